Background: an optimization exercise with open tools, aiming at small area, a short achievable clock period and few clock cycles per item. Do not read the settings as production practice.
The RTL was checked by simulation tests, not by an equivalence proof against the original design.
Order is by start time. A run may have started before the one above it ended, and the first run may already hold edits.
The series may have gaps, and a smaller design here may also do less where the tests do not look.

==> design.v <==
module aes_8_bit (rst, clk, key_in, d_in, d_out, d_vld);
    input rst, clk;
    input [7:0] key_in;
    input [7:0] d_in;
    output [7:0] d_out;
    output reg d_vld;
    wire [3:0] round_cnt_w;
    reg input_sel, sbox_sel, last_out_sel, bit_out_sel;
    reg [7:0] rcon_en;
    reg [3:0] cnt;
    reg [7:0] round_cnt;
    reg [2:0] state;
    wire [7:0] rk_delayed_out, rk_last_out;
    reg [1:0] c3;
    wire pld;
    reg [7:0] mc_en_reg;
    reg pld_reg;
    wire [7:0] mc_en;
    reg [7:0] d_out;
    wire [7:0] d_out_w;
    always @ (posedge clk)
    begin
        d_out <= d_out_w;
    end
    assign pld = pld_reg;
    assign mc_en = mc_en_reg;
    assign round_cnt_w = round_cnt[7:4];
    key_expansion key (key_in, rk_delayed_out, round_cnt_w, rk_last_out, clk, input_sel, sbox_sel, last_out_sel, bit_out_sel, rcon_en);
    aes_data_path data_path (d_in, d_out_w, pld, c3, clk, mc_en, rk_delayed_out, rk_last_out);
    parameter load = 3'h0;  
    parameter b1st = 3'h1;  
    parameter b2nd = 3'h2;  
    parameter b3rd = 3'h3;  
    parameter norm = 3'h4;  
    parameter shif = 3'h5;  
    always @ (posedge clk)
    begin
        if (rst == 1'b1)
        begin
            state <= load;
            cnt <= 4'h0;
        end
        else
        begin
            case (state)
                load: 
                begin
                    cnt <= cnt + 4'h1;
                    if (cnt == 4'hf)
                    begin
                        state <= b1st;
                        cnt <= 4'h0;
                    end
                end
                b1st:
                begin
                    state <= b2nd;
                    cnt <= 4'h0;
                end
                b2nd:
                begin
                    cnt <= cnt + 4'h1;
                    if (cnt == 4'h1)
                    begin
                        state <= b3rd;
                        cnt <= 4'h0;
                    end
                end
                b3rd:
                begin
                    state <= norm;
                    cnt <= 4'h0;
                end
                norm: 
                begin
                    cnt <= cnt + 4'h1;
                    if(cnt == 4'h7)
                    begin
                        state <= shif;
                        cnt <= 4'h0;
                    end
                end
                shif:
                begin
                    cnt <= cnt + 4'h1;
                    if(cnt == 4'h3)
                    begin
                        state <= b1st;
                        cnt <= 4'h0;
                    end
                end
            endcase
        end
    end
    always @ (*)
    begin
        case(state)
            load: 
            begin
                input_sel <= 1'b0;
                sbox_sel <= 1'b1;
                last_out_sel <= 1'b0;
                bit_out_sel <= 1'b0;
                rcon_en <= 8'h00;
            end
            b1st:
            begin
                input_sel <= 1'b1;
                sbox_sel <= 1'b1;
                last_out_sel <= 1'b0;
                bit_out_sel <= 1'b1;
                rcon_en <= 8'hFF;
            end
            b2nd:
            begin
                input_sel <= 1'b1;
                sbox_sel <= 1'b1;
                last_out_sel <= 1'b0;
                bit_out_sel <= 1'b1;
                rcon_en <= 8'h00;
            end
            b3rd:
            begin
                input_sel <= 1'b1;
                sbox_sel <= 1'b0;
                last_out_sel <= 1'b0;
                bit_out_sel <= 1'b1;
                rcon_en <= 8'h00;
            end
            norm:
            begin
                input_sel <= 1'b1;
                sbox_sel <= 1'b0;
                last_out_sel <= 1'b1;
                bit_out_sel <= 1'b1;
                rcon_en <= 8'h00;
            end
            shif:
            begin
                input_sel <= 1'b1;
                sbox_sel <= 1'b0;
                last_out_sel <= 1'b1;
                bit_out_sel <= 1'b0;
                rcon_en <= 8'h00;
            end
            default: 
            begin
                input_sel <= 1'b0;
                sbox_sel <= 1'b1;
                last_out_sel <= 1'b0;
                bit_out_sel <= 1'b0;
                rcon_en <= 8'h00;
            end
        endcase
    end
    always @ (posedge clk)
    begin
        if (rst == 1'b1 || cnt == 4'hf || round_cnt_w == 4'ha)
        begin
            round_cnt <= 6'h00;
        end
        else
        begin
            round_cnt <= round_cnt + 6'h01;
        end
    end
    always @ (posedge clk)
    begin
        if (state == load) 
        begin
            c3 <= 2'h3;
        end
        else
        begin
            case (round_cnt[3:0])
                4'h0: c3 <= 2'h2;
                4'h1: c3 <= 2'h1;
                4'h2: c3 <= 2'h0;
                4'h3: c3 <= 2'h3;
                4'h4: c3 <= 2'h2;
                4'h5: c3 <= 2'h1;
                4'h6: c3 <= 2'h1;
                4'h7: c3 <= 2'h3;
                4'h8: c3 <= 2'h2;
                4'h9: c3 <= 2'h3;
                4'hA: c3 <= 2'h2;
                4'hB: c3 <= 2'h3;
                4'hC: c3 <= 2'h3;
                4'hD: c3 <= 2'h3;
                4'hE: c3 <= 2'h3;
                4'hF: c3 <= 2'h3;
            endcase
        end
    end
    always @ (posedge clk)
    begin
        if (round_cnt[1:0] == 2'b11)
        begin
            mc_en_reg <= 8'h00;
        end
        else
        begin
            mc_en_reg <= 8'hFF;
        end
    end
    always @ (posedge clk)
    begin
        if (state == load)
        begin
            pld_reg <= 1'b0;
        end
        else
        begin
            if (round_cnt[1:0] == 2'b11)
            begin
                pld_reg <= 1'b1;
            end
            else
            begin
                pld_reg <= 1'b0;
            end
        end
    end
    always @(posedge clk)
    begin
        if (rst == 1'b1)
        begin
            d_vld <= 1'b0;
        end
        else
        begin
            if (round_cnt == 8'h90)
            begin
                d_vld <= 1'b1;
            end
        end
    end
endmodule
module aes_data_path(d_in, d_out, pld, c3, clk, mc_en, rk_delayed_out, rk_last_out);
    input [7:0] d_in;
    output [7:0] d_out;
    input pld;
    input [1:0] c3;
    input clk;
    input [7:0] mc_en;
    input [7:0] rk_delayed_out, rk_last_out;
    wire [7:0] sr_in, sr_out, s_out, mc_out0, mc_out1, mc_out2, mc_out3, sbox_o;
    wire [31:0] pdin;
    assign pdin = {mc_out0, mc_out1, mc_out2, mc_out3};
    assign sr_in = rk_delayed_out ^ s_out;
    assign d_out = sbox_o ^ rk_last_out;
    byte_permutation SR (sr_in, sr_out, c3, clk);
    ps_conv PS (d_in, s_out, pdin, pld, clk);
    mixcolumn_8 MC (sbox_o, mc_en, mc_out0, mc_out1, mc_out2, mc_out3, clk);
    bSbox SB (sr_out, sbox_o);
endmodule
module byte_permutation (din, dout, c3, clk);
    input [7:0] din;
    output [7:0] dout;
    input [1:0] c3;
    input clk;
    wire c0, c1, c2;
    wire [7:0] mux0_o, mux1_o, mux2_o;
    reg [7:0] reg12, reg11, reg10, reg9, reg8, reg7, reg6, reg5, reg4, reg3, reg2, reg1;
    assign c0 = ~ (c3[1] | c3[0]);
    assign c1 = ~ (c3[1] | (~ c3[0])); 
    assign c2 = ~ ((~ c3[1]) | c3[0]);
    mux2_1 mux0 (reg1, din, mux0_o, c0);
    mux2_1 mux1 (reg1, reg9, mux1_o, c1);
    mux2_1 mux2 (reg1, reg5, mux2_o, c2);
    mux4_1 mux3 (din, reg9, reg5, reg1, dout, c3);
    always @ (posedge clk)
    begin
        reg12 <= mux0_o;
        reg11 <= reg12;
        reg10 <= reg11;
        reg9  <= reg10;
        reg8  <= mux1_o;
        reg7  <= reg8;
        reg6  <= reg7;
        reg5  <= reg6;
        reg4  <= mux2_o;
        reg3  <= reg4;
        reg2  <= reg3;
        reg1  <= reg2;
    end
endmodule
module key_expansion(key_in, rk_delayed_out, round_cnt, rk_last_out, clk, input_sel, sbox_sel, last_out_sel, bit_out_sel, rcon_en);
    input [7:0] key_in;
    output [7:0] rk_delayed_out;
    output [7:0] rk_last_out;
    input [3:0] round_cnt;
    input clk;
    input input_sel, sbox_sel, last_out_sel, bit_out_sel; 
    input [7:0] rcon_en;
    reg [7:0] r15, r14, r13, r12, r11, r10, r9, r8, r7, r6, r5, r4, r3, r2, r1, r0, r_redun;
    wire [7:0] rcon_sbox_o, sbox_o, rcon_o, sbox_in, mux_in_o, mux_bit_o, rcon_num;
    function [7:0] rcon;
      input [3:0] x;
        casex (x)
          4'b0000: rcon = 8'h01;
          4'b0001: rcon = 8'h02;
          4'b0010: rcon = 8'h04;
          4'b0011: rcon = 8'h08;
          4'b0100: rcon = 8'h10;
          4'b0101: rcon = 8'h20;
          4'b0110: rcon = 8'h40;
          4'b0111: rcon = 8'h80;
          4'b1000: rcon = 8'h1b;
          4'b1001: rcon = 8'h36;
          default: rcon = 8'h01;
        endcase
    endfunction
    assign rcon_num = rcon(round_cnt);
    assign rcon_sbox_o = sbox_o ^ rcon_o;
    assign rcon_o = rcon_en & rcon_num;
    assign rk_delayed_out = r12;
    mux2_1 mux_in (rk_last_out, key_in, mux_in_o, input_sel);
    mux2_1 mux_sbox (r13, r_redun, sbox_in, sbox_sel); 
    mux2_1 mux_bit ((r4 ^ rk_last_out), r4, mux_bit_o, bit_out_sel); 
    mux2_1 mux_last_out (r0, ( r0 ^ rcon_sbox_o),  rk_last_out, last_out_sel);
    bSbox sbox (sbox_in, sbox_o);
    always @ (posedge clk)
    begin
        r15 <= mux_in_o;
        r14 <= r15;
        r13 <= r14;
        r12 <= r13;
        r11 <= r12;
        r10 <= r11;
        r9 <= r10;
        r8 <= r9;
        r7 <= r8;
        r6 <= r7;
        r5 <= r6;
        r4 <= r5;
        r3 <= mux_bit_o;
        r2 <= r3;
        r1 <= r2;
        r0 <= r1;
    end
    always @ (posedge clk)
    begin
        if (rcon_en == 8'hff)
        begin
            r_redun <= r12;
        end
    end 
endmodule
module mixcolumn_8 (din, en, dout0, dout1, dout2, dout3, clk);
    input [7:0] din;
    input [7:0] en;
    output [7:0] dout0, dout1, dout2, dout3;
    input clk;
    reg [7:0] reg0, reg1, reg2, reg3;
    wire [7:0] din02, din03;
    assign din02 = {din[6:4], din[3] ^ din[7], din[2] ^ din[7] , din[1], din[0] ^ din[7], din[7]};
    assign din03 = {din[7] ^ din[6], din[6] ^ din[5], din[5] ^ din[4], din[4] ^ din[3] ^ din[7], din[3] ^ din[2] ^ din[7] , din[2] ^ din[1], din[1] ^ din[0] ^ din[7], din[0] ^ din[7]};
    always @ (posedge clk)
    begin
        reg0 <= din ^ (reg1 & en);
        reg1 <= din ^ (reg2 & en);
        reg2 <= din03 ^ (reg3 & en);
        reg3 <= din02 ^ (reg0 & en);
    end
    assign dout0 = reg0;
    assign dout1 = reg1;
    assign dout2 = reg2;
    assign dout3 = reg3;
endmodule
module mux2_1(In1, In2, Out, sel);
    input [7:0] In1, In2;
    output [7:0] Out;
    input sel;
    assign Out = sel ? In1 : In2;
endmodule
module mux4_1(In1, In2, In3, In4, Out, sel);
    input [7:0] In1, In2, In3, In4;
    output [7:0] Out;
    input [1:0] sel;
    reg [7:0] Out_reg;
    assign Out = Out_reg;
    always@(*)
    begin
        case(sel)
            2'b00: Out_reg = In1;
            2'b01: Out_reg = In2;
            2'b10: Out_reg = In3;
            default: Out_reg = In4;
        endcase
    end
endmodule
module ps_conv(din, dout, pdin, pld, clk);
    input [7:0] din;
    output [7:0] dout; 
    input [31:0] pdin;  
    input pld;  
    input clk;
    reg [7:0] reg3, reg2, reg1, reg0;
    wire [7:0] mux1_o, mux2_o, mux3_o;
    mux2_1 mux0 (pdin[31:24], reg0, dout, pld);
    mux2_1 mux1 (pdin[23:16], reg1, mux1_o, pld);
    mux2_1 mux2 (pdin[15: 8], reg2, mux2_o, pld);
    mux2_1 mux3 (pdin[ 7: 0], reg3, mux3_o, pld);
    always @ (posedge clk)
    begin
        reg3 <= din;
        reg2 <= mux3_o;
        reg1 <= mux2_o;
        reg0 <= mux1_o;
    end
endmodule
module GF_SQ_2 ( A, Q );
    input [1:0] A;
    output [1:0] Q;
    assign Q = { A[0], A[1] };
endmodule
module GF_MULS_2 ( A, ab, B, cd, Y );
    input [1:0] A;
    input ab;
    input [1:0] B;
    input cd;
    output [1:0] Y;
    wire abcd, p, q;
    assign abcd = ~(ab & cd);  
    assign p = (~(A[1] & B[1])) ^ abcd;
    assign q = (~(A[0] & B[0])) ^ abcd;
    assign Y = { p, q };
endmodule
module GF_MULS_SCL_2 ( A, ab, B, cd, Y );
    input [1:0] A;
    input ab;
    input [1:0] B;
    input cd;
    output [1:0] Y;
    wire t, p, q;
    assign t = ~(A[0] & B[0]);  
    assign p = (~(ab & cd)) ^ t;
    assign q = (~(A[1] & B[1])) ^ t;
    assign Y = { p, q };
endmodule
module GF_INV_4 ( X, Y );
input [3:0] X;
output [3:0] Y;
    wire [1:0] a, b, c, d, p, q;
    wire sa, sb, sd;  
    assign a = X[3:2];
    assign b = X[1:0];
    assign sa = a[1] ^ a[0];
    assign sb = b[1] ^ b[0];
    assign c = {  
    ~(a[1] | b[1]) ^ (~(sa & sb)) ,
    ~(sa | sb) ^ (~(a[0] & b[0])) };
    GF_SQ_2 dinv( c, d);
    assign sd = d[1] ^ d[0];
    GF_MULS_2 pmul(d, sd, b, sb, p);
    GF_MULS_2 qmul(d, sd, a, sa, q);
    assign Y = { p, q };
endmodule
module GF_MULS_4 ( A, a1, Al, Ah, aa, B, b1, Bl, Bh, bb, Q );
    input [3:0] A;
    input [1:0] a1;
    input Al;
    input Ah;
    input aa;
    input [3:0] B;
    input [1:0] b1;
    input Bl;
    input Bh;
    input bb;
    output [3:0] Q;
    wire [1:0] ph, pl, p;
    GF_MULS_2 himul(A[3:2], Ah, B[3:2], Bh, ph);
    GF_MULS_2 lomul(A[1:0], Al, B[1:0], Bl, pl);
    GF_MULS_SCL_2 summul( a1, aa, b1, bb, p);
    assign Q = { (ph ^ p), (pl ^ p) };
endmodule
module GF_INV_8 ( X, Y );
    input [7:0] X;
    output [7:0] Y;
    wire [3:0] a, b, c, d, p, q;
    wire [1:0] sa, sb, sd;  
    wire al, ah, aa, bl, bh, bb, dl, dh, dd;  
    wire c1, c2, c3;  
    assign a = X[7:4];
    assign b = X[3:0];
    assign sa = a[3:2] ^ a[1:0];
    assign sb = b[3:2] ^ b[1:0];
    assign al = a[1] ^ a[0];
    assign ah = a[3] ^ a[2];
    assign aa = sa[1] ^ sa[0];
    assign bl = b[1] ^ b[0];
    assign bh = b[3] ^ b[2];
    assign bb = sb[1] ^ sb[0];
    assign c1 = ~(ah & bh);
    assign c2 = ~(sa[0] & sb[0]);
    assign c3 = ~(aa & bb);
    assign c = { 
    (~(sa[0] | sb[0]) ^ (~(a[3] & b[3]))) ^ c1 ^ c3 ,
    (~(sa[1] | sb[1]) ^ (~(a[2] & b[2]))) ^ c1 ^ c2 ,
    (~(al | bl) ^ (~(a[1] & b[1]))) ^ c2 ^ c3 ,
    (~(a[0] | b[0]) ^ (~(al & bl))) ^ (~(sa[1] & sb[1])) ^ c2 };
    GF_INV_4 dinv( c, d);
    assign sd = d[3:2] ^ d[1:0];
    assign dl = d[1] ^ d[0];
    assign dh = d[3] ^ d[2];
    assign dd = sd[1] ^ sd[0];
    GF_MULS_4 pmul(d, sd, dl, dh, dd, b, sb, bl, bh, bb, p);
    GF_MULS_4 qmul(d, sd, dl, dh, dd, a, sa, al, ah, aa, q);
    assign Y = { p, q };
endmodule
module bSbox ( A, Q );
    input [7:0] A;
    output [7:0] Q;
    wire [7:0] B, C;
    wire R1, R2, R3, R4, R5, R6, R7, R8, R9;
    wire T1, T2, T3, T4, T5, T6, T7, T8, T9;
    assign R1 = A[7] ^ A[5] ;
    assign R2 = A[7] ^ A[4] ;
    assign R3 = A[6] ^ A[0] ;
    assign R4 = A[5] ^ R3 ;
    assign R5 = A[4] ^ R4 ;
    assign R6 = A[3] ^ A[0] ;
    assign R7 = A[2] ^ R1 ;
    assign R8 = A[1] ^ R3 ;
    assign R9 = A[3] ^ R8 ;
    assign B[7] = R7 ^ R8 ;
    assign B[6] = R5 ;
    assign B[5] = A[1] ^ R4 ;
    assign B[4] = R1 ^ R3 ;
    assign B[3] = A[1] ^ R2 ^ R6 ;
    assign B[2] = A[0] ;
    assign B[1] = R4 ;
    assign B[0] = A[2] ^ R9 ;
    GF_INV_8 inv( B, C );
    assign T1 = C[7] ^ C[3] ;
    assign T2 = C[6] ^ C[4] ;
    assign T3 = C[6] ^ C[0] ;
    assign T4 = C[5] ^ C[3] ;
    assign T5 = C[5] ^ T1 ;
    assign T6 = C[5] ^ C[1] ;
    assign T7 = C[4] ^ T6 ;
    assign T8 = C[2] ^ T4 ;
    assign T9 = C[1] ^ T2 ;
    assign Q[7] = T4 ;
    assign Q[6] = ~T1 ;
    assign Q[5] = ~T3 ;
    assign Q[4] = T5 ;
    assign Q[3] = T2 ^ T5 ;
    assign Q[2] = T3 ^ T8 ;
    assign Q[1] = ~T7 ;
    assign Q[0] = ~T9 ;
endmodule
==> run.sh <==
#!/bin/bash
# synth_recipe.tcl (not shown) runs the flow's synth.tcl, then flattens the netlist and writes it again
# the make line also repeats each setting of config.mk as NAME=value (left out here)
make -C /OpenROAD-flow-scripts/flow DESIGN_CONFIG=/design/flow/config.mk WORK_HOME=/design/flow/orfs CLKGATE_MAP_FILE= SYNTH_SCRIPT=/design/flow/synth_recipe.tcl finish
==> config.mk <==
export PLATFORM = sky130hd
export DESIGN_NAME = aes_8_bit
export DESIGN_NICKNAME = aes_8_bit
export VERILOG_FILES = /design/flow/design.v
export SDC_FILE = /design/flow/constraint.sdc
export NUM_CORES = 4
export LEC_CHECK = 0
export CAP_MARGIN = 20
export CORE_MARGIN = 2
export CORE_UTILIZATION = 40
export SLEW_MARGIN = 20
==> constraint.sdc <==
create_clock -name core_clock -period 7.0 [get_ports {clk}]
set_input_delay 1.4000 -clock core_clock [delete_from_list [all_inputs] [get_ports {clk}]]
set_output_delay 1.4000 -clock core_clock [all_outputs]
set_load 0.01 [all_outputs]
==> results of run 1 <==
[repair_timing]
action,4_1_cts,5_1_grt
resized for setup,0,6
endpoints found under the hold margin,0,0
endpoints found under the setup margin,0,19
setup buffers,0,1
[path summary, 6_finish.rpt]
kind                                          end  slack, ns                  start
worst max-delay path             d_out[2]$_DFF_P_       0.54  state[2]$_SDFFE_PP0P_
worst min-delay path            key.r9[2]$_DFF_P_       0.31     key.r10[2]$_DFF_P_
worst max register to register   d_out[2]$_DFF_P_       0.54  state[2]$_SDFFE_PP0P_
worst min register to register  key.r9[2]$_DFF_P_       0.31     key.r10[2]$_DFF_P_
[per-layer routing]
metal / up-vias / track usage / wire length, µm
met5: - / 0 / 0
li1: 4453 / - / -
met4: 0 / 0.0665 / 992
met3: 54 / 0.0258 / 1090
met1: 4273 / 0.220 / 13400
met2: 176 / 0.291 / 13700
[area by class of cell]
type	count	share of cell area
Clock buffer	47	0.0663
Clock inverter	13	0.0115
Inverter	13	0.00317
Multi-Input combinational cell	842	0.407
Sequential cell	332	0.437
Tap cell	442	0.0359
Timing Repair Buffer	72	0.0394
[cells in the mapped netlist (all sizes together), types with 4 or more instances]
| library cell | n |
|---|---|
| a221oi | 9 |
| nor3 | 20 |
| a22oi | 8 |
| nand3 | 34 |
| a2111oi | 5 |
| xnor2 | 117 |
| xnor3 | 14 |
| a21boi | 8 |
| o32ai | 7 |
| mux2 | 46 |
| clkbuf | 33 |
| dfxtp | 324 |
| a21o | 4 |
| nor3b | 7 |
| o221ai | 4 |
| nor4 | 4 |
| a31oi | 15 |
| o22ai | 8 |
| a211oi | 8 |
| o21ai | 44 |
| and2 | 14 |
| buf | 18 |
| and3 | 16 |
| nand2b | 6 |
| nor2 | 88 |
| a211o | 5 |
| nand2 | 112 |
| a221o | 4 |
| o211ai | 13 |
| edfxtp | 8 |
| ha | 6 |
| or2 | 6 |
| inv | 13 |
| a2111o | 4 |
| mux2i | 30 |
| o21a | 6 |
| a21oi | 55 |
| nand4 | 9 |
| or3 | 7 |
| xor2 | 56 |
[metrics by stage]
step | utilization | hold slack, ns | instance area (µm²)
2_1_floorplan | - | 0.310 | 13200
3_3_place_gp | 0.435 | 0.310 | 14100
3_5_place_dp | 0.435 | 0.312 | 14100
4_1_cts | 0.472 | 0.303 | 15300
5_1_grt | 0.473 | 0.324 | 15400
6_report | 0.473 | 0.306 | 15400
[worst register-to-register path, stage by stage, from the launching register on]
cell	delay, ns
dfxtp_1	0.54
nand2_1	0.20
a21boi_0	0.40
a21oi_2	0.14
xnor2_4	0.38
xnor2_1	0.24
inv_1	0.14
ha_1	0.32
xnor2_1	0.27
xnor3_1	0.33
or3_1	0.33
nand3_1	0.18
xnor2_1	0.14
buf_4	0.25
nor4_1	0.08
or2_1	0.30
a2111oi_0	0.43
buf_4	0.20
xnor2_1	0.12
xnor3_1	0.29
xor3_1	0.40
or3_1	0.33
and2_1	0.20
xnor2_1	0.13
[cell usage in the layout (no fill, tap or decap), drive strengths merged, types with 9 or more instances in the layout]
master | synthesis | layout
a21oi | 55 | 55
xor2 | 56 | 56
and3 | 16 | 16
xnor2 | 117 | 117
mux2 | 46 | 46
xnor3 | 14 | 14
nor3 | 20 | 20
nand3 | 34 | 34
buf | 18 | 46
clkbuf | 33 | 47
and2 | 14 | 14
mux2i | 30 | 30
o21ai | 44 | 44
o211ai | 13 | 13
nand2 | 112 | 112
clkdlybuf4s50 | 0 | 26
nor2 | 88 | 88
dfxtp | 324 | 324
nand4 | 9 | 9
inv | 13 | 16
a221oi | 9 | 9
a31oi | 15 | 15
[cells by family after synthesis]
| group | count (synthesis) |
|---|---|
| simple gates | 335 |
| flops | 332 |
| compound gates | 236 |
| xor+xnor | 189 |
| mux | 76 |
| buf+inv | 64 |
| fa+ha+maj | 6 |
==> run notes, run 1 <==
- Chip width: 186 µm
- Num rows: 66
- Worst setup SP type: register
- Pin count of the biggest net entering global routing: 33
- Worst Max-Slew Pin Slew: 0.879 ns
- Outcome: timing/DRC/antenna clean
- Most area-consuming cells after synthesis: dfxtp_1, xnor2_1, mux2_2, nand2_1, xor2_1
- Synth Area in Compound Gates: 0.129
- Most frequent cell on the critical path: xnor2_1
- Root Buffer: clkbuf_16
- CTS tree: built
- Synthesized area: 13200 µm²
- Buf/Inv on CP: 3
- Crit path max-delay family: XOR/XNOR gates
- Main synth FF type: dfxtp_1
- Multiplexer share of the synthesized area: 0.0622
- Setup Viol. Count Final: 0
- Fraction of layout cells with a size suffix above 1: 0.149
- Multi-input logic area: 6250 µm²
- Max stage delay cell, worst path: dfxtp_1
- Wirelength per Cell: 16.6 µm
- Critical path's largest stage delay: 0.54 ns
- First-pass DRT Iterations: 8
- Final Max Tran Viols: 0
- Post-synthesis simple-gate area fraction: 0.118
- Total clock sinks: 332
- Final Skew: 0.0216 ns
- Seq cells post-synth: 332
- # placed instances: 1700
- Fin crit share: 0.923
- Yosys cell types: 88
- Post-synthesis instance total: 1238
- Hold Buf Count CTS: 0
- Final Worst Setup Slack: 0.538 ns
- Largest family of logic cells by synthesized area: XOR/XNOR gates
- DRC viols: 0
- Insertion delay to the later sink of the worst-skew pair: 0.52 ns
- Minimum clock period: 6.46 ns
- EDFF count, synth: 8
- Mapped Nets: 1262
- Die area: 34500 µm²
- XOR/XNOR share of the synthesized area: 0.156
- Die Y: 186 µm
- Layout Cells excl Fill: 1761
- Cells on worst reg2reg path: 23
- Register area: 6730 µm²
- Yosys warns: 6
- MaxCap Viol Count: 0
- Data arrival, critical path: 6.86 ns
- Sequential cell area fraction in the yosys report: 0.509
- Critical path depth: 23
- Async SR Flop Fraction: 0
- Slew headroom: 0.411
- H-tree levels: 2
- Gr usage total: 0.172
- Vias post-DR: 8956
- GRT overflow: 0
- Crit Path Max Fanout: 19
- Vias in the first global route: 8660
- Area grow syn2layout: 16.4%
- Worst hold path type: register to register
- Final ANT Viol Nets: 0
- DR vias/cell: 5.09
- Detailed placer's ending HPWL: 21.3 mm
- Routability cong.: 0.901
- Max Root-Sink Buffers: 3
- Final hold vios: 0
- Endpoint class of the critical path: register
- Core area: 32500 µm²
- Worst Hold Path Cells: 0
- Dpl ws: 0.400 ns
- Critical Path RT: 7.40 ns
- Final Net Count: 1319
- TritonCTS buffer count: 34
- I/O pin count: 27
- Post-Synthesis Mean Instance Area: 10.7 µm²
- Fmax: 155 MHz
- Initial antenna violation count: 0
- Synth Area in Adders: 0.00568
- Worst path cell trace: nand2_1, a21boi_0, a21oi_2, xnor2_4, xnor2_1, inv_1, ha_1, xnor2_1, xnor3_1, or3_1, nand3_1, xnor2_1, buf_4, nor4_1, or2_1, a2111oi_0, buf_4, xnor2_1, xnor3_1, xor3_1, or3_1, and2_1, xnor2_1
- Port buffer count: 26
- Total Wirelength: 29.2 mm
- Sum Neg Setup Slack: 0 ns
- Starting Density: 0.406
- Fill cells: 3075
- Ant diodes: 0
- Worst Path Class, Setup: register to register
- Synth area leader: dfxtp_1
- CTS clk-pin slew, worst paths: 0.06 ns
- 1st-iter DRT viols: 537
- Share of the synthesized area in the top cell type: 0.491
- First-pass GRT wire length: 46.5 mm
Testbench counts, summed over its fixed seeds: cycles 90,624, blocks 512.
Power of run 1 is left out: the tool's default activity adds up to more than one toggle a clock period on the data nets, which glitch-free logic cannot reach.
==> run 2: changes to the inputs <==
==> design.v (replaced) <==
module aes_8_bit (rst, clk, key_in, d_in, d_out, d_vld);
    input rst, clk;
    input [7:0] key_in;
    input [7:0] d_in;
    output reg [7:0] d_out;
    output reg d_vld;
    reg [6:0] cnt;
    always @(posedge clk) begin
        if (rst) cnt <= 7'd0;
        else if (cnt != 7'd127) cnt <= cnt + 7'd1;
    end
    localparam CW = 27;
    localparam [CW-1:0] CW0 = 27'b100000000000000000000000000;
    wire [CW-1:0] nx;
    assign nx[0] = (cnt == 7'd76) | (cnt == 7'd78) | (cnt == 7'd80) | (cnt == 7'd82) | (cnt == 7'd84) | (cnt == 7'd86) | (cnt == 7'd88) | (cnt == 7'd90);
    assign nx[1] = (cnt == 7'd77) | (cnt == 7'd78) | (cnt == 7'd81) | (cnt == 7'd82) | (cnt == 7'd85) | (cnt == 7'd86) | (cnt == 7'd89) | (cnt == 7'd90);
    assign nx[2] = (cnt == 7'd75) | (cnt == 7'd76) | (cnt == 7'd77) | (cnt == 7'd78) | (cnt == 7'd79) | (cnt == 7'd80) | (cnt == 7'd81) | (cnt == 7'd82) | (cnt == 7'd83) | (cnt == 7'd84) | (cnt == 7'd85) | (cnt == 7'd86) | (cnt == 7'd87) | (cnt == 7'd88) | (cnt == 7'd89) | (cnt == 7'd90);
    assign nx[3] = (cnt == 7'd1) | (cnt == 7'd5) | (cnt == 7'd9) | (cnt == 7'd13) | (cnt == 7'd25) | (cnt == 7'd26) | (cnt == 7'd27) | (cnt == 7'd28) | (cnt == 7'd31) | (cnt == 7'd32) | (cnt == 7'd33) | (cnt == 7'd34) | (cnt == 7'd37) | (cnt == 7'd38) | (cnt == 7'd39) | (cnt == 7'd40) | (cnt == 7'd43) | (cnt == 7'd44) | (cnt == 7'd45) | (cnt == 7'd46) | (cnt == 7'd49) | (cnt == 7'd50) | (cnt == 7'd51) | (cnt == 7'd52) | (cnt == 7'd55) | (cnt == 7'd56) | (cnt == 7'd57) | (cnt == 7'd58) | (cnt == 7'd61) | (cnt == 7'd62) | (cnt == 7'd63) | (cnt == 7'd64) | (cnt == 7'd67) | (cnt == 7'd68) | (cnt == 7'd69) | (cnt == 7'd70) | (cnt == 7'd73) | (cnt == 7'd74) | (cnt == 7'd75) | (cnt == 7'd76);
    assign nx[4] = (cnt == 7'd2) | (cnt == 7'd6) | (cnt == 7'd10) | (cnt == 7'd14) | (cnt == 7'd25) | (cnt == 7'd26) | (cnt == 7'd27) | (cnt == 7'd28) | (cnt == 7'd31) | (cnt == 7'd32) | (cnt == 7'd33) | (cnt == 7'd34) | (cnt == 7'd37) | (cnt == 7'd38) | (cnt == 7'd39) | (cnt == 7'd40) | (cnt == 7'd43) | (cnt == 7'd44) | (cnt == 7'd45) | (cnt == 7'd46) | (cnt == 7'd49) | (cnt == 7'd50) | (cnt == 7'd51) | (cnt == 7'd52) | (cnt == 7'd55) | (cnt == 7'd56) | (cnt == 7'd57) | (cnt == 7'd58) | (cnt == 7'd61) | (cnt == 7'd62) | (cnt == 7'd63) | (cnt == 7'd64) | (cnt == 7'd67) | (cnt == 7'd68) | (cnt == 7'd69) | (cnt == 7'd70) | (cnt == 7'd73) | (cnt == 7'd74) | (cnt == 7'd75) | (cnt == 7'd76);
    assign nx[5] = (cnt == 7'd3) | (cnt == 7'd7) | (cnt == 7'd11) | (cnt == 7'd15) | (cnt == 7'd25) | (cnt == 7'd26) | (cnt == 7'd27) | (cnt == 7'd28) | (cnt == 7'd31) | (cnt == 7'd32) | (cnt == 7'd33) | (cnt == 7'd34) | (cnt == 7'd37) | (cnt == 7'd38) | (cnt == 7'd39) | (cnt == 7'd40) | (cnt == 7'd43) | (cnt == 7'd44) | (cnt == 7'd45) | (cnt == 7'd46) | (cnt == 7'd49) | (cnt == 7'd50) | (cnt == 7'd51) | (cnt == 7'd52) | (cnt == 7'd55) | (cnt == 7'd56) | (cnt == 7'd57) | (cnt == 7'd58) | (cnt == 7'd61) | (cnt == 7'd62) | (cnt == 7'd63) | (cnt == 7'd64) | (cnt == 7'd67) | (cnt == 7'd68) | (cnt == 7'd69) | (cnt == 7'd70) | (cnt == 7'd73) | (cnt == 7'd74) | (cnt == 7'd75) | (cnt == 7'd76);
    assign nx[6] = (cnt == 7'd4) | (cnt == 7'd8) | (cnt == 7'd12) | (cnt == 7'd16) | (cnt == 7'd25) | (cnt == 7'd26) | (cnt == 7'd27) | (cnt == 7'd28) | (cnt == 7'd31) | (cnt == 7'd32) | (cnt == 7'd33) | (cnt == 7'd34) | (cnt == 7'd37) | (cnt == 7'd38) | (cnt == 7'd39) | (cnt == 7'd40) | (cnt == 7'd43) | (cnt == 7'd44) | (cnt == 7'd45) | (cnt == 7'd46) | (cnt == 7'd49) | (cnt == 7'd50) | (cnt == 7'd51) | (cnt == 7'd52) | (cnt == 7'd55) | (cnt == 7'd56) | (cnt == 7'd57) | (cnt == 7'd58) | (cnt == 7'd61) | (cnt == 7'd62) | (cnt == 7'd63) | (cnt == 7'd64) | (cnt == 7'd67) | (cnt == 7'd68) | (cnt == 7'd69) | (cnt == 7'd70) | (cnt == 7'd73) | (cnt == 7'd74) | (cnt == 7'd75) | (cnt == 7'd76);
    assign nx[7] = (cnt == 7'd1) | (cnt == 7'd2) | (cnt == 7'd3) | (cnt == 7'd4) | (cnt == 7'd25) | (cnt == 7'd31) | (cnt == 7'd37) | (cnt == 7'd43) | (cnt == 7'd49) | (cnt == 7'd55) | (cnt == 7'd61) | (cnt == 7'd67) | (cnt == 7'd73);
    assign nx[8] = (cnt == 7'd5) | (cnt == 7'd6) | (cnt == 7'd7) | (cnt == 7'd8) | (cnt == 7'd26) | (cnt == 7'd32) | (cnt == 7'd38) | (cnt == 7'd44) | (cnt == 7'd50) | (cnt == 7'd56) | (cnt == 7'd62) | (cnt == 7'd68) | (cnt == 7'd74);
    assign nx[9] = (cnt == 7'd9) | (cnt == 7'd10) | (cnt == 7'd11) | (cnt == 7'd12) | (cnt == 7'd27) | (cnt == 7'd33) | (cnt == 7'd39) | (cnt == 7'd45) | (cnt == 7'd51) | (cnt == 7'd57) | (cnt == 7'd63) | (cnt == 7'd69) | (cnt == 7'd75);
    assign nx[10] = (cnt == 7'd13) | (cnt == 7'd14) | (cnt == 7'd15) | (cnt == 7'd16) | (cnt == 7'd28) | (cnt == 7'd34) | (cnt == 7'd40) | (cnt == 7'd46) | (cnt == 7'd52) | (cnt == 7'd58) | (cnt == 7'd64) | (cnt == 7'd70) | (cnt == 7'd76);
    assign nx[11] = (cnt == 7'd17) | (cnt == 7'd18) | (cnt == 7'd19) | (cnt == 7'd20) | (cnt == 7'd65);
    assign nx[12] = (cnt == 7'd23) | (cnt == 7'd65) | (cnt == 7'd71);
    assign nx[13] = (cnt == 7'd29) | (cnt == 7'd71);
    assign nx[14] = (cnt == 7'd35) | (cnt == 7'd65);
    assign nx[15] = (cnt == 7'd41) | (cnt == 7'd65) | (cnt == 7'd71);
    assign nx[16] = (cnt == 7'd47) | (cnt == 7'd71);
    assign nx[17] = (cnt == 7'd53);
    assign nx[18] = (cnt == 7'd59);
    assign nx[19] = (cnt == 7'd78) | (cnt == 7'd82) | (cnt == 7'd86) | (cnt == 7'd90);
    assign nx[20] = (cnt == 7'd17) | (cnt == 7'd23) | (cnt == 7'd29) | (cnt == 7'd35) | (cnt == 7'd41) | (cnt == 7'd47) | (cnt == 7'd53) | (cnt == 7'd59) | (cnt == 7'd65) | (cnt == 7'd71);
    assign nx[21] = (cnt == 7'd17) | (cnt == 7'd18) | (cnt == 7'd19) | (cnt == 7'd20) | (cnt == 7'd23) | (cnt == 7'd24) | (cnt == 7'd25) | (cnt == 7'd26) | (cnt == 7'd29) | (cnt == 7'd30) | (cnt == 7'd31) | (cnt == 7'd32) | (cnt == 7'd35) | (cnt == 7'd36) | (cnt == 7'd37) | (cnt == 7'd38) | (cnt == 7'd41) | (cnt == 7'd42) | (cnt == 7'd43) | (cnt == 7'd44) | (cnt == 7'd47) | (cnt == 7'd48) | (cnt == 7'd49) | (cnt == 7'd50) | (cnt == 7'd53) | (cnt == 7'd54) | (cnt == 7'd55) | (cnt == 7'd56) | (cnt == 7'd59) | (cnt == 7'd60) | (cnt == 7'd61) | (cnt == 7'd62) | (cnt == 7'd65) | (cnt == 7'd66) | (cnt == 7'd67) | (cnt == 7'd68) | (cnt == 7'd71) | (cnt == 7'd72) | (cnt == 7'd73) | (cnt == 7'd74);
    assign nx[22] = (cnt == 7'd24) | (cnt == 7'd26) | (cnt == 7'd30) | (cnt == 7'd32) | (cnt == 7'd36) | (cnt == 7'd38) | (cnt == 7'd42) | (cnt == 7'd44) | (cnt == 7'd48) | (cnt == 7'd50) | (cnt == 7'd54) | (cnt == 7'd56) | (cnt == 7'd60) | (cnt == 7'd62) | (cnt == 7'd66) | (cnt == 7'd68) | (cnt == 7'd72) | (cnt == 7'd74) | (cnt == 7'd79) | (cnt == 7'd80) | (cnt == 7'd81) | (cnt == 7'd82) | (cnt == 7'd87) | (cnt == 7'd88) | (cnt == 7'd89) | (cnt == 7'd90);
    assign nx[23] = (cnt == 7'd25) | (cnt == 7'd26) | (cnt == 7'd31) | (cnt == 7'd32) | (cnt == 7'd37) | (cnt == 7'd38) | (cnt == 7'd43) | (cnt == 7'd44) | (cnt == 7'd49) | (cnt == 7'd50) | (cnt == 7'd55) | (cnt == 7'd56) | (cnt == 7'd61) | (cnt == 7'd62) | (cnt == 7'd67) | (cnt == 7'd68) | (cnt == 7'd73) | (cnt == 7'd74) | (cnt == 7'd83) | (cnt == 7'd84) | (cnt == 7'd85) | (cnt == 7'd86) | (cnt == 7'd87) | (cnt == 7'd88) | (cnt == 7'd89) | (cnt == 7'd90);
    assign nx[24] = (cnt == 7'd23) | (cnt == 7'd24) | (cnt == 7'd25) | (cnt == 7'd26) | (cnt == 7'd29) | (cnt == 7'd30) | (cnt == 7'd31) | (cnt == 7'd32) | (cnt == 7'd35) | (cnt == 7'd36) | (cnt == 7'd37) | (cnt == 7'd38) | (cnt == 7'd41) | (cnt == 7'd42) | (cnt == 7'd43) | (cnt == 7'd44) | (cnt == 7'd47) | (cnt == 7'd48) | (cnt == 7'd49) | (cnt == 7'd50) | (cnt == 7'd53) | (cnt == 7'd54) | (cnt == 7'd55) | (cnt == 7'd56) | (cnt == 7'd59) | (cnt == 7'd60) | (cnt == 7'd61) | (cnt == 7'd62) | (cnt == 7'd65) | (cnt == 7'd66) | (cnt == 7'd67) | (cnt == 7'd68) | (cnt == 7'd71) | (cnt == 7'd72) | (cnt == 7'd73) | (cnt == 7'd74);
    assign nx[25] = (cnt == 7'd15) | (cnt == 7'd21) | (cnt == 7'd27) | (cnt == 7'd33) | (cnt == 7'd39) | (cnt == 7'd45) | (cnt == 7'd51) | (cnt == 7'd57) | (cnt == 7'd63) | (cnt == 7'd69);
    assign nx[26] = (cnt == 7'd0) | (cnt == 7'd1) | (cnt == 7'd2) | (cnt == 7'd3) | (cnt == 7'd4) | (cnt == 7'd5) | (cnt == 7'd6) | (cnt == 7'd7) | (cnt == 7'd8) | (cnt == 7'd9) | (cnt == 7'd10) | (cnt == 7'd11) | (cnt == 7'd12) | (cnt == 7'd13) | (cnt == 7'd14);
    reg [CW-1:0] cw;
    always @(posedge clk) cw <= rst ? CW0 : nx;
    wire       ld      = cw[26];
    wire       p1_key  = cw[25];
    wire       p1_dat  = cw[24];
    wire [1:0] gc      = cw[23:22];
    wire       k_step  = cw[21];
    wire       k_step0 = cw[20];
    wire       k_rot   = cw[19];
    wire [7:0] rcv     = cw[18:11];
    wire [3:0] s_col   = cw[10:7];
    wire [3:0] s_row   = cw[6:3];
    wire       outp    = cw[2];
    wire [1:0] orow    = cw[1:0];
    reg [7:0] S [0:3][0:3];    
    reg [31:0] K0, K1, K2, K3;  
    reg [31:0] P1;
    reg [47:0] P2;
    function [7:0] xt;
        input [7:0] b;
        xt = {b[6:0], 1'b0} ^ (b[7] ? 8'h1b : 8'h00);
    endfunction
    wire [7:0] g0 = S[0][gc];
    reg [7:0] spare;
    always @(posedge clk) spare <= S[1][0];
    wire [1:0] gc1 = gc + 2'd1;
    wire [7:0] g1 = (gc1 == 2'd0) ? spare : S[1][gc1];
    wire [1:0] gc2 = gc + 2'd2;
    wire [1:0] gc3 = gc + 2'd3;
    wire [7:0] g2 = S[2][gc2];
    wire [7:0] g3 = S[3][gc3];
    wire [7:0] mt = g0 ^ g1 ^ g2 ^ g3;
    wire [7:0] m0 = g0 ^ mt ^ xt(g0 ^ g1);
    wire [7:0] m1 = g1 ^ mt ^ xt(g1 ^ g2);
    wire [7:0] m2 = g2 ^ mt ^ xt(g2 ^ g3);
    wire [7:0] m3 = g3 ^ mt ^ xt(g3 ^ g0);
    wire [31:0] xr = {m0, m1, m2, m3} ^ K0;      
    wire [31:0] xo = {g0, g1, g2, g3} ^ K0;      
    wire [7:0] x0in = d_in ^ key_in;
    always @(posedge clk) begin
        if (p1_dat) P1 <= xr;
        else if (p1_key) P1 <= {K3[23:16], K3[15:8], K3[7:0], K3[31:24]};
        else P1 <= {4{x0in}};
    end
    wire [47:0] mid;
    wire [31:0] sb;
    genvar l;
    generate
        for (l = 0; l < 4; l = l + 1) begin : lane
            sbox_s1 u1 (P1[31-8*l -: 8], mid[47-12*l -: 12]);
            sbox_s2 u2 (P2[47-12*l -: 12], sb[31-8*l -: 8]);
        end
    endgenerate
    always @(posedge clk) P2 <= mid;
    integer i, j;
    always @(posedge clk) begin
        for (i = 0; i < 4; i = i + 1)
            for (j = 0; j < 4; j = j + 1)
                if (s_row[i] & s_col[j]) S[i][j] <= sb[31-8*i -: 8];
    end
    wire [31:0] knew = K0 ^ (k_step0 ? (sb ^ {rcv, 24'h0}) : (k_rot ? 32'h0 : K3));
    always @(posedge clk) begin
        if (ld) begin
            case (cnt[1:0])
                2'd0: begin
                    if (cnt[3:2] != 2'd0) begin
                        K0 <= K1; K1 <= K2; K2 <= K3;
                    end
                    K3[31:24] <= key_in;
                end
                2'd1: K3[23:16] <= key_in;
                2'd2: K3[15:8] <= key_in;
                2'd3: K3[7:0] <= key_in;
            endcase
        end else if (k_step | k_rot) begin
            K0 <= K1; K1 <= K2; K2 <= K3; K3 <= knew;
        end
    end
    always @(posedge clk) begin
        d_out <= xo[31 - 8*orow -: 8];
        if (rst) d_vld <= 1'b0;
        else if (outp) d_vld <= 1'b1;
    end
endmodule
module GF_SQ_2 ( A, Q );
    input [1:0] A;
    output [1:0] Q;
    assign Q = { A[0], A[1] };
endmodule
module GF_MULS_2 ( A, ab, B, cd, Y );
    input [1:0] A;
    input ab;
    input [1:0] B;
    input cd;
    output [1:0] Y;
    wire abcd, p, q;
    assign abcd = ~(ab & cd);  
    assign p = (~(A[1] & B[1])) ^ abcd;
    assign q = (~(A[0] & B[0])) ^ abcd;
    assign Y = { p, q };
endmodule
module GF_MULS_SCL_2 ( A, ab, B, cd, Y );
    input [1:0] A;
    input ab;
    input [1:0] B;
    input cd;
    output [1:0] Y;
    wire t, p, q;
    assign t = ~(A[0] & B[0]);  
    assign p = (~(ab & cd)) ^ t;
    assign q = (~(A[1] & B[1])) ^ t;
    assign Y = { p, q };
endmodule
module GF_INV_4 ( X, Y );
input [3:0] X;
output [3:0] Y;
    wire [1:0] a, b, c, d, p, q;
    wire sa, sb, sd;  
    assign a = X[3:2];
    assign b = X[1:0];
    assign sa = a[1] ^ a[0];
    assign sb = b[1] ^ b[0];
    assign c = {  
    ~(a[1] | b[1]) ^ (~(sa & sb)) ,
    ~(sa | sb) ^ (~(a[0] & b[0])) };
    GF_SQ_2 dinv( c, d);
    assign sd = d[1] ^ d[0];
    GF_MULS_2 pmul(d, sd, b, sb, p);
    GF_MULS_2 qmul(d, sd, a, sa, q);
    assign Y = { p, q };
endmodule
module GF_MULS_4 ( A, a1, Al, Ah, aa, B, b1, Bl, Bh, bb, Q );
    input [3:0] A;
    input [1:0] a1;
    input Al;
    input Ah;
    input aa;
    input [3:0] B;
    input [1:0] b1;
    input Bl;
    input Bh;
    input bb;
    output [3:0] Q;
    wire [1:0] ph, pl, p;
    GF_MULS_2 himul(A[3:2], Ah, B[3:2], Bh, ph);
    GF_MULS_2 lomul(A[1:0], Al, B[1:0], Bl, pl);
    GF_MULS_SCL_2 summul( a1, aa, b1, bb, p);
    assign Q = { (ph ^ p), (pl ^ p) };
endmodule
module GF_INV_8 ( X, Y );
    input [7:0] X;
    output [7:0] Y;
    wire [3:0] a, b, c, d, p, q;
    wire [1:0] sa, sb, sd;  
    wire al, ah, aa, bl, bh, bb, dl, dh, dd;  
    wire c1, c2, c3;  
    assign a = X[7:4];
    assign b = X[3:0];
    assign sa = a[3:2] ^ a[1:0];
    assign sb = b[3:2] ^ b[1:0];
    assign al = a[1] ^ a[0];
    assign ah = a[3] ^ a[2];
    assign aa = sa[1] ^ sa[0];
    assign bl = b[1] ^ b[0];
    assign bh = b[3] ^ b[2];
    assign bb = sb[1] ^ sb[0];
    assign c1 = ~(ah & bh);
    assign c2 = ~(sa[0] & sb[0]);
    assign c3 = ~(aa & bb);
    assign c = { 
    (~(sa[0] | sb[0]) ^ (~(a[3] & b[3]))) ^ c1 ^ c3 ,
    (~(sa[1] | sb[1]) ^ (~(a[2] & b[2]))) ^ c1 ^ c2 ,
    (~(al | bl) ^ (~(a[1] & b[1]))) ^ c2 ^ c3 ,
    (~(a[0] | b[0]) ^ (~(al & bl))) ^ (~(sa[1] & sb[1])) ^ c2 };
    GF_INV_4 dinv( c, d);
    assign sd = d[3:2] ^ d[1:0];
    assign dl = d[1] ^ d[0];
    assign dh = d[3] ^ d[2];
    assign dd = sd[1] ^ sd[0];
    GF_MULS_4 pmul(d, sd, dl, dh, dd, b, sb, bl, bh, bb, p);
    GF_MULS_4 qmul(d, sd, dl, dh, dd, a, sa, al, ah, aa, q);
    assign Y = { p, q };
endmodule
module bSbox ( A, Q );
    input [7:0] A;
    output [7:0] Q;
    wire [7:0] B, C;
    wire R1, R2, R3, R4, R5, R6, R7, R8, R9;
    wire T1, T2, T3, T4, T5, T6, T7, T8, T9;
    assign R1 = A[7] ^ A[5] ;
    assign R2 = A[7] ^ A[4] ;
    assign R3 = A[6] ^ A[0] ;
    assign R4 = A[5] ^ R3 ;
    assign R5 = A[4] ^ R4 ;
    assign R6 = A[3] ^ A[0] ;
    assign R7 = A[2] ^ R1 ;
    assign R8 = A[1] ^ R3 ;
    assign R9 = A[3] ^ R8 ;
    assign B[7] = R7 ^ R8 ;
    assign B[6] = R5 ;
    assign B[5] = A[1] ^ R4 ;
    assign B[4] = R1 ^ R3 ;
    assign B[3] = A[1] ^ R2 ^ R6 ;
    assign B[2] = A[0] ;
    assign B[1] = R4 ;
    assign B[0] = A[2] ^ R9 ;
    GF_INV_8 inv( B, C );
    assign T1 = C[7] ^ C[3] ;
    assign T2 = C[6] ^ C[4] ;
    assign T3 = C[6] ^ C[0] ;
    assign T4 = C[5] ^ C[3] ;
    assign T5 = C[5] ^ T1 ;
    assign T6 = C[5] ^ C[1] ;
    assign T7 = C[4] ^ T6 ;
    assign T8 = C[2] ^ T4 ;
    assign T9 = C[1] ^ T2 ;
    assign Q[7] = T4 ;
    assign Q[6] = ~T1 ;
    assign Q[5] = ~T3 ;
    assign Q[4] = T5 ;
    assign Q[3] = T2 ^ T5 ;
    assign Q[2] = T3 ^ T8 ;
    assign Q[1] = ~T7 ;
    assign Q[0] = ~T9 ;
endmodule
module sbox_s1 ( A, M );
    input [7:0] A;
    output [11:0] M;  
    wire [7:0] B;
    wire R1, R2, R3, R4, R5, R6, R7, R8, R9;
    wire [3:0] a, b, c, d;
    wire [1:0] sa, sb;
    wire al, ah, aa, bl, bh, bb, c1, c2, c3;
    assign R1 = A[7] ^ A[5] ;
    assign R2 = A[7] ^ A[4] ;
    assign R3 = A[6] ^ A[0] ;
    assign R4 = A[5] ^ R3 ;
    assign R5 = A[4] ^ R4 ;
    assign R6 = A[3] ^ A[0] ;
    assign R7 = A[2] ^ R1 ;
    assign R8 = A[1] ^ R3 ;
    assign R9 = A[3] ^ R8 ;
    assign B[7] = R7 ^ R8 ;
    assign B[6] = R5 ;
    assign B[5] = A[1] ^ R4 ;
    assign B[4] = R1 ^ R3 ;
    assign B[3] = A[1] ^ R2 ^ R6 ;
    assign B[2] = A[0] ;
    assign B[1] = R4 ;
    assign B[0] = A[2] ^ R9 ;
    assign a = B[7:4];
    assign b = B[3:0];
    assign sa = a[3:2] ^ a[1:0];
    assign sb = b[3:2] ^ b[1:0];
    assign al = a[1] ^ a[0];
    assign ah = a[3] ^ a[2];
    assign aa = sa[1] ^ sa[0];
    assign bl = b[1] ^ b[0];
    assign bh = b[3] ^ b[2];
    assign bb = sb[1] ^ sb[0];
    assign c1 = ~(ah & bh);
    assign c2 = ~(sa[0] & sb[0]);
    assign c3 = ~(aa & bb);
    assign c = {
    (~(sa[0] | sb[0]) ^ (~(a[3] & b[3]))) ^ c1 ^ c3 ,
    (~(sa[1] | sb[1]) ^ (~(a[2] & b[2]))) ^ c1 ^ c2 ,
    (~(al | bl) ^ (~(a[1] & b[1]))) ^ c2 ^ c3 ,
    (~(a[0] | b[0]) ^ (~(al & bl))) ^ (~(sa[1] & sb[1])) ^ c2 };
    GF_INV_4 dinv( c, d);
    assign M = {d, a, b};
endmodule
module sbox_s2 ( M, Q );
    input [11:0] M;
    output [7:0] Q;
    wire [3:0] a, b, d, p, q;
    wire [1:0] sa, sb, sd;
    wire al, ah, aa, bl, bh, bb, dl, dh, dd;
    wire [7:0] C;
    wire T1, T2, T3, T4, T5, T6, T7, T8, T9;
    assign d = M[11:8];
    assign a = M[7:4];
    assign b = M[3:0];
    assign sa = a[3:2] ^ a[1:0];
    assign sb = b[3:2] ^ b[1:0];
    assign al = a[1] ^ a[0];
    assign ah = a[3] ^ a[2];
    assign aa = sa[1] ^ sa[0];
    assign bl = b[1] ^ b[0];
    assign bh = b[3] ^ b[2];
    assign bb = sb[1] ^ sb[0];
    assign sd = d[3:2] ^ d[1:0];
    assign dl = d[1] ^ d[0];
    assign dh = d[3] ^ d[2];
    assign dd = sd[1] ^ sd[0];
    GF_MULS_4 pmul(d, sd, dl, dh, dd, b, sb, bl, bh, bb, p);
    GF_MULS_4 qmul(d, sd, dl, dh, dd, a, sa, al, ah, aa, q);
    assign C = { p, q };
    assign T1 = C[7] ^ C[3] ;
    assign T2 = C[6] ^ C[4] ;
    assign T3 = C[6] ^ C[0] ;
    assign T4 = C[5] ^ C[3] ;
    assign T5 = C[5] ^ T1 ;
    assign T6 = C[5] ^ C[1] ;
    assign T7 = C[4] ^ T6 ;
    assign T8 = C[2] ^ T4 ;
    assign T9 = C[1] ^ T2 ;
    assign Q[7] = T4 ;
    assign Q[6] = ~T1 ;
    assign Q[5] = ~T3 ;
    assign Q[4] = T5 ;
    assign Q[3] = T2 ^ T5 ;
    assign Q[2] = T3 ^ T8 ;
    assign Q[1] = ~T7 ;
    assign Q[0] = ~T9 ;
endmodule
--- a/config.mk
+++ b/config.mk
@@ -10,2 +10,3 @@
 export CORE_UTILIZATION = 40
+export SETUP_SLACK_MARGIN = 4.0
 export SLEW_MARGIN = 20
==> run notes, run 2 <==
- Outcome: timing/DRC/antenna clean
- I/O pin count: 27
- Commonest non-fill, non-tap cell in the layout: edfxtp_1
- Worst Path Class, Setup: register to register
- End of the worst register-to-register path: d_out[3]$_DFF_P_
- Post-synthesis instance total: 2006
- Mapped Nets: 2040
- Critical Path RT: 7.45 ns
- CTS clk-pin slew, worst paths: 0.06 ns
- Multiplexer share of the synthesized area: 0.0319
- Fill cells: 4882
- Hold Buf Count CTS: 0
- Final ANT Viol Nets: 0
- Cells on worst reg2reg path: 5
- Worst Max-Slew Pin Slew: 0.967 ns
- MaxCap Viol Count: 0
- Reg2Reg Setup Slack: 4.01 ns
- Endpoint class of the critical path: register
- Top Usage Layer GRT: met2
- Grt met2 use: 0.337
- Die Y: 237 µm
- Yosys warns: 2
- Main synth FF type: edfxtp_1
- Met1 usage: 0.288
- Commonest non-fill, non-tap cells in the layout: edfxtp_1, xnor2_1, nand2_1, a21oi_1, xor2_1
- Num rows: 85
- Most area-consuming cells after synthesis: edfxtp_1, dfxtp_1, xnor2_1, xor2_1, a21oi_1
- Worst r2r src: cw[0]$_SDFF_PP0_
- Synthesized area: 21700 µm²
- Final Skew: 0.0310 ns
- TritonCTS buffer count: 44
- Crit Path Max Fanout: 11
- Fin crit share: 0.427
- Fraction of layout cells with a size suffix above 1: 0.183
- Data arrival, critical path: 3.44 ns
- Critical path's largest stage delay: 0.73 ns
- Initial antenna violation count: 2
- Core area: 53800 µm²
- H-tree levels: 2
- Largest Register: S
- First-pass GRT wire length: 90.5 mm
- DR vias/cell: 5.54
- Largest family of logic cells by synthesized area: XOR/XNOR gates
- Count leader, synth: xnor2_1
- Top Registers: S (128), P2 (48)
- End point of the critical path: d_out[3]$_DFF_P_
- Insertion delay to the later sink of the worst-skew pair: 0.60 ns
- Detailed placer's ending HPWL: 41.6 mm
- Post-synthesis simple-gate area fraction: 0.0967
- Sequential cell area fraction in the yosys report: 0.474
- CTS tree: built
- Setup Viol. Count Final: 0
- Final hold vios: 0
- Top post-synthesis cells by count: xnor2_1, edfxtp_1, xor2_1
- Async SR Flop Fraction: 0
- Gr usage total: 0.210
- Critical path startpoint: cw[0]$_SDFF_PP0_
- Crit path max-delay family: flip-flops
- 1st-iter DRT viols: 1438
- Worst path cell trace: inv_1, ha_1, nor2_2, a32oi_1, o22ai_1
- Starting Density: 0.404
- Worst hold path type: register to register
- GRT overflow: 0
- Final Max Tran Viols: 0
- Wirelength per Cell: 21.6 µm
- Routability cong.: 0.932
- Synth Area in Adders: 0.0101
- Total clock sinks: 387
- Synth area leader: edfxtp_1
- Max reg flops: 128
- Minimum clock period: 2.99 ns
- Vias post-DR: 15300
- Max Root-Sink Buffers: 3
- Worst setup SP type: register
- Synth Area in Compound Gates: 0.139
- Seq cells post-synth: 387
- Total Wirelength: 59.6 mm
- Critical path depth: 5
- Vias in the first global route: 14800
- Share of the synthesized area in the top cell type: 0.354
- Sum Neg Setup Slack: 0 ns
- Port buffer count: 26
- First-pass DRT Iterations: 5
- Chip width: 237 µm
- Pin count of the biggest net entering global routing: 65
- Global-route track usage on met3: 0.0405
- Post-Synthesis Mean Instance Area: 10.8 µm²
- Slew headroom: 0.356
- XOR/XNOR share of the synthesized area: 0.215
- DRC viols: 0
- Fmax: 334 MHz
- Buf/Inv on CP: 1
- Area grow syn2layout: 17.5%
- RSZ-0062 raised after global routing: true
- Final Net Count: 2059
- Yosys cell types: 87
- Root Buffer: clkbuf_16
- EDFF count, synth: 256
- Die area: 56200 µm²
- Max stage delay cell, worst path: dfxtp_1
run 2: cell types whose count changed after synthesis, sizes merged, moves of 18 or more:
| cell | change |
|---|---|
| inv | +45 |
| a22oi | +67 |
| o21ai | +59 |
| dfxtp | -193 |
| mux2 | -19 |
| a21oi | +79 |
| nand2b | +57 |
| nor2b | +18 |
| xor2 | +89 |
| clkbuf | +43 |
| buf | +20 |
| edfxtp | +248 |
| xnor2 | +200 |
run 2: area by class of cell:
type / instances / area, µm² / area share
Antenna cell: 1 / 2.50 / 0.0000979
Clock buffer: 56 / 1210 / 0.0474
Clock inverter: 26 / 282 / 0.0110
Timing Repair Buffer: 87 / 747 / 0.0292
Inverter: 60 / 241 / 0.00945
Multi-Input combinational cell: 1445 / 11800 / 0.462
Tap cell: 696 / 871 / 0.0341
Sequential cell: 387 / 10400 / 0.407
run 2: cells by family after synthesis:
kind of cell	Yosys count
AOI/OAI and AO/OA	458
and+or+nand+nor	425
DFF	387
adders and majority gates	18
xor gates and xnor gates	478
muxes	66
buffers and inverters	174
run 2: how the worst min path moves through the flow:
stage                                 start          endpoint  slack, ns  cells past startpoint
final                     S[4][7]$_DFFE_PP_  spare[7]$_DFF_P_       0.32                      0
after global routing      S[4][7]$_DFFE_PP_  spare[7]$_DFF_P_       0.33                      0
after CTS                 S[4][7]$_DFFE_PP_  spare[7]$_DFF_P_       0.32                      0
after detailed placement  S[4][5]$_DFFE_PP_  spare[5]$_DFF_P_       0.33                      0
after global placement    S[4][5]$_DFFE_PP_  spare[5]$_DFF_P_       0.32                      0
after floorplan           S[4][0]$_DFFE_PP_  spare[0]$_DFF_P_       0.32                      0
run 2: through the flow:
stage               std cells  area (µm²)  setup WS [ns]   util  hold slack, ns
finish                   2758       25600           4.01  0.475           0.322
global route             2757       25600           3.84  0.475           0.328
CTS                      2731       24700           3.98  0.460           0.319
detailed placement       2628       22600           3.21  0.419           0.328
global placement         2628       22600           3.30  0.419           0.324
floorplan                2006       21800           4.00      -           0.323
run 2: what timing repair did:
item / CTS / global route
setup endpoints to repair: 90 / 74
gates resized for setup: 97 / 118
pin swaps: 19 / 26
gates cloned: 0 / 0
buffers inserted: 21 / 26
run 2: per-layer routing:
layer,share of wire,vias to the layer above
met1,0.44,7464
met4,0.034,0
met3,0.071,99
met5,0,-
li1,-,7174
met2,0.46,530
Testbench counts for the RTL of run 2, summed over its fixed seeds: cycles 47,616, blocks 512.
Power of run 2 is not shown: the default activity estimate is doubtful for this run.
==> run 3: changes to the inputs <==
--- a/config.mk
+++ b/config.mk
@@ -7,2 +7,3 @@
 export LEC_CHECK = 0
+export ABC_CLOCK_PERIOD_IN_PS = 2500
 export CAP_MARGIN = 20
@@ -10,3 +11,3 @@
 export CORE_UTILIZATION = 40
-export SETUP_SLACK_MARGIN = 4.0
+export SETUP_SLACK_MARGIN = 4.5
 export SLEW_MARGIN = 20
==> run notes, run 3 <==
- Outcome: timing/DRC/antenna clean
- Async SR Flop Fraction: 0
- Worst Path Class, Setup: register to register
- Worst setup SP type: register
- Fin crit share: 0.398
- Insertion delay to the later sink of the worst-skew pair: 0.60 ns
- Cells on worst reg2reg path: 10
- First-pass DRT Iterations: 8
- Max Root-Sink Buffers: 3
- Root Buffer: clkbuf_16
- Commonest non-fill, non-tap cell in the layout: edfxtp_1
- Smallest hold slack: 0.332 ns
- Endpoint class of the critical path: register
- DR vias/cell: 5.53
- Die area: 56200 µm²
- First-pass GRT wire length: 95.3 mm
- Routability cong.: 0.906
- Wirelength per Cell: 22.1 µm
- Sequential cell area fraction in the yosys report: 0.474
- Top Registers: S (128), P2 (48)
- CTS tree: built
- Vias post-DR: 16500
- Pin count of the biggest net entering global routing: 80
- I/O pin count: 27
- Largest Register: S
- Hold Buf Count CTS: 0
- Num rows: 85
- Fmax: 359 MHz
- Final Worst Setup Slack: 4.21 ns
- GRT overflow: 0
- Most area-consuming cells after synthesis: edfxtp_1, dfxtp_1, xnor2_1, xor2_1, a21oi_1
- Top post-synthesis cells by count: xnor2_1, edfxtp_1, xor2_1
- Slew headroom: 0.367
- Final Max Tran Viols: 0
- Minimum clock period: 2.79 ns
- CTS clk-pin slew, worst paths: 0.06 ns
- H-tree levels: 2
- Main synth FF type: edfxtp_1
- Initial antenna violation count: 1
- RSZ-0062 raised after global routing: true
- Die Y: 237 µm
- TritonCTS buffer count: 43
- Core area: 53800 µm²
- MaxCap Viol Count: 0
- Vias in the first global route: 15600
- Worst hold path type: register to register
- Starting Density: 0.404
- Synth area leader: edfxtp_1
- Fraction of layout cells with a size suffix above 1: 0.382
- Detailed placer's ending HPWL: 42.6 mm
- Final ANT Viol Nets: 0
- Share of the synthesized area in the top cell type: 0.354
- Final Net Count: 2280
- Max reg flops: 128
- Final hold vios: 0
- Chip width: 237 µm
- Crit Path Max Fanout: 8
- Post-synthesis instance total: 2006
- Post-Synthesis Mean Instance Area: 10.8 µm²
- Total clock sinks: 387
- Count leader, synth: xnor2_1
- Yosys cell types: 87
- EDFF count, synth: 256
- Yosys warns: 2
- Worst Hold Path Cells: 0
- Mapped Nets: 2040
- 1st-iter DRT viols: 1439
- Critical Path RT: 7.43 ns
- Gr usage total: 0.222
- Total Wirelength: 65.7 mm
- Area grow syn2layout: 37.6%
- Setup Viol. Count Final: 0
- Dpl ws: 3.26 ns
- DRC viols: 0
- Synthesized area: 21700 µm²
- Worst Max-Slew Pin Slew: 0.949 ns
- Fin util: 0.556
- Data arrival, critical path: 3.22 ns
- Final Skew: 0.0345 ns
- Seq cells post-synth: 387
- Sum Neg Setup Slack: 0 ns
- Port buffer count: 26
- Commonest non-fill, non-tap cells in the layout: edfxtp_1, buf_4, xnor2_1
==> run 3: cell count changes in the layout (fill, tap and decap cells not counted), moves of 26 or more <==
cell / change
xnor2_2: +57
buf_4: +142
xnor2_1: -92
buf_6: +62
xnor2_4: +35
dfxtp_4: +26
dfxtp_1: -37
xor2_1: -26
==> run 3: layout make-up <==
cell class,instances,area (µm²)
multi-input cells,1445,14000
clock buffers,57,1170
repair buffers,309,2880
fillers,4396,23900
diodes,1,2.50
inverters,60,253
clock inverters,22,205
well taps,696,871
flip-flops and latches,387,10500
==> run 3: cell families after synthesis <==
| group | after synthesis | synth area share |
|---|---|---|
| multiplexers | 66 | 0.0319 |
| flip-flops | 387 | 0.474 |
| AND/OR/NAND/NOR | 425 | 0.0967 |
| adder cells (fa/ha/maj) | 18 | 0.0101 |
| AO/OA/AOI/OAI | 458 | 0.139 |
| XOR/XNOR | 478 | 0.215 |
| buffers and inverters | 174 | 0.0331 |
==> run 3: worst paths after layout <==
kind	slack [ns]	from	endpoint
max	4.21	cw[22]$_SDFF_PP0_	P1[21]$_DFF_P_
max reg2reg	4.21	cw[22]$_SDFF_PP0_	P1[21]$_DFF_P_
min reg2reg	0.33	S[4][5]$_DFFE_PP_	spare[5]$_DFF_P_
min	0.33	S[4][5]$_DFFE_PP_	spare[5]$_DFF_P_
==> run 3: timing repair <==
action / in CTS / in global routing
buffers inserted: 160 / 109
resized for setup: 407 / 253
cloned: 0 / 0
setup endpoints to repair: 267 / 108
pin swaps: 144 / 185
==> run 3: metal layers <==
| layer | routed length [µm] | global-route usage | up-vias |
|---|---|---|---|
| met4 | 1670 | 0.0541 | 0 |
| met3 | 4420 | 0.0262 | 91 |
| met2 | 31600 | 0.368 | 562 |
| met5 | 0 | 0 | - |
| met1 | 28000 | 0.310 | 8209 |
| li1 | - | - | 7594 |
==> run 3: through the flow <==
step                      area, µm²  instances
after floorplan               22400       2006
after global placement        23000       2628
after detailed placement      23000       2628
after CTS                     27600       2867
after global routing          29900       2976
final                         29900       2977
==> run 3: worst max-delay path, cell delays in order, from the launching register on <==
cell	delay (ns)
dfxtp_4	0.38
inv_4	0.05
ha_4	0.17
buf_12	0.13
or4_4	0.65
buf_12	0.20
a31oi_4	0.32
xor2_4	0.29
xnor2_2	0.17
xnor2_1	0.16
a21oi_1	0.11
Power of run 3 is not shown: default switching activity piles up to over one toggle a cycle in this logic, so the estimate is an artifact.
==> run 4: changes to the inputs <==
==> design.v (replaced) <==
module aes_8_bit (rst, clk, key_in, d_in, d_out, d_vld);
    input rst, clk;
    input [7:0] key_in;
    input [7:0] d_in;
    output reg [7:0] d_out;
    output reg d_vld;
    reg [6:0] cnt;
    always @(posedge clk) begin
        if (rst) cnt <= 7'd0;
        else if (cnt != 7'd127) cnt <= cnt + 7'd1;
    end
    localparam CW = 43;
    localparam [CW-1:0] CW0 = 43'b1001000010000100001000000000000000000000001;
    wire [CW-1:0] nx;
    assign nx[0] = (cnt == 7'd0) | (cnt == 7'd1) | (cnt == 7'd2) | (cnt == 7'd3) | (cnt == 7'd4) | (cnt == 7'd5) | (cnt == 7'd6) | (cnt == 7'd7) | (cnt == 7'd8) | (cnt == 7'd9) | (cnt == 7'd10) | (cnt == 7'd11) | (cnt == 7'd12) | (cnt == 7'd13) | (cnt == 7'd14) | (cnt == 7'd15) | (cnt == 7'd16) | (cnt == 7'd17) | (cnt == 7'd18) | (cnt == 7'd19) | (cnt == 7'd20) | (cnt == 7'd21) | (cnt == 7'd22) | (cnt == 7'd23) | (cnt == 7'd24) | (cnt == 7'd25) | (cnt == 7'd26) | (cnt == 7'd27) | (cnt == 7'd28) | (cnt == 7'd29) | (cnt == 7'd30) | (cnt == 7'd31) | (cnt == 7'd32) | (cnt == 7'd33) | (cnt == 7'd34) | (cnt == 7'd35) | (cnt == 7'd36) | (cnt == 7'd37) | (cnt == 7'd38) | (cnt == 7'd39) | (cnt == 7'd40) | (cnt == 7'd41) | (cnt == 7'd42) | (cnt == 7'd43) | (cnt == 7'd44) | (cnt == 7'd45) | (cnt == 7'd46) | (cnt == 7'd47) | (cnt == 7'd48) | (cnt == 7'd49) | (cnt == 7'd50) | (cnt == 7'd51) | (cnt == 7'd52) | (cnt == 7'd53) | (cnt == 7'd54) | (cnt == 7'd55) | (cnt == 7'd56) | (cnt == 7'd57) | (cnt == 7'd58) | (cnt == 7'd59) | (cnt == 7'd60) | (cnt == 7'd61) | (cnt == 7'd62) | (cnt == 7'd63) | (cnt == 7'd64) | (cnt == 7'd65) | (cnt == 7'd66) | (cnt == 7'd67) | (cnt == 7'd68) | (cnt == 7'd69) | (cnt == 7'd70) | (cnt == 7'd71) | (cnt == 7'd72) | (cnt == 7'd73) | (cnt == 7'd74) | (cnt == 7'd75) | (cnt == 7'd79) | (cnt == 7'd83) | (cnt == 7'd87) | (cnt == 7'd91) | (cnt == 7'd92) | (cnt == 7'd93) | (cnt == 7'd94) | (cnt == 7'd95) | (cnt == 7'd96) | (cnt == 7'd97) | (cnt == 7'd98) | (cnt == 7'd99) | (cnt == 7'd100) | (cnt == 7'd101) | (cnt == 7'd102) | (cnt == 7'd103) | (cnt == 7'd104) | (cnt == 7'd105) | (cnt == 7'd106) | (cnt == 7'd107) | (cnt == 7'd108) | (cnt == 7'd109) | (cnt == 7'd110) | (cnt == 7'd111) | (cnt == 7'd112) | (cnt == 7'd113) | (cnt == 7'd114) | (cnt == 7'd115) | (cnt == 7'd116) | (cnt == 7'd117) | (cnt == 7'd118) | (cnt == 7'd119) | (cnt == 7'd120) | (cnt == 7'd121) | (cnt == 7'd122) | (cnt == 7'd123) | (cnt == 7'd124) | (cnt == 7'd125) | (cnt == 7'd126) | (cnt == 7'd127);
    assign nx[1] = (cnt == 7'd76) | (cnt == 7'd80) | (cnt == 7'd84) | (cnt == 7'd88);
    assign nx[2] = (cnt == 7'd77) | (cnt == 7'd81) | (cnt == 7'd85) | (cnt == 7'd89);
    assign nx[3] = (cnt == 7'd78) | (cnt == 7'd82) | (cnt == 7'd86) | (cnt == 7'd90);
    assign nx[4] = (cnt == 7'd75) | (cnt == 7'd76) | (cnt == 7'd77) | (cnt == 7'd78) | (cnt == 7'd79) | (cnt == 7'd80) | (cnt == 7'd81) | (cnt == 7'd82) | (cnt == 7'd83) | (cnt == 7'd84) | (cnt == 7'd85) | (cnt == 7'd86) | (cnt == 7'd87) | (cnt == 7'd88) | (cnt == 7'd89) | (cnt == 7'd90);
    assign nx[5] = (cnt == 7'd1) | (cnt == 7'd5) | (cnt == 7'd9) | (cnt == 7'd13) | (cnt == 7'd25) | (cnt == 7'd26) | (cnt == 7'd27) | (cnt == 7'd28) | (cnt == 7'd31) | (cnt == 7'd32) | (cnt == 7'd33) | (cnt == 7'd34) | (cnt == 7'd37) | (cnt == 7'd38) | (cnt == 7'd39) | (cnt == 7'd40) | (cnt == 7'd43) | (cnt == 7'd44) | (cnt == 7'd45) | (cnt == 7'd46) | (cnt == 7'd49) | (cnt == 7'd50) | (cnt == 7'd51) | (cnt == 7'd52) | (cnt == 7'd55) | (cnt == 7'd56) | (cnt == 7'd57) | (cnt == 7'd58) | (cnt == 7'd61) | (cnt == 7'd62) | (cnt == 7'd63) | (cnt == 7'd64) | (cnt == 7'd67) | (cnt == 7'd68) | (cnt == 7'd69) | (cnt == 7'd70) | (cnt == 7'd73) | (cnt == 7'd74) | (cnt == 7'd75) | (cnt == 7'd76);
    assign nx[6] = (cnt == 7'd2) | (cnt == 7'd6) | (cnt == 7'd10) | (cnt == 7'd14) | (cnt == 7'd25) | (cnt == 7'd26) | (cnt == 7'd27) | (cnt == 7'd28) | (cnt == 7'd31) | (cnt == 7'd32) | (cnt == 7'd33) | (cnt == 7'd34) | (cnt == 7'd37) | (cnt == 7'd38) | (cnt == 7'd39) | (cnt == 7'd40) | (cnt == 7'd43) | (cnt == 7'd44) | (cnt == 7'd45) | (cnt == 7'd46) | (cnt == 7'd49) | (cnt == 7'd50) | (cnt == 7'd51) | (cnt == 7'd52) | (cnt == 7'd55) | (cnt == 7'd56) | (cnt == 7'd57) | (cnt == 7'd58) | (cnt == 7'd61) | (cnt == 7'd62) | (cnt == 7'd63) | (cnt == 7'd64) | (cnt == 7'd67) | (cnt == 7'd68) | (cnt == 7'd69) | (cnt == 7'd70) | (cnt == 7'd73) | (cnt == 7'd74) | (cnt == 7'd75) | (cnt == 7'd76);
    assign nx[7] = (cnt == 7'd3) | (cnt == 7'd7) | (cnt == 7'd11) | (cnt == 7'd15) | (cnt == 7'd25) | (cnt == 7'd26) | (cnt == 7'd27) | (cnt == 7'd28) | (cnt == 7'd31) | (cnt == 7'd32) | (cnt == 7'd33) | (cnt == 7'd34) | (cnt == 7'd37) | (cnt == 7'd38) | (cnt == 7'd39) | (cnt == 7'd40) | (cnt == 7'd43) | (cnt == 7'd44) | (cnt == 7'd45) | (cnt == 7'd46) | (cnt == 7'd49) | (cnt == 7'd50) | (cnt == 7'd51) | (cnt == 7'd52) | (cnt == 7'd55) | (cnt == 7'd56) | (cnt == 7'd57) | (cnt == 7'd58) | (cnt == 7'd61) | (cnt == 7'd62) | (cnt == 7'd63) | (cnt == 7'd64) | (cnt == 7'd67) | (cnt == 7'd68) | (cnt == 7'd69) | (cnt == 7'd70) | (cnt == 7'd73) | (cnt == 7'd74) | (cnt == 7'd75) | (cnt == 7'd76);
    assign nx[8] = (cnt == 7'd4) | (cnt == 7'd8) | (cnt == 7'd12) | (cnt == 7'd16) | (cnt == 7'd25) | (cnt == 7'd26) | (cnt == 7'd27) | (cnt == 7'd28) | (cnt == 7'd31) | (cnt == 7'd32) | (cnt == 7'd33) | (cnt == 7'd34) | (cnt == 7'd37) | (cnt == 7'd38) | (cnt == 7'd39) | (cnt == 7'd40) | (cnt == 7'd43) | (cnt == 7'd44) | (cnt == 7'd45) | (cnt == 7'd46) | (cnt == 7'd49) | (cnt == 7'd50) | (cnt == 7'd51) | (cnt == 7'd52) | (cnt == 7'd55) | (cnt == 7'd56) | (cnt == 7'd57) | (cnt == 7'd58) | (cnt == 7'd61) | (cnt == 7'd62) | (cnt == 7'd63) | (cnt == 7'd64) | (cnt == 7'd67) | (cnt == 7'd68) | (cnt == 7'd69) | (cnt == 7'd70) | (cnt == 7'd73) | (cnt == 7'd74) | (cnt == 7'd75) | (cnt == 7'd76);
    assign nx[9] = (cnt == 7'd1) | (cnt == 7'd2) | (cnt == 7'd3) | (cnt == 7'd4) | (cnt == 7'd25) | (cnt == 7'd31) | (cnt == 7'd37) | (cnt == 7'd43) | (cnt == 7'd49) | (cnt == 7'd55) | (cnt == 7'd61) | (cnt == 7'd67) | (cnt == 7'd73);
    assign nx[10] = (cnt == 7'd5) | (cnt == 7'd6) | (cnt == 7'd7) | (cnt == 7'd8) | (cnt == 7'd26) | (cnt == 7'd32) | (cnt == 7'd38) | (cnt == 7'd44) | (cnt == 7'd50) | (cnt == 7'd56) | (cnt == 7'd62) | (cnt == 7'd68) | (cnt == 7'd74);
    assign nx[11] = (cnt == 7'd9) | (cnt == 7'd10) | (cnt == 7'd11) | (cnt == 7'd12) | (cnt == 7'd27) | (cnt == 7'd33) | (cnt == 7'd39) | (cnt == 7'd45) | (cnt == 7'd51) | (cnt == 7'd57) | (cnt == 7'd63) | (cnt == 7'd69) | (cnt == 7'd75);
    assign nx[12] = (cnt == 7'd13) | (cnt == 7'd14) | (cnt == 7'd15) | (cnt == 7'd16) | (cnt == 7'd28) | (cnt == 7'd34) | (cnt == 7'd40) | (cnt == 7'd46) | (cnt == 7'd52) | (cnt == 7'd58) | (cnt == 7'd64) | (cnt == 7'd70) | (cnt == 7'd76);
    assign nx[13] = (cnt == 7'd17) | (cnt == 7'd18) | (cnt == 7'd19) | (cnt == 7'd20) | (cnt == 7'd65);
    assign nx[14] = (cnt == 7'd23) | (cnt == 7'd65) | (cnt == 7'd71);
    assign nx[15] = (cnt == 7'd29) | (cnt == 7'd71);
    assign nx[16] = (cnt == 7'd35) | (cnt == 7'd65);
    assign nx[17] = (cnt == 7'd41) | (cnt == 7'd65) | (cnt == 7'd71);
    assign nx[18] = (cnt == 7'd47) | (cnt == 7'd71);
    assign nx[19] = (cnt == 7'd53);
    assign nx[20] = (cnt == 7'd59);
    assign nx[21] = (cnt == 7'd78) | (cnt == 7'd82) | (cnt == 7'd86) | (cnt == 7'd90);
    assign nx[22] = (cnt == 7'd17) | (cnt == 7'd23) | (cnt == 7'd29) | (cnt == 7'd35) | (cnt == 7'd41) | (cnt == 7'd47) | (cnt == 7'd53) | (cnt == 7'd59) | (cnt == 7'd65) | (cnt == 7'd71);
    assign nx[23] = (cnt == 7'd17) | (cnt == 7'd18) | (cnt == 7'd19) | (cnt == 7'd20) | (cnt == 7'd23) | (cnt == 7'd24) | (cnt == 7'd25) | (cnt == 7'd26) | (cnt == 7'd29) | (cnt == 7'd30) | (cnt == 7'd31) | (cnt == 7'd32) | (cnt == 7'd35) | (cnt == 7'd36) | (cnt == 7'd37) | (cnt == 7'd38) | (cnt == 7'd41) | (cnt == 7'd42) | (cnt == 7'd43) | (cnt == 7'd44) | (cnt == 7'd47) | (cnt == 7'd48) | (cnt == 7'd49) | (cnt == 7'd50) | (cnt == 7'd53) | (cnt == 7'd54) | (cnt == 7'd55) | (cnt == 7'd56) | (cnt == 7'd59) | (cnt == 7'd60) | (cnt == 7'd61) | (cnt == 7'd62) | (cnt == 7'd65) | (cnt == 7'd66) | (cnt == 7'd67) | (cnt == 7'd68) | (cnt == 7'd71) | (cnt == 7'd72) | (cnt == 7'd73) | (cnt == 7'd74);
    assign nx[24] = (cnt == 7'd0) | (cnt == 7'd1) | (cnt == 7'd2) | (cnt == 7'd3) | (cnt == 7'd4) | (cnt == 7'd5) | (cnt == 7'd6) | (cnt == 7'd7) | (cnt == 7'd8) | (cnt == 7'd9) | (cnt == 7'd10) | (cnt == 7'd11) | (cnt == 7'd12) | (cnt == 7'd13) | (cnt == 7'd14) | (cnt == 7'd15) | (cnt == 7'd16) | (cnt == 7'd17) | (cnt == 7'd18) | (cnt == 7'd19) | (cnt == 7'd20) | (cnt == 7'd21) | (cnt == 7'd22) | (cnt == 7'd23) | (cnt == 7'd27) | (cnt == 7'd28) | (cnt == 7'd29) | (cnt == 7'd33) | (cnt == 7'd34) | (cnt == 7'd35) | (cnt == 7'd39) | (cnt == 7'd40) | (cnt == 7'd41) | (cnt == 7'd45) | (cnt == 7'd46) | (cnt == 7'd47) | (cnt == 7'd51) | (cnt == 7'd52) | (cnt == 7'd53) | (cnt == 7'd57) | (cnt == 7'd58) | (cnt == 7'd59) | (cnt == 7'd63) | (cnt == 7'd64) | (cnt == 7'd65) | (cnt == 7'd69) | (cnt == 7'd70) | (cnt == 7'd71) | (cnt == 7'd75) | (cnt == 7'd76) | (cnt == 7'd77) | (cnt == 7'd78) | (cnt == 7'd91) | (cnt == 7'd92) | (cnt == 7'd93) | (cnt == 7'd94) | (cnt == 7'd95) | (cnt == 7'd96) | (cnt == 7'd97) | (cnt == 7'd98) | (cnt == 7'd99) | (cnt == 7'd100) | (cnt == 7'd101) | (cnt == 7'd102) | (cnt == 7'd103) | (cnt == 7'd104) | (cnt == 7'd105) | (cnt == 7'd106) | (cnt == 7'd107) | (cnt == 7'd108) | (cnt == 7'd109) | (cnt == 7'd110) | (cnt == 7'd111) | (cnt == 7'd112) | (cnt == 7'd113) | (cnt == 7'd114) | (cnt == 7'd115) | (cnt == 7'd116) | (cnt == 7'd117) | (cnt == 7'd118) | (cnt == 7'd119) | (cnt == 7'd120) | (cnt == 7'd121) | (cnt == 7'd122) | (cnt == 7'd123) | (cnt == 7'd124) | (cnt == 7'd125) | (cnt == 7'd126) | (cnt == 7'd127);
    assign nx[25] = (cnt == 7'd24) | (cnt == 7'd30) | (cnt == 7'd36) | (cnt == 7'd42) | (cnt == 7'd48) | (cnt == 7'd54) | (cnt == 7'd60) | (cnt == 7'd66) | (cnt == 7'd72) | (cnt == 7'd79) | (cnt == 7'd80) | (cnt == 7'd81) | (cnt == 7'd82);
    assign nx[26] = (cnt == 7'd25) | (cnt == 7'd31) | (cnt == 7'd37) | (cnt == 7'd43) | (cnt == 7'd49) | (cnt == 7'd55) | (cnt == 7'd61) | (cnt == 7'd67) | (cnt == 7'd73) | (cnt == 7'd83) | (cnt == 7'd84) | (cnt == 7'd85) | (cnt == 7'd86);
    assign nx[27] = (cnt == 7'd26) | (cnt == 7'd32) | (cnt == 7'd38) | (cnt == 7'd44) | (cnt == 7'd50) | (cnt == 7'd56) | (cnt == 7'd62) | (cnt == 7'd68) | (cnt == 7'd74) | (cnt == 7'd87) | (cnt == 7'd88) | (cnt == 7'd89) | (cnt == 7'd90);
    assign nx[28] = (cnt == 7'd26) | (cnt == 7'd32) | (cnt == 7'd38) | (cnt == 7'd44) | (cnt == 7'd50) | (cnt == 7'd56) | (cnt == 7'd62) | (cnt == 7'd68) | (cnt == 7'd74) | (cnt == 7'd87) | (cnt == 7'd88) | (cnt == 7'd89) | (cnt == 7'd90);
    assign nx[29] = (cnt == 7'd0) | (cnt == 7'd1) | (cnt == 7'd2) | (cnt == 7'd3) | (cnt == 7'd4) | (cnt == 7'd5) | (cnt == 7'd6) | (cnt == 7'd7) | (cnt == 7'd8) | (cnt == 7'd9) | (cnt == 7'd10) | (cnt == 7'd11) | (cnt == 7'd12) | (cnt == 7'd13) | (cnt == 7'd14) | (cnt == 7'd15) | (cnt == 7'd16) | (cnt == 7'd17) | (cnt == 7'd18) | (cnt == 7'd19) | (cnt == 7'd20) | (cnt == 7'd21) | (cnt == 7'd22) | (cnt == 7'd23) | (cnt == 7'd27) | (cnt == 7'd28) | (cnt == 7'd29) | (cnt == 7'd33) | (cnt == 7'd34) | (cnt == 7'd35) | (cnt == 7'd39) | (cnt == 7'd40) | (cnt == 7'd41) | (cnt == 7'd45) | (cnt == 7'd46) | (cnt == 7'd47) | (cnt == 7'd51) | (cnt == 7'd52) | (cnt == 7'd53) | (cnt == 7'd57) | (cnt == 7'd58) | (cnt == 7'd59) | (cnt == 7'd63) | (cnt == 7'd64) | (cnt == 7'd65) | (cnt == 7'd69) | (cnt == 7'd70) | (cnt == 7'd71) | (cnt == 7'd75) | (cnt == 7'd76) | (cnt == 7'd77) | (cnt == 7'd78) | (cnt == 7'd91) | (cnt == 7'd92) | (cnt == 7'd93) | (cnt == 7'd94) | (cnt == 7'd95) | (cnt == 7'd96) | (cnt == 7'd97) | (cnt == 7'd98) | (cnt == 7'd99) | (cnt == 7'd100) | (cnt == 7'd101) | (cnt == 7'd102) | (cnt == 7'd103) | (cnt == 7'd104) | (cnt == 7'd105) | (cnt == 7'd106) | (cnt == 7'd107) | (cnt == 7'd108) | (cnt == 7'd109) | (cnt == 7'd110) | (cnt == 7'd111) | (cnt == 7'd112) | (cnt == 7'd113) | (cnt == 7'd114) | (cnt == 7'd115) | (cnt == 7'd116) | (cnt == 7'd117) | (cnt == 7'd118) | (cnt == 7'd119) | (cnt == 7'd120) | (cnt == 7'd121) | (cnt == 7'd122) | (cnt == 7'd123) | (cnt == 7'd124) | (cnt == 7'd125) | (cnt == 7'd126) | (cnt == 7'd127);
    assign nx[30] = (cnt == 7'd24) | (cnt == 7'd30) | (cnt == 7'd36) | (cnt == 7'd42) | (cnt == 7'd48) | (cnt == 7'd54) | (cnt == 7'd60) | (cnt == 7'd66) | (cnt == 7'd72) | (cnt == 7'd79) | (cnt == 7'd80) | (cnt == 7'd81) | (cnt == 7'd82);
    assign nx[31] = (cnt == 7'd25) | (cnt == 7'd31) | (cnt == 7'd37) | (cnt == 7'd43) | (cnt == 7'd49) | (cnt == 7'd55) | (cnt == 7'd61) | (cnt == 7'd67) | (cnt == 7'd73) | (cnt == 7'd83) | (cnt == 7'd84) | (cnt == 7'd85) | (cnt == 7'd86);
    assign nx[32] = (cnt == 7'd25) | (cnt == 7'd31) | (cnt == 7'd37) | (cnt == 7'd43) | (cnt == 7'd49) | (cnt == 7'd55) | (cnt == 7'd61) | (cnt == 7'd67) | (cnt == 7'd73) | (cnt == 7'd83) | (cnt == 7'd84) | (cnt == 7'd85) | (cnt == 7'd86);
    assign nx[33] = (cnt == 7'd26) | (cnt == 7'd32) | (cnt == 7'd38) | (cnt == 7'd44) | (cnt == 7'd50) | (cnt == 7'd56) | (cnt == 7'd62) | (cnt == 7'd68) | (cnt == 7'd74) | (cnt == 7'd87) | (cnt == 7'd88) | (cnt == 7'd89) | (cnt == 7'd90);
    assign nx[34] = (cnt == 7'd0) | (cnt == 7'd1) | (cnt == 7'd2) | (cnt == 7'd3) | (cnt == 7'd4) | (cnt == 7'd5) | (cnt == 7'd6) | (cnt == 7'd7) | (cnt == 7'd8) | (cnt == 7'd9) | (cnt == 7'd10) | (cnt == 7'd11) | (cnt == 7'd12) | (cnt == 7'd13) | (cnt == 7'd14) | (cnt == 7'd15) | (cnt == 7'd16) | (cnt == 7'd17) | (cnt == 7'd18) | (cnt == 7'd19) | (cnt == 7'd20) | (cnt == 7'd21) | (cnt == 7'd22) | (cnt == 7'd23) | (cnt == 7'd27) | (cnt == 7'd28) | (cnt == 7'd29) | (cnt == 7'd33) | (cnt == 7'd34) | (cnt == 7'd35) | (cnt == 7'd39) | (cnt == 7'd40) | (cnt == 7'd41) | (cnt == 7'd45) | (cnt == 7'd46) | (cnt == 7'd47) | (cnt == 7'd51) | (cnt == 7'd52) | (cnt == 7'd53) | (cnt == 7'd57) | (cnt == 7'd58) | (cnt == 7'd59) | (cnt == 7'd63) | (cnt == 7'd64) | (cnt == 7'd65) | (cnt == 7'd69) | (cnt == 7'd70) | (cnt == 7'd71) | (cnt == 7'd75) | (cnt == 7'd76) | (cnt == 7'd77) | (cnt == 7'd78) | (cnt == 7'd91) | (cnt == 7'd92) | (cnt == 7'd93) | (cnt == 7'd94) | (cnt == 7'd95) | (cnt == 7'd96) | (cnt == 7'd97) | (cnt == 7'd98) | (cnt == 7'd99) | (cnt == 7'd100) | (cnt == 7'd101) | (cnt == 7'd102) | (cnt == 7'd103) | (cnt == 7'd104) | (cnt == 7'd105) | (cnt == 7'd106) | (cnt == 7'd107) | (cnt == 7'd108) | (cnt == 7'd109) | (cnt == 7'd110) | (cnt == 7'd111) | (cnt == 7'd112) | (cnt == 7'd113) | (cnt == 7'd114) | (cnt == 7'd115) | (cnt == 7'd116) | (cnt == 7'd117) | (cnt == 7'd118) | (cnt == 7'd119) | (cnt == 7'd120) | (cnt == 7'd121) | (cnt == 7'd122) | (cnt == 7'd123) | (cnt == 7'd124) | (cnt == 7'd125) | (cnt == 7'd126) | (cnt == 7'd127);
    assign nx[35] = (cnt == 7'd24) | (cnt == 7'd30) | (cnt == 7'd36) | (cnt == 7'd42) | (cnt == 7'd48) | (cnt == 7'd54) | (cnt == 7'd60) | (cnt == 7'd66) | (cnt == 7'd72) | (cnt == 7'd79) | (cnt == 7'd80) | (cnt == 7'd81) | (cnt == 7'd82);
    assign nx[36] = (cnt == 7'd24) | (cnt == 7'd30) | (cnt == 7'd36) | (cnt == 7'd42) | (cnt == 7'd48) | (cnt == 7'd54) | (cnt == 7'd60) | (cnt == 7'd66) | (cnt == 7'd72) | (cnt == 7'd79) | (cnt == 7'd80) | (cnt == 7'd81) | (cnt == 7'd82);
    assign nx[37] = (cnt == 7'd25) | (cnt == 7'd31) | (cnt == 7'd37) | (cnt == 7'd43) | (cnt == 7'd49) | (cnt == 7'd55) | (cnt == 7'd61) | (cnt == 7'd67) | (cnt == 7'd73) | (cnt == 7'd83) | (cnt == 7'd84) | (cnt == 7'd85) | (cnt == 7'd86);
    assign nx[38] = (cnt == 7'd26) | (cnt == 7'd32) | (cnt == 7'd38) | (cnt == 7'd44) | (cnt == 7'd50) | (cnt == 7'd56) | (cnt == 7'd62) | (cnt == 7'd68) | (cnt == 7'd74) | (cnt == 7'd87) | (cnt == 7'd88) | (cnt == 7'd89) | (cnt == 7'd90);
    assign nx[39] = (cnt == 7'd0) | (cnt == 7'd1) | (cnt == 7'd2) | (cnt == 7'd3) | (cnt == 7'd4) | (cnt == 7'd5) | (cnt == 7'd6) | (cnt == 7'd7) | (cnt == 7'd8) | (cnt == 7'd9) | (cnt == 7'd10) | (cnt == 7'd11) | (cnt == 7'd12) | (cnt == 7'd13) | (cnt == 7'd14) | (cnt == 7'd15) | (cnt == 7'd16) | (cnt == 7'd17) | (cnt == 7'd18) | (cnt == 7'd19) | (cnt == 7'd20) | (cnt == 7'd21) | (cnt == 7'd22) | (cnt == 7'd23) | (cnt == 7'd27) | (cnt == 7'd28) | (cnt == 7'd29) | (cnt == 7'd33) | (cnt == 7'd34) | (cnt == 7'd35) | (cnt == 7'd39) | (cnt == 7'd40) | (cnt == 7'd41) | (cnt == 7'd45) | (cnt == 7'd46) | (cnt == 7'd47) | (cnt == 7'd51) | (cnt == 7'd52) | (cnt == 7'd53) | (cnt == 7'd57) | (cnt == 7'd58) | (cnt == 7'd59) | (cnt == 7'd63) | (cnt == 7'd64) | (cnt == 7'd65) | (cnt == 7'd69) | (cnt == 7'd70) | (cnt == 7'd71) | (cnt == 7'd75) | (cnt == 7'd76) | (cnt == 7'd77) | (cnt == 7'd78) | (cnt == 7'd91) | (cnt == 7'd92) | (cnt == 7'd93) | (cnt == 7'd94) | (cnt == 7'd95) | (cnt == 7'd96) | (cnt == 7'd97) | (cnt == 7'd98) | (cnt == 7'd99) | (cnt == 7'd100) | (cnt == 7'd101) | (cnt == 7'd102) | (cnt == 7'd103) | (cnt == 7'd104) | (cnt == 7'd105) | (cnt == 7'd106) | (cnt == 7'd107) | (cnt == 7'd108) | (cnt == 7'd109) | (cnt == 7'd110) | (cnt == 7'd111) | (cnt == 7'd112) | (cnt == 7'd113) | (cnt == 7'd114) | (cnt == 7'd115) | (cnt == 7'd116) | (cnt == 7'd117) | (cnt == 7'd118) | (cnt == 7'd119) | (cnt == 7'd120) | (cnt == 7'd121) | (cnt == 7'd122) | (cnt == 7'd123) | (cnt == 7'd124) | (cnt == 7'd125) | (cnt == 7'd126) | (cnt == 7'd127);
    assign nx[40] = (cnt == 7'd23) | (cnt == 7'd24) | (cnt == 7'd25) | (cnt == 7'd26) | (cnt == 7'd29) | (cnt == 7'd30) | (cnt == 7'd31) | (cnt == 7'd32) | (cnt == 7'd35) | (cnt == 7'd36) | (cnt == 7'd37) | (cnt == 7'd38) | (cnt == 7'd41) | (cnt == 7'd42) | (cnt == 7'd43) | (cnt == 7'd44) | (cnt == 7'd47) | (cnt == 7'd48) | (cnt == 7'd49) | (cnt == 7'd50) | (cnt == 7'd53) | (cnt == 7'd54) | (cnt == 7'd55) | (cnt == 7'd56) | (cnt == 7'd59) | (cnt == 7'd60) | (cnt == 7'd61) | (cnt == 7'd62) | (cnt == 7'd65) | (cnt == 7'd66) | (cnt == 7'd67) | (cnt == 7'd68) | (cnt == 7'd71) | (cnt == 7'd72) | (cnt == 7'd73) | (cnt == 7'd74);
    assign nx[41] = (cnt == 7'd15) | (cnt == 7'd21) | (cnt == 7'd27) | (cnt == 7'd33) | (cnt == 7'd39) | (cnt == 7'd45) | (cnt == 7'd51) | (cnt == 7'd57) | (cnt == 7'd63) | (cnt == 7'd69);
    assign nx[42] = (cnt == 7'd0) | (cnt == 7'd1) | (cnt == 7'd2) | (cnt == 7'd3) | (cnt == 7'd4) | (cnt == 7'd5) | (cnt == 7'd6) | (cnt == 7'd7) | (cnt == 7'd8) | (cnt == 7'd9) | (cnt == 7'd10) | (cnt == 7'd11) | (cnt == 7'd12) | (cnt == 7'd13) | (cnt == 7'd14);
    reg [CW-1:0] cw;
    always @(posedge clk) cw <= rst ? CW0 : nx;
    wire        ld      = cw[42];
    wire        p1_key  = cw[41];
    wire        p1_dat  = cw[40];
    wire [15:0] gsel    = cw[39:24];    
    wire        k_step  = cw[23];
    wire        k_step0 = cw[22];
    wire        k_rot   = cw[21];
    wire [7:0]  rcv     = cw[20:13];
    wire [3:0]  s_col   = cw[12:9];
    wire [3:0]  s_row   = cw[8:5];
    wire        outp    = cw[4];
    wire [3:0]  orow    = cw[3:0];      
    reg [7:0] S [0:3][0:3];    
    reg [31:0] K0, K1, K2, K3;  
    reg [31:0] P1;
    reg [47:0] P2;
    function [7:0] xt;
        input [7:0] b;
        xt = {b[6:0], 1'b0} ^ (b[7] ? 8'h1b : 8'h00);
    endfunction
    reg [7:0] spare;
    always @(posedge clk) spare <= S[1][0];
    function [7:0] sel4;
        input [3:0] s;
        input [7:0] a0, a1, a2, a3;
        sel4 = ({8{s[0]}} & a0) | ({8{s[1]}} & a1) | ({8{s[2]}} & a2) | ({8{s[3]}} & a3);
    endfunction
    wire [7:0] g0 = sel4(gsel[3:0],   S[0][0], S[0][1], S[0][2], S[0][3]);
    wire [7:0] g1 = sel4(gsel[7:4],   spare,   S[1][1], S[1][2], S[1][3]);
    wire [7:0] g2 = sel4(gsel[11:8],  S[2][0], S[2][1], S[2][2], S[2][3]);
    wire [7:0] g3 = sel4(gsel[15:12], S[3][0], S[3][1], S[3][2], S[3][3]);
    wire [7:0] mt = g0 ^ g1 ^ g2 ^ g3;
    wire [7:0] m0 = g0 ^ mt ^ xt(g0 ^ g1);
    wire [7:0] m1 = g1 ^ mt ^ xt(g1 ^ g2);
    wire [7:0] m2 = g2 ^ mt ^ xt(g2 ^ g3);
    wire [7:0] m3 = g3 ^ mt ^ xt(g3 ^ g0);
    wire [31:0] xr = {m0, m1, m2, m3} ^ K0;      
    wire [31:0] xo = {g0, g1, g2, g3} ^ K0;      
    wire [7:0] x0in = d_in ^ key_in;
    always @(posedge clk) begin
        if (p1_dat) P1 <= xr;
        else if (p1_key) P1 <= {K3[23:16], K3[15:8], K3[7:0], K3[31:24]};
        else P1 <= {4{x0in}};
    end
    wire [47:0] mid;
    wire [31:0] sb;
    genvar l;
    generate
        for (l = 0; l < 4; l = l + 1) begin : lane
            sbox_s1 u1 (P1[31-8*l -: 8], mid[47-12*l -: 12]);
            sbox_s2 u2 (P2[47-12*l -: 12], sb[31-8*l -: 8]);
        end
    endgenerate
    always @(posedge clk) P2 <= mid;
    integer i, j;
    always @(posedge clk) begin
        for (i = 0; i < 4; i = i + 1)
            for (j = 0; j < 4; j = j + 1)
                if (s_row[i] & s_col[j]) S[i][j] <= sb[31-8*i -: 8];
    end
    wire [31:0] knew = K0 ^ (k_step0 ? (sb ^ {rcv, 24'h0}) : (k_rot ? 32'h0 : K3));
    always @(posedge clk) begin
        if (ld) begin
            case (cnt[1:0])
                2'd0: begin
                    if (cnt[3:2] != 2'd0) begin
                        K0 <= K1; K1 <= K2; K2 <= K3;
                    end
                    K3[31:24] <= key_in;
                end
                2'd1: K3[23:16] <= key_in;
                2'd2: K3[15:8] <= key_in;
                2'd3: K3[7:0] <= key_in;
            endcase
        end else if (k_step | k_rot) begin
            K0 <= K1; K1 <= K2; K2 <= K3; K3 <= knew;
        end
    end
    always @(posedge clk) begin
        d_out <= sel4(orow, xo[31:24], xo[23:16], xo[15:8], xo[7:0]);
        if (rst) d_vld <= 1'b0;
        else if (outp) d_vld <= 1'b1;
    end
endmodule
module GF_SQ_2 ( A, Q );
    input [1:0] A;
    output [1:0] Q;
    assign Q = { A[0], A[1] };
endmodule
module GF_MULS_2 ( A, ab, B, cd, Y );
    input [1:0] A;
    input ab;
    input [1:0] B;
    input cd;
    output [1:0] Y;
    wire abcd, p, q;
    assign abcd = ~(ab & cd);  
    assign p = (~(A[1] & B[1])) ^ abcd;
    assign q = (~(A[0] & B[0])) ^ abcd;
    assign Y = { p, q };
endmodule
module GF_MULS_SCL_2 ( A, ab, B, cd, Y );
    input [1:0] A;
    input ab;
    input [1:0] B;
    input cd;
    output [1:0] Y;
    wire t, p, q;
    assign t = ~(A[0] & B[0]);  
    assign p = (~(ab & cd)) ^ t;
    assign q = (~(A[1] & B[1])) ^ t;
    assign Y = { p, q };
endmodule
module GF_INV_4 ( X, Y );
input [3:0] X;
output [3:0] Y;
    wire [1:0] a, b, c, d, p, q;
    wire sa, sb, sd;  
    assign a = X[3:2];
    assign b = X[1:0];
    assign sa = a[1] ^ a[0];
    assign sb = b[1] ^ b[0];
    assign c = {  
    ~(a[1] | b[1]) ^ (~(sa & sb)) ,
    ~(sa | sb) ^ (~(a[0] & b[0])) };
    GF_SQ_2 dinv( c, d);
    assign sd = d[1] ^ d[0];
    GF_MULS_2 pmul(d, sd, b, sb, p);
    GF_MULS_2 qmul(d, sd, a, sa, q);
    assign Y = { p, q };
endmodule
module GF_MULS_4 ( A, a1, Al, Ah, aa, B, b1, Bl, Bh, bb, Q );
    input [3:0] A;
    input [1:0] a1;
    input Al;
    input Ah;
    input aa;
    input [3:0] B;
    input [1:0] b1;
    input Bl;
    input Bh;
    input bb;
    output [3:0] Q;
    wire [1:0] ph, pl, p;
    GF_MULS_2 himul(A[3:2], Ah, B[3:2], Bh, ph);
    GF_MULS_2 lomul(A[1:0], Al, B[1:0], Bl, pl);
    GF_MULS_SCL_2 summul( a1, aa, b1, bb, p);
    assign Q = { (ph ^ p), (pl ^ p) };
endmodule
module GF_INV_8 ( X, Y );
    input [7:0] X;
    output [7:0] Y;
    wire [3:0] a, b, c, d, p, q;
    wire [1:0] sa, sb, sd;  
    wire al, ah, aa, bl, bh, bb, dl, dh, dd;  
    wire c1, c2, c3;  
    assign a = X[7:4];
    assign b = X[3:0];
    assign sa = a[3:2] ^ a[1:0];
    assign sb = b[3:2] ^ b[1:0];
    assign al = a[1] ^ a[0];
    assign ah = a[3] ^ a[2];
    assign aa = sa[1] ^ sa[0];
    assign bl = b[1] ^ b[0];
    assign bh = b[3] ^ b[2];
    assign bb = sb[1] ^ sb[0];
    assign c1 = ~(ah & bh);
    assign c2 = ~(sa[0] & sb[0]);
    assign c3 = ~(aa & bb);
    assign c = { 
    (~(sa[0] | sb[0]) ^ (~(a[3] & b[3]))) ^ c1 ^ c3 ,
    (~(sa[1] | sb[1]) ^ (~(a[2] & b[2]))) ^ c1 ^ c2 ,
    (~(al | bl) ^ (~(a[1] & b[1]))) ^ c2 ^ c3 ,
    (~(a[0] | b[0]) ^ (~(al & bl))) ^ (~(sa[1] & sb[1])) ^ c2 };
    GF_INV_4 dinv( c, d);
    assign sd = d[3:2] ^ d[1:0];
    assign dl = d[1] ^ d[0];
    assign dh = d[3] ^ d[2];
    assign dd = sd[1] ^ sd[0];
    GF_MULS_4 pmul(d, sd, dl, dh, dd, b, sb, bl, bh, bb, p);
    GF_MULS_4 qmul(d, sd, dl, dh, dd, a, sa, al, ah, aa, q);
    assign Y = { p, q };
endmodule
module bSbox ( A, Q );
    input [7:0] A;
    output [7:0] Q;
    wire [7:0] B, C;
    wire R1, R2, R3, R4, R5, R6, R7, R8, R9;
    wire T1, T2, T3, T4, T5, T6, T7, T8, T9;
    assign R1 = A[7] ^ A[5] ;
    assign R2 = A[7] ^ A[4] ;
    assign R3 = A[6] ^ A[0] ;
    assign R4 = A[5] ^ R3 ;
    assign R5 = A[4] ^ R4 ;
    assign R6 = A[3] ^ A[0] ;
    assign R7 = A[2] ^ R1 ;
    assign R8 = A[1] ^ R3 ;
    assign R9 = A[3] ^ R8 ;
    assign B[7] = R7 ^ R8 ;
    assign B[6] = R5 ;
    assign B[5] = A[1] ^ R4 ;
    assign B[4] = R1 ^ R3 ;
    assign B[3] = A[1] ^ R2 ^ R6 ;
    assign B[2] = A[0] ;
    assign B[1] = R4 ;
    assign B[0] = A[2] ^ R9 ;
    GF_INV_8 inv( B, C );
    assign T1 = C[7] ^ C[3] ;
    assign T2 = C[6] ^ C[4] ;
    assign T3 = C[6] ^ C[0] ;
    assign T4 = C[5] ^ C[3] ;
    assign T5 = C[5] ^ T1 ;
    assign T6 = C[5] ^ C[1] ;
    assign T7 = C[4] ^ T6 ;
    assign T8 = C[2] ^ T4 ;
    assign T9 = C[1] ^ T2 ;
    assign Q[7] = T4 ;
    assign Q[6] = ~T1 ;
    assign Q[5] = ~T3 ;
    assign Q[4] = T5 ;
    assign Q[3] = T2 ^ T5 ;
    assign Q[2] = T3 ^ T8 ;
    assign Q[1] = ~T7 ;
    assign Q[0] = ~T9 ;
endmodule
module sbox_s1 ( A, M );
    input [7:0] A;
    output [11:0] M;  
    wire [7:0] B;
    wire R1, R2, R3, R4, R5, R6, R7, R8, R9;
    wire [3:0] a, b, c, d;
    wire [1:0] sa, sb;
    wire al, ah, aa, bl, bh, bb, c1, c2, c3;
    assign R1 = A[7] ^ A[5] ;
    assign R2 = A[7] ^ A[4] ;
    assign R3 = A[6] ^ A[0] ;
    assign R4 = A[5] ^ R3 ;
    assign R5 = A[4] ^ R4 ;
    assign R6 = A[3] ^ A[0] ;
    assign R7 = A[2] ^ R1 ;
    assign R8 = A[1] ^ R3 ;
    assign R9 = A[3] ^ R8 ;
    assign B[7] = R7 ^ R8 ;
    assign B[6] = R5 ;
    assign B[5] = A[1] ^ R4 ;
    assign B[4] = R1 ^ R3 ;
    assign B[3] = A[1] ^ R2 ^ R6 ;
    assign B[2] = A[0] ;
    assign B[1] = R4 ;
    assign B[0] = A[2] ^ R9 ;
    assign a = B[7:4];
    assign b = B[3:0];
    assign sa = a[3:2] ^ a[1:0];
    assign sb = b[3:2] ^ b[1:0];
    assign al = a[1] ^ a[0];
    assign ah = a[3] ^ a[2];
    assign aa = sa[1] ^ sa[0];
    assign bl = b[1] ^ b[0];
    assign bh = b[3] ^ b[2];
    assign bb = sb[1] ^ sb[0];
    assign c1 = ~(ah & bh);
    assign c2 = ~(sa[0] & sb[0]);
    assign c3 = ~(aa & bb);
    assign c = {
    (~(sa[0] | sb[0]) ^ (~(a[3] & b[3]))) ^ c1 ^ c3 ,
    (~(sa[1] | sb[1]) ^ (~(a[2] & b[2]))) ^ c1 ^ c2 ,
    (~(al | bl) ^ (~(a[1] & b[1]))) ^ c2 ^ c3 ,
    (~(a[0] | b[0]) ^ (~(al & bl))) ^ (~(sa[1] & sb[1])) ^ c2 };
    GF_INV_4 dinv( c, d);
    assign M = {d, a, b};
endmodule
module sbox_s2 ( M, Q );
    input [11:0] M;
    output [7:0] Q;
    wire [3:0] a, b, d, p, q;
    wire [1:0] sa, sb, sd;
    wire al, ah, aa, bl, bh, bb, dl, dh, dd;
    wire [7:0] C;
    wire T1, T2, T3, T4, T5, T6, T7, T8, T9;
    assign d = M[11:8];
    assign a = M[7:4];
    assign b = M[3:0];
    assign sa = a[3:2] ^ a[1:0];
    assign sb = b[3:2] ^ b[1:0];
    assign al = a[1] ^ a[0];
    assign ah = a[3] ^ a[2];
    assign aa = sa[1] ^ sa[0];
    assign bl = b[1] ^ b[0];
    assign bh = b[3] ^ b[2];
    assign bb = sb[1] ^ sb[0];
    assign sd = d[3:2] ^ d[1:0];
    assign dl = d[1] ^ d[0];
    assign dh = d[3] ^ d[2];
    assign dd = sd[1] ^ sd[0];
    GF_MULS_4 pmul(d, sd, dl, dh, dd, b, sb, bl, bh, bb, p);
    GF_MULS_4 qmul(d, sd, dl, dh, dd, a, sa, al, ah, aa, q);
    assign C = { p, q };
    assign T1 = C[7] ^ C[3] ;
    assign T2 = C[6] ^ C[4] ;
    assign T3 = C[6] ^ C[0] ;
    assign T4 = C[5] ^ C[3] ;
    assign T5 = C[5] ^ T1 ;
    assign T6 = C[5] ^ C[1] ;
    assign T7 = C[4] ^ T6 ;
    assign T8 = C[2] ^ T4 ;
    assign T9 = C[1] ^ T2 ;
    assign Q[7] = T4 ;
    assign Q[6] = ~T1 ;
    assign Q[5] = ~T3 ;
    assign Q[4] = T5 ;
    assign Q[3] = T2 ^ T5 ;
    assign Q[2] = T3 ^ T8 ;
    assign Q[1] = ~T7 ;
    assign Q[0] = ~T9 ;
endmodule
--- a/config.mk
+++ b/config.mk
@@ -7,3 +7,2 @@
 export LEC_CHECK = 0
-export ABC_CLOCK_PERIOD_IN_PS = 2500
 export CAP_MARGIN = 20
@@ -11,3 +10,3 @@
 export CORE_UTILIZATION = 40
-export SETUP_SLACK_MARGIN = 4.5
+export SETUP_SLACK_MARGIN = 4.0
 export SLEW_MARGIN = 20
==> run notes, run 4 <==
- Outcome: timing/DRC/antenna clean
- Insertion delay to the later sink of the worst-skew pair: 0.57 ns
- Vias post-DR: 14900
- Fraction of layout cells with a size suffix above 1: 0.136
- Top Registers: S (128), P2 (48)
- MaxCap Viol Count: 0
- Endpoint class of the critical path: register
- Worst Max-Slew Pin Slew: 1.04 ns
- Yosys cell types: 76
- Seq cells post-synth: 390
- Sequential cell area fraction in the yosys report: 0.484
- Most area-consuming cells after synthesis: edfxtp_1, dfxtp_1, xnor2_1, xor2_1, a22oi_1
- Worst setup SP type: register
- Root Buffer: clkbuf_16
- Total Wirelength: 56.9 mm
- Final ANT Viol Nets: 0
- Chip width: 235 µm
- Main synth FF type: edfxtp_1
- Cells on worst reg2reg path: 14
- Final hold vios: 0
- Final Max Tran Viols: 0
- Setup Viol. Count Final: 0
- Crit Path Max Fanout: 9
- H-tree levels: 2
- Sum Neg Setup Slack: 0 ns
- Max stage delay cell, worst path: xnor3_1
- First-pass DRT Iterations: 6
- Fin crit share: 0.417
- Max reg flops: 128
- Commonest non-fill, non-tap cells in the layout: edfxtp_1, xnor2_1, xor2_1
- Async SR Flop Fraction: 0
- Synthesized area: 21400 µm²
- Worst Hold Path Cells: 0
- Critical path's largest stage delay: 0.44 ns
- Worst path cell trace: xnor3_1, inv_2, ha_4, xnor2_2, xor2_1, buf_4, mux2i_1, o21ai_0, a21oi_2, xnor2_2, buf_4, nand2_1, o21ai_0, a21oi_1
- Share of the synthesized area in the top cell type: 0.359
- CTS clk-pin slew, worst paths: 0.06 ns
- Ant diodes: 0
- TritonCTS buffer count: 44
- Worst hold path type: register to register
- Total clock sinks: 390
- 1st-iter DRT viols: 1292
- Pin count of the biggest net entering global routing: 65
- DR vias/cell: 5.52
- Die area: 55400 µm²
- Num rows: 84
- I/O pin count: 27
- Wirelength per Cell: 21.0 µm
- Slew headroom: 0.306
- Routability cong.: 0.914
- First-pass GRT wire length: 86.2 mm
- Detailed placer's ending HPWL: 40.1 mm
- Largest Register: S
- # placed instances: 2605
- Final Net Count: 2010
- CTS tree: built
- GRT overflow: 0
- Mapped Nets: 2023
- Die Y: 235 µm
- RSZ-0062 raised after global routing: true
- Data arrival, critical path: 3.37 ns
- Fill cells: 4846
- Post-synthesis instance total: 1997
- Gr usage total: 0.202
- Fmax: 343 MHz
- Count leader, synth: xnor2_1
- Top post-synthesis cells by count: xnor2_1, edfxtp_1, xor2_1
- Critical Path RT: 7.45 ns
- DRC viols: 0
- Minimum clock period: 2.92 ns
- Initial antenna violation count: 4
- Layout Cells excl Fill: 2708
- Post-Synthesis Mean Instance Area: 10.7 µm²
- Hold Buf Count CTS: 0
- Yosys warns: 2
- Synth area leader: edfxtp_1
- Port buffer count: 26
- Area grow syn2layout: 14.2%
- EDFF count, synth: 256
- Max Root-Sink Buffers: 3
- Starting Density: 0.406
- Worst Path Class, Setup: register to register
- Core area: 52800 µm²
- Vias in the first global route: 14400
- Commonest non-fill, non-tap cell in the layout: edfxtp_1
- Final Skew: 0.0227 ns
## run 4: changes by cell type after synthesis, sizes merged, moves of 16 or more
| cell | delta |
|---|---|
| inv | -25 |
| a222oi | -16 |
| xnor2 | -37 |
| xor2 | +43 |
| a22oi | +56 |
| nand2 | +23 |
## run 4: cells by family (layout without fill, tap and decap cells)
| logic type | after synthesis | after routing | share of synthesized area |
|---|---|---|---|
| compound gates | 457 | 457 | 0.137 |
| xor+xnor | 485 | 485 | 0.218 |
| simple gates | 449 | 449 | 0.101 |
| flops | 390 | 390 | 0.484 |
| mux | 52 | 52 | 0.0259 |
| buf+inv | 156 | 179 | 0.0294 |
| fa+ha+maj | 8 | 8 | 0.00467 |
## run 4: per-stage QoR
stage / cell area, µm² / setup WS, ns / hold WS, ns / utilization
2_1_floorplan: 21500 / 3.96 / 0.323 / -
3_3_place_gp: 22200 / 3.68 / 0.324 / 0.421
6_report: 24500 / 4.08 / 0.340 / 0.463
4_1_cts: 23900 / 4.00 / 0.341 / 0.454
3_5_place_dp: 22200 / 3.54 / 0.328 / 0.421
5_1_grt: 24500 / 3.92 / 0.342 / 0.463
## run 4: timing repair
item / CTS / global route
endpoints found under the setup margin: 30 / 50
pin swaps: 7 / 20
setup buffers: 6 / 14
resized for setup: 53 / 73
## run 4: final timing paths
path                                         from               end  slack, ns
worst max-delay path               P1[30]$_DFF_P_    P2[47]$_DFF_P_       4.08
worst min-delay path            S[4][2]$_DFFE_PP_  spare[2]$_DFF_P_       0.34
worst max register to register     P1[30]$_DFF_P_    P2[47]$_DFF_P_       4.08
worst min register to register  S[4][2]$_DFFE_PP_  spare[2]$_DFF_P_       0.34
## run 4: area by class of cell
| class | instances | area [µm²] | share of cell area |
|---|---|---|---|
| clock buffer | 57 | 1180 | 0.0483 |
| clock inverter | 25 | 322 | 0.0131 |
| inverter | 34 | 134 | 0.00547 |
| multi-input combinational | 1451 | 11000 | 0.448 |
| sequential | 390 | 10400 | 0.427 |
| tap | 688 | 861 | 0.0352 |
| timing repair buffer | 63 | 552 | 0.0226 |
## run 4: layer usage
metal / routed length (µm) / up-vias / GRT usage / part of all wire
li1: - / 7064 / - / -
met1: 24500 / 7281 / 0.267 / 0.43
met2: 26700 / 477 / 0.325 / 0.47
met3: 3370 / 117 / 0.0355 / 0.059
met4: 2300 / 4 / 0.0857 / 0.040
met5: 22 / - / 0 / 0.00039
## run 4: worst max-delay path, delay by kind of cell (launching register included)
family / cells / cell delay [ns]
buf+inv: 3 / 0.43
mux: 1 / 0.06
xor+xnor: 4 / 1.14
simple gates: 1 / 0.04
compound gates: 4 / 0.52
flops: 1 / 0.41
fa+ha+maj: 1 / 0.23
Testbench counts for the RTL of run 4, summed over its fixed seeds: cycles 47,616, blocks 512.
Power of run 4 is not shown: the default activity estimate is doubtful for this run.
==> run 5: changes to the inputs <==
--- a/config.mk
+++ b/config.mk
@@ -9,4 +9,4 @@
 export CORE_MARGIN = 2
-export CORE_UTILIZATION = 40
-export SETUP_SLACK_MARGIN = 4.0
+export CORE_UTILIZATION = 55
+export SETUP_SLACK_MARGIN = 4.3
 export SLEW_MARGIN = 20
==> run notes, run 5 <==
- CTS tree: built
- I/O pin count: 27
- Top post-synthesis cells by count: xnor2_1, edfxtp_1, xor2_1
- Insertion delay to the later sink of the worst-skew pair: 0.57 ns
- Area grow syn2layout: 18.9%
- GRT overflow: 0
- Worst setup SP type: register
- Synthesized area: 21400 µm²
- RSZ-0062 raised after global routing: true
- Final ANT Viol Nets: 0
- Crit Path Max Fanout: 7
- Fill cells: 3027
- Minimum clock period: 2.77 ns
- Largest Register: S
- Vias post-DR: 15200
- Critical Path RT: 7.29 ns
- Chip width: 201 µm
- Yosys warns: 2
- Hold Buf Count CTS: 0
- Ant diodes: 0
- Total Wirelength: 58.2 mm
- Worst Path Class, Setup: register to register
- Setup Viol. Count Final: 0
- Met3 WL: 3.80 mm
- Wirelength per Cell: 22.4 µm
- Vias in the first global route: 14700
- Fraction of layout cells with a size suffix above 1: 0.210
- Met2 wire len: 27.1 mm
- Endpoint class of the critical path: register
- Num rows: 72
- Count leader, synth: xnor2_1
- Final Max Tran Viols: 0
- Synth area leader: edfxtp_1
- Post-Synthesis Mean Instance Area: 10.7 µm²
- Most area-consuming cells after synthesis: edfxtp_1, dfxtp_1, xnor2_1, xor2_1, a22oi_1
- MaxCap Viol Count: 0
- Die Y: 201 µm
- Main synth FF type: edfxtp_1
- Pin count of the biggest net entering global routing: 72
- Worst hold path type: register to register
- Max Root-Sink Buffers: 3
- Sequential cell area fraction in the yosys report: 0.484
- First-pass DRT Iterations: 5
- Seq cells post-synth: 390
- Outcome: timing/DRC/antenna clean
- DR vias/cell: 5.88
- EDFF count, synth: 256
- Worst Max-Slew Pin Slew: 0.947 ns
- H-tree levels: 2
- 1st-iter DRT viols: 1509
- Data arrival, critical path: 3.05 ns
- Yosys cell types: 76
- Mapped Nets: 2023
- Detailed placer's ending HPWL: 39.4 mm
- Slew headroom: 0.364
- Fin crit share: 0.395
- Port buffer count: 26
- Starting Density: 0.555
- Async SR Flop Fraction: 0
- DRC viols: 0
- Gr usage total: 0.284
- DR top layer: met4
- Final Skew: 0.0267 ns
- Initial antenna violation count: 1
- Final hold vios: 0
- Root Buffer: clkbuf_16
- First-pass GRT wire length: 87.9 mm
- Top Registers: S (128), P2 (48)
- Met1 wire length: 25.1 mm
- Commonest non-fill, non-tap cells in the layout: edfxtp_1, xnor2_1, xor2_1
- Max reg flops: 128
- Core area: 38600 µm²
- Sum Neg Setup Slack: 0 ns
- Fmax: 361 MHz
- Die area: 40500 µm²
- Routability cong.: 0.922
- Total clock sinks: 390
- TritonCTS buffer count: 43
- Commonest non-fill, non-tap cell in the layout: edfxtp_1
- Final Net Count: 2068
- Post-synthesis instance total: 1997
- Share of the synthesized area in the top cell type: 0.359
- CTS clk-pin slew, worst paths: 0.06 ns
==> run 5: changes by cell type in the layout (fill, tap and decap cells not counted), moves of 15 or more <==
| cell | change |
|---|---|
| xor2_1 | -15 |
| xnor2_1 | -31 |
| dfxtp_4 | +18 |
| buf_4 | +51 |
| xnor2_4 | +17 |
==> run 5: worst max-delay path, cell delays in order (launching register included) <==
cell	delay, ns
dfxtp_4	0.38
xnor2_4	0.24
and4bb_2	0.29
a211oi_4	0.38
xnor2_4	0.20
xnor3_2	0.32
xnor3_2	0.30
a22oi_2	0.16
xor2_1	0.16
o21ai_1	0.07
==> run 5: through the flow <==
stage	hold WS, ns	util	worst slack, ns	instances	area (µm²)
floorplan	0.323	-	3.96	1997	21700
global placement	0.324	0.574	3.71	2437	22100
detailed placement	0.328	0.574	3.70	2437	22100
CTS	0.343	0.632	4.19	2545	24400
global route	0.346	0.660	4.09	2592	25500
finish	0.343	0.660	4.23	2592	25500
==> run 5: routing by layer <==
layer / global-route usage / up-vias
li1: - / 7166
met1: 0.395 / 7444
met2: 0.449 / 523
met3: 0.0405 / 108
met4: 0.118 / 0
met5: 0 / -
==> run 5: worst paths after layout <==
path | start | to | slack, ns | cells after the start
worst min register to register | S[4][4]$_DFFE_PP_ | spare[4]$_DFF_P_ | 0.34 | 0
worst min-delay path | S[4][4]$_DFFE_PP_ | spare[4]$_DFF_P_ | 0.34 | 0
worst max register to register | P2[21]$_DFF_P_ | K3[10]$_DFFE_PP_ | 4.23 | 9
worst max-delay path | P2[21]$_DFF_P_ | K3[10]$_DFFE_PP_ | 4.23 | 9
==> run 5: timing repair <==
action,in CTS,in global routing
hold endpoints to repair,0,0
gates cloned,0,1
pin swaps,38,47
endpoints found under the setup margin,138,131
gates resized for setup,146,132
setup buffers,31,45
==> run 5: layout make-up <==
class                           instances  area [µm²]  area share
Tap cell                              518         648      0.0255
Multi-Input combinational cell       1452       11800       0.464
Inverter                               34         143     0.00560
Clock inverter                         21         174     0.00683
Clock buffer                           56        1190      0.0466
Timing Repair Buffer                  121        1010      0.0396
Sequential cell                       390       10500       0.412
==> run 5: cell families (layout without fill, tap and decap cells) <==
group,after synthesis,after routing,synth area share
compound gates,457,458,0.137
xor+xnor,485,485,0.218
fa+ha+maj,8,8,0.00467
buf+inv,156,232,0.0294
flops,390,390,0.484
mux,52,52,0.0259
simple gates,449,449,0.101
Power of run 5 is not shown: the default activity estimate is doubtful for this run.
==> run 6: changes to the inputs <==
==> design.v (replaced) <==
module aes_8_bit (rst, clk, key_in, d_in, d_out, d_vld);
    input rst, clk;
    input [7:0] key_in;
    input [7:0] d_in;
    output reg [7:0] d_out;
    output reg d_vld;
    reg [6:0] cnt;
    always @(posedge clk) begin
        if (rst) cnt <= 7'd0;
        else if (cnt != 7'd127) cnt <= cnt + 7'd1;
    end
    localparam CW = 32;
    localparam [CW-1:0] CW0 = 32'b10000010000000000000000000000001;
    wire [CW-1:0] nx;
    assign nx[0] = (cnt == 7'd0) | (cnt == 7'd1) | (cnt == 7'd2) | (cnt == 7'd3) | (cnt == 7'd4) | (cnt == 7'd5) | (cnt == 7'd6) | (cnt == 7'd7) | (cnt == 7'd8) | (cnt == 7'd9) | (cnt == 7'd10) | (cnt == 7'd11) | (cnt == 7'd12) | (cnt == 7'd13) | (cnt == 7'd14) | (cnt == 7'd15) | (cnt == 7'd16) | (cnt == 7'd17) | (cnt == 7'd18) | (cnt == 7'd19) | (cnt == 7'd20) | (cnt == 7'd21) | (cnt == 7'd22) | (cnt == 7'd23) | (cnt == 7'd24) | (cnt == 7'd25) | (cnt == 7'd26) | (cnt == 7'd27) | (cnt == 7'd28) | (cnt == 7'd29) | (cnt == 7'd30) | (cnt == 7'd31) | (cnt == 7'd32) | (cnt == 7'd33) | (cnt == 7'd34) | (cnt == 7'd35) | (cnt == 7'd36) | (cnt == 7'd37) | (cnt == 7'd38) | (cnt == 7'd39) | (cnt == 7'd40) | (cnt == 7'd41) | (cnt == 7'd42) | (cnt == 7'd43) | (cnt == 7'd44) | (cnt == 7'd45) | (cnt == 7'd46) | (cnt == 7'd47) | (cnt == 7'd48) | (cnt == 7'd49) | (cnt == 7'd50) | (cnt == 7'd51) | (cnt == 7'd52) | (cnt == 7'd53) | (cnt == 7'd54) | (cnt == 7'd55) | (cnt == 7'd56) | (cnt == 7'd57) | (cnt == 7'd58) | (cnt == 7'd59) | (cnt == 7'd60) | (cnt == 7'd61) | (cnt == 7'd62) | (cnt == 7'd63) | (cnt == 7'd64) | (cnt == 7'd65) | (cnt == 7'd66) | (cnt == 7'd67) | (cnt == 7'd68) | (cnt == 7'd69) | (cnt == 7'd70) | (cnt == 7'd71) | (cnt == 7'd72) | (cnt == 7'd73) | (cnt == 7'd74) | (cnt == 7'd78) | (cnt == 7'd82) | (cnt == 7'd86) | (cnt == 7'd90) | (cnt == 7'd91) | (cnt == 7'd92) | (cnt == 7'd93) | (cnt == 7'd94) | (cnt == 7'd95) | (cnt == 7'd96) | (cnt == 7'd97) | (cnt == 7'd98) | (cnt == 7'd99) | (cnt == 7'd100) | (cnt == 7'd101) | (cnt == 7'd102) | (cnt == 7'd103) | (cnt == 7'd104) | (cnt == 7'd105) | (cnt == 7'd106) | (cnt == 7'd107) | (cnt == 7'd108) | (cnt == 7'd109) | (cnt == 7'd110) | (cnt == 7'd111) | (cnt == 7'd112) | (cnt == 7'd113) | (cnt == 7'd114) | (cnt == 7'd115) | (cnt == 7'd116) | (cnt == 7'd117) | (cnt == 7'd118) | (cnt == 7'd119) | (cnt == 7'd120) | (cnt == 7'd121) | (cnt == 7'd122) | (cnt == 7'd123) | (cnt == 7'd124) | (cnt == 7'd125) | (cnt == 7'd126) | (cnt == 7'd127);
    assign nx[1] = (cnt == 7'd75) | (cnt == 7'd79) | (cnt == 7'd83) | (cnt == 7'd87);
    assign nx[2] = (cnt == 7'd76) | (cnt == 7'd80) | (cnt == 7'd84) | (cnt == 7'd88);
    assign nx[3] = (cnt == 7'd77) | (cnt == 7'd81) | (cnt == 7'd85) | (cnt == 7'd89);
    assign nx[4] = (cnt == 7'd74);
    assign nx[5] = (cnt == 7'd74) | (cnt == 7'd75) | (cnt == 7'd76) | (cnt == 7'd77) | (cnt == 7'd78) | (cnt == 7'd79) | (cnt == 7'd80) | (cnt == 7'd81) | (cnt == 7'd82) | (cnt == 7'd83) | (cnt == 7'd84) | (cnt == 7'd85) | (cnt == 7'd86) | (cnt == 7'd87) | (cnt == 7'd88) | (cnt == 7'd89);
    assign nx[6] = (cnt == 7'd1) | (cnt == 7'd5) | (cnt == 7'd9) | (cnt == 7'd13) | (cnt == 7'd25) | (cnt == 7'd26) | (cnt == 7'd27) | (cnt == 7'd28) | (cnt == 7'd31) | (cnt == 7'd32) | (cnt == 7'd33) | (cnt == 7'd34) | (cnt == 7'd37) | (cnt == 7'd38) | (cnt == 7'd39) | (cnt == 7'd40) | (cnt == 7'd43) | (cnt == 7'd44) | (cnt == 7'd45) | (cnt == 7'd46) | (cnt == 7'd49) | (cnt == 7'd50) | (cnt == 7'd51) | (cnt == 7'd52) | (cnt == 7'd55) | (cnt == 7'd56) | (cnt == 7'd57) | (cnt == 7'd58) | (cnt == 7'd61) | (cnt == 7'd62) | (cnt == 7'd63) | (cnt == 7'd64) | (cnt == 7'd67) | (cnt == 7'd68) | (cnt == 7'd69) | (cnt == 7'd70) | (cnt == 7'd73) | (cnt == 7'd74) | (cnt == 7'd75) | (cnt == 7'd76);
    assign nx[7] = (cnt == 7'd2) | (cnt == 7'd6) | (cnt == 7'd10) | (cnt == 7'd14) | (cnt == 7'd25) | (cnt == 7'd26) | (cnt == 7'd27) | (cnt == 7'd28) | (cnt == 7'd31) | (cnt == 7'd32) | (cnt == 7'd33) | (cnt == 7'd34) | (cnt == 7'd37) | (cnt == 7'd38) | (cnt == 7'd39) | (cnt == 7'd40) | (cnt == 7'd43) | (cnt == 7'd44) | (cnt == 7'd45) | (cnt == 7'd46) | (cnt == 7'd49) | (cnt == 7'd50) | (cnt == 7'd51) | (cnt == 7'd52) | (cnt == 7'd55) | (cnt == 7'd56) | (cnt == 7'd57) | (cnt == 7'd58) | (cnt == 7'd61) | (cnt == 7'd62) | (cnt == 7'd63) | (cnt == 7'd64) | (cnt == 7'd67) | (cnt == 7'd68) | (cnt == 7'd69) | (cnt == 7'd70) | (cnt == 7'd73) | (cnt == 7'd74) | (cnt == 7'd75) | (cnt == 7'd76);
    assign nx[8] = (cnt == 7'd3) | (cnt == 7'd7) | (cnt == 7'd11) | (cnt == 7'd15) | (cnt == 7'd25) | (cnt == 7'd26) | (cnt == 7'd27) | (cnt == 7'd28) | (cnt == 7'd31) | (cnt == 7'd32) | (cnt == 7'd33) | (cnt == 7'd34) | (cnt == 7'd37) | (cnt == 7'd38) | (cnt == 7'd39) | (cnt == 7'd40) | (cnt == 7'd43) | (cnt == 7'd44) | (cnt == 7'd45) | (cnt == 7'd46) | (cnt == 7'd49) | (cnt == 7'd50) | (cnt == 7'd51) | (cnt == 7'd52) | (cnt == 7'd55) | (cnt == 7'd56) | (cnt == 7'd57) | (cnt == 7'd58) | (cnt == 7'd61) | (cnt == 7'd62) | (cnt == 7'd63) | (cnt == 7'd64) | (cnt == 7'd67) | (cnt == 7'd68) | (cnt == 7'd69) | (cnt == 7'd70) | (cnt == 7'd73) | (cnt == 7'd74) | (cnt == 7'd75) | (cnt == 7'd76);
    assign nx[9] = (cnt == 7'd4) | (cnt == 7'd8) | (cnt == 7'd12) | (cnt == 7'd16) | (cnt == 7'd25) | (cnt == 7'd26) | (cnt == 7'd27) | (cnt == 7'd28) | (cnt == 7'd31) | (cnt == 7'd32) | (cnt == 7'd33) | (cnt == 7'd34) | (cnt == 7'd37) | (cnt == 7'd38) | (cnt == 7'd39) | (cnt == 7'd40) | (cnt == 7'd43) | (cnt == 7'd44) | (cnt == 7'd45) | (cnt == 7'd46) | (cnt == 7'd49) | (cnt == 7'd50) | (cnt == 7'd51) | (cnt == 7'd52) | (cnt == 7'd55) | (cnt == 7'd56) | (cnt == 7'd57) | (cnt == 7'd58) | (cnt == 7'd61) | (cnt == 7'd62) | (cnt == 7'd63) | (cnt == 7'd64) | (cnt == 7'd67) | (cnt == 7'd68) | (cnt == 7'd69) | (cnt == 7'd70) | (cnt == 7'd73) | (cnt == 7'd74) | (cnt == 7'd75) | (cnt == 7'd76);
    assign nx[10] = (cnt == 7'd1) | (cnt == 7'd2) | (cnt == 7'd3) | (cnt == 7'd4) | (cnt == 7'd25) | (cnt == 7'd31) | (cnt == 7'd37) | (cnt == 7'd43) | (cnt == 7'd49) | (cnt == 7'd55) | (cnt == 7'd61) | (cnt == 7'd67) | (cnt == 7'd73);
    assign nx[11] = (cnt == 7'd5) | (cnt == 7'd6) | (cnt == 7'd7) | (cnt == 7'd8) | (cnt == 7'd26) | (cnt == 7'd32) | (cnt == 7'd38) | (cnt == 7'd44) | (cnt == 7'd50) | (cnt == 7'd56) | (cnt == 7'd62) | (cnt == 7'd68) | (cnt == 7'd74);
    assign nx[12] = (cnt == 7'd9) | (cnt == 7'd10) | (cnt == 7'd11) | (cnt == 7'd12) | (cnt == 7'd27) | (cnt == 7'd33) | (cnt == 7'd39) | (cnt == 7'd45) | (cnt == 7'd51) | (cnt == 7'd57) | (cnt == 7'd63) | (cnt == 7'd69) | (cnt == 7'd75);
    assign nx[13] = (cnt == 7'd13) | (cnt == 7'd14) | (cnt == 7'd15) | (cnt == 7'd16) | (cnt == 7'd28) | (cnt == 7'd34) | (cnt == 7'd40) | (cnt == 7'd46) | (cnt == 7'd52) | (cnt == 7'd58) | (cnt == 7'd64) | (cnt == 7'd70) | (cnt == 7'd76);
    assign nx[14] = (cnt == 7'd17) | (cnt == 7'd18) | (cnt == 7'd19) | (cnt == 7'd20) | (cnt == 7'd65);
    assign nx[15] = (cnt == 7'd23) | (cnt == 7'd65) | (cnt == 7'd71);
    assign nx[16] = (cnt == 7'd29) | (cnt == 7'd71);
    assign nx[17] = (cnt == 7'd35) | (cnt == 7'd65);
    assign nx[18] = (cnt == 7'd41) | (cnt == 7'd65) | (cnt == 7'd71);
    assign nx[19] = (cnt == 7'd47) | (cnt == 7'd71);
    assign nx[20] = (cnt == 7'd53);
    assign nx[21] = (cnt == 7'd59);
    assign nx[22] = (cnt == 7'd77) | (cnt == 7'd81) | (cnt == 7'd85) | (cnt == 7'd89);
    assign nx[23] = (cnt == 7'd17) | (cnt == 7'd23) | (cnt == 7'd29) | (cnt == 7'd35) | (cnt == 7'd41) | (cnt == 7'd47) | (cnt == 7'd53) | (cnt == 7'd59) | (cnt == 7'd65) | (cnt == 7'd71);
    assign nx[24] = (cnt == 7'd17) | (cnt == 7'd18) | (cnt == 7'd19) | (cnt == 7'd20) | (cnt == 7'd23) | (cnt == 7'd24) | (cnt == 7'd25) | (cnt == 7'd26) | (cnt == 7'd29) | (cnt == 7'd30) | (cnt == 7'd31) | (cnt == 7'd32) | (cnt == 7'd35) | (cnt == 7'd36) | (cnt == 7'd37) | (cnt == 7'd38) | (cnt == 7'd41) | (cnt == 7'd42) | (cnt == 7'd43) | (cnt == 7'd44) | (cnt == 7'd47) | (cnt == 7'd48) | (cnt == 7'd49) | (cnt == 7'd50) | (cnt == 7'd53) | (cnt == 7'd54) | (cnt == 7'd55) | (cnt == 7'd56) | (cnt == 7'd59) | (cnt == 7'd60) | (cnt == 7'd61) | (cnt == 7'd62) | (cnt == 7'd65) | (cnt == 7'd66) | (cnt == 7'd67) | (cnt == 7'd68) | (cnt == 7'd71) | (cnt == 7'd72) | (cnt == 7'd73) | (cnt == 7'd74);
    assign nx[25] = (cnt == 7'd0) | (cnt == 7'd1) | (cnt == 7'd2) | (cnt == 7'd3) | (cnt == 7'd4) | (cnt == 7'd5) | (cnt == 7'd6) | (cnt == 7'd7) | (cnt == 7'd8) | (cnt == 7'd9) | (cnt == 7'd10) | (cnt == 7'd11) | (cnt == 7'd12) | (cnt == 7'd13) | (cnt == 7'd14) | (cnt == 7'd15) | (cnt == 7'd16) | (cnt == 7'd17) | (cnt == 7'd18) | (cnt == 7'd19) | (cnt == 7'd20) | (cnt == 7'd21) | (cnt == 7'd22) | (cnt == 7'd23) | (cnt == 7'd27) | (cnt == 7'd28) | (cnt == 7'd29) | (cnt == 7'd33) | (cnt == 7'd34) | (cnt == 7'd35) | (cnt == 7'd39) | (cnt == 7'd40) | (cnt == 7'd41) | (cnt == 7'd45) | (cnt == 7'd46) | (cnt == 7'd47) | (cnt == 7'd51) | (cnt == 7'd52) | (cnt == 7'd53) | (cnt == 7'd57) | (cnt == 7'd58) | (cnt == 7'd59) | (cnt == 7'd63) | (cnt == 7'd64) | (cnt == 7'd65) | (cnt == 7'd69) | (cnt == 7'd70) | (cnt == 7'd71) | (cnt == 7'd75) | (cnt == 7'd76) | (cnt == 7'd77) | (cnt == 7'd90) | (cnt == 7'd91) | (cnt == 7'd92) | (cnt == 7'd93) | (cnt == 7'd94) | (cnt == 7'd95) | (cnt == 7'd96) | (cnt == 7'd97) | (cnt == 7'd98) | (cnt == 7'd99) | (cnt == 7'd100) | (cnt == 7'd101) | (cnt == 7'd102) | (cnt == 7'd103) | (cnt == 7'd104) | (cnt == 7'd105) | (cnt == 7'd106) | (cnt == 7'd107) | (cnt == 7'd108) | (cnt == 7'd109) | (cnt == 7'd110) | (cnt == 7'd111) | (cnt == 7'd112) | (cnt == 7'd113) | (cnt == 7'd114) | (cnt == 7'd115) | (cnt == 7'd116) | (cnt == 7'd117) | (cnt == 7'd118) | (cnt == 7'd119) | (cnt == 7'd120) | (cnt == 7'd121) | (cnt == 7'd122) | (cnt == 7'd123) | (cnt == 7'd124) | (cnt == 7'd125) | (cnt == 7'd126) | (cnt == 7'd127);
    assign nx[26] = (cnt == 7'd24) | (cnt == 7'd30) | (cnt == 7'd36) | (cnt == 7'd42) | (cnt == 7'd48) | (cnt == 7'd54) | (cnt == 7'd60) | (cnt == 7'd66) | (cnt == 7'd72) | (cnt == 7'd78) | (cnt == 7'd79) | (cnt == 7'd80) | (cnt == 7'd81);
    assign nx[27] = (cnt == 7'd25) | (cnt == 7'd31) | (cnt == 7'd37) | (cnt == 7'd43) | (cnt == 7'd49) | (cnt == 7'd55) | (cnt == 7'd61) | (cnt == 7'd67) | (cnt == 7'd73) | (cnt == 7'd82) | (cnt == 7'd83) | (cnt == 7'd84) | (cnt == 7'd85);
    assign nx[28] = (cnt == 7'd26) | (cnt == 7'd32) | (cnt == 7'd38) | (cnt == 7'd44) | (cnt == 7'd50) | (cnt == 7'd56) | (cnt == 7'd62) | (cnt == 7'd68) | (cnt == 7'd74) | (cnt == 7'd86) | (cnt == 7'd87) | (cnt == 7'd88) | (cnt == 7'd89);
    assign nx[29] = (cnt == 7'd23) | (cnt == 7'd24) | (cnt == 7'd25) | (cnt == 7'd26) | (cnt == 7'd29) | (cnt == 7'd30) | (cnt == 7'd31) | (cnt == 7'd32) | (cnt == 7'd35) | (cnt == 7'd36) | (cnt == 7'd37) | (cnt == 7'd38) | (cnt == 7'd41) | (cnt == 7'd42) | (cnt == 7'd43) | (cnt == 7'd44) | (cnt == 7'd47) | (cnt == 7'd48) | (cnt == 7'd49) | (cnt == 7'd50) | (cnt == 7'd53) | (cnt == 7'd54) | (cnt == 7'd55) | (cnt == 7'd56) | (cnt == 7'd59) | (cnt == 7'd60) | (cnt == 7'd61) | (cnt == 7'd62) | (cnt == 7'd65) | (cnt == 7'd66) | (cnt == 7'd67) | (cnt == 7'd68) | (cnt == 7'd71) | (cnt == 7'd72) | (cnt == 7'd73) | (cnt == 7'd74);
    assign nx[30] = (cnt == 7'd15) | (cnt == 7'd21) | (cnt == 7'd27) | (cnt == 7'd33) | (cnt == 7'd39) | (cnt == 7'd45) | (cnt == 7'd51) | (cnt == 7'd57) | (cnt == 7'd63) | (cnt == 7'd69);
    assign nx[31] = (cnt == 7'd0) | (cnt == 7'd1) | (cnt == 7'd2) | (cnt == 7'd3) | (cnt == 7'd4) | (cnt == 7'd5) | (cnt == 7'd6) | (cnt == 7'd7) | (cnt == 7'd8) | (cnt == 7'd9) | (cnt == 7'd10) | (cnt == 7'd11) | (cnt == 7'd12) | (cnt == 7'd13) | (cnt == 7'd14);
    reg [CW-1:0] cw;
    always @(posedge clk) cw <= rst ? CW0 : nx;
    wire        ld      = cw[31];
    wire        p1_key  = cw[30];
    wire        p1_dat  = cw[29];
    wire [3:0]  gsel    = cw[28:25];    
    wire        k_step  = cw[24];
    wire        k_step0 = cw[23];
    wire        k_rot   = cw[22];
    wire [7:0]  rcv     = cw[21:14];
    wire [3:0]  s_col   = cw[13:10];
    wire [3:0]  s_row   = cw[9:6];
    wire        outp    = cw[5];
    wire        first   = cw[4];        
    wire [3:0]  orow    = cw[3:0];      
    reg [7:0] S [0:3][0:3];    
    reg [31:0] K0, K1, K2, K3;  
    reg [31:0] P1;
    reg [47:0] P2;
    function [7:0] xt;
        input [7:0] b;
        xt = {b[6:0], 1'b0} ^ (b[7] ? 8'h1b : 8'h00);
    endfunction
    reg [7:0] spare;
    always @(posedge clk) spare <= S[1][0];
    function [7:0] sel4;
        input [3:0] s;
        input [7:0] a0, a1, a2, a3;
        sel4 = ({8{s[0]}} & a0) | ({8{s[1]}} & a1) | ({8{s[2]}} & a2) | ({8{s[3]}} & a3);
    endfunction
    wire [7:0] g0 = sel4(gsel,                 S[0][0], S[0][1], S[0][2], S[0][3]);
    wire [7:0] g1 = sel4({gsel[2:0], gsel[3]},   spare,   S[1][1], S[1][2], S[1][3]);
    wire [7:0] g2 = sel4({gsel[1:0], gsel[3:2]}, S[2][0], S[2][1], S[2][2], S[2][3]);
    wire [7:0] g3 = sel4({gsel[0], gsel[3:1]},   S[3][0], S[3][1], S[3][2], S[3][3]);
    wire [7:0] mt = g0 ^ g1 ^ g2 ^ g3;
    wire [7:0] m0 = g0 ^ mt ^ xt(g0 ^ g1);
    wire [7:0] m1 = g1 ^ mt ^ xt(g1 ^ g2);
    wire [7:0] m2 = g2 ^ mt ^ xt(g2 ^ g3);
    wire [7:0] m3 = g3 ^ mt ^ xt(g3 ^ g0);
    wire [31:0] xr = {m0, m1, m2, m3} ^ K0;      
    wire [31:0] xo = {g0, g1, g2, g3} ^ K0;      
    wire [7:0] x0in = d_in ^ key_in;
    always @(posedge clk) begin
        if (p1_dat) P1 <= xr;
        else if (p1_key) P1 <= {K3[23:16], K3[15:8], K3[7:0], K3[31:24]};
        else P1 <= {4{x0in}};
    end
    wire [47:0] mid;
    wire [31:0] sb;
    genvar l;
    generate
        for (l = 0; l < 4; l = l + 1) begin : lane
            sbox_s1 u1 (P1[31-8*l -: 8], mid[47-12*l -: 12]);
            sbox_s2 u2 (P2[47-12*l -: 12], sb[31-8*l -: 8]);
        end
    endgenerate
    always @(posedge clk) P2 <= mid;
    integer i, j;
    always @(posedge clk) begin
        for (i = 0; i < 4; i = i + 1)
            for (j = 0; j < 4; j = j + 1)
                if (s_row[i] & s_col[j]) S[i][j] <= sb[31-8*i -: 8];
    end
    wire [31:0] knew = K0 ^ (k_step0 ? (sb ^ {rcv, 24'h0}) : (k_rot ? 32'h0 : K3));
    always @(posedge clk) begin
        if (ld) begin
            case (cnt[1:0])
                2'd0: begin
                    if (cnt[3:2] != 2'd0) begin
                        K0 <= K1; K1 <= K2; K2 <= K3;
                    end
                    K3[31:24] <= key_in;
                end
                2'd1: K3[23:16] <= key_in;
                2'd2: K3[15:8] <= key_in;
                2'd3: K3[7:0] <= key_in;
            endcase
        end else if (k_step | k_rot) begin
            K0 <= K1; K1 <= K2; K2 <= K3; K3 <= knew;
        end
    end
    always @(posedge clk) begin
        d_out <= first ? (S[0][0] ^ K1[31:24])
                       : sel4(orow, xo[31:24], xo[23:16], xo[15:8], xo[7:0]);
        if (rst) d_vld <= 1'b0;
        else if (outp) d_vld <= 1'b1;
    end
endmodule
module GF_SQ_2 ( A, Q );
    input [1:0] A;
    output [1:0] Q;
    assign Q = { A[0], A[1] };
endmodule
module GF_MULS_2 ( A, ab, B, cd, Y );
    input [1:0] A;
    input ab;
    input [1:0] B;
    input cd;
    output [1:0] Y;
    wire abcd, p, q;
    assign abcd = ~(ab & cd);  
    assign p = (~(A[1] & B[1])) ^ abcd;
    assign q = (~(A[0] & B[0])) ^ abcd;
    assign Y = { p, q };
endmodule
module GF_MULS_SCL_2 ( A, ab, B, cd, Y );
    input [1:0] A;
    input ab;
    input [1:0] B;
    input cd;
    output [1:0] Y;
    wire t, p, q;
    assign t = ~(A[0] & B[0]);  
    assign p = (~(ab & cd)) ^ t;
    assign q = (~(A[1] & B[1])) ^ t;
    assign Y = { p, q };
endmodule
module GF_INV_4 ( X, Y );
input [3:0] X;
output [3:0] Y;
    wire [1:0] a, b, c, d, p, q;
    wire sa, sb, sd;  
    assign a = X[3:2];
    assign b = X[1:0];
    assign sa = a[1] ^ a[0];
    assign sb = b[1] ^ b[0];
    assign c = {  
    ~(a[1] | b[1]) ^ (~(sa & sb)) ,
    ~(sa | sb) ^ (~(a[0] & b[0])) };
    GF_SQ_2 dinv( c, d);
    assign sd = d[1] ^ d[0];
    GF_MULS_2 pmul(d, sd, b, sb, p);
    GF_MULS_2 qmul(d, sd, a, sa, q);
    assign Y = { p, q };
endmodule
module GF_MULS_4 ( A, a1, Al, Ah, aa, B, b1, Bl, Bh, bb, Q );
    input [3:0] A;
    input [1:0] a1;
    input Al;
    input Ah;
    input aa;
    input [3:0] B;
    input [1:0] b1;
    input Bl;
    input Bh;
    input bb;
    output [3:0] Q;
    wire [1:0] ph, pl, p;
    GF_MULS_2 himul(A[3:2], Ah, B[3:2], Bh, ph);
    GF_MULS_2 lomul(A[1:0], Al, B[1:0], Bl, pl);
    GF_MULS_SCL_2 summul( a1, aa, b1, bb, p);
    assign Q = { (ph ^ p), (pl ^ p) };
endmodule
module GF_INV_8 ( X, Y );
    input [7:0] X;
    output [7:0] Y;
    wire [3:0] a, b, c, d, p, q;
    wire [1:0] sa, sb, sd;  
    wire al, ah, aa, bl, bh, bb, dl, dh, dd;  
    wire c1, c2, c3;  
    assign a = X[7:4];
    assign b = X[3:0];
    assign sa = a[3:2] ^ a[1:0];
    assign sb = b[3:2] ^ b[1:0];
    assign al = a[1] ^ a[0];
    assign ah = a[3] ^ a[2];
    assign aa = sa[1] ^ sa[0];
    assign bl = b[1] ^ b[0];
    assign bh = b[3] ^ b[2];
    assign bb = sb[1] ^ sb[0];
    assign c1 = ~(ah & bh);
    assign c2 = ~(sa[0] & sb[0]);
    assign c3 = ~(aa & bb);
    assign c = { 
    (~(sa[0] | sb[0]) ^ (~(a[3] & b[3]))) ^ c1 ^ c3 ,
    (~(sa[1] | sb[1]) ^ (~(a[2] & b[2]))) ^ c1 ^ c2 ,
    (~(al | bl) ^ (~(a[1] & b[1]))) ^ c2 ^ c3 ,
    (~(a[0] | b[0]) ^ (~(al & bl))) ^ (~(sa[1] & sb[1])) ^ c2 };
    GF_INV_4 dinv( c, d);
    assign sd = d[3:2] ^ d[1:0];
    assign dl = d[1] ^ d[0];
    assign dh = d[3] ^ d[2];
    assign dd = sd[1] ^ sd[0];
    GF_MULS_4 pmul(d, sd, dl, dh, dd, b, sb, bl, bh, bb, p);
    GF_MULS_4 qmul(d, sd, dl, dh, dd, a, sa, al, ah, aa, q);
    assign Y = { p, q };
endmodule
module bSbox ( A, Q );
    input [7:0] A;
    output [7:0] Q;
    wire [7:0] B, C;
    wire R1, R2, R3, R4, R5, R6, R7, R8, R9;
    wire T1, T2, T3, T4, T5, T6, T7, T8, T9;
    assign R1 = A[7] ^ A[5] ;
    assign R2 = A[7] ^ A[4] ;
    assign R3 = A[6] ^ A[0] ;
    assign R4 = A[5] ^ R3 ;
    assign R5 = A[4] ^ R4 ;
    assign R6 = A[3] ^ A[0] ;
    assign R7 = A[2] ^ R1 ;
    assign R8 = A[1] ^ R3 ;
    assign R9 = A[3] ^ R8 ;
    assign B[7] = R7 ^ R8 ;
    assign B[6] = R5 ;
    assign B[5] = A[1] ^ R4 ;
    assign B[4] = R1 ^ R3 ;
    assign B[3] = A[1] ^ R2 ^ R6 ;
    assign B[2] = A[0] ;
    assign B[1] = R4 ;
    assign B[0] = A[2] ^ R9 ;
    GF_INV_8 inv( B, C );
    assign T1 = C[7] ^ C[3] ;
    assign T2 = C[6] ^ C[4] ;
    assign T3 = C[6] ^ C[0] ;
    assign T4 = C[5] ^ C[3] ;
    assign T5 = C[5] ^ T1 ;
    assign T6 = C[5] ^ C[1] ;
    assign T7 = C[4] ^ T6 ;
    assign T8 = C[2] ^ T4 ;
    assign T9 = C[1] ^ T2 ;
    assign Q[7] = T4 ;
    assign Q[6] = ~T1 ;
    assign Q[5] = ~T3 ;
    assign Q[4] = T5 ;
    assign Q[3] = T2 ^ T5 ;
    assign Q[2] = T3 ^ T8 ;
    assign Q[1] = ~T7 ;
    assign Q[0] = ~T9 ;
endmodule
module sbox_s1 ( A, M );
    input [7:0] A;
    output [11:0] M;  
    wire [7:0] B;
    wire R1, R2, R3, R4, R5, R6, R7, R8, R9;
    wire [3:0] a, b, c, d;
    wire [1:0] sa, sb;
    wire al, ah, aa, bl, bh, bb, c1, c2, c3;
    assign R1 = A[7] ^ A[5] ;
    assign R2 = A[7] ^ A[4] ;
    assign R3 = A[6] ^ A[0] ;
    assign R4 = A[5] ^ R3 ;
    assign R5 = A[4] ^ R4 ;
    assign R6 = A[3] ^ A[0] ;
    assign R7 = A[2] ^ R1 ;
    assign R8 = A[1] ^ R3 ;
    assign R9 = A[3] ^ R8 ;
    assign B[7] = R7 ^ R8 ;
    assign B[6] = R5 ;
    assign B[5] = A[1] ^ R4 ;
    assign B[4] = R1 ^ R3 ;
    assign B[3] = A[1] ^ R2 ^ R6 ;
    assign B[2] = A[0] ;
    assign B[1] = R4 ;
    assign B[0] = A[2] ^ R9 ;
    assign a = B[7:4];
    assign b = B[3:0];
    assign sa = a[3:2] ^ a[1:0];
    assign sb = b[3:2] ^ b[1:0];
    assign al = a[1] ^ a[0];
    assign ah = a[3] ^ a[2];
    assign aa = sa[1] ^ sa[0];
    assign bl = b[1] ^ b[0];
    assign bh = b[3] ^ b[2];
    assign bb = sb[1] ^ sb[0];
    assign c1 = ~(ah & bh);
    assign c2 = ~(sa[0] & sb[0]);
    assign c3 = ~(aa & bb);
    assign c = {
    (~(sa[0] | sb[0]) ^ (~(a[3] & b[3]))) ^ c1 ^ c3 ,
    (~(sa[1] | sb[1]) ^ (~(a[2] & b[2]))) ^ c1 ^ c2 ,
    (~(al | bl) ^ (~(a[1] & b[1]))) ^ c2 ^ c3 ,
    (~(a[0] | b[0]) ^ (~(al & bl))) ^ (~(sa[1] & sb[1])) ^ c2 };
    GF_INV_4 dinv( c, d);
    assign M = {d, a, b};
endmodule
module sbox_s2 ( M, Q );
    input [11:0] M;
    output [7:0] Q;
    wire [3:0] a, b, d, p, q;
    wire [1:0] sa, sb, sd;
    wire al, ah, aa, bl, bh, bb, dl, dh, dd;
    wire [7:0] C;
    wire T1, T2, T3, T4, T5, T6, T7, T8, T9;
    assign d = M[11:8];
    assign a = M[7:4];
    assign b = M[3:0];
    assign sa = a[3:2] ^ a[1:0];
    assign sb = b[3:2] ^ b[1:0];
    assign al = a[1] ^ a[0];
    assign ah = a[3] ^ a[2];
    assign aa = sa[1] ^ sa[0];
    assign bl = b[1] ^ b[0];
    assign bh = b[3] ^ b[2];
    assign bb = sb[1] ^ sb[0];
    assign sd = d[3:2] ^ d[1:0];
    assign dl = d[1] ^ d[0];
    assign dh = d[3] ^ d[2];
    assign dd = sd[1] ^ sd[0];
    GF_MULS_4 pmul(d, sd, dl, dh, dd, b, sb, bl, bh, bb, p);
    GF_MULS_4 qmul(d, sd, dl, dh, dd, a, sa, al, ah, aa, q);
    assign C = { p, q };
    assign T1 = C[7] ^ C[3] ;
    assign T2 = C[6] ^ C[4] ;
    assign T3 = C[6] ^ C[0] ;
    assign T4 = C[5] ^ C[3] ;
    assign T5 = C[5] ^ T1 ;
    assign T6 = C[5] ^ C[1] ;
    assign T7 = C[4] ^ T6 ;
    assign T8 = C[2] ^ T4 ;
    assign T9 = C[1] ^ T2 ;
    assign Q[7] = T4 ;
    assign Q[6] = ~T1 ;
    assign Q[5] = ~T3 ;
    assign Q[4] = T5 ;
    assign Q[3] = T2 ^ T5 ;
    assign Q[2] = T3 ^ T8 ;
    assign Q[1] = ~T7 ;
    assign Q[0] = ~T9 ;
endmodule
==> run notes, run 6 <==
- Outcome: timing/DRC/antenna clean
- Post-Synthesis Mean Instance Area: 10.6 µm²
- Count leader, synth: xnor2_1
- Crit Path Max Fanout: 7
- Most frequent cell on the critical path: xnor2_2
- Detailed placer's ending HPWL: 42.3 mm
- Total clock sinks: 391
- DP Area: 22900 µm²
- Die area: 41500 µm²
- Worst hold path type: register to register
- Yosys cell types: 78
- Main synth FF type: edfxtp_1
- Multiplexer share of the synthesized area: 0.0257
- Async SR Flop Fraction: 0
- Yosys warns: 2
- Final cell area excluding filler cells: 26700 µm²
- Minimum clock period: 2.93 ns
- GRT overflow: 0
- I/O pin count: 27
- First-pass DRT Iterations: 8
- Gr usage total: 0.298
- Critical path's largest stage delay: 0.36 ns
- Total Wirelength: 63.2 mm
- H-tree levels: 2
- Routability cong.: 0.950
- Mapped Nets: 2097
- Setup Viol. Count Final: 0
- Max stage delay cell, worst path: dfxtp_4
- Die Y: 204 µm
- Critical Path RT: 7.45 ns
- Sequential cell area fraction in the yosys report: 0.473
- Sum Neg Setup Slack: 0 ns
- Largest Register: S
- Synth Area in Adders: 0.00593
- Slew headroom: 0.282
- Commonest non-fill, non-tap cells in the layout: edfxtp_1, xnor2_1, xor2_1
- Port buffer count: 26
- Pin count of the biggest net entering global routing: 65
- RSZ-0062 raised after global routing: true
- DR vias/cell: 6.07
- Num rows: 73
- Synth area leader: edfxtp_1
- Final Max Tran Viols: 0
- Max Root-Sink Buffers: 3
- Insertion delay to the later sink of the worst-skew pair: 0.57 ns
- CTS tree: built
- Core area: 39500 µm²
- Synthesized area: 21900 µm²
- Initial antenna violation count: 1
- Max reg flops: 128
- Fmax: 341 MHz
- Area grow syn2layout: 21.7%
- Wirelength per Cell: 23.3 µm
- Synth Area in Compound Gates: 0.145
- Largest family of logic cells by synthesized area: XOR/XNOR gates
- Data arrival, critical path: 3.38 ns
- Vias post-DR: 16500
- MaxCap Viol Count: 0
- DRC viols: 0
- Seq cells post-synth: 391
- Starting Density: 0.555
- Post-synthesis simple-gate area fraction: 0.101
- CTS clk-pin slew, worst paths: 0.06 ns
- Top post-synthesis cells by count: xnor2_1, edfxtp_1, xor2_1
- 1st-iter DRT viols: 1713
- Final Skew: 0.0144 ns
- Final ANT Viol Nets: 0
- Vias in the first global route: 15500
- Final Worst Setup Slack: 4.07 ns
- Dpl ws: 3.59 ns
- Worst Max-Slew Pin Slew: 1.08 ns
- Share of the synthesized area in the top cell type: 0.350
- Hold Buf Count CTS: 0
- Post-synthesis instance total: 2071
- Worst Path Class, Setup: register to register
- Worst setup SP type: register
- Chip width: 204 µm
- First-pass GRT wire length: 94.0 mm
- Top Registers: S (128), P2 (48)
- Final hold vios: 0
- Root Buffer: clkbuf_16
- Final Net Count: 2183
- Worst path cell trace: xor2_4, xnor2_2, inv_2, ha_4, xnor3_1, xnor2_2, maj3_2, xnor2_2, mux2i_1, xnor2_2, inv_1, a21oi_1, a21oi_1
- Fin crit share: 0.419
- Endpoint class of the critical path: register
- Most area-consuming cells after synthesis: edfxtp_1, dfxtp_1, xnor2_1, xor2_1, a22oi_1
- EDFF count, synth: 256
- Fraction of layout cells with a size suffix above 1: 0.238
- Commonest non-fill, non-tap cell in the layout: edfxtp_1
- TritonCTS buffer count: 43
- XOR/XNOR share of the synthesized area: 0.218
[run 6: cell count changes after synthesis, sizes merged, moves of 9 or more]
cell / change
nand2b: +9
o21ai: +18
a22oi: -16
a21oi: +10
nor3: +10
a22o: +24
[run 6: layout make-up]
cell class / count / area, µm²
inverter: 33 / 153
clock inverter: 26 / 256
timing repair inverter: 1 / 5.00
sequential: 391 / 10500
timing repair buffer: 168 / 1440
tap: 525 / 657
fill: 2926 / 12800
clock buffer: 54 / 1140
antenna: 1 / 2.50
multi-input combinational: 1519 / 12500
[run 6: worst max-delay path: cells and delay by family, from the launching register on]
| family | cells | cell delay, ns |
|---|---|---|
| compound gates | 2 | 0.23 |
| xor+xnor | 6 | 1.16 |
| fa+ha+maj | 2 | 0.61 |
| buf+inv | 2 | 0.21 |
| flops | 1 | 0.36 |
| mux | 1 | 0.24 |
[run 6: metal layers]
layer | global-route usage | share of wire
met3 | 0.0479 | 0.067
met1 | 0.421 | 0.43
met5 | 0 | 0
met2 | 0.467 | 0.46
met4 | 0.102 | 0.038
[run 6: final timing paths]
check                    start          endpoint  slack (ns)  cells past startpoint
min          S[4][2]$_DFFE_PP_  spare[2]$_DFF_P_        0.34                      0
max reg2reg     P1[14]$_DFF_P_    P2[22]$_DFF_P_        4.07                     13
max             P1[14]$_DFF_P_    P2[22]$_DFF_P_        4.07                     13
min reg2reg  S[4][2]$_DFFE_PP_  spare[2]$_DFF_P_        0.34                      0
[run 6: logic make-up after synthesis]
kind of cell	Yosys count
adder cells (fa/ha/maj)	11
multiplexers	52
buffers and inverters	161
XOR/XNOR	494
AND/OR/NAND/NOR	464
flip-flops	391
AO/OA/AOI/OAI	498
[run 6: what timing repair did]
item                       CTS  global route
setup endpoints to repair  157           111
pin swaps                   47            94
buffers inserted            55            59
cloned                       0             1
resized for setup          179           147
[run 6: per-stage QoR]
| stage | hold WS, ns | cells | util |
|---|---|---|---|
| 2_1_floorplan | 0.323 | 2071 | - |
| 3_3_place_gp | 0.325 | 2522 | 0.578 |
| 3_5_place_dp | 0.327 | 2522 | 0.578 |
| 4_1_cts | 0.336 | 2657 | 0.644 |
| 5_1_grt | 0.350 | 2717 | 0.675 |
| 6_report | 0.336 | 2718 | 0.675 |
Testbench counts for the RTL of run 6, summed over its fixed seeds: cycles 47,104, blocks 512.
Power of run 6 is not shown: the default activity estimate is doubtful for this run.
==> run 7: changes to the inputs <==
--- a/config.mk
+++ b/config.mk
@@ -7,2 +7,3 @@
 export LEC_CHECK = 0
+export ABC_AREA = 1
 export CAP_MARGIN = 20
==> run notes, run 7 <==
- Top post-synthesis cells by count: nand2_1, inv_1, edfxtp_1
- Routability cong.: 1.01
- Commonest non-fill, non-tap cell in the layout: nand2_1
- Main synth FF type: edfxtp_1
- Final Skew: 0.0394 ns
- Pin count of the biggest net entering global routing: 52
- Max Root-Sink Buffers: 3
- Ant diodes: 0
- Post-synthesis instance total: 2562
- Largest Register: S
- Chip width: 204 µm
- Fmax: 356 MHz
- RSZ-0062 raised after global routing: true
- Wirelength per Cell: 21.6 µm
- Post-Synthesis Mean Instance Area: 8.57 µm²
- Count leader, synth: nand2_1
- Final Max Tran Viols: 0
- First-pass DRT Iterations: 6
- MaxCap Viol Count: 0
- DRC viols: 0
- Seq cells post-synth: 391
- Dpl ws: 3.60 ns
- Fin crit share: 0.401
- GRT overflow: 0
- Fin util: 0.672
- EDFF count, synth: 256
- Slew headroom: 0.244
- Initial antenna violation count: 0
- Final ANT Viol Nets: 0
- Total clock sinks: 391
- Async SR Flop Fraction: 0
- Detailed placer's ending HPWL: 49.2 mm
- Die area: 41500 µm²
- Final Net Count: 2700
- I/O pin count: 27
- Crit Path Max Fanout: 5
- Yosys cell types: 57
- Share of the synthesized area in the top cell type: 0.350
- Fraction of layout cells with a size suffix above 1: 0.203
- Area grow syn2layout: 21.0%
- Root Buffer: clkbuf_16
- DR vias/cell: 5.76
- CTS tree: built
- Worst Path Class, Setup: register to register
- Reg2Reg Setup Slack: 4.19 ns
- First-pass GRT wire length: 102 mm
- Outcome: timing/DRC/antenna clean
- Final Worst Setup Slack: 4.19 ns
- Max reg flops: 128
- Most area-consuming cells after synthesis: edfxtp_1, dfxtp_1, nand2_1, xor2_1, xnor2_1
- Num rows: 73
- Fill cells: 3033
- Sum Neg Setup Slack: 0 ns
- Final hold vios: 0
- Yosys warns: 2
- Hold Buf Count CTS: 0
- Vias in the first global route: 17500
- Starting Density: 0.555
- Vias post-DR: 18600
- Data arrival, critical path: 3.22 ns
- Setup Viol. Count Final: 0
- Critical Path RT: 7.41 ns
- # placed instances: 3084
- Gr usage total: 0.324
- Worst hold path type: register to register
- Mapped Nets: 2588
- Synth area leader: edfxtp_1
- Layout Cells excl Fill: 3233
- Synthesized area: 22000 µm²
- Endpoint class of the critical path: register
- Insertion delay to the later sink of the worst-skew pair: 0.60 ns
- 1st-iter DRT viols: 1950
- CTS clk-pin slew, worst paths: 0.06 ns
- Die Y: 204 µm
- Top Registers: S (128), P2 (48)
- Core area: 39500 µm²
- Commonest non-fill, non-tap cells in the layout: nand2_1, edfxtp_1, inv_1
- Worst setup SP type: register
- H-tree levels: 2
- Total Wirelength: 69.8 mm
- Minimum clock period: 2.81 ns
- Port buffer count: 26
- Sequential cell area fraction in the yosys report: 0.473
- TritonCTS buffer count: 43
- Worst Max-Slew Pin Slew: 1.13 ns
==> run 7: cell types whose count changed after synthesis, moves of 103 or more <==
cell	previous run	this run
nand2_1	148	675
nor2_1	101	210
inv_1	31	275
xnor2_1	279	121
a22oi_1	115	12
nand3_1	29	156
==> run 7: worst max-delay path: stages (launching register included) <==
cell,delay [ns]
dfxtp_2,0.35
ha_1,0.21
inv_1,0.25
nor2_1,0.18
o21ai_0,0.47
nand2_1,0.14
inv_1,0.09
nand3_1,0.23
nor4_1,0.52
nand3_1,0.21
==> run 7: repair_timing <==
| action | CTS | global route |
|---|---|---|
| setup endpoints to repair | 129 | 120 |
| pin swaps | 19 | 79 |
| resized for setup | 132 | 295 |
| buffers inserted | 16 | 54 |
==> run 7: area by class of cell <==
cell class              count  area, µm²  share of cell area
clock buffers              53       1160              0.0438
clock inverters            26        201             0.00758
inverters                 287       1100              0.0414
multi-input cells        1837      12000               0.451
flip-flops and latches    391      10500               0.395
well taps                 525        657              0.0247
repair buffers            114        968              0.0364
==> run 7: stage by stage <==
stage / hold slack, ns / area [µm²]
after CTS: 0.344 / 24900
after global routing: 0.354 / 26600
after floorplan: 0.323 / 22000
final: 0.342 / 26600
after global placement: 0.324 / 22800
after detailed placement: 0.330 / 22800
==> run 7: final timing paths <==
check / depth (start not counted) / startpoint / endpoint
max: 9 / cnt[0]$_SDFFE_PP0N_ / cw[25]$_SDFF_PP1_
max reg2reg: 9 / cnt[0]$_SDFFE_PP0N_ / cw[25]$_SDFF_PP1_
min reg2reg: 0 / S[4][7]$_DFFE_PP_ / spare[7]$_DFF_P_
min: 0 / S[4][7]$_DFFE_PP_ / spare[7]$_DFF_P_
==> run 7: kinds of logic (layout without fill, tap and decap cells) <==
family,Yosys count,after routing,share of synthesized area
multiplexers,3,3,0.00137
AND/OR/NAND/NOR,1140,1140,0.214
buffers and inverters,334,480,0.0585
flip-flops,391,391,0.473
adder cells (fa/ha/maj),8,8,0.00456
AO/OA/AOI/OAI,323,323,0.0965
XOR/XNOR,363,363,0.152
==> run 7: per-layer routing <==
| metal | part of all wire | up-vias | global-route usage |
|---|---|---|---|
| met5 | 0 | - | 0 |
| met4 | 0.046 | 0 | 0.139 |
| met3 | 0.076 | 186 | 0.0517 |
| met2 | 0.48 | 811 | 0.526 |
| met1 | 0.40 | 9000 | 0.430 |
| li1 | - | 8611 | - |
Power of run 7 is not shown: the default activity estimate is doubtful for this run.
==> run 8: changes to the inputs <==
--- a/config.mk
+++ b/config.mk
@@ -7,3 +7,2 @@
 export LEC_CHECK = 0
-export ABC_AREA = 1
 export CAP_MARGIN = 20
@@ -11,3 +10,3 @@
 export CORE_UTILIZATION = 55
-export SETUP_SLACK_MARGIN = 4.3
+export SETUP_SLACK_MARGIN = 4.0
 export SLEW_MARGIN = 20
==> run notes, run 8 <==
- Outcome: timing/DRC/antenna clean
- Top post-synthesis cells by count: xnor2_1, edfxtp_1, xor2_1
- Largest Register: S
- Final ANT Viol Nets: 0
- Worst Path Class, Setup: register to register
- Endpoint class of the critical path: register
- Starting Density: 0.555
- GRT overflow: 0
- Slew headroom: 0.372
- Vias post-DR: 15800
- Post-synthesis instance total: 2071
- Most frequent cell on the critical path: xnor2_2
- Multiplexer share of the synthesized area: 0.0257
- Largest family of logic cells by synthesized area: XOR/XNOR gates
- CTS clk-pin slew, worst paths: 0.06 ns
- Data arrival, critical path: 3.48 ns
- Die area: 41500 µm²
- Max reg flops: 128
- Crit Path Max Fanout: 8
- Reg2Reg Setup Slack: 3.96 ns
- Initial antenna violation count: 1
- Share of the synthesized area in the top cell type: 0.350
- Total Wirelength: 60.9 mm
- Root Buffer: clkbuf_16
- Post-Synthesis Mean Instance Area: 10.6 µm²
- Max stage delay cell, worst path: xnor2_2
- Final Max Tran Viols: 0
- Commonest non-fill, non-tap cells in the layout: edfxtp_1, xnor2_1, xor2_1
- Mapped Nets: 2097
- RSZ-0062 raised after global routing: true
- Synth Area in Adders: 0.00593
- Minimum clock period: 3.04 ns
- Max Root-Sink Buffers: 3
- XOR/XNOR share of the synthesized area: 0.218
- Gr usage total: 0.292
- Final hold vios: 0
- Top Registers: S (128), P2 (48)
- Num rows: 73
- Worst hold path type: register to register
- Synth area leader: edfxtp_1
- Pin count of the biggest net entering global routing: 65
- Sequential cell area fraction in the yosys report: 0.473
- Chip width: 204 µm
- Detailed placer's ending HPWL: 42.4 mm
- Fmax: 329 MHz
- Synth Area in Compound Gates: 0.145
- Async SR Flop Fraction: 0
- Fraction of layout cells with a size suffix above 1: 0.157
- I/O pin count: 27
- Critical path's largest stage delay: 0.38 ns
- Sum Neg Setup Slack: 0 ns
- Insertion delay to the later sink of the worst-skew pair: 0.57 ns
- MaxCap Viol Count: 0
- Port buffer count: 26
- CTS tree: built
- Vias in the first global route: 15200
- Yosys warns: 2
- Total clock sinks: 391
- Yosys cell types: 78
- 1st-iter DRT viols: 1684
- Routability cong.: 0.956
- Synthesized area: 21900 µm²
- Layout Cells excl Fill: 2642
- First-pass GRT wire length: 91.5 mm
- Worst path cell trace: xor2_4, xnor2_2, inv_2, ha_4, xnor3_1, xnor2_2, nand2_2, nand2_2, xnor2_2, mux2i_2, xnor2_2, o22ai_2, a31o_2
- Wirelength per Cell: 23.1 µm
- DR vias/cell: 5.98
- Ant diodes: 0
- Area grow syn2layout: 14.2%
- EDFF count, synth: 256
- Worst Max-Slew Pin Slew: 0.935 ns
- Fin crit share: 0.434
- TritonCTS buffer count: 42
- # placed instances: 2519
- Smallest hold slack: 0.334 ns
- Main synth FF type: edfxtp_1
- DRC viols: 0
- Critical Path RT: 7.44 ns
- Final Skew: 0.0220 ns
- H-tree levels: 2
- Seq cells post-synth: 391
- Post-synthesis simple-gate area fraction: 0.101
- Die Y: 204 µm
- Most area-consuming cells after synthesis: edfxtp_1, dfxtp_1, xnor2_1, xor2_1, a22oi_1
- Commonest non-fill, non-tap cell in the layout: edfxtp_1
- Final Net Count: 2110
- First-pass DRT Iterations: 7
- Count leader, synth: xnor2_1
- Setup Viol. Count Final: 0
- Core area: 39500 µm²
- Fill cells: 3210
- Worst setup SP type: register
-- run 8: cell count changes after synthesis, sizes merged, moves of 103 or more --
cell / before / now
nand2: 686 / 148
inv: 283 / 32
xnor2: 128 / 286
nand3: 157 / 29
nor2: 216 / 101
a22oi: 12 / 115
-- run 8: worst paths after layout --
kind,start,endpoint,depth (start not counted)
max,P1[14]$_DFF_P_,P2[23]$_DFF_P_,13
min,S[4][4]$_DFFE_PP_,spare[4]$_DFF_P_,0
max reg2reg,P1[14]$_DFF_P_,P2[23]$_DFF_P_,13
min reg2reg,S[4][4]$_DFFE_PP_,spare[4]$_DFF_P_,0
-- run 8: per-stage QoR --
stage	area, µm²	utilization	worst slack [ns]
after floorplan	22100	-	3.86
after global placement	22600	0.572	3.58
after detailed placement	22600	0.572	3.50
after CTS	24300	0.614	3.90
after global routing	25100	0.633	3.85
final	25100	0.633	3.96
-- run 8: per-layer routing --
| layer | share of wire | vias up | GRT usage |
|---|---|---|---|
| li1 | - | 7404 | - |
| met1 | 0.43 | 7671 | 0.401 |
| met2 | 0.47 | 597 | 0.471 |
| met3 | 0.067 | 130 | 0.0393 |
| met4 | 0.035 | 0 | 0.113 |
| met5 | 0 | - | 0 |
-- run 8: logic make-up after synthesis --
logic type	Yosys count
compound gates	498
mux	52
simple gates	464
buf+inv	161
xor+xnor	494
fa+ha+maj	11
flops	391
-- run 8: what timing repair did --
| action | in CTS | in global routing |
|---|---|---|
| pin swaps | 11 | 47 |
| hold buffers | 0 | 0 |
| resized for setup | 52 | 100 |
| buffers inserted | 11 | 34 |
| endpoints found under the setup margin | 45 | 48 |
| cloned | 0 | 1 |
-- run 8: area by class of cell --
type                    count  area [µm²]  share of cell area
multi-input cells        1520       11700               0.465
well taps                 525         657              0.0262
clock buffers              60        1220              0.0487
clock inverters            17         120             0.00479
flip-flops and latches    391       10500               0.418
repair buffers             96         795              0.0317
inverters                  33         135             0.00539
-- run 8: critical path: cells and delay by family (launching register included) --
family | cells | cell delay (ns)
adder cells (fa/ha/maj) | 1 | 0.28
multiplexers | 1 | 0.12
buffers and inverters | 1 | 0.08
XOR/XNOR | 6 | 1.47
flip-flops | 1 | 0.36
AO/OA/AOI/OAI | 2 | 0.36
AND/OR/NAND/NOR | 2 | 0.25
Power of run 8 is not shown: the default activity estimate is doubtful for this run.
==> run 9: changes to the inputs <==
--- a/config.mk
+++ b/config.mk
@@ -9,4 +9,5 @@
 export CORE_MARGIN = 2
-export CORE_UTILIZATION = 55
-export SETUP_SLACK_MARGIN = 4.0
+export CORE_UTILIZATION = 65
+export SETUP_SLACK_MARGIN = 4.4
 export SLEW_MARGIN = 20
+export TNS_END_PERCENT = 100
==> run notes, run 9 <==
- Outcome: timing/DRC/antenna clean
- Commonest non-fill, non-tap cell in the layout: edfxtp_1
- Largest Register: S
- CTS tree: built
- Die Y: 188 µm
- Die area: 35200 µm²
- Core area: 33400 µm²
- Critical Path RT: 7.43 ns
- Max stage delay cell, worst path: dfxtp_4
- Port buffer count: 26
- Commonest non-fill, non-tap cells in the layout: edfxtp_1, xnor2_1, buf_4
- Data arrival, critical path: 3.51 ns
- Initial antenna violation count: 0
- Num rows: 67
- Worst Path Class, Setup: register to register
- Count leader, synth: xnor2_1
- Final hold vios: 0
- Top post-synthesis cells by count: xnor2_1, edfxtp_1, xor2_1
- Final Net Count: 2249
- Worst hold path type: register to register
- Pin count of the biggest net entering global routing: 65
- Post-Synthesis Mean Instance Area: 10.6 µm²
- DRC viols: 0
- Total clock sinks: 391
- Top Registers: S (128), P2 (48)
- Most area-consuming cells after synthesis: edfxtp_1, dfxtp_1, xnor2_1, xor2_1, a22oi_1
- H-tree levels: 2
- Worst path cell trace: xor2_4, xnor2_2, inv_2, ha_4, xnor3_1, xnor2_2, o21ai_1, a21bo_2, a21oi_2, xnor2_2, buf_4, nand2_1, o22ai_1, a31o_2
- Fmax: 324 MHz
- Most frequent cell on the critical path: xnor2_2
- Minimum clock period: 3.08 ns
- GRT overflow: 0
- Seq cells post-synth: 391
- First-pass GRT wire length: 97.2 mm
- RSZ-0062 raised after global routing: true
- Total Wirelength: 73.3 mm
- Chip width: 188 µm
- Endpoint class of the critical path: register
- EDFF count, synth: 256
- I/O pin count: 27
- Main synth FF type: edfxtp_1
- Setup Viol. Count Final: 0
- Async SR Flop Fraction: 0
- Max Root-Sink Buffers: 3
- Wirelength per Cell: 27.1 µm
- Hold Buf Count CTS: 0
- TritonCTS buffer count: 41
- Gr usage total: 0.357
- Routability cong.: 0.966
- Crit path max-delay family: compound AO/OA/AOI/OAI gates
- Final Max Tran Viols: 0
- Final ANT Viol Nets: 0
- Buf/Inv on CP: 2
- Insertion delay to the later sink of the worst-skew pair: 0.55 ns
- 1st-iter DRT viols: 2357
- Fin crit share: 0.441
- CTS clk-pin slew, worst paths: 0.06 ns
- Critical path depth: 14
- Detailed placer's ending HPWL: 41.4 mm
- MaxCap Viol Count: 0
- Worst Max-Slew Pin Slew: 1.05 ns
- Worst setup SP type: register
- Max reg flops: 128
- Fill cells: 1672
- Area grow syn2layout: 26.7%
- Sequential cell area fraction in the yosys report: 0.473
- Synth area leader: edfxtp_1
- Yosys cell types: 78
- Final Skew: 0.0257 ns
- First-pass DRT Iterations: 8
- DR vias/cell: 6.68
- Sum Neg Setup Slack: 0 ns
- Mapped Nets: 2097
- Crit Path Max Fanout: 5
- Synthesized area: 21900 µm²
- Starting Density: 0.658
- Fraction of layout cells with a size suffix above 1: 0.286
- Share of the synthesized area in the top cell type: 0.350
- Post-synthesis instance total: 2071
- Slew headroom: 0.292
- Cells on worst reg2reg path: 14
- Yosys warns: 2
- Root Buffer: clkbuf_16
- Vias post-DR: 18100
- Worst Hold Path Cells: 0
- Vias in the first global route: 16400
- Critical path's largest stage delay: 0.36 ns
- Ant diodes: 0
-- run 9: cell counts after synthesis --
Identical to the previous run, type by type.
-- run 9: path summary, 6_finish.rpt --
kind                            slack [ns]              start          endpoint
worst max register to register        3.92     P1[14]$_DFF_P_    P2[23]$_DFF_P_
worst min-delay path                  0.35  S[4][3]$_DFFE_PP_  spare[3]$_DFF_P_
worst max-delay path                  3.92     P1[14]$_DFF_P_    P2[23]$_DFF_P_
worst min register to register        0.35  S[4][3]$_DFFE_PP_  spare[3]$_DFF_P_
-- run 9: what timing repair did --
item | CTS | global route
gates cloned | 1 | 1
pin swaps | 70 | 120
gates resized for setup | 204 | 234
setup endpoints to repair | 190 | 149
buffers inserted | 85 | 100
hold endpoints to repair | 0 | 0
-- run 9: metal layers --
layer | global-route usage | part of all wire | vias to the layer above
met5 | 0 | 0 | -
met1 | 0.483 | 0.37 | 8791
met2 | 0.580 | 0.48 | 1344
met3 | 0.0580 | 0.10 | 268
li1 | - | - | 7662
met4 | 0.140 | 0.050 | 0
-- run 9: through the flow --
step / area, µm² / setup slack (ns) / std cells / util / hold slack [ns]
CTS: 25800 / 4.13 / 2602 / 0.773 / 0.349
global placement: 22800 / 3.76 / 2441 / 0.684 / 0.326
finish: 27800 / 3.92 / 2703 / 0.833 / 0.351
floorplan: 22500 / 3.86 / 2071 / - / 0.323
global route: 27800 / 3.81 / 2703 / 0.833 / 0.362
detailed placement: 22800 / 3.64 / 2441 / 0.684 / 0.335
-- run 9: cell families (layout without fill, tap and decap cells) --
family	count (synthesis)	count (layout)	share of synthesized area
adder cells (fa/ha/maj)	11	11	0.00593
AND/OR/NAND/NOR	464	464	0.101
buffers and inverters	161	344	0.0296
XOR/XNOR	494	495	0.218
AO/OA/AOI/OAI	498	498	0.145
multiplexers	52	52	0.0257
flip-flops	391	391	0.473
-- run 9: cell type report --
type	count	area, µm²	area share
flip-flops and latches	391	10500	0.379
clock inverters	19	204	0.00733
clock buffers	56	1170	0.0423
well taps	448	561	0.0202
multi-input cells	1520	13100	0.471
repair buffers	236	2080	0.0747
inverters	33	153	0.00549
Power of run 9 is not shown: default switching activity piles up to over one toggle a cycle in this logic, so the estimate is an artifact.
==> run 10: changes to the inputs <==
--- a/design.v
+++ b/design.v
@@ -88,10 +88,15 @@
     wire [7:0] x0in = d_in ^ key_in;
-    always @(posedge clk) begin
-        if (p1_dat) P1 <= xr;
-        else if (p1_key) P1 <= {K3[23:16], K3[15:8], K3[7:0], K3[31:24]};
-        else P1 <= {4{x0in}};
-    end
+    wire [31:0] p1_in = p1_dat ? xr :
+                        p1_key ? {K3[23:16], K3[15:8], K3[7:0], K3[31:24]} :
+                        {4{x0in}};
+    wire [31:0] p1_lin;
+    genvar l;
+    generate
+        for (l = 0; l < 4; l = l + 1) begin : lin
+            sbox_lin u0 (p1_in[31-8*l -: 8], p1_lin[31-8*l -: 8]);
+        end
+    endgenerate
+    always @(posedge clk) P1 <= p1_lin;
     wire [47:0] mid;
     wire [31:0] sb;
-    genvar l;
     generate
@@ -275,10 +280,6 @@
 endmodule
-module sbox_s1 ( A, M );
+module sbox_lin ( A, B );
     input [7:0] A;
-    output [11:0] M;  
-    wire [7:0] B;
+    output [7:0] B;
     wire R1, R2, R3, R4, R5, R6, R7, R8, R9;
-    wire [3:0] a, b, c, d;
-    wire [1:0] sa, sb;
-    wire al, ah, aa, bl, bh, bb, c1, c2, c3;
     assign R1 = A[7] ^ A[5] ;
@@ -300,2 +301,9 @@
     assign B[0] = A[2] ^ R9 ;
+endmodule
+module sbox_s1 ( B, M );
+    input [7:0] B;
+    output [11:0] M;  
+    wire [3:0] a, b, c, d;
+    wire [1:0] sa, sb;
+    wire al, ah, aa, bl, bh, bb, c1, c2, c3;
     assign a = B[7:4];
--- a/config.mk
+++ b/config.mk
@@ -9,5 +9,4 @@
 export CORE_MARGIN = 2
-export CORE_UTILIZATION = 65
-export SETUP_SLACK_MARGIN = 4.4
+export CORE_UTILIZATION = 55
+export SETUP_SLACK_MARGIN = 4.3
 export SLEW_MARGIN = 20
-export TNS_END_PERCENT = 100
==> run notes, run 10 <==
- Outcome: timing/DRC/antenna clean
- Yosys cell types: 72
- Synth area leader: edfxtp_1
- Worst r2r src: P2[10]$_DFF_P_
- Num rows: 72
- Post-synthesis instance total: 2024
- Yosys warns: 2
- Reg2Reg Setup Slack: 4.26 ns
- Total clock sinks: 391
- Crit Path Max Fanout: 6
- Async SR Flop Fraction: 0
- Commonest non-fill, non-tap cell in the layout: edfxtp_1
- Minimum clock period: 2.74 ns
- Post-Synthesis Mean Instance Area: 10.5 µm²
- Fin crit share: 0.391
- Worst hold path type: register to register
- Area grow syn2layout: 21.8%
- Port buffer count: 26
- EDFF count, synth: 256
- Gr usage total: 0.292
- Worst path cell trace: xor2_1, or3_4, a31oi_4, xor2_2, xor2_2, xor2_2, buf_4, xnor2_4, and4b_1, nor3_2
- Most area-consuming cells after synthesis: edfxtp_1, dfxtp_1, xnor2_1, xor2_1, a22oi_1
- Max Root-Sink Buffers: 3
- Largest Register: S
- Top Registers: S (128), P2 (48)
- Critical path's largest stage delay: 0.38 ns
- H-tree levels: 2
- Insertion delay to the later sink of the worst-skew pair: 0.58 ns
- Critical Path RT: 7.33 ns
- Final Max Tran Viols: 0
- End of the worst register-to-register path: K3[2]$_DFFE_PP_
- Root Buffer: clkbuf_16
- CTS tree: built
- First-pass DRT Iterations: 6
- Data arrival, critical path: 3.07 ns
- Max reg flops: 128
- Initial antenna violation count: 0
- Sum Neg Setup Slack: 0 ns
- Final Skew: 0.0169 ns
- RSZ-0062 raised after global routing: true
- Routability cong.: 0.951
- Worst Max-Slew Pin Slew: 0.991 ns
- GRT overflow: 0
- DRC viols: 0
- Max stage delay cell, worst path: dfxtp_4
- Starting Density: 0.555
- WHS Endpoint: spare[0]$_DFF_P_
- Ant diodes: 0
- Commonest non-fill, non-tap cells in the layout: edfxtp_1, xnor2_1, xor2_1
- 1st-iter DRT viols: 1399
- MaxCap Viol Count: 0
- Worst Path Class, Setup: register to register
- Vias in the first global route: 14800
- Fmax: 365 MHz
- Wirelength per Cell: 23.1 µm
- Fraction of layout cells with a size suffix above 1: 0.227
- Chip width: 201 µm
- Final hold vios: 0
- Cells on worst reg2reg path: 10
- Seq cells post-synth: 391
- TritonCTS buffer count: 44
- Count leader, synth: edfxtp_1
- Setup Viol. Count Final: 0
- Endpoint class of the critical path: register
- Top post-synthesis cells by count: edfxtp_1, xnor2_1, xor2_1
- Mapped Nets: 2046
- Fill cells: 2969
- Total Wirelength: 61.6 mm
- Share of the synthesized area in the top cell type: 0.360
- Worst Hold Path Cells: 0
- Die area: 40400 µm²
- Detailed placer's ending HPWL: 41.4 mm
- Slew headroom: 0.340
- Worst hold start: S[4][0]$_DFFE_PP_
- CTS clk-pin slew, worst paths: 0.06 ns
- Synthesized area: 21300 µm²
- Final Net Count: 2131
- DR vias/cell: 5.98
- First-pass GRT wire length: 89.9 mm
- Most frequent cell on the critical path: xor2_2
- Vias post-DR: 15900
- Worst setup SP type: register
- I/O pin count: 27
- Core area: 38500 µm²
- Final ANT Viol Nets: 0
- Pin count of the biggest net entering global routing: 63
- Die Y: 201 µm
- Sequential cell area fraction in the yosys report: 0.487
- Main synth FF type: edfxtp_1
## run 10: cell count changes after synthesis, moves of 24 or more
cell	previous run	this run
o21ai_0	104	139
xor2_1	178	203
nand2b_1	77	31
xnor2_1	279	248
inv_1	31	55
nand2_1	148	113
## run 10: per-stage QoR
step	hold WS (ns)	setup slack, ns	std cells	area (µm²)	util
floorplan	0.323	4.04	2024	21500	-
global placement	0.325	3.54	2469	22000	0.573
detailed placement	0.328	3.47	2469	22000	0.573
CTS	0.340	4.22	2594	24700	0.642
global route	0.342	4.11	2663	26000	0.675
finish	0.338	4.26	2663	26000	0.675
## run 10: what timing repair did
item	in CTS	in global routing
endpoints found under the setup margin	163	121
cloned	0	4
hold buffers	0	0
gates resized for setup	179	130
pin swaps	44	68
buffers inserted	43	65
## run 10: area by class of cell
class,count,area (µm²),area share
Clock inverter,31,329,0.0127
Timing Repair Buffer,157,1390,0.0535
Multi-Input combinational cell,1459,11800,0.453
Inverter,56,218,0.00838
Clock buffer,51,1150,0.0442
Tap cell,518,648,0.0249
Sequential cell,391,10500,0.403
## run 10: cell families after synthesis
kind of cell / share of synthesized area
buffers and inverters: 0.0324
adders and majority gates: 0.00235
muxes: 0.0262
AOI/OAI and AO/OA: 0.148
xor gates and xnor gates: 0.207
and+or+nand+nor: 0.0965
DFF: 0.487
## run 10: how the worst max path moves through the flow
stage                        start          endpoint  cells after the start
6_report            P2[10]$_DFF_P_   K3[2]$_DFFE_PP_                     10
5_1_grt             P2[44]$_DFF_P_  K3[28]$_DFFE_PP_                     10
4_1_cts              P2[1]$_DFF_P_   K3[2]$_DFFE_PP_                      9
3_5_place_dp             key_in[5]    P1[23]$_DFF_P_                     10
3_3_place_gp             key_in[5]    P1[23]$_DFF_P_                     10
2_1_floorplan  cnt[1]$_SDFFE_PP0N_   K0[0]$_DFFE_PP_                      6
## run 10: worst max-delay path: cells and delay by family, from the launching register on
family | cells | cell delay [ns]
XOR/XNOR | 5 | 1.06
AND/OR/NAND/NOR | 3 | 0.67
flip-flops | 1 | 0.38
AO/OA/AOI/OAI | 1 | 0.22
buffers and inverters | 1 | 0.16
## run 10: routing by layer
metal  track usage  vias to the layer above  routed length [µm]
met2         0.479                      573               29800
li1              -                     7365                   -
met5             0                        -                   0
met1         0.400                     7893               26100
met4        0.0889                        0                1760
met3        0.0461                      103                3890
Testbench counts for the RTL of run 10, summed over its fixed seeds: cycles 47,104, blocks 512.
Power of run 10 is not shown: the default activity estimate is doubtful for this run.
==> run 11: changes to the inputs <==
--- a/config.mk
+++ b/config.mk
@@ -10,3 +10,3 @@
 export CORE_UTILIZATION = 55
-export SETUP_SLACK_MARGIN = 4.3
+export SETUP_SLACK_MARGIN = 4.6
 export SLEW_MARGIN = 20
==> run notes, run 11 <==
- Outcome: timing/DRC/antenna clean
- Setup Viol. Count Final: 0
- Fin crit share: 0.389
- Cells on worst reg2reg path: 11
- Yosys warns: 2
- Crit Path Max Fanout: 7
- GRT overflow: 0
- First-pass GRT wire length: 97.7 mm
- CTS clk-pin slew, worst paths: 0.06 ns
- Share of the synthesized area in the top cell type: 0.360
- MaxCap Viol Count: 0
- Final ANT Viol Nets: 0
- Worst r2r src: cw[25]$_SDFF_PP1_
- Top Registers: S (128), P2 (48)
- Max Root-Sink Buffers: 3
- Worst setup SP type: register
- Port buffer count: 26
- Pin count of the biggest net entering global routing: 63
- Worst hold path type: register to register
- Chip width: 201 µm
- Num rows: 72
- CTS tree: built
- Final Max Tran Viols: 0
- Worst Hold Path Cells: 0
- Worst hold start: S[4][4]$_DFFE_PP_
- Core area: 38500 µm²
- Top post-synthesis cells by count: edfxtp_1, xnor2_1, xor2_1
- Seq cells post-synth: 391
- Sequential cell area fraction in the yosys report: 0.487
- Hold Buf Count CTS: 0
- Worst Max-Slew Pin Slew: 1.06 ns
- Commonest non-fill, non-tap cell in the layout: edfxtp_1
- Final hold vios: 0
- Data arrival, critical path: 3.21 ns
- Synthesized area: 21300 µm²
- Largest Register: S
- Count leader, synth: edfxtp_1
- EDFF count, synth: 256
- DRC viols: 0
- Commonest non-fill, non-tap cells in the layout: edfxtp_1, buf_4, xor2_1
- Routability cong.: 0.938
- Area grow syn2layout: 35.2%
- Async SR Flop Fraction: 0
- Yosys cell types: 72
- Final Worst Setup Slack: 4.28 ns
- Gr usage total: 0.319
- Most area-consuming cells after synthesis: edfxtp_1, dfxtp_1, xnor2_1, xor2_1, a22oi_1
- H-tree levels: 2
- Insertion delay to the later sink of the worst-skew pair: 0.58 ns
- Die Y: 201 µm
- Synth area leader: edfxtp_1
- DR vias/cell: 6.06
- Final Skew: 0.0289 ns
- RSZ-0062 raised after global routing: true
- First-pass DRT Iterations: 7
- Vias post-DR: 16900
- End of the worst register-to-register path: P1[8]$_DFF_P_
- 1st-iter DRT viols: 1594
- Starting Density: 0.555
- Total clock sinks: 391
- Reg2Reg Setup Slack: 4.28 ns
- Vias in the first global route: 16000
- WHS Endpoint: spare[4]$_DFF_P_
- Wirelength per Cell: 24.5 µm
- Fill cells: 2536
- Dpl ws: 3.45 ns
- Mapped Nets: 2046
- Fmax: 367 MHz
- Slew headroom: 0.287
- TritonCTS buffer count: 45
- Max reg flops: 128
- Endpoint class of the critical path: register
- Fraction of layout cells with a size suffix above 1: 0.357
- Final Net Count: 2264
- Worst Path Class, Setup: register to register
- Die area: 40400 µm²
- I/O pin count: 27
- Root Buffer: clkbuf_16
- Initial antenna violation count: 1
- Minimum clock period: 2.72 ns
- Main synth FF type: edfxtp_1
- Post-synthesis instance total: 2024
- Total Wirelength: 68.6 mm
- Critical Path RT: 7.49 ns
- Post-Synthesis Mean Instance Area: 10.5 µm²
- Detailed placer's ending HPWL: 41.9 mm
- Sum Neg Setup Slack: 0 ns
## run 11: changes by cell type in the layout (fill, tap and decap cells not counted), moves of 16 or more
cell     change
buf_4       +79
xnor2_4     +22
xor2_1      -19
dfxtp_2     +16
xnor2_1     -61
dfxtp_1     -25
xnor2_2     +39
a22oi_1     -29
buf_6       +39
xor2_4      +16
a22oi_2     +29
## run 11: critical path, cell delays in order (launching register included)
cell and delay [ns]:
dfxtp_4 0.42, buf_12 0.18, a22oi_2 0.23, nand2_4 0.13
xnor2_4 0.24, buf_6 0.13, xnor3_1 0.42, a21oi_4 0.21
buf_6 0.16, xor2_4 0.17, xor2_2 0.16, xnor2_1 0.16
## run 11: per-stage QoR
step	hold WS, ns	util	std cells	area, µm²
after floorplan	0.323	-	2024	21800
after global placement	0.328	0.579	2469	22300
after CTS	0.340	0.699	2700	26900
final	0.339	0.750	2797	28800
after global routing	0.347	0.750	2796	28800
after detailed placement	0.327	0.579	2469	22300
## run 11: cell type report
cell class                 count  area [µm²]  area share
clock inverter                32         313      0.0108
sequential                   391       10500       0.365
tap                          518         648      0.0225
antenna                        1        2.50   0.0000868
multi-input combinational   1459       13200       0.458
clock buffer                  51        1180      0.0409
inverter                      56         219     0.00759
timing repair buffer         289        2730      0.0945
## run 11: worst max path at each step
stage | end | cells after the start | slack (ns) | start
global placement | P1[31]$_DFF_P_ | 10 | 3.49 | key_in[0]
floorplan | K0[0]$_DFFE_PP_ | 6 | 4.04 | cnt[1]$_SDFFE_PP0N_
finish | P1[8]$_DFF_P_ | 11 | 4.28 | cw[25]$_SDFF_PP1_
detailed placement | P1[31]$_DFF_P_ | 10 | 3.45 | key_in[0]
CTS | K3[18]$_DFFE_PP_ | 8 | 4.35 | P2[33]$_DFF_P_
global route | K3[18]$_DFFE_PP_ | 9 | 4.17 | P2[32]$_DFF_P_
## run 11: timing repair
item,4_1_cts,5_1_grt
setup buffers,144,92
pin swaps,146,125
cloned,4,4
setup endpoints to repair,241,181
gates resized for setup,411,201
## run 11: cell families (layout without fill, tap and decap cells)
| group | Yosys count | count (layout) | share of synthesized area |
|---|---|---|---|
| buf+inv | 175 | 428 | 0.0324 |
| mux | 52 | 52 | 0.0262 |
| compound gates | 500 | 500 | 0.148 |
| fa+ha+maj | 4 | 4 | 0.00235 |
| flops | 391 | 391 | 0.487 |
| simple gates | 427 | 427 | 0.0965 |
| other cells | 0 | 1 | 0 |
| xor+xnor | 475 | 476 | 0.207 |
## run 11: metal layers
layer,up-vias,global-route usage,share of wire
met4,0,0.114,0.036
met5,-,0,0
met3,150,0.0500,0.071
met1,8468,0.433,0.41
li1,7628,-,-
met2,692,0.521,0.49
Power of run 11 is left out: the tool's default activity adds up to more than one toggle a clock period on the data nets, which glitch-free logic cannot reach.
==> run 12: changes to the inputs <==
--- a/config.mk
+++ b/config.mk
@@ -7,2 +7,3 @@
 export LEC_CHECK = 0
+export ABC_CLOCK_PERIOD_IN_PS = 2800
 export CAP_MARGIN = 20
@@ -10,3 +11,3 @@
 export CORE_UTILIZATION = 55
-export SETUP_SLACK_MARGIN = 4.6
+export SETUP_SLACK_MARGIN = 4.3
 export SLEW_MARGIN = 20
==> run notes, run 12 <==
- # placed instances: 2469
- Async SR Flop Fraction: 0
- Final Skew: 0.0169 ns
- Reg2Reg Setup Slack: 4.26 ns
- Total clock sinks: 391
- First-pass DRT Iterations: 6
- Area grow syn2layout: 21.8%
- Worst Max-Slew Pin Slew: 0.991 ns
- Worst path cell trace: xor2_1, or3_4, a31oi_4, xor2_2, xor2_2, xor2_2, buf_4, xnor2_4, and4b_1, nor3_2
- Mapped Nets: 2046
- Share of the synthesized area in the top cell type: 0.360
- Final hold vios: 0
- Max reg flops: 128
- Critical Path RT: 7.33 ns
- Chip width: 201 µm
- Fin util: 0.675
- Seq cells post-synth: 391
- Total Wirelength: 61.6 mm
- Vias post-DR: 15900
- Fill cells: 2969
- Post-synthesis instance total: 2024
- Sequential cell area fraction in the yosys report: 0.487
- RSZ-0062 raised after global routing: true
- 1st-iter DRT viols: 1399
- Yosys warns: 2
- Commonest non-fill, non-tap cells in the layout: edfxtp_1, xnor2_1, xor2_1
- Worst hold path type: register to register
- Crit path max-delay family: XOR/XNOR gates
- Final ANT Viol Nets: 0
- Max stage delay cell, worst path: dfxtp_4
- I/O pin count: 27
- Pin count of the biggest net entering global routing: 63
- Ant diodes: 0
- Worst Path Class, Setup: register to register
- Top Registers: S (128), P2 (48)
- Gr usage total: 0.292
- Register area: 10500 µm²
- DP Area: 22000 µm²
- EDFF count, synth: 256
- Top post-synthesis cells by count: edfxtp_1, xnor2_1, xor2_1
- Max Root-Sink Buffers: 3
- Buf/Inv on CP: 1
- H-tree levels: 2
- Multi-input logic area: 11800 µm²
- Die Y: 201 µm
- Num rows: 72
- Initial antenna violation count: 0
- Data arrival, critical path: 3.07 ns
- Starting Density: 0.555
- Most frequent cell on the critical path: xor2_2
- Routability cong.: 0.951
- TritonCTS buffer count: 44
- CTS tree: built
- Main synth FF type: edfxtp_1
- Endpoint class of the critical path: register
- Most area-consuming cells after synthesis: edfxtp_1, dfxtp_1, xnor2_1, xor2_1, a22oi_1
- Commonest non-fill, non-tap cell in the layout: edfxtp_1
- Sum Neg Setup Slack: 0 ns
- Vias in the first global route: 14800
- Final Max Tran Viols: 0
- Post-Synthesis Mean Instance Area: 10.5 µm²
- MaxCap Viol Count: 0
- Insertion delay to the later sink of the worst-skew pair: 0.58 ns
- CTS clk-pin slew, worst paths: 0.06 ns
- Wirelength per Cell: 23.1 µm
- Largest Register: S
- Crit Path Max Fanout: 6
- Synthesized area: 21300 µm²
- Outcome: timing/DRC/antenna clean
- Fraction of layout cells with a size suffix above 1: 0.227
- DRC viols: 0
- Slew headroom: 0.340
- Fmax: 365 MHz
- Detailed placer's ending HPWL: 41.4 mm
- Minimum clock period: 2.74 ns
- Synth area leader: edfxtp_1
- Critical path's largest stage delay: 0.38 ns
- DR vias/cell: 5.98
- Core area: 38500 µm²
- Worst setup SP type: register
- Root Buffer: clkbuf_16
- Die area: 40400 µm²
- Port buffer count: 26
- Final cell area excluding filler cells: 26000 µm²
- Setup Viol. Count Final: 0
- Final Net Count: 2131
- Fin crit share: 0.391
- First-pass GRT wire length: 89.9 mm
- Yosys cell types: 72
- Layout Cells excl Fill: 2663
- Count leader, synth: edfxtp_1
- GRT overflow: 0
==> run 12: cell counts after synthesis <==
No cell type changed its count.
==> run 12: worst paths after layout <==
| path | start | end | depth (start not counted) |
|---|---|---|---|
| setup / recovery | P2[10]$_DFF_P_ | K3[2]$_DFFE_PP_ | 10 |
| hold / removal | S[4][0]$_DFFE_PP_ | spare[0]$_DFF_P_ | 0 |
| setup reg to reg | P2[10]$_DFF_P_ | K3[2]$_DFFE_PP_ | 10 |
| hold reg to reg | S[4][0]$_DFFE_PP_ | spare[0]$_DFF_P_ | 0 |
==> run 12: metal layers <==
layer / track usage / wire length (µm) / up-vias
met1: 0.400 / 26100 / 7893
met4: 0.0889 / 1760 / 0
met2: 0.479 / 29800 / 573
li1: - / - / 7365
met5: 0 / 0 / -
met3: 0.0461 / 3890 / 103
==> run 12: repair_timing <==
action	4_1_cts	5_1_grt
cloned	0	4
hold buffers	0	0
setup buffers	43	65
pin swaps	44	68
resized for setup	179	130
setup endpoints to repair	163	121
==> run 12: through the flow <==
step           hold WS [ns]  worst slack (ns)
2_1_floorplan         0.323              4.04
3_3_place_gp          0.325              3.54
3_5_place_dp          0.328              3.47
4_1_cts               0.340              4.22
5_1_grt               0.342              4.11
6_report              0.338              4.26
==> run 12: cell families (layout without fill, tap and decap cells) <==
| group | count (synthesis) | count (layout) | share of synthesized area |
|---|---|---|---|
| buffers and inverters | 175 | 295 | 0.0324 |
| adder cells (fa/ha/maj) | 4 | 4 | 0.00235 |
| XOR/XNOR | 475 | 476 | 0.207 |
| multiplexers | 52 | 52 | 0.0262 |
| AND/OR/NAND/NOR | 427 | 427 | 0.0965 |
| flip-flops | 391 | 391 | 0.487 |
| AO/OA/AOI/OAI | 500 | 500 | 0.148 |
==> run 12: cell type report <==
class	instances	area share
timing repair buffer	157	0.0535
clock buffer	51	0.0442
inverter	56	0.00838
tap	518	0.0249
multi-input combinational	1459	0.453
clock inverter	31	0.0127
sequential	391	0.403
Power of run 12 is not shown: the default activity estimate is doubtful for this run.
==> run 13: changes to the inputs <==
--- a/config.mk
+++ b/config.mk
@@ -7,7 +7,6 @@
 export LEC_CHECK = 0
-export ABC_CLOCK_PERIOD_IN_PS = 2800
 export CAP_MARGIN = 20
 export CORE_MARGIN = 2
-export CORE_UTILIZATION = 55
-export SETUP_SLACK_MARGIN = 4.3
+export CORE_UTILIZATION = 45
+export SETUP_SLACK_MARGIN = 4.2
 export SLEW_MARGIN = 20
==> run notes, run 13 <==
- Count leader, synth: edfxtp_1
- DR vias/cell: 5.80
- Most area-consuming cells after synthesis: edfxtp_1, dfxtp_1, xnor2_1, xor2_1, a22oi_1
- DRC viols: 0
- EDFF count, synth: 256
- Total clock sinks: 391
- Area grow syn2layout: 21.9%
- Post-Synthesis Mean Instance Area: 10.5 µm²
- CTS clk-pin slew, worst paths: 0.06 ns
- GRT overflow: 0
- Global-route track usage on met3: 0.0413
- Final Net Count: 2133
- Fin crit share: 0.401
- Layout Cells excl Fill: 2751
- Total Wirelength: 63.5 mm
- Fmax: 356 MHz
- Worst hold path type: register to register
- Final Skew: 0.0186 ns
- Seq cells post-synth: 391
- MaxCap Viol Count: 0
- Yosys warns: 2
- First-pass GRT wire length: 92.7 mm
- Routability cong.: 1.01
- Mapped Nets: 2046
- Top Usage Layer GRT: met2
- Final ANT Viol Nets: 0
- Setup Viol. Count Final: 0
- Num rows: 79
- Die area: 49200 µm²
- Grt met2 use: 0.392
- Commonest non-fill, non-tap cell in the layout: edfxtp_1
- Data arrival, critical path: 3.30 ns
- Vias post-DR: 16000
- Root Buffer: clkbuf_16
- Final hold vios: 0
- Fraction of layout cells with a size suffix above 1: 0.225
- Insertion delay to the later sink of the worst-skew pair: 0.57 ns
- Yosys cell types: 72
- Chip width: 222 µm
- # placed instances: 2556
- Main synth FF type: edfxtp_1
- Detailed placer's ending HPWL: 42.8 mm
- CTS tree: built
- I/O pin count: 27
- Synth area leader: edfxtp_1
- Port buffer count: 26
- Top Registers: S (128), P2 (48)
- Vias in the first global route: 15000
- Reg2Reg Setup Slack: 4.23 ns
- Minimum clock period: 2.81 ns
- Worst setup SP type: primary input
- Worst Path Class, Setup: primary input to register
- Post-synthesis instance total: 2024
- Critical Path RT: 7.50 ns
- Outcome: timing/DRC/antenna clean
- Top post-synthesis cells by count: edfxtp_1, xnor2_1, xor2_1
- Starting Density: 0.457
- Max Root-Sink Buffers: 3
- Max reg flops: 128
- Crit Path Max Fanout: 4
- Worst Max-Slew Pin Slew: 1.05 ns
- Sum Neg Setup Slack: 0 ns
- Endpoint class of the critical path: register
- Smallest hold slack: 0.332 ns
- First-pass DRT Iterations: 16
- Synthesized area: 21300 µm²
- H-tree levels: 2
- Pin count of the biggest net entering global routing: 63
- Gr usage total: 0.245
- Share of the synthesized area in the top cell type: 0.360
- Commonest non-fill, non-tap cells in the layout: edfxtp_1, xnor2_1, xor2_1
- 1st-iter DRT viols: 1687
- Async SR Flop Fraction: 0
- Sequential cell area fraction in the yosys report: 0.487
- Die Y: 222 µm
- Hold Buf Count CTS: 0
- Final Worst Setup Slack: 4.19 ns
- TritonCTS buffer count: 43
- Largest Register: S
- Ant diodes: 0
- Slew headroom: 0.295
- Final Max Tran Viols: 0
- RSZ-0062 raised after global routing: true
- Core area: 46700 µm²
- Wirelength per Cell: 23.1 µm
- Met1 usage: 0.337
- Initial antenna violation count: 2
- Dpl ws: 3.30 ns
==> run 13: cell counts after synthesis <==
No cell type changed its count.
==> run 13: what timing repair did <==
action | CTS | global route
pin swaps | 30 | 58
gates resized for setup | 169 | 142
hold endpoints to repair | 0 | 0
cloned | 0 | 2
setup buffers | 32 | 83
setup endpoints to repair | 97 | 74
==> run 13: area by class of cell <==
class,instances,area [µm²]
Clock inverter,23,191
Fill cell,3963,20600
Multi-Input combinational cell,1458,11800
Sequential cell,391,10500
Inverter,56,218
Clock buffer,55,1160
Timing Repair Buffer,161,1410
Tap cell,607,759
==> run 13: worst max-delay path: stages <==
cell	delay, ns
clkdlybuf4s50_1	0.52
xor2_2	0.22
nor2_2	0.10
nor3_1	0.32
a21oi_2	0.12
xor2_2	0.24
xnor2_1	0.24
xnor2_1	0.14
==> run 13: kinds of logic (layout without fill, tap and decap cells) <==
| family | Yosys count | count (layout) | synth area share |
|---|---|---|---|
| AO/OA/AOI/OAI | 500 | 500 | 0.148 |
| XOR/XNOR | 475 | 475 | 0.207 |
| adder cells (fa/ha/maj) | 4 | 4 | 0.00235 |
| buffers and inverters | 175 | 295 | 0.0324 |
| flip-flops | 391 | 391 | 0.487 |
| multiplexers | 52 | 52 | 0.0262 |
| AND/OR/NAND/NOR | 427 | 427 | 0.0965 |
==> run 13: final timing paths <==
path                          start          endpoint  cells past startpoint
setup / recovery          key_in[1]    P1[24]$_DFF_P_                      8
setup reg to reg  cw[25]$_SDFF_PP1_    P1[22]$_DFF_P_                      9
hold / removal    S[4][0]$_DFFE_PP_  spare[0]$_DFF_P_                      0
hold reg to reg   S[4][0]$_DFFE_PP_  spare[0]$_DFF_P_                      0
==> run 13: per-layer routing <==
layer,vias to the layer above,share of wire
met4,2,0.038
li1,7335,-
met1,7884,0.44
met3,142,0.062
met5,-,0.00020
met2,595,0.46
==> run 13: through the flow <==
step / cell area (µm²) / util
final: 26000 / 0.558
after global routing: 26000 / 0.558
after CTS: 24500 / 0.525
after detailed placement: 22100 / 0.473
after global placement: 22100 / 0.473
after floorplan: 21400 / -
Power of run 13 is not shown: the default activity estimate is doubtful for this run.
==> run 14: changes to the inputs <==
--- a/config.mk
+++ b/config.mk
@@ -9,4 +9,4 @@
 export CORE_MARGIN = 2
-export CORE_UTILIZATION = 45
-export SETUP_SLACK_MARGIN = 4.2
+export CORE_UTILIZATION = 60
+export SETUP_SLACK_MARGIN = 4.3
 export SLEW_MARGIN = 20
==> run notes, run 14 <==
- First-pass DRT Iterations: 6
- Yosys cell types: 72
- Buf/Inv on CP: 1
- Post-synthesis instance total: 2024
- Worst hold path type: register to register
- GRT overflow: 0
- Sequential cell area fraction in the yosys report: 0.487
- Crit path max-delay family: XOR/XNOR gates
- Chip width: 193 µm
- XOR/XNOR share of the synthesized area: 0.207
- Fmax: 362 MHz
- Final Skew: 0.0242 ns
- H-tree levels: 2
- Seq cells post-synth: 391
- Gr usage total: 0.315
- Top post-synthesis cells by count: edfxtp_1, xnor2_1, xor2_1
- Critical path's largest stage delay: 0.43 ns
- Final Max Tran Viols: 0
- Count leader, synth: edfxtp_1
- Multiplexer share of the synthesized area: 0.0262
- CTS tree: built
- Final Worst Setup Slack: 4.24 ns
- Ant diodes: 0
- Num rows: 69
- Routability cong.: 0.963
- Max reg flops: 128
- Data arrival, critical path: 3.24 ns
- Final ANT Viol Nets: 0
- Worst Path Class, Setup: register to register
- Fill cells: 2436
- Worst Hold Path Cells: 0
- Insertion delay to the later sink of the worst-skew pair: 0.56 ns
- MaxCap Viol Count: 0
- Fin crit share: 0.395
- Sum Neg Setup Slack: 0 ns
- Total clock sinks: 391
- Detailed placer's ending HPWL: 40.3 mm
- Total Wirelength: 60.9 mm
- Slew headroom: 0.298
- Worst Max-Slew Pin Slew: 1.04 ns
- End of the worst register-to-register path: P1[31]$_DFF_P_
- Minimum clock period: 2.76 ns
- Initial antenna violation count: 1
- Cells on worst reg2reg path: 10
- Share of the synthesized area in the top cell type: 0.360
- Commonest non-fill, non-tap cell in the layout: edfxtp_1
- Outcome: timing/DRC/antenna clean
- Max stage delay cell, worst path: xnor3_1
- Area grow syn2layout: 22.1%
- Async SR Flop Fraction: 0
- Final cell area excluding filler cells: 26000 µm²
- Grt met2 use: 0.511
- Reg2Reg Setup Slack: 4.24 ns
- Post-synthesis simple-gate area fraction: 0.0965
- Setup Viol. Count Final: 0
- Top Registers: S (128), P2 (48)
- Fraction of layout cells with a size suffix above 1: 0.243
- Yosys warns: 2
- Hold Buf Count CTS: 0
- Root Buffer: clkbuf_16
- Worst setup SP type: register
- Wirelength per Cell: 23.3 µm
- Main synth FF type: edfxtp_1
- Most area-consuming cells after synthesis: edfxtp_1, dfxtp_1, xnor2_1, xor2_1, a22oi_1
- Top Usage Layer GRT: met2
- Final hold vios: 0
- Max Root-Sink Buffers: 3
- TritonCTS buffer count: 43
- Global-route track usage on met3: 0.0367
- CTS clk-pin slew, worst paths: 0.06 ns
- Worst r2r src: cw[25]$_SDFF_PP1_
- Starting Density: 0.604
- Die Y: 193 µm
- Most frequent cell on the critical path: xnor2_2
- Critical Path RT: 7.48 ns
- Crit Path Max Fanout: 24
- Post-Synthesis Mean Instance Area: 10.5 µm²
- Synthesized area: 21300 µm²
- First-pass GRT wire length: 87.7 mm
- Synth Area in Compound Gates: 0.148
- Largest Register: S
- WHS Endpoint: spare[0]$_DFF_P_
- Pin count of the biggest net entering global routing: 63
- DRC viols: 0
- DR vias/cell: 6.15
- Synth area leader: edfxtp_1
- Dpl ws: 3.47 ns
- Vias in the first global route: 14600
- RSZ-0062 raised after global routing: true
- EDFF count, synth: 256
- Worst path cell trace: buf_12, a22oi_1, nand2_2, xnor2_1, xnor3_1, a21oi_1, xnor2_2, xnor2_2, xnor2_2, xnor2_1
- Die area: 37100 µm²
- Mapped Nets: 2046
- Synth Area in Adders: 0.00235
- Endpoint class of the critical path: register
- Core area: 35300 µm²
- Commonest non-fill, non-tap cells in the layout: edfxtp_1, xnor2_1, xor2_1
- Worst hold start: S[4][0]$_DFFE_PP_
- Largest family of logic cells by synthesized area: XOR/XNOR gates
- Met1 usage: 0.442
- DP Area: 22000 µm²
- Vias post-DR: 16100
- Final Net Count: 2138
- I/O pin count: 27
- Port buffer count: 26
- 1st-iter DRT viols: 1559
## run 14: cell families after synthesis
kind of cell / Yosys count
flip-flops: 391
multiplexers: 52
adder cells (fa/ha/maj): 4
buffers and inverters: 175
XOR/XNOR: 475
AO/OA/AOI/OAI: 500
AND/OR/NAND/NOR: 427
## run 14: through the flow
stage,hold slack (ns),std cells,utilization
floorplan,0.323,2024,-
global placement,0.324,2412,0.622
detailed placement,0.327,2412,0.622
CTS,0.339,2532,0.694
global route,0.344,2612,0.738
finish,0.339,2612,0.738
## run 14: worst max-delay path by stage
stage                        startpoint               to  cells past startpoint
floorplan           cnt[1]$_SDFFE_PP0N_  K0[0]$_DFFE_PP_                      6
global placement              key_in[3]   P1[27]$_DFF_P_                      9
global route          cw[25]$_SDFF_PP1_   P1[29]$_DFF_P_                     10
CTS                           key_in[7]    P1[7]$_DFF_P_                      9
finish                cw[25]$_SDFF_PP1_   P1[31]$_DFF_P_                     10
detailed placement            key_in[0]   P1[15]$_DFF_P_                     10
## run 14: area by class of cell
type | instances | area, µm² | area share
Tap cell | 461 | 577 | 0.0221
Multi-Input combinational cell | 1459 | 11900 | 0.457
Clock inverter | 16 | 189 | 0.00725
Timing Repair Buffer | 165 | 1410 | 0.0540
Inverter | 56 | 215 | 0.00826
Sequential cell | 391 | 10500 | 0.403
Clock buffer | 64 | 1260 | 0.0482
## run 14: what timing repair did
action,in CTS,in global routing
endpoints found under the setup margin,171,134
gates resized for setup,181,162
buffers inserted,40,79
pin swaps,44,82
cloned,0,1
## run 14: routing by layer
layer,wire length [µm],part of all wire
met5,18,0.00030
met4,1990,0.033
met3,3860,0.063
met2,29500,0.48
met1,25500,0.42
Power of run 14 is not shown: default switching activity piles up to over one toggle a cycle in this logic, so the estimate is an artifact.
==> run 15: changes to the inputs <==
--- a/config.mk
+++ b/config.mk
@@ -7,6 +7,6 @@
 export LEC_CHECK = 0
-export CAP_MARGIN = 20
+export CAP_MARGIN = 5
 export CORE_MARGIN = 2
-export CORE_UTILIZATION = 60
+export CORE_UTILIZATION = 55
 export SETUP_SLACK_MARGIN = 4.3
-export SLEW_MARGIN = 20
+export SLEW_MARGIN = 5
==> run notes, run 15 <==
- Outcome: timing/DRC/antenna clean
- Vias in the first global route: 14800
- DP Area: 22000 µm²
- Worst setup SP type: register
- DRC viols: 0
- Data arrival, critical path: 3.16 ns
- Fmax: 351 MHz
- Largest Register: S
- Final hold vios: 0
- Starting Density: 0.555
- Share of the synthesized area in the top cell type: 0.360
- MaxCap Viol Count: 0
- Total Wirelength: 61.6 mm
- Core area: 38500 µm²
- Die Y: 201 µm
- Endpoint class of the critical path: register
- Final Max Tran Viols: 0
- Vias post-DR: 15900
- Top Registers: S (128), P2 (48)
- Fill cells: 2978
- Final cell area excluding filler cells: 26200 µm²
- Count leader, synth: edfxtp_1
- Final Net Count: 2134
- TritonCTS buffer count: 45
- RSZ-0062 raised after global routing: true
- # placed instances: 2469
- I/O pin count: 27
- Worst hold path type: register to register
- Final ANT Viol Nets: 0
- Post-synthesis instance total: 2024
- Register area: 10500 µm²
- Seq cells post-synth: 391
- Ant diodes: 0
- Detailed placer's ending HPWL: 41.3 mm
- CTS tree: built
- Multi-input logic area: 11900 µm²
- Synthesized area: 21300 µm²
- Slew headroom: 0.324
- Gr usage total: 0.293
- Layout Cells excl Fill: 2667
- Mapped Nets: 2046
- First-pass GRT wire length: 90.3 mm
- Sequential cell area fraction in the yosys report: 0.487
- Synth area leader: edfxtp_1
- Final Skew: 0.0268 ns
- Max Root-Sink Buffers: 3
- Commonest non-fill, non-tap cells in the layout: edfxtp_1, xnor2_1, xor2_1
- Insertion delay to the later sink of the worst-skew pair: 0.58 ns
- Top post-synthesis cells by count: edfxtp_1, xnor2_1, xor2_1
- Pin count of the biggest net entering global routing: 63
- Crit Path Max Fanout: 7
- Total clock sinks: 391
- Post-Synthesis Mean Instance Area: 10.5 µm²
- Critical Path RT: 7.31 ns
- Hold Buf Count CTS: 0
- Routability cong.: 0.951
- GRT overflow: 0
- Die area: 40400 µm²
- DR vias/cell: 5.98
- Fraction of layout cells with a size suffix above 1: 0.238
- Yosys warns: 2
- Num rows: 72
- Async SR Flop Fraction: 0
- H-tree levels: 2
- EDFF count, synth: 256
- Worst Max-Slew Pin Slew: 1.01 ns
- Sum Neg Setup Slack: 0 ns
- Chip width: 201 µm
- Most area-consuming cells after synthesis: edfxtp_1, dfxtp_1, xnor2_1, xor2_1, a22oi_1
- Wirelength per Cell: 23.1 µm
- Setup Viol. Count Final: 0
- Port buffer count: 26
- Area grow syn2layout: 22.9%
- Fin crit share: 0.407
- Minimum clock period: 2.85 ns
- Root Buffer: clkbuf_16
- 1st-iter DRT viols: 1329
- Main synth FF type: edfxtp_1
- Max reg flops: 128
- CTS clk-pin slew, worst paths: 0.06 ns
- Commonest non-fill, non-tap cell in the layout: edfxtp_1
- Yosys cell types: 72
- First-pass DRT Iterations: 5
- Initial antenna violation count: 1
- Worst Path Class, Setup: register to register
-- run 15: cell counts after synthesis --
No cell type changed its count.
-- run 15: stage by stage --
step | worst slack (ns) | util | hold WS, ns
after floorplan | 4.04 | - | 0.323
after global placement | 3.54 | 0.573 | 0.325
after detailed placement | 3.49 | 0.573 | 0.328
after CTS | 4.14 | 0.644 | 0.339
after global routing | 3.97 | 0.682 | 0.343
final | 4.15 | 0.682 | 0.339
-- run 15: cells by family (layout without fill, tap and decap cells) --
logic type               Yosys count  count (layout)  synth area share
AO/OA/AOI/OAI                    500             500             0.148
XOR/XNOR                         475             475             0.207
adder cells (fa/ha/maj)            4               4           0.00235
buffers and inverters            175             300            0.0324
flip-flops                       391             391             0.487
multiplexers                      52              52            0.0262
AND/OR/NAND/NOR                  427             427            0.0965
-- run 15: what timing repair did --
item | in CTS | in global routing
gates resized for setup | 187 | 160
setup buffers | 41 | 71
setup endpoints to repair | 168 | 130
pin swaps | 48 | 77
gates cloned | 0 | 2
-- run 15: per-layer routing --
layer,global-route usage,vias to the layer above,wire length [µm]
met5,0,-,0
met4,0.0876,0,1680
met3,0.0351,91,3790
met2,0.486,547,29900
met1,0.407,7928,26200
li1,-,7371,-
-- run 15: layout make-up --
cell class,instances,share of cell area
Clock inverter,24,0.00997
Tap cell,518,0.0247
Multi-Input combinational cell,1458,0.456
Timing Repair Buffer,160,0.0537
Clock buffer,60,0.0479
Sequential cell,391,0.400
Inverter,56,0.00840
-- run 15: path summary, 6_finish.rpt --
check | slack, ns | cells after the start | endpoint | from
max | 4.15 | 9 | K3[2]$_DFFE_PP_ | P2[0]$_DFF_P_
min | 0.34 | 0 | spare[0]$_DFF_P_ | S[4][0]$_DFFE_PP_
max reg2reg | 4.15 | 9 | K3[2]$_DFFE_PP_ | P2[0]$_DFF_P_
min reg2reg | 0.34 | 0 | spare[0]$_DFF_P_ | S[4][0]$_DFFE_PP_
-- run 15: critical path: stages, from the launching register on --
cell and delay (ns):
dfxtp_1 0.37, xnor2_1 0.49, nor2_1 0.11, xnor2_1 0.19, xnor2_1 0.11, xnor2_1 0.36
xor2_1 0.41, xnor2_4 0.24, and4b_1 0.27, nor3_2 0.04
Power of run 15 is not shown: the default activity estimate is doubtful for this run.
==> run 16: changes to the inputs <==
--- a/design.v
+++ b/design.v
@@ -28,3 +28,3 @@
     assign nx[13] = (cnt == 7'd13) | (cnt == 7'd14) | (cnt == 7'd15) | (cnt == 7'd16) | (cnt == 7'd28) | (cnt == 7'd34) | (cnt == 7'd40) | (cnt == 7'd46) | (cnt == 7'd52) | (cnt == 7'd58) | (cnt == 7'd64) | (cnt == 7'd70) | (cnt == 7'd76);
-    assign nx[14] = (cnt == 7'd17) | (cnt == 7'd18) | (cnt == 7'd19) | (cnt == 7'd20) | (cnt == 7'd65);
+    assign nx[14] = (cnt == 7'd17) | (cnt == 7'd65);
     assign nx[15] = (cnt == 7'd23) | (cnt == 7'd65) | (cnt == 7'd71);
@@ -114,3 +114,4 @@
     end
-    wire [31:0] knew = K0 ^ (k_step0 ? (sb ^ {rcv, 24'h0}) : (k_rot ? 32'h0 : K3));
+    wire [31:0] k0r  = K0 ^ {rcv, 24'h0};
+    wire [31:0] knew = k0r ^ (k_step0 ? sb : (k_rot ? 32'h0 : K3));
     always @(posedge clk) begin
--- a/config.mk
+++ b/config.mk
@@ -7,3 +7,3 @@
 export LEC_CHECK = 0
-export CAP_MARGIN = 5
+export CAP_MARGIN = 20
 export CORE_MARGIN = 2
@@ -11,2 +11,2 @@
 export SETUP_SLACK_MARGIN = 4.3
-export SLEW_MARGIN = 5
+export SLEW_MARGIN = 20
==> run notes, run 16 <==
- Endpoint class of the critical path: register
- CTS tree: built
- Die area: 40700 µm²
- 1st-iter DRT viols: 1508
- First-pass DRT Iterations: 5
- Max reg flops: 128
- Worst Path Class, Setup: register to register
- Worst setup SP type: register
- Starting Density: 0.557
- Critical Path RT: 7.31 ns
- Crit Path Max Fanout: 6
- Worst Max-Slew Pin Slew: 1.01 ns
- GRT overflow: 0
- Worst hold path type: register to register
- Largest Register: S
- H-tree levels: 2
- Sum Neg Setup Slack: 0 ns
- Pin count of the biggest net entering global routing: 61
- Yosys cell types: 73
- Setup Viol. Count Final: 0
- Data arrival, critical path: 3.10 ns
- Num rows: 72
- Final hold vios: 0
- Ant diodes: 0
- Synthesized area: 21500 µm²
- Die Y: 202 µm
- Async SR Flop Fraction: 0
- Final Worst Setup Slack: 4.21 ns
- Mapped Nets: 2041
- Final Max Tran Viols: 0
- Chip width: 202 µm
- I/O pin count: 27
- Insertion delay to the later sink of the worst-skew pair: 0.57 ns
- Max Root-Sink Buffers: 3
- RSZ-0062 raised after global routing: true
- Main synth FF type: edfxtp_1
- Post-Synthesis Mean Instance Area: 10.7 µm²
- Yosys warns: 2
- Post-synthesis instance total: 2019
- First-pass GRT wire length: 91.7 mm
- Routability cong.: 0.905
- Commonest non-fill, non-tap cell in the layout: edfxtp_1
- Area grow syn2layout: 21.7%
- Commonest non-fill, non-tap cells in the layout: edfxtp_1, xnor2_1, xor2_1
- Fraction of layout cells with a size suffix above 1: 0.243
- CTS clk-pin slew, worst paths: 0.06 ns
- Vias in the first global route: 15300
- DR vias/cell: 5.97
- Most area-consuming cells after synthesis: edfxtp_1, dfxtp_1, xnor2_1, xor2_1, a22oi_1
- Total clock sinks: 391
- Final Net Count: 2137
- Final ANT Viol Nets: 0
- Count leader, synth: edfxtp_1
- MaxCap Viol Count: 0
- Outcome: timing/DRC/antenna clean
- Fmax: 358 MHz
- Dpl ws: 3.22 ns
- Seq cells post-synth: 391
- Fin crit share: 0.399
- Sequential cell area fraction in the yosys report: 0.483
- Top Registers: S (128), P2 (48)
- Wirelength per Cell: 23.8 µm
- Core area: 38600 µm²
- Synth area leader: edfxtp_1
- Final Skew: 0.0310 ns
- Vias post-DR: 15900
- Detailed placer's ending HPWL: 41.0 mm
- TritonCTS buffer count: 44
- Minimum clock period: 2.79 ns
- DRC viols: 0
- Slew headroom: 0.325
- Gr usage total: 0.298
- Top post-synthesis cells by count: edfxtp_1, xnor2_1, xor2_1
- Total Wirelength: 63.4 mm
- EDFF count, synth: 256
- Share of the synthesized area in the top cell type: 0.357
- Root Buffer: clkbuf_16
- Port buffer count: 26
- Initial antenna violation count: 1
## run 16: cell count changes in the layout (fill, tap and decap cells not counted), sizes merged, moves of 6 or more
cell,previous run,this run
buf,130,136
nand2b,31,37
xor2,211,202
nor2,120,136
## run 16: final timing paths
kind / startpoint / to / slack (ns) / cells past startpoint
worst max-delay path: P2[44]$_DFF_P_ / K3[26]$_DFFE_PP_ / 4.21 / 9
worst min-delay path: S[4][7]$_DFFE_PP_ / spare[7]$_DFF_P_ / 0.34 / 0
worst max register to register: P2[44]$_DFF_P_ / K3[26]$_DFFE_PP_ / 4.21 / 9
worst min register to register: S[4][7]$_DFFE_PP_ / spare[7]$_DFF_P_ / 0.34 / 0
## run 16: what timing repair did
item                                    in CTS  in global routing
hold buffers                                 0                  0
gates resized for setup                    212                126
pin swaps                                   53                 64
buffers inserted                            63                 53
hold endpoints to repair                     0                  0
endpoints found under the setup margin     170                 60
gates cloned                                 2                  4
## run 16: cell type report
class | instances | area (µm²)
repair buffers | 166 | 1480
multi-input cells | 1457 | 11900
inverters | 54 | 211
repair inverters | 1 | 7.51
well taps | 518 | 648
clock inverters | 23 | 211
flip-flops and latches | 391 | 10500
fillers | 2847 | 12400
clock buffers | 57 | 1220
## run 16: worst max-delay path, stage by stage, from the launching register on
cell and delay, ns:
dfxtp_4 0.42, xor2_4 0.23, mux2i_1 0.11, o211a_1 0.25
xnor2_1 0.18, xnor3_2 0.30, xnor3_2 0.54, a22oi_2 0.09
xnor2_1 0.16, mux2_2 0.25
## run 16: kinds of logic after synthesis
| family | after synthesis | synth area share |
|---|---|---|
| AOI/OAI and AO/OA | 492 | 0.147 |
| xor gates and xnor gates | 475 | 0.212 |
| adders and majority gates | 4 | 0.00233 |
| buffers and inverters | 171 | 0.0321 |
| DFF | 391 | 0.483 |
| muxes | 61 | 0.0304 |
| and+or+nand+nor | 425 | 0.0934 |
## run 16: stage by stage
step,instances,utilization,instance area [µm²],hold slack [ns]
floorplan,2019,-,21700,0.323
global route,2667,0.678,26200,0.342
global placement,2465,0.575,22200,0.327
finish,2667,0.678,26200,0.337
detailed placement,2465,0.575,22200,0.327
CTS,2610,0.649,25100,0.337
## run 16: per-layer routing
metal | track usage | routed length (µm)
met4 | 0.133 | 2890
met1 | 0.399 | 26300
met5 | 0 | 0
met2 | 0.476 | 29400
met3 | 0.0545 | 4800
Testbench counts for the RTL of run 16, summed over its fixed seeds: cycles 47,104, blocks 512.
Power of run 16 is not shown: default switching activity piles up to over one toggle a cycle in this logic, so the estimate is an artifact.
==> run 17: changes to the inputs <==
--- a/design.v
+++ b/design.v
@@ -28,3 +28,3 @@
     assign nx[13] = (cnt == 7'd13) | (cnt == 7'd14) | (cnt == 7'd15) | (cnt == 7'd16) | (cnt == 7'd28) | (cnt == 7'd34) | (cnt == 7'd40) | (cnt == 7'd46) | (cnt == 7'd52) | (cnt == 7'd58) | (cnt == 7'd64) | (cnt == 7'd70) | (cnt == 7'd76);
-    assign nx[14] = (cnt == 7'd17) | (cnt == 7'd65);
+    assign nx[14] = (cnt == 7'd17) | (cnt == 7'd18) | (cnt == 7'd19) | (cnt == 7'd20) | (cnt == 7'd65);
     assign nx[15] = (cnt == 7'd23) | (cnt == 7'd65) | (cnt == 7'd71);
@@ -114,4 +114,3 @@
     end
-    wire [31:0] k0r  = K0 ^ {rcv, 24'h0};
-    wire [31:0] knew = k0r ^ (k_step0 ? sb : (k_rot ? 32'h0 : K3));
+    wire [31:0] knew = K0 ^ (k_step0 ? (sb ^ {rcv, 24'h0}) : (k_rot ? 32'h0 : K3));
     always @(posedge clk) begin
--- a/config.mk
+++ b/config.mk
@@ -10,3 +10,3 @@
 export CORE_UTILIZATION = 55
-export SETUP_SLACK_MARGIN = 4.3
+export SETUP_SLACK_MARGIN = 4.4
 export SLEW_MARGIN = 20
==> run notes, run 17 <==
- Vias post-DR: 16100
- I/O pin count: 27
- Max Root-Sink Buffers: 3
- Fraction of layout cells with a size suffix above 1: 0.284
- Setup Viol. Count Final: 0
- H-tree levels: 2
- Critical Path RT: 7.32 ns
- DP Area: 22100 µm²
- Die Y: 201 µm
- Worst path cell trace: xnor2_2, or3_4, a31oi_4, xor2_2, xor2_2, xor2_2, buf_4, xnor2_4, and4b_1, nor3_2
- Worst hold path type: register to register
- Largest Register: S
- Final hold vios: 0
- Final ANT Viol Nets: 0
- Hold Buf Count CTS: 0
- Ant diodes: 0
- Minimum clock period: 2.69 ns
- Final Net Count: 2186
- Count leader, synth: edfxtp_1
- Top post-synthesis cells by count: edfxtp_1, xnor2_1, xor2_1
- Num rows: 72
- Most area-consuming cells after synthesis: edfxtp_1, dfxtp_1, xnor2_1, xor2_1, a22oi_1
- Area grow syn2layout: 26.8%
- Critical path's largest stage delay: 0.41 ns
- Outcome: timing/DRC/antenna clean
- TritonCTS buffer count: 42
- Die area: 40400 µm²
- Root Buffer: clkbuf_16
- Seq cells post-synth: 391
- Sequential cell area fraction in the yosys report: 0.487
- Data arrival, critical path: 3.01 ns
- Slew headroom: 0.271
- Async SR Flop Fraction: 0
- Total clock sinks: 391
- Final Skew: 0.0146 ns
- Share of the synthesized area in the top cell type: 0.360
- Mapped Nets: 2046
- Initial antenna violation count: 1
- First-pass DRT Iterations: 6
- Total Wirelength: 62.5 mm
- Yosys warns: 2
- Synth area leader: edfxtp_1
- DR vias/cell: 5.95
- DRC viols: 0
- Starting Density: 0.555
- Worst setup SP type: register
- Worst Max-Slew Pin Slew: 1.09 ns
- Yosys cell types: 72
- Fin crit share: 0.384
- Crit Path Max Fanout: 4
- Synthesized area: 21300 µm²
- EDFF count, synth: 256
- Main synth FF type: edfxtp_1
- Max stage delay cell, worst path: or3_4
- Top Registers: S (128), P2 (48)
- Endpoint class of the critical path: register
- Final cell area excluding filler cells: 27100 µm²
- Post-synthesis instance total: 2024
- 1st-iter DRT viols: 1666
- Commonest non-fill, non-tap cell in the layout: edfxtp_1
- Commonest non-fill, non-tap cells in the layout: edfxtp_1, xnor2_1, xor2_1, buf_4, o21ai_0
- CTS clk-pin slew, worst paths: 0.06 ns
- MaxCap Viol Count: 0
- Sum Neg Setup Slack: 0 ns
- GRT overflow: 0
- Worst Path Class, Setup: register to register
- Detailed placer's ending HPWL: 41.2 mm
- Gr usage total: 0.295
- First-pass GRT wire length: 90.9 mm
- Core area: 38500 µm²
- CTS tree: built
- Fmax: 372 MHz
- Vias in the first global route: 15100
- Routability cong.: 0.956
- Port buffer count: 26
- RSZ-0062 raised after global routing: true
- Chip width: 201 µm
- Post-Synthesis Mean Instance Area: 10.5 µm²
- Insertion delay to the later sink of the worst-skew pair: 0.57 ns
- Pin count of the biggest net entering global routing: 63
- Final Max Tran Viols: 0
- Wirelength per Cell: 23.0 µm
- Most frequent cell on the critical path: xor2_2
- Max reg flops: 128
## run 17: per-layer routing
metal  global-route usage  up-vias  wire length, µm
met1                0.404     7990            26400
li1                     -     7451                -
met3               0.0310      124             3660
met2                0.490      584            30000
met5                    0        -                0
met4                0.107        0             2430
## run 17: cells by family after synthesis
logic type / after synthesis / share of synthesized area
compound gates: 500 / 0.148
xor+xnor: 475 / 0.207
simple gates: 427 / 0.0965
flops: 391 / 0.487
buf+inv: 175 / 0.0324
mux: 52 / 0.0262
fa+ha+maj: 4 / 0.00235
## run 17: timing repair
item                                    CTS  global route
resized for setup                       252           205
setup buffers                            70            97
endpoints found under the setup margin  185           140
endpoints found under the hold margin     0             0
pin swaps                                63           127
gates cloned                              2             2
## run 17: layout make-up
type / instances / area (µm²)
repair buffers: 215 / 1940
multi-input cells: 1458 / 12500
fillers: 2772 / 11400
inverters: 56 / 223
well taps: 518 / 648
clock inverters: 15 / 105
clock buffers: 62 / 1180
flip-flops and latches: 391 / 10500
## run 17: path summary, 6_finish.rpt
kind / start / endpoint / slack, ns / depth (start not counted)
worst max-delay path: P2[6]$_DFF_P_ / K3[2]$_DFFE_PP_ / 4.31 / 10
worst min register to register: S[4][6]$_DFFE_PP_ / spare[6]$_DFF_P_ / 0.34 / 0
worst max register to register: P2[6]$_DFF_P_ / K3[2]$_DFFE_PP_ / 4.31 / 10
worst min-delay path: S[4][6]$_DFFE_PP_ / spare[6]$_DFF_P_ / 0.34 / 0
## run 17: worst max-delay path, delay by kind of cell (launching register included)
family,cells,cell delay [ns]
xor+xnor,5,1.00
buf+inv,1,0.16
simple gates,3,0.70
flops,1,0.35
compound gates,1,0.22
## run 17: through the flow
step / setup WS [ns] / std cells / hold slack, ns / utilization
after global routing: 4.21 / 2715 / 0.348 / 0.703
after global placement: 3.50 / 2467 / 0.325 / 0.574
after detailed placement: 3.48 / 2467 / 0.330 / 0.574
after floorplan: 4.04 / 2024 / 0.323 / -
final: 4.31 / 2715 / 0.339 / 0.703
after CTS: 4.24 / 2616 / 0.343 / 0.654
Testbench counts for the RTL of run 17, summed over its fixed seeds: cycles 47,104, blocks 512.
Power of run 17 is left out for the same reason.
==> run 18: changes to the inputs <==
--- a/config.mk
+++ b/config.mk
@@ -7,2 +7,3 @@
 export LEC_CHECK = 0
+export ABC_AREA = 1
 export CAP_MARGIN = 20
@@ -10,3 +11,3 @@
 export CORE_UTILIZATION = 55
-export SETUP_SLACK_MARGIN = 4.4
+export SETUP_SLACK_MARGIN = 4.3
 export SLEW_MARGIN = 20
==> run notes, run 18 <==
- Outcome: timing/DRC/antenna clean
- Top post-synthesis cells by count: nand2_1, inv_1, edfxtp_1
- TritonCTS buffer count: 42
- Worst setup SP type: register
- Most area-consuming cells after synthesis: edfxtp_1, nand2_1, dfxtp_1, inv_1, xor2_1
- XOR/XNOR share of the synthesized area: 0.105
- Num rows: 75
- Final hold vios: 0
- Critical Path RT: 7.43 ns
- Final Net Count: 3220
- Fill cells: 3566
- Worst Path Class, Setup: register to register
- DR vias/cell: 5.73
- Vias in the first global route: 20000
- Vias post-DR: 21600
- Total clock sinks: 391
- Largest Register: S
- Setup Viol. Count Final: 0
- Insertion delay to the later sink of the worst-skew pair: 0.58 ns
- Top Registers: S (128), P2 (48)
- I/O pin count: 27
- Routability cong.: 1.02
- Pin count of the biggest net entering global routing: 65
- Share of the synthesized area in the top cell type: 0.326
- Post-synthesis simple-gate area fraction: 0.309
- Core area: 42100 µm²
- Final ANT Viol Nets: 0
- Crit path max-delay family: simple AND/OR/NAND/NOR gates
- Slew headroom: 0.242
- Ant diodes: 0
- Synthesized area: 23600 µm²
- Post-Synthesis Mean Instance Area: 7.61 µm²
- CTS clk-pin slew, worst paths: 0.07 ns
- Starting Density: 0.560
- Die area: 44600 µm²
- Wirelength per Cell: 21.1 µm
- 1st-iter DRT viols: 2721
- Area grow syn2layout: 16.0%
- Worst path cell trace: ha_1, inv_1, nor2_1, inv_1, nor2_1, nor2_1, inv_1, nor3_2, nand4_1, nor3_2, nor2_1
- Max Root-Sink Buffers: 3
- Max reg flops: 128
- Synth area leader: edfxtp_1
- H-tree levels: 2
- Gr usage total: 0.346
- Mapped Nets: 3121
- Port buffer count: 26
- Dpl ws: 3.31 ns
- Minimum clock period: 2.66 ns
- Max stage delay cell, worst path: dfxtp_2
- Die Y: 211 µm
- Post-synthesis instance total: 3099
- Async SR Flop Fraction: 0
- First-pass DRT Iterations: 8
- Initial antenna violation count: 1
- First-pass GRT wire length: 116 mm
- Final Max Tran Viols: 0
- DRC viols: 0
- Sequential cell area fraction in the yosys report: 0.440
- Worst hold path type: register to register
- Crit Path Max Fanout: 5
- Main synth FF type: edfxtp_1
- Final Worst Setup Slack: 4.34 ns
- Fin crit share: 0.379
- MaxCap Viol Count: 0
- RSZ-0062 raised after global routing: true
- CTS tree: built
- Buf/Inv on CP: 3
- Count leader, synth: nand2_1
- Synth Area in Adders: 0.00212
- Smallest hold slack: 0.333 ns
- Most frequent cell on the critical path: nor2_1
- GRT overflow: 0
- Fmax: 377 MHz
- Yosys cell types: 64
- Multiplexer share of the synthesized area: 0
- Fraction of layout cells with a size suffix above 1: 0.144
- Final Skew: 0.0240 ns
- Endpoint class of the critical path: register
- Synth Area in Compound Gates: 0.0698
- Chip width: 211 µm
- Commonest non-fill, non-tap cells in the layout: nand2_1, inv_1, edfxtp_1
- EDFF count, synth: 256
- Largest family of logic cells by synthesized area: simple AND/OR/NAND/NOR gates
- Data arrival, critical path: 3.09 ns
- Critical path's largest stage delay: 0.35 ns
- Seq cells post-synth: 391
- Total Wirelength: 79.6 mm
- Worst Max-Slew Pin Slew: 1.13 ns
- Yosys warns: 2
- Root Buffer: clkbuf_16
- Commonest non-fill, non-tap cell in the layout: nand2_1
- Detailed placer's ending HPWL: 58.8 mm
- Sum Neg Setup Slack: 0 ns
==> run 18: cell types whose count changed in the layout (fill, tap and decap cells not counted), moves of 47 or more <==
cell     change
xnor2_2     -66
nor2_1      +90
o21ai_0     -47
xnor2_1     -66
buf_4       -91
nand2_1    +976
a22oi_1     -86
inv_1      +298
nand2_2     +55
nand3_1    +196
==> run 18: path summary, 6_finish.rpt <==
| check | to | cells after the start | slack (ns) | startpoint |
|---|---|---|---|---|
| setup / recovery | cw[8]$_SDFF_PP0_ | 11 | 4.34 | cnt[0]$_SDFFE_PP0N_ |
| hold / removal | spare[2]$_DFF_P_ | 0 | 0.33 | S[4][2]$_DFFE_PP_ |
| setup reg to reg | cw[8]$_SDFF_PP0_ | 11 | 4.34 | cnt[0]$_SDFFE_PP0N_ |
| hold reg to reg | spare[2]$_DFF_P_ | 0 | 0.33 | S[4][2]$_DFFE_PP_ |
==> run 18: metrics by stage <==
step	util	instances	instance area (µm²)
2_1_floorplan	-	3099	23600
3_3_place_gp	0.580	3635	24400
3_5_place_dp	0.580	3635	24400
4_1_cts	0.620	3724	26100
5_1_grt	0.649	3770	27400
6_report	0.649	3770	27400
==> run 18: cell families (layout without fill, tap and decap cells) <==
group / count (synthesis) / in the layout
AO/OA/AOI/OAI: 274 / 274
XOR/XNOR: 266 / 266
adder cells (fa/ha/maj): 4 / 4
buffers and inverters: 441 / 572
flip-flops: 391 / 391
AND/OR/NAND/NOR: 1723 / 1724
==> run 18: layout make-up <==
| cell class | count | area [µm²] | share of cell area |
|---|---|---|---|
| Sequential cell | 391 | 10400 | 0.382 |
| Clock buffer | 63 | 1210 | 0.0443 |
| Multi-Input combinational cell | 2268 | 12400 | 0.453 |
| Inverter | 393 | 1510 | 0.0552 |
| Tap cell | 539 | 674 | 0.0247 |
| Clock inverter | 14 | 176 | 0.00645 |
| Timing Repair Buffer | 102 | 953 | 0.0349 |
==> run 18: timing repair <==
item,4_1_cts,5_1_grt
hold buffers,0,0
cloned,0,2
setup buffers,12,44
gates resized for setup,74,213
setup endpoints to repair,62,68
pin swaps,12,38
==> run 18: worst reg2reg max path: stages (launching register included) <==
cell and delay, ns:
dfxtp_2 0.35, ha_1 0.25, inv_1 0.16, nor2_1 0.16, inv_1 0.19, nor2_1 0.12, nor2_1 0.25, inv_1 0.09
nor3_2 0.28, nand4_1 0.17, nor3_2 0.35, nor2_1 0.13
==> run 18: layer usage <==
metal	up-vias	global-route usage	share of wire	wire length, µm
li1	10100	-	-	-
met1	10100	0.480	0.42	33100
met2	1212	0.540	0.44	35000
met3	215	0.0605	0.10	7970
met4	4	0.140	0.045	3550
met5	-	0	0.00034	27
Power of run 18 is not shown: the default activity estimate is doubtful for this run.
==> run 19: changes to the inputs <==
--- a/config.mk
+++ b/config.mk
@@ -7,6 +7,5 @@
 export LEC_CHECK = 0
-export ABC_AREA = 1
 export CAP_MARGIN = 20
 export CORE_MARGIN = 2
-export CORE_UTILIZATION = 55
+export CORE_UTILIZATION = 50
 export SETUP_SLACK_MARGIN = 4.3
==> run notes, run 19 <==
- Routability cong.: 0.949
- Gr usage total: 0.268
- Max Root-Sink Buffers: 3
- Initial antenna violation count: 1
- Port buffer count: 26
- Final cell area excluding filler cells: 26100 µm²
- MaxCap Viol Count: 0
- Top Registers: S (128), P2 (48)
- Largest Register: S
- Count leader, synth: edfxtp_1
- Minimum clock period: 2.73 ns
- Hold Buf Count CTS: 0
- Pin count of the biggest net entering global routing: 63
- Worst setup SP type: register
- Data arrival, critical path: 3.01 ns
- Main synth FF type: edfxtp_1
- Most area-consuming cells after synthesis: edfxtp_1, dfxtp_1, xnor2_1, xor2_1, a22oi_1
- Area grow syn2layout: 22.2%
- Mapped Nets: 2046
- GRT overflow: 0
- Synth area leader: edfxtp_1
- DRC viols: 0
- DP Area: 22100 µm²
- Fin crit share: 0.390
- Chip width: 211 µm
- Layout Cells excl Fill: 2683
- Worst hold path type: register to register
- Final Worst Setup Slack: 4.27 ns
- Root Buffer: clkbuf_16
- CTS tree: built
- Final hold vios: 0
- H-tree levels: 2
- Worst Max-Slew Pin Slew: 1.08 ns
- # placed instances: 2489
- Fraction of layout cells with a size suffix above 1: 0.235
- Share of the synthesized area in the top cell type: 0.360
- DR vias/cell: 5.88
- Die Y: 211 µm
- Worst Path Class, Setup: register to register
- Yosys warns: 2
- First-pass DRT Iterations: 5
- Num rows: 75
- Max reg flops: 128
- Top post-synthesis cells by count: edfxtp_1, xnor2_1, xor2_1
- Endpoint class of the critical path: register
- Synthesized area: 21300 µm²
- Insertion delay to the later sink of the worst-skew pair: 0.57 ns
- Detailed placer's ending HPWL: 41.6 mm
- First-pass GRT wire length: 89.5 mm
- Multi-input logic area: 11900 µm²
- Sum Neg Setup Slack: 0 ns
- Total clock sinks: 391
- Final Skew: 0.0162 ns
- Crit Path Max Fanout: 13
- Core area: 42000 µm²
- Final Net Count: 2130
- Commonest non-fill, non-tap cell in the layout: edfxtp_1
- TritonCTS buffer count: 44
- Fmax: 367 MHz
- Seq cells post-synth: 391
- Async SR Flop Fraction: 0
- Die area: 44300 µm²
- Vias in the first global route: 14900
- Critical path's largest stage delay: 0.45 ns
- Yosys cell types: 72
- Most frequent cell on the critical path: xnor2_2
- I/O pin count: 27
- Total Wirelength: 61.3 mm
- Fill cells: 3393
- Post-Synthesis Mean Instance Area: 10.5 µm²
- Max stage delay cell, worst path: dfxtp_4
- Critical Path RT: 7.29 ns
- CTS clk-pin slew, worst paths: 0.06 ns
- Outcome: timing/DRC/antenna clean
- Vias post-DR: 15800
- Setup Viol. Count Final: 0
- Commonest non-fill, non-tap cells in the layout: edfxtp_1, xnor2_1, xor2_1
- Starting Density: 0.507
- RSZ-0062 raised after global routing: true
- Register area: 10500 µm²
- Slew headroom: 0.272
- Wirelength per Cell: 22.8 µm
- 1st-iter DRT viols: 1444
- Final ANT Viol Nets: 0
- EDFF count, synth: 256
- Final Max Tran Viols: 0
- Dpl ws: 3.41 ns
- Sequential cell area fraction in the yosys report: 0.487
- Post-synthesis instance total: 2024
- Worst path cell trace: mux2_2, a221oi_4, xnor2_2, xnor3_2, xor2_2, xnor2_2, a22oi_1, xor2_1, o21ai_0
run 19: changes by cell type in the layout (fill, tap and decap cells not counted), sizes merged, moves of 26 or more:
cell,change
nand2,-1033
inv,-330
nand3,-205
xnor2,+145
nor2,-117
a22oi,+116
buf,+53
xor2,+52
a21oi,+46
o21ai,+33
mux2,+31
nand2b,+30
nor2b,+26
run 19: critical path: cells and delay by family (launching register included):
kind / cells / cell delay (ns)
AO/OA/AOI/OAI: 3 / 0.59
multiplexers: 1 / 0.38
flip-flops: 1 / 0.45
XOR/XNOR: 5 / 1.03
run 19: repair_timing:
item / 4_1_cts / 5_1_grt
pin swaps: 37 / 79
cloned: 0 / 1
resized for setup: 180 / 154
endpoints found under the setup margin: 176 / 65
setup buffers: 37 / 73
run 19: logic make-up (layout without fill, tap and decap cells):
kind of cell / Yosys count / count (layout) / synth area share
AO/OA/AOI/OAI: 500 / 500 / 0.148
XOR/XNOR: 475 / 475 / 0.207
AND/OR/NAND/NOR: 427 / 427 / 0.0965
flip-flops: 391 / 391 / 0.487
buffers and inverters: 175 / 293 / 0.0324
multiplexers: 52 / 52 / 0.0262
adder cells (fa/ha/maj): 4 / 4 / 0.00235
other: 0 / 2 / 0
run 19: worst paths after layout:
kind | from | end | slack, ns | cells after the start
setup / recovery | P2[47]$_DFF_P_ | K3[26]$_DFFE_PP_ | 4.27 | 9
setup reg to reg | P2[47]$_DFF_P_ | K3[26]$_DFFE_PP_ | 4.27 | 9
hold / removal | S[4][0]$_DFFE_PP_ | spare[0]$_DFF_P_ | 0.34 | 0
hold reg to reg | S[4][0]$_DFFE_PP_ | spare[0]$_DFF_P_ | 0.34 | 0
run 19: stage by stage:
stage / hold slack, ns / util
after floorplan: 0.323 / -
after global placement: 0.325 / 0.525
after detailed placement: 0.327 / 0.525
after CTS: 0.341 / 0.587
after global routing: 0.347 / 0.620
final: 0.340 / 0.620
run 19: cell type report:
cell class	count	area share
Inverter	56	0.00835
Multi-Input combinational cell	1458	0.456
Clock inverter	21	0.00893
Timing Repair Buffer	157	0.0526
Clock buffer	59	0.0464
Tap cell	539	0.0259
Sequential cell	391	0.402
Antenna cell	2	0.000192
run 19: metal layers:
metal  vias up  GRT usage  part of all wire
met5         -          0                 0
met4         0      0.111             0.037
met3       128     0.0423             0.058
met2       503      0.432              0.48
met1      7783      0.362              0.43
li1       7350          -                 -
Power of run 19 is not shown: the default activity estimate is doubtful for this run.
==> run 20: changes to the inputs <==
--- a/design.v
+++ b/design.v
@@ -11,4 +11,4 @@
     end
-    localparam CW = 32;
-    localparam [CW-1:0] CW0 = 32'b10000010000000000000000000000001;
+    localparam CW = 44;
+    localparam [CW-1:0] CW0 = 44'b10010000100001000010000000000000000000000001;
     wire [CW-1:0] nx;
@@ -43,11 +43,23 @@
     assign nx[28] = (cnt == 7'd26) | (cnt == 7'd32) | (cnt == 7'd38) | (cnt == 7'd44) | (cnt == 7'd50) | (cnt == 7'd56) | (cnt == 7'd62) | (cnt == 7'd68) | (cnt == 7'd74) | (cnt == 7'd86) | (cnt == 7'd87) | (cnt == 7'd88) | (cnt == 7'd89);
-    assign nx[29] = (cnt == 7'd23) | (cnt == 7'd24) | (cnt == 7'd25) | (cnt == 7'd26) | (cnt == 7'd29) | (cnt == 7'd30) | (cnt == 7'd31) | (cnt == 7'd32) | (cnt == 7'd35) | (cnt == 7'd36) | (cnt == 7'd37) | (cnt == 7'd38) | (cnt == 7'd41) | (cnt == 7'd42) | (cnt == 7'd43) | (cnt == 7'd44) | (cnt == 7'd47) | (cnt == 7'd48) | (cnt == 7'd49) | (cnt == 7'd50) | (cnt == 7'd53) | (cnt == 7'd54) | (cnt == 7'd55) | (cnt == 7'd56) | (cnt == 7'd59) | (cnt == 7'd60) | (cnt == 7'd61) | (cnt == 7'd62) | (cnt == 7'd65) | (cnt == 7'd66) | (cnt == 7'd67) | (cnt == 7'd68) | (cnt == 7'd71) | (cnt == 7'd72) | (cnt == 7'd73) | (cnt == 7'd74);
-    assign nx[30] = (cnt == 7'd15) | (cnt == 7'd21) | (cnt == 7'd27) | (cnt == 7'd33) | (cnt == 7'd39) | (cnt == 7'd45) | (cnt == 7'd51) | (cnt == 7'd57) | (cnt == 7'd63) | (cnt == 7'd69);
-    assign nx[31] = (cnt == 7'd0) | (cnt == 7'd1) | (cnt == 7'd2) | (cnt == 7'd3) | (cnt == 7'd4) | (cnt == 7'd5) | (cnt == 7'd6) | (cnt == 7'd7) | (cnt == 7'd8) | (cnt == 7'd9) | (cnt == 7'd10) | (cnt == 7'd11) | (cnt == 7'd12) | (cnt == 7'd13) | (cnt == 7'd14);
+    assign nx[29] = (cnt == 7'd26) | (cnt == 7'd32) | (cnt == 7'd38) | (cnt == 7'd44) | (cnt == 7'd50) | (cnt == 7'd56) | (cnt == 7'd62) | (cnt == 7'd68) | (cnt == 7'd74) | (cnt == 7'd86) | (cnt == 7'd87) | (cnt == 7'd88) | (cnt == 7'd89);
+    assign nx[30] = (cnt == 7'd0) | (cnt == 7'd1) | (cnt == 7'd2) | (cnt == 7'd3) | (cnt == 7'd4) | (cnt == 7'd5) | (cnt == 7'd6) | (cnt == 7'd7) | (cnt == 7'd8) | (cnt == 7'd9) | (cnt == 7'd10) | (cnt == 7'd11) | (cnt == 7'd12) | (cnt == 7'd13) | (cnt == 7'd14) | (cnt == 7'd15) | (cnt == 7'd16) | (cnt == 7'd17) | (cnt == 7'd18) | (cnt == 7'd19) | (cnt == 7'd20) | (cnt == 7'd21) | (cnt == 7'd22) | (cnt == 7'd23) | (cnt == 7'd27) | (cnt == 7'd28) | (cnt == 7'd29) | (cnt == 7'd33) | (cnt == 7'd34) | (cnt == 7'd35) | (cnt == 7'd39) | (cnt == 7'd40) | (cnt == 7'd41) | (cnt == 7'd45) | (cnt == 7'd46) | (cnt == 7'd47) | (cnt == 7'd51) | (cnt == 7'd52) | (cnt == 7'd53) | (cnt == 7'd57) | (cnt == 7'd58) | (cnt == 7'd59) | (cnt == 7'd63) | (cnt == 7'd64) | (cnt == 7'd65) | (cnt == 7'd69) | (cnt == 7'd70) | (cnt == 7'd71) | (cnt == 7'd75) | (cnt == 7'd76) | (cnt == 7'd77) | (cnt == 7'd90) | (cnt == 7'd91) | (cnt == 7'd92) | (cnt == 7'd93) | (cnt == 7'd94) | (cnt == 7'd95) | (cnt == 7'd96) | (cnt == 7'd97) | (cnt == 7'd98) | (cnt == 7'd99) | (cnt == 7'd100) | (cnt == 7'd101) | (cnt == 7'd102) | (cnt == 7'd103) | (cnt == 7'd104) | (cnt == 7'd105) | (cnt == 7'd106) | (cnt == 7'd107) | (cnt == 7'd108) | (cnt == 7'd109) | (cnt == 7'd110) | (cnt == 7'd111) | (cnt == 7'd112) | (cnt == 7'd113) | (cnt == 7'd114) | (cnt == 7'd115) | (cnt == 7'd116) | (cnt == 7'd117) | (cnt == 7'd118) | (cnt == 7'd119) | (cnt == 7'd120) | (cnt == 7'd121) | (cnt == 7'd122) | (cnt == 7'd123) | (cnt == 7'd124) | (cnt == 7'd125) | (cnt == 7'd126) | (cnt == 7'd127);
+    assign nx[31] = (cnt == 7'd24) | (cnt == 7'd30) | (cnt == 7'd36) | (cnt == 7'd42) | (cnt == 7'd48) | (cnt == 7'd54) | (cnt == 7'd60) | (cnt == 7'd66) | (cnt == 7'd72) | (cnt == 7'd78) | (cnt == 7'd79) | (cnt == 7'd80) | (cnt == 7'd81);
+    assign nx[32] = (cnt == 7'd25) | (cnt == 7'd31) | (cnt == 7'd37) | (cnt == 7'd43) | (cnt == 7'd49) | (cnt == 7'd55) | (cnt == 7'd61) | (cnt == 7'd67) | (cnt == 7'd73) | (cnt == 7'd82) | (cnt == 7'd83) | (cnt == 7'd84) | (cnt == 7'd85);
+    assign nx[33] = (cnt == 7'd25) | (cnt == 7'd31) | (cnt == 7'd37) | (cnt == 7'd43) | (cnt == 7'd49) | (cnt == 7'd55) | (cnt == 7'd61) | (cnt == 7'd67) | (cnt == 7'd73) | (cnt == 7'd82) | (cnt == 7'd83) | (cnt == 7'd84) | (cnt == 7'd85);
+    assign nx[34] = (cnt == 7'd26) | (cnt == 7'd32) | (cnt == 7'd38) | (cnt == 7'd44) | (cnt == 7'd50) | (cnt == 7'd56) | (cnt == 7'd62) | (cnt == 7'd68) | (cnt == 7'd74) | (cnt == 7'd86) | (cnt == 7'd87) | (cnt == 7'd88) | (cnt == 7'd89);
+    assign nx[35] = (cnt == 7'd0) | (cnt == 7'd1) | (cnt == 7'd2) | (cnt == 7'd3) | (cnt == 7'd4) | (cnt == 7'd5) | (cnt == 7'd6) | (cnt == 7'd7) | (cnt == 7'd8) | (cnt == 7'd9) | (cnt == 7'd10) | (cnt == 7'd11) | (cnt == 7'd12) | (cnt == 7'd13) | (cnt == 7'd14) | (cnt == 7'd15) | (cnt == 7'd16) | (cnt == 7'd17) | (cnt == 7'd18) | (cnt == 7'd19) | (cnt == 7'd20) | (cnt == 7'd21) | (cnt == 7'd22) | (cnt == 7'd23) | (cnt == 7'd27) | (cnt == 7'd28) | (cnt == 7'd29) | (cnt == 7'd33) | (cnt == 7'd34) | (cnt == 7'd35) | (cnt == 7'd39) | (cnt == 7'd40) | (cnt == 7'd41) | (cnt == 7'd45) | (cnt == 7'd46) | (cnt == 7'd47) | (cnt == 7'd51) | (cnt == 7'd52) | (cnt == 7'd53) | (cnt == 7'd57) | (cnt == 7'd58) | (cnt == 7'd59) | (cnt == 7'd63) | (cnt == 7'd64) | (cnt == 7'd65) | (cnt == 7'd69) | (cnt == 7'd70) | (cnt == 7'd71) | (cnt == 7'd75) | (cnt == 7'd76) | (cnt == 7'd77) | (cnt == 7'd90) | (cnt == 7'd91) | (cnt == 7'd92) | (cnt == 7'd93) | (cnt == 7'd94) | (cnt == 7'd95) | (cnt == 7'd96) | (cnt == 7'd97) | (cnt == 7'd98) | (cnt == 7'd99) | (cnt == 7'd100) | (cnt == 7'd101) | (cnt == 7'd102) | (cnt == 7'd103) | (cnt == 7'd104) | (cnt == 7'd105) | (cnt == 7'd106) | (cnt == 7'd107) | (cnt == 7'd108) | (cnt == 7'd109) | (cnt == 7'd110) | (cnt == 7'd111) | (cnt == 7'd112) | (cnt == 7'd113) | (cnt == 7'd114) | (cnt == 7'd115) | (cnt == 7'd116) | (cnt == 7'd117) | (cnt == 7'd118) | (cnt == 7'd119) | (cnt == 7'd120) | (cnt == 7'd121) | (cnt == 7'd122) | (cnt == 7'd123) | (cnt == 7'd124) | (cnt == 7'd125) | (cnt == 7'd126) | (cnt == 7'd127);
+    assign nx[36] = (cnt == 7'd24) | (cnt == 7'd30) | (cnt == 7'd36) | (cnt == 7'd42) | (cnt == 7'd48) | (cnt == 7'd54) | (cnt == 7'd60) | (cnt == 7'd66) | (cnt == 7'd72) | (cnt == 7'd78) | (cnt == 7'd79) | (cnt == 7'd80) | (cnt == 7'd81);
+    assign nx[37] = (cnt == 7'd24) | (cnt == 7'd30) | (cnt == 7'd36) | (cnt == 7'd42) | (cnt == 7'd48) | (cnt == 7'd54) | (cnt == 7'd60) | (cnt == 7'd66) | (cnt == 7'd72) | (cnt == 7'd78) | (cnt == 7'd79) | (cnt == 7'd80) | (cnt == 7'd81);
+    assign nx[38] = (cnt == 7'd25) | (cnt == 7'd31) | (cnt == 7'd37) | (cnt == 7'd43) | (cnt == 7'd49) | (cnt == 7'd55) | (cnt == 7'd61) | (cnt == 7'd67) | (cnt == 7'd73) | (cnt == 7'd82) | (cnt == 7'd83) | (cnt == 7'd84) | (cnt == 7'd85);
+    assign nx[39] = (cnt == 7'd26) | (cnt == 7'd32) | (cnt == 7'd38) | (cnt == 7'd44) | (cnt == 7'd50) | (cnt == 7'd56) | (cnt == 7'd62) | (cnt == 7'd68) | (cnt == 7'd74) | (cnt == 7'd86) | (cnt == 7'd87) | (cnt == 7'd88) | (cnt == 7'd89);
+    assign nx[40] = (cnt == 7'd0) | (cnt == 7'd1) | (cnt == 7'd2) | (cnt == 7'd3) | (cnt == 7'd4) | (cnt == 7'd5) | (cnt == 7'd6) | (cnt == 7'd7) | (cnt == 7'd8) | (cnt == 7'd9) | (cnt == 7'd10) | (cnt == 7'd11) | (cnt == 7'd12) | (cnt == 7'd13) | (cnt == 7'd14) | (cnt == 7'd15) | (cnt == 7'd16) | (cnt == 7'd17) | (cnt == 7'd18) | (cnt == 7'd19) | (cnt == 7'd20) | (cnt == 7'd21) | (cnt == 7'd22) | (cnt == 7'd23) | (cnt == 7'd27) | (cnt == 7'd28) | (cnt == 7'd29) | (cnt == 7'd33) | (cnt == 7'd34) | (cnt == 7'd35) | (cnt == 7'd39) | (cnt == 7'd40) | (cnt == 7'd41) | (cnt == 7'd45) | (cnt == 7'd46) | (cnt == 7'd47) | (cnt == 7'd51) | (cnt == 7'd52) | (cnt == 7'd53) | (cnt == 7'd57) | (cnt == 7'd58) | (cnt == 7'd59) | (cnt == 7'd63) | (cnt == 7'd64) | (cnt == 7'd65) | (cnt == 7'd69) | (cnt == 7'd70) | (cnt == 7'd71) | (cnt == 7'd75) | (cnt == 7'd76) | (cnt == 7'd77) | (cnt == 7'd90) | (cnt == 7'd91) | (cnt == 7'd92) | (cnt == 7'd93) | (cnt == 7'd94) | (cnt == 7'd95) | (cnt == 7'd96) | (cnt == 7'd97) | (cnt == 7'd98) | (cnt == 7'd99) | (cnt == 7'd100) | (cnt == 7'd101) | (cnt == 7'd102) | (cnt == 7'd103) | (cnt == 7'd104) | (cnt == 7'd105) | (cnt == 7'd106) | (cnt == 7'd107) | (cnt == 7'd108) | (cnt == 7'd109) | (cnt == 7'd110) | (cnt == 7'd111) | (cnt == 7'd112) | (cnt == 7'd113) | (cnt == 7'd114) | (cnt == 7'd115) | (cnt == 7'd116) | (cnt == 7'd117) | (cnt == 7'd118) | (cnt == 7'd119) | (cnt == 7'd120) | (cnt == 7'd121) | (cnt == 7'd122) | (cnt == 7'd123) | (cnt == 7'd124) | (cnt == 7'd125) | (cnt == 7'd126) | (cnt == 7'd127);
+    assign nx[41] = (cnt == 7'd23) | (cnt == 7'd24) | (cnt == 7'd25) | (cnt == 7'd26) | (cnt == 7'd29) | (cnt == 7'd30) | (cnt == 7'd31) | (cnt == 7'd32) | (cnt == 7'd35) | (cnt == 7'd36) | (cnt == 7'd37) | (cnt == 7'd38) | (cnt == 7'd41) | (cnt == 7'd42) | (cnt == 7'd43) | (cnt == 7'd44) | (cnt == 7'd47) | (cnt == 7'd48) | (cnt == 7'd49) | (cnt == 7'd50) | (cnt == 7'd53) | (cnt == 7'd54) | (cnt == 7'd55) | (cnt == 7'd56) | (cnt == 7'd59) | (cnt == 7'd60) | (cnt == 7'd61) | (cnt == 7'd62) | (cnt == 7'd65) | (cnt == 7'd66) | (cnt == 7'd67) | (cnt == 7'd68) | (cnt == 7'd71) | (cnt == 7'd72) | (cnt == 7'd73) | (cnt == 7'd74);
+    assign nx[42] = (cnt == 7'd15) | (cnt == 7'd21) | (cnt == 7'd27) | (cnt == 7'd33) | (cnt == 7'd39) | (cnt == 7'd45) | (cnt == 7'd51) | (cnt == 7'd57) | (cnt == 7'd63) | (cnt == 7'd69);
+    assign nx[43] = (cnt == 7'd0) | (cnt == 7'd1) | (cnt == 7'd2) | (cnt == 7'd3) | (cnt == 7'd4) | (cnt == 7'd5) | (cnt == 7'd6) | (cnt == 7'd7) | (cnt == 7'd8) | (cnt == 7'd9) | (cnt == 7'd10) | (cnt == 7'd11) | (cnt == 7'd12) | (cnt == 7'd13) | (cnt == 7'd14);
     reg [CW-1:0] cw;
     always @(posedge clk) cw <= rst ? CW0 : nx;
-    wire        ld      = cw[31];
-    wire        p1_key  = cw[30];
-    wire        p1_dat  = cw[29];
-    wire [3:0]  gsel    = cw[28:25];    
+    wire        ld      = cw[43];
+    wire        p1_key  = cw[42];
+    wire        p1_dat  = cw[41];
+    wire [15:0] gsel    = cw[40:25];    
     wire        k_step  = cw[24];
@@ -76,6 +88,6 @@
     endfunction
-    wire [7:0] g0 = sel4(gsel,                 S[0][0], S[0][1], S[0][2], S[0][3]);
-    wire [7:0] g1 = sel4({gsel[2:0], gsel[3]},   spare,   S[1][1], S[1][2], S[1][3]);
-    wire [7:0] g2 = sel4({gsel[1:0], gsel[3:2]}, S[2][0], S[2][1], S[2][2], S[2][3]);
-    wire [7:0] g3 = sel4({gsel[0], gsel[3:1]},   S[3][0], S[3][1], S[3][2], S[3][3]);
+    wire [7:0] g0 = sel4(gsel[3:0],   S[0][0], S[0][1], S[0][2], S[0][3]);
+    wire [7:0] g1 = sel4(gsel[7:4],   spare,   S[1][1], S[1][2], S[1][3]);
+    wire [7:0] g2 = sel4(gsel[11:8],  S[2][0], S[2][1], S[2][2], S[2][3]);
+    wire [7:0] g3 = sel4(gsel[15:12], S[3][0], S[3][1], S[3][2], S[3][3]);
     wire [7:0] mt = g0 ^ g1 ^ g2 ^ g3;
--- a/config.mk
+++ b/config.mk
@@ -9,3 +9,3 @@
 export CORE_MARGIN = 2
-export CORE_UTILIZATION = 50
+export CORE_UTILIZATION = 55
 export SETUP_SLACK_MARGIN = 4.3
==> run notes, run 20 <==
- Vias in the first global route: 15000
- Data arrival, critical path: 3.26 ns
- EDFF count, synth: 256
- Post-synthesis instance total: 2002
- Layout Cells excl Fill: 2674
- Minimum clock period: 2.80 ns
- Count leader, synth: edfxtp_1
- Root Buffer: clkbuf_16
- TritonCTS buffer count: 43
- Fill cells: 2919
- Register area: 10500 µm²
- Insertion delay to the later sink of the worst-skew pair: 0.58 ns
- 1st-iter DRT viols: 1555
- Worst path cell trace: clkbuf_16, buf_8, a22oi_1, nand2_2, xnor2_4, xnor2_1, xnor2_1, a21oi_2, xor2_1, xnor3_1
- Mapped Nets: 2024
- Async SR Flop Fraction: 0
- Gr usage total: 0.297
- Most area-consuming cells after synthesis: edfxtp_1, dfxtp_1, xnor2_1, xor2_1, a22oi_1
- Max stage delay cell, worst path: dfxtp_4
- Num rows: 73
- Main synth FF type: edfxtp_1
- Final Net Count: 2136
- Die Y: 204 µm
- Max Root-Sink Buffers: 3
- Max reg flops: 128
- Die area: 41500 µm²
- DR vias/cell: 5.93
- Seq cells post-synth: 391
- Final Worst Setup Slack: 4.20 ns
- Multi-input logic area: 12400 µm²
- CTS clk-pin slew, worst paths: 0.06 ns
- Post-Synthesis Mean Instance Area: 11.0 µm²
- Critical path's largest stage delay: 0.38 ns
- Setup Viol. Count Final: 0
- Fraction of layout cells with a size suffix above 1: 0.273
- Final hold vios: 0
- Yosys warns: 2
- Area grow syn2layout: 22.8%
- Yosys cell types: 80
- I/O pin count: 27
- Crit Path Max Fanout: 9
- Hold Buf Count CTS: 0
- Detailed placer's ending HPWL: 42.3 mm
- Reg2Reg Setup Slack: 4.20 ns
- Routability cong.: 0.940
- Top post-synthesis cells by count: edfxtp_1, xnor2_1, xor2_1
- Outcome: timing/DRC/antenna clean
- H-tree levels: 2
- Endpoint class of the critical path: register
- Total clock sinks: 391
- Final ANT Viol Nets: 0
- Critical Path RT: 7.46 ns
- Synthesized area: 22000 µm²
- MaxCap Viol Count: 0
- Slew headroom: 0.245
- Fin crit share: 0.400
- Most frequent cell on the critical path: xnor2_1
- Top Registers: S (128), P2 (48)
- Wirelength per Cell: 24.0 µm
- Final Skew: 0.0199 ns
- Worst setup SP type: register
- DRC viols: 0
- Commonest non-fill, non-tap cell in the layout: edfxtp_1
- Vias post-DR: 15800
- Initial antenna violation count: 4
- Total Wirelength: 64.1 mm
- First-pass GRT wire length: 92.4 mm
- Final Max Tran Viols: 0
- Worst Max-Slew Pin Slew: 1.13 ns
- Dpl ws: 3.36 ns
- # placed instances: 2452
- Worst hold path type: register to register
- Sequential cell area fraction in the yosys report: 0.473
- Largest Register: S
- Pin count of the biggest net entering global routing: 60
- CTS tree: built
- RSZ-0062 raised after global routing: true
- Synth area leader: edfxtp_1
- Starting Density: 0.555
- GRT overflow: 0
- Fmax: 358 MHz
- First-pass DRT Iterations: 5
- Worst Path Class, Setup: register to register
- Chip width: 204 µm
- Core area: 39500 µm²
- Commonest non-fill, non-tap cells in the layout: edfxtp_1, xnor2_1, xor2_1
- Port buffer count: 26
- Sum Neg Setup Slack: 0 ns
- Share of the synthesized area in the top cell type: 0.350
## run 20: cell types whose count changed in the layout (fill, tap and decap cells not counted), sizes merged, moves of 7 or more
| cell | delta |
|---|---|
| o21ai | -35 |
| and2 | -7 |
| xnor3 | +22 |
| nor2 | +13 |
| xor2 | -46 |
| nor3 | +7 |
| nand2b | -8 |
| nor2b | -10 |
| nand2 | +16 |
| nand3 | -8 |
| buf | +28 |
| mux2i | +14 |
| inv | +11 |
## run 20: path summary, 6_finish.rpt
check | startpoint | end | depth (start not counted)
worst min register to register | S[4][1]$_DFFE_PP_ | spare[1]$_DFF_P_ | 0
worst max register to register | cw[37]$_SDFF_PP0_ | P1[19]$_DFF_P_ | 10
worst min-delay path | S[4][1]$_DFFE_PP_ | spare[1]$_DFF_P_ | 0
worst max-delay path | cw[37]$_SDFF_PP0_ | P1[19]$_DFF_P_ | 10
## run 20: metal layers
layer	vias up	part of all wire	global-route usage
met5	-	0	0
met4	0	0.033	0.0998
met3	124	0.065	0.0320
met2	542	0.47	0.475
met1	7827	0.44	0.423
li1	7353	-	-
## run 20: timing repair
item                       4_1_cts  5_1_grt
setup endpoints to repair      165      119
gates cloned                     1        4
pin swaps                       66       98
setup buffers                   78       59
resized for setup              213      167
## run 20: cell type report
| type | count | share of cell area |
|---|---|---|
| Multi-Input combinational cell | 1424 | 0.461 |
| Clock inverter | 18 | 0.00770 |
| Antenna cell | 1 | 0.0000928 |
| Clock buffer | 61 | 0.0462 |
| Inverter | 68 | 0.00969 |
| Tap cell | 525 | 0.0244 |
| Timing Repair Buffer | 186 | 0.0623 |
| Sequential cell | 391 | 0.389 |
## run 20: cell families after synthesis
family | synth area share
AOI/OAI and AO/OA | 0.143
xor gates and xnor gates | 0.222
and+or+nand+nor | 0.0898
DFF | 0.473
buffers and inverters | 0.0370
muxes | 0.0329
adders and majority gates | 0.00228
## run 20: metrics by stage
stage | hold WS, ns | utilization | cell area (µm²)
after floorplan | 0.323 | - | 22000
after global placement | 0.325 | 0.569 | 22500
after detailed placement | 0.327 | 0.569 | 22500
after CTS | 0.340 | 0.646 | 25600
after global routing | 0.344 | 0.682 | 27000
final | 0.338 | 0.682 | 27000
## run 20: critical path: cells and delay by family (launching register included)
family	cells	cell delay [ns]
flops	1	0.38
xor+xnor	5	1.23
compound gates	2	0.47
buf+inv	2	0.37
simple gates	1	0.24
Testbench counts for the RTL of run 20, summed over its fixed seeds: cycles 47,104, blocks 512.
Power of run 20 is left out: the tool's default activity adds up to more than one toggle a clock period on the data nets, which glitch-free logic cannot reach.
==> run 21: changes to the inputs <==
==> design.v: back to that of run 10 <==
--- a/config.mk
+++ b/config.mk
@@ -10,2 +10,4 @@
 export CORE_UTILIZATION = 55
+export GPL_ROUTABILITY_DRIVEN = 0
+export GPL_TIMING_DRIVEN = 1
 export SETUP_SLACK_MARGIN = 4.3
==> run notes, run 21 <==
- Worst hold path type: register to register
- Worst Max-Slew Pin Slew: 1.06 ns
- Slew headroom: 0.290
- Largest Register: S
- I/O pin count: 27
- Final Skew: 0.0149 ns
- Final hold vios: 0
- Fin crit share: 0.390
- Count leader, synth: edfxtp_1
- Synthesized area: 21300 µm²
- Ant diodes: 0
- GRT overflow: 0
- Final Max Tran Viols: 0
- First-pass DRT Iterations: 5
- Minimum clock period: 2.73 ns
- Mapped Nets: 2046
- Commonest non-fill, non-tap cell in the layout: edfxtp_1
- First-pass GRT wire length: 90.4 mm
- DRC viols: 0
- Wirelength per Cell: 22.6 µm
- CTS tree: built
- Share of the synthesized area in the top cell type: 0.360
- Critical Path RT: 7.49 ns
- Data arrival, critical path: 3.22 ns
- MaxCap Viol Count: 0
- Total clock sinks: 391
- Root Buffer: clkbuf_16
- Fmax: 367 MHz
- RSZ-0062 raised after global routing: true
- Num rows: 72
- Vias post-DR: 16100
- Chip width: 201 µm
- CTS clk-pin slew, worst paths: 0.06 ns
- DR vias/cell: 6.00
- Area grow syn2layout: 23.4%
- Main synth FF type: edfxtp_1
- Commonest non-fill, non-tap cells in the layout: edfxtp_1, xnor2_1, xor2_1
- 1st-iter DRT viols: 1409
- Insertion delay to the later sink of the worst-skew pair: 0.57 ns
- Sum Neg Setup Slack: 0 ns
- TritonCTS buffer count: 43
- H-tree levels: 2
- Port buffer count: 26
- Yosys cell types: 72
- Die area: 40400 µm²
- Endpoint class of the critical path: register
- Final Net Count: 2148
- Synth area leader: edfxtp_1
- Worst setup SP type: primary input
- Gr usage total: 0.292
- EDFF count, synth: 256
- Setup Viol. Count Final: 0
- Post-synthesis instance total: 2024
- Detailed placer's ending HPWL: 40.7 mm
- Final ANT Viol Nets: 0
- Seq cells post-synth: 391
- Initial antenna violation count: 1
- Max reg flops: 128
- Top Registers: S (128), P2 (48)
- Outcome: timing/DRC/antenna clean
- Sequential cell area fraction in the yosys report: 0.487
- Async SR Flop Fraction: 0
- Max Root-Sink Buffers: 3
- Core area: 38500 µm²
- Most area-consuming cells after synthesis: edfxtp_1, dfxtp_1, xnor2_1, xor2_1, a22oi_1
- Yosys warns: 2
- Top post-synthesis cells by count: edfxtp_1, xnor2_1, xor2_1
- Die Y: 201 µm
- Fraction of layout cells with a size suffix above 1: 0.247
- Starting Density: 0.555
- Crit Path Max Fanout: 4
- Pin count of the biggest net entering global routing: 63
- Post-Synthesis Mean Instance Area: 10.5 µm²
- Smallest hold slack: 0.338 ns
- Worst Path Class, Setup: primary input to register
- Fill cells: 2881
- Vias in the first global route: 15000
- Total Wirelength: 60.6 mm
run 21: path summary, 6_finish.rpt:
kind                     startpoint          endpoint  slack [ns]  cells after the start
hold reg to reg   S[4][7]$_DFFE_PP_  spare[7]$_DFF_P_        0.34                      0
setup reg to reg  cw[25]$_SDFF_PP1_     P1[7]$_DFF_P_        4.29                     12
setup / recovery            d_in[1]     P1[8]$_DFF_P_        4.27                      9
hold / removal    S[4][7]$_DFFE_PP_  spare[7]$_DFF_P_        0.34                      0
run 21: critical path: stages:
cell	delay (ns)
clkdlybuf4s50_1	0.41
xor2_1	0.17
nor2_2	0.24
buf_4	0.18
nor3_2	0.04
a21oi_2	0.26
xnor2_2	0.18
xor2_1	0.20
xnor2_1	0.14
run 21: stage by stage:
stage | util | instances | setup slack, ns | cell area [µm²]
2_1_floorplan | - | 2024 | 4.04 | 21500
6_report | 0.684 | 2677 | 4.27 | 26300
3_5_place_dp | 0.572 | 2466 | 3.45 | 22000
5_1_grt | 0.684 | 2677 | 4.12 | 26300
3_3_place_gp | 0.572 | 2466 | 3.49 | 22000
4_1_cts | 0.645 | 2589 | 4.21 | 24800
run 21: cells by family (layout without fill, tap and decap cells):
kind of cell | Yosys count | in the layout | share of synthesized area
multiplexers | 52 | 52 | 0.0262
buffers and inverters | 175 | 310 | 0.0324
flip-flops | 391 | 391 | 0.487
adder cells (fa/ha/maj) | 4 | 4 | 0.00235
XOR/XNOR | 475 | 475 | 0.207
AO/OA/AOI/OAI | 500 | 500 | 0.148
AND/OR/NAND/NOR | 427 | 427 | 0.0965
run 21: what timing repair did:
item,CTS,global route
gates resized for setup,204,152
cloned,0,0
pin swaps,47,85
hold buffers,0,0
endpoints found under the setup margin,163,132
setup buffers,45,88
run 21: final cells by class:
cell class                 count  area [µm²]  share of cell area
multi-input combinational   1458       11900               0.453
inverter                      56         215             0.00817
timing repair buffer         176        1520              0.0577
sequential                   391       10500               0.398
clock buffer                  59        1240              0.0470
tap                          518         648              0.0246
clock inverter                19         282              0.0107
run 21: metal layers:
metal | vias to the layer above | GRT usage | wire (µm)
li1 | 7397 | - | -
met4 | 2 | 0.105 | 2240
met1 | 7880 | 0.393 | 25100
met5 | - | 0 | 13
met3 | 150 | 0.0412 | 3990
met2 | 639 | 0.485 | 29300
Testbench counts for the RTL of run 21, summed over its fixed seeds: cycles 47,104, blocks 512.
Power of run 21 is left out for the same reason.
==> run 22: changes to the inputs <==
==> design.v (replaced) <==
module aes_8_bit (rst, clk, key_in, d_in, d_out, d_vld);
    input rst, clk;
    input [7:0] key_in;
    input [7:0] d_in;
    output reg [7:0] d_out;
    output reg d_vld;
    reg [6:0] cnt;
    always @(posedge clk) begin
        if (rst) cnt <= 7'd0;
        else if (cnt != 7'd127) cnt <= cnt + 7'd1;
    end
    localparam CW = 33;
    localparam [CW-1:0] CW0 = 33'b100000010000000000000000000000001;
    wire [CW-1:0] nx;
    assign nx[0] = (cnt == 7'd0) | (cnt == 7'd1) | (cnt == 7'd2) | (cnt == 7'd3) | (cnt == 7'd4) | (cnt == 7'd5) | (cnt == 7'd6) | (cnt == 7'd7) | (cnt == 7'd8) | (cnt == 7'd9) | (cnt == 7'd10) | (cnt == 7'd11) | (cnt == 7'd12) | (cnt == 7'd13) | (cnt == 7'd14) | (cnt == 7'd15) | (cnt == 7'd16) | (cnt == 7'd17) | (cnt == 7'd18) | (cnt == 7'd19) | (cnt == 7'd20) | (cnt == 7'd21) | (cnt == 7'd22) | (cnt == 7'd23) | (cnt == 7'd24) | (cnt == 7'd25) | (cnt == 7'd26) | (cnt == 7'd27) | (cnt == 7'd28) | (cnt == 7'd29) | (cnt == 7'd30) | (cnt == 7'd31) | (cnt == 7'd32) | (cnt == 7'd33) | (cnt == 7'd34) | (cnt == 7'd35) | (cnt == 7'd36) | (cnt == 7'd37) | (cnt == 7'd38) | (cnt == 7'd39) | (cnt == 7'd40) | (cnt == 7'd41) | (cnt == 7'd42) | (cnt == 7'd43) | (cnt == 7'd44) | (cnt == 7'd45) | (cnt == 7'd46) | (cnt == 7'd47) | (cnt == 7'd48) | (cnt == 7'd49) | (cnt == 7'd50) | (cnt == 7'd51) | (cnt == 7'd52) | (cnt == 7'd53) | (cnt == 7'd54) | (cnt == 7'd55) | (cnt == 7'd56) | (cnt == 7'd57) | (cnt == 7'd58) | (cnt == 7'd59) | (cnt == 7'd60) | (cnt == 7'd61) | (cnt == 7'd62) | (cnt == 7'd63) | (cnt == 7'd64) | (cnt == 7'd65) | (cnt == 7'd66) | (cnt == 7'd67) | (cnt == 7'd68) | (cnt == 7'd69) | (cnt == 7'd70) | (cnt == 7'd71) | (cnt == 7'd72) | (cnt == 7'd73) | (cnt == 7'd77) | (cnt == 7'd81) | (cnt == 7'd85) | (cnt == 7'd89) | (cnt == 7'd90) | (cnt == 7'd91) | (cnt == 7'd92) | (cnt == 7'd93) | (cnt == 7'd94) | (cnt == 7'd95) | (cnt == 7'd96) | (cnt == 7'd97) | (cnt == 7'd98) | (cnt == 7'd99) | (cnt == 7'd100) | (cnt == 7'd101) | (cnt == 7'd102) | (cnt == 7'd103) | (cnt == 7'd104) | (cnt == 7'd105) | (cnt == 7'd106) | (cnt == 7'd107) | (cnt == 7'd108) | (cnt == 7'd109) | (cnt == 7'd110) | (cnt == 7'd111) | (cnt == 7'd112) | (cnt == 7'd113) | (cnt == 7'd114) | (cnt == 7'd115) | (cnt == 7'd116) | (cnt == 7'd117) | (cnt == 7'd118) | (cnt == 7'd119) | (cnt == 7'd120) | (cnt == 7'd121) | (cnt == 7'd122) | (cnt == 7'd123) | (cnt == 7'd124) | (cnt == 7'd125) | (cnt == 7'd126) | (cnt == 7'd127);
    assign nx[1] = (cnt == 7'd74) | (cnt == 7'd78) | (cnt == 7'd82) | (cnt == 7'd86);
    assign nx[2] = (cnt == 7'd75) | (cnt == 7'd79) | (cnt == 7'd83) | (cnt == 7'd87);
    assign nx[3] = (cnt == 7'd76) | (cnt == 7'd80) | (cnt == 7'd84) | (cnt == 7'd88);
    assign nx[4] = (cnt == 7'd73);
    assign nx[5] = (cnt == 7'd73) | (cnt == 7'd74) | (cnt == 7'd75) | (cnt == 7'd76) | (cnt == 7'd77) | (cnt == 7'd78) | (cnt == 7'd79) | (cnt == 7'd80) | (cnt == 7'd81) | (cnt == 7'd82) | (cnt == 7'd83) | (cnt == 7'd84) | (cnt == 7'd85) | (cnt == 7'd86) | (cnt == 7'd87) | (cnt == 7'd88);
    assign nx[6] = (cnt == 7'd1) | (cnt == 7'd5) | (cnt == 7'd9) | (cnt == 7'd13) | (cnt == 7'd24) | (cnt == 7'd25) | (cnt == 7'd26) | (cnt == 7'd27) | (cnt == 7'd30) | (cnt == 7'd31) | (cnt == 7'd32) | (cnt == 7'd33) | (cnt == 7'd36) | (cnt == 7'd37) | (cnt == 7'd38) | (cnt == 7'd39) | (cnt == 7'd42) | (cnt == 7'd43) | (cnt == 7'd44) | (cnt == 7'd45) | (cnt == 7'd48) | (cnt == 7'd49) | (cnt == 7'd50) | (cnt == 7'd51) | (cnt == 7'd54) | (cnt == 7'd55) | (cnt == 7'd56) | (cnt == 7'd57) | (cnt == 7'd60) | (cnt == 7'd61) | (cnt == 7'd62) | (cnt == 7'd63) | (cnt == 7'd66) | (cnt == 7'd67) | (cnt == 7'd68) | (cnt == 7'd69) | (cnt == 7'd72) | (cnt == 7'd73) | (cnt == 7'd74) | (cnt == 7'd75);
    assign nx[7] = (cnt == 7'd2) | (cnt == 7'd6) | (cnt == 7'd10) | (cnt == 7'd14) | (cnt == 7'd24) | (cnt == 7'd25) | (cnt == 7'd26) | (cnt == 7'd27) | (cnt == 7'd30) | (cnt == 7'd31) | (cnt == 7'd32) | (cnt == 7'd33) | (cnt == 7'd36) | (cnt == 7'd37) | (cnt == 7'd38) | (cnt == 7'd39) | (cnt == 7'd42) | (cnt == 7'd43) | (cnt == 7'd44) | (cnt == 7'd45) | (cnt == 7'd48) | (cnt == 7'd49) | (cnt == 7'd50) | (cnt == 7'd51) | (cnt == 7'd54) | (cnt == 7'd55) | (cnt == 7'd56) | (cnt == 7'd57) | (cnt == 7'd60) | (cnt == 7'd61) | (cnt == 7'd62) | (cnt == 7'd63) | (cnt == 7'd66) | (cnt == 7'd67) | (cnt == 7'd68) | (cnt == 7'd69) | (cnt == 7'd72) | (cnt == 7'd73) | (cnt == 7'd74) | (cnt == 7'd75);
    assign nx[8] = (cnt == 7'd3) | (cnt == 7'd7) | (cnt == 7'd11) | (cnt == 7'd15) | (cnt == 7'd24) | (cnt == 7'd25) | (cnt == 7'd26) | (cnt == 7'd27) | (cnt == 7'd30) | (cnt == 7'd31) | (cnt == 7'd32) | (cnt == 7'd33) | (cnt == 7'd36) | (cnt == 7'd37) | (cnt == 7'd38) | (cnt == 7'd39) | (cnt == 7'd42) | (cnt == 7'd43) | (cnt == 7'd44) | (cnt == 7'd45) | (cnt == 7'd48) | (cnt == 7'd49) | (cnt == 7'd50) | (cnt == 7'd51) | (cnt == 7'd54) | (cnt == 7'd55) | (cnt == 7'd56) | (cnt == 7'd57) | (cnt == 7'd60) | (cnt == 7'd61) | (cnt == 7'd62) | (cnt == 7'd63) | (cnt == 7'd66) | (cnt == 7'd67) | (cnt == 7'd68) | (cnt == 7'd69) | (cnt == 7'd72) | (cnt == 7'd73) | (cnt == 7'd74) | (cnt == 7'd75);
    assign nx[9] = (cnt == 7'd4) | (cnt == 7'd8) | (cnt == 7'd12) | (cnt == 7'd16) | (cnt == 7'd24) | (cnt == 7'd25) | (cnt == 7'd26) | (cnt == 7'd27) | (cnt == 7'd30) | (cnt == 7'd31) | (cnt == 7'd32) | (cnt == 7'd33) | (cnt == 7'd36) | (cnt == 7'd37) | (cnt == 7'd38) | (cnt == 7'd39) | (cnt == 7'd42) | (cnt == 7'd43) | (cnt == 7'd44) | (cnt == 7'd45) | (cnt == 7'd48) | (cnt == 7'd49) | (cnt == 7'd50) | (cnt == 7'd51) | (cnt == 7'd54) | (cnt == 7'd55) | (cnt == 7'd56) | (cnt == 7'd57) | (cnt == 7'd60) | (cnt == 7'd61) | (cnt == 7'd62) | (cnt == 7'd63) | (cnt == 7'd66) | (cnt == 7'd67) | (cnt == 7'd68) | (cnt == 7'd69) | (cnt == 7'd72) | (cnt == 7'd73) | (cnt == 7'd74) | (cnt == 7'd75);
    assign nx[10] = (cnt == 7'd1) | (cnt == 7'd2) | (cnt == 7'd3) | (cnt == 7'd4) | (cnt == 7'd24) | (cnt == 7'd30) | (cnt == 7'd36) | (cnt == 7'd42) | (cnt == 7'd48) | (cnt == 7'd54) | (cnt == 7'd60) | (cnt == 7'd66) | (cnt == 7'd72);
    assign nx[11] = (cnt == 7'd5) | (cnt == 7'd6) | (cnt == 7'd7) | (cnt == 7'd8) | (cnt == 7'd25) | (cnt == 7'd31) | (cnt == 7'd37) | (cnt == 7'd43) | (cnt == 7'd49) | (cnt == 7'd55) | (cnt == 7'd61) | (cnt == 7'd67) | (cnt == 7'd73);
    assign nx[12] = (cnt == 7'd9) | (cnt == 7'd10) | (cnt == 7'd11) | (cnt == 7'd12) | (cnt == 7'd26) | (cnt == 7'd32) | (cnt == 7'd38) | (cnt == 7'd44) | (cnt == 7'd50) | (cnt == 7'd56) | (cnt == 7'd62) | (cnt == 7'd68) | (cnt == 7'd74);
    assign nx[13] = (cnt == 7'd13) | (cnt == 7'd14) | (cnt == 7'd15) | (cnt == 7'd16) | (cnt == 7'd27) | (cnt == 7'd33) | (cnt == 7'd39) | (cnt == 7'd45) | (cnt == 7'd51) | (cnt == 7'd57) | (cnt == 7'd63) | (cnt == 7'd69) | (cnt == 7'd75);
    assign nx[14] = (cnt == 7'd17) | (cnt == 7'd18) | (cnt == 7'd19) | (cnt == 7'd20) | (cnt == 7'd64);
    assign nx[15] = (cnt == 7'd22) | (cnt == 7'd64) | (cnt == 7'd70);
    assign nx[16] = (cnt == 7'd28) | (cnt == 7'd70);
    assign nx[17] = (cnt == 7'd34) | (cnt == 7'd64);
    assign nx[18] = (cnt == 7'd40) | (cnt == 7'd64) | (cnt == 7'd70);
    assign nx[19] = (cnt == 7'd46) | (cnt == 7'd70);
    assign nx[20] = (cnt == 7'd52);
    assign nx[21] = (cnt == 7'd58);
    assign nx[22] = (cnt == 7'd76) | (cnt == 7'd80) | (cnt == 7'd84) | (cnt == 7'd88);
    assign nx[23] = (cnt == 7'd17) | (cnt == 7'd22) | (cnt == 7'd28) | (cnt == 7'd34) | (cnt == 7'd40) | (cnt == 7'd46) | (cnt == 7'd52) | (cnt == 7'd58) | (cnt == 7'd64) | (cnt == 7'd70);
    assign nx[24] = (cnt == 7'd17) | (cnt == 7'd18) | (cnt == 7'd19) | (cnt == 7'd20) | (cnt == 7'd22) | (cnt == 7'd23) | (cnt == 7'd24) | (cnt == 7'd25) | (cnt == 7'd28) | (cnt == 7'd29) | (cnt == 7'd30) | (cnt == 7'd31) | (cnt == 7'd34) | (cnt == 7'd35) | (cnt == 7'd36) | (cnt == 7'd37) | (cnt == 7'd40) | (cnt == 7'd41) | (cnt == 7'd42) | (cnt == 7'd43) | (cnt == 7'd46) | (cnt == 7'd47) | (cnt == 7'd48) | (cnt == 7'd49) | (cnt == 7'd52) | (cnt == 7'd53) | (cnt == 7'd54) | (cnt == 7'd55) | (cnt == 7'd58) | (cnt == 7'd59) | (cnt == 7'd60) | (cnt == 7'd61) | (cnt == 7'd64) | (cnt == 7'd65) | (cnt == 7'd66) | (cnt == 7'd67) | (cnt == 7'd70) | (cnt == 7'd71) | (cnt == 7'd72) | (cnt == 7'd73);
    assign nx[25] = (cnt == 7'd0) | (cnt == 7'd1) | (cnt == 7'd2) | (cnt == 7'd3) | (cnt == 7'd4) | (cnt == 7'd5) | (cnt == 7'd6) | (cnt == 7'd7) | (cnt == 7'd8) | (cnt == 7'd9) | (cnt == 7'd10) | (cnt == 7'd11) | (cnt == 7'd12) | (cnt == 7'd13) | (cnt == 7'd14) | (cnt == 7'd15) | (cnt == 7'd16) | (cnt == 7'd17) | (cnt == 7'd18) | (cnt == 7'd19) | (cnt == 7'd20) | (cnt == 7'd21) | (cnt == 7'd22) | (cnt == 7'd26) | (cnt == 7'd27) | (cnt == 7'd28) | (cnt == 7'd32) | (cnt == 7'd33) | (cnt == 7'd34) | (cnt == 7'd38) | (cnt == 7'd39) | (cnt == 7'd40) | (cnt == 7'd44) | (cnt == 7'd45) | (cnt == 7'd46) | (cnt == 7'd50) | (cnt == 7'd51) | (cnt == 7'd52) | (cnt == 7'd56) | (cnt == 7'd57) | (cnt == 7'd58) | (cnt == 7'd62) | (cnt == 7'd63) | (cnt == 7'd64) | (cnt == 7'd68) | (cnt == 7'd69) | (cnt == 7'd70) | (cnt == 7'd74) | (cnt == 7'd75) | (cnt == 7'd76) | (cnt == 7'd89) | (cnt == 7'd90) | (cnt == 7'd91) | (cnt == 7'd92) | (cnt == 7'd93) | (cnt == 7'd94) | (cnt == 7'd95) | (cnt == 7'd96) | (cnt == 7'd97) | (cnt == 7'd98) | (cnt == 7'd99) | (cnt == 7'd100) | (cnt == 7'd101) | (cnt == 7'd102) | (cnt == 7'd103) | (cnt == 7'd104) | (cnt == 7'd105) | (cnt == 7'd106) | (cnt == 7'd107) | (cnt == 7'd108) | (cnt == 7'd109) | (cnt == 7'd110) | (cnt == 7'd111) | (cnt == 7'd112) | (cnt == 7'd113) | (cnt == 7'd114) | (cnt == 7'd115) | (cnt == 7'd116) | (cnt == 7'd117) | (cnt == 7'd118) | (cnt == 7'd119) | (cnt == 7'd120) | (cnt == 7'd121) | (cnt == 7'd122) | (cnt == 7'd123) | (cnt == 7'd124) | (cnt == 7'd125) | (cnt == 7'd126) | (cnt == 7'd127);
    assign nx[26] = (cnt == 7'd23) | (cnt == 7'd29) | (cnt == 7'd35) | (cnt == 7'd41) | (cnt == 7'd47) | (cnt == 7'd53) | (cnt == 7'd59) | (cnt == 7'd65) | (cnt == 7'd71) | (cnt == 7'd77) | (cnt == 7'd78) | (cnt == 7'd79) | (cnt == 7'd80);
    assign nx[27] = (cnt == 7'd24) | (cnt == 7'd30) | (cnt == 7'd36) | (cnt == 7'd42) | (cnt == 7'd48) | (cnt == 7'd54) | (cnt == 7'd60) | (cnt == 7'd66) | (cnt == 7'd72) | (cnt == 7'd81) | (cnt == 7'd82) | (cnt == 7'd83) | (cnt == 7'd84);
    assign nx[28] = (cnt == 7'd25) | (cnt == 7'd31) | (cnt == 7'd37) | (cnt == 7'd43) | (cnt == 7'd49) | (cnt == 7'd55) | (cnt == 7'd61) | (cnt == 7'd67) | (cnt == 7'd73) | (cnt == 7'd85) | (cnt == 7'd86) | (cnt == 7'd87) | (cnt == 7'd88);
    assign nx[29] = (cnt == 7'd22) | (cnt == 7'd23) | (cnt == 7'd24) | (cnt == 7'd25) | (cnt == 7'd28) | (cnt == 7'd29) | (cnt == 7'd30) | (cnt == 7'd31) | (cnt == 7'd34) | (cnt == 7'd35) | (cnt == 7'd36) | (cnt == 7'd37) | (cnt == 7'd40) | (cnt == 7'd41) | (cnt == 7'd42) | (cnt == 7'd43) | (cnt == 7'd46) | (cnt == 7'd47) | (cnt == 7'd48) | (cnt == 7'd49) | (cnt == 7'd52) | (cnt == 7'd53) | (cnt == 7'd54) | (cnt == 7'd55) | (cnt == 7'd58) | (cnt == 7'd59) | (cnt == 7'd60) | (cnt == 7'd61) | (cnt == 7'd64) | (cnt == 7'd65) | (cnt == 7'd66) | (cnt == 7'd67) | (cnt == 7'd70) | (cnt == 7'd71) | (cnt == 7'd72) | (cnt == 7'd73);
    assign nx[30] = (cnt == 7'd20);
    assign nx[31] = (cnt == 7'd15) | (cnt == 7'd20) | (cnt == 7'd26) | (cnt == 7'd32) | (cnt == 7'd38) | (cnt == 7'd44) | (cnt == 7'd50) | (cnt == 7'd56) | (cnt == 7'd62) | (cnt == 7'd68);
    assign nx[32] = (cnt == 7'd0) | (cnt == 7'd1) | (cnt == 7'd2) | (cnt == 7'd3) | (cnt == 7'd4) | (cnt == 7'd5) | (cnt == 7'd6) | (cnt == 7'd7) | (cnt == 7'd8) | (cnt == 7'd9) | (cnt == 7'd10) | (cnt == 7'd11) | (cnt == 7'd12) | (cnt == 7'd13) | (cnt == 7'd14);
    reg [CW-1:0] cw;
    always @(posedge clk) cw <= rst ? CW0 : nx;
    wire        ld      = cw[32];
    wire        p1_key  = cw[31];
    wire        p1_knew = cw[30];       
    wire        p1_dat  = cw[29];
    wire [3:0]  gsel    = cw[28:25];    
    wire        k_step  = cw[24];
    wire        k_step0 = cw[23];
    wire        k_rot   = cw[22];
    wire [7:0]  rcv     = cw[21:14];
    wire [3:0]  s_col   = cw[13:10];
    wire [3:0]  s_row   = cw[9:6];
    wire        outp    = cw[5];
    wire        first   = cw[4];        
    wire [3:0]  orow    = cw[3:0];      
    reg [7:0] S [0:3][0:3];    
    reg [31:0] K0, K1, K2, K3;  
    reg [31:0] P1;
    reg [47:0] P2;
    function [7:0] xt;
        input [7:0] b;
        xt = {b[6:0], 1'b0} ^ (b[7] ? 8'h1b : 8'h00);
    endfunction
    reg [7:0] spare;
    always @(posedge clk) spare <= S[1][0];
    function [7:0] sel4;
        input [3:0] s;
        input [7:0] a0, a1, a2, a3;
        sel4 = ({8{s[0]}} & a0) | ({8{s[1]}} & a1) | ({8{s[2]}} & a2) | ({8{s[3]}} & a3);
    endfunction
    wire [7:0] g0 = sel4(gsel,                 S[0][0], S[0][1], S[0][2], S[0][3]);
    wire [7:0] g1 = sel4({gsel[2:0], gsel[3]},   spare,   S[1][1], S[1][2], S[1][3]);
    wire [7:0] g2 = sel4({gsel[1:0], gsel[3:2]}, S[2][0], S[2][1], S[2][2], S[2][3]);
    wire [7:0] g3 = sel4({gsel[0], gsel[3:1]},   S[3][0], S[3][1], S[3][2], S[3][3]);
    wire [7:0] mt = g0 ^ g1 ^ g2 ^ g3;
    wire [7:0] m0 = g0 ^ mt ^ xt(g0 ^ g1);
    wire [7:0] m1 = g1 ^ mt ^ xt(g1 ^ g2);
    wire [7:0] m2 = g2 ^ mt ^ xt(g2 ^ g3);
    wire [7:0] m3 = g3 ^ mt ^ xt(g3 ^ g0);
    wire [31:0] xr = {m0, m1, m2, m3} ^ K0;      
    wire [31:0] xo = {g0, g1, g2, g3} ^ K0;      
    wire [7:0] x0in = d_in ^ key_in;
    wire [31:0] knew;
    wire [31:0] kiss = p1_knew ? knew : K3;
    wire [31:0] p1_in = p1_dat ? xr :
                        p1_key ? {kiss[23:16], kiss[15:8], kiss[7:0], kiss[31:24]} :
                        {4{x0in}};
    wire [31:0] p1_lin;
    genvar l;
    generate
        for (l = 0; l < 4; l = l + 1) begin : lin
            sbox_lin u0 (p1_in[31-8*l -: 8], p1_lin[31-8*l -: 8]);
        end
    endgenerate
    always @(posedge clk) P1 <= p1_lin;
    wire [47:0] mid;
    wire [31:0] sb;
    generate
        for (l = 0; l < 4; l = l + 1) begin : lane
            sbox_s1 u1 (P1[31-8*l -: 8], mid[47-12*l -: 12]);
            sbox_s2 u2 (P2[47-12*l -: 12], sb[31-8*l -: 8]);
        end
    endgenerate
    always @(posedge clk) P2 <= mid;
    integer i, j;
    always @(posedge clk) begin
        for (i = 0; i < 4; i = i + 1)
            for (j = 0; j < 4; j = j + 1)
                if (s_row[i] & s_col[j]) S[i][j] <= sb[31-8*i -: 8];
    end
    assign knew = K0 ^ (k_step0 ? (sb ^ {rcv, 24'h0}) : (k_rot ? 32'h0 : K3));
    always @(posedge clk) begin
        if (ld) begin
            case (cnt[1:0])
                2'd0: begin
                    if (cnt[3:2] != 2'd0) begin
                        K0 <= K1; K1 <= K2; K2 <= K3;
                    end
                    K3[31:24] <= key_in;
                end
                2'd1: K3[23:16] <= key_in;
                2'd2: K3[15:8] <= key_in;
                2'd3: K3[7:0] <= key_in;
            endcase
        end else if (k_step | k_rot) begin
            K0 <= K1; K1 <= K2; K2 <= K3; K3 <= knew;
        end
    end
    always @(posedge clk) begin
        d_out <= first ? (S[0][0] ^ K1[31:24])
                       : sel4(orow, xo[31:24], xo[23:16], xo[15:8], xo[7:0]);
        if (rst) d_vld <= 1'b0;
        else if (outp) d_vld <= 1'b1;
    end
endmodule
module GF_SQ_2 ( A, Q );
    input [1:0] A;
    output [1:0] Q;
    assign Q = { A[0], A[1] };
endmodule
module GF_MULS_2 ( A, ab, B, cd, Y );
    input [1:0] A;
    input ab;
    input [1:0] B;
    input cd;
    output [1:0] Y;
    wire abcd, p, q;
    assign abcd = ~(ab & cd);  
    assign p = (~(A[1] & B[1])) ^ abcd;
    assign q = (~(A[0] & B[0])) ^ abcd;
    assign Y = { p, q };
endmodule
module GF_MULS_SCL_2 ( A, ab, B, cd, Y );
    input [1:0] A;
    input ab;
    input [1:0] B;
    input cd;
    output [1:0] Y;
    wire t, p, q;
    assign t = ~(A[0] & B[0]);  
    assign p = (~(ab & cd)) ^ t;
    assign q = (~(A[1] & B[1])) ^ t;
    assign Y = { p, q };
endmodule
module GF_INV_4 ( X, Y );
input [3:0] X;
output [3:0] Y;
    wire [1:0] a, b, c, d, p, q;
    wire sa, sb, sd;  
    assign a = X[3:2];
    assign b = X[1:0];
    assign sa = a[1] ^ a[0];
    assign sb = b[1] ^ b[0];
    assign c = {  
    ~(a[1] | b[1]) ^ (~(sa & sb)) ,
    ~(sa | sb) ^ (~(a[0] & b[0])) };
    GF_SQ_2 dinv( c, d);
    assign sd = d[1] ^ d[0];
    GF_MULS_2 pmul(d, sd, b, sb, p);
    GF_MULS_2 qmul(d, sd, a, sa, q);
    assign Y = { p, q };
endmodule
module GF_MULS_4 ( A, a1, Al, Ah, aa, B, b1, Bl, Bh, bb, Q );
    input [3:0] A;
    input [1:0] a1;
    input Al;
    input Ah;
    input aa;
    input [3:0] B;
    input [1:0] b1;
    input Bl;
    input Bh;
    input bb;
    output [3:0] Q;
    wire [1:0] ph, pl, p;
    GF_MULS_2 himul(A[3:2], Ah, B[3:2], Bh, ph);
    GF_MULS_2 lomul(A[1:0], Al, B[1:0], Bl, pl);
    GF_MULS_SCL_2 summul( a1, aa, b1, bb, p);
    assign Q = { (ph ^ p), (pl ^ p) };
endmodule
module GF_INV_8 ( X, Y );
    input [7:0] X;
    output [7:0] Y;
    wire [3:0] a, b, c, d, p, q;
    wire [1:0] sa, sb, sd;  
    wire al, ah, aa, bl, bh, bb, dl, dh, dd;  
    wire c1, c2, c3;  
    assign a = X[7:4];
    assign b = X[3:0];
    assign sa = a[3:2] ^ a[1:0];
    assign sb = b[3:2] ^ b[1:0];
    assign al = a[1] ^ a[0];
    assign ah = a[3] ^ a[2];
    assign aa = sa[1] ^ sa[0];
    assign bl = b[1] ^ b[0];
    assign bh = b[3] ^ b[2];
    assign bb = sb[1] ^ sb[0];
    assign c1 = ~(ah & bh);
    assign c2 = ~(sa[0] & sb[0]);
    assign c3 = ~(aa & bb);
    assign c = { 
    (~(sa[0] | sb[0]) ^ (~(a[3] & b[3]))) ^ c1 ^ c3 ,
    (~(sa[1] | sb[1]) ^ (~(a[2] & b[2]))) ^ c1 ^ c2 ,
    (~(al | bl) ^ (~(a[1] & b[1]))) ^ c2 ^ c3 ,
    (~(a[0] | b[0]) ^ (~(al & bl))) ^ (~(sa[1] & sb[1])) ^ c2 };
    GF_INV_4 dinv( c, d);
    assign sd = d[3:2] ^ d[1:0];
    assign dl = d[1] ^ d[0];
    assign dh = d[3] ^ d[2];
    assign dd = sd[1] ^ sd[0];
    GF_MULS_4 pmul(d, sd, dl, dh, dd, b, sb, bl, bh, bb, p);
    GF_MULS_4 qmul(d, sd, dl, dh, dd, a, sa, al, ah, aa, q);
    assign Y = { p, q };
endmodule
module bSbox ( A, Q );
    input [7:0] A;
    output [7:0] Q;
    wire [7:0] B, C;
    wire R1, R2, R3, R4, R5, R6, R7, R8, R9;
    wire T1, T2, T3, T4, T5, T6, T7, T8, T9;
    assign R1 = A[7] ^ A[5] ;
    assign R2 = A[7] ^ A[4] ;
    assign R3 = A[6] ^ A[0] ;
    assign R4 = A[5] ^ R3 ;
    assign R5 = A[4] ^ R4 ;
    assign R6 = A[3] ^ A[0] ;
    assign R7 = A[2] ^ R1 ;
    assign R8 = A[1] ^ R3 ;
    assign R9 = A[3] ^ R8 ;
    assign B[7] = R7 ^ R8 ;
    assign B[6] = R5 ;
    assign B[5] = A[1] ^ R4 ;
    assign B[4] = R1 ^ R3 ;
    assign B[3] = A[1] ^ R2 ^ R6 ;
    assign B[2] = A[0] ;
    assign B[1] = R4 ;
    assign B[0] = A[2] ^ R9 ;
    GF_INV_8 inv( B, C );
    assign T1 = C[7] ^ C[3] ;
    assign T2 = C[6] ^ C[4] ;
    assign T3 = C[6] ^ C[0] ;
    assign T4 = C[5] ^ C[3] ;
    assign T5 = C[5] ^ T1 ;
    assign T6 = C[5] ^ C[1] ;
    assign T7 = C[4] ^ T6 ;
    assign T8 = C[2] ^ T4 ;
    assign T9 = C[1] ^ T2 ;
    assign Q[7] = T4 ;
    assign Q[6] = ~T1 ;
    assign Q[5] = ~T3 ;
    assign Q[4] = T5 ;
    assign Q[3] = T2 ^ T5 ;
    assign Q[2] = T3 ^ T8 ;
    assign Q[1] = ~T7 ;
    assign Q[0] = ~T9 ;
endmodule
module sbox_lin ( A, B );
    input [7:0] A;
    output [7:0] B;
    wire R1, R2, R3, R4, R5, R6, R7, R8, R9;
    assign R1 = A[7] ^ A[5] ;
    assign R2 = A[7] ^ A[4] ;
    assign R3 = A[6] ^ A[0] ;
    assign R4 = A[5] ^ R3 ;
    assign R5 = A[4] ^ R4 ;
    assign R6 = A[3] ^ A[0] ;
    assign R7 = A[2] ^ R1 ;
    assign R8 = A[1] ^ R3 ;
    assign R9 = A[3] ^ R8 ;
    assign B[7] = R7 ^ R8 ;
    assign B[6] = R5 ;
    assign B[5] = A[1] ^ R4 ;
    assign B[4] = R1 ^ R3 ;
    assign B[3] = A[1] ^ R2 ^ R6 ;
    assign B[2] = A[0] ;
    assign B[1] = R4 ;
    assign B[0] = A[2] ^ R9 ;
endmodule
module sbox_s1 ( B, M );
    input [7:0] B;
    output [11:0] M;  
    wire [3:0] a, b, c, d;
    wire [1:0] sa, sb;
    wire al, ah, aa, bl, bh, bb, c1, c2, c3;
    assign a = B[7:4];
    assign b = B[3:0];
    assign sa = a[3:2] ^ a[1:0];
    assign sb = b[3:2] ^ b[1:0];
    assign al = a[1] ^ a[0];
    assign ah = a[3] ^ a[2];
    assign aa = sa[1] ^ sa[0];
    assign bl = b[1] ^ b[0];
    assign bh = b[3] ^ b[2];
    assign bb = sb[1] ^ sb[0];
    assign c1 = ~(ah & bh);
    assign c2 = ~(sa[0] & sb[0]);
    assign c3 = ~(aa & bb);
    assign c = {
    (~(sa[0] | sb[0]) ^ (~(a[3] & b[3]))) ^ c1 ^ c3 ,
    (~(sa[1] | sb[1]) ^ (~(a[2] & b[2]))) ^ c1 ^ c2 ,
    (~(al | bl) ^ (~(a[1] & b[1]))) ^ c2 ^ c3 ,
    (~(a[0] | b[0]) ^ (~(al & bl))) ^ (~(sa[1] & sb[1])) ^ c2 };
    GF_INV_4 dinv( c, d);
    assign M = {d, a, b};
endmodule
module sbox_s2 ( M, Q );
    input [11:0] M;
    output [7:0] Q;
    wire [3:0] a, b, d, p, q;
    wire [1:0] sa, sb, sd;
    wire al, ah, aa, bl, bh, bb, dl, dh, dd;
    wire [7:0] C;
    wire T1, T2, T3, T4, T5, T6, T7, T8, T9;
    assign d = M[11:8];
    assign a = M[7:4];
    assign b = M[3:0];
    assign sa = a[3:2] ^ a[1:0];
    assign sb = b[3:2] ^ b[1:0];
    assign al = a[1] ^ a[0];
    assign ah = a[3] ^ a[2];
    assign aa = sa[1] ^ sa[0];
    assign bl = b[1] ^ b[0];
    assign bh = b[3] ^ b[2];
    assign bb = sb[1] ^ sb[0];
    assign sd = d[3:2] ^ d[1:0];
    assign dl = d[1] ^ d[0];
    assign dh = d[3] ^ d[2];
    assign dd = sd[1] ^ sd[0];
    GF_MULS_4 pmul(d, sd, dl, dh, dd, b, sb, bl, bh, bb, p);
    GF_MULS_4 qmul(d, sd, dl, dh, dd, a, sa, al, ah, aa, q);
    assign C = { p, q };
    assign T1 = C[7] ^ C[3] ;
    assign T2 = C[6] ^ C[4] ;
    assign T3 = C[6] ^ C[0] ;
    assign T4 = C[5] ^ C[3] ;
    assign T5 = C[5] ^ T1 ;
    assign T6 = C[5] ^ C[1] ;
    assign T7 = C[4] ^ T6 ;
    assign T8 = C[2] ^ T4 ;
    assign T9 = C[1] ^ T2 ;
    assign Q[7] = T4 ;
    assign Q[6] = ~T1 ;
    assign Q[5] = ~T3 ;
    assign Q[4] = T5 ;
    assign Q[3] = T2 ^ T5 ;
    assign Q[2] = T3 ^ T8 ;
    assign Q[1] = ~T7 ;
    assign Q[0] = ~T9 ;
endmodule
--- a/config.mk
+++ b/config.mk
@@ -10,4 +10,2 @@
 export CORE_UTILIZATION = 55
-export GPL_ROUTABILITY_DRIVEN = 0
-export GPL_TIMING_DRIVEN = 1
 export SETUP_SLACK_MARGIN = 4.3
==> run notes, run 22 <==
- Outcome: timing/DRC/antenna clean
- Most area-consuming cells after synthesis: edfxtp_1, dfxtp_1, xnor2_1, xor2_1, o21ai_0
- Area grow syn2layout: 24.4%
- Worst Path Class, Setup: register to register
- Critical Path RT: 7.49 ns
- Die Y: 211 µm
- Post-Synthesis Mean Instance Area: 10.1 µm²
- H-tree levels: 2
- End of the worst register-to-register path: P1[7]$_DFF_P_
- Max reg flops: 128
- Yosys cell types: 88
- DR vias/cell: 6.32
- MaxCap Viol Count: 0
- Critical path startpoint: cw[23]$_SDFF_PP0_
- Starting Density: 0.559
- Chip width: 211 µm
- Num rows: 75
- Gr usage total: 0.335
- DRC viols: 0
- First-pass GRT wire length: 111 mm
- Final Net Count: 2459
- Worst Max-Slew Pin Slew: 1.06 ns
- Fin crit share: 0.455
- Commonest non-fill, non-tap cells in the layout: edfxtp_1, xnor2_1, o21ai_0
- RSZ-0062 raised after global routing: true
- Dpl ws: 2.90 ns
- XOR/XNOR share of the synthesized area: 0.215
- Multiplexer share of the synthesized area: 0.0203
- Top post-synthesis cells by count: xnor2_1, edfxtp_1, o21ai_0
- Largest Register: S
- 1st-iter DRT viols: 2229
- Core area: 42000 µm²
- Final hold vios: 0
- Yosys warns: 2
- Final Skew: 0.0280 ns
- Synthesized area: 23500 µm²
- Smallest hold slack: 0.342 ns
- Slew headroom: 0.282
- TritonCTS buffer count: 42
- Sequential cell area fraction in the yosys report: 0.443
- Share of the synthesized area in the top cell type: 0.327
- Count leader, synth: xnor2_1
- Async SR Flop Fraction: 0
- Data arrival, critical path: 3.67 ns
- Post-synthesis instance total: 2334
- Synth Area in Compound Gates: 0.172
- Top Usage Layer GRT: met2
- Main synth FF type: edfxtp_1
- Top Registers: S (128), P2 (48)
- Largest family of logic cells by synthesized area: XOR/XNOR gates
- Vias post-DR: 19000
- Final Worst Setup Slack: 3.82 ns
- Final ANT Viol Nets: 0
- Post-synthesis simple-gate area fraction: 0.108
- Fraction of layout cells with a size suffix above 1: 0.270
- I/O pin count: 27
- Mapped Nets: 2356
- Synth Area in Adders: 0.00213
- Met1 usage: 0.459
- Cells on worst reg2reg path: 10
- Total Wirelength: 75.7 mm
- Max Root-Sink Buffers: 3
- Hold Buf Count CTS: 0
- Reg2Reg Setup Slack: 3.82 ns
- EDFF count, synth: 256
- Insertion delay to the later sink of the worst-skew pair: 0.59 ns
- Final Max Tran Viols: 0
- Fill cells: 3114
- Synth area leader: edfxtp_1
- Worst setup SP type: register
- Crit Path Max Fanout: 29
- First-pass DRT Iterations: 6
- Initial antenna violation count: 2
- Endpoint class of the critical path: register
- Global-route track usage on met3: 0.0699
- Worst hold path type: register to register
- Wirelength per Cell: 25.2 µm
- Port buffer count: 26
- Seq cells post-synth: 392
- Worst r2r src: cw[23]$_SDFF_PP0_
- Pin count of the biggest net entering global routing: 51
- Fmax: 314 MHz
- Die area: 44400 µm²
- CTS tree: built
- CTS clk-pin slew, worst paths: 0.07 ns
- Detailed placer's ending HPWL: 50.1 mm
- Grt met2 use: 0.524
- End point of the critical path: P1[7]$_DFF_P_
- Sum Neg Setup Slack: 0 ns
- Minimum clock period: 3.18 ns
- Commonest non-fill, non-tap cell in the layout: edfxtp_1
- Root Buffer: clkbuf_16
- Vias in the first global route: 18100
- Ant diodes: 0
- Setup Viol. Count Final: 0
- Routability cong.: 1.01
- GRT overflow: 0
- Total clock sinks: 392
## run 22: metal layers
metal | routed length (µm) | vias to the layer above
met5 | 0 | -
met4 | 3000 | 0
met3 | 6880 | 203
met2 | 34700 | 1003
met1 | 31100 | 9287
li1 | - | 8542
## run 22: kinds of logic after synthesis
logic type / after synthesis
AO/OA/AOI/OAI: 624
AND/OR/NAND/NOR: 538
XOR/XNOR: 506
flip-flops: 392
buffers and inverters: 225
multiplexers: 45
adder cells (fa/ha/maj): 4
## run 22: worst min-delay path by stage
stage	slack [ns]	from	depth (start not counted)	endpoint
6_report	0.34	S[4][5]$_DFFE_PP_	0	spare[5]$_DFF_P_
5_1_grt	0.35	S[4][4]$_DFFE_PP_	0	spare[4]$_DFF_P_
4_1_cts	0.34	S[4][5]$_DFFE_PP_	0	spare[5]$_DFF_P_
3_5_place_dp	0.33	S[4][5]$_DFFE_PP_	0	spare[5]$_DFF_P_
3_3_place_gp	0.32	S[4][7]$_DFFE_PP_	0	spare[7]$_DFF_P_
2_1_floorplan	0.32	S[4][0]$_DFFE_PP_	0	spare[0]$_DFF_P_
## run 22: repair_timing
item | CTS | global route
pin swaps | 125 | 80
setup buffers | 119 | 54
cloned | 2 | 0
setup endpoints to repair | 200 | 117
gates resized for setup | 349 | 119
## run 22: final cells by class
| type | count | area [µm²] | area share |
|---|---|---|---|
| Inverter | 57 | 233 | 0.00795 |
| Multi-Input combinational cell | 1719 | 14300 | 0.490 |
| Clock inverter | 28 | 355 | 0.0121 |
| Tap cell | 539 | 674 | 0.0231 |
| Clock buffer | 50 | 1140 | 0.0390 |
| Sequential cell | 392 | 10600 | 0.361 |
| Timing Repair Buffer | 225 | 1960 | 0.0671 |
## run 22: worst max-delay path, stage by stage, from the launching register on
cell and delay, ns:
dfxtp_4 0.60, clkinv_4 0.30, nor2_1 0.39, buf_4 0.33
nand2_1 0.14, a2111oi_2 0.25, nor2_1 0.11, nand3_1 0.15
xnor3_2 0.42, xor2_4 0.19, xor2_2 0.17
## run 22: stage by stage
step,instance area [µm²],std cells,utilization
global route,29300,3010,0.696
global placement,24200,2757,0.576
floorplan,23800,2334,-
CTS,28300,2956,0.673
detailed placement,24200,2757,0.576
finish,29300,3010,0.696
Testbench counts for the RTL of run 22, summed over its fixed seeds: cycles 46,592, blocks 512.
Power of run 22 is left out for the same reason.
==> run 23: changes to the inputs <==
--- a/config.mk
+++ b/config.mk
@@ -10,3 +10,3 @@
 export CORE_UTILIZATION = 55
-export SETUP_SLACK_MARGIN = 4.3
+export SETUP_SLACK_MARGIN = 4.2
 export SLEW_MARGIN = 20
==> run notes, run 23 <==
- Outcome: timing/DRC/antenna clean
- Yosys warns: 2
- Main synth FF type: edfxtp_1
- Slew headroom: 0.298
- Share of the synthesized area in the top cell type: 0.327
- Starting Density: 0.559
- Yosys cell types: 88
- Max Root-Sink Buffers: 3
- Sequential cell area fraction in the yosys report: 0.443
- Top Registers: S (128), P2 (48)
- Initial antenna violation count: 3
- Mapped Nets: 2356
- Synthesized area: 23500 µm²
- Vias in the first global route: 18300
- Die Y: 211 µm
- Post-synthesis instance total: 2334
- Crit Path Max Fanout: 4
- Fmax: 313 MHz
- Detailed placer's ending HPWL: 50.8 mm
- Wirelength per Cell: 26.1 µm
- H-tree levels: 2
- Largest Register: S
- DR vias/cell: 6.40
- Sum Neg Setup Slack: 0 ns
- Final hold vios: 0
- Worst hold path type: register to register
- Fin crit share: 0.457
- Max reg flops: 128
- Final Net Count: 2476
- CTS tree: built
- Worst Hold Path Cells: 0
- Routability cong.: 0.984
- Ant diodes: 0
- Worst Max-Slew Pin Slew: 1.05 ns
- MaxCap Viol Count: 0
- CTS clk-pin slew, worst paths: 0.06 ns
- Chip width: 211 µm
- Fill cells: 3019
- Synth area leader: edfxtp_1
- Multi-input logic area: 14500 µm²
- Cells on worst reg2reg path: 13
- 1st-iter DRT viols: 2454
- Root Buffer: clkbuf_16
- Fraction of layout cells with a size suffix above 1: 0.269
- Count leader, synth: xnor2_1
- First-pass GRT wire length: 115 mm
- Total Wirelength: 79.0 mm
- Die area: 44400 µm²
- Setup Viol. Count Final: 0
- TritonCTS buffer count: 44
- Insertion delay to the later sink of the worst-skew pair: 0.59 ns
- I/O pin count: 27
- Core area: 42000 µm²
- Data arrival, critical path: 3.68 ns
- Final Skew: 0.0256 ns
- Total clock sinks: 392
- Port buffer count: 26
- Final Max Tran Viols: 0
- Commonest non-fill, non-tap cells in the layout: edfxtp_1, xnor2_1, o21ai_0, buf_4, nand2_1
- Register area: 10600 µm²
- Endpoint class of the critical path: register
- Worst setup SP type: register
- Async SR Flop Fraction: 0
- Gr usage total: 0.347
- Post-Synthesis Mean Instance Area: 10.1 µm²
- Commonest non-fill, non-tap cell in the layout: edfxtp_1
- Final ANT Viol Nets: 0
- EDFF count, synth: 256
- Vias post-DR: 19400
- First-pass DRT Iterations: 6
- Critical Path RT: 7.49 ns
- GRT overflow: 0
- Worst Path Class, Setup: register to register
- RSZ-0062 raised after global routing: true
- Seq cells post-synth: 392
- Top post-synthesis cells by count: xnor2_1, edfxtp_1, o21ai_0
- Area grow syn2layout: 25.7%
- Minimum clock period: 3.20 ns
- Pin count of the biggest net entering global routing: 51
- Most area-consuming cells after synthesis: edfxtp_1, dfxtp_1, xnor2_1, xor2_1, o21ai_0
- DRC viols: 0
- Num rows: 75
[run 23: path summary, 6_finish.rpt]
kind,startpoint,end,slack [ns]
setup / recovery,P2[5]$_DFF_P_,P1[8]$_DFF_P_,3.80
hold / removal,S[4][2]$_DFFE_PP_,spare[2]$_DFF_P_,0.34
setup reg to reg,P2[5]$_DFF_P_,P1[8]$_DFF_P_,3.80
hold reg to reg,S[4][2]$_DFFE_PP_,spare[2]$_DFF_P_,0.34
[run 23: kinds of logic (layout without fill, tap and decap cells)]
group           after synthesis  in the layout  synth area share
mux                          45             45            0.0203
compound gates              624            624             0.172
xor+xnor                    506            506             0.215
fa+ha+maj                     4              4           0.00213
simple gates                538            540             0.108
flops                       392            392             0.443
buf+inv                     225            378            0.0392
[run 23: worst max-delay path, stage by stage (launching register included)]
cell and delay (ns):
dfxtp_4 0.37, xnor2_4 0.16, buf_4 0.14, and2_4 0.15
a221oi_4 0.25, buf_6 0.19, xor3_2 0.57, xnor2_2 0.18
a21oi_2 0.21, o22a_4 0.22, xor2_4 0.19, buf_6 0.14
xor2_2 0.17, xnor2_1 0.16
[run 23: metal layers]
metal	up-vias	wire length (µm)	global-route usage
met5	-	15	0
met1	9552	32300	0.483
met4	2	3210	0.135
met2	1026	36100	0.539
li1	8606	-	-
met3	202	7300	0.0648
[run 23: what timing repair did]
| item | 4_1_cts | 5_1_grt |
|---|---|---|
| hold buffers | 0 | 0 |
| pin swaps | 133 | 65 |
| buffers inserted | 126 | 63 |
| cloned | 3 | 0 |
| setup endpoints to repair | 187 | 107 |
| endpoints found under the hold margin | 0 | 0 |
| resized for setup | 359 | 127 |
[run 23: stage by stage]
step                      area, µm²  instances   util  hold WS [ns]  worst slack, ns
after global placement        24200       2755  0.576         0.324             2.97
after detailed placement      24200       2755  0.576         0.327             2.94
after global routing          29600       3028  0.703         0.343             3.72
final                         29600       3028  0.703         0.341             3.80
after floorplan               23800       2334      -         0.323             3.87
after CTS                     28400       2965  0.675         0.341             3.83
[run 23: cell type report]
cell class              instances  share of cell area
flip-flops and latches        392               0.357
inverters                      57             0.00779
well taps                     539              0.0228
clock buffers                  53              0.0405
multi-input cells            1719               0.490
repair inverters                1            0.000169
clock inverters                28             0.00965
repair buffers                239              0.0722
Power of run 23 is left out for the same reason.
==> run 24: changes to the inputs <==
--- a/design.v
+++ b/design.v
@@ -90,4 +90,3 @@
     wire [7:0] x0in = d_in ^ key_in;
-    wire [31:0] knew;
-    wire [31:0] kiss = p1_knew ? knew : K3;
+    wire [31:0] kiss = K3 ^ (K0 & {32{p1_knew}});
     wire [31:0] p1_in = p1_dat ? xr :
@@ -118,3 +117,3 @@
     end
-    assign knew = K0 ^ (k_step0 ? (sb ^ {rcv, 24'h0}) : (k_rot ? 32'h0 : K3));
+    wire [31:0] knew = K0 ^ (k_step0 ? (sb ^ {rcv, 24'h0}) : (k_rot ? 32'h0 : K3));
     always @(posedge clk) begin
--- a/config.mk
+++ b/config.mk
@@ -10,3 +10,3 @@
 export CORE_UTILIZATION = 55
-export SETUP_SLACK_MARGIN = 4.2
+export SETUP_SLACK_MARGIN = 4.3
 export SLEW_MARGIN = 20
==> run notes, run 24 <==
- Fmax: 348 MHz
- Worst Path Class, Setup: register to register
- 1st-iter DRT viols: 1878
- Sum Neg Setup Slack: 0 ns
- I/O pin count: 27
- Total clock sinks: 392
- Setup Viol. Count Final: 0
- First-pass DRT Iterations: 7
- Starting Density: 0.559
- Most area-consuming cells after synthesis: edfxtp_1, dfxtp_1, xnor2_1, xor2_1, a22oi_1
- Max reg flops: 128
- Vias in the first global route: 15400
- Count leader, synth: edfxtp_1
- Worst setup SP type: register
- Mapped Nets: 2052
- CTS tree: built
- Most frequent cell on the critical path: xnor2_2
- Wirelength per Cell: 24.8 µm
- Max Root-Sink Buffers: 3
- Detailed placer's ending HPWL: 43.6 mm
- TritonCTS buffer count: 44
- Core area: 38700 µm²
- Final Max Tran Viols: 0
- Die area: 41000 µm²
- Final Net Count: 2163
- Final hold vios: 0
- Sequential cell area fraction in the yosys report: 0.481
- Post-synthesis instance total: 2030
- H-tree levels: 2
- Data arrival, critical path: 3.37 ns
- DRC viols: 0
- Async SR Flop Fraction: 0
- Worst path cell trace: buf_16, a22oi_2, nand2_4, buf_4, buf_4, xnor2_2, xnor3_1, a22oi_4, xnor2_2, xnor2_2, buf_6, xnor2_2
- Outcome: timing/DRC/antenna clean
- Seq cells post-synth: 392
- EDFF count, synth: 256
- Vias post-DR: 16600
- Worst hold path type: register to register
- GRT overflow: 0
- Minimum clock period: 2.88 ns
- Fill cells: 2834
- Main synth FF type: edfxtp_1
- Area grow syn2layout: 23.8%
- RSZ-0062 raised after global routing: true
- Final ANT Viol Nets: 0
- Port buffer count: 26
- Crit Path Max Fanout: 8
- Critical Path RT: 7.49 ns
- Top post-synthesis cells by count: edfxtp_1, xnor2_1, xor2_1
- Die Y: 202 µm
- First-pass GRT wire length: 96.0 mm
- Top Registers: S (128), P2 (48)
- Worst Max-Slew Pin Slew: 1.09 ns
- Synthesized area: 21700 µm²
- Commonest non-fill, non-tap cell in the layout: edfxtp_1
- Num rows: 72
- Layout Cells excl Fill: 2694
- Initial antenna violation count: 4
- MaxCap Viol Count: 0
- Commonest non-fill, non-tap cells in the layout: edfxtp_1, xnor2_1, xor2_1
- Slew headroom: 0.273
- Synth area leader: edfxtp_1
- Total Wirelength: 66.8 mm
- Final Skew: 0.0142 ns
- Pin count of the biggest net entering global routing: 61
- Max stage delay cell, worst path: dfxtp_4
- Fin crit share: 0.411
- # placed instances: 2475
- Post-Synthesis Mean Instance Area: 10.7 µm²
- Root Buffer: clkbuf_16
- Ant diodes: 0
- Fraction of layout cells with a size suffix above 1: 0.261
- Gr usage total: 0.312
- Yosys warns: 2
- Share of the synthesized area in the top cell type: 0.355
- Chip width: 202 µm
- Insertion delay to the later sink of the worst-skew pair: 0.58 ns
- DR vias/cell: 6.16
- Smallest hold slack: 0.338 ns
- Yosys cell types: 66
- CTS clk-pin slew, worst paths: 0.06 ns
- Routability cong.: 0.947
- Largest Register: S
- Critical path's largest stage delay: 0.41 ns
- Endpoint class of the critical path: register
==> run 24: cell count changes in the layout (fill, tap and decap cells not counted), sizes merged, moves of 23 or more <==
cell,delta
nor2,-31
and3,+30
buf,-58
xnor2,-23
o21ai,-50
nand3,-28
nand2,-39
a22oi,+31
==> run 24: what timing repair did <==
item | in CTS | in global routing
endpoints found under the setup margin | 165 | 128
gates resized for setup | 230 | 163
hold buffers | 0 | 0
cloned | 2 | 2
pin swaps | 85 | 102
setup buffers | 57 | 77
==> run 24: path summary, 6_finish.rpt <==
| path | start | end | slack (ns) | cells after the start |
|---|---|---|---|---|
| worst min-delay path | S[4][5]$_DFFE_PP_ | spare[5]$_DFF_P_ | 0.34 | 0 |
| worst max-delay path | cw[25]$_SDFF_PP1_ | P1[5]$_DFF_P_ | 4.12 | 12 |
| worst max register to register | cw[25]$_SDFF_PP1_ | P1[5]$_DFF_P_ | 4.12 | 12 |
| worst min register to register | S[4][5]$_DFFE_PP_ | spare[5]$_DFF_P_ | 0.34 | 0 |
==> run 24: logic make-up after synthesis <==
kind of cell / count (synthesis) / synth area share
adder cells (fa/ha/maj): 4 / 0.00231
AND/OR/NAND/NOR: 425 / 0.0945
multiplexers: 50 / 0.0247
buffers and inverters: 163 / 0.0317
AO/OA/AOI/OAI: 511 / 0.153
XOR/XNOR: 485 / 0.213
flip-flops: 392 / 0.481
==> run 24: through the flow <==
| stage | setup slack [ns] | util | area [µm²] |
|---|---|---|---|
| finish | 4.12 | 0.692 | 26800 |
| global route | 4.09 | 0.692 | 26800 |
| floorplan | 4.02 | - | 21800 |
| CTS | 4.16 | 0.654 | 25300 |
| global placement | 3.41 | 0.575 | 22300 |
| detailed placement | 3.33 | 0.575 | 22300 |
==> run 24: worst max-delay path, delay by kind of cell, from the launching register on <==
kind,cells,cell delay [ns]
AND/OR/NAND/NOR,1,0.14
AO/OA/AOI/OAI,2,0.56
buffers and inverters,4,0.69
XOR/XNOR,5,1.00
flip-flops,1,0.41
==> run 24: cell type report <==
cell class	instances	area, µm²	area share
inverters	43	171	0.00639
clock inverters	24	190	0.00709
well taps	518	648	0.0242
multi-input cells	1475	12400	0.463
clock buffers	57	1220	0.0456
flip-flops and latches	392	10500	0.393
repair buffers	185	1630	0.0607
==> run 24: layer usage <==
| metal | GRT usage | wire (µm) |
|---|---|---|
| met1 | 0.450 | 28100 |
| met2 | 0.487 | 30200 |
| met3 | 0.0476 | 5840 |
| met4 | 0.0944 | 2680 |
| met5 | 0 | 0 |
Testbench counts for the RTL of run 24, summed over its fixed seeds: cycles 46,592, blocks 512.
Power of run 24 is not shown: the default activity estimate is doubtful for this run.
==> run 25: changes to the inputs <==
--- a/config.mk
+++ b/config.mk
@@ -9,3 +9,3 @@
 export CORE_MARGIN = 2
-export CORE_UTILIZATION = 55
+export CORE_UTILIZATION = 50
 export SETUP_SLACK_MARGIN = 4.3
==> run notes, run 25 <==
- Die Y: 212 µm
- Synth Area in Adders: 0.00231
- Synth Area in Compound Gates: 0.153
- Max reg flops: 128
- Commonest non-fill, non-tap cell in the layout: edfxtp_1
- Post-synthesis simple-gate area fraction: 0.0945
- H-tree levels: 2
- Top post-synthesis cells by count: edfxtp_1, xnor2_1, xor2_1
- Most area-consuming cells after synthesis: edfxtp_1, dfxtp_1, xnor2_1, xor2_1, a22oi_1
- Max Root-Sink Buffers: 3
- Ant diodes: 0
- Main synth FF type: edfxtp_1
- Count leader, synth: edfxtp_1
- Hold Buf Count CTS: 0
- Final hold vios: 0
- Yosys warns: 2
- Synthesized area: 21700 µm²
- TritonCTS buffer count: 43
- Async SR Flop Fraction: 0
- Root Buffer: clkbuf_16
- Fmax: 361 MHz
- Mapped Nets: 2052
- EDFF count, synth: 256
- Vias in the first global route: 15400
- Worst Path Class, Setup: primary input to register
- Post-Synthesis Mean Instance Area: 10.7 µm²
- Commonest non-fill, non-tap cells in the layout: edfxtp_1, xnor2_1, xor2_1
- Met1 usage: 0.413
- Fin util: 0.623
- DR vias/cell: 5.93
- CTS clk-pin slew, worst paths: 0.06 ns
- Largest Register: S
- CTS tree: built
- Pin count of the biggest net entering global routing: 56
- Sum Neg Setup Slack: 0 ns
- First-pass DRT Iterations: 8
- Insertion delay to the later sink of the worst-skew pair: 0.57 ns
- Die area: 45000 µm²
- Port buffer count: 26
- Gr usage total: 0.291
- Final Skew: 0.0172 ns
- Critical path startpoint: key_in[2]
- I/O pin count: 27
- Setup Viol. Count Final: 0
- Outcome: timing/DRC/antenna clean
- Fin crit share: 0.396
- Starting Density: 0.505
- Vias post-DR: 16300
- Final ANT Viol Nets: 0
- Seq cells post-synth: 392
- Layout Cells excl Fill: 2750
- Num rows: 76
- Final Net Count: 2153
- Largest family of logic cells by synthesized area: XOR/XNOR gates
- Total clock sinks: 392
- Core area: 42900 µm²
- DRC viols: 0
- MaxCap Viol Count: 0
- Top Usage Layer GRT: met2
- Area grow syn2layout: 23.3%
- Post-synthesis instance total: 2030
- Routability cong.: 0.943
- Detailed placer's ending HPWL: 44.3 mm
- Worst Max-Slew Pin Slew: 1.09 ns
- Endpoint class of the critical path: register
- Share of the synthesized area in the top cell type: 0.355
- XOR/XNOR share of the synthesized area: 0.213
- Synth area leader: edfxtp_1
- Yosys cell types: 66
- RSZ-0062 raised after global routing: true
- Global-route track usage on met3: 0.0473
- First-pass GRT wire length: 96.7 mm
- Total Wirelength: 66.5 mm
- Worst setup SP type: primary input
- Top Registers: S (128), P2 (48)
- Chip width: 212 µm
- Multiplexer share of the synthesized area: 0.0247
- # placed instances: 2542
- GRT overflow: 0
- Initial antenna violation count: 2
- Data arrival, critical path: 3.26 ns
- Worst hold start: S[4][6]$_DFFE_PP_
- Critical Path RT: 7.49 ns
- Sequential cell area fraction in the yosys report: 0.481
- Minimum clock period: 2.77 ns
- Grt met2 use: 0.453
- 1st-iter DRT viols: 1947
- Worst hold path type: register to register
- Wirelength per Cell: 24.2 µm
- Crit Path Max Fanout: 4
- Worst r2r src: cw[27]$_SDFF_PP0_
- Fraction of layout cells with a size suffix above 1: 0.252
- Final Max Tran Viols: 0
- Slew headroom: 0.273
## run 25: changes by cell type in the layout (fill, tap and decap cells not counted), sizes merged, moves of 2 or more
cell / change
buf: -9
clkinv: -4
clkbuf: +2
clkdlybuf4s50: +5
dlymetal6s2s: -4
## run 25: final timing paths
path / end / cells past startpoint / slack, ns
max: P1[8]$_DFF_P_ / 8 / 4.23
min: spare[6]$_DFF_P_ / 0 / 0.34
max reg2reg: P1[8]$_DFF_P_ / 10 / 4.24
min reg2reg: spare[6]$_DFF_P_ / 0 / 0.34
## run 25: area by class of cell
cell class / count / area, µm²
fillers: 3372 / 16200
multi-input cells: 1475 / 12300
flip-flops and latches: 392 / 10500
repair buffers: 176 / 1570
clock buffers: 60 / 1240
clock inverters: 19 / 175
well taps: 585 / 732
inverters: 43 / 171
## run 25: metrics by stage
stage                     hold WS, ns  worst slack [ns]  cell area, µm²
after global placement          0.325              3.30           22400
after global routing            0.346              4.15           26700
final                           0.342              4.23           26700
after floorplan                 0.323              4.02           21800
after detailed placement        0.328              3.26           22400
after CTS                       0.343              4.24           25400
## run 25: kinds of logic after synthesis
| family | count (synthesis) |
|---|---|
| fa+ha+maj | 4 |
| compound gates | 511 |
| buf+inv | 163 |
| mux | 50 |
| simple gates | 425 |
| xor+xnor | 485 |
| flops | 392 |
## run 25: repair_timing
item	4_1_cts	5_1_grt
endpoints found under the setup margin	158	124
cloned	1	3
hold endpoints to repair	0	0
pin swaps	76	81
buffers inserted	65	60
gates resized for setup	232	130
## run 25: routing by layer
metal	wire (µm)	share of wire
met5	0	0
met2	30700	0.46
met3	5170	0.078
met1	28500	0.43
met4	2180	0.033
## run 25: critical path: stages
cell and delay, ns:
clkdlybuf4s50_1 0.55, xor2_1 0.16, nor2_1 0.08, nor2_4 0.23, a22oi_1 0.15, xnor2_2 0.28, xor2_1 0.26, xnor2_1 0.15
Power of run 25 is not shown: the default activity estimate is doubtful for this run.
==> run 26: changes to the inputs <==
==> design.v: back to that of run 10 <==
--- a/config.mk
+++ b/config.mk
@@ -8,4 +8,6 @@
 export CAP_MARGIN = 20
+export CELL_PAD_IN_SITES_DETAIL_PLACEMENT = 0
+export CELL_PAD_IN_SITES_GLOBAL_PLACEMENT = 0
 export CORE_MARGIN = 2
-export CORE_UTILIZATION = 50
+export CORE_UTILIZATION = 55
 export SETUP_SLACK_MARGIN = 4.3
==> run notes, run 26 <==
- Fraction of layout cells with a size suffix above 1: 0.227
- RSZ-0062 raised after global routing: true
- # placed instances: 2469
- Num rows: 72
- Die Y: 201 µm
- Detailed placer's ending HPWL: 41.4 mm
- CTS tree: built
- Core area: 38500 µm²
- Max Root-Sink Buffers: 3
- Share of the synthesized area in the top cell type: 0.360
- EDFF count, synth: 256
- Layout Cells excl Fill: 2663
- Final Skew: 0.0169 ns
- Seq cells post-synth: 391
- Top Registers: S (128), P2 (48)
- Endpoint class of the critical path: register
- Sequential cell area fraction in the yosys report: 0.487
- Setup Viol. Count Final: 0
- Sum Neg Setup Slack: 0 ns
- Most frequent cell on the critical path: xor2_2
- Area grow syn2layout: 21.8%
- Synth area leader: edfxtp_1
- Commonest non-fill, non-tap cells in the layout: edfxtp_1, xnor2_1, xor2_1
- Critical path's largest stage delay: 0.38 ns
- Max stage delay cell, worst path: dfxtp_4
- Fin crit share: 0.391
- Initial antenna violation count: 0
- Pin count of the biggest net entering global routing: 63
- Met1 usage: 0.400
- Final ANT Viol Nets: 0
- Synthesized area: 21300 µm²
- Worst Path Class, Setup: register to register
- Wirelength per Cell: 23.1 µm
- Largest Register: S
- Total clock sinks: 391
- Commonest non-fill, non-tap cell in the layout: edfxtp_1
- Grt met2 use: 0.479
- Crit Path Max Fanout: 6
- First-pass DRT Iterations: 6
- Vias post-DR: 15900
- Fin util: 0.675
- TritonCTS buffer count: 44
- 1st-iter DRT viols: 1399
- Post-Synthesis Mean Instance Area: 10.5 µm²
- CTS clk-pin slew, worst paths: 0.06 ns
- Minimum clock period: 2.74 ns
- Buf/Inv on CP: 1
- Outcome: timing/DRC/antenna clean
- Count leader, synth: edfxtp_1
- Slew headroom: 0.340
- Final Worst Setup Slack: 4.26 ns
- Most area-consuming cells after synthesis: edfxtp_1, dfxtp_1, xnor2_1, xor2_1, a22oi_1
- GRT overflow: 0
- Insertion delay to the later sink of the worst-skew pair: 0.58 ns
- Fmax: 365 MHz
- Mapped Nets: 2046
- Worst Max-Slew Pin Slew: 0.991 ns
- DR vias/cell: 5.98
- Worst path cell trace: xor2_1, or3_4, a31oi_4, xor2_2, xor2_2, xor2_2, buf_4, xnor2_4, and4b_1, nor3_2
- Root Buffer: clkbuf_16
- Final Max Tran Viols: 0
- Final hold vios: 0
- Global-route track usage on met3: 0.0461
- Dpl ws: 3.47 ns
- Top post-synthesis cells by count: edfxtp_1, xnor2_1, xor2_1
- Vias in the first global route: 14800
- Post-synthesis instance total: 2024
- Top Usage Layer GRT: met2
- Final Net Count: 2131
- Routability cong.: 0.951
- Ant diodes: 0
- DRC viols: 0
- Max reg flops: 128
- Critical Path RT: 7.33 ns
- H-tree levels: 2
- Die area: 40400 µm²
- Main synth FF type: edfxtp_1
- Data arrival, critical path: 3.07 ns
- Port buffer count: 26
- Gr usage total: 0.292
- Async SR Flop Fraction: 0
- Worst setup SP type: register
- Yosys cell types: 72
- I/O pin count: 27
- Chip width: 201 µm
- Crit path max-delay family: XOR/XNOR gates
- First-pass GRT wire length: 89.9 mm
- Worst hold path type: register to register
- Total Wirelength: 61.6 mm
- MaxCap Viol Count: 0
- Starting Density: 0.555
- Yosys warns: 2
[run 26: cell types whose count changed after synthesis, moves of 8 or more]
cell / before / now
nand2_2: 10 / 2
buf_2: 12 / 20
a21oi_1: 116 / 124
nor2b_1: 11 / 26
inv_1: 43 / 55
nor3_1: 30 / 38
a22oi_1: 140 / 118
and3_1: 39 / 8
[run 26: worst register-to-register path, cell delays in order (launching register included)]
cell and delay, ns:
dfxtp_4 0.38, xor2_1 0.18, or3_4 0.38, a31oi_4 0.22, xor2_2 0.30, xor2_2 0.25, xor2_2 0.11, buf_4 0.16
xnor2_4 0.22, and4b_1 0.25, nor3_2 0.04
[run 26: kinds of logic after synthesis]
| family | after synthesis | synth area share |
|---|---|---|
| and+or+nand+nor | 427 | 0.0965 |
| DFF | 391 | 0.487 |
| adders and majority gates | 4 | 0.00235 |
| buffers and inverters | 175 | 0.0324 |
| xor gates and xnor gates | 475 | 0.207 |
| AOI/OAI and AO/OA | 500 | 0.148 |
| muxes | 52 | 0.0262 |
[run 26: layout make-up]
| type | count | area [µm²] |
|---|---|---|
| fillers | 2969 | 12500 |
| repair buffers | 157 | 1390 |
| inverters | 56 | 218 |
| well taps | 518 | 648 |
| flip-flops and latches | 391 | 10500 |
| clock buffers | 51 | 1150 |
| clock inverters | 31 | 329 |
| multi-input cells | 1459 | 11800 |
[run 26: routing by layer]
| layer | up-vias | share of wire |
|---|---|---|
| li1 | 7365 | - |
| met1 | 7893 | 0.42 |
| met2 | 573 | 0.48 |
| met3 | 103 | 0.063 |
| met4 | 0 | 0.028 |
| met5 | - | 0 |
[run 26: worst paths after layout]
kind | from | endpoint | slack (ns) | cells past startpoint
setup / recovery | P2[10]$_DFF_P_ | K3[2]$_DFFE_PP_ | 4.26 | 10
hold / removal | S[4][0]$_DFFE_PP_ | spare[0]$_DFF_P_ | 0.34 | 0
setup reg to reg | P2[10]$_DFF_P_ | K3[2]$_DFFE_PP_ | 4.26 | 10
hold reg to reg | S[4][0]$_DFFE_PP_ | spare[0]$_DFF_P_ | 0.34 | 0
[run 26: through the flow]
stage | hold slack, ns | instance area [µm²]
CTS | 0.340 | 24700
floorplan | 0.323 | 21500
detailed placement | 0.328 | 22000
global placement | 0.325 | 22000
finish | 0.338 | 26000
global route | 0.342 | 26000
[run 26: what timing repair did]
item                                    4_1_cts  5_1_grt
endpoints found under the setup margin      163      121
hold buffers                                  0        0
pin swaps                                    44       68
resized for setup                           179      130
buffers inserted                             43       65
cloned                                        0        4
Testbench counts for the RTL of run 26, summed over its fixed seeds: cycles 47,104, blocks 512.
Power of run 26 is not shown: the default activity estimate is doubtful for this run.
==> run 27: changes to the inputs <==
--- a/config.mk
+++ b/config.mk
@@ -8,6 +8,5 @@
 export CAP_MARGIN = 20
-export CELL_PAD_IN_SITES_DETAIL_PLACEMENT = 0
-export CELL_PAD_IN_SITES_GLOBAL_PLACEMENT = 0
 export CORE_MARGIN = 2
 export CORE_UTILIZATION = 55
+export PLACE_DENSITY_LB_ADDON = 0.1
 export SETUP_SLACK_MARGIN = 4.3
==> run notes, run 27 <==
- Max Root-Sink Buffers: 3
- Detailed placer's ending HPWL: 40.1 mm
- Commonest non-fill, non-tap cell in the layout: edfxtp_1
- Insertion delay to the later sink of the worst-skew pair: 0.58 ns
- CTS clk-pin slew, worst paths: 0.06 ns
- Critical Path RT: 7.28 ns
- Worst hold path type: register to register
- TritonCTS buffer count: 42
- Largest Register: S
- DR vias/cell: 5.97
- H-tree levels: 2
- Final Net Count: 2171
- Outcome: timing/DRC/antenna clean
- DRC viols: 0
- Setup Viol. Count Final: 0
- Sum Neg Setup Slack: 0 ns
- Cells on worst reg2reg path: 11
- Total Wirelength: 61.2 mm
- Synthesized area: 21300 µm²
- I/O pin count: 27
- Final Worst Setup Slack: 4.27 ns
- Fin util: 0.689
- Max reg flops: 128
- Ant diodes: 0
- Vias post-DR: 16100
- Yosys cell types: 72
- RSZ-0062 raised after global routing: true
- Slew headroom: 0.274
- Commonest non-fill, non-tap cells in the layout: edfxtp_1, xnor2_1, xor2_1
- Worst Max-Slew Pin Slew: 1.09 ns
- Gr usage total: 0.294
- Smallest hold slack: 0.339 ns
- Num rows: 72
- Sequential cell area fraction in the yosys report: 0.487
- Wirelength per Cell: 22.7 µm
- MaxCap Viol Count: 0
- Area grow syn2layout: 24.2%
- Count leader, synth: edfxtp_1
- Final hold vios: 0
- GRT overflow: 0
- Most area-consuming cells after synthesis: edfxtp_1, dfxtp_1, xnor2_1, xor2_1, a22oi_1
- Hold Buf Count CTS: 0
- End of the worst register-to-register path: K3[1]$_DFFE_PP_
- Worst setup SP type: register
- 1st-iter DRT viols: 1568
- Final Skew: 0.0219 ns
- Crit Path Max Fanout: 9
- Critical path startpoint: P2[8]$_DFF_P_
- Post-synthesis instance total: 2024
- Dpl ws: 3.39 ns
- Fraction of layout cells with a size suffix above 1: 0.255
- Vias in the first global route: 15300
- CTS tree: built
- Top post-synthesis cells by count: edfxtp_1, xnor2_1, xor2_1
- Fill cells: 2793
- Share of the synthesized area in the top cell type: 0.360
- Fin crit share: 0.390
- Total clock sinks: 391
- Data arrival, critical path: 3.01 ns
- Initial antenna violation count: 1
- Mapped Nets: 2046
- Routability cong.: 0.976
- Root Buffer: clkbuf_16
- Yosys warns: 2
- Port buffer count: 26
- First-pass GRT wire length: 91.1 mm
- Seq cells post-synth: 391
- Final Max Tran Viols: 0
- Die area: 40400 µm²
- Synth area leader: edfxtp_1
- Starting Density: 0.555
- Top Registers: S (128), P2 (48)
- First-pass DRT Iterations: 6
- Pin count of the biggest net entering global routing: 63
- Die Y: 201 µm
- Worst r2r src: P2[8]$_DFF_P_
- Async SR Flop Fraction: 0
- Minimum clock period: 2.73 ns
- Core area: 38500 µm²
- Reg2Reg Setup Slack: 4.27 ns
- Fmax: 366 MHz
- Worst Path Class, Setup: register to register
- Post-Synthesis Mean Instance Area: 10.5 µm²
- Final ANT Viol Nets: 0
- Chip width: 201 µm
- EDFF count, synth: 256
- End point of the critical path: K3[1]$_DFFE_PP_
- Main synth FF type: edfxtp_1
- Endpoint class of the critical path: register
[run 27: critical path: stages (launching register included)]
cell	delay, ns
dfxtp_4	0.38
buf_12	0.14
xnor2_4	0.16
nor3_2	0.28
a31oi_4	0.07
buf_4	0.17
xnor2_2	0.35
xor2_2	0.14
xnor2_2	0.34
a22oi_1	0.14
xor2_1	0.17
o21ai_0	0.09
[run 27: per-layer routing]
metal | GRT usage | part of all wire | vias to the layer above
li1 | - | - | 7413
met1 | 0.402 | 0.42 | 7977
met2 | 0.485 | 0.48 | 627
met3 | 0.0469 | 0.072 | 111
met4 | 0.0868 | 0.029 | 0
met5 | 0 | 0 | -
[run 27: per-stage QoR]
step | instance area, µm² | cells
CTS | 25000 | 2610
detailed placement | 22000 | 2466
finish | 26500 | 2700
floorplan | 21500 | 2024
global placement | 22000 | 2466
global route | 26500 | 2700
[run 27: kinds of logic (layout without fill, tap and decap cells)]
| family | count (synthesis) | after routing | synth area share |
|---|---|---|---|
| DFF | 391 | 391 | 0.487 |
| adders and majority gates | 4 | 4 | 0.00235 |
| muxes | 52 | 52 | 0.0262 |
| AOI/OAI and AO/OA | 500 | 500 | 0.148 |
| and+or+nand+nor | 427 | 427 | 0.0965 |
| xor gates and xnor gates | 475 | 475 | 0.207 |
| buffers and inverters | 175 | 333 | 0.0324 |
[run 27: area by class of cell]
cell class              instances  area, µm²  area share
clock buffers                  57       1170      0.0441
clock inverters                20        256     0.00968
inverters                      56        215     0.00812
multi-input cells            1458      12000       0.452
flip-flops and latches        391      10500       0.396
well taps                     518        648      0.0245
repair buffers                200       1750      0.0660
[run 27: how the worst min path moves through the flow]
stage / from / to / slack (ns) / cells past startpoint
finish: S[4][6]$_DFFE_PP_ / spare[6]$_DFF_P_ / 0.34 / 0
global route: S[4][3]$_DFFE_PP_ / spare[3]$_DFF_P_ / 0.36 / 0
CTS: S[4][6]$_DFFE_PP_ / spare[6]$_DFF_P_ / 0.35 / 0
detailed placement: S[4][6]$_DFFE_PP_ / spare[6]$_DFF_P_ / 0.33 / 0
global placement: S[4][2]$_DFFE_PP_ / spare[2]$_DFF_P_ / 0.32 / 0
floorplan: S[4][0]$_DFFE_PP_ / spare[0]$_DFF_P_ / 0.32 / 0
[run 27: repair_timing]
action | in CTS | in global routing
cloned | 0 | 0
resized for setup | 198 | 158
endpoints found under the setup margin | 174 | 118
pin swaps | 51 | 91
setup buffers | 67 | 90
Power of run 27 is not shown: default switching activity piles up to over one toggle a cycle in this logic, so the estimate is an artifact.

separate check: timing with driven ports:
In the flow no input, the clock included, has a driving cell. The finished layouts below were timed again as built, in two steps. Step 1 (the two cells are an assumption about what drives the block):
set clk [get_ports {clk}]
set_driving_cell -lib_cell sky130_fd_sc_hd__clkbuf_16 $clk
set_driving_cell -lib_cell sky130_fd_sc_hd__buf_2 [delete_from_list [all_inputs] $clk]
Step 2 also shifts input and output timing later by t, the mid clock arrival at the registers, as if the neighbouring blocks saw the same clock. a / b / c = no drivers / after step 1 / after step 2; a / b = the first two.
run	t (ns)	slack for setup (ns)	worst setup path after step 2	latest minus earliest clock arrival (ns)
run 1	0.557	0.538 / 0.538 / 0.538	register to register	0.023 / 0.023
run 2	0.637	4.009 / 4.009 / 4.009	register to register	0.032 / 0.032
run 3	0.641	4.214 / 4.214 / 4.141	input to register	0.035 / 0.035
run 4	0.623	4.081 / 4.081 / 3.820	input to register	0.025 / 0.024
run 5	0.617	4.232 / 4.232 / 3.921	input to register	0.028 / 0.027
run 6	0.623	4.066 / 4.066 / 3.821	input to register	0.016 / 0.017
run 7	0.637	4.193 / 4.193 / 3.842	input to register	0.040 / 0.040
run 8	0.613	3.962 / 3.962 / 3.625	input to register	0.024 / 0.024
run 9	0.596	3.916 / 3.916 / 3.916	register to register	0.026 / 0.026
run 10	0.631	4.263 / 4.263 / 3.694	input to register	0.017 / 0.017
run 11	0.626	4.278 / 4.278 / 3.765	input to register	0.029 / 0.030
run 12	0.631	4.263 / 4.263 / 3.694	input to register	0.017 / 0.017
run 13	0.611	4.193 / 4.215 / 3.604	input to register	0.021 / 0.021
run 14	0.603	4.236 / 4.236 / 3.702	input to register	0.025 / 0.025
run 15	0.627	4.151 / 4.151 / 3.722	input to register	0.028 / 0.028
run 16	0.617	4.206 / 4.206 / 3.678	input to register	0.032 / 0.032
run 17	0.615	4.314 / 4.314 / 3.816	input to register	0.015 / 0.015
run 18	0.629	4.345 / 4.345 / 3.791	input to register	0.025 / 0.025
run 19	0.621	4.273 / 4.273 / 3.688	input to register	0.017 / 0.016
run 20	0.625	4.203 / 4.203 / 3.693	input to register	0.021 / 0.020
run 21	0.614	4.272 / 4.287 / 3.690	input to register	0.015 / 0.016
run 22	0.641	3.815 / 3.815 / 3.256	input to register	0.028 / 0.028
run 23	0.641	3.802 / 3.802 / 3.227	input to register	0.027 / 0.027
run 24	0.625	4.123 / 4.123 / 3.693	input to register	0.015 / 0.015
run 25	0.627	4.227 / 4.239 / 3.635	input to register	0.018 / 0.017
run 26	0.631	4.263 / 4.263 / 3.694	input to register	0.017 / 0.017
run 27	0.625	4.271 / 4.271 / 3.746	input to register	0.023 / 0.022
After both steps setup and hold are still met in every run listed. The setup slack of run 25, which loses most, moves by +0.012 ns with the drivers and by -0.592 ns with both steps.
